From an optimization exercise on the open Yosys and OpenROAD flow, aimed at small area, a short achievable clock period and few clock cycles per item; shortcuts taken in it are not production practice.
RTL that was checked went through simulation tests only; none was proved equivalent to the original.
Runs are listed by start time; runs that overlapped did not see each other's results, and the first one shown may already differ from the original design.
The series may have gaps, and a smaller design here may also do less where the tests do not look.
For runs 2 to 10, 18 and 24 to 27, only the layout was checked, not whether the RTL still works.

[config.mk]
export PLATFORM = sky130hd
export DESIGN_NAME = booth_multiplier
export DESIGN_NICKNAME = booth_multiplier
export VERILOG_FILES = /design/flow/design.v
export SDC_FILE = /design/flow/constraint.sdc
export NUM_CORES = 4
export LEC_CHECK = 0
export CAP_MARGIN = 20
export CELL_PAD_IN_SITES_DETAIL_PLACEMENT = 2
export CELL_PAD_IN_SITES_GLOBAL_PLACEMENT = 2
export CORE_MARGIN = 2
export CORE_UTILIZATION = 30
export PLACE_DENSITY = 0.5
export SLEW_MARGIN = 20
[constraint.sdc]
create_clock -name core_clock -period 32.0 [get_ports {clk}]
set_input_delay 6.4000 -clock core_clock [delete_from_list [all_inputs] [get_ports {clk}]]
set_output_delay 6.4000 -clock core_clock [all_outputs]
set_load 0.01 [all_outputs]
[design.v]
module CLA(
	input[3:0]	in1	,
	input[3:0]	in2	,
	input		cin	,
	output		cout,
	output[3:0]	s	
);
wire[3:0]	p,g;
wire[4:0]	c_temp;
assign	p=in1^in2;
assign	g=in1&in2;
assign	c_temp[0] = cin;
assign	cout = c_temp[4];
assign	s = p^c_temp[3:0];
assign	c_temp[1] = g[0]|(p[0]&c_temp[0]);
assign	c_temp[2] = g[1]|(p[1]&(g[0]|(p[0]&c_temp[0])));
assign	c_temp[3] = g[2]|(p[2]&(g[1]|(p[1]&(g[0]|(p[0]&c_temp[0])))));
assign	c_temp[4] = g[3]|(p[3]&(g[2]|(p[2]&(g[1]|(p[1]&(g[0]|(p[0]&c_temp[0])))))));
endmodule
module CLA_64bits(
	input[63:0]		in1,
	input[63:0]		in2,
	input			cin,
	output[63:0]	res
);
	wire[16:0]	select;
	wire[16:0]	c_temp1,c_temp2;
	wire[63:0]	s_temp1,s_temp2;
	genvar	i;
	generate
		for(i=0;i<16;i=i+1)
		begin:CLA_inst
			if(i==0)begin
				CLA CLA_0(
					.in1	(in1[3:0]),
					.in2	(in2[3:0]),
					.cin	(cin),
					.cout	(select[1]),
					.s	    (s_temp1[3:0])
				);
				assign	res[3:0] = s_temp1[3:0];
			end
			else begin
				CLA CLA_c0(
					.in1	(in1[4*i+3:4*i]),
					.in2	(in2[4*i+3:4*i]),
					.cin	(1'b0),
					.cout	(c_temp1[i+1]),
					.s	    (s_temp1[4*i+3:4*i])
				);
				CLA CLA_c1(
					.in1	(in1[4*i+3:4*i]),
					.in2	(in2[4*i+3:4*i]),
					.cin	(1'b1),
					.cout	(c_temp2[i+1]),
					.s	    (s_temp2[4*i+3:4*i])
				);
				assign	select[i+1]  = select[i]?c_temp2[i+1]:c_temp1[i+1];
				assign	res[4*i+3:4*i] = select[i]?s_temp2[4*i+3:4*i]:s_temp1[4*i+3:4*i];
			end
		end
	endgenerate
endmodule
module compressor4_2(
	input	i1		,
	input	i2		,
	input	i3		,
	input	i4		,
	input	cin		,
	output	cout	,
	output  C		,
	output	S
);
  wire s_temp = i1^i2^i3^i4;
  assign S  = cin^s_temp;
  assign cout = (i1|i2) & (i3|i4);
  assign C  = (cin&s_temp) | ~(s_temp | ~((i1&i2) | (i3&i4)));
endmodule
module	pp_compressor4_2(
	input[63:0]		i1	,
	input[63:0]		i2	,
	input[63:0]		i3	,
	input[63:0]		i4	,
	output[63:0]	C	,
	output[63:0]	S	
);
	wire[63:0]	C_comb;
	wire[63:0]	S_comb;
	wire[64:0]	c_temp_append;
	assign	c_temp_append[0] = 1'b0;
	genvar i;
	generate
	for(i=0;i<64;i=i+1)
		begin:compressor4_2_inst
			compressor4_2 u_compressor4_2(
				.i1		(i1[i]),
				.i2		(i2[i]),
				.i3		(i3[i]),
				.i4		(i4[i]),
				.cin	(c_temp_append[i]),
				.cout	(c_temp_append[i+1]),
				.C		(C_comb[i]),
				.S      (S_comb[i])
			);
		end
	endgenerate
	assign	C = {C_comb,1'b0};
	assign	S = S_comb;
endmodule
module booth_ctrl(
	input [32:0]		A,
	output[16:0]        set0,
	output[16:0]        inv,
	output[16:0]    	X2
);
	wire[34:0]	ext_data = {1'b0,A,1'b0}; 
	wire[2:0]	code[16:0];
	genvar	i;
	generate
		for(i=0;i<=16;i=i+1)
		begin:encoder
			assign code[i] = ext_data[2*i+2:2*i];
		end
	endgenerate
	genvar j;
	generate
		for(j=0;j<=16;j=j+1)
		begin:ctrl_signal
			assign	set0[j] = (code[j]==3'b000)|(code[j]==3'b111);
			assign	inv[j]	= (((~code[j][0])|(~code[j][1]))&(code[j][2])); 
			assign	X2[j]   = (code[j]==3'b011)|(code[j]==3'b100);
		end
	endgenerate
endmodule
module pp_generator(
	input 			   clk	,
	input			   rst_n,
	input [32:0]	   data_i,
	input [16:0]       set0	,	
	input [16:0]       inv	,	
	input [16:0]       X2	,
	input			valid_i,
	output			ready_o,
	input			ready_i,
	output			valid_o,
	output reg[63:0]       pp0	,
	output reg[63:0]       pp1	,
	output reg[63:0]       pp2	,
	output reg[63:0]       pp3	,
	output reg[63:0]       pp4	,
	output reg[63:0]       pp5	,
	output reg[63:0]       pp6	,
	output reg[63:0]       pp7	,
	output reg[63:0]       pp8	,
	output reg[63:0]       pp9	,
	output reg[63:0]       pp10	,
	output reg[63:0]       pp11	,
	output reg[63:0]       pp12	,
	output reg[63:0]       pp13	,
	output reg[63:0]       pp14	,
	output reg[63:0]       pp15	,
	output reg[63:0]	   pp16
);
	assign		ready_o = ready_i;
	reg			valid_r;
	always @(posedge clk or negedge rst_n) begin
		if(!rst_n)begin
			valid_r<=1'b0;
		end
		else if(ready_o)begin
			valid_r<=valid_i;
		end
	end
	wire[63:0]  pp_temp[16:0];
	wire[33:0]  data;
	assign	data = {data_i[32],data_i};
	genvar	i;
	generate
		for(i=0;i<=16;i=i+1)
		begin:pp_gen
			assign pp_temp[i] = {64{((~set0[i])&(~inv[i])&(~X2[i]))}}&({{30{data[33]}},data})
							|   {64{((inv[i])&(~X2[i]))}}&((~({{30{data[33]}},data}))+64'b1)
							|   {64{((~inv[i])&(X2[i]))}}&({{30{data[33]}},data<<1})
							|	{64{((inv[i])&(X2[i]))}}&((~({{30{data[33]}},data<<1}))+64'b1)
							|   {64{(set0[i])}}&(64'b0)
							;
		end
	endgenerate
	always@(posedge clk or negedge rst_n)begin
		if(!rst_n)begin
			{pp0,pp1,pp2,pp3,pp4,pp5,pp6,pp7,pp8,pp9,pp10,pp11,pp12,pp13,pp14,pp15,pp16} <= 'b0;
		end
		else if(ready_o&valid_i)begin
			pp0	 <= pp_temp[0];
			pp1	 <= {pp_temp[1]<<2};
			pp2	 <= {pp_temp[2]<<4};
			pp3	 <= {pp_temp[3]<<6};
			pp4	 <= {pp_temp[4]<<8};
			pp5	 <= {pp_temp[5]<<10};
			pp6	 <= {pp_temp[6]<<12};
			pp7	 <= {pp_temp[7]<<14};
			pp8	 <= {pp_temp[8]<<16};
			pp9	 <= {pp_temp[9]<<18};
			pp10 <= {pp_temp[10]<<20};	
			pp11 <= {pp_temp[11]<<22};	
			pp12 <= {pp_temp[12]<<24};	
			pp13 <= {pp_temp[13]<<26};	
			pp14 <= {pp_temp[14]<<28};	
			pp15 <= {pp_temp[15]<<30};
			pp16 <= {pp_temp[16]<<32};			
		end
	end
	assign		valid_o	= valid_r;
endmodule
module booth_multiplier(
	input			clk,
	input			rst_n,
	input [32:0]	data1,
	input [32:0]	data2,
	input			valid_i,
	output			ready_o,
	input			ready_i,
	output			valid_o,
	output [63:0] 	res
);
	wire[16:0]        set0; 
	wire[16:0]        inv; 
	wire[16:0]    	  X2; 
	wire[63:0]	pp0	;		
	wire[63:0]	pp1	;		
	wire[63:0]	pp2	;		
	wire[63:0]	pp3	;		
	wire[63:0]	pp4	;		
	wire[63:0]	pp5	;		
	wire[63:0]	pp6	;		
	wire[63:0]	pp7	;		
	wire[63:0]	pp8	;		
	wire[63:0]	pp9	;		
	wire[63:0]	pp10;		
	wire[63:0]	pp11;		
	wire[63:0]	pp12;		
	wire[63:0]	pp13;		
	wire[63:0]	pp14;		
	wire[63:0]	pp15;	
	wire[63:0]	pp16;	
booth_ctrl u_booth_ctrl(
	.A		(data2),
	.set0	(set0),
	.inv	(inv),
	.X2     (X2)
);
wire		ready_r1,valid_r1;
pp_generator u_pp_generator(
	.clk	(clk),
	.rst_n	(rst_n),
	.data_i	(data1),
	.valid_i(valid_i),
	.ready_o(ready_o),
	.ready_i(ready_i),
	.valid_o(valid_o),
	.set0	(set0),	
	.inv	(inv),	
	.X2		(X2),
	.pp0	(pp0),
	.pp1	(pp1),
	.pp2	(pp2),
	.pp3	(pp3),
	.pp4	(pp4),
	.pp5	(pp5),
	.pp6	(pp6),
	.pp7	(pp7),
	.pp8	(pp8),
	.pp9	(pp9),
	.pp10	(pp10),
	.pp11	(pp11),
	.pp12	(pp12),
	.pp13	(pp13),
	.pp14	(pp14),
	.pp15	(pp15),
	.pp16	(pp16)
);
	wire[63:0]	c0_stage1,c1_stage1,c2_stage1,c3_stage1;
	wire[63:0]	s0_stage1,s1_stage1,s2_stage1,s3_stage1;
pp_compressor4_2 pp_compressor4_2_s10(
	.i1	(pp0),
	.i2	(pp1),
	.i3	(pp2),
	.i4	(pp3),
	.C	(c0_stage1),
	.S	(s0_stage1)
);
pp_compressor4_2 pp_compressor4_2_s11(
	.i1	(pp4),
	.i2	(pp5),
	.i3	(pp6),
	.i4	(pp7),
	.C	(c1_stage1),
	.S	(s1_stage1)
);
pp_compressor4_2 pp_compressor4_2_s12(
	.i1	(pp8),
	.i2	(pp9),
	.i3	(pp10),
	.i4	(pp11),
	.C	(c2_stage1),
	.S	(s2_stage1)
);
pp_compressor4_2 pp_compressor4_2_s13(
	.i1	(pp12),
	.i2	(pp13),
	.i3	(pp14),
	.i4	(pp15),
	.C	(c3_stage1),
	.S	(s3_stage1)
);
	wire[63:0]	c0_stage2,c1_stage2;
	wire[63:0]	s0_stage2,s1_stage2;
pp_compressor4_2 pp_compressor4_2_s20(
	.i1	(c0_stage1),
	.i2	(s0_stage1),
	.i3	(c1_stage1),
	.i4	(s1_stage1),
	.C	(c0_stage2),
	.S	(s0_stage2)
);
pp_compressor4_2 pp_compressor4_2_s21(
	.i1	(c2_stage1),
	.i2	(s2_stage1),
	.i3	(c3_stage1),
	.i4	(s3_stage1),
	.C	(c1_stage2),
	.S	(s1_stage2)
);
	wire[63:0]	c0_stage3;
	wire[63:0]	s0_stage3;
	wire[63:0]	CLA_res;
pp_compressor4_2 pp_compressor4_2_s3(
	.i1	(c0_stage2),
	.i2	(s0_stage2),
	.i3	(c1_stage2),
	.i4	(s1_stage2),
	.C	(c0_stage3),
	.S	(s0_stage3)
);
CLA_64bits CLA_64bits_s4(
	.in1(c0_stage3),
	.in2(s0_stage3),
	.cin(1'b0),
	.res(CLA_res)
);
	assign res = CLA_res+pp16;
endmodule
[run.sh]
#!/bin/bash
# synth_recipe.tcl (not shown) runs the flow's synth.tcl, then flattens the netlist and writes it again
# the make line also repeats each setting of config.mk as NAME=value (left out here)
make -C /OpenROAD-flow-scripts/flow DESIGN_CONFIG=/design/flow/config.mk WORK_HOME=/design/flow/orfs CLKGATE_MAP_FILE= SYNTH_SCRIPT=/design/flow/synth_recipe.tcl finish
==> flow_metrics.env, run 1 <==
export IMPL_synth_seq_cells=817
export IMPL_fin_crit_sh=0.917
export IMPL_seq_area_frac_synth=0.248
export IMPL_grt_pass1_vias=84000
export IMPL_yosysTopAreaCell="dfrtp_1"
export IMPL_synth_edf_count=0
export IMPL_drive_gt1_frac=0.0922
export IMPL_cts_tree="built"
export IMPL_dr_pass1_iters=5
export IMPL_clock_latency_ns=0.80
export IMPL_clk_pin_slew_ns=0.06
export IMPL_clock_fmax_ghz=0.0341
export IMPL_max_cap_violations=0
export IMPL_core_area_um2=273000
export IMPL_cts_repair_resized=0
export IMPL_cts_buffer_depth=4
export IMPL_hold_viol_final=0
export IMPL_grtUsageTotal=0.314
export IMPL_hpwl_mm=314
export IMPL_critical_path_class="reg -> out"
export IMPL_die_w_um=528
export IMPL_pre_cts_slack_ns=3.41
export IMPL_drt_total_wl_mm=447
export IMPL_wire_per_inst_um=33.3
export IMPL_drc=0
export IMPL_slew_violations=0
export IMPL_crit_top_cell="a21oi_1"
export IMPL_worst_slack_ns=2.67
export IMPL_crit_path_end_kind="output pin"
export IMPL_critPathMaxFanout=3
export IMPL_cp_arrival_ns=22.93
export IMPL_status="complete, no violations"
export IMPL_slew_headroom=0.136
export IMPL_num_vias=80500
export IMPL_start_util=0.301
export IMPL_crit_path_start_kind="flip-flop"
export IMPL_root_buffer="clkbuf_16"
export IMPL_numCtsBuffers=138
export IMPL_grt_ovfl_total=0
export IMPL_die_area_um2=279000
export IMPL_final_common_cell="nor2_1"
export IMPL_netlist_area_um2=82400
export IMPL_ys_warn_count=2
export IMPL_portBuffers=135
export IMPL_die_y_um=528
export IMPL_critPathSlowestCell="fa_1"
export IMPL_placementRows=192
export IMPL_hold_buffers=0
export IMPL_final_cell_mix="958 x nor2_1, 829 x a21oi_1, 828 x inv_1, 817 x dfrtp_1, 775 x ha_1"
export IMPL_tightest_slew_ns=1.29
export IMPL_grt_max_degree=164
export IMPL_ys_flop_type="dfrtp_1"
export IMPL_cp_required_ns=25.60
export IMPL_syn_mean_instance_area_um2=8.24
export IMPL_rsz0062_at_grt="false"
export IMPL_final_net_count=10600
export IMPL_synth_cells=9995
export IMPL_postCtsSetupBuffers=0
export IMPL_fin_tns_setup_ns=0
export IMPL_ant_nets=0
export IMPL_hp_class="reg -> reg"
export IMPL_ios=136
export IMPL_synthTopCellsByArea="dfrtp_1 25%, ha_1 12%, xnor2_1 7.7%"
export IMPL_antenna_found_initial=46
export IMPL_gp_congestion=0.872
export IMPL_setup_viol=0
export IMPL_cts_max_level=4
export IMPL_layout_min_cycle_time_ns=29.33
export IMPL_area_growth_pct=11.6
export IMPL_max_stage_delay_ns=0.57
export IMPL_via_per_inst=6.00
export IMPL_synth_top_area_share=0.248
export IMPL_holdWs_ns=0.474
export IMPL_drt_iter0_drc=6952
export IMPL_cts_sinks=817
export IMPL_ys_types=94
export IMPL_synthArstFlopShare=1.00
export IMPL_grt_first_pass_wirelength_mm=635
export IMPL_finClkSkew_ns=0
[area by class of cell]
type	instances	area (um2)
Fill cell	30700	181000
Multi-Input combinational cell	7538	56300
Tap cell	3589	4490
Clock inverter	23	229
Inverter	830	3120
Timing Repair Buffer	399	3230
Antenna cell	23	57.6
Sequential cell	817	20400
Clock buffer	203	4120
[flip-flops by register name, summed over array words and instances, names as in the netlist, 34 cells and up]
name                 cells
u_pp_generator.pp14     36
u_pp_generator.pp12     40
u_pp_generator.pp1      62
u_pp_generator.pp8      48
u_pp_generator.pp10     44
u_pp_generator.pp7      50
u_pp_generator.pp11     42
u_pp_generator.pp0      64
u_pp_generator.pp4      56
u_pp_generator.pp5      54
u_pp_generator.pp9      46
u_pp_generator.pp3      58
u_pp_generator.pp13     38
u_pp_generator.pp6      52
u_pp_generator.pp15     34
u_pp_generator.pp2      60
[synthesized netlist by cell type (all sizes together), types with 10 or more instances]
master and n:
a211o 29, a211oi 145, a21boi 73, a21o 101
a21oi 833, a221o 128, a221oi 503, a222oi 10
a22oi 122, a311oi 53, a31oi 50, and2 57
and3 23, buf 103, clkbuf 707, dfrtp 817
fa 17, ha 777, inv 829, mux2 106
mux2i 191, nand2 392, nand2b 40, nand3 48
nand4 20, nor2 993, nor2b 179, nor3 129
nor3b 105, nor4 97, nor4b 106, o211ai 47
o21a 167, o21ai 340, o21ba 24, o21bai 62
o221a 34, o221ai 92, o22ai 30, o311ai 12
o31ai 16, or2 101, or3 31, xnor2 733
xor2 442
[per-layer routing]
metal,GRT usage,part of all wire,vias up
met4,0.102,0.034,14
met5,0.00554,0.00060,-
li1,-,-,34800
met3,0.0580,0.074,639
met2,0.481,0.43,2817
met1,0.439,0.46,42200
[worst max-delay path: cells and delay by family, from the launching register on]
family	cells	cell delay, ns
AOI/OAI and AO/OA	33	7.32
xor gates and xnor gates	11	2.60
adders and majority gates	20	8.16
buffers and inverters	11	1.27
DFF	1	0.36
muxes	8	2.05
and+or+nand+nor	3	0.31
[worst paths after layout]
kind	startpoint	slack [ns]	end	depth (start not counted)
setup / recovery	u_pp_generator.pp0[5]$_DFFE_PN0P_	2.67	res[63]	86
hold / removal	u_pp_generator.pp0[0]$_DFFE_PN0P_	0.47	u_pp_generator.pp0[0]$_DFFE_PN0P_	2
setup reg to reg	u_pp_generator.pp15[33]$_DFFE_PN0P_	30.94	u_pp_generator.pp15[33]$_DFFE_PN0P_	2
hold reg to reg	u_pp_generator.pp0[0]$_DFFE_PN0P_	0.47	u_pp_generator.pp0[0]$_DFFE_PN0P_	2
max in group asynchronous	rst_n	22.90	u_pp_generator.pp11[41]$_DFFE_PN0P_	5
min in group asynchronous	rst_n	5.49	u_pp_generator.pp0[4]$_DFFE_PN0P_	1
[metrics by stage]
stage          area [um2]  cells  utilization
2_1_floorplan       82400   9995            -
3_3_place_gp        87500  13200        0.320
3_5_place_dp        87500  13200        0.320
4_1_cts             91800  13400        0.336
5_1_grt             91900  13400        0.336
6_report            91900  13400        0.336
[logic make-up (layout without fill, tap and decap cells)]
kind of cell / after synthesis / after routing / synth area share
AO/OA/AOI/OAI: 2920 / 2920 / 0.248
flip-flops: 817 / 817 / 0.248
adder cells (fa/ha/maj): 794 / 794 / 0.122
buffers and inverters: 1640 / 1455 / 0.0764
other: 0 / 23 / 0
AND/OR/NAND/NOR: 2343 / 2343 / 0.140
XOR/XNOR: 1184 / 1184 / 0.128
multiplexers: 297 / 297 / 0.0377
Testbench counts, summed over its fixed seeds: cycles 2,056, items 2,048.
Power of run 1 is not shown: default switching activity piles up to over one toggle a cycle in this logic, so the estimate is an artifact.
==> run 2: too many edits to list; what changed since run 1 <==
design.v: 352 -> 2909 lines; modules unchanged: 0
  booth_multiplier: edited, 138 -> 50 lines
  mul33: new, 2851 lines, shown in part
  fa: new, 4 lines
  ha: new, 4 lines
  removed: CLA, CLA_64bits, compressor4_2, pp_compressor4_2, booth_ctrl, pp_generator
==> module booth_multiplier as of run 2 <==
module booth_multiplier(
	input			clk,
	input			rst_n,
	input [32:0]	data1,
	input [32:0]	data2,
	input			valid_i,
	output			ready_o,
	input			ready_i,
	output			valid_o,
	output [63:0] 	res
);
	reg			va, vs, vr;
	reg [32:0]	a1, a2, s1, s2;
	reg [63:0]	r;
	wire [63:0]	prod;
	wire		r_free = ~vr | ready_i;
	wire		a_load = r_free | ~va;
	assign ready_o = ~vs;
	assign valid_o = vr;
	assign res = r;
	always @(posedge clk or negedge rst_n) begin
		if (!rst_n) begin
			va <= 1'b0;
			vs <= 1'b0;
			vr <= 1'b0;
		end else begin
			if (r_free)
				vr <= va;
			if (a_load)
				va <= vs | valid_i;
			if (vs)
				vs <= ~r_free;
			else
				vs <= valid_i & ~a_load;
		end
	end
	always @(posedge clk) begin
		if (a_load) begin
			a1 <= vs ? s1 : data1;
			a2 <= vs ? s2 : data2;
		end
		if (~vs) begin
			s1 <= data1;
			s2 <= data2;
		end
		if (r_free)
			r <= prod;
	end
	mul33 u_mul (.a(a1), .b(a2), .p(prod));
endmodule
==> module mul33 as of run 2, first 139 of 2851 lines <==
module mul33 (input [32:0] a, input [32:0] b, output [63:0] p);
wire one0;
wire two0;
wire neg0;
wire pp0_0;
wire pp0_1;
wire pp0_2;
wire pp0_3;
wire pp0_4;
wire pp0_5;
wire pp0_6;
wire pp0_7;
wire pp0_8;
wire pp0_9;
wire pp0_10;
wire pp0_11;
wire pp0_12;
wire pp0_13;
wire pp0_14;
wire pp0_15;
wire pp0_16;
wire pp0_17;
wire pp0_18;
wire pp0_19;
wire pp0_20;
wire pp0_21;
wire pp0_22;
wire pp0_23;
wire pp0_24;
wire pp0_25;
wire pp0_26;
wire pp0_27;
wire pp0_28;
wire pp0_29;
wire pp0_30;
wire pp0_31;
wire pp0_32;
wire pp0_33;
wire one1;
wire two1;
wire neg1;
wire pp1_0;
wire pp1_1;
wire pp1_2;
wire pp1_3;
wire pp1_4;
wire pp1_5;
wire pp1_6;
wire pp1_7;
wire pp1_8;
wire pp1_9;
wire pp1_10;
wire pp1_11;
wire pp1_12;
wire pp1_13;
wire pp1_14;
wire pp1_15;
wire pp1_16;
wire pp1_17;
wire pp1_18;
wire pp1_19;
wire pp1_20;
wire pp1_21;
wire pp1_22;
wire pp1_23;
wire pp1_24;
wire pp1_25;
wire pp1_26;
wire pp1_27;
wire pp1_28;
wire pp1_29;
wire pp1_30;
wire pp1_31;
wire pp1_32;
wire pp1_33;
wire one2;
wire two2;
wire neg2;
wire pp2_0;
wire pp2_1;
wire pp2_2;
wire pp2_3;
wire pp2_4;
wire pp2_5;
wire pp2_6;
wire pp2_7;
wire pp2_8;
wire pp2_9;
wire pp2_10;
wire pp2_11;
wire pp2_12;
wire pp2_13;
wire pp2_14;
wire pp2_15;
wire pp2_16;
wire pp2_17;
wire pp2_18;
wire pp2_19;
wire pp2_20;
wire pp2_21;
wire pp2_22;
wire pp2_23;
wire pp2_24;
wire pp2_25;
wire pp2_26;
wire pp2_27;
wire pp2_28;
wire pp2_29;
wire pp2_30;
wire pp2_31;
wire pp2_32;
wire pp2_33;
wire one3;
wire two3;
wire neg3;
wire pp3_0;
wire pp3_1;
wire pp3_2;
wire pp3_3;
wire pp3_4;
wire pp3_5;
wire pp3_6;
wire pp3_7;
wire pp3_8;
wire pp3_9;
wire pp3_10;
wire pp3_11;
wire pp3_12;
wire pp3_13;
wire pp3_14;
wire pp3_15;
wire pp3_16;
wire pp3_17;
wire pp3_18;
wire pp3_19;
wire pp3_20;
wire pp3_21;
wire pp3_22;
wire pp3_23;
==> module fa as of run 2 <==
module fa (input a, input b, input ci, output s, output co);
assign s = a ^ b ^ ci;
assign co = (a & b) | (a & ci) | (b & ci);
endmodule
==> module ha as of run 2 <==
module ha (input a, input b, output s, output co);
assign s = a ^ b;
assign co = a & b;
endmodule
==> run 2 against run 1 <==
  * Sequential share of layout area down 10 points
  * Synthesized area down 50%
  * Clock skew up 0.030 ns
  * Still clean on timing, DRC and antenna
  * Worst hold slack better by 0.0043 ns
  * Global-route usage down 1.2 points
  * Die area down 49%
  * Core utilization down 1.2 points
  * Critical path type is now reg -> reg
==> flow_metrics.env, run 2 <==
export IMPL_synth_seq_cells=199
export IMPL_hold_viol_final=0
export IMPL_netlist_area_um2=41500
export IMPL_syn_mean_instance_area_um2=7.70
export IMPL_hp_class="reg -> reg"
export IMPL_slew_violations=0
export IMPL_yosysTopAreaCell="fa_1"
export IMPL_synthTopCellsByArea="fa_1 23%, edfxtp_1 9.4%, nand2_1 6.9%"
export IMPL_top_register="r"
export IMPL_slew_headroom=0.279
export IMPL_hold_buffers=0
export IMPL_cp_arrival_ns=9.80
export IMPL_clk_pin_slew_ns=0.10
export IMPL_drive_gt1_frac=0.0603
export IMPL_die_y_um=376
export IMPL_finClkSkew_ns=0.0299
export IMPL_synth_edf_count=130
export IMPL_die_w_um=376
export IMPL_multi_input_area_um2=31700
export IMPL_tightest_slew_ns=1.08
export IMPL_synth_common_cells="767 x nand2_1, 568 x clkbuf_1, 515 x inv_1"
export IMPL_rsz0062_at_grt="false"
export IMPL_die_area_um2=141000
export IMPL_grtUsageTotal=0.302
export IMPL_drt_total_wl_mm=216
export IMPL_ys_warn_count=1
export IMPL_cts_repair_resized=0
export IMPL_cts_max_level=4
export IMPL_ios=136
export IMPL_hpwl_mm=153
export IMPL_fin_tns_setup_ns=0
export IMPL_cp_required_ns=32.28
export IMPL_crit_path_end_kind="flip-flop"
export IMPL_final_common_cell="nand2_1"
export IMPL_critPathMaxFanout=52
export IMPL_area_growth_pct=7.24
export IMPL_fin_crit_sh=0.297
export IMPL_ys_flop_type="edfxtp_1"
export IMPL_max_cap_violations=0
export IMPL_yosysMostFrequentCell="nand2_1"
export IMPL_setup_viol=0
export IMPL_cts_tree="built"
export IMPL_crit_path_start_kind="flip-flop"
export IMPL_largest_register_ffs=64
export IMPL_grt_pass1_vias=41900
export IMPL_start_util=0.302
export IMPL_gp_congestion=0.846
export IMPL_ant_nets=0
export IMPL_numCtsBuffers=17
export IMPL_grt_ovfl_total=0
export IMPL_seq_area_frac_synth=0.128
export IMPL_fill_cells=15800
export IMPL_final_cell_mix="766 x nand2_1, 513 x inv_1, 482 x fa_1, 420 x a21oi_1, 311 x o21ai_0"
export IMPL_cts_buffer_depth=2
export IMPL_grt_first_pass_wirelength_mm=313
export IMPL_portBuffers=135
export IMPL_grt_max_degree=176
export IMPL_postCtsSetupBuffers=0
export IMPL_synthArstFlopShare=0.0151
export IMPL_wire_per_inst_um=31.7
export IMPL_via_per_inst=6.02
export IMPL_antenna_found_initial=11
export IMPL_clock_fmax_ghz=0.105
export IMPL_num_vias=41000
export IMPL_core_area_um2=137000
export IMPL_placementRows=136
export IMPL_drt_iter0_drc=3431
export IMPL_dr_pass1_iters=7
export IMPL_status="complete, no violations"
export IMPL_synth_cells=5387
export IMPL_cts_sinks=199
export IMPL_ys_types=82
export IMPL_drc=0
export IMPL_layout_min_cycle_time_ns=9.52
export IMPL_final_net_count=5644
export IMPL_clock_latency_ns=0.55
export IMPL_critical_path_class="reg -> reg"
export IMPL_synth_top_area_share=0.233
export IMPL_root_buffer="clkbuf_16"
export IMPL_regArea_um2=5300
## run 2: cell count changes in the layout (fill, tap and decap cells not counted), sizes merged, moves of 181 or more
cell / change
dfrtp: -814
nor2: -792
ha: -693
xnor2: -683
fa: +465
a221oi: -413
a21oi: -411
xor2: -399
nand2: +375
inv: -304
maj3: +224
clkbuf: -186
mux2i: -181
## run 2: kinds of logic after synthesis
logic type | share of synthesized area
buffers and inverters | 0.110
adders and majority gates | 0.312
xor gates and xnor gates | 0.0196
DFF | 0.128
and+or+nand+nor | 0.136
muxes | 0.0206
AOI/OAI and AO/OA | 0.274
## run 2: final cells by class
| type | count | area share |
|---|---|---|
| multi-input combinational | 3973 | 0.713 |
| sequential | 199 | 0.119 |
| timing repair buffer | 299 | 0.0598 |
| tap | 1794 | 0.0504 |
| inverter | 518 | 0.0437 |
| clock buffer | 17 | 0.00956 |
| clock inverter | 15 | 0.00458 |
| antenna | 2 | 0.000112 |
## run 2: metrics by stage
| step | cell area, um2 | worst slack (ns) | std cells | utilization | hold WS (ns) |
|---|---|---|---|---|---|
| 2_1_floorplan | 41500 | 23.18 | 5387 | - | 0.446 |
| 3_3_place_gp | 43900 | 22.63 | 6783 | 0.319 | 0.453 |
| 3_5_place_dp | 43900 | 22.54 | 6783 | 0.319 | 0.458 |
| 4_1_cts | 44500 | 22.49 | 6815 | 0.324 | 0.481 |
| 5_1_grt | 44500 | 22.00 | 6815 | 0.324 | 0.494 |
| 6_report | 44500 | 22.48 | 6817 | 0.324 | 0.478 |
## run 2: metal layers
layer / routed length, um / vias up / GRT usage
met5: 21 / - / 0
met3: 11200 / 163 / 0.0352
met1: 109000 / 21900 / 0.460
li1: - / 17900 / -
met2: 91200 / 1085 / 0.450
met4: 4920 / 4 / 0.0693
## run 2: path summary, 6_finish.rpt
check	from	endpoint	slack [ns]	cells after the start
setup / recovery	a2[3]$_DFFE_PP_	r[61]$_DFFE_PN_	22.48	26
hold / removal	s1[2]$_DFF_P_	s1[2]$_DFF_P_	0.48	1
setup reg to reg	a2[3]$_DFFE_PP_	r[61]$_DFFE_PN_	22.48	26
hold reg to reg	s1[2]$_DFF_P_	s1[2]$_DFF_P_	0.48	1
max in group asynchronous	rst_n	vs$_DFF_PN0_	25.81	1
min in group asynchronous	rst_n	vs$_DFF_PN0_	6.04	1
## run 2: worst max-delay path, stage by stage (launching register included)
cell      delay, ns
edfxtp_1       0.35
buf_4          0.49
inv_1          0.29
nor2_2         0.72
buf_4          0.42
a22oi_1        0.12
o221ai_1       0.36
fa_1           0.51
fa_1           0.40
inv_1          0.13
fa_1           0.46
fa_1           0.51
fa_1           0.49
inv_1          0.05
fa_1           0.50
inv_1          0.05
ha_1           0.50
nor2b_1        0.22
and3_1         0.20
and4_1         0.23
nand2_1        0.07
o211ai_1       0.60
a21oi_1        0.40
o21ai_1        0.51
a21oi_1        0.21
o31ai_1        0.33
xnor2_1        0.10
Power of run 2 is left out for the same reason.
## Run 3: large edit since run 2, in outline
design.v: 2909 -> 3379 lines; modules unchanged: 2
  booth_multiplier: edited, 50 -> 69 lines
  mul33: edited, 2851 -> 3302 lines, shown in part
==> module booth_multiplier as of run 3 <==
module booth_multiplier(
	input			clk,
	input			rst_n,
	input [32:0]	data1,
	input [32:0]	data2,
	input			valid_i,
	output			ready_o,
	input			ready_i,
	output			valid_o,
	output [63:0] 	res
);
	reg			va, vs, vr;
	reg [32:0]	a1, s1, s2;
	reg [16:0]	a_one, a_two;
	reg [15:0]	a_neg;
	reg [63:0]	r;
	wire [63:0]	prod;
	wire		r_free = ~vr | ready_i;
	wire		a_load = r_free | ~va;
	assign ready_o = ~vs;
	assign valid_o = vr;
	assign res = r;
	wire [32:0]	b_in = vs ? s2 : data2;
	wire [34:0]	b_ext = {1'b0, b_in, 1'b0};
	wire [16:0]	e_one, e_two;
	wire [15:0]	e_neg;
	genvar j;
	generate
		for (j = 0; j < 17; j = j + 1) begin : enc
			assign e_one[j] = b_ext[2*j+1] ^ b_ext[2*j];
			assign e_two[j] = (b_ext[2*j+2] & ~b_ext[2*j+1] & ~b_ext[2*j]) |
			                  (~b_ext[2*j+2] & b_ext[2*j+1] & b_ext[2*j]);
			if (j < 16) begin : n
				assign e_neg[j] = b_ext[2*j+2];
			end
		end
	endgenerate
	always @(posedge clk or negedge rst_n) begin
		if (!rst_n) begin
			va <= 1'b0;
			vs <= 1'b0;
			vr <= 1'b0;
		end else begin
			if (r_free)
				vr <= va;
			if (a_load)
				va <= vs | valid_i;
			if (vs)
				vs <= ~r_free;
			else
				vs <= valid_i & ~a_load;
		end
	end
	always @(posedge clk) begin
		if (a_load) begin
			a1 <= vs ? s1 : data1;
			a_one <= e_one;
			a_two <= e_two;
			a_neg <= e_neg;
		end
		if (~vs) begin
			s1 <= data1;
			s2 <= data2;
		end
		if (r_free)
			r <= prod;
	end
	mul33 u_mul (.a(a1), .one(a_one), .two(a_two), .neg(a_neg), .p(prod));
endmodule
==> module mul33 as of run 3, first 134 of 3302 lines <==
module mul33 (input [32:0] a, input [16:0] one, input [16:0] two, input [15:0] neg, output [63:0] p);
wire pp0_0;
wire pp0_1;
wire pp0_2;
wire pp0_3;
wire pp0_4;
wire pp0_5;
wire pp0_6;
wire pp0_7;
wire pp0_8;
wire pp0_9;
wire pp0_10;
wire pp0_11;
wire pp0_12;
wire pp0_13;
wire pp0_14;
wire pp0_15;
wire pp0_16;
wire pp0_17;
wire pp0_18;
wire pp0_19;
wire pp0_20;
wire pp0_21;
wire pp0_22;
wire pp0_23;
wire pp0_24;
wire pp0_25;
wire pp0_26;
wire pp0_27;
wire pp0_28;
wire pp0_29;
wire pp0_30;
wire pp0_31;
wire pp0_32;
wire pp0_33;
wire pp1_0;
wire pp1_1;
wire pp1_2;
wire pp1_3;
wire pp1_4;
wire pp1_5;
wire pp1_6;
wire pp1_7;
wire pp1_8;
wire pp1_9;
wire pp1_10;
wire pp1_11;
wire pp1_12;
wire pp1_13;
wire pp1_14;
wire pp1_15;
wire pp1_16;
wire pp1_17;
wire pp1_18;
wire pp1_19;
wire pp1_20;
wire pp1_21;
wire pp1_22;
wire pp1_23;
wire pp1_24;
wire pp1_25;
wire pp1_26;
wire pp1_27;
wire pp1_28;
wire pp1_29;
wire pp1_30;
wire pp1_31;
wire pp1_32;
wire pp1_33;
wire pp2_0;
wire pp2_1;
wire pp2_2;
wire pp2_3;
wire pp2_4;
wire pp2_5;
wire pp2_6;
wire pp2_7;
wire pp2_8;
wire pp2_9;
wire pp2_10;
wire pp2_11;
wire pp2_12;
wire pp2_13;
wire pp2_14;
wire pp2_15;
wire pp2_16;
wire pp2_17;
wire pp2_18;
wire pp2_19;
wire pp2_20;
wire pp2_21;
wire pp2_22;
wire pp2_23;
wire pp2_24;
wire pp2_25;
wire pp2_26;
wire pp2_27;
wire pp2_28;
wire pp2_29;
wire pp2_30;
wire pp2_31;
wire pp2_32;
wire pp2_33;
wire pp3_0;
wire pp3_1;
wire pp3_2;
wire pp3_3;
wire pp3_4;
wire pp3_5;
wire pp3_6;
wire pp3_7;
wire pp3_8;
wire pp3_9;
wire pp3_10;
wire pp3_11;
wire pp3_12;
wire pp3_13;
wire pp3_14;
wire pp3_15;
wire pp3_16;
wire pp3_17;
wire pp3_18;
wire pp3_19;
wire pp3_20;
wire pp3_21;
wire pp3_22;
wire pp3_23;
wire pp3_24;
wire pp3_25;
wire pp3_26;
wire pp3_27;
wire pp3_28;
wire pp3_29;
wire pp3_30;
--- a/config.mk
+++ b/config.mk
@@ -5,6 +5,7 @@
 export SDC_FILE = /design/flow/constraint.sdc
 export NUM_CORES = 4
 export LEC_CHECK = 0
+export ABC_AREA = 1
 export CAP_MARGIN = 20
 export CELL_PAD_IN_SITES_DETAIL_PLACEMENT = 2
 export CELL_PAD_IN_SITES_GLOBAL_PLACEMENT = 2
@@ -12,3 +13,5 @@
 export CORE_UTILIZATION = 30
 export PLACE_DENSITY = 0.5
 export SLEW_MARGIN = 20
+export SYNTH_HIERARCHICAL = 1
+export SYNTH_MINIMUM_KEEP_SIZE = 0
==> run 3 against run 2 <==
  * Critical path type is now reg -> out
  * Count of clock-buffer cells in the layout is 20 higher
  * Global-route usage is 4.3 points lower
  * Sequential cell count is 17 higher
==> flow_metrics.env, run 3 <==
export IMPL_synth_top_area_share=0.336
export IMPL_regArea_um2=5810
export IMPL_ios=136
export IMPL_rr_startpoint="a_neg[7]$_DFFE_PP_"
export IMPL_slew_headroom=0.214
export IMPL_ys_warn_count=7
export IMPL_ant_nets=0
export IMPL_cts_sinks=216
export IMPL_critPathSlowestCell="dfrtp_4"
export IMPL_synth_common_cells="558 x xor2_1, 543 x o22ai_1, 501 x fa_1"
export IMPL_root_buffer="clkbuf_16"
export IMPL_grt_first_pass_wirelength_mm=195
export IMPL_tightest_slew_ns=1.18
export IMPL_final_cell_mix="558 x xor2_1, 543 x o22ai_1, 501 x fa_1, 409 x nand2_1, 166 x inv_1"
export IMPL_drc=0
export IMPL_antenna_found_initial=0
export IMPL_synth_edf_count=147
export IMPL_core_area_um2=98600
export IMPL_num_vias=24000
export IMPL_grt_use_met3=0.0438
export IMPL_cts_max_level=1
export IMPL_drive_gt1_frac=0.0692
export IMPL_hold_viol_final=0
export IMPL_critical_path_class="reg -> out"
export IMPL_holdWs_ns=0.457
export IMPL_slew_violations=0
export IMPL_final_net_count=3635
export IMPL_grt_pass1_vias=28000
export IMPL_synth_seq_cells=216
export IMPL_grt_max_degree=74
export IMPL_grt_met1_usage=0.355
export IMPL_hp_class="reg -> reg"
export IMPL_cp_arrival_ns=2.16
export IMPL_start_util=0.303
export IMPL_max_cap_violations=0
export IMPL_die_w_um=320
export IMPL_multi_input_area_um2=22000
export IMPL_clock_latency_ns=0.64
export IMPL_placementRows=115
export IMPL_finClkSkew_ns=0.0376
export IMPL_layout_min_cycle_time_ns=8.56
export IMPL_yosysTopAreaCell="fa_1"
export IMPL_area_growth_pct=11.4
export IMPL_synthTopCellsByArea="fa_1 34%, xor2_1 16%, edfxtp_1 15%"
export IMPL_dr_pass1_iters=5
export IMPL_netlist_area_um2=29900
export IMPL_rsz0062_at_grt="false"
export IMPL_yosysMostFrequentCell="xor2_1"
export IMPL_crit_path_end_kind="output pin"
export IMPL_die_y_um=320
export IMPL_drt_iter0_drc=1680
export IMPL_portBuffers=135
export IMPL_clock_fmax_ghz=0.117
export IMPL_setup_viol=0
export IMPL_via_per_inst=5.60
export IMPL_critPathMaxFanout=33
export IMPL_ys_types=34
export IMPL_crit_path_start_kind="flip-flop"
export IMPL_gp_congestion=0.810
export IMPL_grtUsageTotal=0.259
export IMPL_top_register="r"
export IMPL_grt_ovfl_total=0
export IMPL_cts_repair_resized=0
export IMPL_hold_buffers=0
export IMPL_numCtsBuffers=29
export IMPL_cts_tree="built"
export IMPL_synthArstFlopShare=0.0139
export IMPL_ys_flop_type="edfxtp_1"
export IMPL_fin_crit_sh=0.267
export IMPL_max_stage_delay_ns=0.63
export IMPL_gr_max_usage_layer="met2"
export IMPL_final_common_cell="xor2_1"
export IMPL_use_met2=0.418
export IMPL_fill_cells=10600
export IMPL_clk_pin_slew_ns=0.06
export IMPL_seq_area_frac_synth=0.194
export IMPL_min_delay_path_depth=2
export IMPL_hold_start="s1[20]$_DFF_P_"
export IMPL_cts_buffer_depth=3
export IMPL_drt_total_wl_mm=133
export IMPL_path_cells="inv_6, clkdlybuf4s50_1"
export IMPL_postCtsSetupBuffers=0
export IMPL_reg2reg_depth=26
export IMPL_hold_end="s1[20]$_DFF_P_"
export IMPL_cp_required_ns=25.60
export IMPL_syn_mean_instance_area_um2=9.98
export IMPL_r2r_end="r[63]$_DFFE_PN_"
export IMPL_wire_per_inst_um=31.1
export IMPL_fin_tns_setup_ns=0
export IMPL_status="complete, no violations"
export IMPL_hpwl_mm=88.2
export IMPL_largest_register_ffs=64
export IMPL_r2r_slack_ns=24.15
export IMPL_die_area_um2=102000
export IMPL_synth_cells=2993
-- run 3: changes by cell type after synthesis, moves of 274 or more --
cell	change
clkbuf_1	-353
nand2_1	-357
o22ai_1	+333
o21ai_0	-293
xor2_1	+515
a21oi_1	-408
inv_1	-329
a22oi_1	-274
-- run 3: area by class of cell --
class	instances	area share
clock inverters	17	0.00451
clock buffers	37	0.0239
well taps	1287	0.0484
multi-input cells	2273	0.662
flip-flops and latches	216	0.175
repair buffers	229	0.0618
inverters	218	0.0247
diodes	1	0.0000752
-- run 3: worst max-delay path: cells and delay by family (launching register included) --
kind	cells	cell delay, ns
flops	1	0.63
buf+inv	2	0.86
-- run 3: logic make-up after synthesis --
logic type	count (synthesis)	share of synthesized area
fa+ha+maj	598	0.376
compound gates	592	0.124
xor+xnor	575	0.169
simple gates	508	0.0685
buf+inv	504	0.0685
flops	216	0.194
-- run 3: per-stage QoR --
step,std cells,worst slack (ns),cell area [um2],util
global route,4277,23.30,33300,0.338
global placement,4223,23.52,32300,0.328
floorplan,2993,22.64,29900,-
detailed placement,4223,23.49,32300,0.328
CTS,4277,23.36,33300,0.338
finish,4278,23.44,33300,0.338
-- run 3: how the worst max path moves through the flow --
| stage | to | depth (start not counted) | slack (ns) | start |
|---|---|---|---|---|
| 2_1_floorplan | a1[0]$_DFFE_PP_ | 2 | 22.64 | ready_i |
| 3_3_place_gp | r[46]$_DFFE_PN_ | 4 | 23.52 | ready_i |
| 3_5_place_dp | r[45]$_DFFE_PN_ | 4 | 23.49 | ready_i |
| 4_1_cts | ready_o | 2 | 23.36 | vs$_DFF_PN0_ |
| 5_1_grt | ready_o | 2 | 23.30 | vs$_DFF_PN0_ |
| 6_report | ready_o | 2 | 23.44 | vs$_DFF_PN0_ |
-- run 3: metal layers --
metal / vias up / share of wire
li1: 9952 / -
met1: 13000 / 0.45
met5: - / 0
met2: 847 / 0.46
met3: 196 / 0.062
met4: 0 / 0.026
-- run 3: modules after synthesis (local to each module, per instance) --
module	cells	flops+latches	area, um2	times used
ha	1	0	12.5	25
booth_multiplier	692	216	7770	1
mul33	1791	0	12100	1
fa	1	0	20.0	485
Power of run 3 is left out for the same reason.
==> run 4: changes to the inputs <==
--- a/config.mk
+++ b/config.mk
@@ -7,11 +7,11 @@
 export LEC_CHECK = 0
 export ABC_AREA = 1
 export CAP_MARGIN = 20
-export CELL_PAD_IN_SITES_DETAIL_PLACEMENT = 2
-export CELL_PAD_IN_SITES_GLOBAL_PLACEMENT = 2
+export CELL_PAD_IN_SITES_DETAIL_PLACEMENT = 0
+export CELL_PAD_IN_SITES_GLOBAL_PLACEMENT = 0
 export CORE_MARGIN = 2
-export CORE_UTILIZATION = 30
-export PLACE_DENSITY = 0.5
+export CORE_UTILIZATION = 55
+export PLACE_DENSITY = 0.7
 export SLEW_MARGIN = 20
 export SYNTH_HIERARCHICAL = 1
 export SYNTH_MINIMUM_KEEP_SIZE = 0
==> run 4 against run 3 <==
  * Still clean on timing, DRC and antenna
  * Cell count down 14%
  * First-iteration DRC count up 110%
  * Worst hold slack got worse by 0.0083 ns
  * Register-to-register slack got worse by 0.16 ns
  * Core utilization rose by 27 points
  * Fmax is 0.72% lower
  * Synthesized cell count unchanged
  * Critical endpoint unchanged
  * Largest cell class unchanged
==> flow_metrics.env, run 4 <==
export IMPL_fin_tns_setup_ns=0
export IMPL_finClkSkew_ns=0.0214
export IMPL_num_vias=25000
export IMPL_final_core_util=0.603
export IMPL_synth_top_area_share=0.336
export IMPL_startpoint="vs$_DFF_PN0_"
export IMPL_status="complete, no violations"
export IMPL_critical_path_class="reg -> out"
export IMPL_dr_pass1_iters=9
export IMPL_core_area_um2=53800
export IMPL_cts_tree="built"
export IMPL_hold_end="s1[27]$_DFF_P_"
export IMPL_final_net_count=3623
export IMPL_seq_area_frac_synth=0.194
export IMPL_drc=0
export IMPL_ios=136
export IMPL_critPathBufInv=2
export IMPL_layout_min_cycle_time_ns=8.62
export IMPL_wire_per_inst_um=27.0
export IMPL_hold_start="s1[27]$_DFF_P_"
export IMPL_grtUsageTotal=0.350
export IMPL_hp_class="reg -> reg"
export IMPL_area_growth_pct=8.61
export IMPL_cp_top_family="buffers and inverters"
export IMPL_grt_pass1_vias=26100
export IMPL_yosysTopAreaCell="fa_1"
export IMPL_max_cap_violations=0
export IMPL_worst_slack_ns=23.38
export IMPL_root_buffer="clkbuf_16"
export IMPL_placementRows=85
export IMPL_synth_seq_cells=216
export IMPL_setup_viol=0
export IMPL_synth_cells=2993
export IMPL_hpwl_mm=61.6
export IMPL_slew_violations=0
export IMPL_regArea_um2=5810
export IMPL_synth_edf_count=147
export IMPL_grt_max_degree=100
export IMPL_ys_types=34
export IMPL_drt_total_wl_mm=99.3
export IMPL_clock_fmax_ghz=0.116
export IMPL_diodes=0
export IMPL_r2r_end="r[58]$_DFFE_PN_"
export IMPL_cp_arrival_ns=2.22
export IMPL_rr_startpoint="a1[0]$_DFFE_PP_"
export IMPL_cts_max_level=1
export IMPL_gp_congestion=0.941
export IMPL_fin_crit_sh=0.269
export IMPL_r2r_slack_ns=23.99
export IMPL_die_w_um=237
export IMPL_netlist_area_um2=29900
export IMPL_clk_pin_slew_ns=0.06
export IMPL_stdcell_area_um2=32500
export IMPL_synthTopCellsByArea="fa_1 34%, xor2_1 16%, edfxtp_1 15%"
export IMPL_drive_gt1_frac=0.0551
export IMPL_grt_ovfl_total=0
export IMPL_pre_cts_slack_ns=23.74
export IMPL_numCtsBuffers=25
export IMPL_reg2reg_depth=22
export IMPL_synth_common_cells="558 x xor2_1, 543 x o22ai_1, 501 x fa_1"
export IMPL_tightest_slew_ns=1.04
export IMPL_die_area_um2=56200
export IMPL_multi_input_area_um2=22000
export IMPL_final_cell_mix="558 x xor2_1, 543 x o22ai_1, 501 x fa_1, 409 x nand2_1, 181 x inv_1"
export IMPL_cts_repair_resized=0
export IMPL_antenna_found_initial=0
export IMPL_yosysMostFrequentCell="xor2_1"
export IMPL_critPathSlowestCell="clkdlybuf4s50_1"
export IMPL_start_util=0.555
export IMPL_postCtsSetupBuffers=0
export IMPL_fill_cells=4442
export IMPL_synthArstFlopShare=0.0139
export IMPL_place_area_um2=31500
export IMPL_syn_mean_instance_area_um2=9.98
export IMPL_grt_first_pass_wirelength_mm=151
export IMPL_hold_buffers=0
export IMPL_cts_buffer_depth=3
export IMPL_ys_flop_type="edfxtp_1"
export IMPL_via_per_inst=6.82
export IMPL_top_register="r"
export IMPL_path_cells="inv_6, clkdlybuf4s50_1"
export IMPL_cts_sinks=216
export IMPL_hold_viol_final=0
export IMPL_crit_path_end_kind="output pin"
export IMPL_final_common_cell="xor2_1"
export IMPL_ant_nets=0
export IMPL_rsz0062_at_grt="false"
export IMPL_clock_latency_ns=0.60
export IMPL_die_y_um=237
export IMPL_portBuffers=135
export IMPL_ys_warn_count=7
export IMPL_slew_headroom=0.306
export IMPL_cp_required_ns=25.60
export IMPL_max_stage_delay_ns=0.67
export IMPL_largest_register_ffs=64
export IMPL_crit_path_start_kind="flip-flop"
export IMPL_drt_iter0_drc=3540
export IMPL_min_delay_path_depth=2
export IMPL_critPathMaxFanout=98
run 4: cell type report:
| type | count | share of cell area |
|---|---|---|
| Timing Repair Buffer | 221 | 0.0615 |
| Tap cell | 696 | 0.0268 |
| Clock inverter | 16 | 0.00659 |
| Inverter | 218 | 0.0254 |
| Clock buffer | 30 | 0.0214 |
| Multi-Input combinational cell | 2273 | 0.679 |
| Sequential cell | 216 | 0.179 |
run 4: through the flow:
stage	hold slack, ns	cells
after global routing	0.480	3670
after detailed placement	0.437	3624
after floorplan	0.414	2993
after global placement	0.432	3624
final	0.449	3670
after CTS	0.451	3670
run 4: cells by family after synthesis:
logic type	synth area share
flip-flops	0.194
adder cells (fa/ha/maj)	0.376
XOR/XNOR	0.169
AND/OR/NAND/NOR	0.0685
AO/OA/AOI/OAI	0.124
buffers and inverters	0.0685
run 4: metal layers:
layer,part of all wire,GRT usage,vias up
li1,-,-,9945
met1,0.35,0.439,12000
met2,0.42,0.514,2416
met3,0.16,0.138,645
met4,0.072,0.211,0
met5,0,0,-
run 4: how the worst max path moves through the flow:
stage / endpoint / slack, ns / depth (start not counted)
final: ready_o / 23.38 / 2
after global routing: ready_o / 23.31 / 2
after floorplan: a1[0]$_DFFE_PP_ / 22.64 / 2
after global placement: a1[24]$_DFFE_PP_ / 23.77 / 4
after detailed placement: a1[24]$_DFFE_PP_ / 23.74 / 4
after CTS: ready_o / 23.38 / 2
run 4: worst register-to-register path, cell delays in order, from the launching register on:
cell and delay, ns:
edfxtp_1 0.74, clkinv_1 0.85, o22ai_1 0.49, fa_1 0.50
fa_1 0.44, fa_1 0.51, fa_1 0.44, fa_1 0.46
fa_1 0.39, fa_1 0.39, fa_1 0.38, ha_1 0.33
inv_1 0.06, nor3_1 0.24, nand2_1 0.12, nor3_1 0.20
nand2_2 0.08, nand2_2 0.18, nand2_1 0.07, nand2_1 0.14
inv_1 0.09, o21ai_1 0.17, fa_1 0.46
run 4: modules after synthesis, one instance, submodules excluded:
module | flip-flops and latches | times used | cells | cell area, um2
booth_multiplier | 216 | 1 | 692 | 7770
mul33 | 0 | 1 | 1791 | 12100
fa | 0 | 485 | 1 | 20.0
ha | 0 | 25 | 1 | 12.5
Power of run 4 is left out for the same reason.
==> run 5: changes to the inputs <==
--- a/design.v
+++ b/design.v
@@ -10,6 +10,7 @@
 	output [63:0] 	res
 );
 	reg			va, vs, vr;
+	reg			rdy, vo;	 
 	reg [32:0]	a1, s1, s2;
 	reg [16:0]	a_one, a_two;
 	reg [15:0]	a_neg;
@@ -17,8 +18,8 @@
 	wire [63:0]	prod;
 	wire		r_free = ~vr | ready_i;
 	wire		a_load = r_free | ~va;
-	assign ready_o = ~vs;
-	assign valid_o = vr;
+	assign ready_o = rdy;
+	assign valid_o = vo;
 	assign res = r;
 	wire [32:0]	b_in = vs ? s2 : data2;
 	wire [34:0]	b_ext = {1'b0, b_in, 1'b0};
@@ -40,15 +41,22 @@
 			va <= 1'b0;
 			vs <= 1'b0;
 			vr <= 1'b0;
+			rdy <= 1'b1;
+			vo <= 1'b0;
 		end else begin
-			if (r_free)
+			if (r_free) begin
 				vr <= va;
+				vo <= va;
+			end
 			if (a_load)
 				va <= vs | valid_i;
-			if (vs)
+			if (vs) begin
 				vs <= ~r_free;
-			else
+				rdy <= r_free;
+			end else begin
 				vs <= valid_i & ~a_load;
+				rdy <= ~(valid_i & ~a_load);
+			end
 		end
 	end
 	always @(posedge clk) begin
==> flow/run.sh (new file) <==
#!/bin/bash
# The standard layout (standard.sh) with extra ORFS make variables:
#  - port buffers use a plain buffer cell (buf_2) instead of the default choice
#  - flow/extra.txt, if present, holds one more VAR=VALUE per line
set -euo pipefail
ARGS=("BUFFER_PORTS_ARGS=-buffer_cell sky130_fd_sc_hd__buf_2")
if [[ -f flow/extra.txt ]]; then
  while read -r line; do [[ -n "$line" ]] && ARGS+=("$line"); done < flow/extra.txt
fi
bash standard.sh "${ARGS[@]}" finish > make.log 2>&1
==> standard.sh (new file) <==
#!/bin/bash
# synth_recipe.tcl (not shown) runs the flow's synth.tcl, then flattens the netlist and writes it again
# the make line also repeats each setting of config.mk as NAME=value (left out here)
make -C /OpenROAD-flow-scripts/flow DESIGN_CONFIG=/design/flow/config.mk WORK_HOME=/design/flow/orfs CLKGATE_MAP_FILE= SYNTH_SCRIPT=/design/flow/synth_recipe.tcl "${@:-finish}"
--- a/config.mk
+++ b/config.mk
@@ -7,11 +7,11 @@
 export LEC_CHECK = 0
 export ABC_AREA = 1
 export CAP_MARGIN = 20
-export CELL_PAD_IN_SITES_DETAIL_PLACEMENT = 0
-export CELL_PAD_IN_SITES_GLOBAL_PLACEMENT = 0
+export CELL_PAD_IN_SITES_DETAIL_PLACEMENT = 2
+export CELL_PAD_IN_SITES_GLOBAL_PLACEMENT = 2
 export CORE_MARGIN = 2
-export CORE_UTILIZATION = 55
-export PLACE_DENSITY = 0.7
+export CORE_UTILIZATION = 30
+export PLACE_DENSITY = 0.5
 export SLEW_MARGIN = 20
 export SYNTH_HIERARCHICAL = 1
 export SYNTH_MINIMUM_KEEP_SIZE = 0
removed: run.sh
==> run 5 against run 4 <==
  * Core utilization shrank 27 points
  * Setup slack better by 0.83 ns
  * Sequential cell count is 1 higher
  * Count of clock-buffer cells in the layout rose by 14
  * Cell count is 17% higher
  * Via count shrank 4.5%
  * Register-to-register slack better by 0.22 ns
  * Clock skew rose by 0.019 ns
  * Global-route usage is 9.3 points lower
  * Routed wire length increased by 33%
  * Critical endpoint is now r[63]$_DFFE_PN_
==> flow_metrics.env, run 5 <==
export IMPL_multi_input_area_um2=22100
export IMPL_yosysTopAreaCell="fa_1"
export IMPL_cts_tree="built"
export IMPL_synth_cells=2995
export IMPL_wire_per_inst_um=30.9
export IMPL_cts_sinks=217
export IMPL_die_w_um=320
export IMPL_drt_iter0_drc=1633
export IMPL_critPathBufInv=3
export IMPL_crit_path_end_kind="flip-flop"
export IMPL_drc=0
export IMPL_num_vias=23900
export IMPL_crit_top_cell="fa_1"
export IMPL_clk_pin_slew_ns=0.06
export IMPL_hp_class="reg -> reg"
export IMPL_setup_viol=0
export IMPL_rsz0062_at_grt="false"
export IMPL_ys_warn_count=7
export IMPL_dp_cells=4221
export IMPL_grt_pass1_vias=27400
export IMPL_slew_violations=0
export IMPL_postCtsSetupBuffers=0
export IMPL_instances_no_fill=4282
export IMPL_dr_pass1_iters=7
export IMPL_die_area_um2=102000
export IMPL_ys_types=37
export IMPL_critical_path_class="reg -> reg"
export IMPL_grt_first_pass_wirelength_mm=195
export IMPL_max_cap_violations=0
export IMPL_start_util=0.303
export IMPL_fin_crit_sh=0.243
export IMPL_yosysMostFrequentCell="xor2_1"
export IMPL_cp_required_ns=32.38
export IMPL_cp_arrival_ns=8.16
export IMPL_seq_area_frac_synth=0.195
export IMPL_cts_repair_resized=0
export IMPL_cp_top_family="adder cells"
export IMPL_ys_flop_type="edfxtp_1"
export IMPL_final_net_count=3635
export IMPL_die_y_um=320
export IMPL_gp_congestion=0.814
export IMPL_layout_min_cycle_time_ns=7.79
export IMPL_regArea_um2=5840
export IMPL_tightest_slew_ns=1.10
export IMPL_critPathSlowestCell="fa_1"
export IMPL_antenna_found_initial=2
export IMPL_drt_total_wl_mm=132
export IMPL_final_core_util=0.332
export IMPL_final_cell_mix="558 x xor2_1, 543 x o22ai_1, 501 x fa_1, 397 x nand2_1, 165 x inv_1"
export IMPL_grt_ovfl_total=0
export IMPL_numCtsBuffers=31
export IMPL_crit_path_start_kind="flip-flop"
export IMPL_syn_mean_instance_area_um2=10.0
export IMPL_portBuffers=135
export IMPL_cts_max_level=1
export IMPL_area_growth_pct=9.56
export IMPL_placementRows=115
export IMPL_clock_latency_ns=0.65
export IMPL_netlist_area_um2=30000
export IMPL_final_common_cell="xor2_1"
export IMPL_critPathMaxFanout=21
export IMPL_root_buffer="clkbuf_16"
export IMPL_grtUsageTotal=0.258
export IMPL_synth_top_area_share=0.335
export IMPL_clock_fmax_ghz=0.128
export IMPL_ant_nets=0
export IMPL_fill_cells=10800
export IMPL_core_area_um2=98700
export IMPL_via_per_inst=5.58
export IMPL_cts_buffer_depth=3
export IMPL_hold_viol_final=0
export IMPL_status="complete, no violations"
export IMPL_top_register="r"
export IMPL_largest_register_ffs=64
export IMPL_grt_max_degree=98
export IMPL_finClkSkew_ns=0.0400
export IMPL_synthTopCellsByArea="fa_1 33%, xor2_1 16%, edfxtp_1 15%"
export IMPL_synth_seq_cells=217
export IMPL_fin_tns_setup_ns=0
export IMPL_max_stage_delay_ns=0.52
export IMPL_slew_headroom=0.265
export IMPL_ios=136
export IMPL_synthArstFlopShare=0.0184
export IMPL_hpwl_mm=87.6
export IMPL_synth_common_cells="558 x xor2_1, 543 x o22ai_1, 501 x fa_1"
export IMPL_drive_gt1_frac=0.114
export IMPL_synth_edf_count=147
export IMPL_hold_buffers=0
[run 5: cell count changes in the layout (fill, tap and decap cells not counted), sizes merged]
cell           change
buf              +139
clkdlybuf4s50    -135
clkbuf            +14
diode              +3
bufinv             +2
clkinv             -1
clkinvlp           -1
dfstp              +1
inv                -1
nand3              -1
nor3               -1
o21ai              +1
or2                +1
[run 5: final timing paths]
check / slack [ns] / endpoint / from / depth (start not counted)
max: 24.21 / r[63]$_DFFE_PN_ / a_one[10]$_DFFE_PP_ / 29
min: 0.45 / s1[19]$_DFF_P_ / s1[19]$_DFF_P_ / 2
max reg2reg: 24.21 / r[63]$_DFFE_PN_ / a_one[10]$_DFFE_PP_ / 29
min reg2reg: 0.45 / s1[19]$_DFF_P_ / s1[19]$_DFF_P_ / 2
max in group asynchronous: 26.21 / rdy$_DFF_PN1_ / rst_n / 1
min in group asynchronous: 5.58 / vs$_DFF_PN0_ / rst_n / 1
[run 5: cells by family after synthesis]
logic type | after synthesis | share of synthesized area
AO/OA/AOI/OAI | 593 | 0.123
adder cells (fa/ha/maj) | 598 | 0.375
buffers and inverters | 505 | 0.0691
XOR/XNOR | 575 | 0.168
AND/OR/NAND/NOR | 507 | 0.0692
flip-flops | 217 | 0.195
[run 5: worst reg2reg max path: cells and delay by family (launching register included)]
family | cells | cell delay [ns]
adders and majority gates | 10 | 4.11
xor gates and xnor gates | 2 | 0.37
buffers and inverters | 3 | 0.89
DFF | 1 | 0.42
AOI/OAI and AO/OA | 2 | 0.38
and+or+nand+nor | 12 | 1.33
[run 5: metal layers]
metal  GRT usage  wire [um]
met1       0.362      61200
met2       0.417      60900
met3      0.0305       6490
met4      0.0737       3740
met5           0          0
[run 5: layout make-up]
type                            instances  area share
Multi-Input combinational cell       2273       0.672
Sequential cell                       217       0.178
Tap cell                             1287      0.0491
Timing Repair Buffer                  225      0.0412
Clock buffer                           44      0.0270
Inverter                              219      0.0253
Clock inverter                         14     0.00698
Antenna cell                            3    0.000229
[run 5: Yosys stat by module, one instance, submodules excluded]
module,flops+latches,times used,area [um2]
booth_multiplier,217,1,7850
fa,0,485,20.0
ha,0,25,12.5
mul33,0,1,12100
[run 5: metrics by stage]
stage | worst slack (ns) | hold WS, ns | area (um2)
6_report | 24.21 | 0.455 | 32800
5_1_grt | 23.94 | 0.484 | 32800
4_1_cts | 24.16 | 0.461 | 32800
3_5_place_dp | 23.50 | 0.444 | 31700
3_3_place_gp | 23.54 | 0.441 | 31700
2_1_floorplan | 21.74 | 0.414 | 30000
Power of run 5 is left out for the same reason.
==> run 6: changes to the inputs <==
==> flow/extra.txt (new file) <==
SETUP_SLACK_MARGIN=24
==> run 6 against run 5 <==
  * Cell area is 0.22% lower
  * Clock skew is 0.0079 ns lower
  * Sequential cell count stayed put
  * Die area stayed put
  * Largest cell class unchanged
  * Highest routed layer is now met5
  * Worst hold slack worse by 0.0025 ns
  * Cell count is 0.14% lower
  * Critical path type unchanged
==> flow_metrics.env, run 6 <==
export IMPL_status="complete, no violations"
export IMPL_grt_use_met3=0.0282
export IMPL_ys_types=37
export IMPL_area_growth_pct=9.32
export IMPL_yosysMostFrequentCell="xor2_1"
export IMPL_layout_min_cycle_time_ns=7.72
export IMPL_instances_no_fill=4276
export IMPL_synth_edf_count=147
export IMPL_die_area_um2=102000
export IMPL_final_common_cell="xor2_1"
export IMPL_portBuffers=135
export IMPL_die_w_um=320
export IMPL_wire_per_inst_um=31.5
export IMPL_seq_area_frac_synth=0.195
export IMPL_crit_path_end_kind="flip-flop"
export IMPL_top_register="r"
export IMPL_antenna_found_initial=3
export IMPL_synthTopCellsByArea="fa_1 33%, xor2_1 16%, edfxtp_1 15%"
export IMPL_rsz0062_at_grt="false"
export IMPL_gp_congestion=0.819
export IMPL_fin_tns_setup_ns=0
export IMPL_synth_cells=2995
export IMPL_synth_top_area_share=0.335
export IMPL_syn_mean_instance_area_um2=10.0
export IMPL_use_met2=0.433
export IMPL_crit_path_start_kind="flip-flop"
export IMPL_netlist_area_um2=30000
export IMPL_via_per_inst=5.64
export IMPL_clk_pin_slew_ns=0.06
export IMPL_core_area_um2=98700
export IMPL_fin_crit_sh=0.241
export IMPL_drt_total_wl_mm=135
export IMPL_grt_first_pass_wirelength_mm=197
export IMPL_diodes=0
export IMPL_hpwl_mm=87.0
export IMPL_numCtsBuffers=29
export IMPL_synth_seq_cells=217
export IMPL_grt_max_degree=100
export IMPL_finClkSkew_ns=0.0321
export IMPL_grt_met1_usage=0.361
export IMPL_ys_warn_count=7
export IMPL_cts_sinks=217
export IMPL_critical_path_class="reg -> reg"
export IMPL_ant_nets=0
export IMPL_final_cell_mix="558 x xor2_1, 543 x o22ai_1, 501 x fa_1, 397 x nand2_1, 166 x inv_1"
export IMPL_ios=136
export IMPL_drc=0
export IMPL_cp_required_ns=32.36
export IMPL_cts_max_level=1
export IMPL_final_net_count=3634
export IMPL_tightest_slew_ns=0.993
export IMPL_dp_cells=4219
export IMPL_slew_violations=0
export IMPL_grt_ovfl_total=0
export IMPL_setup_viol=0
export IMPL_grtUsageTotal=0.261
export IMPL_clock_fmax_ghz=0.130
export IMPL_placementRows=115
export IMPL_dr_pass1_iters=5
export IMPL_gr_max_usage_layer="met2"
export IMPL_drive_gt1_frac=0.114
export IMPL_synthArstFlopShare=0.0184
export IMPL_slew_headroom=0.338
export IMPL_synth_common_cells="558 x xor2_1, 543 x o22ai_1, 501 x fa_1"
export IMPL_root_buffer="clkbuf_16"
export IMPL_num_vias=24100
export IMPL_max_cap_violations=0
export IMPL_r2r_slack_ns=24.28
export IMPL_hp_class="reg -> reg"
export IMPL_grt_pass1_vias=27600
export IMPL_yosysTopAreaCell="fa_1"
export IMPL_die_y_um=320
export IMPL_clock_latency_ns=0.64
export IMPL_largest_register_ffs=64
export IMPL_cts_tree="built"
export IMPL_cts_buffer_depth=3
export IMPL_cp_arrival_ns=8.08
export IMPL_drt_iter0_drc=1582
export IMPL_critPathMaxFanout=32
export IMPL_hold_viol_final=0
export IMPL_ys_flop_type="edfxtp_1"
export IMPL_start_util=0.303
-- run 6: changes by cell type in the layout (fill, tap and decap cells not counted), moves of 2 or more --
cell,change
clkbuf_1,-2
inv_2,-2
clkinv_1,-3
bufinv_16,-4
diode_2,-3
inv_4,+3
-- run 6: cells by family (layout without fill, tap and decap cells) --
group | after synthesis | count (layout) | synth area share
adders and majority gates | 598 | 598 | 0.375
AOI/OAI and AO/OA | 593 | 593 | 0.123
DFF | 217 | 217 | 0.195
buffers and inverters | 505 | 499 | 0.0691
xor gates and xnor gates | 575 | 575 | 0.168
and+or+nand+nor | 507 | 507 | 0.0692
-- run 6: path summary, 6_finish.rpt --
check / start / end / cells after the start
setup / recovery: a_two[3]$_DFFE_PP_ / r[58]$_DFFE_PN_ / 23
hold / removal: s1[28]$_DFF_P_ / s1[28]$_DFF_P_ / 2
setup reg to reg: a_two[3]$_DFFE_PP_ / r[58]$_DFFE_PN_ / 23
hold reg to reg: s1[28]$_DFF_P_ / s1[28]$_DFF_P_ / 2
max in group asynchronous: rst_n / rdy$_DFF_PN1_ / 1
min in group asynchronous: rst_n / va$_DFFE_PN0P_ / 1
-- run 6: per-module statistics from Yosys (local to each module, per instance) --
| module | copies in the design | flops+latches | area, um2 | cells |
|---|---|---|---|---|
| fa | 485 | 0 | 20.0 | 1 |
| booth_multiplier | 1 | 217 | 7850 | 694 |
| mul33 | 1 | 0 | 12100 | 1791 |
| ha | 25 | 0 | 12.5 | 1 |
-- run 6: layout make-up --
| cell class | count | area [um2] |
|---|---|---|
| clock buffers | 44 | 917 |
| clock inverters | 10 | 101 |
| fillers | 10700 | 66000 |
| inverters | 219 | 842 |
| multi-input cells | 2273 | 22100 |
| flip-flops and latches | 217 | 5840 |
| well taps | 1287 | 1610 |
| repair buffers | 226 | 1360 |
-- run 6: timing repair --
item	CTS	global route
setup buffers	0	3
hold buffers	0	0
setup endpoints to repair	0	5
resized for setup	0	6
-- run 6: critical path, cell delays in order (launching register included) --
cell and delay (ns):
edfxtp_1 0.41, inv_2 0.72, o22ai_1 0.24, xor2_1 0.22, fa_1 0.45, fa_1 0.45
fa_1 0.55, fa_1 0.44, fa_1 0.49, fa_1 0.41, fa_1 0.42, fa_1 0.40
ha_1 0.34, inv_1 0.07, nor3_1 0.24, nand2_1 0.12, nor3_1 0.21, nand2_2 0.08
nand2_2 0.21, nand2_1 0.11, nand2_1 0.15, inv_1 0.09, o21ai_1 0.15, fa_1 0.44
-- run 6: per-stage QoR --
stage / setup WS (ns) / hold slack, ns / util / area, um2
global route: 24.02 / 0.484 / 0.332 / 32700
CTS: 24.23 / 0.457 / 0.331 / 32700
detailed placement: 23.89 / 0.441 / 0.321 / 31700
global placement: 23.89 / 0.434 / 0.321 / 31700
finish: 24.28 / 0.452 / 0.332 / 32700
floorplan: 24.06 / 0.414 / - / 30000
-- run 6: per-layer routing --
metal | share of wire | routed length (um) | vias to the layer above
met1 | 0.45 | 60600 | 13100
met2 | 0.47 | 63400 | 859
met3 | 0.052 | 7000 | 202
met5 | 0.000097 | 13 | -
met4 | 0.026 | 3550 | 2
li1 | - | - | 9951
Power of run 6 is left out for the same reason.
==> run 7: changes to the inputs <==
--- a/design.v
+++ b/design.v
@@ -18,6 +18,7 @@
 	wire [63:0]	prod;
 	wire		r_free = ~vr | ready_i;
 	wire		a_load = r_free | ~va;
+	wire		acc = valid_i & rdy;
 	assign ready_o = rdy;
 	assign valid_o = vo;
 	assign res = r;
@@ -49,13 +50,13 @@
 				vo <= va;
 			end
 			if (a_load)
-				va <= vs | valid_i;
+				va <= vs | acc;
 			if (vs) begin
 				vs <= ~r_free;
 				rdy <= r_free;
 			end else begin
-				vs <= valid_i & ~a_load;
-				rdy <= ~(valid_i & ~a_load);
+				vs <= acc & ~a_load;
+				rdy <= ~(acc & ~a_load);
 			end
 		end
 	end
@@ -2283,15 +2284,15 @@
 fa u_s1 (.a(neg[1]), .b(pp0_2), .ci(pp1_0), .s(s1), .co(c2));
 ha u_s3 (.a(pp0_3), .b(pp1_1), .s(s3), .co(c4));
 fa u_s5 (.a(neg[2]), .b(pp0_4), .ci(pp1_2), .s(s5), .co(c6));
-fa u_s7 (.a(pp2_0), .b(c4), .ci(s5), .s(s7), .co(c8));
+ha u_s7 (.a(pp2_0), .b(c4), .s(s7), .co(c8));
 fa u_s9 (.a(pp0_5), .b(pp1_3), .ci(pp2_1), .s(s9), .co(c10));
 ha u_s11 (.a(c6), .b(s9), .s(s11), .co(c12));
 fa u_s13 (.a(neg[3]), .b(pp0_6), .ci(pp1_4), .s(s13), .co(c14));
 fa u_s15 (.a(pp2_2), .b(pp3_0), .ci(c10), .s(s15), .co(c16));
-fa u_s17 (.a(s13), .b(c12), .ci(s15), .s(s17), .co(c18));
+ha u_s17 (.a(s13), .b(c12), .s(s17), .co(c18));
 fa u_s19 (.a(pp0_7), .b(pp1_5), .ci(pp2_3), .s(s19), .co(c20));
 fa u_s21 (.a(pp3_1), .b(c14), .ci(s19), .s(s21), .co(c22));
-fa u_s23 (.a(c16), .b(s21), .ci(c18), .s(s23), .co(c24));
+ha u_s23 (.a(c16), .b(s21), .s(s23), .co(c24));
 fa u_s25 (.a(neg[4]), .b(pp0_8), .ci(pp1_6), .s(s25), .co(c26));
 fa u_s27 (.a(pp2_4), .b(pp3_2), .ci(pp4_0), .s(s27), .co(c28));
 fa u_s29 (.a(c20), .b(s25), .ci(s27), .s(s29), .co(c30));
@@ -2299,12 +2300,12 @@
 fa u_s33 (.a(pp0_9), .b(pp1_7), .ci(pp2_5), .s(s33), .co(c34));
 fa u_s35 (.a(pp3_3), .b(pp4_1), .ci(c26), .s(s35), .co(c36));
 fa u_s37 (.a(c28), .b(s33), .ci(c30), .s(s37), .co(c38));
-fa u_s39 (.a(s35), .b(c32), .ci(s37), .s(s39), .co(c40));
+ha u_s39 (.a(s35), .b(c32), .s(s39), .co(c40));
 fa u_s41 (.a(neg[5]), .b(pp0_10), .ci(pp1_8), .s(s41), .co(c42));
 fa u_s43 (.a(pp2_6), .b(pp3_4), .ci(pp4_2), .s(s43), .co(c44));
 fa u_s45 (.a(pp5_0), .b(c34), .ci(s41), .s(s45), .co(c46));
 fa u_s47 (.a(s43), .b(c36), .ci(s45), .s(s47), .co(c48));
-fa u_s49 (.a(c38), .b(s47), .ci(c40), .s(s49), .co(c50));
+ha u_s49 (.a(c38), .b(s47), .s(s49), .co(c50));
 fa u_s51 (.a(pp0_11), .b(pp1_9), .ci(pp2_7), .s(s51), .co(c52));
 fa u_s53 (.a(pp3_5), .b(pp4_3), .ci(pp5_1), .s(s53), .co(c54));
 fa u_s55 (.a(c42), .b(c44), .ci(s51), .s(s55), .co(c56));
@@ -2315,13 +2316,13 @@
 fa u_s65 (.a(pp5_2), .b(pp6_0), .ci(c52), .s(s65), .co(c66));
 fa u_s67 (.a(c54), .b(s61), .ci(s63), .s(s67), .co(c68));
 fa u_s69 (.a(c56), .b(s65), .ci(s67), .s(s69), .co(c70));
-fa u_s71 (.a(c58), .b(s69), .ci(c60), .s(s71), .co(c72));
+ha u_s71 (.a(c58), .b(s69), .s(s71), .co(c72));
 fa u_s73 (.a(pp0_13), .b(pp1_11), .ci(pp2_9), .s(s73), .co(c74));
 fa u_s75 (.a(pp3_7), .b(pp4_5), .ci(pp5_3), .s(s75), .co(c76));
 fa u_s77 (.a(pp6_1), .b(c62), .ci(c64), .s(s77), .co(c78));
 fa u_s79 (.a(s73), .b(s75), .ci(c66), .s(s79), .co(c80));
 fa u_s81 (.a(c68), .b(s77), .ci(s79), .s(s81), .co(c82));
-fa u_s83 (.a(c70), .b(s81), .ci(c72), .s(s83), .co(c84));
+ha u_s83 (.a(c70), .b(c72), .s(s83), .co(c84));
 fa u_s85 (.a(neg[7]), .b(pp0_14), .ci(pp1_12), .s(s85), .co(c86));
 fa u_s87 (.a(pp2_10), .b(pp3_8), .ci(pp4_6), .s(s87), .co(c88));
 fa u_s89 (.a(pp5_4), .b(pp6_2), .ci(pp7_0), .s(s89), .co(c90));
@@ -2335,7 +2336,7 @@
 fa u_s105 (.a(c88), .b(c90), .ci(s101), .s(s105), .co(c106));
 fa u_s107 (.a(s99), .b(c92), .ci(s103), .s(s107), .co(c108));
 fa u_s109 (.a(s105), .b(c94), .ci(s107), .s(s109), .co(c110));
-fa u_s111 (.a(c96), .b(s109), .ci(c98), .s(s111), .co(c112));
+ha u_s111 (.a(c96), .b(s109), .s(s111), .co(c112));
 fa u_s113 (.a(neg[8]), .b(pp0_16), .ci(pp1_14), .s(s113), .co(c114));
 fa u_s115 (.a(pp2_12), .b(pp3_10), .ci(pp4_8), .s(s115), .co(c116));
 fa u_s117 (.a(pp5_6), .b(pp6_4), .ci(pp7_2), .s(s117), .co(c118));
@@ -2351,7 +2352,7 @@
 fa u_s137 (.a(s129), .b(s131), .ci(s133), .s(s137), .co(c138));
 fa u_s139 (.a(c120), .b(c122), .ci(s135), .s(s139), .co(c140));
 fa u_s141 (.a(s137), .b(c124), .ci(s139), .s(s141), .co(c142));
-fa u_s143 (.a(c126), .b(s141), .ci(c128), .s(s143), .co(c144));
+ha u_s143 (.a(c126), .b(s141), .s(s143), .co(c144));
 fa u_s145 (.a(neg[9]), .b(pp0_18), .ci(pp1_16), .s(s145), .co(c146));
 fa u_s147 (.a(pp2_14), .b(pp3_12), .ci(pp4_10), .s(s147), .co(c148));
 fa u_s149 (.a(pp5_8), .b(pp6_6), .ci(pp7_4), .s(s149), .co(c150));
@@ -2369,7 +2370,7 @@
 fa u_s173 (.a(s167), .b(c152), .ci(c154), .s(s173), .co(c174));
 fa u_s175 (.a(s169), .b(s171), .ci(c156), .s(s175), .co(c176));
 fa u_s177 (.a(c158), .b(s173), .ci(s175), .s(s177), .co(c178));
-fa u_s179 (.a(c160), .b(c162), .ci(s177), .s(s179), .co(c180));
+ha u_s179 (.a(c160), .b(c162), .s(s179), .co(c180));
 fa u_s181 (.a(neg[10]), .b(pp0_20), .ci(pp10_0), .s(s181), .co(c182));
 fa u_s183 (.a(pp1_18), .b(pp2_16), .ci(pp3_14), .s(s183), .co(c184));
 fa u_s185 (.a(pp4_12), .b(pp5_10), .ci(pp6_8), .s(s185), .co(c186));
@@ -2379,7 +2380,7 @@
 fa u_s193 (.a(s187), .b(c170), .ci(c172), .s(s193), .co(c194));
 fa u_s195 (.a(s189), .b(s191), .ci(c174), .s(s195), .co(c196));
 fa u_s197 (.a(s193), .b(c176), .ci(s195), .s(s197), .co(c198));
-fa u_s199 (.a(c178), .b(s197), .ci(c180), .s(s199), .co(c200));
+ha u_s199 (.a(c178), .b(s197), .s(s199), .co(c200));
 fa u_s201 (.a(pp0_21), .b(pp10_1), .ci(pp1_19), .s(s201), .co(c202));
 fa u_s203 (.a(pp2_17), .b(pp3_15), .ci(pp4_13), .s(s203), .co(c204));
 fa u_s205 (.a(pp5_11), .b(pp6_9), .ci(pp7_7), .s(s205), .co(c206));
@@ -2400,7 +2401,7 @@
 fa u_s235 (.a(c210), .b(c212), .ci(s229), .s(s235), .co(c236));
 fa u_s237 (.a(s231), .b(c214), .ci(s233), .s(s237), .co(c238));
 fa u_s239 (.a(s235), .b(c216), .ci(s237), .s(s239), .co(c240));
-fa u_s241 (.a(c218), .b(s239), .ci(c220), .s(s241), .co(c242));
+ha u_s241 (.a(c218), .b(s239), .s(s241), .co(c242));
 fa u_s243 (.a(pp0_23), .b(pp10_3), .ci(pp11_1), .s(s243), .co(c244));
 fa u_s245 (.a(pp1_21), .b(pp2_19), .ci(pp3_17), .s(s245), .co(c246));
 fa u_s247 (.a(pp4_15), .b(pp5_13), .ci(pp6_11), .s(s247), .co(c248));
@@ -2423,7 +2424,7 @@
 fa u_s281 (.a(s273), .b(s275), .ci(s277), .s(s281), .co(c282));
 fa u_s283 (.a(c256), .b(c258), .ci(s279), .s(s283), .co(c284));
 fa u_s285 (.a(s281), .b(c260), .ci(s283), .s(s285), .co(c286));
-fa u_s287 (.a(c262), .b(s285), .ci(c264), .s(s287), .co(c288));
+ha u_s287 (.a(c262), .b(s285), .s(s287), .co(c288));
 fa u_s289 (.a(pp0_25), .b(pp10_5), .ci(pp11_3), .s(s289), .co(c290));
 fa u_s291 (.a(pp12_1), .b(pp1_23), .ci(pp2_21), .s(s291), .co(c292));
 fa u_s293 (.a(pp3_19), .b(pp4_17), .ci(pp5_15), .s(s293), .co(c294));
@@ -2448,7 +2449,7 @@
 fa u_s331 (.a(s323), .b(s325), .ci(s327), .s(s331), .co(c332));
 fa u_s333 (.a(c304), .b(c306), .ci(s329), .s(s333), .co(c334));
 fa u_s335 (.a(s331), .b(c308), .ci(s333), .s(s335), .co(c336));
-fa u_s337 (.a(c310), .b(s335), .ci(c312), .s(s337), .co(c338));
+ha u_s337 (.a(c310), .b(s335), .s(s337), .co(c338));
 fa u_s339 (.a(pp0_27), .b(pp10_7), .ci(pp11_5), .s(s339), .co(c340));
 fa u_s341 (.a(pp12_3), .b(pp13_1), .ci(pp1_25), .s(s341), .co(c342));
 fa u_s343 (.a(pp2_23), .b(pp3_21), .ci(pp4_19), .s(s343), .co(c344));
@@ -2460,7 +2461,7 @@
 fa u_s355 (.a(c326), .b(c328), .ci(s347), .s(s355), .co(c356));
 fa u_s357 (.a(s349), .b(s351), .ci(c330), .s(s357), .co(c358));
 fa u_s359 (.a(s353), .b(c332), .ci(s355), .s(s359), .co(c360));
-fa u_s361 (.a(c334), .b(s357), .ci(s359), .s(s361), .co(c362));
+fa u_s361 (.a(s357), .b(c334), .ci(s359), .s(s361), .co(c362));
 ha u_s363 (.a(c336), .b(s361), .s(s363), .co(c364));
 fa u_s365 (.a(neg[14]), .b(pp0_28), .ci(pp10_8), .s(s365), .co(c366));
 fa u_s367 (.a(pp11_6), .b(pp12_4), .ci(pp13_2), .s(s367), .co(c368));
@@ -2474,8 +2475,8 @@
 fa u_s383 (.a(c352), .b(s375), .ci(s377), .s(s383), .co(c384));
 fa u_s385 (.a(s379), .b(c354), .ci(c356), .s(s385), .co(c386));
 fa u_s387 (.a(s381), .b(s383), .ci(c358), .s(s387), .co(c388));
-fa u_s389 (.a(c360), .b(s385), .ci(s387), .s(s389), .co(c390));
-fa u_s391 (.a(c362), .b(c364), .ci(s389), .s(s391), .co(c392));
+fa u_s389 (.a(s385), .b(c360), .ci(s387), .s(s389), .co(c390));
+ha u_s391 (.a(c362), .b(c364), .s(s391), .co(c392));
 fa u_s393 (.a(pp0_29), .b(pp10_9), .ci(pp11_7), .s(s393), .co(c394));
 fa u_s395 (.a(pp12_5), .b(pp13_3), .ci(pp14_1), .s(s395), .co(c396));
 fa u_s397 (.a(pp1_27), .b(pp2_25), .ci(pp3_23), .s(s397), .co(c398));
@@ -2504,7 +2505,7 @@
 fa u_s443 (.a(s437), .b(c410), .ci(c412), .s(s443), .co(c444));
 fa u_s445 (.a(s439), .b(s441), .ci(c414), .s(s445), .co(c446));
 fa u_s447 (.a(s443), .b(c416), .ci(s445), .s(s447), .co(c448));
-fa u_s449 (.a(c418), .b(s447), .ci(c420), .s(s449), .co(c450));
+ha u_s449 (.a(c418), .b(s447), .s(s449), .co(c450));
 fa u_s451 (.a(pp0_31), .b(pp10_11), .ci(pp11_9), .s(s451), .co(c452));
 fa u_s453 (.a(pp12_7), .b(pp13_5), .ci(pp14_3), .s(s453), .co(c454));
 fa u_s455 (.a(pp15_1), .b(pp1_29), .ci(pp2_27), .s(s455), .co(c456));
@@ -2533,7 +2534,7 @@
 fa u_s501 (.a(s491), .b(s493), .ci(s495), .s(s501), .co(c502));
 fa u_s503 (.a(s497), .b(c468), .ci(c470), .s(s503), .co(c504));
 fa u_s505 (.a(c472), .b(s499), .ci(s501), .s(s505), .co(c506));
-fa u_s507 (.a(c474), .b(s503), .ci(s505), .s(s507), .co(c508));
+fa u_s507 (.a(s503), .b(c474), .ci(s505), .s(s507), .co(c508));
 fa u_s509 (.a(c476), .b(s507), .ci(c478), .s(s509), .co(c510));
 assign s511 = ~(pp0_33 ^ pp10_13);
 assign c512 = pp0_33 | pp10_13;
@@ -2568,7 +2569,7 @@
 fa u_s567 (.a(c532), .b(s561), .ci(c534), .s(s567), .co(c568));
 fa u_s569 (.a(s563), .b(s565), .ci(c536), .s(s569), .co(c570));
 fa u_s571 (.a(s567), .b(c538), .ci(s569), .s(s571), .co(c572));
-fa u_s573 (.a(c540), .b(s571), .ci(c542), .s(s573), .co(c574));
+ha u_s573 (.a(c540), .b(s571), .s(s573), .co(c574));
 fa u_s575 (.a(pp10_15), .b(pp11_13), .ci(pp12_11), .s(s575), .co(c576));
 fa u_s577 (.a(pp13_9), .b(pp14_7), .ci(pp15_5), .s(s577), .co(c578));
 fa u_s579 (.a(pp16_3), .b(pp1_33), .ci(pp2_31), .s(s579), .co(c580));
@@ -2582,7 +2583,7 @@
 fa u_s595 (.a(s585), .b(s587), .ci(s589), .s(s595), .co(c596));
 fa u_s597 (.a(s591), .b(c562), .ci(c564), .s(s597), .co(c598));
 fa u_s599 (.a(s593), .b(s595), .ci(c566), .s(s599), .co(c600));
-fa u_s601 (.a(c568), .b(s597), .ci(s599), .s(s601), .co(c602));
+fa u_s601 (.a(s597), .b(c568), .ci(s599), .s(s601), .co(c602));
 fa u_s603 (.a(c570), .b(s601), .ci(c572), .s(s603), .co(c604));
 assign s605 = ~(pp10_16 ^ pp11_14);
 assign c606 = pp10_16 | pp11_14;
@@ -2612,7 +2613,7 @@
 fa u_s653 (.a(c620), .b(s645), .ci(s647), .s(s653), .co(c654));
 fa u_s655 (.a(s649), .b(c622), .ci(c624), .s(s655), .co(c656));
 fa u_s657 (.a(s651), .b(s653), .ci(c626), .s(s657), .co(c658));
-fa u_s659 (.a(c628), .b(s655), .ci(s657), .s(s659), .co(c660));
+fa u_s659 (.a(s655), .b(c628), .ci(s657), .s(s659), .co(c660));
 fa u_s661 (.a(c630), .b(s659), .ci(c632), .s(s661), .co(c662));
 assign s663 = ~(pp10_18 ^ pp11_16);
 assign c664 = pp10_18 | pp11_16;
@@ -2628,7 +2629,7 @@
 fa u_s683 (.a(s677), .b(c652), .ci(c654), .s(s683), .co(c684));
 fa u_s685 (.a(s679), .b(s681), .ci(c656), .s(s685), .co(c686));
 fa u_s687 (.a(s683), .b(c658), .ci(s685), .s(s687), .co(c688));
-fa u_s689 (.a(c660), .b(s687), .ci(c662), .s(s689), .co(c690));
+ha u_s689 (.a(c660), .b(s687), .s(s689), .co(c690));
 fa u_s691 (.a(pp10_19), .b(pp11_17), .ci(pp12_15), .s(s691), .co(c692));
 fa u_s693 (.a(pp13_13), .b(pp14_11), .ci(pp15_9), .s(s693), .co(c694));
 fa u_s695 (.a(pp16_7), .b(pp3_33), .ci(pp4_31), .s(s695), .co(c696));
@@ -2690,8 +2691,8 @@
 fa u_s803 (.a(s795), .b(s797), .ci(c776), .s(s803), .co(c804));
 fa u_s805 (.a(c778), .b(c780), .ci(s799), .s(s805), .co(c806));
 fa u_s807 (.a(s801), .b(c782), .ci(s803), .s(s807), .co(c808));
-fa u_s809 (.a(c784), .b(s805), .ci(c786), .s(s809), .co(c810));
-fa u_s811 (.a(s807), .b(c788), .ci(s809), .s(s811), .co(c812));
+fa u_s809 (.a(c784), .b(s805), .ci(s807), .s(s809), .co(c810));
+fa u_s811 (.a(c786), .b(s809), .ci(c788), .s(s811), .co(c812));
 assign s813 = ~(pp10_24 ^ pp11_22);
 assign c814 = pp10_24 | pp11_22;
 fa u_s815 (.a(pp12_20), .b(pp13_18), .ci(pp14_16), .s(s815), .co(c816));
@@ -2724,7 +2725,7 @@
 fa u_s867 (.a(s861), .b(c844), .ci(c846), .s(s867), .co(c868));
 fa u_s869 (.a(s863), .b(s865), .ci(c848), .s(s869), .co(c870));
 fa u_s871 (.a(s867), .b(c850), .ci(s869), .s(s871), .co(c872));
-fa u_s873 (.a(c852), .b(s871), .ci(c854), .s(s873), .co(c874));
+ha u_s873 (.a(c852), .b(s871), .s(s873), .co(c874));
 fa u_s875 (.a(pp10_27), .b(pp11_25), .ci(pp12_23), .s(s875), .co(c876));
 fa u_s877 (.a(pp13_21), .b(pp14_19), .ci(pp15_17), .s(s877), .co(c878));
 fa u_s879 (.a(pp16_15), .b(pp7_33), .ci(pp8_31), .s(s879), .co(c880));
@@ -2767,7 +2768,7 @@
 fa u_s949 (.a(c930), .b(c932), .ci(s943), .s(s949), .co(c950));
 fa u_s951 (.a(s945), .b(s947), .ci(c934), .s(s951), .co(c952));
 fa u_s953 (.a(c936), .b(s949), .ci(c938), .s(s953), .co(c954));
-fa u_s955 (.a(s951), .b(c940), .ci(s953), .s(s955), .co(c956));
+fa u_s955 (.a(s951), .b(s953), .ci(c940), .s(s955), .co(c956));
 assign s957 = ~(pp10_32 ^ pp11_30);
 assign c958 = pp10_32 | pp11_30;
 fa u_s959 (.a(pp12_28), .b(pp13_26), .ci(pp14_24), .s(s959), .co(c960));
@@ -2775,7 +2776,7 @@
 fa u_s963 (.a(c944), .b(c946), .ci(s959), .s(s963), .co(c964));
 fa u_s965 (.a(c948), .b(s961), .ci(c950), .s(s965), .co(c966));
 fa u_s967 (.a(s963), .b(c952), .ci(s965), .s(s967), .co(c968));
-fa u_s969 (.a(c954), .b(s967), .ci(c956), .s(s969), .co(c970));
+ha u_s969 (.a(c954), .b(s967), .s(s969), .co(c970));
 fa u_s971 (.a(pp10_33), .b(pp11_31), .ci(pp12_29), .s(s971), .co(c972));
 fa u_s973 (.a(pp13_27), .b(pp14_25), .ci(pp15_23), .s(s973), .co(c974));
 fa u_s975 (.a(pp16_21), .b(c958), .ci(c960), .s(s975), .co(c976));
@@ -2822,8 +2823,8 @@
 assign c1048 = pp15_32 | pp16_30;
 ha u_s1049 (.a(s1047), .b(c1044), .s(s1049), .co(c1050));
 fa u_s1051 (.a(pp15_33), .b(pp16_31), .ci(c1048), .s(s1051), .co(c1052));
-wire [63:0] x = {c1050, s1049, c1042, s1041, c1030, s1029, c1014, s1013, c994, s993, s981, s969, c942, s941, c910, s909, s891, s873, c834, s833, c790, s789, c742, s741, s715, s689, c634, s633, s603, s573, s541, c480, s479, s449, s419, s391, s363, s337, s311, s287, s263, s241, s219, s199, s179, s161, s143, s127, s111, s97, s83, s71, s59, s49, s39, s31, s23, s17, s11, s7, s3, s1, pp0_1, neg[0]};
-wire [63:0] y = {s1051, c1046, s1045, c1036, s1035, c1022, s1021, c1004, s1003, c982, c970, 1'b0, s955, c926, s925, c892, c874, 1'b0, s853, c812, s811, c766, s765, c716, c690, 1'b0, s661, c604, c574, 1'b0, c510, s509, c450, 1'b0, c392, 1'b0, c338, 1'b0, c288, 1'b0, c242, 1'b0, c200, 1'b0, 1'b0, c144, 1'b0, c112, 1'b0, c84, 1'b0, 1'b0, c50, 1'b0, 1'b0, c24, 1'b0, 1'b0, c8, 1'b0, c2, 1'b0, 1'b0, pp0_0};
+wire [63:0] x = {s1051, s1049, c1042, s1041, c1030, s1029, c1014, s1013, c994, s993, c970, s969, c942, s941, c910, s909, c874, s873, c834, s833, c790, s789, c742, s741, c690, s689, c634, s633, c574, c542, s541, c480, c450, c420, c392, s389, c338, c312, c288, c264, c242, c220, c200, c180, s177, c144, c128, c112, c98, c84, s81, c60, c50, c40, s37, c24, c18, s15, c8, s5, s3, s1, pp0_1, neg[0]};
+wire [63:0] y = {c1050, c1046, s1045, c1036, s1035, c1022, s1021, c1004, s1003, c982, s981, c956, s955, c926, s925, c892, s891, c854, s853, c812, s811, c766, s765, c716, s715, c662, s661, c604, s603, s573, c510, s509, s479, s449, s419, s391, s363, s337, s311, s287, s263, s241, s219, s199, s179, s161, s143, s127, s111, s97, s83, s71, s59, s49, s39, s31, s23, s17, s11, s7, c2, 1'b0, 1'b0, pp0_0};
 wire ag0, ap0;
 assign ag0 = neg[0] & pp0_0; assign ap0 = neg[0] ^ pp0_0;
 wire ag1, ap1;
@@ -2833,77 +2834,77 @@
 wire ag3, ap3;
 assign ag3 = s3 & c2; assign ap3 = s3 ^ c2;
 wire ag4, ap4;
-assign ag4 = 1'b0; assign ap4 = s7;
+assign ag4 = s5 & s7; assign ap4 = s5 ^ s7;
 wire ag5, ap5;
-assign ag5 = s11 & c8; assign ap5 = s11 ^ c8;
+assign ag5 = c8 & s11; assign ap5 = c8 ^ s11;
 wire ag6, ap6;
-assign ag6 = 1'b0; assign ap6 = s17;
+assign ag6 = s15 & s17; assign ap6 = s15 ^ s17;
 wire ag7, ap7;
-assign ag7 = 1'b0; assign ap7 = s23;
+assign ag7 = c18 & s23; assign ap7 = c18 ^ s23;
 wire ag8, ap8;
-assign ag8 = s31 & c24; assign ap8 = s31 ^ c24;
+assign ag8 = c24 & s31; assign ap8 = c24 ^ s31;
 wire ag9, ap9;
-assign ag9 = 1'b0; assign ap9 = s39;
+assign ag9 = s37 & s39; assign ap9 = s37 ^ s39;
 wire ag10, ap10;
-assign ag10 = 1'b0; assign ap10 = s49;
+assign ag10 = c40 & s49; assign ap10 = c40 ^ s49;
 wire ag11, ap11;
-assign ag11 = s59 & c50; assign ap11 = s59 ^ c50;
+assign ag11 = c50 & s59; assign ap11 = c50 ^ s59;
 wire ag12, ap12;
-assign ag12 = 1'b0; assign ap12 = s71;
+assign ag12 = c60 & s71; assign ap12 = c60 ^ s71;
 wire ag13, ap13;
-assign ag13 = 1'b0; assign ap13 = s83;
+assign ag13 = s81 & s83; assign ap13 = s81 ^ s83;
 wire ag14, ap14;
-assign ag14 = s97 & c84; assign ap14 = s97 ^ c84;
+assign ag14 = c84 & s97; assign ap14 = c84 ^ s97;
 wire ag15, ap15;
-assign ag15 = 1'b0; assign ap15 = s111;
+assign ag15 = c98 & s111; assign ap15 = c98 ^ s111;
 wire ag16, ap16;
-assign ag16 = s127 & c112; assign ap16 = s127 ^ c112;
+assign ag16 = c112 & s127; assign ap16 = c112 ^ s127;
 wire ag17, ap17;
-assign ag17 = 1'b0; assign ap17 = s143;
+assign ag17 = c128 & s143; assign ap17 = c128 ^ s143;
 wire ag18, ap18;
-assign ag18 = s161 & c144; assign ap18 = s161 ^ c144;
+assign ag18 = c144 & s161; assign ap18 = c144 ^ s161;
 wire ag19, ap19;
-assign ag19 = 1'b0; assign ap19 = s179;
+assign ag19 = s177 & s179; assign ap19 = s177 ^ s179;
 wire ag20, ap20;
-assign ag20 = 1'b0; assign ap20 = s199;
+assign ag20 = c180 & s199; assign ap20 = c180 ^ s199;
 wire ag21, ap21;
-assign ag21 = s219 & c200; assign ap21 = s219 ^ c200;
+assign ag21 = c200 & s219; assign ap21 = c200 ^ s219;
 wire ag22, ap22;
-assign ag22 = 1'b0; assign ap22 = s241;
+assign ag22 = c220 & s241; assign ap22 = c220 ^ s241;
 wire ag23, ap23;
-assign ag23 = s263 & c242; assign ap23 = s263 ^ c242;
+assign ag23 = c242 & s263; assign ap23 = c242 ^ s263;
 wire ag24, ap24;
-assign ag24 = 1'b0; assign ap24 = s287;
+assign ag24 = c264 & s287; assign ap24 = c264 ^ s287;
 wire ag25, ap25;
-assign ag25 = s311 & c288; assign ap25 = s311 ^ c288;
+assign ag25 = c288 & s311; assign ap25 = c288 ^ s311;
 wire ag26, ap26;
-assign ag26 = 1'b0; assign ap26 = s337;
+assign ag26 = c312 & s337; assign ap26 = c312 ^ s337;
 wire ag27, ap27;
-assign ag27 = s363 & c338; assign ap27 = s363 ^ c338;
+assign ag27 = c338 & s363; assign ap27 = c338 ^ s363;
 wire ag28, ap28;
-assign ag28 = 1'b0; assign ap28 = s391;
+assign ag28 = s389 & s391; assign ap28 = s389 ^ s391;
 wire ag29, ap29;
-assign ag29 = s419 & c392; assign ap29 = s419 ^ c392;
+assign ag29 = c392 & s419; assign ap29 = c392 ^ s419;
 wire ag30, ap30;
-assign ag30 = 1'b0; assign ap30 = s449;
+assign ag30 = c420 & s449; assign ap30 = c420 ^ s449;
 wire ag31, ap31;
-assign ag31 = s479 & c450; assign ap31 = s479 ^ c450;
+assign ag31 = c450 & s479; assign ap31 = c450 ^ s479;
 wire ag32, ap32;
 assign ag32 = c480 & s509; assign ap32 = c480 ^ s509;
 wire ag33, ap33;
 assign ag33 = s541 & c510; assign ap33 = s541 ^ c510;
 wire ag34, ap34;
-assign ag34 = 1'b0; assign ap34 = s573;
+assign ag34 = c542 & s573; assign ap34 = c542 ^ s573;
 wire ag35, ap35;
-assign ag35 = s603 & c574; assign ap35 = s603 ^ c574;
+assign ag35 = c574 & s603; assign ap35 = c574 ^ s603;
 wire ag36, ap36;
 assign ag36 = s633 & c604; assign ap36 = s633 ^ c604;
 wire ag37, ap37;
 assign ag37 = c634 & s661; assign ap37 = c634 ^ s661;
 wire ag38, ap38;
-assign ag38 = 1'b0; assign ap38 = s689;
+assign ag38 = s689 & c662; assign ap38 = s689 ^ c662;
 wire ag39, ap39;
-assign ag39 = s715 & c690; assign ap39 = s715 ^ c690;
+assign ag39 = c690 & s715; assign ap39 = c690 ^ s715;
 wire ag40, ap40;
 assign ag40 = s741 & c716; assign ap40 = s741 ^ c716;
 wire ag41, ap41;
@@ -2917,9 +2918,9 @@
 wire ag45, ap45;
 assign ag45 = c834 & s853; assign ap45 = c834 ^ s853;
 wire ag46, ap46;
-assign ag46 = 1'b0; assign ap46 = s873;
+assign ag46 = s873 & c854; assign ap46 = s873 ^ c854;
 wire ag47, ap47;
-assign ag47 = s891 & c874; assign ap47 = s891 ^ c874;
+assign ag47 = c874 & s891; assign ap47 = c874 ^ s891;
 wire ag48, ap48;
 assign ag48 = s909 & c892; assign ap48 = s909 ^ c892;
 wire ag49, ap49;
@@ -2929,9 +2930,9 @@
 wire ag51, ap51;
 assign ag51 = c942 & s955; assign ap51 = c942 ^ s955;
 wire ag52, ap52;
-assign ag52 = 1'b0; assign ap52 = s969;
+assign ag52 = s969 & c956; assign ap52 = s969 ^ c956;
 wire ag53, ap53;
-assign ag53 = s981 & c970; assign ap53 = s981 ^ c970;
+assign ag53 = c970 & s981; assign ap53 = c970 ^ s981;
 wire ag54, ap54;
 assign ag54 = s993 & c982; assign ap54 = s993 ^ c982;
 wire ag55, ap55;
@@ -2951,7 +2952,7 @@
 wire ag62, ap62;
 assign ag62 = s1049 & c1046; assign ap62 = s1049 ^ c1046;
 wire ag63, ap63;
-assign ag63 = c1050 & s1051; assign ap63 = c1050 ^ s1051;
+assign ag63 = s1051 & c1050; assign ap63 = s1051 ^ c1050;
 wire bg1, bp1;
 assign bg1 = ag1 | (ap1 & ag0);
 assign bp1 = ap1 & ap0;
removed: flow/extra.txt
==> run 7 against run 6 <==
  * Worst hold slack better by 0.0032 ns
  * Synthesized cell count up 1.5%
  * Routed wire length down 1.8%
  * Cell area up 1.3%
  * Core utilization down 0.061 points
  * Fmax up 0.56%
  * Sequential cell count unchanged
==> flow_metrics.env, run 7 <==
export IMPL_cp_top_family="flip-flops"
export IMPL_gp_congestion=0.815
export IMPL_cts_sinks=217
export IMPL_max_stage_delay_ns=0.53
export IMPL_clock_latency_ns=0.63
export IMPL_crit_path_end_kind="output pin"
export IMPL_final_cell_mix="558 x xor2_1, 543 x o22ai_1, 495 x fa_1, 418 x nand2_1, 163 x inv_1"
export IMPL_rsz0062_at_grt="false"
export IMPL_drt_iter0_drc=1422
export IMPL_die_y_um=322
export IMPL_setup_viol=0
export IMPL_numCtsBuffers=30
export IMPL_drive_gt1_frac=0.122
export IMPL_num_vias=24300
export IMPL_ys_flop_type="edfxtp_1"
export IMPL_via_per_inst=5.62
export IMPL_clk_pin_slew_ns=0.06
export IMPL_synth_top_area_share=0.327
export IMPL_grt_use_met3=0.0329
export IMPL_yosysMostFrequentCell="xor2_1"
export IMPL_portBuffers=135
export IMPL_gr_max_usage_layer="met2"
export IMPL_cts_max_level=1
export IMPL_tightest_slew_ns=1.14
export IMPL_max_cap_violations=0
export IMPL_drt_total_wl_mm=132
export IMPL_status="complete, no violations"
export IMPL_top_register="r"
export IMPL_start_util=0.303
export IMPL_ys_warn_count=7
export IMPL_synthArstFlopShare=0.0184
export IMPL_grt_ovfl_total=0
export IMPL_synth_common_cells="558 x xor2_1, 543 x o22ai_1, 495 x fa_1"
export IMPL_hold_buffers=0
export IMPL_cts_repair_resized=0
export IMPL_core_area_um2=100000
export IMPL_critPathBufInv=1
export IMPL_placementRows=116
export IMPL_die_area_um2=104000
export IMPL_antenna_found_initial=0
export IMPL_netlist_area_um2=30300
export IMPL_synth_cells=3039
export IMPL_cts_tree="built"
export IMPL_multi_input_area_um2=22400
export IMPL_wire_per_inst_um=30.5
export IMPL_final_common_cell="xor2_1"
export IMPL_finClkSkew_ns=0.0353
export IMPL_drc=0
export IMPL_critPathMaxFanout=2
export IMPL_grt_pass1_vias=27900
export IMPL_grtUsageTotal=0.254
export IMPL_die_w_um=322
export IMPL_fin_tns_setup_ns=0
export IMPL_fin_crit_sh=0.240
export IMPL_hold_viol_final=0
export IMPL_synthTopCellsByArea="fa_1 33%, xor2_1 16%, edfxtp_1 15%"
export IMPL_grt_met1_usage=0.350
export IMPL_synth_edf_count=147
export IMPL_seq_area_frac_synth=0.192
export IMPL_area_growth_pct=9.36
export IMPL_slew_headroom=0.239
export IMPL_postCtsSetupBuffers=0
export IMPL_dr_pass1_iters=7
export IMPL_hp_class="reg -> reg"
export IMPL_r2r_slack_ns=24.52
export IMPL_cts_buffer_depth=3
export IMPL_syn_mean_instance_area_um2=9.98
export IMPL_critical_path_class="reg -> out"
export IMPL_ys_types=39
export IMPL_diodes=0
export IMPL_cp_arrival_ns=1.28
export IMPL_ios=136
export IMPL_slew_violations=0
export IMPL_final_net_count=3694
export IMPL_yosysTopAreaCell="fa_1"
export IMPL_layout_min_cycle_time_ns=7.68
export IMPL_grt_first_pass_wirelength_mm=194
export IMPL_use_met2=0.417
export IMPL_grt_max_degree=98
export IMPL_regArea_um2=5840
export IMPL_crit_path_start_kind="flip-flop"
export IMPL_critPathSlowestCell="dfstp_2"
export IMPL_ant_nets=0
export IMPL_largest_register_ffs=64
export IMPL_cp_required_ns=25.60
export IMPL_path_cells="buf_2"
export IMPL_synth_seq_cells=217
export IMPL_fill_cells=10900
export IMPL_clock_fmax_ghz=0.130
export IMPL_hpwl_mm=86.5
export IMPL_root_buffer="clkbuf_16"
## run 7: cell types whose count changed after synthesis, moves of 4 or more
| cell | before | now |
|---|---|---|
| nor3_1 | 5 | 0 |
| nand2_1 | 399 | 419 |
| nand3_1 | 44 | 39 |
| a31o_2 | 1 | 9 |
| o21bai_1 | 7 | 3 |
| fa_1 | 501 | 495 |
| a21oi_2 | 0 | 5 |
| ha_1 | 97 | 123 |
| a21o_1 | 4 | 8 |
| nand2_4 | 0 | 6 |
| buf_2 | 46 | 41 |
| nand2_2 | 34 | 22 |
| clkbuf_1 | 215 | 223 |
## run 7: path summary, 6_finish.rpt
| path | startpoint | depth (start not counted) | end |
|---|---|---|---|
| worst max-delay path | rdy$_DFF_PN1_ | 1 | ready_o |
| worst max register to register | a_one[15]$_DFFE_PP_ | 25 | r[63]$_DFFE_PN_ |
| min in group asynchronous | rst_n | 1 | vo$_DFFE_PN0N_ |
| worst min-delay path | s1[4]$_DFF_P_ | 2 | s1[4]$_DFF_P_ |
| max in group asynchronous | rst_n | 1 | rdy$_DFF_PN1_ |
| worst min register to register | s1[4]$_DFF_P_ | 2 | s1[4]$_DFF_P_ |
## run 7: through the flow
stage / util / worst slack (ns) / area [um2] / hold slack, ns / instances
2_1_floorplan: - / 23.22 / 30300 / 0.414 / 3039
3_3_place_gp: 0.320 / 23.99 / 32100 / 0.436 / 4272
3_5_place_dp: 0.320 / 23.93 / 32100 / 0.447 / 4272
4_1_cts: 0.331 / 24.24 / 33200 / 0.462 / 4328
5_1_grt: 0.331 / 24.22 / 33200 / 0.476 / 4328
6_report: 0.331 / 24.32 / 33200 / 0.456 / 4328
## run 7: Yosys stat by module (local to each module, per instance)
| module | area, um2 | copies in the design |
|---|---|---|
| mul33 | 12600 | 1 |
| ha | 12.5 | 45 |
| fa | 20.0 | 465 |
| booth_multiplier | 7810 | 1 |
## run 7: cells by family (layout without fill, tap and decap cells)
kind of cell	count (synthesis)	count (layout)	share of synthesized area
buffers and inverters	509	500	0.0677
adders and majority gates	618	618	0.378
and+or+nand+nor	513	513	0.0700
DFF	217	217	0.192
AOI/OAI and AO/OA	607	607	0.126
xor gates and xnor gates	575	575	0.166
## run 7: layout make-up
cell class,instances,share of cell area
multi-input cells,2313,0.677
flip-flops and latches,217,0.176
well taps,1298,0.0490
repair buffers,221,0.0401
clock buffers,39,0.0265
inverters,223,0.0254
clock inverters,17,0.00623
## run 7: worst min-delay path, delay by kind of cell (launching register included)
| family | cells | cell delay [ns] |
|---|---|---|
| AND/OR/NAND/NOR | 2 | 0.12 |
| flip-flops | 1 | 0.30 |
## run 7: layer usage
metal	share of wire	up-vias
li1	-	10100
met1	0.45	13100
met2	0.47	870
met3	0.055	234
met4	0.029	0
met5	0	-
Power of run 7 is left out for the same reason.
==> run 8: changes to the inputs <==
--- a/design.v
+++ b/design.v
@@ -3050,333 +3050,549 @@
 assign bg32 = ag63 | (ap63 & ag62);
 assign bp32 = ap63 & ap62;
 wire bg33, bp33;
-assign bg33 = bg2 | (bp2 & bg1);
-assign bp33 = bp2 & bp1;
+assign bg33 = ag2 | (ap2 & bg1);
+assign bp33 = ap2 & bp1;
 wire bg34, bp34;
-assign bg34 = bg4 | (bp4 & bg3);
-assign bp34 = bp4 & bp3;
+assign bg34 = bg2 | (bp2 & bg1);
+assign bp34 = bp2 & bp1;
 wire bg35, bp35;
-assign bg35 = bg6 | (bp6 & bg5);
-assign bp35 = bp6 & bp5;
+assign bg35 = ag6 | (ap6 & bg3);
+assign bp35 = ap6 & bp3;
 wire bg36, bp36;
-assign bg36 = bg8 | (bp8 & bg7);
-assign bp36 = bp8 & bp7;
+assign bg36 = bg4 | (bp4 & bg3);
+assign bp36 = bp4 & bp3;
 wire bg37, bp37;
-assign bg37 = bg10 | (bp10 & bg9);
-assign bp37 = bp10 & bp9;
+assign bg37 = ag10 | (ap10 & bg5);
+assign bp37 = ap10 & bp5;
 wire bg38, bp38;
-assign bg38 = bg12 | (bp12 & bg11);
-assign bp38 = bp12 & bp11;
+assign bg38 = bg6 | (bp6 & bg5);
+assign bp38 = bp6 & bp5;
 wire bg39, bp39;
-assign bg39 = bg14 | (bp14 & bg13);
-assign bp39 = bp14 & bp13;
+assign bg39 = ag14 | (ap14 & bg7);
+assign bp39 = ap14 & bp7;
 wire bg40, bp40;
-assign bg40 = bg16 | (bp16 & bg15);
-assign bp40 = bp16 & bp15;
+assign bg40 = bg8 | (bp8 & bg7);
+assign bp40 = bp8 & bp7;
 wire bg41, bp41;
-assign bg41 = bg18 | (bp18 & bg17);
-assign bp41 = bp18 & bp17;
+assign bg41 = ag18 | (ap18 & bg9);
+assign bp41 = ap18 & bp9;
 wire bg42, bp42;
-assign bg42 = bg20 | (bp20 & bg19);
-assign bp42 = bp20 & bp19;
+assign bg42 = bg10 | (bp10 & bg9);
+assign bp42 = bp10 & bp9;
 wire bg43, bp43;
-assign bg43 = bg22 | (bp22 & bg21);
-assign bp43 = bp22 & bp21;
+assign bg43 = ag22 | (ap22 & bg11);
+assign bp43 = ap22 & bp11;
 wire bg44, bp44;
-assign bg44 = bg24 | (bp24 & bg23);
-assign bp44 = bp24 & bp23;
+assign bg44 = bg12 | (bp12 & bg11);
+assign bp44 = bp12 & bp11;
 wire bg45, bp45;
-assign bg45 = bg26 | (bp26 & bg25);
-assign bp45 = bp26 & bp25;
+assign bg45 = ag26 | (ap26 & bg13);
+assign bp45 = ap26 & bp13;
 wire bg46, bp46;
-assign bg46 = bg28 | (bp28 & bg27);
-assign bp46 = bp28 & bp27;
+assign bg46 = bg14 | (bp14 & bg13);
+assign bp46 = bp14 & bp13;
 wire bg47, bp47;
-assign bg47 = bg30 | (bp30 & bg29);
-assign bp47 = bp30 & bp29;
+assign bg47 = ag30 | (ap30 & bg15);
+assign bp47 = ap30 & bp15;
 wire bg48, bp48;
-assign bg48 = bg32 | (bp32 & bg31);
-assign bp48 = bp32 & bp31;
+assign bg48 = bg16 | (bp16 & bg15);
+assign bp48 = bp16 & bp15;
 wire bg49, bp49;
-assign bg49 = bg34 | (bp34 & bg33);
-assign bp49 = bp34 & bp33;
+assign bg49 = ag34 | (ap34 & bg17);
+assign bp49 = ap34 & bp17;
 wire bg50, bp50;
-assign bg50 = bg36 | (bp36 & bg35);
-assign bp50 = bp36 & bp35;
+assign bg50 = bg18 | (bp18 & bg17);
+assign bp50 = bp18 & bp17;
 wire bg51, bp51;
-assign bg51 = bg38 | (bp38 & bg37);
-assign bp51 = bp38 & bp37;
+assign bg51 = ag38 | (ap38 & bg19);
+assign bp51 = ap38 & bp19;
 wire bg52, bp52;
-assign bg52 = bg40 | (bp40 & bg39);
-assign bp52 = bp40 & bp39;
+assign bg52 = bg20 | (bp20 & bg19);
+assign bp52 = bp20 & bp19;
 wire bg53, bp53;
-assign bg53 = bg42 | (bp42 & bg41);
-assign bp53 = bp42 & bp41;
+assign bg53 = ag42 | (ap42 & bg21);
+assign bp53 = ap42 & bp21;
 wire bg54, bp54;
-assign bg54 = bg44 | (bp44 & bg43);
-assign bp54 = bp44 & bp43;
+assign bg54 = bg22 | (bp22 & bg21);
+assign bp54 = bp22 & bp21;
 wire bg55, bp55;
-assign bg55 = bg46 | (bp46 & bg45);
-assign bp55 = bp46 & bp45;
+assign bg55 = ag46 | (ap46 & bg23);
+assign bp55 = ap46 & bp23;
 wire bg56, bp56;
-assign bg56 = bg48 | (bp48 & bg47);
-assign bp56 = bp48 & bp47;
+assign bg56 = bg24 | (bp24 & bg23);
+assign bp56 = bp24 & bp23;
 wire bg57, bp57;
-assign bg57 = bg50 | (bp50 & bg49);
-assign bp57 = bp50 & bp49;
+assign bg57 = ag50 | (ap50 & bg25);
+assign bp57 = ap50 & bp25;
 wire bg58, bp58;
-assign bg58 = bg52 | (bp52 & bg51);
-assign bp58 = bp52 & bp51;
+assign bg58 = bg26 | (bp26 & bg25);
+assign bp58 = bp26 & bp25;
 wire bg59, bp59;
-assign bg59 = bg54 | (bp54 & bg53);
-assign bp59 = bp54 & bp53;
+assign bg59 = ag54 | (ap54 & bg27);
+assign bp59 = ap54 & bp27;
 wire bg60, bp60;
-assign bg60 = bg56 | (bp56 & bg55);
-assign bp60 = bp56 & bp55;
+assign bg60 = bg28 | (bp28 & bg27);
+assign bp60 = bp28 & bp27;
 wire bg61, bp61;
-assign bg61 = bg58 | (bp58 & bg57);
-assign bp61 = bp58 & bp57;
+assign bg61 = ag58 | (ap58 & bg29);
+assign bp61 = ap58 & bp29;
 wire bg62, bp62;
-assign bg62 = bg60 | (bp60 & bg59);
-assign bp62 = bp60 & bp59;
+assign bg62 = bg30 | (bp30 & bg29);
+assign bp62 = bp30 & bp29;
 wire bg63, bp63;
-assign bg63 = bg62 | (bp62 & bg61);
-assign bp63 = bp62 & bp61;
+assign bg63 = ag62 | (ap62 & bg31);
+assign bp63 = ap62 & bp31;
 wire bg64, bp64;
-assign bg64 = bg59 | (bp59 & bg61);
-assign bp64 = bp59 & bp61;
+assign bg64 = bg32 | (bp32 & bg31);
+assign bp64 = bp32 & bp31;
 wire bg65, bp65;
-assign bg65 = bg51 | (bp51 & bg57);
-assign bp65 = bp51 & bp57;
+assign bg65 = ag4 | (ap4 & bg34);
+assign bp65 = ap4 & bp34;
 wire bg66, bp66;
-assign bg66 = bg53 | (bp53 & bg61);
-assign bp66 = bp53 & bp61;
+assign bg66 = bg3 | (bp3 & bg34);
+assign bp66 = bp3 & bp34;
 wire bg67, bp67;
-assign bg67 = bg55 | (bp55 & bg64);
-assign bp67 = bp55 & bp64;
+assign bg67 = bg35 | (bp35 & bg34);
+assign bp67 = bp35 & bp34;
 wire bg68, bp68;
-assign bg68 = bg35 | (bp35 & bg49);
-assign bp68 = bp35 & bp49;
+assign bg68 = bg36 | (bp36 & bg34);
+assign bp68 = bp36 & bp34;
 wire bg69, bp69;
-assign bg69 = bg37 | (bp37 & bg57);
-assign bp69 = bp37 & bp57;
+assign bg69 = ag12 | (ap12 & bg38);
+assign bp69 = ap12 & bp38;
 wire bg70, bp70;
-assign bg70 = bg39 | (bp39 & bg65);
-assign bp70 = bp39 & bp65;
+assign bg70 = bg7 | (bp7 & bg38);
+assign bp70 = bp7 & bp38;
 wire bg71, bp71;
-assign bg71 = bg41 | (bp41 & bg61);
-assign bp71 = bp41 & bp61;
+assign bg71 = bg39 | (bp39 & bg38);
+assign bp71 = bp39 & bp38;
 wire bg72, bp72;
-assign bg72 = bg43 | (bp43 & bg66);
-assign bp72 = bp43 & bp66;
+assign bg72 = bg40 | (bp40 & bg38);
+assign bp72 = bp40 & bp38;
 wire bg73, bp73;
-assign bg73 = bg45 | (bp45 & bg64);
-assign bp73 = bp45 & bp64;
+assign bg73 = ag20 | (ap20 & bg42);
+assign bp73 = ap20 & bp42;
 wire bg74, bp74;
-assign bg74 = bg47 | (bp47 & bg67);
-assign bp74 = bp47 & bp67;
+assign bg74 = bg11 | (bp11 & bg42);
+assign bp74 = bp11 & bp42;
 wire bg75, bp75;
-assign bg75 = bg3 | (bp3 & bg33);
-assign bp75 = bp3 & bp33;
+assign bg75 = bg43 | (bp43 & bg42);
+assign bp75 = bp43 & bp42;
 wire bg76, bp76;
-assign bg76 = bg5 | (bp5 & bg49);
-assign bp76 = bp5 & bp49;
+assign bg76 = bg44 | (bp44 & bg42);
+assign bp76 = bp44 & bp42;
 wire bg77, bp77;
-assign bg77 = bg7 | (bp7 & bg68);
-assign bp77 = bp7 & bp68;
+assign bg77 = ag28 | (ap28 & bg46);
+assign bp77 = ap28 & bp46;
 wire bg78, bp78;
-assign bg78 = bg9 | (bp9 & bg57);
-assign bp78 = bp9 & bp57;
+assign bg78 = bg15 | (bp15 & bg46);
+assign bp78 = bp15 & bp46;
 wire bg79, bp79;
-assign bg79 = bg11 | (bp11 & bg69);
-assign bp79 = bp11 & bp69;
+assign bg79 = bg47 | (bp47 & bg46);
+assign bp79 = bp47 & bp46;
 wire bg80, bp80;
-assign bg80 = bg13 | (bp13 & bg65);
-assign bp80 = bp13 & bp65;
+assign bg80 = bg48 | (bp48 & bg46);
+assign bp80 = bp48 & bp46;
 wire bg81, bp81;
-assign bg81 = bg15 | (bp15 & bg70);
-assign bp81 = bp15 & bp70;
+assign bg81 = ag36 | (ap36 & bg50);
+assign bp81 = ap36 & bp50;
 wire bg82, bp82;
-assign bg82 = bg17 | (bp17 & bg61);
-assign bp82 = bp17 & bp61;
+assign bg82 = bg19 | (bp19 & bg50);
+assign bp82 = bp19 & bp50;
 wire bg83, bp83;
-assign bg83 = bg19 | (bp19 & bg71);
-assign bp83 = bp19 & bp71;
+assign bg83 = bg51 | (bp51 & bg50);
+assign bp83 = bp51 & bp50;
 wire bg84, bp84;
-assign bg84 = bg21 | (bp21 & bg66);
-assign bp84 = bp21 & bp66;
+assign bg84 = bg52 | (bp52 & bg50);
+assign bp84 = bp52 & bp50;
 wire bg85, bp85;
-assign bg85 = bg23 | (bp23 & bg72);
-assign bp85 = bp23 & bp72;
+assign bg85 = ag44 | (ap44 & bg54);
+assign bp85 = ap44 & bp54;
 wire bg86, bp86;
-assign bg86 = bg25 | (bp25 & bg64);
-assign bp86 = bp25 & bp64;
+assign bg86 = bg23 | (bp23 & bg54);
+assign bp86 = bp23 & bp54;
 wire bg87, bp87;
-assign bg87 = bg27 | (bp27 & bg73);
-assign bp87 = bp27 & bp73;
+assign bg87 = bg55 | (bp55 & bg54);
+assign bp87 = bp55 & bp54;
 wire bg88, bp88;
-assign bg88 = bg29 | (bp29 & bg67);
-assign bp88 = bp29 & bp67;
+assign bg88 = bg56 | (bp56 & bg54);
+assign bp88 = bp56 & bp54;
 wire bg89, bp89;
-assign bg89 = bg31 | (bp31 & bg74);
-assign bp89 = bp31 & bp74;
+assign bg89 = ag52 | (ap52 & bg58);
+assign bp89 = ap52 & bp58;
 wire bg90, bp90;
-assign bg90 = ag2 | (ap2 & bg1);
-assign bp90 = ap2 & bp1;
+assign bg90 = bg27 | (bp27 & bg58);
+assign bp90 = bp27 & bp58;
 wire bg91, bp91;
-assign bg91 = ag4 | (ap4 & bg33);
-assign bp91 = ap4 & bp33;
+assign bg91 = bg59 | (bp59 & bg58);
+assign bp91 = bp59 & bp58;
 wire bg92, bp92;
-assign bg92 = ag6 | (ap6 & bg75);
-assign bp92 = ap6 & bp75;
+assign bg92 = bg60 | (bp60 & bg58);
+assign bp92 = bp60 & bp58;
 wire bg93, bp93;
-assign bg93 = ag8 | (ap8 & bg49);
-assign bp93 = ap8 & bp49;
+assign bg93 = ag60 | (ap60 & bg62);
+assign bp93 = ap60 & bp62;
 wire bg94, bp94;
-assign bg94 = ag10 | (ap10 & bg76);
-assign bp94 = ap10 & bp76;
+assign bg94 = bg31 | (bp31 & bg62);
+assign bp94 = bp31 & bp62;
 wire bg95, bp95;
-assign bg95 = ag12 | (ap12 & bg68);
-assign bp95 = ap12 & bp68;
+assign bg95 = bg63 | (bp63 & bg62);
+assign bp95 = bp63 & bp62;
 wire bg96, bp96;
-assign bg96 = ag14 | (ap14 & bg77);
-assign bp96 = ap14 & bp77;
+assign bg96 = bg64 | (bp64 & bg62);
+assign bp96 = bp64 & bp62;
 wire bg97, bp97;
-assign bg97 = ag16 | (ap16 & bg57);
-assign bp97 = ap16 & bp57;
+assign bg97 = ag8 | (ap8 & bg68);
+assign bp97 = ap8 & bp68;
 wire bg98, bp98;
-assign bg98 = ag18 | (ap18 & bg78);
-assign bp98 = ap18 & bp78;
+assign bg98 = bg5 | (bp5 & bg68);
+assign bp98 = bp5 & bp68;
 wire bg99, bp99;
-assign bg99 = ag20 | (ap20 & bg69);
-assign bp99 = ap20 & bp69;
+assign bg99 = bg37 | (bp37 & bg68);
+assign bp99 = bp37 & bp68;
 wire bg100, bp100;
-assign bg100 = ag22 | (ap22 & bg79);
-assign bp100 = ap22 & bp79;
+assign bg100 = bg38 | (bp38 & bg68);
+assign bp100 = bp38 & bp68;
 wire bg101, bp101;
-assign bg101 = ag24 | (ap24 & bg65);
-assign bp101 = ap24 & bp65;
+assign bg101 = bg69 | (bp69 & bg68);
+assign bp101 = bp69 & bp68;
 wire bg102, bp102;
-assign bg102 = ag26 | (ap26 & bg80);
-assign bp102 = ap26 & bp80;
+assign bg102 = bg70 | (bp70 & bg68);
+assign bp102 = bp70 & bp68;
 wire bg103, bp103;
-assign bg103 = ag28 | (ap28 & bg70);
-assign bp103 = ap28 & bp70;
+assign bg103 = bg71 | (bp71 & bg68);
+assign bp103 = bp71 & bp68;
 wire bg104, bp104;
-assign bg104 = ag30 | (ap30 & bg81);
-assign bp104 = ap30 & bp81;
+assign bg104 = bg72 | (bp72 & bg68);
+assign bp104 = bp72 & bp68;
 wire bg105, bp105;
-assign bg105 = ag32 | (ap32 & bg61);
-assign bp105 = ap32 & bp61;
+assign bg105 = ag24 | (ap24 & bg76);
+assign bp105 = ap24 & bp76;
 wire bg106, bp106;
-assign bg106 = ag34 | (ap34 & bg82);
-assign bp106 = ap34 & bp82;
+assign bg106 = bg13 | (bp13 & bg76);
+assign bp106 = bp13 & bp76;
 wire bg107, bp107;
-assign bg107 = ag36 | (ap36 & bg71);
-assign bp107 = ap36 & bp71;
+assign bg107 = bg45 | (bp45 & bg76);
+assign bp107 = bp45 & bp76;
 wire bg108, bp108;
-assign bg108 = ag38 | (ap38 & bg83);
-assign bp108 = ap38 & bp83;
+assign bg108 = bg46 | (bp46 & bg76);
+assign bp108 = bp46 & bp76;
 wire bg109, bp109;
-assign bg109 = ag40 | (ap40 & bg66);
-assign bp109 = ap40 & bp66;
+assign bg109 = bg77 | (bp77 & bg76);
+assign bp109 = bp77 & bp76;
 wire bg110, bp110;
-assign bg110 = ag42 | (ap42 & bg84);
-assign bp110 = ap42 & bp84;
+assign bg110 = bg78 | (bp78 & bg76);
+assign bp110 = bp78 & bp76;
 wire bg111, bp111;
-assign bg111 = ag44 | (ap44 & bg72);
-assign bp111 = ap44 & bp72;
+assign bg111 = bg79 | (bp79 & bg76);
+assign bp111 = bp79 & bp76;
 wire bg112, bp112;
-assign bg112 = ag46 | (ap46 & bg85);
-assign bp112 = ap46 & bp85;
+assign bg112 = bg80 | (bp80 & bg76);
+assign bp112 = bp80 & bp76;
 wire bg113, bp113;
-assign bg113 = ag48 | (ap48 & bg64);
-assign bp113 = ap48 & bp64;
+assign bg113 = ag40 | (ap40 & bg84);
+assign bp113 = ap40 & bp84;
 wire bg114, bp114;
-assign bg114 = ag50 | (ap50 & bg86);
-assign bp114 = ap50 & bp86;
+assign bg114 = bg21 | (bp21 & bg84);
+assign bp114 = bp21 & bp84;
 wire bg115, bp115;
-assign bg115 = ag52 | (ap52 & bg73);
-assign bp115 = ap52 & bp73;
+assign bg115 = bg53 | (bp53 & bg84);
+assign bp115 = bp53 & bp84;
 wire bg116, bp116;
-assign bg116 = ag54 | (ap54 & bg87);
-assign bp116 = ap54 & bp87;
+assign bg116 = bg54 | (bp54 & bg84);
+assign bp116 = bp54 & bp84;
 wire bg117, bp117;
-assign bg117 = ag56 | (ap56 & bg67);
-assign bp117 = ap56 & bp67;
+assign bg117 = bg85 | (bp85 & bg84);
+assign bp117 = bp85 & bp84;
 wire bg118, bp118;
-assign bg118 = ag58 | (ap58 & bg88);
-assign bp118 = ap58 & bp88;
+assign bg118 = bg86 | (bp86 & bg84);
+assign bp118 = bp86 & bp84;
 wire bg119, bp119;
-assign bg119 = ag60 | (ap60 & bg74);
-assign bp119 = ap60 & bp74;
+assign bg119 = bg87 | (bp87 & bg84);
+assign bp119 = bp87 & bp84;
 wire bg120, bp120;
-assign bg120 = ag62 | (ap62 & bg89);
-assign bp120 = ap62 & bp89;
+assign bg120 = bg88 | (bp88 & bg84);
+assign bp120 = bp88 & bp84;
+wire bg121, bp121;
+assign bg121 = ag56 | (ap56 & bg92);
+assign bp121 = ap56 & bp92;
+wire bg122, bp122;
+assign bg122 = bg29 | (bp29 & bg92);
+assign bp122 = bp29 & bp92;
+wire bg123, bp123;
+assign bg123 = bg61 | (bp61 & bg92);
+assign bp123 = bp61 & bp92;
+wire bg124, bp124;
+assign bg124 = bg62 | (bp62 & bg92);
+assign bp124 = bp62 & bp92;
+wire bg125, bp125;
+assign bg125 = bg93 | (bp93 & bg92);
+assign bp125 = bp93 & bp92;
+wire bg126, bp126;
+assign bg126 = bg94 | (bp94 & bg92);
+assign bp126 = bp94 & bp92;
+wire bg127, bp127;
+assign bg127 = bg95 | (bp95 & bg92);
+assign bp127 = bp95 & bp92;
+wire bg128, bp128;
+assign bg128 = bg96 | (bp96 & bg92);
+assign bp128 = bp96 & bp92;
+wire bg129, bp129;
+assign bg129 = ag16 | (ap16 & bg104);
+assign bp129 = ap16 & bp104;
+wire bg130, bp130;
+assign bg130 = bg9 | (bp9 & bg104);
+assign bp130 = bp9 & bp104;
+wire bg131, bp131;
+assign bg131 = bg41 | (bp41 & bg104);
+assign bp131 = bp41 & bp104;
+wire bg132, bp132;
+assign bg132 = bg42 | (bp42 & bg104);
+assign bp132 = bp42 & bp104;
+wire bg133, bp133;
+assign bg133 = bg73 | (bp73 & bg104);
+assign bp133 = bp73 & bp104;
+wire bg134, bp134;
+assign bg134 = bg74 | (bp74 & bg104);
+assign bp134 = bp74 & bp104;
+wire bg135, bp135;
+assign bg135 = bg75 | (bp75 & bg104);
+assign bp135 = bp75 & bp104;
+wire bg136, bp136;
+assign bg136 = bg76 | (bp76 & bg104);
+assign bp136 = bp76 & bp104;
+wire bg137, bp137;
+assign bg137 = bg105 | (bp105 & bg104);
+assign bp137 = bp105 & bp104;
+wire bg138, bp138;
+assign bg138 = bg106 | (bp106 & bg104);
+assign bp138 = bp106 & bp104;
+wire bg139, bp139;
+assign bg139 = bg107 | (bp107 & bg104);
+assign bp139 = bp107 & bp104;
+wire bg140, bp140;
+assign bg140 = bg108 | (bp108 & bg104);
+assign bp140 = bp108 & bp104;
+wire bg141, bp141;
+assign bg141 = bg109 | (bp109 & bg104);
+assign bp141 = bp109 & bp104;
+wire bg142, bp142;
+assign bg142 = bg110 | (bp110 & bg104);
+assign bp142 = bp110 & bp104;
+wire bg143, bp143;
+assign bg143 = bg111 | (bp111 & bg104);
+assign bp143 = bp111 & bp104;
+wire bg144, bp144;
+assign bg144 = bg112 | (bp112 & bg104);
+assign bp144 = bp112 & bp104;
+wire bg145, bp145;
+assign bg145 = ag48 | (ap48 & bg120);
+assign bp145 = ap48 & bp120;
+wire bg146, bp146;
+assign bg146 = bg25 | (bp25 & bg120);
+assign bp146 = bp25 & bp120;
+wire bg147, bp147;
+assign bg147 = bg57 | (bp57 & bg120);
+assign bp147 = bp57 & bp120;
+wire bg148, bp148;
+assign bg148 = bg58 | (bp58 & bg120);
+assign bp148 = bp58 & bp120;
+wire bg149, bp149;
+assign bg149 = bg89 | (bp89 & bg120);
+assign bp149 = bp89 & bp120;
+wire bg150, bp150;
+assign bg150 = bg90 | (bp90 & bg120);
+assign bp150 = bp90 & bp120;
+wire bg151, bp151;
+assign bg151 = bg91 | (bp91 & bg120);
+assign bp151 = bp91 & bp120;
+wire bg152, bp152;
+assign bg152 = bg92 | (bp92 & bg120);
+assign bp152 = bp92 & bp120;
+wire bg153, bp153;
+assign bg153 = bg121 | (bp121 & bg120);
+assign bp153 = bp121 & bp120;
+wire bg154, bp154;
+assign bg154 = bg122 | (bp122 & bg120);
+assign bp154 = bp122 & bp120;
+wire bg155, bp155;
+assign bg155 = bg123 | (bp123 & bg120);
+assign bp155 = bp123 & bp120;
+wire bg156, bp156;
+assign bg156 = bg124 | (bp124 & bg120);
+assign bp156 = bp124 & bp120;
+wire bg157, bp157;
+assign bg157 = bg125 | (bp125 & bg120);
+assign bp157 = bp125 & bp120;
+wire bg158, bp158;
+assign bg158 = bg126 | (bp126 & bg120);
+assign bp158 = bp126 & bp120;
+wire bg159, bp159;
+assign bg159 = bg127 | (bp127 & bg120);
+assign bp159 = bp127 & bp120;
+wire bg160, bp160;
+assign bg160 = bg128 | (bp128 & bg120);
+assign bp160 = bp128 & bp120;
+wire bg161, bp161;
+assign bg161 = ag32 | (ap32 & bg144);
+assign bp161 = ap32 & bp144;
+wire bg162, bp162;
+assign bg162 = bg17 | (bp17 & bg144);
+assign bp162 = bp17 & bp144;
+wire bg163, bp163;
+assign bg163 = bg49 | (bp49 & bg144);
+assign bp163 = bp49 & bp144;
+wire bg164, bp164;
+assign bg164 = bg50 | (bp50 & bg144);
+assign bp164 = bp50 & bp144;
+wire bg165, bp165;
+assign bg165 = bg81 | (bp81 & bg144);
+assign bp165 = bp81 & bp144;
+wire bg166, bp166;
+assign bg166 = bg82 | (bp82 & bg144);
+assign bp166 = bp82 & bp144;
+wire bg167, bp167;
+assign bg167 = bg83 | (bp83 & bg144);
+assign bp167 = bp83 & bp144;
+wire bg168, bp168;
+assign bg168 = bg84 | (bp84 & bg144);
+assign bp168 = bp84 & bp144;
+wire bg169, bp169;
+assign bg169 = bg113 | (bp113 & bg144);
+assign bp169 = bp113 & bp144;
+wire bg170, bp170;
+assign bg170 = bg114 | (bp114 & bg144);
+assign bp170 = bp114 & bp144;
+wire bg171, bp171;
+assign bg171 = bg115 | (bp115 & bg144);
+assign bp171 = bp115 & bp144;
+wire bg172, bp172;
+assign bg172 = bg116 | (bp116 & bg144);
+assign bp172 = bp116 & bp144;
+wire bg173, bp173;
+assign bg173 = bg117 | (bp117 & bg144);
+assign bp173 = bp117 & bp144;
+wire bg174, bp174;
+assign bg174 = bg118 | (bp118 & bg144);
+assign bp174 = bp118 & bp144;
+wire bg175, bp175;
+assign bg175 = bg119 | (bp119 & bg144);
+assign bp175 = bp119 & bp144;
+wire bg176, bp176;
+assign bg176 = bg120 | (bp120 & bg144);
+assign bp176 = bp120 & bp144;
+wire bg177, bp177;
+assign bg177 = bg145 | (bp145 & bg144);
+assign bp177 = bp145 & bp144;
+wire bg178, bp178;
+assign bg178 = bg146 | (bp146 & bg144);
+assign bp178 = bp146 & bp144;
+wire bg179, bp179;
+assign bg179 = bg147 | (bp147 & bg144);
+assign bp179 = bp147 & bp144;
+wire bg180, bp180;
+assign bg180 = bg148 | (bp148 & bg144);
+assign bp180 = bp148 & bp144;
+wire bg181, bp181;
+assign bg181 = bg149 | (bp149 & bg144);
+assign bp181 = bp149 & bp144;
+wire bg182, bp182;
+assign bg182 = bg150 | (bp150 & bg144);
+assign bp182 = bp150 & bp144;
+wire bg183, bp183;
+assign bg183 = bg151 | (bp151 & bg144);
+assign bp183 = bp151 & bp144;
+wire bg184, bp184;
+assign bg184 = bg152 | (bp152 & bg144);
+assign bp184 = bp152 & bp144;
+wire bg185, bp185;
+assign bg185 = bg153 | (bp153 & bg144);
+assign bp185 = bp153 & bp144;
+wire bg186, bp186;
+assign bg186 = bg154 | (bp154 & bg144);
+assign bp186 = bp154 & bp144;
+wire bg187, bp187;
+assign bg187 = bg155 | (bp155 & bg144);
+assign bp187 = bp155 & bp144;
+wire bg188, bp188;
+assign bg188 = bg156 | (bp156 & bg144);
+assign bp188 = bp156 & bp144;
+wire bg189, bp189;
+assign bg189 = bg157 | (bp157 & bg144);
+assign bp189 = bp157 & bp144;
+wire bg190, bp190;
+assign bg190 = bg158 | (bp158 & bg144);
+assign bp190 = bp158 & bp144;
+wire bg191, bp191;
+assign bg191 = bg159 | (bp159 & bg144);
+assign bp191 = bp159 & bp144;
+wire bg192, bp192;
+assign bg192 = bg160 | (bp160 & bg144);
+assign bp192 = bp160 & bp144;
 assign p[0] = ap0 ^ 1'b0;
 assign p[1] = ap1 ^ ag0;
 assign p[2] = ap2 ^ bg1;
-assign p[3] = ap3 ^ bg90;
-assign p[4] = ap4 ^ bg33;
-assign p[5] = ap5 ^ bg91;
-assign p[6] = ap6 ^ bg75;
-assign p[7] = ap7 ^ bg92;
-assign p[8] = ap8 ^ bg49;
-assign p[9] = ap9 ^ bg93;
-assign p[10] = ap10 ^ bg76;
-assign p[11] = ap11 ^ bg94;
-assign p[12] = ap12 ^ bg68;
-assign p[13] = ap13 ^ bg95;
-assign p[14] = ap14 ^ bg77;
-assign p[15] = ap15 ^ bg96;
-assign p[16] = ap16 ^ bg57;
-assign p[17] = ap17 ^ bg97;
-assign p[18] = ap18 ^ bg78;
-assign p[19] = ap19 ^ bg98;
-assign p[20] = ap20 ^ bg69;
-assign p[21] = ap21 ^ bg99;
-assign p[22] = ap22 ^ bg79;
-assign p[23] = ap23 ^ bg100;
-assign p[24] = ap24 ^ bg65;
-assign p[25] = ap25 ^ bg101;
-assign p[26] = ap26 ^ bg80;
-assign p[27] = ap27 ^ bg102;
-assign p[28] = ap28 ^ bg70;
-assign p[29] = ap29 ^ bg103;
-assign p[30] = ap30 ^ bg81;
-assign p[31] = ap31 ^ bg104;
-assign p[32] = ap32 ^ bg61;
-assign p[33] = ap33 ^ bg105;
-assign p[34] = ap34 ^ bg82;
-assign p[35] = ap35 ^ bg106;
-assign p[36] = ap36 ^ bg71;
-assign p[37] = ap37 ^ bg107;
-assign p[38] = ap38 ^ bg83;
-assign p[39] = ap39 ^ bg108;
-assign p[40] = ap40 ^ bg66;
-assign p[41] = ap41 ^ bg109;
-assign p[42] = ap42 ^ bg84;
-assign p[43] = ap43 ^ bg110;
-assign p[44] = ap44 ^ bg72;
-assign p[45] = ap45 ^ bg111;
-assign p[46] = ap46 ^ bg85;
-assign p[47] = ap47 ^ bg112;
-assign p[48] = ap48 ^ bg64;
-assign p[49] = ap49 ^ bg113;
-assign p[50] = ap50 ^ bg86;
-assign p[51] = ap51 ^ bg114;
-assign p[52] = ap52 ^ bg73;
-assign p[53] = ap53 ^ bg115;
-assign p[54] = ap54 ^ bg87;
-assign p[55] = ap55 ^ bg116;
-assign p[56] = ap56 ^ bg67;
-assign p[57] = ap57 ^ bg117;
-assign p[58] = ap58 ^ bg88;
-assign p[59] = ap59 ^ bg118;
-assign p[60] = ap60 ^ bg74;
-assign p[61] = ap61 ^ bg119;
-assign p[62] = ap62 ^ bg89;
-assign p[63] = ap63 ^ bg120;
+assign p[3] = ap3 ^ bg33;
+assign p[4] = ap4 ^ bg34;
+assign p[5] = ap5 ^ bg65;
+assign p[6] = ap6 ^ bg66;
+assign p[7] = ap7 ^ bg67;
+assign p[8] = ap8 ^ bg68;
+assign p[9] = ap9 ^ bg97;
+assign p[10] = ap10 ^ bg98;
+assign p[11] = ap11 ^ bg99;
+assign p[12] = ap12 ^ bg100;
+assign p[13] = ap13 ^ bg101;
+assign p[14] = ap14 ^ bg102;
+assign p[15] = ap15 ^ bg103;
+assign p[16] = ap16 ^ bg104;
+assign p[17] = ap17 ^ bg129;
+assign p[18] = ap18 ^ bg130;
+assign p[19] = ap19 ^ bg131;
+assign p[20] = ap20 ^ bg132;
+assign p[21] = ap21 ^ bg133;
+assign p[22] = ap22 ^ bg134;
+assign p[23] = ap23 ^ bg135;
+assign p[24] = ap24 ^ bg136;
+assign p[25] = ap25 ^ bg137;
+assign p[26] = ap26 ^ bg138;
+assign p[27] = ap27 ^ bg139;
+assign p[28] = ap28 ^ bg140;
+assign p[29] = ap29 ^ bg141;
+assign p[30] = ap30 ^ bg142;
+assign p[31] = ap31 ^ bg143;
+assign p[32] = ap32 ^ bg144;
+assign p[33] = ap33 ^ bg161;
+assign p[34] = ap34 ^ bg162;
+assign p[35] = ap35 ^ bg163;
+assign p[36] = ap36 ^ bg164;
+assign p[37] = ap37 ^ bg165;
+assign p[38] = ap38 ^ bg166;
+assign p[39] = ap39 ^ bg167;
+assign p[40] = ap40 ^ bg168;
+assign p[41] = ap41 ^ bg169;
+assign p[42] = ap42 ^ bg170;
+assign p[43] = ap43 ^ bg171;
+assign p[44] = ap44 ^ bg172;
+assign p[45] = ap45 ^ bg173;
+assign p[46] = ap46 ^ bg174;
+assign p[47] = ap47 ^ bg175;
+assign p[48] = ap48 ^ bg176;
+assign p[49] = ap49 ^ bg177;
+assign p[50] = ap50 ^ bg178;
+assign p[51] = ap51 ^ bg179;
+assign p[52] = ap52 ^ bg180;
+assign p[53] = ap53 ^ bg181;
+assign p[54] = ap54 ^ bg182;
+assign p[55] = ap55 ^ bg183;
+assign p[56] = ap56 ^ bg184;
+assign p[57] = ap57 ^ bg185;
+assign p[58] = ap58 ^ bg186;
+assign p[59] = ap59 ^ bg187;
+assign p[60] = ap60 ^ bg188;
+assign p[61] = ap61 ^ bg189;
+assign p[62] = ap62 ^ bg190;
+assign p[63] = ap63 ^ bg191;
 endmodule
 module fa (input a, input b, input ci, output s, output co);
 assign s = a ^ b ^ ci;
==> run 8 against run 7 <==
  * Routed wire length up 6.0%
  * Register-to-register slack got worse by 0.24 ns
  * Cell area up 2.8%
  * Die area increased by 3.1%
  * Sequential share of layout area is 0.48 points lower
  * Cell count rose by 10%
  * Critical path depth increased by 4
  * Non-clock buffer count grew 4
  * Core utilization fell by 0.18 points
  * Via count rose by 9.0%
  * Worst hold slack hardly changed
  * Count of clock-buffer cells in the layout decreased by 7
  * Critical endpoint is now r[61]$_DFFE_PN_
==> flow_metrics.env, run 8 <==
export IMPL_status="complete, no violations"
export IMPL_fill_cells=11500
export IMPL_syn_mean_instance_area_um2=9.20
export IMPL_seq_area_frac_synth=0.187
export IMPL_drt_iter0_drc=1700
export IMPL_antenna_found_initial=0
export IMPL_top_register="r"
export IMPL_synth_cells=3399
export IMPL_drc=0
export IMPL_cts_sinks=217
export IMPL_cts_max_level=1
export IMPL_pre_cts_slack_ns=23.57
export IMPL_grt_pass1_vias=30300
export IMPL_root_buffer="clkbuf_16"
export IMPL_cp_required_ns=32.32
export IMPL_ys_types=39
export IMPL_ios=136
export IMPL_ant_nets=0
export IMPL_grtUsageTotal=0.260
export IMPL_grt_max_degree=98
export IMPL_synth_common_cells="623 x nand2_1, 550 x xor2_1, 543 x o22ai_1"
export IMPL_drive_gt1_frac=0.106
export IMPL_final_cell_mix="621 x nand2_1, 550 x xor2_1, 543 x o22ai_1, 469 x fa_1, 225 x inv_1"
export IMPL_start_util=0.302
export IMPL_clock_latency_ns=0.64
export IMPL_hp_class="reg -> reg"
export IMPL_worst_slack_ns=24.27
export IMPL_fin_tns_setup_ns=0
export IMPL_cts_tree="built"
export IMPL_hpwl_mm=91.8
export IMPL_final_common_cell="nand2_1"
export IMPL_synth_seq_cells=217
export IMPL_synthArstFlopShare=0.0184
export IMPL_tightest_slew_ns=1.10
export IMPL_fin_crit_sh=0.242
export IMPL_final_net_count=4025
export IMPL_die_y_um=327
export IMPL_postCtsSetupBuffers=0
export IMPL_area_growth_pct=8.95
export IMPL_dp_cells=4711
export IMPL_core_area_um2=103000
export IMPL_diodes=0
export IMPL_yosysTopAreaCell="fa_1"
export IMPL_numCtsBuffers=29
export IMPL_gp_congestion=0.799
export IMPL_hold_viol_final=0
export IMPL_cts_buffer_depth=3
export IMPL_yosysMostFrequentCell="nand2_1"
export IMPL_finClkSkew_ns=0.0332
export IMPL_multi_input_area_um2=23100
export IMPL_netlist_area_um2=31300
export IMPL_clock_fmax_ghz=0.129
export IMPL_grt_first_pass_wirelength_mm=207
export IMPL_portBuffers=135
export IMPL_regArea_um2=5840
export IMPL_wire_per_inst_um=29.4
export IMPL_placementRows=118
export IMPL_setup_viol=0
export IMPL_hold_buffers=0
export IMPL_rsz0062_at_grt="false"
export IMPL_synth_edf_count=147
export IMPL_crit_path_end_kind="flip-flop"
export IMPL_slew_violations=0
export IMPL_cp_arrival_ns=8.05
export IMPL_slew_headroom=0.266
export IMPL_drt_total_wl_mm=140
export IMPL_crit_path_start_kind="input port"
export IMPL_layout_min_cycle_time_ns=7.73
export IMPL_synthTopCellsByArea="fa_1 30%, xor2_1 15%, edfxtp_1 14%"
export IMPL_num_vias=26500
export IMPL_instances_no_fill=4764
export IMPL_synth_top_area_share=0.300
export IMPL_die_w_um=327
export IMPL_max_cap_violations=0
export IMPL_ys_warn_count=7
export IMPL_largest_register_ffs=64
export IMPL_clk_pin_slew_ns=0.06
export IMPL_critical_path_class="in -> reg"
export IMPL_die_area_um2=107000
export IMPL_cts_repair_resized=0
export IMPL_grt_ovfl_total=0
export IMPL_dr_pass1_iters=5
export IMPL_via_per_inst=5.56
export IMPL_ys_flop_type="edfxtp_1"
export IMPL_critPathMaxFanout=30
-- run 8: cell count changes after synthesis, moves of 9 or more --
cell     previous run  this run
a21oi_1            14        51
inv_1             187       248
fa_1              495       469
nand2_1           419       623
a31o_2              9         0
nand3_1            39        80
nor2_1             18        59
-- run 8: modules after synthesis (local to each module, per instance) --
module            copies in the design  flip-flops and latches  cell area (um2)  cells inside
mul33                                1                       0            13600          2195
booth_multiplier                     1                     217             7810           694
fa                                 465                       0             20.0             1
ha                                  45                       0             12.5             1
-- run 8: stage by stage --
step           cell area, um2   util  hold slack [ns]
2_1_floorplan           31300      -            0.414
3_3_place_gp            33100  0.320            0.433
3_5_place_dp            33100  0.320            0.442
4_1_cts                 34100  0.329            0.461
5_1_grt                 34100  0.329            0.475
6_report                34100  0.329            0.455
-- run 8: worst max-delay path, stage by stage --
cell      delay (ns)
buf_2           0.10
nor2_1          0.34
clkinv_2        0.44
buf_4           0.37
buf_4           0.30
-- run 8: area by class of cell --
class,count,area share
Inverter,290,0.0321
Timing Repair Buffer,225,0.0396
Multi-Input combinational cell,2599,0.677
Sequential cell,217,0.171
Clock inverter,21,0.00727
Tap cell,1380,0.0507
Clock buffer,32,0.0216
-- run 8: worst paths after layout --
| kind | cells past startpoint | slack, ns | end | startpoint |
|---|---|---|---|---|
| min in group asynchronous | 1 | 5.58 | vo$_DFFE_PN0N_ | rst_n |
| worst max-delay path | 5 | 24.27 | r[61]$_DFFE_PN_ | ready_i |
| worst min register to register | 2 | 0.46 | s1[19]$_DFF_P_ | s1[19]$_DFF_P_ |
| worst max register to register | 20 | 24.28 | r[33]$_DFFE_PN_ | a1[0]$_DFFE_PP_ |
| worst min-delay path | 2 | 0.46 | s1[19]$_DFF_P_ | s1[19]$_DFF_P_ |
| max in group asynchronous | 1 | 26.21 | rdy$_DFF_PN1_ | rst_n |
-- run 8: logic make-up after synthesis --
| logic type | Yosys count | share of synthesized area |
|---|---|---|
| flip-flops | 217 | 0.187 |
| buffers and inverters | 583 | 0.0757 |
| XOR/XNOR | 565 | 0.158 |
| adder cells (fa/ha/maj) | 593 | 0.350 |
| AND/OR/NAND/NOR | 805 | 0.104 |
| AO/OA/AOI/OAI | 636 | 0.126 |
-- run 8: layer usage --
metal / part of all wire / wire length [um] / vias up / track usage
met1: 0.45 / 62700 / 14200 / 0.355
met4: 0.030 / 4190 / 0 / 0.0758
met2: 0.47 / 65700 / 898 / 0.432
met3: 0.053 / 7460 / 232 / 0.0329
met5: 0 / 0 / - / 0
li1: - / - / 11200 / -
Power of run 8 is left out for the same reason.
==> run 9: changes to the inputs <==
--- a/design.v
+++ b/design.v
@@ -10,7 +10,7 @@
 	output [63:0] 	res
 );
 	reg			va, vs, vr;
-	reg			rdy, vo;	 
+	reg			nrdy, vo;	 
 	reg [32:0]	a1, s1, s2;
 	reg [16:0]	a_one, a_two;
 	reg [15:0]	a_neg;
@@ -18,8 +18,8 @@
 	wire [63:0]	prod;
 	wire		r_free = ~vr | ready_i;
 	wire		a_load = r_free | ~va;
-	wire		acc = valid_i & rdy;
-	assign ready_o = rdy;
+	wire		acc = valid_i & ~vs;
+	assign ready_o = ~nrdy;
 	assign valid_o = vo;
 	assign res = r;
 	wire [32:0]	b_in = vs ? s2 : data2;
@@ -42,7 +42,7 @@
 			va <= 1'b0;
 			vs <= 1'b0;
 			vr <= 1'b0;
-			rdy <= 1'b1;
+			nrdy <= 1'b0;
 			vo <= 1'b0;
 		end else begin
 			if (r_free) begin
@@ -53,10 +53,10 @@
 				va <= vs | acc;
 			if (vs) begin
 				vs <= ~r_free;
-				rdy <= r_free;
+				nrdy <= ~r_free;
 			end else begin
 				vs <= acc & ~a_load;
-				rdy <= ~(acc & ~a_load);
+				nrdy <= acc & ~a_load;
 			end
 		end
 	end
@@ -3050,549 +3050,333 @@
 assign bg32 = ag63 | (ap63 & ag62);
 assign bp32 = ap63 & ap62;
 wire bg33, bp33;
-assign bg33 = ag2 | (ap2 & bg1);
-assign bp33 = ap2 & bp1;
+assign bg33 = bg2 | (bp2 & bg1);
+assign bp33 = bp2 & bp1;
 wire bg34, bp34;
-assign bg34 = bg2 | (bp2 & bg1);
-assign bp34 = bp2 & bp1;
+assign bg34 = bg4 | (bp4 & bg3);
+assign bp34 = bp4 & bp3;
 wire bg35, bp35;
-assign bg35 = ag6 | (ap6 & bg3);
-assign bp35 = ap6 & bp3;
+assign bg35 = bg6 | (bp6 & bg5);
+assign bp35 = bp6 & bp5;
 wire bg36, bp36;
-assign bg36 = bg4 | (bp4 & bg3);
-assign bp36 = bp4 & bp3;
+assign bg36 = bg8 | (bp8 & bg7);
+assign bp36 = bp8 & bp7;
 wire bg37, bp37;
-assign bg37 = ag10 | (ap10 & bg5);
-assign bp37 = ap10 & bp5;
+assign bg37 = bg10 | (bp10 & bg9);
+assign bp37 = bp10 & bp9;
 wire bg38, bp38;
-assign bg38 = bg6 | (bp6 & bg5);
-assign bp38 = bp6 & bp5;
+assign bg38 = bg12 | (bp12 & bg11);
+assign bp38 = bp12 & bp11;
 wire bg39, bp39;
-assign bg39 = ag14 | (ap14 & bg7);
-assign bp39 = ap14 & bp7;
+assign bg39 = bg14 | (bp14 & bg13);
+assign bp39 = bp14 & bp13;
 wire bg40, bp40;
-assign bg40 = bg8 | (bp8 & bg7);
-assign bp40 = bp8 & bp7;
+assign bg40 = bg16 | (bp16 & bg15);
+assign bp40 = bp16 & bp15;
 wire bg41, bp41;
-assign bg41 = ag18 | (ap18 & bg9);
-assign bp41 = ap18 & bp9;
+assign bg41 = bg18 | (bp18 & bg17);
+assign bp41 = bp18 & bp17;
 wire bg42, bp42;
-assign bg42 = bg10 | (bp10 & bg9);
-assign bp42 = bp10 & bp9;
+assign bg42 = bg20 | (bp20 & bg19);
+assign bp42 = bp20 & bp19;
 wire bg43, bp43;
-assign bg43 = ag22 | (ap22 & bg11);
-assign bp43 = ap22 & bp11;
+assign bg43 = bg22 | (bp22 & bg21);
+assign bp43 = bp22 & bp21;
 wire bg44, bp44;
-assign bg44 = bg12 | (bp12 & bg11);
-assign bp44 = bp12 & bp11;
+assign bg44 = bg24 | (bp24 & bg23);
+assign bp44 = bp24 & bp23;
 wire bg45, bp45;
-assign bg45 = ag26 | (ap26 & bg13);
-assign bp45 = ap26 & bp13;
+assign bg45 = bg26 | (bp26 & bg25);
+assign bp45 = bp26 & bp25;
 wire bg46, bp46;
-assign bg46 = bg14 | (bp14 & bg13);
-assign bp46 = bp14 & bp13;
+assign bg46 = bg28 | (bp28 & bg27);
+assign bp46 = bp28 & bp27;
 wire bg47, bp47;
-assign bg47 = ag30 | (ap30 & bg15);
-assign bp47 = ap30 & bp15;
+assign bg47 = bg30 | (bp30 & bg29);
+assign bp47 = bp30 & bp29;
 wire bg48, bp48;
-assign bg48 = bg16 | (bp16 & bg15);
-assign bp48 = bp16 & bp15;
+assign bg48 = bg32 | (bp32 & bg31);
+assign bp48 = bp32 & bp31;
 wire bg49, bp49;
-assign bg49 = ag34 | (ap34 & bg17);
-assign bp49 = ap34 & bp17;
+assign bg49 = bg34 | (bp34 & bg33);
+assign bp49 = bp34 & bp33;
 wire bg50, bp50;
-assign bg50 = bg18 | (bp18 & bg17);
-assign bp50 = bp18 & bp17;
+assign bg50 = bg36 | (bp36 & bg35);
+assign bp50 = bp36 & bp35;
 wire bg51, bp51;
-assign bg51 = ag38 | (ap38 & bg19);
-assign bp51 = ap38 & bp19;
+assign bg51 = bg38 | (bp38 & bg37);
+assign bp51 = bp38 & bp37;
 wire bg52, bp52;
-assign bg52 = bg20 | (bp20 & bg19);
-assign bp52 = bp20 & bp19;
+assign bg52 = bg40 | (bp40 & bg39);
+assign bp52 = bp40 & bp39;
 wire bg53, bp53;
-assign bg53 = ag42 | (ap42 & bg21);
-assign bp53 = ap42 & bp21;
+assign bg53 = bg42 | (bp42 & bg41);
+assign bp53 = bp42 & bp41;
 wire bg54, bp54;
-assign bg54 = bg22 | (bp22 & bg21);
-assign bp54 = bp22 & bp21;
+assign bg54 = bg44 | (bp44 & bg43);
+assign bp54 = bp44 & bp43;
 wire bg55, bp55;
-assign bg55 = ag46 | (ap46 & bg23);
-assign bp55 = ap46 & bp23;
+assign bg55 = bg46 | (bp46 & bg45);
+assign bp55 = bp46 & bp45;
 wire bg56, bp56;
-assign bg56 = bg24 | (bp24 & bg23);
-assign bp56 = bp24 & bp23;
+assign bg56 = bg48 | (bp48 & bg47);
+assign bp56 = bp48 & bp47;
 wire bg57, bp57;
-assign bg57 = ag50 | (ap50 & bg25);
-assign bp57 = ap50 & bp25;
+assign bg57 = bg50 | (bp50 & bg49);
+assign bp57 = bp50 & bp49;
 wire bg58, bp58;
-assign bg58 = bg26 | (bp26 & bg25);
-assign bp58 = bp26 & bp25;
+assign bg58 = bg52 | (bp52 & bg51);
+assign bp58 = bp52 & bp51;
 wire bg59, bp59;
-assign bg59 = ag54 | (ap54 & bg27);
-assign bp59 = ap54 & bp27;
+assign bg59 = bg54 | (bp54 & bg53);
+assign bp59 = bp54 & bp53;
 wire bg60, bp60;
-assign bg60 = bg28 | (bp28 & bg27);
-assign bp60 = bp28 & bp27;
+assign bg60 = bg56 | (bp56 & bg55);
+assign bp60 = bp56 & bp55;
 wire bg61, bp61;
-assign bg61 = ag58 | (ap58 & bg29);
-assign bp61 = ap58 & bp29;
+assign bg61 = bg58 | (bp58 & bg57);
+assign bp61 = bp58 & bp57;
 wire bg62, bp62;
-assign bg62 = bg30 | (bp30 & bg29);
-assign bp62 = bp30 & bp29;
+assign bg62 = bg60 | (bp60 & bg59);
+assign bp62 = bp60 & bp59;
 wire bg63, bp63;
-assign bg63 = ag62 | (ap62 & bg31);
-assign bp63 = ap62 & bp31;
+assign bg63 = bg62 | (bp62 & bg61);
+assign bp63 = bp62 & bp61;
 wire bg64, bp64;
-assign bg64 = bg32 | (bp32 & bg31);
-assign bp64 = bp32 & bp31;
+assign bg64 = bg59 | (bp59 & bg61);
+assign bp64 = bp59 & bp61;
 wire bg65, bp65;
-assign bg65 = ag4 | (ap4 & bg34);
-assign bp65 = ap4 & bp34;
+assign bg65 = bg51 | (bp51 & bg57);
+assign bp65 = bp51 & bp57;
 wire bg66, bp66;
-assign bg66 = bg3 | (bp3 & bg34);
-assign bp66 = bp3 & bp34;
+assign bg66 = bg53 | (bp53 & bg61);
+assign bp66 = bp53 & bp61;
 wire bg67, bp67;
-assign bg67 = bg35 | (bp35 & bg34);
-assign bp67 = bp35 & bp34;
+assign bg67 = bg55 | (bp55 & bg64);
+assign bp67 = bp55 & bp64;
 wire bg68, bp68;
-assign bg68 = bg36 | (bp36 & bg34);
-assign bp68 = bp36 & bp34;
+assign bg68 = bg35 | (bp35 & bg49);
+assign bp68 = bp35 & bp49;
 wire bg69, bp69;
-assign bg69 = ag12 | (ap12 & bg38);
-assign bp69 = ap12 & bp38;
+assign bg69 = bg37 | (bp37 & bg57);
+assign bp69 = bp37 & bp57;
 wire bg70, bp70;
-assign bg70 = bg7 | (bp7 & bg38);
-assign bp70 = bp7 & bp38;
+assign bg70 = bg39 | (bp39 & bg65);
+assign bp70 = bp39 & bp65;
 wire bg71, bp71;
-assign bg71 = bg39 | (bp39 & bg38);
-assign bp71 = bp39 & bp38;
+assign bg71 = bg41 | (bp41 & bg61);
+assign bp71 = bp41 & bp61;
 wire bg72, bp72;
-assign bg72 = bg40 | (bp40 & bg38);
-assign bp72 = bp40 & bp38;
+assign bg72 = bg43 | (bp43 & bg66);
+assign bp72 = bp43 & bp66;
 wire bg73, bp73;
-assign bg73 = ag20 | (ap20 & bg42);
-assign bp73 = ap20 & bp42;
+assign bg73 = bg45 | (bp45 & bg64);
+assign bp73 = bp45 & bp64;
 wire bg74, bp74;
-assign bg74 = bg11 | (bp11 & bg42);
-assign bp74 = bp11 & bp42;
+assign bg74 = bg47 | (bp47 & bg67);
+assign bp74 = bp47 & bp67;
 wire bg75, bp75;
-assign bg75 = bg43 | (bp43 & bg42);
-assign bp75 = bp43 & bp42;
+assign bg75 = bg3 | (bp3 & bg33);
+assign bp75 = bp3 & bp33;
 wire bg76, bp76;
-assign bg76 = bg44 | (bp44 & bg42);
-assign bp76 = bp44 & bp42;
+assign bg76 = bg5 | (bp5 & bg49);
+assign bp76 = bp5 & bp49;
 wire bg77, bp77;
-assign bg77 = ag28 | (ap28 & bg46);
-assign bp77 = ap28 & bp46;
+assign bg77 = bg7 | (bp7 & bg68);
+assign bp77 = bp7 & bp68;
 wire bg78, bp78;
-assign bg78 = bg15 | (bp15 & bg46);
-assign bp78 = bp15 & bp46;
+assign bg78 = bg9 | (bp9 & bg57);
+assign bp78 = bp9 & bp57;
 wire bg79, bp79;
-assign bg79 = bg47 | (bp47 & bg46);
-assign bp79 = bp47 & bp46;
+assign bg79 = bg11 | (bp11 & bg69);
+assign bp79 = bp11 & bp69;
 wire bg80, bp80;
-assign bg80 = bg48 | (bp48 & bg46);
-assign bp80 = bp48 & bp46;
+assign bg80 = bg13 | (bp13 & bg65);
+assign bp80 = bp13 & bp65;
 wire bg81, bp81;
-assign bg81 = ag36 | (ap36 & bg50);
-assign bp81 = ap36 & bp50;
+assign bg81 = bg15 | (bp15 & bg70);
+assign bp81 = bp15 & bp70;
 wire bg82, bp82;
-assign bg82 = bg19 | (bp19 & bg50);
-assign bp82 = bp19 & bp50;
+assign bg82 = bg17 | (bp17 & bg61);
+assign bp82 = bp17 & bp61;
 wire bg83, bp83;
-assign bg83 = bg51 | (bp51 & bg50);
-assign bp83 = bp51 & bp50;
+assign bg83 = bg19 | (bp19 & bg71);
+assign bp83 = bp19 & bp71;
 wire bg84, bp84;
-assign bg84 = bg52 | (bp52 & bg50);
-assign bp84 = bp52 & bp50;
+assign bg84 = bg21 | (bp21 & bg66);
+assign bp84 = bp21 & bp66;
 wire bg85, bp85;
-assign bg85 = ag44 | (ap44 & bg54);
-assign bp85 = ap44 & bp54;
+assign bg85 = bg23 | (bp23 & bg72);
+assign bp85 = bp23 & bp72;
 wire bg86, bp86;
-assign bg86 = bg23 | (bp23 & bg54);
-assign bp86 = bp23 & bp54;
+assign bg86 = bg25 | (bp25 & bg64);
+assign bp86 = bp25 & bp64;
 wire bg87, bp87;
-assign bg87 = bg55 | (bp55 & bg54);
-assign bp87 = bp55 & bp54;
+assign bg87 = bg27 | (bp27 & bg73);
+assign bp87 = bp27 & bp73;
 wire bg88, bp88;
-assign bg88 = bg56 | (bp56 & bg54);
-assign bp88 = bp56 & bp54;
+assign bg88 = bg29 | (bp29 & bg67);
+assign bp88 = bp29 & bp67;
 wire bg89, bp89;
-assign bg89 = ag52 | (ap52 & bg58);
-assign bp89 = ap52 & bp58;
+assign bg89 = bg31 | (bp31 & bg74);
+assign bp89 = bp31 & bp74;
 wire bg90, bp90;
-assign bg90 = bg27 | (bp27 & bg58);
-assign bp90 = bp27 & bp58;
+assign bg90 = ag2 | (ap2 & bg1);
+assign bp90 = ap2 & bp1;
 wire bg91, bp91;
-assign bg91 = bg59 | (bp59 & bg58);
-assign bp91 = bp59 & bp58;
+assign bg91 = ag4 | (ap4 & bg33);
+assign bp91 = ap4 & bp33;
 wire bg92, bp92;
-assign bg92 = bg60 | (bp60 & bg58);
-assign bp92 = bp60 & bp58;
+assign bg92 = ag6 | (ap6 & bg75);
+assign bp92 = ap6 & bp75;
 wire bg93, bp93;
-assign bg93 = ag60 | (ap60 & bg62);
-assign bp93 = ap60 & bp62;
+assign bg93 = ag8 | (ap8 & bg49);
+assign bp93 = ap8 & bp49;
 wire bg94, bp94;
-assign bg94 = bg31 | (bp31 & bg62);
-assign bp94 = bp31 & bp62;
+assign bg94 = ag10 | (ap10 & bg76);
+assign bp94 = ap10 & bp76;
 wire bg95, bp95;
-assign bg95 = bg63 | (bp63 & bg62);
-assign bp95 = bp63 & bp62;
+assign bg95 = ag12 | (ap12 & bg68);
+assign bp95 = ap12 & bp68;
 wire bg96, bp96;
-assign bg96 = bg64 | (bp64 & bg62);
-assign bp96 = bp64 & bp62;
+assign bg96 = ag14 | (ap14 & bg77);
+assign bp96 = ap14 & bp77;
 wire bg97, bp97;
-assign bg97 = ag8 | (ap8 & bg68);
-assign bp97 = ap8 & bp68;
+assign bg97 = ag16 | (ap16 & bg57);
+assign bp97 = ap16 & bp57;
 wire bg98, bp98;
-assign bg98 = bg5 | (bp5 & bg68);
-assign bp98 = bp5 & bp68;
+assign bg98 = ag18 | (ap18 & bg78);
+assign bp98 = ap18 & bp78;
 wire bg99, bp99;
-assign bg99 = bg37 | (bp37 & bg68);
-assign bp99 = bp37 & bp68;
+assign bg99 = ag20 | (ap20 & bg69);
+assign bp99 = ap20 & bp69;
 wire bg100, bp100;
-assign bg100 = bg38 | (bp38 & bg68);
-assign bp100 = bp38 & bp68;
+assign bg100 = ag22 | (ap22 & bg79);
+assign bp100 = ap22 & bp79;
 wire bg101, bp101;
-assign bg101 = bg69 | (bp69 & bg68);
-assign bp101 = bp69 & bp68;
+assign bg101 = ag24 | (ap24 & bg65);
+assign bp101 = ap24 & bp65;
 wire bg102, bp102;
-assign bg102 = bg70 | (bp70 & bg68);
-assign bp102 = bp70 & bp68;
+assign bg102 = ag26 | (ap26 & bg80);
+assign bp102 = ap26 & bp80;
 wire bg103, bp103;
-assign bg103 = bg71 | (bp71 & bg68);
-assign bp103 = bp71 & bp68;
+assign bg103 = ag28 | (ap28 & bg70);
+assign bp103 = ap28 & bp70;
 wire bg104, bp104;
-assign bg104 = bg72 | (bp72 & bg68);
-assign bp104 = bp72 & bp68;
+assign bg104 = ag30 | (ap30 & bg81);
+assign bp104 = ap30 & bp81;
 wire bg105, bp105;
-assign bg105 = ag24 | (ap24 & bg76);
-assign bp105 = ap24 & bp76;
+assign bg105 = ag32 | (ap32 & bg61);
+assign bp105 = ap32 & bp61;
 wire bg106, bp106;
-assign bg106 = bg13 | (bp13 & bg76);
-assign bp106 = bp13 & bp76;
+assign bg106 = ag34 | (ap34 & bg82);
+assign bp106 = ap34 & bp82;
 wire bg107, bp107;
-assign bg107 = bg45 | (bp45 & bg76);
-assign bp107 = bp45 & bp76;
+assign bg107 = ag36 | (ap36 & bg71);
+assign bp107 = ap36 & bp71;
 wire bg108, bp108;
-assign bg108 = bg46 | (bp46 & bg76);
-assign bp108 = bp46 & bp76;
+assign bg108 = ag38 | (ap38 & bg83);
+assign bp108 = ap38 & bp83;
 wire bg109, bp109;
-assign bg109 = bg77 | (bp77 & bg76);
-assign bp109 = bp77 & bp76;
+assign bg109 = ag40 | (ap40 & bg66);
+assign bp109 = ap40 & bp66;
 wire bg110, bp110;
-assign bg110 = bg78 | (bp78 & bg76);
-assign bp110 = bp78 & bp76;
+assign bg110 = ag42 | (ap42 & bg84);
+assign bp110 = ap42 & bp84;
 wire bg111, bp111;
-assign bg111 = bg79 | (bp79 & bg76);
-assign bp111 = bp79 & bp76;
+assign bg111 = ag44 | (ap44 & bg72);
+assign bp111 = ap44 & bp72;
 wire bg112, bp112;
-assign bg112 = bg80 | (bp80 & bg76);
-assign bp112 = bp80 & bp76;
+assign bg112 = ag46 | (ap46 & bg85);
+assign bp112 = ap46 & bp85;
 wire bg113, bp113;
-assign bg113 = ag40 | (ap40 & bg84);
-assign bp113 = ap40 & bp84;
+assign bg113 = ag48 | (ap48 & bg64);
+assign bp113 = ap48 & bp64;
 wire bg114, bp114;
-assign bg114 = bg21 | (bp21 & bg84);
-assign bp114 = bp21 & bp84;
+assign bg114 = ag50 | (ap50 & bg86);
+assign bp114 = ap50 & bp86;
 wire bg115, bp115;
-assign bg115 = bg53 | (bp53 & bg84);
-assign bp115 = bp53 & bp84;
+assign bg115 = ag52 | (ap52 & bg73);
+assign bp115 = ap52 & bp73;
 wire bg116, bp116;
-assign bg116 = bg54 | (bp54 & bg84);
-assign bp116 = bp54 & bp84;
+assign bg116 = ag54 | (ap54 & bg87);
+assign bp116 = ap54 & bp87;
 wire bg117, bp117;
-assign bg117 = bg85 | (bp85 & bg84);
-assign bp117 = bp85 & bp84;
+assign bg117 = ag56 | (ap56 & bg67);
+assign bp117 = ap56 & bp67;
 wire bg118, bp118;
-assign bg118 = bg86 | (bp86 & bg84);
-assign bp118 = bp86 & bp84;
+assign bg118 = ag58 | (ap58 & bg88);
+assign bp118 = ap58 & bp88;
 wire bg119, bp119;
-assign bg119 = bg87 | (bp87 & bg84);
-assign bp119 = bp87 & bp84;
+assign bg119 = ag60 | (ap60 & bg74);
+assign bp119 = ap60 & bp74;
 wire bg120, bp120;
-assign bg120 = bg88 | (bp88 & bg84);
-assign bp120 = bp88 & bp84;
-wire bg121, bp121;
-assign bg121 = ag56 | (ap56 & bg92);
-assign bp121 = ap56 & bp92;
-wire bg122, bp122;
-assign bg122 = bg29 | (bp29 & bg92);
-assign bp122 = bp29 & bp92;
-wire bg123, bp123;
-assign bg123 = bg61 | (bp61 & bg92);
-assign bp123 = bp61 & bp92;
-wire bg124, bp124;
-assign bg124 = bg62 | (bp62 & bg92);
-assign bp124 = bp62 & bp92;
-wire bg125, bp125;
-assign bg125 = bg93 | (bp93 & bg92);
-assign bp125 = bp93 & bp92;
-wire bg126, bp126;
-assign bg126 = bg94 | (bp94 & bg92);
-assign bp126 = bp94 & bp92;
-wire bg127, bp127;
-assign bg127 = bg95 | (bp95 & bg92);
-assign bp127 = bp95 & bp92;
-wire bg128, bp128;
-assign bg128 = bg96 | (bp96 & bg92);
-assign bp128 = bp96 & bp92;
-wire bg129, bp129;
-assign bg129 = ag16 | (ap16 & bg104);
-assign bp129 = ap16 & bp104;
-wire bg130, bp130;
-assign bg130 = bg9 | (bp9 & bg104);
-assign bp130 = bp9 & bp104;
-wire bg131, bp131;
-assign bg131 = bg41 | (bp41 & bg104);
-assign bp131 = bp41 & bp104;
-wire bg132, bp132;
-assign bg132 = bg42 | (bp42 & bg104);
-assign bp132 = bp42 & bp104;
-wire bg133, bp133;
-assign bg133 = bg73 | (bp73 & bg104);
-assign bp133 = bp73 & bp104;
-wire bg134, bp134;
-assign bg134 = bg74 | (bp74 & bg104);
-assign bp134 = bp74 & bp104;
-wire bg135, bp135;
-assign bg135 = bg75 | (bp75 & bg104);
-assign bp135 = bp75 & bp104;
-wire bg136, bp136;
-assign bg136 = bg76 | (bp76 & bg104);
-assign bp136 = bp76 & bp104;
-wire bg137, bp137;
-assign bg137 = bg105 | (bp105 & bg104);
-assign bp137 = bp105 & bp104;
-wire bg138, bp138;
-assign bg138 = bg106 | (bp106 & bg104);
-assign bp138 = bp106 & bp104;
-wire bg139, bp139;
-assign bg139 = bg107 | (bp107 & bg104);
-assign bp139 = bp107 & bp104;
-wire bg140, bp140;
-assign bg140 = bg108 | (bp108 & bg104);
-assign bp140 = bp108 & bp104;
-wire bg141, bp141;
-assign bg141 = bg109 | (bp109 & bg104);
-assign bp141 = bp109 & bp104;
-wire bg142, bp142;
-assign bg142 = bg110 | (bp110 & bg104);
-assign bp142 = bp110 & bp104;
-wire bg143, bp143;
-assign bg143 = bg111 | (bp111 & bg104);
-assign bp143 = bp111 & bp104;
-wire bg144, bp144;
-assign bg144 = bg112 | (bp112 & bg104);
-assign bp144 = bp112 & bp104;
-wire bg145, bp145;
-assign bg145 = ag48 | (ap48 & bg120);
-assign bp145 = ap48 & bp120;
-wire bg146, bp146;
-assign bg146 = bg25 | (bp25 & bg120);
-assign bp146 = bp25 & bp120;
-wire bg147, bp147;
-assign bg147 = bg57 | (bp57 & bg120);
-assign bp147 = bp57 & bp120;
-wire bg148, bp148;
-assign bg148 = bg58 | (bp58 & bg120);
-assign bp148 = bp58 & bp120;
-wire bg149, bp149;
-assign bg149 = bg89 | (bp89 & bg120);
-assign bp149 = bp89 & bp120;
-wire bg150, bp150;
-assign bg150 = bg90 | (bp90 & bg120);
-assign bp150 = bp90 & bp120;
-wire bg151, bp151;
-assign bg151 = bg91 | (bp91 & bg120);
-assign bp151 = bp91 & bp120;
-wire bg152, bp152;
-assign bg152 = bg92 | (bp92 & bg120);
-assign bp152 = bp92 & bp120;
-wire bg153, bp153;
-assign bg153 = bg121 | (bp121 & bg120);
-assign bp153 = bp121 & bp120;
-wire bg154, bp154;
-assign bg154 = bg122 | (bp122 & bg120);
-assign bp154 = bp122 & bp120;
-wire bg155, bp155;
-assign bg155 = bg123 | (bp123 & bg120);
-assign bp155 = bp123 & bp120;
-wire bg156, bp156;
-assign bg156 = bg124 | (bp124 & bg120);
-assign bp156 = bp124 & bp120;
-wire bg157, bp157;
-assign bg157 = bg125 | (bp125 & bg120);
-assign bp157 = bp125 & bp120;
-wire bg158, bp158;
-assign bg158 = bg126 | (bp126 & bg120);
-assign bp158 = bp126 & bp120;
-wire bg159, bp159;
-assign bg159 = bg127 | (bp127 & bg120);
-assign bp159 = bp127 & bp120;
-wire bg160, bp160;
-assign bg160 = bg128 | (bp128 & bg120);
-assign bp160 = bp128 & bp120;
-wire bg161, bp161;
-assign bg161 = ag32 | (ap32 & bg144);
-assign bp161 = ap32 & bp144;
-wire bg162, bp162;
-assign bg162 = bg17 | (bp17 & bg144);
-assign bp162 = bp17 & bp144;
-wire bg163, bp163;
-assign bg163 = bg49 | (bp49 & bg144);
-assign bp163 = bp49 & bp144;
-wire bg164, bp164;
-assign bg164 = bg50 | (bp50 & bg144);
-assign bp164 = bp50 & bp144;
-wire bg165, bp165;
-assign bg165 = bg81 | (bp81 & bg144);
-assign bp165 = bp81 & bp144;
-wire bg166, bp166;
-assign bg166 = bg82 | (bp82 & bg144);
-assign bp166 = bp82 & bp144;
-wire bg167, bp167;
-assign bg167 = bg83 | (bp83 & bg144);
-assign bp167 = bp83 & bp144;
-wire bg168, bp168;
-assign bg168 = bg84 | (bp84 & bg144);
-assign bp168 = bp84 & bp144;
-wire bg169, bp169;
-assign bg169 = bg113 | (bp113 & bg144);
-assign bp169 = bp113 & bp144;
-wire bg170, bp170;
-assign bg170 = bg114 | (bp114 & bg144);
-assign bp170 = bp114 & bp144;
-wire bg171, bp171;
-assign bg171 = bg115 | (bp115 & bg144);
-assign bp171 = bp115 & bp144;
-wire bg172, bp172;
-assign bg172 = bg116 | (bp116 & bg144);
-assign bp172 = bp116 & bp144;
-wire bg173, bp173;
-assign bg173 = bg117 | (bp117 & bg144);
-assign bp173 = bp117 & bp144;
-wire bg174, bp174;
-assign bg174 = bg118 | (bp118 & bg144);
-assign bp174 = bp118 & bp144;
-wire bg175, bp175;
-assign bg175 = bg119 | (bp119 & bg144);
-assign bp175 = bp119 & bp144;
-wire bg176, bp176;
-assign bg176 = bg120 | (bp120 & bg144);
-assign bp176 = bp120 & bp144;
-wire bg177, bp177;
-assign bg177 = bg145 | (bp145 & bg144);
-assign bp177 = bp145 & bp144;
-wire bg178, bp178;
-assign bg178 = bg146 | (bp146 & bg144);
-assign bp178 = bp146 & bp144;
-wire bg179, bp179;
-assign bg179 = bg147 | (bp147 & bg144);
-assign bp179 = bp147 & bp144;
-wire bg180, bp180;
-assign bg180 = bg148 | (bp148 & bg144);
-assign bp180 = bp148 & bp144;
-wire bg181, bp181;
-assign bg181 = bg149 | (bp149 & bg144);
-assign bp181 = bp149 & bp144;
-wire bg182, bp182;
-assign bg182 = bg150 | (bp150 & bg144);
-assign bp182 = bp150 & bp144;
-wire bg183, bp183;
-assign bg183 = bg151 | (bp151 & bg144);
-assign bp183 = bp151 & bp144;
-wire bg184, bp184;
-assign bg184 = bg152 | (bp152 & bg144);
-assign bp184 = bp152 & bp144;
-wire bg185, bp185;
-assign bg185 = bg153 | (bp153 & bg144);
-assign bp185 = bp153 & bp144;
-wire bg186, bp186;
-assign bg186 = bg154 | (bp154 & bg144);
-assign bp186 = bp154 & bp144;
-wire bg187, bp187;
-assign bg187 = bg155 | (bp155 & bg144);
-assign bp187 = bp155 & bp144;
-wire bg188, bp188;
-assign bg188 = bg156 | (bp156 & bg144);
-assign bp188 = bp156 & bp144;
-wire bg189, bp189;
-assign bg189 = bg157 | (bp157 & bg144);
-assign bp189 = bp157 & bp144;
-wire bg190, bp190;
-assign bg190 = bg158 | (bp158 & bg144);
-assign bp190 = bp158 & bp144;
-wire bg191, bp191;
-assign bg191 = bg159 | (bp159 & bg144);
-assign bp191 = bp159 & bp144;
-wire bg192, bp192;
-assign bg192 = bg160 | (bp160 & bg144);
-assign bp192 = bp160 & bp144;
+assign bg120 = ag62 | (ap62 & bg89);
+assign bp120 = ap62 & bp89;
 assign p[0] = ap0 ^ 1'b0;
 assign p[1] = ap1 ^ ag0;
 assign p[2] = ap2 ^ bg1;
-assign p[3] = ap3 ^ bg33;
-assign p[4] = ap4 ^ bg34;
-assign p[5] = ap5 ^ bg65;
-assign p[6] = ap6 ^ bg66;
-assign p[7] = ap7 ^ bg67;
-assign p[8] = ap8 ^ bg68;
-assign p[9] = ap9 ^ bg97;
-assign p[10] = ap10 ^ bg98;
-assign p[11] = ap11 ^ bg99;
-assign p[12] = ap12 ^ bg100;
-assign p[13] = ap13 ^ bg101;
-assign p[14] = ap14 ^ bg102;
-assign p[15] = ap15 ^ bg103;
-assign p[16] = ap16 ^ bg104;
-assign p[17] = ap17 ^ bg129;
-assign p[18] = ap18 ^ bg130;
-assign p[19] = ap19 ^ bg131;
-assign p[20] = ap20 ^ bg132;
-assign p[21] = ap21 ^ bg133;
-assign p[22] = ap22 ^ bg134;
-assign p[23] = ap23 ^ bg135;
-assign p[24] = ap24 ^ bg136;
-assign p[25] = ap25 ^ bg137;
-assign p[26] = ap26 ^ bg138;
-assign p[27] = ap27 ^ bg139;
-assign p[28] = ap28 ^ bg140;
-assign p[29] = ap29 ^ bg141;
-assign p[30] = ap30 ^ bg142;
-assign p[31] = ap31 ^ bg143;
-assign p[32] = ap32 ^ bg144;
-assign p[33] = ap33 ^ bg161;
-assign p[34] = ap34 ^ bg162;
-assign p[35] = ap35 ^ bg163;
-assign p[36] = ap36 ^ bg164;
-assign p[37] = ap37 ^ bg165;
-assign p[38] = ap38 ^ bg166;
-assign p[39] = ap39 ^ bg167;
-assign p[40] = ap40 ^ bg168;
-assign p[41] = ap41 ^ bg169;
-assign p[42] = ap42 ^ bg170;
-assign p[43] = ap43 ^ bg171;
-assign p[44] = ap44 ^ bg172;
-assign p[45] = ap45 ^ bg173;
-assign p[46] = ap46 ^ bg174;
-assign p[47] = ap47 ^ bg175;
-assign p[48] = ap48 ^ bg176;
-assign p[49] = ap49 ^ bg177;
-assign p[50] = ap50 ^ bg178;
-assign p[51] = ap51 ^ bg179;
-assign p[52] = ap52 ^ bg180;
-assign p[53] = ap53 ^ bg181;
-assign p[54] = ap54 ^ bg182;
-assign p[55] = ap55 ^ bg183;
-assign p[56] = ap56 ^ bg184;
-assign p[57] = ap57 ^ bg185;
-assign p[58] = ap58 ^ bg186;
-assign p[59] = ap59 ^ bg187;
-assign p[60] = ap60 ^ bg188;
-assign p[61] = ap61 ^ bg189;
-assign p[62] = ap62 ^ bg190;
-assign p[63] = ap63 ^ bg191;
+assign p[3] = ap3 ^ bg90;
+assign p[4] = ap4 ^ bg33;
+assign p[5] = ap5 ^ bg91;
+assign p[6] = ap6 ^ bg75;
+assign p[7] = ap7 ^ bg92;
+assign p[8] = ap8 ^ bg49;
+assign p[9] = ap9 ^ bg93;
+assign p[10] = ap10 ^ bg76;
+assign p[11] = ap11 ^ bg94;
+assign p[12] = ap12 ^ bg68;
+assign p[13] = ap13 ^ bg95;
+assign p[14] = ap14 ^ bg77;
+assign p[15] = ap15 ^ bg96;
+assign p[16] = ap16 ^ bg57;
+assign p[17] = ap17 ^ bg97;
+assign p[18] = ap18 ^ bg78;
+assign p[19] = ap19 ^ bg98;
+assign p[20] = ap20 ^ bg69;
+assign p[21] = ap21 ^ bg99;
+assign p[22] = ap22 ^ bg79;
+assign p[23] = ap23 ^ bg100;
+assign p[24] = ap24 ^ bg65;
+assign p[25] = ap25 ^ bg101;
+assign p[26] = ap26 ^ bg80;
+assign p[27] = ap27 ^ bg102;
+assign p[28] = ap28 ^ bg70;
+assign p[29] = ap29 ^ bg103;
+assign p[30] = ap30 ^ bg81;
+assign p[31] = ap31 ^ bg104;
+assign p[32] = ap32 ^ bg61;
+assign p[33] = ap33 ^ bg105;
+assign p[34] = ap34 ^ bg82;
+assign p[35] = ap35 ^ bg106;
+assign p[36] = ap36 ^ bg71;
+assign p[37] = ap37 ^ bg107;
+assign p[38] = ap38 ^ bg83;
+assign p[39] = ap39 ^ bg108;
+assign p[40] = ap40 ^ bg66;
+assign p[41] = ap41 ^ bg109;
+assign p[42] = ap42 ^ bg84;
+assign p[43] = ap43 ^ bg110;
+assign p[44] = ap44 ^ bg72;
+assign p[45] = ap45 ^ bg111;
+assign p[46] = ap46 ^ bg85;
+assign p[47] = ap47 ^ bg112;
+assign p[48] = ap48 ^ bg64;
+assign p[49] = ap49 ^ bg113;
+assign p[50] = ap50 ^ bg86;
+assign p[51] = ap51 ^ bg114;
+assign p[52] = ap52 ^ bg73;
+assign p[53] = ap53 ^ bg115;
+assign p[54] = ap54 ^ bg87;
+assign p[55] = ap55 ^ bg116;
+assign p[56] = ap56 ^ bg67;
+assign p[57] = ap57 ^ bg117;
+assign p[58] = ap58 ^ bg88;
+assign p[59] = ap59 ^ bg118;
+assign p[60] = ap60 ^ bg74;
+assign p[61] = ap61 ^ bg119;
+assign p[62] = ap62 ^ bg89;
+assign p[63] = ap63 ^ bg120;
 endmodule
 module fa (input a, input b, input ci, output s, output co);
 assign s = a ^ b ^ ci;
==> flow/extra.txt (new file) <==
REMOVE_ABC_BUFFERS=1
==> run 9 against run 8 <==
  * Still clean on timing, DRC and antenna
  * Sequential share of layout area is 0.46 points higher
  * Clock skew up 0.0044 ns
  * Setup slack got worse by 0.52 ns
  * Global-route usage fell by 0.70 points
  * Non-clock buffer count is 3 higher
  * Core utilization up 0.062 points
  * Via count fell by 9.0%
  * First-iteration DRC count is 18% lower
  * Synthesized cell count decreased by 11%
  * Largest cell class unchanged
==> flow_metrics.env, run 9 <==
export IMPL_hp_class="reg -> reg"
export IMPL_final_net_count=3698
export IMPL_status="complete, no violations"
export IMPL_path_cells="inv_6, buf_2"
export IMPL_portBuffers=135
export IMPL_max_stage_delay_ns=0.71
export IMPL_slew_violations=0
export IMPL_tightest_slew_ns=1.11
export IMPL_grt_pass1_vias=28500
export IMPL_netlist_area_um2=30300
export IMPL_critPathBufInv=2
export IMPL_cts_repair_resized=0
export IMPL_area_growth_pct=9.09
export IMPL_final_cell_mix="558 x xor2_1, 543 x o22ai_1, 495 x fa_1, 420 x nand2_1, 156 x inv_1"
export IMPL_root_buffer="clkbuf_16"
export IMPL_cts_sinks=216
export IMPL_synth_top_area_share=0.327
export IMPL_clk_pin_slew_ns=0.06
export IMPL_synthArstFlopShare=0.0139
export IMPL_final_common_cell="xor2_1"
export IMPL_num_vias=24100
export IMPL_fin_tns_setup_ns=0
export IMPL_yosysMostFrequentCell="xor2_1"
export IMPL_pre_cts_slack_ns=23.91
export IMPL_clock_latency_ns=0.64
export IMPL_drc=0
export IMPL_cts_max_level=1
export IMPL_seq_area_frac_synth=0.192
export IMPL_layout_min_cycle_time_ns=8.25
export IMPL_min_delay_path_depth=2
export IMPL_setup_viol=0
export IMPL_cts_buffer_depth=3
export IMPL_synthTopCellsByArea="fa_1 33%, xor2_1 16%, edfxtp_1 15%"
export IMPL_ys_types=38
export IMPL_largest_register_ffs=64
export IMPL_grt_max_degree=58
export IMPL_wire_per_inst_um=30.1
export IMPL_synth_common_cells="558 x xor2_1, 543 x o22ai_1, 495 x fa_1"
export IMPL_grtUsageTotal=0.253
export IMPL_grt_first_pass_wirelength_mm=193
export IMPL_top_register="r"
export IMPL_hold_buffers=0
export IMPL_cp_arrival_ns=1.85
export IMPL_drive_gt1_frac=0.127
export IMPL_crit_path_start_kind="flip-flop"
export IMPL_core_area_um2=100000
export IMPL_start_util=0.302
export IMPL_finClkSkew_ns=0.0376
export IMPL_via_per_inst=5.57
export IMPL_clock_fmax_ghz=0.121
export IMPL_reg2reg_depth=21
export IMPL_ant_nets=0
export IMPL_numCtsBuffers=29
export IMPL_hpwl_mm=85.3
export IMPL_hold_end="s1[16]$_DFF_P_"
export IMPL_syn_mean_instance_area_um2=9.97
export IMPL_slew_headroom=0.262
export IMPL_cp_top_family="flip-flops"
export IMPL_die_area_um2=104000
export IMPL_crit_path_end_kind="output pin"
export IMPL_critPathMaxFanout=47
export IMPL_grt_ovfl_total=0
export IMPL_critical_path_class="reg -> out"
export IMPL_ys_warn_count=7
export IMPL_rsz0062_at_grt="false"
export IMPL_die_y_um=322
export IMPL_cp_required_ns=25.60
export IMPL_ys_flop_type="edfxtp_1"
export IMPL_antenna_found_initial=2
export IMPL_synth_edf_count=147
export IMPL_postCtsSetupBuffers=0
export IMPL_gp_congestion=0.848
export IMPL_worst_slack_ns=23.75
export IMPL_hold_viol_final=0
export IMPL_diodes=0
export IMPL_r2r_end="r[58]$_DFFE_PN_"
export IMPL_drt_iter0_drc=1399
export IMPL_rr_startpoint="a_neg[5]$_DFFE_PP_"
export IMPL_max_cap_violations=0
export IMPL_r2r_slack_ns=24.41
export IMPL_synth_cells=3037
export IMPL_critPathSlowestCell="dfrtp_4"
export IMPL_drt_total_wl_mm=131
export IMPL_yosysTopAreaCell="fa_1"
export IMPL_fin_crit_sh=0.258
export IMPL_synth_seq_cells=216
export IMPL_die_w_um=322
export IMPL_placementRows=116
export IMPL_ios=136
export IMPL_hold_start="s1[16]$_DFF_P_"
export IMPL_cts_tree="built"
export IMPL_dr_pass1_iters=7
==> run 9: cell types whose count changed after synthesis, sizes merged, moves of 26 or more <==
cell,delta
nor2,-43
nand3,-40
fa,+26
nand2,-198
a21oi,-43
inv,-69
==> run 9: final cells by class <==
class	count	area, um2
timing repair buffer	228	1370
tap	1298	1620
fill	10900	67100
clock inverter	17	129
inverter	222	838
multi-input combinational	2313	22500
clock buffer	37	817
sequential	216	5810
==> run 9: per-module statistics from Yosys (local to each module, per instance) <==
module / copies in the design / flip-flops and latches
mul33: 1 / 0
ha: 45 / 0
fa: 465 / 0
booth_multiplier: 1 / 216
==> run 9: cells by family after synthesis <==
family                   synth area share
adder cells (fa/ha/maj)             0.378
AND/OR/NAND/NOR                    0.0702
flip-flops                          0.192
AO/OA/AOI/OAI                       0.126
XOR/XNOR                            0.166
buffers and inverters              0.0677
==> run 9: worst max path at each step <==
stage                  from         endpoint  slack (ns)  cells past startpoint
2_1_floorplan       ready_i  a1[0]$_DFFE_PP_       22.64                      2
3_3_place_gp        ready_i  r[30]$_DFFE_PN_       23.95                      4
3_5_place_dp        ready_i  r[30]$_DFFE_PN_       23.91                      4
4_1_cts        vs$_DFF_PN0_          ready_o       23.64                      2
5_1_grt        vs$_DFF_PN0_          ready_o       23.56                      2
6_report       vs$_DFF_PN0_          ready_o       23.75                      2
==> run 9: worst reg2reg max path, cell delays in order, from the launching register on <==
cell      delay, ns
edfxtp_1       1.07
buf_4          0.61
xor2_1         0.19
fa_1           0.47
fa_1           0.42
fa_1           0.47
fa_1           0.40
fa_1           0.47
fa_1           0.43
fa_1           0.49
ha_1           0.37
nand4_1        0.39
inv_1          0.16
nand2_1        0.08
nand2_1        0.20
a21oi_2        0.11
nand2_4        0.15
nand2_2        0.07
nand2_2        0.11
inv_2          0.07
o21ai_1        0.16
fa_1           0.45
==> run 9: through the flow <==
step                utilization  instances  hold slack, ns  instance area (um2)
floorplan                     -       2751           0.414                29100
global placement          0.321       4277           0.432                32100
detailed placement        0.321       4277           0.443                32100
CTS                       0.330       4331           0.459                33000
global route              0.330       4331           0.478                33000
finish                    0.330       4331           0.452                33000
==> run 9: routing by layer <==
metal / global-route usage / routed length [um] / vias to the layer above
li1: - / - / 10100
met3: 0.0292 / 6010 / 198
met1: 0.323 / 55400 / 13100
met4: 0.0712 / 3620 / 0
met5: 0 / 0 / -
met2: 0.449 / 65500 / 722
Power of run 9 is left out for the same reason.
==> run 10: changes to the inputs <==
--- a/flow/run.sh
+++ b/flow/run.sh
@@ -3,7 +3,7 @@
 #  - port buffers use a plain buffer cell (buf_2) instead of the default choice
 #  - flow/extra.txt, if present, holds one more VAR=VALUE per line
 set -euo pipefail
-ARGS=("BUFFER_PORTS_ARGS=-buffer_cell sky130_fd_sc_hd__buf_2")
+ARGS=("BUFFER_PORTS_ARGS=-buffer_cell sky130_fd_sc_hd__buf_1")
 if [[ -f flow/extra.txt ]]; then
   while read -r line; do [[ -n "$line" ]] && ARGS+=("$line"); done < flow/extra.txt
 fi
--- a/config.mk
+++ b/config.mk
@@ -11,6 +11,7 @@
 export CELL_PAD_IN_SITES_GLOBAL_PLACEMENT = 2
 export CORE_MARGIN = 2
 export CORE_UTILIZATION = 30
+export CTS_BUF_LIST = sky130_fd_sc_hd__clkbuf_8
 export PLACE_DENSITY = 0.5
 export SLEW_MARGIN = 20
 export SYNTH_HIERARCHICAL = 1
removed: flow/extra.txt
==> run 10 against run 9 <==
  * Via count grew 0.35%
  * Global-route usage grew 0.55 points
  * Core utilization shrank 0.17 points
  * Routed wire length grew 2.0%
  * Setup slack lost 0.066 ns
  * Synthesized area is the same
  * Cell count grew 0.74%
  * Critical endpoint unchanged
  * Register-to-register slack gained 0.04 ns
  * Largest cell class unchanged
  * Sequential share of layout area grew 0.090 points
  * Count of clock-buffer cells in the layout grew 17
  * Non-clock buffer count shrank 3
  * Critical path depth is the same
==> flow_metrics.env, run 10 <==
export IMPL_status="complete, no violations"
export IMPL_grtUsageTotal=0.258
export IMPL_cts_tree="built"
export IMPL_ys_flop_type="edfxtp_1"
export IMPL_synthTopCellsByArea="fa_1 33%, xor2_1 16%, edfxtp_1 15%"
export IMPL_synthArstFlopShare=0.0139
export IMPL_hold_buffers=0
export IMPL_critical_path_class="reg -> out"
export IMPL_hold_end="s1[12]$_DFF_P_"
export IMPL_fin_crit_sh=0.260
export IMPL_gp_congestion=0.815
export IMPL_die_w_um=322
export IMPL_drt_total_wl_mm=133
export IMPL_clk_pin_slew_ns=0.06
export IMPL_cts_max_level=2
export IMPL_rr_startpoint="a_one[6]$_DFFE_PP_"
export IMPL_die_y_um=322
export IMPL_portBuffers=135
export IMPL_hpwl_mm=89.5
export IMPL_cts_buffer_depth=3
export IMPL_largest_register_ffs=64
export IMPL_fill_cells=11000
export IMPL_critPathMaxFanout=44
export IMPL_final_common_cell="xor2_1"
export IMPL_tightest_slew_ns=1.16
export IMPL_die_area_um2=104000
export IMPL_hp_class="reg -> reg"
export IMPL_synth_common_cells="558 x xor2_1, 543 x o22ai_1, 495 x fa_1"
export IMPL_grt_pass1_vias=28100
export IMPL_finClkSkew_ns=0.0699
export IMPL_clock_latency_ns=0.73
export IMPL_top_register="r"
export IMPL_root_buffer="clkbuf_8"
export IMPL_placementRows=116
export IMPL_slew_violations=0
export IMPL_final_core_util=0.328
export IMPL_ant_nets=0
export IMPL_multi_input_area_um2=22500
export IMPL_regArea_um2=5810
export IMPL_r2r_slack_ns=24.45
export IMPL_seq_area_frac_synth=0.192
export IMPL_drive_gt1_frac=0.0819
export IMPL_area_growth_pct=8.54
export IMPL_grt_ovfl_total=0
export IMPL_slew_headroom=0.225
export IMPL_place_area_um2=31900
export IMPL_numCtsBuffers=47
export IMPL_final_cell_mix="558 x xor2_1, 543 x o22ai_1, 495 x fa_1, 420 x nand2_1, 175 x inv_1"
export IMPL_drt_iter0_drc=1676
export IMPL_via_per_inst=5.55
export IMPL_ys_types=38
export IMPL_syn_mean_instance_area_um2=9.97
export IMPL_num_vias=24200
export IMPL_postCtsSetupBuffers=0
export IMPL_antenna_found_initial=1
export IMPL_synth_seq_cells=216
export IMPL_start_util=0.302
export IMPL_reg2reg_depth=21
export IMPL_min_delay_path_depth=2
export IMPL_ios=136
export IMPL_drc=0
export IMPL_hold_start="s1[12]$_DFF_P_"
export IMPL_fin_tns_setup_ns=0
export IMPL_cts_sinks=216
export IMPL_cp_required_ns=25.60
export IMPL_yosysTopAreaCell="fa_1"
export IMPL_grt_max_degree=85
export IMPL_synth_top_area_share=0.327
export IMPL_synth_edf_count=147
export IMPL_synth_cells=3037
export IMPL_stdcell_area_um2=32900
export IMPL_yosysMostFrequentCell="xor2_1"
export IMPL_crit_path_start_kind="flip-flop"
export IMPL_cts_repair_resized=0
export IMPL_r2r_end="r[58]$_DFFE_PN_"
export IMPL_cp_arrival_ns=1.92
export IMPL_final_net_count=3713
export IMPL_hold_viol_final=0
export IMPL_clock_fmax_ghz=0.120
export IMPL_wire_per_inst_um=30.5
export IMPL_netlist_area_um2=30300
export IMPL_dr_pass1_iters=6
export IMPL_ys_warn_count=7
export IMPL_grt_first_pass_wirelength_mm=196
export IMPL_crit_path_end_kind="output pin"
export IMPL_max_cap_violations=0
export IMPL_layout_min_cycle_time_ns=8.32
export IMPL_setup_viol=0
export IMPL_rsz0062_at_grt="false"
export IMPL_core_area_um2=100000
## run 10: cell counts after synthesis
No cell type changed its count.
## run 10: cells by family (layout without fill, tap and decap cells)
family	Yosys count	in the layout	synth area share
flip-flops	216	216	0.192
AO/OA/AOI/OAI	605	605	0.126
other	0	1	0
AND/OR/NAND/NOR	515	515	0.0702
adder cells (fa/ha/maj)	618	618	0.378
buffers and inverters	508	535	0.0677
XOR/XNOR	575	575	0.166
## run 10: final cells by class
cell class | count | area share
multi-input cells | 2313 | 0.683
flip-flops and latches | 216 | 0.177
well taps | 1298 | 0.0494
repair buffers | 225 | 0.0362
inverters | 222 | 0.0255
clock buffers | 54 | 0.0226
clock inverters | 34 | 0.00658
diodes | 1 | 0.0000761
## run 10: worst max-delay path, stage by stage, from the launching register on
cell and delay (ns):
dfrtp_4 0.69, inv_6 0.29, buf_1 0.18
## run 10: routing by layer
layer / vias to the layer above / part of all wire / GRT usage
met5: - / 0 / 0
met4: 0 / 0.031 / 0.0801
met3: 208 / 0.051 / 0.0369
met2: 801 / 0.47 / 0.424
met1: 13000 / 0.45 / 0.352
li1: 10200 / - / -
## run 10: per-module statistics from Yosys, one instance, submodules excluded
| module | cell area, um2 | cells inside |
|---|---|---|
| booth_multiplier | 7770 | 692 |
| fa | 20.0 | 1 |
| ha | 12.5 | 1 |
| mul33 | 12600 | 1835 |
## run 10: worst max path at each step
stage	startpoint	to	slack, ns	depth (start not counted)
floorplan	ready_i	a1[0]$_DFFE_PP_	22.64	2
global placement	ready_i	a1[23]$_DFFE_PP_	23.99	4
detailed placement	ready_i	r[33]$_DFFE_PN_	23.97	4
CTS	vs$_DFF_PN0_	ready_o	23.58	2
global route	vs$_DFF_PN0_	ready_o	23.53	2
finish	vs$_DFF_PN0_	ready_o	23.68	2
## run 10: per-stage QoR
stage / hold slack [ns] / instances / setup WS [ns]
2_1_floorplan: 0.414 / 3037 / 22.64
3_5_place_dp: 0.440 / 4274 / 23.97
4_1_cts: 0.460 / 4362 / 23.58
3_3_place_gp: 0.437 / 4274 / 23.99
5_1_grt: 0.479 / 4363 / 23.53
6_report: 0.450 / 4363 / 23.68
Power of run 10 is left out for the same reason.
==> run 11: changes to the inputs <==
--- a/design.v
+++ b/design.v
@@ -10,7 +10,7 @@
 	output [63:0] 	res
 );
 	reg			va, vs, vr;
-	reg			nrdy, vo;	 
+	reg			nrdy, vo;
 	reg [32:0]	a1, s1, s2;
 	reg [16:0]	a_one, a_two;
 	reg [15:0]	a_neg;
@@ -51,13 +51,14 @@
 			end
 			if (a_load)
 				va <= vs | acc;
-			if (vs) begin
+			if (vs)
 				vs <= ~r_free;
-				nrdy <= ~r_free;
-			end else begin
+			else
 				vs <= acc & ~a_load;
+			if (nrdy)
+				nrdy <= ~r_free;
+			else
 				nrdy <= acc & ~a_load;
-			end
 		end
 	end
 	always @(posedge clk) begin
--- a/flow/run.sh
+++ b/flow/run.sh
@@ -3,7 +3,7 @@
 #  - port buffers use a plain buffer cell (buf_2) instead of the default choice
 #  - flow/extra.txt, if present, holds one more VAR=VALUE per line
 set -euo pipefail
-ARGS=("BUFFER_PORTS_ARGS=-buffer_cell sky130_fd_sc_hd__buf_1")
+ARGS=("BUFFER_PORTS_ARGS=-buffer_cell sky130_fd_sc_hd__buf_2")
 if [[ -f flow/extra.txt ]]; then
   while read -r line; do [[ -n "$line" ]] && ARGS+=("$line"); done < flow/extra.txt
 fi
--- a/config.mk
+++ b/config.mk
@@ -11,7 +11,6 @@
 export CELL_PAD_IN_SITES_GLOBAL_PLACEMENT = 2
 export CORE_MARGIN = 2
 export CORE_UTILIZATION = 30
-export CTS_BUF_LIST = sky130_fd_sc_hd__clkbuf_8
 export PLACE_DENSITY = 0.5
 export SLEW_MARGIN = 20
 export SYNTH_HIERARCHICAL = 1
==> run 11 against run 10 <==
  * Still clean
  * Global-route usage is 0.16 points lower
  * Sequential share of layout area is 0.080 points lower
  * Core utilization is 0.28 points higher
  * Count of clock-buffer cells in the layout is 18 lower
  * Critical path depth is 1 lower
  * Register-to-register slack better by 0.13 ns
  * Critical path type unchanged
==> flow_metrics.env, run 11 <==
export IMPL_status="complete, no violations"
export IMPL_critPathMaxFanout=1
export IMPL_hold_buffers=0
export IMPL_placementRows=116
export IMPL_synth_top_area_share=0.327
export IMPL_critical_path_class="reg -> out"
export IMPL_grt_pass1_vias=27700
export IMPL_crit_path_end_kind="output pin"
export IMPL_ys_flop_type="edfxtp_1"
export IMPL_setup_viol=0
export IMPL_ys_warn_count=7
export IMPL_max_cap_violations=0
export IMPL_synth_cells=3042
export IMPL_cp_top_family="flip-flops"
export IMPL_path_cells="buf_2"
export IMPL_dr_pass1_iters=7
export IMPL_cp_required_ns=25.60
export IMPL_hp_class="reg -> reg"
export IMPL_final_common_cell="xor2_1"
export IMPL_postCtsSetupBuffers=0
export IMPL_final_cell_mix="558 x xor2_1, 543 x o22ai_1, 495 x fa_1, 422 x nand2_1, 166 x inv_1"
export IMPL_tightest_slew_ns=1.23
export IMPL_final_net_count=3695
export IMPL_diodes=0
export IMPL_clock_latency_ns=0.65
export IMPL_numCtsBuffers=30
export IMPL_synth_edf_count=147
export IMPL_start_util=0.303
export IMPL_die_w_um=322
export IMPL_drt_total_wl_mm=133
export IMPL_drt_iter0_drc=1563
export IMPL_gp_congestion=0.823
export IMPL_grtUsageTotal=0.257
export IMPL_ant_nets=0
export IMPL_die_y_um=322
export IMPL_clock_fmax_ghz=0.131
export IMPL_critPathSlowestCell="edfxtp_1"
export IMPL_synth_seq_cells=217
export IMPL_clk_pin_slew_ns=0.06
export IMPL_cts_repair_resized=0
export IMPL_hpwl_mm=88.7
export IMPL_cp_arrival_ns=1.24
export IMPL_syn_mean_instance_area_um2=9.97
export IMPL_top_register="r"
export IMPL_rsz0062_at_grt="false"
export IMPL_r2r_slack_ns=24.58
export IMPL_critPathBufInv=1
export IMPL_finClkSkew_ns=0.0269
export IMPL_drive_gt1_frac=0.120
export IMPL_via_per_inst=5.59
export IMPL_yosysTopAreaCell="fa_1"
export IMPL_hold_viol_final=0
export IMPL_layout_min_cycle_time_ns=7.64
export IMPL_ios=136
export IMPL_cts_sinks=217
export IMPL_num_vias=24200
export IMPL_seq_area_frac_synth=0.192
export IMPL_root_buffer="clkbuf_16"
export IMPL_synthArstFlopShare=0.0184
export IMPL_drc=0
export IMPL_area_growth_pct=9.29
export IMPL_die_area_um2=104000
export IMPL_yosysMostFrequentCell="xor2_1"
export IMPL_largest_register_ffs=64
export IMPL_cts_max_level=1
export IMPL_grt_max_degree=100
export IMPL_antenna_found_initial=0
export IMPL_synth_common_cells="558 x xor2_1, 543 x o22ai_1, 495 x fa_1"
export IMPL_portBuffers=135
export IMPL_grt_first_pass_wirelength_mm=196
export IMPL_core_area_um2=100000
export IMPL_ys_types=38
export IMPL_crit_path_start_kind="flip-flop"
export IMPL_netlist_area_um2=30300
export IMPL_slew_headroom=0.178
export IMPL_slew_violations=0
export IMPL_wire_per_inst_um=30.6
export IMPL_synthTopCellsByArea="fa_1 33%, xor2_1 16%, edfxtp_1 15%"
export IMPL_cts_buffer_depth=3
export IMPL_cts_tree="built"
export IMPL_grt_ovfl_total=0
export IMPL_max_stage_delay_ns=0.43
export IMPL_fin_tns_setup_ns=0
export IMPL_fin_crit_sh=0.239
## run 11: cell count changes after synthesis, sizes merged
cell   previous run  this run
inv             190       192
o21ai            18        20
dfrtp             3         4
nand2           448       449
nor2             20        19
nor3              1         0
or2               0         1
## run 11: cell type report
| cell class | instances | area (um2) |
|---|---|---|
| Inverter | 224 | 847 |
| Timing Repair Buffer | 219 | 1310 |
| Tap cell | 1298 | 1620 |
| Clock buffer | 36 | 793 |
| Sequential cell | 217 | 5840 |
| Multi-Input combinational cell | 2315 | 22500 |
| Clock inverter | 19 | 289 |
| Fill cell | 10900 | 67000 |
## run 11: path summary, 6_finish.rpt
path,startpoint,to,cells after the start
min in group asynchronous,rst_n,vo$_DFFE_PN0N_,1
max reg2reg,a_neg[7]$_DFFE_PP_,r[63]$_DFFE_PN_,22
max,r[57]$_DFFE_PN_,res[57],1
min reg2reg,s1[27]$_DFF_P_,s1[27]$_DFF_P_,2
max in group asynchronous,rst_n,vs$_DFF_PN0_,1
min,s1[27]$_DFF_P_,s1[27]$_DFF_P_,2
## run 11: tightest hold or removal path: stages (launching register included)
cell and delay, ns:
dfxtp_1 0.31, nand2_1 0.05, nand2_1 0.07
## run 11: layer usage
layer  vias up  part of all wire  global-route usage  routed length [um]
met2       813              0.46               0.417               61400
met3       198             0.054              0.0345                7170
met1     13000              0.45               0.353               59500
met4         0             0.033              0.0823                4420
met5         -                 0                   0                   0
li1      10100                 -                   -                   -
## run 11: per-module statistics from Yosys (local to each module, per instance)
module | cell area [um2] | copies in the design | flip-flops and latches
mul33 | 12600 | 1 | 0
booth_multiplier | 7820 | 1 | 217
fa | 20.0 | 465 | 0
ha | 12.5 | 45 | 0
## run 11: per-stage QoR
step / hold slack, ns / util / cells / instance area, um2 / setup slack [ns]
CTS: 0.459 / 0.331 / 4328 / 33200 / 24.28
floorplan: 0.414 / - / 3042 / 30300 / 23.14
global route: 0.488 / 0.331 / 4328 / 33200 / 24.22
global placement: 0.436 / 0.320 / 4273 / 32100 / 23.75
finish: 0.452 / 0.331 / 4328 / 33200 / 24.36
detailed placement: 0.442 / 0.320 / 4273 / 32100 / 23.78
## run 11: cell families (layout without fill, tap and decap cells)
group / Yosys count / after routing / share of synthesized area
buffers and inverters: 510 / 498 / 0.0680
DFF: 217 / 217 / 0.192
and+or+nand+nor: 515 / 515 / 0.0701
AOI/OAI and AO/OA: 607 / 607 / 0.126
xor gates and xnor gates: 575 / 575 / 0.166
adders and majority gates: 618 / 618 / 0.377
Testbench counts for the RTL of run 11, summed over its fixed seeds: cycles 2,064, items 2,048.
Power of run 11 is left out for the same reason.
==> run 12: changes to the inputs <==
--- a/config.mk
+++ b/config.mk
@@ -11,6 +11,7 @@
 export CELL_PAD_IN_SITES_GLOBAL_PLACEMENT = 2
 export CORE_MARGIN = 2
 export CORE_UTILIZATION = 30
+export CTS_BUF_LIST = sky130_fd_sc_hd__clkbuf_8
 export PLACE_DENSITY = 0.5
 export SLEW_MARGIN = 20
 export SYNTH_HIERARCHICAL = 1
==> run 12 against run 11 <==
  * Still clean
  * Cell count grew 0.85%
  * Routed wire length rose by 0.46%
  * Core utilization barely moved
  * Worst hold slack gained 0.0016 ns
  * Register-to-register slack hardly changed
  * Largest cell class unchanged
==> flow_metrics.env, run 12 <==
export IMPL_ys_types=38
export IMPL_yosysMostFrequentCell="xor2_1"
export IMPL_clock_latency_ns=0.73
export IMPL_cp_arrival_ns=1.31
export IMPL_die_w_um=322
export IMPL_critical_path_class="reg -> out"
export IMPL_die_y_um=322
export IMPL_slew_violations=0
export IMPL_synth_edf_count=147
export IMPL_drt_iter0_drc=1473
export IMPL_synth_common_cells="558 x xor2_1, 543 x o22ai_1, 495 x fa_1"
export IMPL_via_per_inst=5.57
export IMPL_max_cap_violations=0
export IMPL_portBuffers=135
export IMPL_min_delay_path_depth=2
export IMPL_area_growth_pct=9.32
export IMPL_grt_ovfl_total=0
export IMPL_top_register="r"
export IMPL_numCtsBuffers=48
export IMPL_status="complete, no violations"
export IMPL_cts_max_level=2
export IMPL_max_stage_delay_ns=0.42
export IMPL_ant_nets=0
export IMPL_reg2reg_depth=24
export IMPL_ios=136
export IMPL_grt_pass1_vias=27900
export IMPL_synthTopCellsByArea="fa_1 33%, xor2_1 16%, edfxtp_1 15%"
export IMPL_r2r_end="r[63]$_DFFE_PN_"
export IMPL_root_buffer="clkbuf_8"
export IMPL_hold_start="s1[27]$_DFF_P_"
export IMPL_hpwl_mm=88.7
export IMPL_drive_gt1_frac=0.127
export IMPL_die_area_um2=104000
export IMPL_start_util=0.303
export IMPL_drc=0
export IMPL_postCtsSetupBuffers=0
export IMPL_fin_crit_sh=0.241
export IMPL_gp_congestion=0.823
export IMPL_clock_fmax_ghz=0.130
export IMPL_slew_headroom=0.208
export IMPL_cp_top_family="flip-flops"
export IMPL_dr_pass1_iters=7
export IMPL_seq_area_frac_synth=0.192
export IMPL_cts_tree="built"
export IMPL_largest_register_ffs=64
export IMPL_critPathBufInv=1
export IMPL_placementRows=116
export IMPL_synthArstFlopShare=0.0184
export IMPL_cts_repair_resized=0
export IMPL_hold_end="s1[27]$_DFF_P_"
export IMPL_finClkSkew_ns=0.0614
export IMPL_final_common_cell="xor2_1"
export IMPL_layout_min_cycle_time_ns=7.71
export IMPL_drt_total_wl_mm=133
export IMPL_clk_pin_slew_ns=0.06
export IMPL_final_net_count=3713
export IMPL_critPathSlowestCell="edfxtp_1"
export IMPL_core_area_um2=100000
export IMPL_cts_sinks=217
export IMPL_tightest_slew_ns=1.19
export IMPL_ys_flop_type="edfxtp_1"
export IMPL_hold_viol_final=0
export IMPL_grt_max_degree=100
export IMPL_synth_top_area_share=0.327
export IMPL_yosysTopAreaCell="fa_1"
export IMPL_hp_class="reg -> reg"
export IMPL_num_vias=24300
export IMPL_ys_warn_count=7
export IMPL_grtUsageTotal=0.259
export IMPL_synth_seq_cells=217
export IMPL_rr_startpoint="a1[11]$_DFFE_PP_"
export IMPL_wire_per_inst_um=30.5
export IMPL_cp_required_ns=25.60
export IMPL_fin_tns_setup_ns=0
export IMPL_syn_mean_instance_area_um2=9.97
export IMPL_final_cell_mix="558 x xor2_1, 543 x o22ai_1, 495 x fa_1, 422 x nand2_1, 178 x inv_1"
export IMPL_hold_buffers=0
export IMPL_setup_viol=0
export IMPL_antenna_found_initial=1
export IMPL_grt_first_pass_wirelength_mm=197
export IMPL_netlist_area_um2=30300
export IMPL_critPathMaxFanout=1
export IMPL_path_cells="buf_2"
export IMPL_r2r_slack_ns=24.58
export IMPL_rsz0062_at_grt="false"
export IMPL_crit_path_end_kind="output pin"
export IMPL_crit_path_start_kind="flip-flop"
export IMPL_synth_cells=3042
export IMPL_cts_buffer_depth=3
## run 12: cell count changes in the layout (fill, tap and decap cells not counted), moves of 3 or more
cell and change:
clkbuf_1 -4, clkbuf_16 -30, clkbuf_8 +55, inv_1 +12, inv_6 -3
## run 12: cell type report
cell class | count | area, um2
diodes | 2 | 5.00
fillers | 11000 | 67000
clock buffers | 57 | 785
clock inverters | 33 | 302
flip-flops and latches | 217 | 5840
multi-input cells | 2315 | 22500
repair buffers | 219 | 1310
well taps | 1298 | 1620
inverters | 224 | 847
## run 12: kinds of logic (layout without fill, tap and decap cells)
logic type | count (synthesis) | after routing | synth area share
AO/OA/AOI/OAI | 607 | 607 | 0.126
XOR/XNOR | 575 | 575 | 0.166
adder cells (fa/ha/maj) | 618 | 618 | 0.377
buffers and inverters | 510 | 533 | 0.0680
flip-flops | 217 | 217 | 0.192
other | 0 | 2 | 0
AND/OR/NAND/NOR | 515 | 515 | 0.0701
## run 12: stage by stage
step	utilization	cell area (um2)	worst slack, ns	instances	hold slack (ns)
6_report	0.331	33200	24.29	4365	0.454
5_1_grt	0.331	33200	24.21	4364	0.489
4_1_cts	0.331	33200	24.21	4363	0.458
3_5_place_dp	0.320	32100	23.78	4273	0.442
3_3_place_gp	0.320	32100	23.75	4273	0.436
2_1_floorplan	-	30300	23.14	3042	0.414
## run 12: worst max-delay path by stage
stage | from | to | slack, ns | cells after the start
after global routing | r[56]$_DFFE_PN_ | res[56] | 24.21 | 1
after detailed placement | ready_i | nrdy$_DFF_PN0_ | 23.78 | 4
final | r[11]$_DFFE_PN_ | res[11] | 24.29 | 1
after floorplan | ready_i | a1[0]$_DFFE_PP_ | 23.14 | 2
after CTS | r[56]$_DFFE_PN_ | res[56] | 24.21 | 1
after global placement | ready_i | nrdy$_DFF_PN0_ | 23.75 | 4
## run 12: per-module statistics from Yosys, one instance, submodules excluded
module	flops+latches	cells inside	times used	area [um2]
booth_multiplier	217	697	1	7820
fa	0	1	465	20.0
mul33	0	1835	1	12600
ha	0	1	45	12.5
## run 12: routing by layer
layer  global-route usage  vias to the layer above  wire, um
li1                     -                    10200         -
met1                0.352                    13100     60000
met3               0.0380                      242      6930
met4               0.0892                        0      4570
met5                    0                        -         0
met2                0.420                      844     61600
Power of run 12 is left out for the same reason.
==> run 13: changes to the inputs <==
==> flow/extra.txt (new file) <==
SETUP_SLACK_MARGIN=25
--- a/config.mk
+++ b/config.mk
@@ -11,7 +11,6 @@
 export CELL_PAD_IN_SITES_GLOBAL_PLACEMENT = 2
 export CORE_MARGIN = 2
 export CORE_UTILIZATION = 30
-export CTS_BUF_LIST = sky130_fd_sc_hd__clkbuf_8
 export PLACE_DENSITY = 0.5
 export SLEW_MARGIN = 20
 export SYNTH_HIERARCHICAL = 1
==> run 13 against run 12 <==
  * Count of clock-buffer cells in the layout is 26 lower
  * Global-route usage is 0.28 points lower
  * Synthesized area stayed put
  * Cell count is 0.30% higher
  * Synthesized cell count stayed put
  * Die area stayed put
  * Non-clock buffer count is 49 higher
  * Clock skew is 0.040 ns lower
  * Highest routed layer unchanged
==> flow_metrics.env, run 13 <==
export IMPL_reg2reg_depth=24
export IMPL_place_area_um2=32200
export IMPL_cp_required_ns=25.60
export IMPL_ios=136
export IMPL_hp_class="reg -> reg"
export IMPL_ys_types=38
export IMPL_r2r_end="r[63]$_DFFE_PN_"
export IMPL_clock_latency_ns=0.64
export IMPL_critical_path_class="reg -> out"
export IMPL_tightest_slew_ns=0.856
export IMPL_grt_pass1_vias=28200
export IMPL_slew_violations=0
export IMPL_fin_crit_sh=0.238
export IMPL_gp_congestion=0.847
export IMPL_synth_seq_cells=217
export IMPL_clk_pin_slew_ns=0.06
export IMPL_num_vias=24400
export IMPL_cts_sinks=217
export IMPL_root_buffer="clkbuf_16"
export IMPL_hold_start="s1[30]$_DFF_P_"
export IMPL_fin_tns_setup_ns=0
export IMPL_synth_adder_area_share=0.377
export IMPL_hold_end="s1[30]$_DFF_P_"
export IMPL_final_net_count=3744
export IMPL_layout_min_cycle_time_ns=7.62
export IMPL_rsz0062_at_grt="true"
export IMPL_yosys_area_share_simple=0.0701
export IMPL_synth_top_area_share=0.327
export IMPL_critPathBufInv=2
export IMPL_numCtsBuffers=29
export IMPL_synth_common_cells="558 x xor2_1, 543 x o22ai_1, 495 x fa_1"
export IMPL_min_delay_path_depth=2
export IMPL_r2r_slack_ns=25.23
export IMPL_core_area_um2=100000
export IMPL_critPathSlowestCell="dfrtp_1"
export IMPL_final_common_cell="xor2_1"
export IMPL_synth_edf_count=147
export IMPL_setup_viol=0
export IMPL_stdcell_area_um2=34700
export IMPL_hold_viol_final=0
export IMPL_cts_tree="built"
export IMPL_die_area_um2=104000
export IMPL_max_stage_delay_ns=0.39
export IMPL_portBuffers=135
export IMPL_via_per_inst=5.57
export IMPL_top_register="r"
export IMPL_cp_top_family="flip-flops"
export IMPL_synth_xor_xnor_area_share=0.166
export IMPL_largest_register_ffs=64
export IMPL_drive_gt1_frac=0.156
export IMPL_ys_flop_type="edfxtp_1"
export IMPL_synth_cells=3042
export IMPL_grt_ovfl_total=0
export IMPL_muxShareOfSynthArea=0
export IMPL_crit_path_end_kind="output pin"
export IMPL_rr_startpoint="a_one[4]$_DFFE_PP_"
export IMPL_syn_mean_instance_area_um2=9.97
export IMPL_drt_total_wl_mm=135
export IMPL_path_cells="inv_1, buf_2"
export IMPL_dr_pass1_iters=5
export IMPL_synth_top_family_by_area="adder cells"
export IMPL_yosysTopAreaCell="fa_1"
export IMPL_max_cap_violations=0
export IMPL_finClkSkew_ns=0.0211
export IMPL_critPathMaxFanout=2
export IMPL_grtUsageTotal=0.256
export IMPL_clock_fmax_ghz=0.131
export IMPL_synthTopCellsByArea="fa_1 33%, xor2_1 16%, edfxtp_1 15%"
export IMPL_wire_per_inst_um=30.8
export IMPL_cts_buffer_depth=3
export IMPL_yosysMostFrequentCell="xor2_1"
export IMPL_crit_path_start_kind="flip-flop"
export IMPL_cp_arrival_ns=1.22
export IMPL_start_util=0.303
export IMPL_final_cell_mix="555 x xor2_1, 535 x o22ai_1, 460 x fa_1, 418 x nand2_1, 158 x inv_1"
export IMPL_antenna_found_initial=1
export IMPL_synthArstFlopShare=0.0184
export IMPL_placementRows=116
export IMPL_die_y_um=322
export IMPL_grt_first_pass_wirelength_mm=196
export IMPL_drc=0
export IMPL_die_w_um=322
export IMPL_hold_buffers=0
export IMPL_status="complete, no violations"
export IMPL_slew_headroom=0.423
export IMPL_seq_area_frac_synth=0.192
export IMPL_cts_max_level=1
export IMPL_area_growth_pct=14.5
export IMPL_grt_max_degree=100
export IMPL_ant_nets=0
export IMPL_hpwl_mm=88.8
export IMPL_drt_iter0_drc=1830
export IMPL_netlist_area_um2=30300
export IMPL_synth_compound_area_frac=0.126
export IMPL_ys_warn_count=7
[run 13: cell counts after synthesis]
Identical to the previous run, type by type.
[run 13: through the flow]
stage          cells  utilization  setup slack (ns)  hold slack [ns]
2_1_floorplan   3042            -             24.11            0.414
3_3_place_gp    4281        0.321             23.99            0.438
3_5_place_dp    4281        0.321             23.96            0.441
4_1_cts         4337        0.336             24.30            0.458
5_1_grt         4377        0.347             24.32            0.477
6_report        4378        0.347             24.38            0.453
[run 13: worst max-delay path by stage]
stage          slack, ns  depth (start not counted)                to            start
3_5_place_dp       23.96                          4  a1[26]$_DFFE_PP_          ready_i
5_1_grt            24.32                          1           res[57]  r[57]$_DFFE_PN_
3_3_place_gp       23.99                          4  a1[26]$_DFFE_PP_          ready_i
4_1_cts            24.30                          1           res[57]  r[57]$_DFFE_PN_
2_1_floorplan      24.11                          2    r[0]$_DFFE_PN_          ready_i
6_report           24.38                          2           ready_o   nrdy$_DFF_PN0_
[run 13: cell type report]
type | count | area (um2)
Timing Repair Buffer | 268 | 2620
Sequential cell | 217 | 5840
Antenna cell | 1 | 2.50
Clock inverter | 23 | 292
Fill cell | 10800 | 65400
Tap cell | 1298 | 1620
Clock buffer | 31 | 733
Inverter | 224 | 930
Multi-Input combinational cell | 2316 | 22700
[run 13: repair_timing]
| item | in CTS | in global routing |
|---|---|---|
| gates cloned | 0 | 13 |
| endpoints found under the setup margin | 200 | 151 |
| pin swaps | 0 | 20 |
| setup buffers | 2 | 27 |
| gates resized for setup | 115 | 188 |
| endpoints found under the hold margin | 0 | 0 |
[run 13: worst register-to-register path: cells and delay by family (launching register included)]
| kind | cells | cell delay (ns) |
|---|---|---|
| fa+ha+maj | 8 | 3.67 |
| simple gates | 10 | 1.01 |
| compound gates | 2 | 0.54 |
| xor+xnor | 2 | 0.52 |
| flops | 1 | 0.49 |
| buf+inv | 2 | 0.28 |
[run 13: modules after synthesis (local to each module, per instance)]
module,cells inside,flip-flops and latches,cell area (um2),times used
ha,1,0,12.5,45
mul33,1835,0,12600,1
fa,1,0,20.0,465
booth_multiplier,697,217,7820,1
[run 13: logic make-up after synthesis]
| group | count (synthesis) |
|---|---|
| xor gates and xnor gates | 575 |
| DFF | 217 |
| adders and majority gates | 618 |
| AOI/OAI and AO/OA | 607 |
| buffers and inverters | 510 |
| and+or+nand+nor | 515 |
[run 13: metal layers]
metal	part of all wire	global-route usage
met4	0.024	0.0646
met1	0.45	0.355
met5	0	0
met3	0.055	0.0339
met2	0.47	0.421
Power of run 13 is left out for the same reason.
==> run 14: changes to the inputs <==
--- a/config.mk
+++ b/config.mk
@@ -10,8 +10,8 @@
 export CELL_PAD_IN_SITES_DETAIL_PLACEMENT = 2
 export CELL_PAD_IN_SITES_GLOBAL_PLACEMENT = 2
 export CORE_MARGIN = 2
-export CORE_UTILIZATION = 30
-export PLACE_DENSITY = 0.5
+export CORE_UTILIZATION = 45
+export PLACE_DENSITY = 0.6
 export SLEW_MARGIN = 20
 export SYNTH_HIERARCHICAL = 1
 export SYNTH_MINIMUM_KEEP_SIZE = 0
==> run 14 against run 13 <==
  * Still clean on timing, DRC and antenna
  * Via count grew 6.3%
  * Fmax grew 0.30%
  * Non-clock buffer count grew 5
  * Routed wire length shrank 3.2%
  * Register-to-register slack lost 0.14 ns
  * Critical path depth shrank 1
  * Cell area shrank 1.2%
  * Largest cell class unchanged
  * Highest routed layer is now met5
==> flow_metrics.env, run 14 <==
export IMPL_status="complete, no violations"
export IMPL_fin_tns_setup_ns=0
export IMPL_antenna_found_initial=2
export IMPL_netlist_area_um2=30300
export IMPL_final_common_cell="xor2_1"
export IMPL_r2r_end="r[63]$_DFFE_PN_"
export IMPL_diodes=0
export IMPL_synthArstFlopShare=0.0184
export IMPL_fin_crit_sh=0.237
export IMPL_grt_max_degree=100
export IMPL_via_per_inst=6.56
export IMPL_final_cell_mix="552 x xor2_1, 532 x o22ai_1, 469 x fa_1, 418 x nand2_1, 158 x inv_1"
export IMPL_crit_path_end_kind="output pin"
export IMPL_cts_tree="built"
export IMPL_r2r_slack_ns=25.09
export IMPL_hold_start="s1[19]$_DFF_P_"
export IMPL_critPathSlowestCell="edfxtp_1"
export IMPL_root_buffer="clkbuf_16"
export IMPL_core_area_um2=66900
export IMPL_synth_top_area_share=0.327
export IMPL_num_vias=25900
export IMPL_clk_pin_slew_ns=0.07
export IMPL_min_delay_path_depth=2
export IMPL_hpwl_mm=80.5
export IMPL_hold_viol_final=0
export IMPL_rr_startpoint="a_one[5]$_DFFE_PP_"
export IMPL_hold_end="s1[19]$_DFF_P_"
export IMPL_dr_pass1_iters=5
export IMPL_synthTopCellsByArea="fa_1 33%, xor2_1 16%, edfxtp_1 15%"
export IMPL_multi_input_area_um2=22700
export IMPL_grt_pass1_vias=29000
export IMPL_yosysTopAreaCell="fa_1"
export IMPL_clock_fmax_ghz=0.132
export IMPL_drt_iter0_drc=2830
export IMPL_layout_min_cycle_time_ns=7.60
export IMPL_drc=0
export IMPL_holdWs_ns=0.455
export IMPL_largest_register_ffs=64
export IMPL_setup_viol=0
export IMPL_rsz0062_at_grt="true"
export IMPL_max_stage_delay_ns=0.42
export IMPL_finClkSkew_ns=0.0183
export IMPL_die_w_um=264
export IMPL_cp_required_ns=25.60
export IMPL_tightest_slew_ns=1.04
export IMPL_grtUsageTotal=0.357
export IMPL_ios=136
export IMPL_seq_area_frac_synth=0.192
export IMPL_synth_seq_cells=217
export IMPL_ys_warn_count=7
export IMPL_slew_violations=0
export IMPL_ys_types=38
export IMPL_gp_congestion=0.876
export IMPL_critical_path_class="reg -> out"
export IMPL_synth_common_cells="558 x xor2_1, 543 x o22ai_1, 495 x fa_1"
export IMPL_cts_max_level=1
export IMPL_max_cap_violations=0
export IMPL_portBuffers=135
export IMPL_fill_cells=6780
export IMPL_drive_gt1_frac=0.153
export IMPL_cp_top_family="flip-flops"
export IMPL_slew_headroom=0.308
export IMPL_ys_flop_type="edfxtp_1"
export IMPL_wire_per_inst_um=33.0
export IMPL_numCtsBuffers=27
export IMPL_ant_nets=0
export IMPL_critPathMaxFanout=1
export IMPL_cts_sinks=217
export IMPL_path_cells="buf_2"
export IMPL_cp_arrival_ns=1.20
export IMPL_crit_path_start_kind="flip-flop"
export IMPL_yosysMostFrequentCell="xor2_1"
export IMPL_synth_edf_count=147
export IMPL_critPathBufInv=1
export IMPL_area_growth_pct=13.1
export IMPL_die_area_um2=69500
export IMPL_regArea_um2=5840
export IMPL_start_util=0.453
export IMPL_die_y_um=264
export IMPL_placementRows=95
export IMPL_top_register="r"
export IMPL_syn_mean_instance_area_um2=9.97
export IMPL_drt_total_wl_mm=130
export IMPL_synth_cells=3042
export IMPL_reg2reg_depth=30
export IMPL_cts_buffer_depth=3
export IMPL_grt_ovfl_total=0
export IMPL_grt_first_pass_wirelength_mm=187
export IMPL_final_net_count=3748
export IMPL_clock_latency_ns=0.62
export IMPL_hp_class="reg -> reg"
run 14: worst max path at each step:
| stage | start | end | slack (ns) | depth (start not counted) |
|---|---|---|---|---|
| after global placement | ready_i | r[25]$_DFFE_PN_ | 24.15 | 4 |
| after floorplan | ready_i | r[0]$_DFFE_PN_ | 24.11 | 2 |
| final | r[59]$_DFFE_PN_ | res[59] | 24.40 | 1 |
| after CTS | r[59]$_DFFE_PN_ | res[59] | 24.37 | 1 |
| after global routing | r[59]$_DFFE_PN_ | res[59] | 24.36 | 1 |
| after detailed placement | ready_i | nrdy$_DFF_PN0_ | 24.02 | 4 |
run 14: layout make-up:
class,instances,share of cell area
multi-input combinational,2316,0.662
sequential,217,0.170
timing repair buffer,273,0.0813
tap,873,0.0318
inverter,224,0.0266
clock buffer,30,0.0209
clock inverter,20,0.00660
timing repair inverter,1,0.000255
run 14: through the flow:
step	cells	instance area (um2)	worst slack, ns	util
after floorplan	3042	30400	24.11	-
after global placement	3852	31600	24.15	0.472
after detailed placement	3852	31600	24.02	0.472
after CTS	3917	33100	24.37	0.494
after global routing	3954	34300	24.36	0.513
final	3954	34300	24.40	0.513
run 14: modules after synthesis (local to each module, per instance):
| module | cells | flops+latches | times used | area [um2] |
|---|---|---|---|---|
| mul33 | 1835 | 0 | 1 | 12600 |
| ha | 1 | 0 | 45 | 12.5 |
| booth_multiplier | 697 | 217 | 1 | 7820 |
| fa | 1 | 0 | 465 | 20.0 |
run 14: cells by family after synthesis:
family | Yosys count | share of synthesized area
fa+ha+maj | 618 | 0.377
compound gates | 607 | 0.126
xor+xnor | 575 | 0.166
simple gates | 515 | 0.0701
buf+inv | 510 | 0.0680
flops | 217 | 0.192
run 14: timing repair:
item                                    in CTS  in global routing
resized for setup                           94                219
endpoints found under the hold margin        0                  0
hold buffers                                 0                  0
setup buffers                               13                 19
pin swaps                                    2                 14
gates cloned                                 2                 18
endpoints found under the setup margin     241                136
run 14: routing by layer:
metal	vias up	global-route usage	routed length, um
met5	-	0	10
met2	1693	0.582	60400
met4	2	0.141	6230
met1	13600	0.473	50900
met3	396	0.0626	13000
li1	10200	-	-
run 14: tightest hold or removal path, delay by kind of cell (launching register included):
kind | cells | cell delay (ns)
and+or+nand+nor | 2 | 0.11
DFF | 1 | 0.31
Power of run 14 is left out for the same reason.
==> run 15: changes to the inputs <==
--- a/config.mk
+++ b/config.mk
@@ -10,8 +10,10 @@
 export CELL_PAD_IN_SITES_DETAIL_PLACEMENT = 2
 export CELL_PAD_IN_SITES_GLOBAL_PLACEMENT = 2
 export CORE_MARGIN = 2
-export CORE_UTILIZATION = 45
-export PLACE_DENSITY = 0.6
+export CORE_UTILIZATION = 30
+export CTS_CLUSTER_DIAMETER = 100
+export CTS_CLUSTER_SIZE = 24
+export PLACE_DENSITY = 0.5
 export SLEW_MARGIN = 20
 export SYNTH_HIERARCHICAL = 1
 export SYNTH_MINIMUM_KEEP_SIZE = 0
removed: flow/extra.txt
==> run 15 against run 14 <==
  * Critical path depth is the same
  * Worst hold slack better by 0.0044 ns
  * Sequential cell count unchanged
  * Setup slack worse by 0.021 ns
  * Non-clock buffer count decreased by 54
  * Core utilization decreased by 18 points
  * Clock skew up 0.0061 ns
  * Fmax shrank 0.28%
  * Via count decreased by 7.2%
  * Count of clock-buffer cells in the layout fell by 8
==> flow_metrics.env, run 15 <==
export IMPL_clk_pin_slew_ns=0.10
export IMPL_gp_congestion=0.823
export IMPL_final_common_cell="xor2_1"
export IMPL_core_area_um2=100000
export IMPL_synth_edf_count=147
export IMPL_yosysTopAreaCell="fa_1"
export IMPL_seq_area_frac_synth=0.192
export IMPL_cts_max_level=1
export IMPL_critPathSlowestCell="edfxtp_1"
export IMPL_top_register="r"
export IMPL_clock_latency_ns=0.61
export IMPL_cp_endpoint="res[57]"
export IMPL_yosysMostFrequentCell="xor2_1"
export IMPL_hp_class="reg -> reg"
export IMPL_root_buffer="clkbuf_16"
export IMPL_area_growth_pct=8.27
export IMPL_grt_first_pass_wirelength_mm=196
export IMPL_fin_crit_sh=0.238
export IMPL_setup_viol=0
export IMPL_cts_repair_resized=0
export IMPL_r2r_slack_ns=24.57
export IMPL_r2r_end="r[63]$_DFFE_PN_"
export IMPL_postCtsSetupBuffers=0
export IMPL_placementRows=116
export IMPL_drive_gt1_frac=0.116
export IMPL_cp_top_family="flip-flops"
export IMPL_portBuffers=135
export IMPL_cp_required_ns=25.60
export IMPL_grt_ovfl_total=0
export IMPL_dr_pass1_iters=5
export IMPL_slew_violations=0
export IMPL_synth_top_area_share=0.327
export IMPL_slew_headroom=0.206
export IMPL_rsz0062_at_grt="false"
export IMPL_ant_nets=0
export IMPL_critPathMaxFanout=1
export IMPL_ys_types=38
export IMPL_crit_cells=1
export IMPL_drc=0
export IMPL_clock_fmax_ghz=0.131
export IMPL_start_util=0.303
export IMPL_synthArstFlopShare=0.0184
export IMPL_final_net_count=3686
export IMPL_critPathBufInv=1
export IMPL_die_y_um=322
export IMPL_drt_total_wl_mm=132
export IMPL_drt_iter0_drc=1532
export IMPL_rr_startpoint="a1[11]$_DFFE_PP_"
export IMPL_critical_path_class="reg -> out"
export IMPL_max_stage_delay_ns=0.44
export IMPL_numCtsBuffers=21
export IMPL_layout_min_cycle_time_ns=7.62
export IMPL_synth_common_cells="558 x xor2_1, 543 x o22ai_1, 495 x fa_1"
export IMPL_crit_path_end_kind="output pin"
export IMPL_antenna_found_initial=0
export IMPL_startpoint="r[57]$_DFFE_PN_"
export IMPL_synth_seq_cells=217
export IMPL_num_vias=24100
export IMPL_cp_arrival_ns=1.22
export IMPL_ios=136
export IMPL_cts_buffer_depth=3
export IMPL_final_cell_mix="558 x xor2_1, 543 x o22ai_1, 495 x fa_1, 422 x nand2_1, 166 x inv_1"
export IMPL_ys_warn_count=7
export IMPL_cts_tree="built"
export IMPL_die_area_um2=104000
export IMPL_netlist_area_um2=30300
export IMPL_status="complete, no violations"
export IMPL_path_cells="buf_2"
export IMPL_synthTopCellsByArea="fa_1 33%, xor2_1 16%, edfxtp_1 15%"
export IMPL_wire_per_inst_um=30.7
export IMPL_crit_path_start_kind="flip-flop"
export IMPL_tightest_slew_ns=1.19
export IMPL_hold_buffers=0
export IMPL_max_cap_violations=0
export IMPL_die_w_um=322
export IMPL_synth_cells=3042
export IMPL_fin_tns_setup_ns=0
export IMPL_grt_pass1_vias=27600
export IMPL_hold_viol_final=0
export IMPL_syn_mean_instance_area_um2=9.97
export IMPL_diodes=0
export IMPL_ys_flop_type="edfxtp_1"
export IMPL_largest_register_ffs=64
export IMPL_grtUsageTotal=0.257
export IMPL_reg2reg_depth=24
export IMPL_via_per_inst=5.58
export IMPL_hpwl_mm=88.7
export IMPL_grt_max_degree=100
export IMPL_cts_sinks=217
export IMPL_finClkSkew_ns=0.0244
-- run 15: worst min path at each step --
stage | endpoint | slack [ns] | startpoint | cells past startpoint
floorplan | s1[28]$_DFF_P_ | 0.41 | s1[28]$_DFF_P_ | 2
global placement | s1[3]$_DFF_P_ | 0.44 | s1[3]$_DFF_P_ | 2
detailed placement | s1[27]$_DFF_P_ | 0.44 | s1[27]$_DFF_P_ | 2
CTS | s1[27]$_DFF_P_ | 0.47 | s1[27]$_DFF_P_ | 2
global route | s1[18]$_DFF_P_ | 0.49 | s1[18]$_DFF_P_ | 2
finish | s1[27]$_DFF_P_ | 0.46 | s1[27]$_DFF_P_ | 2
-- run 15: stage by stage --
| stage | util | instance area [um2] | std cells | worst slack, ns | hold WS [ns] |
|---|---|---|---|---|---|
| CTS | 0.328 | 32800 | 4310 | 24.31 | 0.466 |
| detailed placement | 0.320 | 32100 | 4273 | 23.78 | 0.442 |
| global route | 0.328 | 32800 | 4310 | 24.20 | 0.495 |
| floorplan | - | 30300 | 3042 | 23.14 | 0.414 |
| finish | 0.328 | 32800 | 4310 | 24.38 | 0.459 |
| global placement | 0.320 | 32100 | 4273 | 23.75 | 0.436 |
-- run 15: metal layers --
metal  share of wire  wire (um)  vias to the layer above  global-route usage
met4           0.033       4330                        0              0.0798
li1                -          -                    10100                   -
met5               0          0                        -                   0
met3           0.049       6450                      201              0.0338
met2            0.47      61600                      740               0.420
met1            0.45      60000                    13000               0.351
-- run 15: final cells by class --
cell class / count / area [um2]
Fill cell: 10900 / 67300
Clock inverter: 15 / 243
Tap cell: 1298 / 1620
Timing Repair Buffer: 219 / 1310
Multi-Input combinational cell: 2315 / 22500
Sequential cell: 217 / 5840
Clock buffer: 22 / 529
Inverter: 224 / 847
-- run 15: modules after synthesis, one instance, submodules excluded --
| module | area [um2] | cells | flops+latches | copies in the design |
|---|---|---|---|---|
| mul33 | 12600 | 1835 | 0 | 1 |
| booth_multiplier | 7820 | 697 | 217 | 1 |
| fa | 20.0 | 1 | 0 | 465 |
| ha | 12.5 | 1 | 0 | 45 |
-- run 15: logic make-up after synthesis --
group	Yosys count	share of synthesized area
adders and majority gates	618	0.377
AOI/OAI and AO/OA	607	0.126
xor gates and xnor gates	575	0.166
and+or+nand+nor	515	0.0701
buffers and inverters	510	0.0680
DFF	217	0.192
-- run 15: tightest hold or removal path: cells and delay by family (launching register included) --
family	cells	cell delay, ns
simple gates	2	0.12
flops	1	0.32
Power of run 15 is left out for the same reason.
==> run 16: changes to the inputs <==
--- a/config.mk
+++ b/config.mk
@@ -12,7 +12,7 @@
 export CORE_MARGIN = 2
 export CORE_UTILIZATION = 30
 export CTS_CLUSTER_DIAMETER = 100
-export CTS_CLUSTER_SIZE = 24
+export CTS_CLUSTER_SIZE = 20
 export PLACE_DENSITY = 0.5
 export SLEW_MARGIN = 20
 export SYNTH_HIERARCHICAL = 1
==> run 16 against run 15 <==
  * Still clean on timing, DRC and antenna
  * Cell area is essentially flat
  * Die area stayed put
  * Cell count about the same
  * Non-clock buffer count stayed put
  * Count of clock-buffer cells in the layout rose by 3
  * Synthesized area did not move
  * Via count increased by 0.44%
  * First-iteration DRC count is 2.6% lower
  * Clock skew rose by 0.020 ns
  * Synthesized cell count stayed put
  * Fmax is essentially flat
  * Largest cell class unchanged
  * Highest routed layer unchanged
==> flow_metrics.env, run 16 <==
export IMPL_grtUsageTotal=0.257
export IMPL_synth_edf_count=147
export IMPL_cts_sinks=217
export IMPL_yosysTopAreaCell="fa_1"
export IMPL_slew_violations=0
export IMPL_cts_max_level=1
export IMPL_grt_max_degree=100
export IMPL_critPathSlowestCell="edfxtp_1"
export IMPL_critPathMaxFanout=1
export IMPL_crit_path_end_kind="output pin"
export IMPL_die_area_um2=104000
export IMPL_ys_types=38
export IMPL_layout_min_cycle_time_ns=7.62
export IMPL_max_stage_delay_ns=0.43
export IMPL_synth_cells=3042
export IMPL_path_cells="buf_2"
export IMPL_finClkSkew_ns=0.0446
export IMPL_instances_no_fill=4312
export IMPL_antenna_found_initial=0
export IMPL_num_vias=24200
export IMPL_gp_congestion=0.823
export IMPL_cts_repair_resized=0
export IMPL_grt_first_pass_wirelength_mm=196
export IMPL_cts_buffer_depth=3
export IMPL_rsz0062_at_grt="false"
export IMPL_cts_tree="built"
export IMPL_status="complete, no violations"
export IMPL_synth_common_cells="558 x xor2_1, 543 x o22ai_1, 495 x fa_1"
export IMPL_synthTopCellsByArea="fa_1 33%, xor2_1 16%, edfxtp_1 15%"
export IMPL_clk_pin_slew_ns=0.09
export IMPL_drt_iter0_drc=1492
export IMPL_start_util=0.303
export IMPL_area_growth_pct=8.28
export IMPL_syn_mean_instance_area_um2=9.97
export IMPL_placementRows=116
export IMPL_grt_ovfl_total=0
export IMPL_grt_pass1_vias=27600
export IMPL_cp_required_ns=25.60
export IMPL_core_area_um2=100000
export IMPL_final_net_count=3687
export IMPL_dr_pass1_iters=7
export IMPL_portBuffers=135
export IMPL_hpwl_mm=88.7
export IMPL_final_common_cell="xor2_1"
export IMPL_slew_headroom=0.210
export IMPL_clock_fmax_ghz=0.131
export IMPL_synth_top_area_share=0.327
export IMPL_drc=0
export IMPL_synth_seq_cells=217
export IMPL_fin_tns_setup_ns=0
export IMPL_hp_class="reg -> reg"
export IMPL_dp_cells=4273
export IMPL_numCtsBuffers=22
export IMPL_die_w_um=322
export IMPL_via_per_inst=5.60
export IMPL_critPathBufInv=1
export IMPL_cp_arrival_ns=1.22
export IMPL_top_register="r"
export IMPL_critical_path_class="reg -> out"
export IMPL_wire_per_inst_um=30.7
export IMPL_largest_register_ffs=64
export IMPL_clock_latency_ns=0.62
export IMPL_setup_viol=0
export IMPL_drive_gt1_frac=0.115
export IMPL_netlist_area_um2=30300
export IMPL_seq_area_frac_synth=0.192
export IMPL_synthArstFlopShare=0.0184
export IMPL_hold_viol_final=0
export IMPL_yosysMostFrequentCell="xor2_1"
export IMPL_postCtsSetupBuffers=0
export IMPL_diodes=0
export IMPL_ios=136
export IMPL_root_buffer="clkbuf_16"
export IMPL_tightest_slew_ns=1.18
export IMPL_max_cap_violations=0
export IMPL_final_cell_mix="558 x xor2_1, 543 x o22ai_1, 495 x fa_1, 422 x nand2_1, 166 x inv_1"
export IMPL_ant_nets=0
export IMPL_cp_top_family="flip-flops"
export IMPL_die_y_um=322
export IMPL_ys_warn_count=7
export IMPL_hold_buffers=0
export IMPL_fin_crit_sh=0.238
export IMPL_ys_flop_type="edfxtp_1"
export IMPL_drt_total_wl_mm=132
export IMPL_crit_path_start_kind="flip-flop"
run 16: cell counts after synthesis:
No cell type changed its count.
run 16: metal layers:
metal,GRT usage,part of all wire,vias to the layer above,wire [um]
met5,0,0,-,0
met4,0.0844,0.036,0,4780
met3,0.0348,0.052,224,6900
met2,0.419,0.46,750,61200
met1,0.350,0.45,13100,59600
li1,-,-,10100,-
run 16: final cells by class:
cell class              count  area, um2
inverters                 224        847
multi-input cells        2315      22500
clock inverters            14        214
clock buffers              25        562
well taps                1298       1620
flip-flops and latches    217       5840
repair buffers            219       1310
fillers                 10900      67300
run 16: worst paths after layout:
kind	slack (ns)	endpoint	from	cells after the start
setup / recovery	24.38	res[11]	r[11]$_DFFE_PN_	1
hold / removal	0.46	s1[28]$_DFF_P_	s1[28]$_DFF_P_	2
setup reg to reg	24.59	r[63]$_DFFE_PN_	a1[0]$_DFFE_PP_	27
hold reg to reg	0.46	s1[28]$_DFF_P_	s1[28]$_DFF_P_	2
max in group asynchronous	26.30	vs$_DFF_PN0_	rst_n	1
min in group asynchronous	5.56	vo$_DFFE_PN0N_	rst_n	1
run 16: modules after synthesis (local to each module, per instance):
module            cells inside  copies in the design  flip-flops and latches  cell area, um2
booth_multiplier           697                     1                     217            7820
mul33                     1835                     1                       0           12600
ha                           1                    45                       0            12.5
fa                           1                   465                       0            20.0
run 16: cells by family (layout without fill, tap and decap cells):
kind of cell	count (synthesis)	in the layout	synth area share
flops	217	217	0.192
buf+inv	510	482	0.0680
fa+ha+maj	618	618	0.377
compound gates	607	607	0.126
simple gates	515	515	0.0701
xor+xnor	575	575	0.166
run 16: stage by stage:
stage | worst slack [ns] | hold slack [ns] | utilization | instance area [um2]
6_report | 24.38 | 0.461 | 0.328 | 32800
3_5_place_dp | 23.78 | 0.442 | 0.320 | 32100
4_1_cts | 24.32 | 0.463 | 0.328 | 32800
5_1_grt | 24.18 | 0.494 | 0.328 | 32800
2_1_floorplan | 23.14 | 0.414 | - | 30300
3_3_place_gp | 23.75 | 0.436 | 0.320 | 32100
Power of run 16 is left out for the same reason.
==> run 17: changes to the inputs <==
--- a/config.mk
+++ b/config.mk
@@ -11,8 +11,8 @@
 export CELL_PAD_IN_SITES_GLOBAL_PLACEMENT = 2
 export CORE_MARGIN = 2
 export CORE_UTILIZATION = 30
-export CTS_CLUSTER_DIAMETER = 100
-export CTS_CLUSTER_SIZE = 20
+export CTS_CLUSTER_DIAMETER = 120
+export CTS_CLUSTER_SIZE = 30
 export PLACE_DENSITY = 0.5
 export SLEW_MARGIN = 20
 export SYNTH_HIERARCHICAL = 1
==> run 17 against run 16 <==
  * Still clean
  * Synthesized cell count unchanged
  * Routed wire length down 0.17%
  * Via count down 0.24%
  * Cell count down 0.16%
  * Worst hold slack better by 0.0029 ns
  * First-iteration DRC count up 6.5%
  * Cell area down 0.17%
  * Fmax up 0.28%
  * Register-to-register slack about the same
  * Core utilization down 0.056 points
  * Highest routed layer unchanged
==> flow_metrics.env, run 17 <==
export IMPL_hold_buffers=0
export IMPL_drive_gt1_frac=0.114
export IMPL_dr_pass1_iters=5
export IMPL_wire_per_inst_um=30.7
export IMPL_critPathSlowestCell="dfrtp_1"
export IMPL_rsz0062_at_grt="false"
export IMPL_ys_flop_type="edfxtp_1"
export IMPL_critPathBufInv=2
export IMPL_ios=136
export IMPL_hp_class="reg -> reg"
export IMPL_synth_edf_count=147
export IMPL_fill_cells=11000
export IMPL_path_cells="inv_1, buf_2"
export IMPL_final_cell_mix="558 x xor2_1, 543 x o22ai_1, 495 x fa_1, 422 x nand2_1, 166 x inv_1"
export IMPL_grt_max_degree=100
export IMPL_max_stage_delay_ns=0.41
export IMPL_yosysTopAreaCell="fa_1"
export IMPL_tightest_slew_ns=1.19
export IMPL_slew_violations=0
export IMPL_synth_seq_cells=217
export IMPL_yosysMostFrequentCell="xor2_1"
export IMPL_gp_congestion=0.823
export IMPL_grtUsageTotal=0.257
export IMPL_final_common_cell="xor2_1"
export IMPL_clock_latency_ns=0.60
export IMPL_cts_max_level=1
export IMPL_ys_warn_count=7
export IMPL_antenna_found_initial=0
export IMPL_cts_repair_resized=0
export IMPL_layout_min_cycle_time_ns=7.60
export IMPL_cp_top_family="flip-flops"
export IMPL_fin_crit_sh=0.237
export IMPL_drt_iter0_drc=1589
export IMPL_setup_viol=0
export IMPL_crit_path_start_kind="flip-flop"
export IMPL_grt_first_pass_wirelength_mm=196
export IMPL_netlist_area_um2=30300
export IMPL_largest_register_ffs=64
export IMPL_die_area_um2=104000
export IMPL_synth_top_area_share=0.327
export IMPL_synth_common_cells="558 x xor2_1, 543 x o22ai_1, 495 x fa_1"
export IMPL_final_net_count=3683
export IMPL_portBuffers=135
export IMPL_core_area_um2=100000
export IMPL_syn_mean_instance_area_um2=9.97
export IMPL_synth_cells=3042
export IMPL_cp_required_ns=25.60
export IMPL_numCtsBuffers=18
export IMPL_status="complete, no violations"
export IMPL_diodes=0
export IMPL_critical_path_class="reg -> out"
export IMPL_synthArstFlopShare=0.0184
export IMPL_hold_viol_final=0
export IMPL_crit_path_end_kind="output pin"
export IMPL_max_cap_violations=0
export IMPL_ys_types=38
export IMPL_grt_pass1_vias=27600
export IMPL_clk_pin_slew_ns=0.11
export IMPL_seq_area_frac_synth=0.192
export IMPL_cts_tree="built"
export IMPL_die_y_um=322
export IMPL_cp_arrival_ns=1.20
export IMPL_fin_tns_setup_ns=0
export IMPL_drt_total_wl_mm=132
export IMPL_area_growth_pct=8.09
export IMPL_start_util=0.303
export IMPL_die_w_um=322
export IMPL_via_per_inst=5.60
export IMPL_grt_ovfl_total=0
export IMPL_cts_buffer_depth=3
export IMPL_slew_headroom=0.206
export IMPL_clock_fmax_ghz=0.132
export IMPL_num_vias=24100
export IMPL_postCtsSetupBuffers=0
export IMPL_top_register="r"
export IMPL_regArea_um2=5840
export IMPL_ant_nets=0
export IMPL_placementRows=116
export IMPL_critPathMaxFanout=2
export IMPL_hpwl_mm=88.7
export IMPL_finClkSkew_ns=0.0407
export IMPL_root_buffer="clkbuf_16"
export IMPL_drc=0
export IMPL_cts_sinks=217
export IMPL_synthTopCellsByArea="fa_1 33%, xor2_1 16%, edfxtp_1 15%"
export IMPL_multi_input_area_um2=22500
-- run 17: cell counts after synthesis --
No cell type changed its count.
-- run 17: modules after synthesis, one instance, submodules excluded --
module | cells | copies in the design | cell area [um2] | flops+latches
mul33 | 1835 | 1 | 12600 | 0
booth_multiplier | 697 | 1 | 7820 | 217
fa | 1 | 465 | 20.0 | 0
ha | 1 | 45 | 12.5 | 0
-- run 17: worst register-to-register path, cell delays in order (launching register included) --
cell and delay (ns):
edfxtp_1 0.50, inv_2 0.77, o22ai_1 0.22, xor2_1 0.21, fa_1 0.54, fa_1 0.55, fa_1 0.52, fa_1 0.41
fa_1 0.46, fa_1 0.40, fa_1 0.44, ha_1 0.35, a21o_1 0.22, a31oi_1 0.15, nand2_1 0.12, a21oi_2 0.20
nand2_4 0.14, nand2_2 0.10, nand2_2 0.09, nand2_2 0.08, nand2_2 0.06, nand2_2 0.07, nand2_2 0.05, fa_1 0.38
xnor2_1 0.14
-- run 17: cell families after synthesis --
group / Yosys count / share of synthesized area
AO/OA/AOI/OAI: 607 / 0.126
buffers and inverters: 510 / 0.0680
XOR/XNOR: 575 / 0.166
flip-flops: 217 / 0.192
adder cells (fa/ha/maj): 618 / 0.377
AND/OR/NAND/NOR: 515 / 0.0701
-- run 17: stage by stage --
stage	instance area, um2	setup WS (ns)	util	std cells	hold slack, ns
global route	32800	24.21	0.327	4305	0.495
CTS	32800	24.32	0.327	4305	0.469
global placement	32100	23.75	0.320	4273	0.436
finish	32800	24.40	0.327	4305	0.464
floorplan	30300	23.14	-	3042	0.414
detailed placement	32100	23.78	0.320	4273	0.442
-- run 17: area by class of cell --
| cell class | count | share of cell area |
|---|---|---|
| clock inverter | 13 | 0.00809 |
| sequential | 217 | 0.178 |
| timing repair buffer | 219 | 0.0399 |
| inverter | 224 | 0.0258 |
| multi-input combinational | 2315 | 0.685 |
| clock buffer | 19 | 0.0139 |
| tap | 1298 | 0.0495 |
-- run 17: final timing paths --
kind	cells past startpoint	start	endpoint	slack, ns
setup reg to reg	24	a1[11]$_DFFE_PP_	r[63]$_DFFE_PN_	24.58
setup / recovery	2	nrdy$_DFF_PN0_	ready_o	24.40
hold / removal	2	s1[6]$_DFF_P_	s1[6]$_DFF_P_	0.46
hold reg to reg	2	s1[6]$_DFF_P_	s1[6]$_DFF_P_	0.46
max in group asynchronous	1	rst_n	vs$_DFF_PN0_	26.29
min in group asynchronous	1	rst_n	vo$_DFFE_PN0N_	5.58
-- run 17: routing by layer --
layer,global-route usage,up-vias,part of all wire
li1,-,10100,-
met1,0.353,13100,0.45
met2,0.422,759,0.47
met3,0.0312,182,0.050
met4,0.0762,0,0.030
met5,0,-,0
Power of run 17 is left out for the same reason.
--- run 18: outline of the changes from run 17 ---
design.v: 3389 -> 3389 lines; modules unchanged: 2
  booth_multiplier: edited, 79 -> 79 lines
  mul33: edited, 3302 -> 3302 lines, shown in part
==> module booth_multiplier, changes in run 18 <==
@@ -11,8 +11,8 @@
 );
 	reg			va, vs, vr;
 	reg			nrdy, vo;
-	reg [32:0]	a1, s1, s2;
-	reg [16:0]	a_one, a_two;
+	reg [32:0]	na1, s1, s2;
+	reg [16:0]	na_one, na_two;
 	reg [15:0]	a_neg;
 	reg [63:0]	r;
 	wire [63:0]	prod;
@@ -63,9 +63,9 @@
 	end
 	always @(posedge clk) begin
 		if (a_load) begin
-			a1 <= vs ? s1 : data1;
-			a_one <= e_one;
-			a_two <= e_two;
+			na1 <= ~(vs ? s1 : data1);
+			na_one <= ~e_one;
+			na_two <= ~e_two;
 			a_neg <= e_neg;
 		end
 		if (~vs) begin
@@ -75,5 +75,5 @@
 		if (r_free)
 			r <= prod;
 	end
-	mul33 u_mul (.a(a1), .one(a_one), .two(a_two), .neg(a_neg), .p(prod));
+	mul33 u_mul (.na(na1), .none(na_one), .ntwo(na_two), .neg(a_neg), .p(prod));
 endmodule
==> module mul33 as of run 18, first 134 of 3302 lines <==
module mul33 (input [32:0] na, input [16:0] none, input [16:0] ntwo, input [15:0] neg, output [63:0] p);
wire pp0_0;
wire pp0_1;
wire pp0_2;
wire pp0_3;
wire pp0_4;
wire pp0_5;
wire pp0_6;
wire pp0_7;
wire pp0_8;
wire pp0_9;
wire pp0_10;
wire pp0_11;
wire pp0_12;
wire pp0_13;
wire pp0_14;
wire pp0_15;
wire pp0_16;
wire pp0_17;
wire pp0_18;
wire pp0_19;
wire pp0_20;
wire pp0_21;
wire pp0_22;
wire pp0_23;
wire pp0_24;
wire pp0_25;
wire pp0_26;
wire pp0_27;
wire pp0_28;
wire pp0_29;
wire pp0_30;
wire pp0_31;
wire pp0_32;
wire pp0_33;
wire pp1_0;
wire pp1_1;
wire pp1_2;
wire pp1_3;
wire pp1_4;
wire pp1_5;
wire pp1_6;
wire pp1_7;
wire pp1_8;
wire pp1_9;
wire pp1_10;
wire pp1_11;
wire pp1_12;
wire pp1_13;
wire pp1_14;
wire pp1_15;
wire pp1_16;
wire pp1_17;
wire pp1_18;
wire pp1_19;
wire pp1_20;
wire pp1_21;
wire pp1_22;
wire pp1_23;
wire pp1_24;
wire pp1_25;
wire pp1_26;
wire pp1_27;
wire pp1_28;
wire pp1_29;
wire pp1_30;
wire pp1_31;
wire pp1_32;
wire pp1_33;
wire pp2_0;
wire pp2_1;
wire pp2_2;
wire pp2_3;
wire pp2_4;
wire pp2_5;
wire pp2_6;
wire pp2_7;
wire pp2_8;
wire pp2_9;
wire pp2_10;
wire pp2_11;
wire pp2_12;
wire pp2_13;
wire pp2_14;
wire pp2_15;
wire pp2_16;
wire pp2_17;
wire pp2_18;
wire pp2_19;
wire pp2_20;
wire pp2_21;
wire pp2_22;
wire pp2_23;
wire pp2_24;
wire pp2_25;
wire pp2_26;
wire pp2_27;
wire pp2_28;
wire pp2_29;
wire pp2_30;
wire pp2_31;
wire pp2_32;
wire pp2_33;
wire pp3_0;
wire pp3_1;
wire pp3_2;
wire pp3_3;
wire pp3_4;
wire pp3_5;
wire pp3_6;
wire pp3_7;
wire pp3_8;
wire pp3_9;
wire pp3_10;
wire pp3_11;
wire pp3_12;
wire pp3_13;
wire pp3_14;
wire pp3_15;
wire pp3_16;
wire pp3_17;
wire pp3_18;
wire pp3_19;
wire pp3_20;
wire pp3_21;
wire pp3_22;
wire pp3_23;
wire pp3_24;
wire pp3_25;
wire pp3_26;
wire pp3_27;
wire pp3_28;
wire pp3_29;
wire pp3_30;
--- a/config.mk
+++ b/config.mk
@@ -11,8 +11,8 @@
 export CELL_PAD_IN_SITES_GLOBAL_PLACEMENT = 2
 export CORE_MARGIN = 2
 export CORE_UTILIZATION = 30
-export CTS_CLUSTER_DIAMETER = 120
-export CTS_CLUSTER_SIZE = 30
+export CTS_CLUSTER_DIAMETER = 100
+export CTS_CLUSTER_SIZE = 24
 export PLACE_DENSITY = 0.5
 export SLEW_MARGIN = 20
 export SYNTH_HIERARCHICAL = 1
==> run 18 against run 17 <==
  * Still clean
  * Global-route usage decreased by 0.94 points
  * Worst hold slack improved by 0.027 ns
  * Sequential cell count unchanged
  * Core utilization decreased by 0.076 points
  * Cell count about the same
  * Sequential share of layout area about the same
  * Via count decreased by 0.56%
  * Critical path type unchanged
  * Highest routed layer unchanged
==> flow_metrics.env, run 18 <==
export IMPL_ys_types=45
export IMPL_cts_max_level=1
export IMPL_core_area_um2=100000
export IMPL_multi_input_area_um2=22500
export IMPL_critical_path_class="reg -> out"
export IMPL_critPathBufInv=1
export IMPL_drc=0
export IMPL_cp_arrival_ns=1.17
export IMPL_largest_register_ffs=64
export IMPL_drt_iter0_drc=1493
export IMPL_final_net_count=3623
export IMPL_grt_first_pass_wirelength_mm=191
export IMPL_cts_sinks=217
export IMPL_postCtsSetupBuffers=0
export IMPL_synth_seq_cells=217
export IMPL_cts_repair_resized=0
export IMPL_portBuffers=135
export IMPL_placementRows=116
export IMPL_yosysMostFrequentCell="xor2_1"
export IMPL_clock_latency_ns=0.59
export IMPL_r2r_slack_ns=24.78
export IMPL_dr_pass1_iters=5
export IMPL_fin_crit_sh=0.237
export IMPL_final_common_cell="xor2_1"
export IMPL_synth_edf_count=147
export IMPL_status="complete, no violations"
export IMPL_slew_headroom=0.335
export IMPL_setup_viol=0
export IMPL_die_y_um=323
export IMPL_synth_common_cells="558 x xor2_1, 544 x o22ai_1, 495 x fa_1"
export IMPL_grt_ovfl_total=0
export IMPL_gp_congestion=0.797
export IMPL_synthTopCellsByArea="fa_1 32%, xor2_1 16%, edfxtp_1 14%"
export IMPL_drt_total_wl_mm=129
export IMPL_cp_required_ns=25.60
export IMPL_ant_nets=0
export IMPL_synth_cells=3035
export IMPL_drive_gt1_frac=0.114
export IMPL_via_per_inst=5.57
export IMPL_crit_path_start_kind="flip-flop"
export IMPL_clock_fmax_ghz=0.132
export IMPL_antenna_found_initial=0
export IMPL_top_register="r"
export IMPL_wire_per_inst_um=29.9
export IMPL_gr_max_usage_layer="met2"
export IMPL_start_util=0.304
export IMPL_cts_tree="built"
export IMPL_cp_top_family="flip-flops"
export IMPL_area_growth_pct=7.57
export IMPL_slew_violations=0
export IMPL_hold_end="s2[12]$_DFF_P_"
export IMPL_rsz0062_at_grt="false"
export IMPL_hp_class="reg -> reg"
export IMPL_root_buffer="clkbuf_16"
export IMPL_ios=136
export IMPL_die_area_um2=104000
export IMPL_hold_buffers=0
export IMPL_critPathMaxFanout=3
export IMPL_grtUsageTotal=0.247
export IMPL_cts_buffer_depth=3
export IMPL_use_met2=0.421
export IMPL_grt_pass1_vias=28200
export IMPL_critPathSlowestCell="dfrtp_1"
export IMPL_max_cap_violations=0
export IMPL_hpwl_mm=82.3
export IMPL_min_delay_path_depth=2
export IMPL_final_core_util=0.327
export IMPL_fin_tns_setup_ns=0
export IMPL_grt_use_met3=0.0282
export IMPL_synthArstFlopShare=0.0184
export IMPL_num_vias=24000
export IMPL_tightest_slew_ns=0.997
export IMPL_ys_warn_count=7
export IMPL_diodes=0
export IMPL_synth_top_area_share=0.325
export IMPL_grt_met1_usage=0.329
export IMPL_path_cells="buf_2"
export IMPL_hold_start="s2[12]$_DFF_P_"
export IMPL_r2r_end="r[63]$_DFFE_PN_"
export IMPL_finClkSkew_ns=0.0284
export IMPL_numCtsBuffers=18
export IMPL_fill_cells=11000
export IMPL_netlist_area_um2=30500
export IMPL_ys_flop_type="edfxtp_1"
export IMPL_reg2reg_depth=28
export IMPL_clk_pin_slew_ns=0.09
export IMPL_grt_max_degree=101
export IMPL_rr_startpoint="a_neg[7]$_DFFE_PP_"
export IMPL_crit_path_end_kind="output pin"
export IMPL_yosysTopAreaCell="fa_1"
export IMPL_seq_area_frac_synth=0.191
export IMPL_layout_min_cycle_time_ns=7.57
export IMPL_regArea_um2=5840
export IMPL_die_w_um=323
export IMPL_syn_mean_instance_area_um2=10.1
export IMPL_final_cell_mix="558 x xor2_1, 544 x o22ai_1, 495 x fa_1, 340 x nand2_1, 181 x inv_1"
export IMPL_hold_viol_final=0
export IMPL_max_stage_delay_ns=0.43
-- run 18: cell count changes in the layout (fill, tap and decap cells not counted), moves of 15 or more --
cell / delta
o21ai_0: -17
nand3_1: -30
or2_1: +33
nand2_1: -82
a21oi_1: +17
inv_2: -37
o21ai_2: +33
inv_1: +15
-- run 18: through the flow --
| step | area (um2) | worst slack (ns) | cells | hold WS (ns) |
|---|---|---|---|---|
| final | 32800 | 24.43 | 4303 | 0.491 |
| after detailed placement | 32200 | 23.99 | 4271 | 0.479 |
| after global routing | 32800 | 24.36 | 4303 | 0.512 |
| after global placement | 32200 | 24.04 | 4271 | 0.458 |
| after floorplan | 30500 | 23.27 | 3035 | 0.426 |
| after CTS | 32800 | 24.37 | 4303 | 0.497 |
-- run 18: layout make-up --
type / instances / area share
repair buffers: 230 / 0.0424
inverters: 188 / 0.0216
multi-input cells: 2279 / 0.687
clock inverters: 12 / 0.00580
clock buffers: 20 / 0.0140
flip-flops and latches: 217 / 0.178
well taps: 1357 / 0.0517
-- run 18: routing by layer --
metal	up-vias	part of all wire
met5	-	0
met4	0	0.033
met3	236	0.045
met2	784	0.48
met1	13000	0.44
li1	9943	-
-- run 18: modules after synthesis (local to each module, per instance) --
module            area (um2)  cells  flops+latches
fa                      20.0      1              0
mul33                  12700   1830              0
ha                      12.5      1              0
booth_multiplier        7980    695            217
-- run 18: kinds of logic after synthesis --
logic type / count (synthesis) / synth area share
flip-flops: 217 / 0.191
adder cells (fa/ha/maj): 619 / 0.376
buffers and inverters: 539 / 0.0707
AO/OA/AOI/OAI: 643 / 0.136
AND/OR/NAND/NOR: 441 / 0.0613
XOR/XNOR: 576 / 0.165
-- run 18: worst max-delay path by stage --
stage	from	end	cells after the start
floorplan	ready_i	a_neg[0]$_DFFE_PP_	2
global placement	ready_i	na1[18]$_DFFE_PP_	4
detailed placement	ready_i	r[32]$_DFFE_PN_	4
CTS	nrdy$_DFF_PN0_	ready_o	2
global route	vo$_DFFE_PN0N_	valid_o	1
finish	vo$_DFFE_PN0N_	valid_o	1
Power of run 18 is left out for the same reason.
==> run 19: changes to the inputs <==
--- a/design.v
+++ b/design.v
@@ -45,20 +45,16 @@
 			nrdy <= 1'b0;
 			vo <= 1'b0;
 		end else begin
-			if (r_free) begin
+			if (r_free)
 				vr <= va;
-				vo <= va;
-			end
+			vo <= va | (vr & ~ready_i);
 			if (a_load)
 				va <= vs | acc;
 			if (vs)
 				vs <= ~r_free;
 			else
 				vs <= acc & ~a_load;
-			if (nrdy)
-				nrdy <= ~r_free;
-			else
-				nrdy <= acc & ~a_load;
+			nrdy <= vr & ~ready_i & (vs | (valid_i & va));
 		end
 	end
 	always @(posedge clk) begin
==> run 19 against run 18 <==
  * Still clean on timing, DRC and antenna
  * Synthesized area down 0.34%
  * Via count is 0.27% lower
  * First-iteration DRC count increased by 2.1%
  * Clock skew shrank 0.0013 ns
  * Setup slack better by 0.0030 ns
  * Core utilization about the same
  * Sequential cell count is 1 higher
  * Worst hold slack worse by 0.011 ns
  * Synthesized cell count hardly changed
  * Critical endpoint is now res[19]
  * Highest routed layer unchanged
==> flow_metrics.env, run 19 <==
export IMPL_core_area_um2=100000
export IMPL_grt_ovfl_total=0
export IMPL_yosysTopAreaCell="fa_1"
export IMPL_tightest_slew_ns=1.00
export IMPL_syn_mean_instance_area_um2=10.0
export IMPL_wire_per_inst_um=29.8
export IMPL_hold_buffers=0
export IMPL_cp_top_family="flip-flops"
export IMPL_drt_total_wl_mm=128
export IMPL_cp_required_ns=25.60
export IMPL_cp_arrival_ns=1.17
export IMPL_critPathMaxFanout=1
export IMPL_portBuffers=135
export IMPL_cts_tree="built"
export IMPL_grt_first_pass_wirelength_mm=190
export IMPL_synthTopCellsByArea="fa_1 33%, xor2_1 16%, edfxtp_1 15%"
export IMPL_fin_crit_sh=0.236
export IMPL_die_y_um=322
export IMPL_top_register="r"
export IMPL_seq_area_frac_synth=0.193
export IMPL_holdWs_ns=0.480
export IMPL_max_stage_delay_ns=0.42
export IMPL_clock_latency_ns=0.60
export IMPL_ant_nets=0
export IMPL_start_util=0.303
export IMPL_largest_register_ffs=64
export IMPL_stdcell_area_um2=32700
export IMPL_crit_path_end_kind="output pin"
export IMPL_status="complete, no violations"
export IMPL_ys_flop_type="edfxtp_1"
export IMPL_placementRows=116
export IMPL_fin_tns_setup_ns=0
export IMPL_gp_congestion=0.798
export IMPL_drt_iter0_drc=1525
export IMPL_hold_viol_final=0
export IMPL_hp_class="reg -> reg"
export IMPL_diodes=0
export IMPL_grtUsageTotal=0.248
export IMPL_crit_path_start_kind="flip-flop"
export IMPL_cts_buffer_depth=3
export IMPL_path_cells="buf_2"
export IMPL_area_growth_pct=7.71
export IMPL_synth_edf_count=147
export IMPL_drive_gt1_frac=0.110
export IMPL_cts_repair_resized=0
export IMPL_drc=0
export IMPL_slew_headroom=0.331
export IMPL_place_area_um2=32100
export IMPL_num_vias=23900
export IMPL_grt_max_degree=98
export IMPL_grt_pass1_vias=27800
export IMPL_final_net_count=3627
export IMPL_synth_common_cells="558 x xor2_1, 542 x o22ai_1, 495 x fa_1"
export IMPL_layout_min_cycle_time_ns=7.57
export IMPL_dp_cells=4275
export IMPL_critPathBufInv=1
export IMPL_yosysMostFrequentCell="xor2_1"
export IMPL_final_cell_mix="558 x xor2_1, 542 x o22ai_1, 495 x fa_1, 340 x nand2_1, 172 x inv_1"
export IMPL_cts_sinks=218
export IMPL_ios=136
export IMPL_final_common_cell="xor2_1"
export IMPL_die_w_um=322
export IMPL_numCtsBuffers=18
export IMPL_hpwl_mm=82.3
export IMPL_rsz0062_at_grt="false"
export IMPL_instances_no_fill=4307
export IMPL_root_buffer="clkbuf_16"
export IMPL_synth_top_area_share=0.326
export IMPL_synthArstFlopShare=0.0229
export IMPL_via_per_inst=5.55
export IMPL_netlist_area_um2=30400
export IMPL_ys_warn_count=7
export IMPL_die_area_um2=104000
export IMPL_slew_violations=0
export IMPL_critPathSlowestCell="edfxtp_1"
export IMPL_antenna_found_initial=5
export IMPL_critical_path_class="reg -> out"
export IMPL_finClkSkew_ns=0.0272
export IMPL_synth_cells=3036
export IMPL_max_cap_violations=0
export IMPL_cts_max_level=1
export IMPL_clk_pin_slew_ns=0.10
export IMPL_ys_types=44
export IMPL_dr_pass1_iters=5
export IMPL_synth_seq_cells=218
export IMPL_postCtsSetupBuffers=0
export IMPL_clock_fmax_ghz=0.132
export IMPL_setup_viol=0
run 19: path summary, 6_finish.rpt:
path / endpoint / from / cells after the start / slack (ns)
worst max-delay path: res[19] / r[19]$_DFFE_PN_ / 1 / 24.43
worst max register to register: r[63]$_DFFE_PN_ / a_neg[8]$_DFFE_PP_ / 23 / 24.72
worst min register to register: s2[32]$_DFF_P_ / s2[32]$_DFF_P_ / 2 / 0.48
min in group asynchronous: vs$_DFF_PN0_ / rst_n / 1 / 5.61
max in group asynchronous: vs$_DFF_PN0_ / rst_n / 1 / 26.24
worst min-delay path: s2[32]$_DFF_P_ / s2[32]$_DFF_P_ / 2 / 0.48
run 19: kinds of logic (layout without fill, tap and decap cells):
logic type	count (synthesis)	count (layout)	share of synthesized area
adders and majority gates	619	619	0.377
DFF	218	218	0.193
xor gates and xnor gates	576	576	0.166
AOI/OAI and AO/OA	642	642	0.132
and+or+nand+nor	443	443	0.0618
buffers and inverters	538	452	0.0701
run 19: area by class of cell:
cell class | instances | area (um2)
Timing Repair Buffer | 233 | 1420
Tap cell | 1357 | 1700
Sequential cell | 218 | 5860
Fill cell | 10900 | 67600
Inverter | 187 | 706
Clock inverter | 13 | 185
Multi-Input combinational cell | 2280 | 22400
Clock buffer | 19 | 454
run 19: per-module statistics from Yosys (local to each module, per instance):
| module | flops+latches | cells |
|---|---|---|
| mul33 | 0 | 1830 |
| booth_multiplier | 218 | 696 |
| fa | 0 | 1 |
| ha | 0 | 1 |
run 19: through the flow:
step,worst slack (ns),utilization
2_1_floorplan,23.23,-
3_3_place_gp,24.03,0.320
3_5_place_dp,24.01,0.320
4_1_cts,24.37,0.326
5_1_grt,24.37,0.326
6_report,24.43,0.326
run 19: per-layer routing:
metal  vias to the layer above  wire (um)  GRT usage
met3                       252       5940     0.0258
met4                         0       5000     0.0945
met1                     12900      55300      0.323
met2                       795      62100      0.422
met5                         -          0          0
li1                       9948          -          -
Testbench counts for the RTL of run 19, summed over its fixed seeds: cycles 2,064, items 2,048.
Power of run 19 is left out for the same reason.
==> run 20: changes to the inputs <==
--- a/config.mk
+++ b/config.mk
@@ -6,7 +6,7 @@
 export NUM_CORES = 4
 export LEC_CHECK = 0
 export ABC_AREA = 1
-export CAP_MARGIN = 20
+export CAP_MARGIN = 0
 export CELL_PAD_IN_SITES_DETAIL_PLACEMENT = 2
 export CELL_PAD_IN_SITES_GLOBAL_PLACEMENT = 2
 export CORE_MARGIN = 2
@@ -14,6 +14,6 @@
 export CTS_CLUSTER_DIAMETER = 100
 export CTS_CLUSTER_SIZE = 24
 export PLACE_DENSITY = 0.5
-export SLEW_MARGIN = 20
+export SLEW_MARGIN = 0
 export SYNTH_HIERARCHICAL = 1
 export SYNTH_MINIMUM_KEEP_SIZE = 0
==> run 20 against run 19 <==
  * Count of clock-buffer cells in the layout unchanged
  * Via count about the same
  * Die area unchanged
  * Fmax about the same
  * Largest cell class unchanged
  * Sequential share of layout area about the same
  * Sequential cell count unchanged
==> flow_metrics.env, run 20 <==
export IMPL_fin_tns_setup_ns=0
export IMPL_antenna_found_initial=5
export IMPL_cts_buffer_depth=3
export IMPL_synth_cells=3036
export IMPL_clock_latency_ns=0.60
export IMPL_cp_top_family="flip-flops"
export IMPL_crit_path_end_kind="output pin"
export IMPL_core_area_um2=100000
export IMPL_reg2reg_depth=23
export IMPL_final_common_cell="xor2_1"
export IMPL_die_y_um=322
export IMPL_clk_pin_slew_ns=0.10
export IMPL_grt_first_pass_wirelength_mm=190
export IMPL_final_cell_mix="558 x xor2_1, 542 x o22ai_1, 495 x fa_1, 340 x nand2_1, 172 x inv_1"
export IMPL_critical_path_class="reg -> out"
export IMPL_status="complete, no violations"
export IMPL_gp_congestion=0.798
export IMPL_grtUsageTotal=0.248
export IMPL_critPathMaxFanout=1
export IMPL_wire_per_inst_um=29.8
export IMPL_slew_violations=0
export IMPL_synth_seq_cells=218
export IMPL_final_net_count=3627
export IMPL_synthArstFlopShare=0.0229
export IMPL_min_delay_path_depth=2
export IMPL_cts_repair_resized=0
export IMPL_root_buffer="clkbuf_16"
export IMPL_cts_max_level=1
export IMPL_ios=136
export IMPL_slew_headroom=0.232
export IMPL_clock_fmax_ghz=0.132
export IMPL_cp_required_ns=25.60
export IMPL_seq_area_frac_synth=0.193
export IMPL_ys_flop_type="edfxtp_1"
export IMPL_grt_ovfl_total=0
export IMPL_fin_crit_sh=0.236
export IMPL_postCtsSetupBuffers=0
export IMPL_ant_nets=0
export IMPL_drc=0
export IMPL_critPathSlowestCell="edfxtp_1"
export IMPL_ys_types=44
export IMPL_grt_max_degree=98
export IMPL_crit_path_start_kind="flip-flop"
export IMPL_finClkSkew_ns=0.0272
export IMPL_max_cap_violations=0
export IMPL_top_register="r"
export IMPL_largest_register_ffs=64
export IMPL_diodes=0
export IMPL_stdcell_area_um2=32700
export IMPL_drt_iter0_drc=1526
export IMPL_num_vias=23900
export IMPL_drt_total_wl_mm=128
export IMPL_grt_pass1_vias=27800
export IMPL_synth_top_area_share=0.326
export IMPL_cp_arrival_ns=1.17
export IMPL_hold_end="s2[32]$_DFF_P_"
export IMPL_syn_mean_instance_area_um2=10.0
export IMPL_placementRows=116
export IMPL_die_area_um2=104000
export IMPL_start_util=0.303
export IMPL_yosysTopAreaCell="fa_1"
export IMPL_cts_tree="built"
export IMPL_r2r_end="r[63]$_DFFE_PN_"
export IMPL_numCtsBuffers=18
export IMPL_ys_warn_count=7
export IMPL_tightest_slew_ns=1.15
export IMPL_layout_min_cycle_time_ns=7.57
export IMPL_dr_pass1_iters=5
export IMPL_max_stage_delay_ns=0.42
export IMPL_hp_class="reg -> reg"
export IMPL_hold_start="s2[32]$_DFF_P_"
export IMPL_setup_viol=0
export IMPL_hold_buffers=0
export IMPL_rsz0062_at_grt="false"
export IMPL_fill_cells=10900
export IMPL_hold_viol_final=0
export IMPL_drive_gt1_frac=0.110
export IMPL_yosysMostFrequentCell="xor2_1"
export IMPL_synth_edf_count=147
export IMPL_rr_startpoint="a_neg[8]$_DFFE_PP_"
export IMPL_netlist_area_um2=30400
export IMPL_synth_common_cells="558 x xor2_1, 542 x o22ai_1, 495 x fa_1"
export IMPL_path_cells="buf_2"
export IMPL_synthTopCellsByArea="fa_1 33%, xor2_1 16%, edfxtp_1 15%"
export IMPL_hpwl_mm=82.3
export IMPL_critPathBufInv=1
export IMPL_portBuffers=135
export IMPL_die_w_um=322
export IMPL_cts_sinks=218
export IMPL_r2r_slack_ns=24.72
export IMPL_area_growth_pct=7.68
export IMPL_via_per_inst=5.55
export IMPL_place_area_um2=32100
[run 20: cell counts after synthesis]
Identical to the previous run, type by type.
[run 20: cells by family after synthesis]
family,after synthesis,share of synthesized area
compound gates,642,0.132
xor+xnor,576,0.166
fa+ha+maj,619,0.377
buf+inv,538,0.0701
flops,218,0.193
simple gates,443,0.0618
[run 20: routing by layer]
metal | track usage | vias to the layer above | share of wire
li1 | - | 9950 | -
met1 | 0.323 | 12900 | 0.43
met2 | 0.422 | 781 | 0.48
met3 | 0.0258 | 253 | 0.045
met4 | 0.0945 | 0 | 0.039
met5 | 0 | - | 0
[run 20: area by class of cell]
cell class / instances / area, um2 / share of cell area
timing repair buffer: 233 / 1410 / 0.0431
tap: 1357 / 1700 / 0.0519
inverter: 187 / 706 / 0.0216
sequential: 218 / 5860 / 0.179
clock inverter: 13 / 185 / 0.00566
multi-input combinational: 2280 / 22400 / 0.685
clock buffer: 19 / 454 / 0.0139
[run 20: how the worst max path moves through the flow]
stage / to / slack [ns] / cells after the start / from
floorplan: a_neg[0]$_DFFE_PP_ / 23.23 / 2 / ready_i
global placement: na1[26]$_DFFE_PP_ / 24.03 / 4 / ready_i
detailed placement: na1[26]$_DFFE_PP_ / 24.01 / 4 / ready_i
CTS: res[19] / 24.37 / 1 / r[19]$_DFFE_PN_
global route: res[19] / 24.37 / 1 / r[19]$_DFFE_PN_
finish: res[19] / 24.43 / 1 / r[19]$_DFFE_PN_
[run 20: through the flow]
step                setup WS (ns)  hold slack, ns  cells   util
floorplan                   23.23           0.426   3036      -
global placement            24.03           0.456   4275  0.320
detailed placement          24.01           0.461   4275  0.320
CTS                         24.37           0.489   4307  0.326
global route                24.37           0.517   4307  0.326
finish                      24.43           0.480   4307  0.326
[run 20: Yosys stat by module, one instance, submodules excluded]
module / cells inside / area (um2) / flops+latches
ha: 1 / 12.5 / 0
booth_multiplier: 696 / 7880 / 218
fa: 1 / 20.0 / 0
mul33: 1830 / 12700 / 0
Power of run 20 is left out for the same reason.
==> run 21: changes to the inputs <==
--- a/config.mk
+++ b/config.mk
@@ -6,14 +6,14 @@
 export NUM_CORES = 4
 export LEC_CHECK = 0
 export ABC_AREA = 1
-export CAP_MARGIN = 0
+export CAP_MARGIN = 20
 export CELL_PAD_IN_SITES_DETAIL_PLACEMENT = 2
 export CELL_PAD_IN_SITES_GLOBAL_PLACEMENT = 2
 export CORE_MARGIN = 2
-export CORE_UTILIZATION = 30
+export CORE_UTILIZATION = 60
 export CTS_CLUSTER_DIAMETER = 100
 export CTS_CLUSTER_SIZE = 24
-export PLACE_DENSITY = 0.5
-export SLEW_MARGIN = 0
+export PLACE_DENSITY = 0.75
+export SLEW_MARGIN = 20
 export SYNTH_HIERARCHICAL = 1
 export SYNTH_MINIMUM_KEEP_SIZE = 0
==> run 21 against run 20 <==
  * The run now fails in detailed placement (3_5_place_dp)
  * Synthesized area unchanged
  * Synthesized cell count unchanged
==> flow_metrics.env, run 21 <==
export IMPL_netlist_area_um2=30400
export IMPL_yosysTopAreaCell="fa_1"
export IMPL_seq_area_frac_synth=0.193
export IMPL_lastStage="detailed placement (3_5_place_dp)"
export IMPL_hpwl_mm=93.3
export IMPL_synth_seq_cells=218
export IMPL_ios=136
export IMPL_ys_types=44
export IMPL_die_y_um=229
export IMPL_ys_warn_count=7
export IMPL_synthTopCellsByArea="fa_1 33%, xor2_1 16%, edfxtp_1 15%"
export IMPL_synthArstFlopShare=0.0229
export IMPL_gp_congestion=0.897
export IMPL_synth_edf_count=147
export IMPL_die_w_um=229
export IMPL_portBuffers=135
export IMPL_syn_mean_instance_area_um2=10.0
export IMPL_synth_top_area_share=0.326
export IMPL_error="[ERROR DPL-0033] detailed placement checks failed during check placement."
export IMPL_synth_common_cells="558 x xor2_1, 542 x o22ai_1, 495 x fa_1"
export IMPL_ys_flop_type="edfxtp_1"
export IMPL_status="stopped before the end"
export IMPL_start_util=0.607
export IMPL_synth_cells=3036
export IMPL_yosysMostFrequentCell="xor2_1"
export IMPL_placementRows=82
==> run 21: how the worst max path moves through the flow <==
stage                    endpoint  startpoint  slack (ns)  depth (start not counted)
3_3_place_gp    na1[24]$_DFFE_PP_     ready_i       23.96                          3
2_1_floorplan  a_neg[0]$_DFFE_PP_     ready_i       23.23                          2
==> run 21: cell families after synthesis <==
group | after synthesis | synth area share
compound gates | 642 | 0.132
buf+inv | 538 | 0.0701
xor+xnor | 576 | 0.166
flops | 218 | 0.193
simple gates | 443 | 0.0618
fa+ha+maj | 619 | 0.377
==> run 21: modules after synthesis, one instance, submodules excluded <==
module	cells	flops+latches
mul33	1830	0
booth_multiplier	696	218
fa	1	0
ha	1	0
==> run 21: through the flow <==
stage | cell area [um2] | hold slack, ns | instances
3_3_place_gp | 31200 | 0.440 | 3579
2_1_floorplan | 30400 | 0.426 | 3036
==> run 22: changes to the inputs <==
==> flow/extra.txt (new file) <==
CTS_ARGS=-sink_clustering_enable -repair_clock_nets -sink_clustering_size 24 -sink_clustering_max_diameter 100 -buf_list sky130_fd_sc_hd__clkbuf_16 -branching_point_buffers_distance 1000 -distance_between_buffers 1000
--- a/config.mk
+++ b/config.mk
@@ -10,10 +10,10 @@
 export CELL_PAD_IN_SITES_DETAIL_PLACEMENT = 2
 export CELL_PAD_IN_SITES_GLOBAL_PLACEMENT = 2
 export CORE_MARGIN = 2
-export CORE_UTILIZATION = 60
+export CORE_UTILIZATION = 50
 export CTS_CLUSTER_DIAMETER = 100
 export CTS_CLUSTER_SIZE = 24
-export PLACE_DENSITY = 0.75
+export PLACE_DENSITY = 0.65
 export SLEW_MARGIN = 20
 export SYNTH_HIERARCHICAL = 1
 export SYNTH_MINIMUM_KEEP_SIZE = 0
==> run 22 against run 21 <==
  * Now clean on timing, DRC and antenna
  * Synthesized area stayed put
  * Synthesized cell count is the same
==> flow_metrics.env, run 22 <==
export IMPL_drt_iter0_drc=2469
export IMPL_critPathMaxFanout=1
export IMPL_rsz0062_at_grt="false"
export IMPL_critPathSlowestCell="edfxtp_1"
export IMPL_ys_flop_type="edfxtp_1"
export IMPL_root_buffer="clkbuf_16"
export IMPL_cp_required_ns=25.60
export IMPL_place_area_um2=31300
export IMPL_max_cap_violations=0
export IMPL_die_y_um=251
export IMPL_start_util=0.505
export IMPL_diodes=0
export IMPL_ys_types=44
export IMPL_stdcell_area_um2=31900
export IMPL_yosysTopAreaCell="fa_1"
export IMPL_hold_start="s2[30]$_DFF_P_"
export IMPL_netlist_area_um2=30400
export IMPL_cts_max_level=1
export IMPL_core_area_um2=60200
export IMPL_gp_congestion=0.862
export IMPL_antenna_found_initial=1
export IMPL_ys_warn_count=7
export IMPL_grt_met1_usage=0.469
export IMPL_dr_pass1_iters=7
export IMPL_hold_buffers=0
export IMPL_rr_startpoint="na1[25]$_DFFE_PP_"
export IMPL_cp_top_family="flip-flops"
export IMPL_synth_edf_count=147
export IMPL_slew_violations=0
export IMPL_clock_latency_ns=0.61
export IMPL_setup_viol=0
export IMPL_hp_class="reg -> reg"
export IMPL_portBuffers=135
export IMPL_status="complete, no violations"
export IMPL_gr_max_usage_layer="met2"
export IMPL_finClkSkew_ns=0.0434
export IMPL_area_growth_pct=4.79
export IMPL_min_delay_path_depth=2
export IMPL_ios=136
export IMPL_yosysMostFrequentCell="xor2_1"
export IMPL_clk_pin_slew_ns=0.10
export IMPL_synth_common_cells="558 x xor2_1, 542 x o22ai_1, 495 x fa_1"
export IMPL_wire_per_inst_um=33.2
export IMPL_final_cell_mix="558 x xor2_1, 542 x o22ai_1, 495 x fa_1, 340 x nand2_1, 175 x inv_1"
export IMPL_reg2reg_depth=26
export IMPL_path_cells="buf_2"
export IMPL_slew_headroom=0.347
export IMPL_synthTopCellsByArea="fa_1 33%, xor2_1 16%, edfxtp_1 15%"
export IMPL_max_stage_delay_ns=0.44
export IMPL_tightest_slew_ns=0.979
export IMPL_crit_path_end_kind="output pin"
export IMPL_synth_seq_cells=218
export IMPL_top_register="r"
export IMPL_synth_top_area_share=0.326
export IMPL_numCtsBuffers=16
export IMPL_grt_ovfl_total=0
export IMPL_use_met2=0.668
export IMPL_critical_path_class="reg -> out"
export IMPL_r2r_slack_ns=24.75
export IMPL_postCtsSetupBuffers=0
export IMPL_seq_area_frac_synth=0.193
export IMPL_placementRows=90
export IMPL_drc=0
export IMPL_grt_max_degree=98
export IMPL_num_vias=25500
export IMPL_grt_pass1_vias=29900
export IMPL_grt_first_pass_wirelength_mm=186
export IMPL_cts_buffer_depth=3
export IMPL_drive_gt1_frac=0.105
export IMPL_cts_tree="built"
export IMPL_layout_min_cycle_time_ns=7.61
export IMPL_r2r_end="r[63]$_DFFE_PN_"
export IMPL_cp_arrival_ns=1.21
export IMPL_grt_use_met3=0.0874
export IMPL_cts_repair_resized=0
export IMPL_grtUsageTotal=0.395
export IMPL_clock_fmax_ghz=0.131
export IMPL_synth_cells=3036
export IMPL_largest_register_ffs=64
export IMPL_die_area_um2=62800
export IMPL_fin_tns_setup_ns=0
export IMPL_final_net_count=3614
export IMPL_hold_end="s2[30]$_DFF_P_"
export IMPL_ant_nets=0
export IMPL_drt_total_wl_mm=123
export IMPL_fin_crit_sh=0.238
export IMPL_crit_path_start_kind="flip-flop"
export IMPL_critPathBufInv=1
export IMPL_hpwl_mm=77.5
export IMPL_hold_viol_final=0
export IMPL_syn_mean_instance_area_um2=10.0
export IMPL_synthArstFlopShare=0.0229
export IMPL_cts_sinks=218
export IMPL_via_per_inst=6.86
export IMPL_die_w_um=251
export IMPL_final_common_cell="xor2_1"
==> run 22: through the flow <==
step | utilization | setup slack [ns] | instances | hold WS (ns)
after floorplan | - | 23.23 | 3036 | 0.426
after global placement | 0.519 | 24.07 | 3688 | 0.445
after CTS | 0.528 | 24.41 | 3716 | 0.491
final | 0.529 | 24.39 | 3717 | 0.489
after global routing | 0.529 | 24.39 | 3717 | 0.505
after detailed placement | 0.519 | 24.04 | 3688 | 0.468
==> run 22: modules after synthesis, one instance, submodules excluded <==
module,times used,flops+latches
booth_multiplier,1,218
ha,45,0
mul33,1,0
fa,465,0
==> run 22: logic make-up after synthesis <==
group,synth area share
xor+xnor,0.166
buf+inv,0.0701
fa+ha+maj,0.377
simple gates,0.0618
flops,0.193
compound gates,0.132
==> run 22: worst max path at each step <==
stage	start	end	cells after the start
after floorplan	ready_i	a_neg[0]$_DFFE_PP_	2
after global placement	ready_i	na1[30]$_DFFE_PP_	4
after detailed placement	ready_i	na1[25]$_DFFE_PP_	4
after CTS	r[31]$_DFFE_PN_	res[31]	1
after global routing	r[48]$_DFFE_PN_	res[48]	1
final	r[31]$_DFFE_PN_	res[31]	1
==> run 22: final cells by class <==
cell class	count	area (um2)
clock buffers	17	425
clock inverters	11	120
fillers	6155	28400
inverters	187	706
multi-input cells	2280	22400
flip-flops and latches	218	5860
well taps	782	978
repair buffers	222	1350
==> run 22: metal layers <==
layer	up-vias	routed length, um
li1	9916	-
met3	523	11000
met2	1675	60500
met4	2	7040
met1	13400	44800
met5	-	13
Power of run 22 is left out for the same reason.
==> run 23: changes to the inputs <==
--- a/config.mk
+++ b/config.mk
@@ -10,10 +10,10 @@
 export CELL_PAD_IN_SITES_DETAIL_PLACEMENT = 2
 export CELL_PAD_IN_SITES_GLOBAL_PLACEMENT = 2
 export CORE_MARGIN = 2
-export CORE_UTILIZATION = 50
+export CORE_UTILIZATION = 30
 export CTS_CLUSTER_DIAMETER = 100
 export CTS_CLUSTER_SIZE = 24
-export PLACE_DENSITY = 0.65
+export PLACE_DENSITY = 0.5
 export SLEW_MARGIN = 20
 export SYNTH_HIERARCHICAL = 1
 export SYNTH_MINIMUM_KEEP_SIZE = 0
==> run 23 against run 22 <==
  * Routed wire length grew 4.0%
  * Die area grew 65%
  * Cell count grew 16%
  * Via count shrank 6.3%
  * Sequential cell count is the same
  * Worst hold slack lost 0.0089 ns
  * Critical endpoint is now res[19]
==> flow_metrics.env, run 23 <==
export IMPL_finClkSkew_ns=0.0272
export IMPL_portBuffers=135
export IMPL_synthTopCellsByArea="fa_1 33%, xor2_1 16%, edfxtp_1 15%"
export IMPL_reg2reg_depth=23
export IMPL_cp_endpoint="res[19]"
export IMPL_grt_first_pass_wirelength_mm=190
export IMPL_critical_path_class="reg -> out"
export IMPL_dr_pass1_iters=5
export IMPL_cts_tree="built"
export IMPL_seq_area_frac_synth=0.193
export IMPL_die_area_um2=104000
export IMPL_cts_sinks=218
export IMPL_hold_buffers=0
export IMPL_diodes=0
export IMPL_ys_types=44
export IMPL_netlist_area_um2=30400
export IMPL_multi_input_area_um2=22400
export IMPL_synth_top_area_share=0.326
export IMPL_critPathBufInv=1
export IMPL_root_buffer="clkbuf_16"
export IMPL_max_cap_violations=0
export IMPL_cp_arrival_ns=1.17
export IMPL_grt_ovfl_total=0
export IMPL_die_y_um=322
export IMPL_tightest_slew_ns=1.00
export IMPL_synth_common_cells="558 x xor2_1, 542 x o22ai_1, 495 x fa_1"
export IMPL_regArea_um2=5860
export IMPL_final_common_cell="xor2_1"
export IMPL_largest_register_ffs=64
export IMPL_fill_cells=10900
export IMPL_crit_cells=1
export IMPL_grt_pass1_vias=27800
export IMPL_synthArstFlopShare=0.0229
export IMPL_drc=0
export IMPL_via_per_inst=5.55
export IMPL_final_net_count=3627
export IMPL_drt_iter0_drc=1525
export IMPL_clock_latency_ns=0.60
export IMPL_drive_gt1_frac=0.110
export IMPL_wire_per_inst_um=29.8
export IMPL_cts_max_level=1
export IMPL_gp_congestion=0.798
export IMPL_cts_repair_resized=0
export IMPL_core_area_um2=100000
export IMPL_setup_viol=0
export IMPL_ios=136
export IMPL_yosysMostFrequentCell="xor2_1"
export IMPL_final_core_util=0.326
export IMPL_cts_buffer_depth=3
export IMPL_start_util=0.303
export IMPL_clk_pin_slew_ns=0.10
export IMPL_ant_nets=0
export IMPL_grt_max_degree=98
export IMPL_grtUsageTotal=0.248
export IMPL_synth_edf_count=147
export IMPL_antenna_found_initial=5
export IMPL_ys_warn_count=7
export IMPL_cp_required_ns=25.60
export IMPL_rsz0062_at_grt="false"
export IMPL_ys_flop_type="edfxtp_1"
export IMPL_area_growth_pct=7.71
export IMPL_critPathMaxFanout=1
export IMPL_min_delay_path_depth=2
export IMPL_r2r_end="r[63]$_DFFE_PN_"
export IMPL_critPathSlowestCell="edfxtp_1"
export IMPL_crit_path_start_kind="flip-flop"
export IMPL_hold_viol_final=0
export IMPL_die_w_um=322
export IMPL_fin_crit_sh=0.236
export IMPL_slew_headroom=0.331
export IMPL_status="complete, no violations"
export IMPL_rr_startpoint="a_neg[8]$_DFFE_PP_"
export IMPL_path_cells="buf_2"
export IMPL_r2r_slack_ns=24.72
export IMPL_yosysTopAreaCell="fa_1"
export IMPL_cp_top_family="flip-flops"
export IMPL_placementRows=116
export IMPL_synth_seq_cells=218
export IMPL_startpoint="r[19]$_DFFE_PN_"
export IMPL_clock_fmax_ghz=0.132
export IMPL_crit_path_end_kind="output pin"
export IMPL_num_vias=23900
export IMPL_fin_tns_setup_ns=0
export IMPL_syn_mean_instance_area_um2=10.0
export IMPL_final_cell_mix="558 x xor2_1, 542 x o22ai_1, 495 x fa_1, 340 x nand2_1, 173 x inv_1"
export IMPL_max_stage_delay_ns=0.42
export IMPL_postCtsSetupBuffers=0
export IMPL_slew_violations=0
export IMPL_drt_total_wl_mm=128
export IMPL_layout_min_cycle_time_ns=7.57
export IMPL_synth_cells=3036
export IMPL_top_register="r"
export IMPL_numCtsBuffers=18
export IMPL_hpwl_mm=82.3
export IMPL_hp_class="reg -> reg"
[run 23: layer usage]
| metal | global-route usage | wire length, um | vias to the layer above |
|---|---|---|---|
| met5 | 0 | 0 | - |
| met4 | 0.0945 | 5000 | 0 |
| met3 | 0.0258 | 5810 | 252 |
| met2 | 0.422 | 62100 | 789 |
| met1 | 0.323 | 55400 | 12900 |
| li1 | - | - | 9949 |
[run 23: cells by family (layout without fill, tap and decap cells)]
| group | after synthesis | after routing | synth area share |
|---|---|---|---|
| XOR/XNOR | 576 | 576 | 0.166 |
| buffers and inverters | 538 | 452 | 0.0701 |
| adder cells (fa/ha/maj) | 619 | 619 | 0.377 |
| AND/OR/NAND/NOR | 443 | 443 | 0.0618 |
| flip-flops | 218 | 218 | 0.193 |
| AO/OA/AOI/OAI | 642 | 642 | 0.132 |
[run 23: tightest hold or removal path, cell delays in order, from the launching register on]
cell,delay [ns]
dfxtp_1,0.32
nand2_1,0.05
nand2_1,0.08
[run 23: worst min-delay path by stage]
stage,start,to
final,s2[32]$_DFF_P_,s2[32]$_DFF_P_
after global routing,s2[2]$_DFF_P_,s2[2]$_DFF_P_
after CTS,s2[26]$_DFF_P_,s2[26]$_DFF_P_
after detailed placement,s2[32]$_DFF_P_,s2[32]$_DFF_P_
after global placement,s2[26]$_DFF_P_,s2[26]$_DFF_P_
after floorplan,s2[32]$_DFF_P_,s2[32]$_DFF_P_
[run 23: area by class of cell]
type	instances	area share
well taps	1357	0.0519
flip-flops and latches	218	0.179
multi-input cells	2280	0.685
repair buffers	233	0.0433
inverters	187	0.0216
clock inverters	14	0.00577
clock buffers	18	0.0138
[run 23: per-stage QoR]
stage	instances	hold WS, ns	cell area (um2)	setup WS [ns]
after floorplan	3036	0.426	30400	23.23
after global placement	4275	0.456	32100	24.03
after detailed placement	4275	0.461	32100	24.01
after CTS	4307	0.489	32700	24.37
after global routing	4307	0.517	32700	24.36
final	4307	0.480	32700	24.43
[run 23: per-module statistics from Yosys (local to each module, per instance)]
| module | area [um2] | cells inside |
|---|---|---|
| fa | 20.0 | 1 |
| mul33 | 12700 | 1830 |
| ha | 12.5 | 1 |
| booth_multiplier | 7880 | 696 |
Power of run 23 is left out for the same reason.
==> run 24: changes to the inputs <==
--- a/design.v
+++ b/design.v
@@ -11,9 +11,7 @@
 );
 	reg			va, vs, vr;
 	reg			nrdy, vo;
-	reg [32:0]	na1, s1, s2;
-	reg [16:0]	na_one, na_two;
-	reg [15:0]	a_neg;
+	reg [32:0]	na1, a2, s1, s2;
 	reg [63:0]	r;
 	wire [63:0]	prod;
 	wire		r_free = ~vr | ready_i;
@@ -22,21 +20,6 @@
 	assign ready_o = ~nrdy;
 	assign valid_o = vo;
 	assign res = r;
-	wire [32:0]	b_in = vs ? s2 : data2;
-	wire [34:0]	b_ext = {1'b0, b_in, 1'b0};
-	wire [16:0]	e_one, e_two;
-	wire [15:0]	e_neg;
-	genvar j;
-	generate
-		for (j = 0; j < 17; j = j + 1) begin : enc
-			assign e_one[j] = b_ext[2*j+1] ^ b_ext[2*j];
-			assign e_two[j] = (b_ext[2*j+2] & ~b_ext[2*j+1] & ~b_ext[2*j]) |
-			                  (~b_ext[2*j+2] & b_ext[2*j+1] & b_ext[2*j]);
-			if (j < 16) begin : n
-				assign e_neg[j] = b_ext[2*j+2];
-			end
-		end
-	endgenerate
 	always @(posedge clk or negedge rst_n) begin
 		if (!rst_n) begin
 			va <= 1'b0;
@@ -60,9 +43,7 @@
 	always @(posedge clk) begin
 		if (a_load) begin
 			na1 <= ~(vs ? s1 : data1);
-			na_one <= ~e_one;
-			na_two <= ~e_two;
-			a_neg <= e_neg;
+			a2 <= vs ? s2 : data2;
 		end
 		if (~vs) begin
 			s1 <= data1;
@@ -71,9 +52,22 @@
 		if (r_free)
 			r <= prod;
 	end
-	mul33 u_mul (.na(na1), .none(na_one), .ntwo(na_two), .neg(a_neg), .p(prod));
+	mul33 u_mul (.na(na1), .b(a2), .p(prod));
 endmodule
-module mul33 (input [32:0] na, input [16:0] none, input [16:0] ntwo, input [15:0] neg, output [63:0] p);
+module mul33 (input [32:0] na, input [32:0] b, output [63:0] p);
+wire [34:0] b_ext = {1'b0, b, 1'b0};
+wire [16:0] none, ntwo;
+wire [15:0] neg;
+genvar j;
+generate
+for (j = 0; j < 17; j = j + 1) begin : enc
+assign none[j] = ~(b_ext[2*j+1] ^ b_ext[2*j]);
+assign ntwo[j] = ~((b_ext[2*j+2] & ~b_ext[2*j+1] & ~b_ext[2*j]) | (~b_ext[2*j+2] & b_ext[2*j+1] & b_ext[2*j]));
+if (j < 16) begin : n
+assign neg[j] = b_ext[2*j+2];
+end
+end
+endgenerate
 wire pp0_0;
 wire pp0_1;
 wire pp0_2;
removed: flow/extra.txt
==> run 24 against run 23 <==
  * Via count decreased by 4.5%
  * Count of clock-buffer cells in the layout grew 2
  * Register-to-register slack got worse by 1.4 ns
==> flow_metrics.env, run 24 <==
export IMPL_status="complete, no violations"
export IMPL_diodes=0
export IMPL_root_buffer="clkbuf_16"
export IMPL_finClkSkew_ns=0.0262
export IMPL_ant_nets=0
export IMPL_critPathBufInv=2
export IMPL_yosysMostFrequentCell="xor2_1"
export IMPL_ys_flop_type="edfxtp_1"
export IMPL_syn_mean_instance_area_um2=10.1
export IMPL_drt_met1_wl_mm=52.5
export IMPL_drt_total_wl_mm=122
export IMPL_cp_top_family="adder cells"
export IMPL_slew_violations=0
export IMPL_antenna_found_initial=1
export IMPL_layout_min_cycle_time_ns=8.72
export IMPL_yosysTopAreaCell="fa_1"
export IMPL_crit_path_start_kind="flip-flop"
export IMPL_grtUsageTotal=0.245
export IMPL_top_layer="met4"
export IMPL_die_area_um2=100000
export IMPL_hold_buffers=0
export IMPL_ys_types=36
export IMPL_wire_per_inst_um=29.5
export IMPL_synthTopCellsByArea="fa_1 34%, xor2_1 16%, edfxtp_1 13%"
export IMPL_cp_required_ns=32.34
export IMPL_crit_path_end_kind="flip-flop"
export IMPL_postCtsSetupBuffers=0
export IMPL_tightest_slew_ns=1.08
export IMPL_slew_headroom=0.279
export IMPL_top_register="r"
export IMPL_final_net_count=3525
export IMPL_die_y_um=317
export IMPL_die_w_um=317
export IMPL_synth_edf_count=130
export IMPL_grt_ovfl_total=0
export IMPL_drc=0
export IMPL_hp_class="reg -> reg"
export IMPL_fin_tns_setup_ns=0
export IMPL_cts_sinks=201
export IMPL_core_area_um2=96900
export IMPL_grt_max_degree=68
export IMPL_final_common_cell="xor2_1"
export IMPL_grt_first_pass_wirelength_mm=181
export IMPL_cp_arrival_ns=9.05
export IMPL_cts_buffer_depth=3
export IMPL_dr_pass1_iters=5
export IMPL_grt_pass1_vias=26500
export IMPL_clock_fmax_ghz=0.115
export IMPL_numCtsBuffers=19
export IMPL_hold_viol_final=0
export IMPL_synth_top_area_share=0.338
export IMPL_met3WireLength_mm=4.48
export IMPL_ys_warn_count=7
export IMPL_synthArstFlopShare=0.0249
export IMPL_rsz0062_at_grt="false"
export IMPL_setup_viol=0
export IMPL_synth_common_cells="549 x xor2_1, 542 x o22ai_1, 495 x fa_1"
export IMPL_clk_pin_slew_ns=0.10
export IMPL_crit_top_cell="fa_1"
export IMPL_largest_register_ffs=64
export IMPL_placementRows=114
export IMPL_num_vias=22800
export IMPL_hpwl_mm=84.4
export IMPL_final_cell_mix="549 x xor2_1, 542 x o22ai_1, 495 x fa_1, 263 x nand2_1, 141 x inv_1"
export IMPL_netlist_area_um2=29300
export IMPL_drive_gt1_frac=0.110
export IMPL_max_cap_violations=0
export IMPL_via_per_inst=5.54
export IMPL_seq_area_frac_synth=0.182
export IMPL_clock_latency_ns=0.59
export IMPL_start_util=0.303
export IMPL_critical_path_class="reg -> reg"
export IMPL_ios=136
export IMPL_area_growth_pct=8.29
export IMPL_max_stage_delay_ns=0.63
export IMPL_cts_max_level=1
export IMPL_synth_seq_cells=201
export IMPL_critPathMaxFanout=40
export IMPL_gp_congestion=0.847
export IMPL_drt_iter0_drc=1189
export IMPL_fin_crit_sh=0.272
export IMPL_critPathSlowestCell="fa_1"
export IMPL_portBuffers=135
export IMPL_synth_cells=2906
export IMPL_wl_met2_mm=60.7
export IMPL_cts_tree="built"
export IMPL_cts_repair_resized=0
[run 24: worst min-delay path: cells and delay by family, from the launching register on]
kind                   cells  cell delay, ns
buffers and inverters      1            0.06
flip-flops                 1            0.31
AO/OA/AOI/OAI              1            0.05
[run 24: logic make-up after synthesis]
| kind of cell | after synthesis | share of synthesized area |
|---|---|---|
| buffers and inverters | 465 | 0.0646 |
| XOR/XNOR | 559 | 0.167 |
| flip-flops | 201 | 0.182 |
| AND/OR/NAND/NOR | 357 | 0.0479 |
| adder cells (fa/ha/maj) | 619 | 0.391 |
| AO/OA/AOI/OAI | 705 | 0.148 |
[run 24: final cells by class]
| cell class | instances | area (um2) |
|---|---|---|
| well taps | 1276 | 1600 |
| clock inverters | 14 | 189 |
| flip-flops and latches | 201 | 5350 |
| inverters | 143 | 538 |
| multi-input cells | 2240 | 22200 |
| clock buffers | 20 | 479 |
| fillers | 10500 | 65100 |
| repair buffers | 231 | 1400 |
[run 24: Yosys stat by module (local to each module, per instance)]
module	cell area, um2	copies in the design	flops+latches
booth_multiplier	6620	1	201
fa	20.0	465	0
ha	12.5	45	0
mul33	12800	1	0
[run 24: through the flow]
| stage | instance area, um2 | hold slack (ns) | util | setup WS (ns) | std cells |
|---|---|---|---|---|---|
| 2_1_floorplan | 29300 | 0.418 | - | 23.17 | 2906 |
| 3_3_place_gp | 31100 | 0.434 | 0.321 | 23.37 | 4091 |
| 3_5_place_dp | 31100 | 0.444 | 0.321 | 23.20 | 4091 |
| 4_1_cts | 31800 | 0.459 | 0.328 | 23.15 | 4125 |
| 5_1_grt | 31800 | 0.478 | 0.328 | 22.86 | 4125 |
| 6_report | 31800 | 0.454 | 0.328 | 23.28 | 4125 |
[run 24: layer usage]
| layer | global-route usage | vias to the layer above |
|---|---|---|
| li1 | - | 9737 |
| met1 | 0.320 | 12400 |
| met2 | 0.428 | 524 |
| met3 | 0.0265 | 154 |
| met4 | 0.0721 | 0 |
| met5 | 0 | - |
[run 24: worst paths after layout]
kind	to	startpoint	slack [ns]	depth (start not counted)
setup reg to reg	r[47]$_DFFE_PN_	a2[7]$_DFFE_PP_	23.28	26
hold reg to reg	s1[9]$_DFF_P_	s1[9]$_DFF_P_	0.45	2
min in group asynchronous	vo$_DFF_PN0_	rst_n	5.62	1
setup / recovery	r[47]$_DFFE_PN_	a2[7]$_DFFE_PP_	23.28	26
max in group asynchronous	vs$_DFF_PN0_	rst_n	26.23	1
hold / removal	s1[9]$_DFF_P_	s1[9]$_DFF_P_	0.45	2
Power of run 24 is left out for the same reason.
==> run 25: changes to the inputs <==
--- a/config.mk
+++ b/config.mk
@@ -10,10 +10,10 @@
 export CELL_PAD_IN_SITES_DETAIL_PLACEMENT = 2
 export CELL_PAD_IN_SITES_GLOBAL_PLACEMENT = 2
 export CORE_MARGIN = 2
-export CORE_UTILIZATION = 30
+export CORE_UTILIZATION = 50
 export CTS_CLUSTER_DIAMETER = 100
 export CTS_CLUSTER_SIZE = 24
-export PLACE_DENSITY = 0.5
+export PLACE_DENSITY = 0.65
 export SLEW_MARGIN = 20
 export SYNTH_HIERARCHICAL = 1
 export SYNTH_MINIMUM_KEEP_SIZE = 0
==> run 25 against run 24 <==
  * Still clean
  * Synthesized cell count unchanged
  * Register-to-register slack lost 0.19 ns
  * Non-clock buffer count is 9 lower
  * Cell count decreased by 13%
  * Sequential share of layout area is 0.45 points higher
  * Setup slack lost 0.19 ns
  * Critical path depth stayed put
  * Routed wire length fell by 0.12%
  * Largest cell class unchanged
  * Highest routed layer unchanged
==> flow_metrics.env, run 25 <==
export IMPL_top_register="r"
export IMPL_drt_met1_wl_mm=43.6
export IMPL_synth_seq_cells=201
export IMPL_die_area_um2=60600
export IMPL_fin_tns_setup_ns=0
export IMPL_portBuffers=135
export IMPL_critPathMaxFanout=37
export IMPL_die_w_um=246
export IMPL_finClkSkew_ns=0.0509
export IMPL_final_core_util=0.535
export IMPL_syn_mean_instance_area_um2=10.1
export IMPL_synthTopCellsByArea="fa_1 34%, xor2_1 16%, edfxtp_1 13%"
export IMPL_cts_repair_resized=0
export IMPL_cts_sinks=201
export IMPL_ys_types=36
export IMPL_layout_min_cycle_time_ns=8.90
export IMPL_grt_pass1_vias=29000
export IMPL_rsz0062_at_grt="false"
export IMPL_antenna_found_initial=2
export IMPL_clock_fmax_ghz=0.112
export IMPL_core_area_um2=57800
export IMPL_top_layer="met4"
export IMPL_max_cap_violations=0
export IMPL_grt_max_degree=89
export IMPL_cp_required_ns=32.31
export IMPL_drt_iter0_drc=1973
export IMPL_cp_top_family="adder cells"
export IMPL_synth_cells=2906
export IMPL_synth_edf_count=130
export IMPL_diodes=0
export IMPL_cts_buffer_depth=3
export IMPL_area_growth_pct=5.46
export IMPL_hpwl_mm=82.7
export IMPL_ys_flop_type="edfxtp_1"
export IMPL_netlist_area_um2=29300
export IMPL_postCtsSetupBuffers=0
export IMPL_yosysMostFrequentCell="xor2_1"
export IMPL_cp_arrival_ns=9.21
export IMPL_crit_path_start_kind="flip-flop"
export IMPL_slew_violations=0
export IMPL_final_cell_mix="549 x xor2_1, 542 x o22ai_1, 495 x fa_1, 262 x nand2_1, 141 x inv_1"
export IMPL_tightest_slew_ns=1.12
export IMPL_final_net_count=3512
export IMPL_grt_ovfl_total=0
export IMPL_grt_first_pass_wirelength_mm=183
export IMPL_placementRows=88
export IMPL_yosysTopAreaCell="fa_1"
export IMPL_hold_buffers=0
export IMPL_num_vias=24600
export IMPL_root_buffer="clkbuf_16"
export IMPL_cts_max_level=1
export IMPL_met3WireLength_mm=10.1
export IMPL_critPathSlowestCell="o21ai_2"
export IMPL_wl_met2_mm=59.9
export IMPL_ant_nets=0
export IMPL_status="complete, no violations"
export IMPL_via_per_inst=6.85
export IMPL_place_area_um2=30400
export IMPL_stdcell_area_um2=30900
export IMPL_clock_latency_ns=0.57
export IMPL_crit_path_end_kind="flip-flop"
export IMPL_critical_path_class="reg -> reg"
export IMPL_worst_slack_ns=23.10
export IMPL_wire_per_inst_um=33.8
export IMPL_critPathBufInv=3
export IMPL_drive_gt1_frac=0.104
export IMPL_fill_cells=5880
export IMPL_ys_warn_count=7
export IMPL_max_stage_delay_ns=0.91
export IMPL_hold_viol_final=0
export IMPL_hp_class="reg -> reg"
export IMPL_cts_tree="built"
export IMPL_setup_viol=0
export IMPL_numCtsBuffers=15
export IMPL_start_util=0.508
export IMPL_grtUsageTotal=0.406
export IMPL_drt_total_wl_mm=121
export IMPL_crit_top_cell="fa_1"
export IMPL_final_common_cell="xor2_1"
export IMPL_synthArstFlopShare=0.0249
export IMPL_fin_crit_sh=0.278
export IMPL_clk_pin_slew_ns=0.11
export IMPL_seq_area_frac_synth=0.182
export IMPL_slew_headroom=0.250
export IMPL_gp_congestion=0.938
export IMPL_ios=136
export IMPL_drc=0
export IMPL_dr_pass1_iters=7
export IMPL_pre_cts_slack_ns=23.35
export IMPL_synth_top_area_share=0.338
export IMPL_die_y_um=246
export IMPL_largest_register_ffs=64
export IMPL_synth_common_cells="549 x xor2_1, 542 x o22ai_1, 495 x fa_1"
## run 25: cell families after synthesis
group | share of synthesized area
xor gates and xnor gates | 0.167
buffers and inverters | 0.0646
DFF | 0.182
and+or+nand+nor | 0.0479
adders and majority gates | 0.391
AOI/OAI and AO/OA | 0.148
## run 25: cell type report
cell class	instances	area (um2)	area share
clock inverter	7	114	0.00368
clock buffer	19	400	0.0129
inverter	143	538	0.0174
tap	765	957	0.0309
timing repair buffer	222	1370	0.0442
sequential	201	5350	0.173
multi-input combinational	2240	22200	0.718
## run 25: worst min-delay path: stages, from the launching register on
cell	delay [ns]
dfxtp_1	0.30
inv_1	0.06
o21ai_1	0.05
## run 25: worst paths after layout
kind                            slack [ns]  cells past startpoint         endpoint             start
worst max register to register       23.10                     26  r[58]$_DFFE_PN_  a2[27]$_DFFE_PP_
min in group asynchronous             5.63                      1     vo$_DFF_PN0_             rst_n
max in group asynchronous            26.23                      1     vs$_DFF_PN0_             rst_n
worst min-delay path                  0.46                      2   s1[21]$_DFF_P_    s1[21]$_DFF_P_
worst max-delay path                 23.10                     26  r[58]$_DFFE_PN_  a2[27]$_DFFE_PP_
worst min register to register        0.46                      2   s1[21]$_DFF_P_    s1[21]$_DFF_P_
## run 25: per-layer routing
layer | up-vias | GRT usage
met2 | 1489 | 0.687
met3 | 521 | 0.0902
li1 | 9701 | -
met4 | 0 | 0.246
met5 | - | 0
met1 | 12900 | 0.470
## run 25: per-stage QoR
stage	hold slack, ns	cells
2_1_floorplan	0.418	2906
3_3_place_gp	0.431	3569
3_5_place_dp	0.448	3570
4_1_cts	0.462	3596
5_1_grt	0.473	3597
6_report	0.456	3597
## run 25: per-module statistics from Yosys, one instance, submodules excluded
module,flops+latches,cell area (um2),cells inside,times used
booth_multiplier,201,6620,500,1
mul33,0,12800,1896,1
fa,0,20.0,1,465
ha,0,12.5,1,45
Power of run 25 is left out for the same reason.
==> run 26: changes to the inputs <==
==> flow/extra.txt (new file) <==
SETUP_SLACK_MARGIN=24.5
--- a/config.mk
+++ b/config.mk
@@ -10,10 +10,10 @@
 export CELL_PAD_IN_SITES_DETAIL_PLACEMENT = 2
 export CELL_PAD_IN_SITES_GLOBAL_PLACEMENT = 2
 export CORE_MARGIN = 2
-export CORE_UTILIZATION = 50
+export CORE_UTILIZATION = 30
 export CTS_CLUSTER_DIAMETER = 100
 export CTS_CLUSTER_SIZE = 24
-export PLACE_DENSITY = 0.65
+export PLACE_DENSITY = 0.5
 export SLEW_MARGIN = 20
 export SYNTH_HIERARCHICAL = 1
 export SYNTH_MINIMUM_KEEP_SIZE = 0
==> run 26 against run 25 <==
  * Global-route usage is 15 points lower
  * Die area up 65%
  * Fmax increased by 17%
  * Still clean on timing, DRC and antenna
  * Highest routed layer unchanged
  * Critical endpoint is now res[47]
==> flow_metrics.env, run 26 <==
export IMPL_synth_edf_count=130
export IMPL_setup_viol=0
export IMPL_final_cell_mix="544 x xor2_1, 538 x o22ai_1, 483 x fa_1, 247 x nand2_1, 136 x inv_1"
export IMPL_cp_required_ns=25.60
export IMPL_grt_max_degree=80
export IMPL_slew_violations=0
export IMPL_holdWs_ns=0.458
export IMPL_max_stage_delay_ns=0.43
export IMPL_ant_nets=0
export IMPL_cts_max_level=1
export IMPL_rsz0062_at_grt="true"
export IMPL_wire_per_inst_um=30.4
export IMPL_drt_iter0_drc=1673
export IMPL_drive_gt1_frac=0.166
export IMPL_synth_top_area_share=0.338
export IMPL_portBuffers=135
export IMPL_finClkSkew_ns=0.0261
export IMPL_cts_tree="built"
export IMPL_hold_viol_final=0
export IMPL_fill_cells=10300
export IMPL_ios=136
export IMPL_antenna_found_initial=0
export IMPL_final_net_count=3626
export IMPL_gp_congestion=0.868
export IMPL_clock_latency_ns=0.60
export IMPL_instances_no_fill=4227
export IMPL_synth_cells=2906
export IMPL_root_buffer="clkbuf_16"
export IMPL_num_vias=23800
export IMPL_clk_pin_slew_ns=0.09
export IMPL_ys_types=36
export IMPL_core_area_um2=96900
export IMPL_layout_min_cycle_time_ns=7.60
export IMPL_grt_pass1_vias=27300
export IMPL_netlist_area_um2=29300
export IMPL_crit_path_start_kind="flip-flop"
export IMPL_hp_class="reg -> reg"
export IMPL_grt_first_pass_wirelength_mm=188
export IMPL_ys_warn_count=7
export IMPL_crit_path_end_kind="output pin"
export IMPL_critical_path_class="reg -> out"
export IMPL_cts_sinks=201
export IMPL_top_register="r"
export IMPL_slew_headroom=0.277
export IMPL_drc=0
export IMPL_placementRows=114
export IMPL_tightest_slew_ns=1.09
export IMPL_hpwl_mm=84.8
export IMPL_critPathBufInv=1
export IMPL_dp_cells=4089
export IMPL_die_area_um2=100000
export IMPL_seq_area_frac_synth=0.182
export IMPL_ys_flop_type="edfxtp_1"
export IMPL_area_growth_pct=15.9
export IMPL_grt_ovfl_total=0
export IMPL_synthArstFlopShare=0.0249
export IMPL_diodes=0
export IMPL_yosysTopAreaCell="fa_1"
export IMPL_r2r_slack_ns=24.73
export IMPL_path_cells="buf_2"
export IMPL_largest_register_ffs=64
export IMPL_final_common_cell="xor2_1"
export IMPL_die_y_um=317
export IMPL_grtUsageTotal=0.255
export IMPL_status="complete, no violations"
export IMPL_synth_common_cells="549 x xor2_1, 542 x o22ai_1, 495 x fa_1"
export IMPL_yosysMostFrequentCell="xor2_1"
export IMPL_dr_pass1_iters=7
export IMPL_max_cap_violations=0
export IMPL_critPathSlowestCell="edfxtp_1"
export IMPL_syn_mean_instance_area_um2=10.1
export IMPL_cts_buffer_depth=3
export IMPL_clock_fmax_ghz=0.132
export IMPL_cp_arrival_ns=1.20
export IMPL_synth_seq_cells=201
export IMPL_fin_tns_setup_ns=0
export IMPL_cp_top_family="flip-flops"
export IMPL_start_util=0.303
export IMPL_fin_crit_sh=0.237
export IMPL_die_w_um=317
export IMPL_via_per_inst=5.62
export IMPL_numCtsBuffers=20
export IMPL_drt_total_wl_mm=129
export IMPL_synthTopCellsByArea="fa_1 34%, xor2_1 16%, edfxtp_1 13%"
export IMPL_critPathMaxFanout=1
run 26: changes by cell type in the layout (fill, tap and decap cells not counted), moves of 10 or more:
cell / delta
clkbuf_16: +13
nand2_4: +10
fa_2: +12
fa_1: -12
buf_4: +42
buf_6: +10
buf_12: +32
nor2_1: -18
nor2_4: +12
nand2_1: -15
run 26: stage by stage:
step	area [um2]	util	setup WS [ns]
after floorplan	29400	-	24.48
after global placement	31100	0.321	23.50
after detailed placement	31100	0.321	23.31
after CTS	33000	0.340	24.33
after global routing	34000	0.351	24.35
final	34000	0.351	24.40
run 26: worst paths after layout:
kind / to / depth (start not counted) / from
max: res[47] / 1 / r[47]$_DFFE_PN_
min: s1[13]$_DFF_P_ / 2 / s1[13]$_DFF_P_
max reg2reg: r[55]$_DFFE_PN_ / 30 / a2[15]$_DFFE_PP_
min reg2reg: s1[13]$_DFF_P_ / 2 / s1[13]$_DFF_P_
max in group asynchronous: vs$_DFF_PN0_ / 1 / rst_n
min in group asynchronous: va$_DFFE_PN0P_ / 1 / rst_n
run 26: per-module statistics from Yosys, one instance, submodules excluded:
module / cells inside / flip-flops and latches
booth_multiplier: 500 / 201
fa: 1 / 0
ha: 1 / 0
mul33: 1896 / 0
run 26: cell families (layout without fill, tap and decap cells):
| kind of cell | Yosys count | count (layout) | share of synthesized area |
|---|---|---|---|
| compound gates | 705 | 707 | 0.148 |
| fa+ha+maj | 619 | 619 | 0.391 |
| xor+xnor | 559 | 559 | 0.167 |
| buf+inv | 465 | 507 | 0.0646 |
| simple gates | 357 | 358 | 0.0479 |
| flops | 201 | 201 | 0.182 |
run 26: per-layer routing:
| metal | wire length, um | part of all wire | track usage |
|---|---|---|---|
| met1 | 54200 | 0.42 | 0.327 |
| met2 | 63900 | 0.50 | 0.445 |
| met3 | 5480 | 0.043 | 0.0273 |
| met4 | 5060 | 0.039 | 0.0887 |
| met5 | 0 | 0 | 0 |
run 26: area by class of cell:
| cell class | count | area, um2 | area share |
|---|---|---|---|
| inverters | 143 | 552 | 0.0162 |
| clock inverters | 14 | 231 | 0.00681 |
| flip-flops and latches | 201 | 5350 | 0.157 |
| repair buffers | 328 | 3010 | 0.0886 |
| clock buffers | 22 | 518 | 0.0152 |
| well taps | 1276 | 1600 | 0.0469 |
| multi-input cells | 2243 | 22700 | 0.669 |
run 26: timing repair:
action / 4_1_cts / 5_1_grt
cloned: 11 / 9
pin swaps: 12 / 29
resized for setup: 129 / 112
hold buffers: 0 / 0
endpoints found under the setup margin: 142 / 87
setup buffers: 38 / 44
Power of run 26 is left out for the same reason.
==> run 27: changes to the inputs <==
--- a/config.mk
+++ b/config.mk
@@ -10,10 +10,10 @@
 export CELL_PAD_IN_SITES_DETAIL_PLACEMENT = 2
 export CELL_PAD_IN_SITES_GLOBAL_PLACEMENT = 2
 export CORE_MARGIN = 2
-export CORE_UTILIZATION = 30
+export CORE_UTILIZATION = 50
 export CTS_CLUSTER_DIAMETER = 100
 export CTS_CLUSTER_SIZE = 24
-export PLACE_DENSITY = 0.5
+export PLACE_DENSITY = 0.65
 export SLEW_MARGIN = 20
 export SYNTH_HIERARCHICAL = 1
 export SYNTH_MINIMUM_KEEP_SIZE = 0
==> run 27 against run 26 <==
  * The flow now stops in global routing (5_1_grt)
  * Synthesized cell count unchanged
  * Synthesized area unchanged
==> flow_metrics.env, run 27 <==
export IMPL_status="stopped before the end"
export IMPL_lastStage="global routing (5_1_grt)"
export IMPL_error="[ERROR DPL-0033] detailed placement checks failed during check placement."
export IMPL_cts_buffer_depth=3
export IMPL_ios=136
export IMPL_synthTopCellsByArea="fa_1 34%, xor2_1 16%, edfxtp_1 13%"
export IMPL_die_y_um=246
export IMPL_hpwl_mm=80.8
export IMPL_synthArstFlopShare=0.0249
export IMPL_numCtsBuffers=15
export IMPL_cts_max_level=1
export IMPL_root_buffer="clkbuf_16"
export IMPL_yosysMostFrequentCell="xor2_1"
export IMPL_antenna_found_initial=11
export IMPL_netlist_area_um2=29300
export IMPL_grt_max_degree=62
export IMPL_syn_mean_instance_area_um2=10.1
export IMPL_gp_congestion=0.944
export IMPL_ys_flop_type="edfxtp_1"
export IMPL_synth_top_area_share=0.338
export IMPL_synth_common_cells="549 x xor2_1, 542 x o22ai_1, 495 x fa_1"
export IMPL_seq_area_frac_synth=0.182
export IMPL_portBuffers=135
export IMPL_cts_sinks=201
export IMPL_start_util=0.508
export IMPL_worst_endpoint="res[38]"
export IMPL_yosysTopAreaCell="fa_1"
export IMPL_die_w_um=246
export IMPL_placementRows=88
export IMPL_ys_warn_count=7
export IMPL_synth_edf_count=130
export IMPL_ys_types=36
export IMPL_hold_buffers=0
export IMPL_synth_cells=2906
export IMPL_worst_path_end_type="top-level output"
export IMPL_synth_seq_cells=201
[run 27: logic make-up after synthesis]
kind of cell / Yosys count / share of synthesized area
buf+inv: 465 / 0.0646
fa+ha+maj: 619 / 0.391
compound gates: 705 / 0.148
xor+xnor: 559 / 0.167
flops: 201 / 0.182
simple gates: 357 / 0.0479
[run 27: repair_timing]
item,4_1_cts
cloned,6
pin swaps,7
setup endpoints to repair,176
gates resized for setup,122
buffers inserted,24
[run 27: how the worst max path moves through the flow]
stage               cells past startpoint         endpoint
floorplan                               2  a2[0]$_DFFE_PP_
CTS                                     1          res[38]
global placement                       25  r[47]$_DFFE_PN_
detailed placement                     27  r[63]$_DFFE_PN_
[run 27: per-stage QoR]
stage          instance area, um2  hold slack, ns  worst slack (ns)  std cells
3_5_place_dp                30400           0.435             23.19       3571
4_1_cts                     31800           0.459             24.40       3627
3_3_place_gp                30400           0.428             23.55       3570
2_1_floorplan               29400           0.418             24.48       2906
[run 27: Yosys stat by module, one instance, submodules excluded]
module | flip-flops and latches | cell area [um2] | times used | cells
mul33 | 0 | 12800 | 1 | 1896
ha | 0 | 12.5 | 45 | 1
booth_multiplier | 201 | 6620 | 1 | 500
fa | 0 | 20.0 | 465 | 1
==> run 28: changes to the inputs <==
--- a/design.v
+++ b/design.v
@@ -11,7 +11,9 @@
 );
 	reg			va, vs, vr;
 	reg			nrdy, vo;
-	reg [32:0]	na1, a2, s1, s2;
+	reg [32:0]	na1, s1, s2;
+	reg [16:0]	na_one, na_two;
+	reg [15:0]	a_neg;
 	reg [63:0]	r;
 	wire [63:0]	prod;
 	wire		r_free = ~vr | ready_i;
@@ -20,6 +22,21 @@
 	assign ready_o = ~nrdy;
 	assign valid_o = vo;
 	assign res = r;
+	wire [32:0]	b_in = vs ? s2 : data2;
+	wire [34:0]	b_ext = {1'b0, b_in, 1'b0};
+	wire [16:0]	e_one, e_two;
+	wire [15:0]	e_neg;
+	genvar j;
+	generate
+		for (j = 0; j < 17; j = j + 1) begin : enc
+			assign e_one[j] = b_ext[2*j+1] ^ b_ext[2*j];
+			assign e_two[j] = (b_ext[2*j+2] & ~b_ext[2*j+1] & ~b_ext[2*j]) |
+			                  (~b_ext[2*j+2] & b_ext[2*j+1] & b_ext[2*j]);
+			if (j < 16) begin : n
+				assign e_neg[j] = b_ext[2*j+2];
+			end
+		end
+	endgenerate
 	always @(posedge clk or negedge rst_n) begin
 		if (!rst_n) begin
 			va <= 1'b0;
@@ -43,7 +60,9 @@
 	always @(posedge clk) begin
 		if (a_load) begin
 			na1 <= ~(vs ? s1 : data1);
-			a2 <= vs ? s2 : data2;
+			na_one <= ~e_one;
+			na_two <= ~e_two;
+			a_neg <= e_neg;
 		end
 		if (~vs) begin
 			s1 <= data1;
@@ -52,22 +71,9 @@
 		if (r_free)
 			r <= prod;
 	end
-	mul33 u_mul (.na(na1), .b(a2), .p(prod));
+	mul33 u_mul (.na(na1), .none(na_one), .ntwo(na_two), .neg(a_neg), .p(prod));
 endmodule
-module mul33 (input [32:0] na, input [32:0] b, output [63:0] p);
-wire [34:0] b_ext = {1'b0, b, 1'b0};
-wire [16:0] none, ntwo;
-wire [15:0] neg;
-genvar j;
-generate
-for (j = 0; j < 17; j = j + 1) begin : enc
-assign none[j] = ~(b_ext[2*j+1] ^ b_ext[2*j]);
-assign ntwo[j] = ~((b_ext[2*j+2] & ~b_ext[2*j+1] & ~b_ext[2*j]) | (~b_ext[2*j+2] & b_ext[2*j+1] & b_ext[2*j]));
-if (j < 16) begin : n
-assign neg[j] = b_ext[2*j+2];
-end
-end
-endgenerate
+module mul33 (input [32:0] na, input [16:0] none, input [16:0] ntwo, input [15:0] neg, output [63:0] p);
 wire pp0_0;
 wire pp0_1;
 wire pp0_2;
removed: flow/extra.txt
==> run 28 against run 27 <==
  * Now clean on timing, DRC and antenna
  * Synthesized area up 3.6%
  * Synthesized cell count up 4.5%
==> flow_metrics.env, run 28 <==
export IMPL_ant_nets=0
export IMPL_area_growth_pct=4.83
export IMPL_placementRows=90
export IMPL_slew_headroom=0.338
export IMPL_clock_fmax_ghz=0.131
export IMPL_startpoint="r[31]$_DFFE_PN_"
export IMPL_path_cells="buf_2"
export IMPL_drt_total_wl_mm=123
export IMPL_synth_top_area_share=0.326
export IMPL_r2r_end="r[63]$_DFFE_PN_"
export IMPL_clock_latency_ns=0.61
export IMPL_start_util=0.505
export IMPL_rr_startpoint="na1[25]$_DFFE_PP_"
export IMPL_cp_arrival_ns=1.21
export IMPL_die_w_um=251
export IMPL_cp_top_family="flip-flops"
export IMPL_finClkSkew_ns=0.0446
export IMPL_drive_gt1_frac=0.105
export IMPL_wire_per_inst_um=33.2
export IMPL_num_vias=25500
export IMPL_rsz0062_at_grt="false"
export IMPL_r2r_slack_ns=24.73
export IMPL_largest_register_ffs=64
export IMPL_cp_required_ns=25.60
export IMPL_synth_common_cells="558 x xor2_1, 542 x o22ai_1, 495 x fa_1"
export IMPL_hold_viol_final=0
export IMPL_fin_tns_setup_ns=0
export IMPL_grt_pass1_vias=29900
export IMPL_cts_sinks=218
export IMPL_via_per_inst=6.86
export IMPL_yosysTopAreaCell="fa_1"
export IMPL_dr_pass1_iters=5
export IMPL_crit_path_start_kind="flip-flop"
export IMPL_drc=0
export IMPL_fin_crit_sh=0.238
export IMPL_final_common_cell="xor2_1"
export IMPL_place_area_um2=31300
export IMPL_grtUsageTotal=0.395
export IMPL_layout_min_cycle_time_ns=7.61
export IMPL_cts_tree="built"
export IMPL_holdWs_ns=0.489
export IMPL_drt_iter0_drc=2549
export IMPL_seq_area_frac_synth=0.193
export IMPL_cts_max_level=1
export IMPL_min_delay_path_depth=2
export IMPL_crit_path_end_kind="output pin"
export IMPL_final_net_count=3614
export IMPL_reg2reg_depth=26
export IMPL_yosysMostFrequentCell="xor2_1"
export IMPL_tightest_slew_ns=0.993
export IMPL_final_core_util=0.529
export IMPL_synthArstFlopShare=0.0229
export IMPL_max_stage_delay_ns=0.44
export IMPL_hold_start="s2[32]$_DFF_P_"
export IMPL_grt_max_degree=98
export IMPL_slew_violations=0
export IMPL_hold_buffers=0
export IMPL_root_buffer="clkbuf_16"
export IMPL_ios=136
export IMPL_setup_viol=0
export IMPL_synth_seq_cells=218
export IMPL_die_area_um2=62800
export IMPL_netlist_area_um2=30400
export IMPL_syn_mean_instance_area_um2=10.0
export IMPL_synthTopCellsByArea="fa_1 33%, xor2_1 16%, edfxtp_1 15%"
export IMPL_synth_edf_count=147
export IMPL_ys_warn_count=7
export IMPL_hpwl_mm=77.5
export IMPL_critPathSlowestCell="edfxtp_1"
export IMPL_antenna_found_initial=2
export IMPL_critical_path_class="reg -> out"
export IMPL_ys_types=44
export IMPL_status="complete, no violations"
export IMPL_critPathMaxFanout=1
export IMPL_numCtsBuffers=16
export IMPL_ys_flop_type="edfxtp_1"
export IMPL_synth_cells=3036
export IMPL_cts_repair_resized=0
export IMPL_hold_end="s2[32]$_DFF_P_"
export IMPL_core_area_um2=60200
export IMPL_postCtsSetupBuffers=0
export IMPL_clk_pin_slew_ns=0.09
export IMPL_max_cap_violations=0
export IMPL_grt_first_pass_wirelength_mm=186
export IMPL_hp_class="reg -> reg"
export IMPL_top_register="r"
export IMPL_cts_buffer_depth=3
export IMPL_grt_ovfl_total=0
export IMPL_portBuffers=135
export IMPL_gp_congestion=0.862
export IMPL_final_cell_mix="558 x xor2_1, 542 x o22ai_1, 495 x fa_1, 340 x nand2_1, 172 x inv_1"
export IMPL_stdcell_area_um2=31900
export IMPL_die_y_um=251
export IMPL_critPathBufInv=1
==> run 28: cells by family (layout without fill, tap and decap cells) <==
| kind of cell | Yosys count | count (layout) | synth area share |
|---|---|---|---|
| AND/OR/NAND/NOR | 443 | 443 | 0.0618 |
| AO/OA/AOI/OAI | 642 | 642 | 0.132 |
| buffers and inverters | 538 | 437 | 0.0701 |
| flip-flops | 218 | 218 | 0.193 |
| adder cells (fa/ha/maj) | 619 | 619 | 0.377 |
| XOR/XNOR | 576 | 576 | 0.166 |
| other | 0 | 1 | 0 |
==> run 28: routing by layer <==
layer | up-vias | share of wire | GRT usage
met2 | 1638 | 0.49 | 0.667
met5 | - | 0.00011 | 0.00463
met3 | 515 | 0.090 | 0.0878
met1 | 13400 | 0.36 | 0.469
li1 | 9922 | - | -
met4 | 2 | 0.058 | 0.213
==> run 28: worst max path at each step <==
stage	to	slack, ns	cells past startpoint
finish	res[31]	24.39	1
global placement	na1[30]$_DFFE_PP_	24.07	4
global route	res[48]	24.39	1
detailed placement	na1[25]$_DFFE_PP_	24.04	4
CTS	res[31]	24.41	1
floorplan	a_neg[0]$_DFFE_PP_	23.23	2
==> run 28: final cells by class <==
type,count,area [um2]
fillers,6152,28400
multi-input cells,2280,22400
flip-flops and latches,218,5860
repair buffers,222,1350
well taps,782,978
inverters,187,706
clock buffers,21,450
clock inverters,7,105
diodes,1,2.50
==> run 28: per-stage QoR <==
stage / std cells / worst slack, ns
floorplan: 3036 / 23.23
global placement: 3688 / 24.07
CTS: 3716 / 24.41
global route: 3718 / 24.39
detailed placement: 3688 / 24.04
finish: 3718 / 24.39
==> run 28: Yosys stat by module, one instance, submodules excluded <==
module            cells  copies in the design
mul33              1830                     1
fa                    1                   465
ha                    1                    45
booth_multiplier    696                     1
Testbench counts for the RTL of run 28, summed over its fixed seeds: cycles 2,064, items 2,048.
Power of run 28 is left out for the same reason.

==> afterwards: timing with drivers on the ports <==
The flow's constraints put no driver on any port. The routed layouts listed below were extracted and timed again, unchanged, in two steps.
Step 1 assumes that a clkbuf_16 drives the clock port and a buf_2 every other input.
Step 2 adds t to the input delays and takes it off the output delays; t is the mean of the earliest and latest rising clock arrival at the registers after step 1. Input paths then give back, and output paths get back, about the clock's delay inside the block.
a / b / c = ideal ports / drivers / drivers and shift; a / b = the first two.
run	t, ns	slack for setup (ns)	worst setup path after step 2	latest minus earliest clock arrival (ns)	pins driven straight from the clock port
run 1	0.919	2.666 / 2.566 / 3.485	register to output	0.065 / 0.065	1
run 2	0.621	22.481 / 22.481 / 22.481	register to register	0.030 / 0.030	1
run 3	0.685	23.443 / 23.376 / 23.523	input to register	0.039 / 0.039	1
run 4	0.652	23.381 / 23.313 / 23.736	input to register	0.023 / 0.022	1
run 5	0.710	24.211 / 24.211 / 23.559	input to register	0.041 / 0.041	1
run 6	0.700	24.281 / 24.255 / 23.915	input to register	0.032 / 0.032	1
run 7	0.678	24.323 / 24.256 / 23.963	input to register	0.036 / 0.035	1
run 8	0.697	24.270 / 24.259 / 23.629	input to register	0.036 / 0.036	1
run 9	0.697	23.749 / 23.675 / 23.966	input to register	0.038 / 0.038	1
run 10	0.759	23.684 / 23.618 / 24.213	input to register	0.070 / 0.070	1
run 11	0.710	24.365 / 24.291 / 23.908	input to register	0.026 / 0.027	1
run 12	0.760	24.292 / 24.231 / 23.876	input to register	0.062 / 0.062	1
run 13	0.694	24.381 / 24.313 / 24.364	input to register	0.022 / 0.021	1
run 14	0.681	24.404 / 24.330 / 24.381	input to register	0.019 / 0.018	1
run 15	0.669	24.382 / 24.309 / 23.914	input to register	0.024 / 0.025	1
run 16	0.673	24.381 / 24.310 / 23.915	input to register	0.045 / 0.044	1
run 17	0.661	24.402 / 24.323 / 23.913	input to register	0.042 / 0.042	1
run 18	0.641	24.430 / 24.361 / 24.058	input to register	0.029 / 0.029	1
run 19	0.657	24.433 / 24.361 / 24.298	input to register	0.027 / 0.027	1
run 20	0.657	24.433 / 24.361 / 24.057	input to register	0.027 / 0.027	1
run 22	0.653	24.393 / 24.328 / 24.136	input to register	0.046 / 0.046	1
run 23	0.657	24.433 / 24.361 / 24.298	input to register	0.027 / 0.027	1
run 24	0.647	23.284 / 23.284 / 23.284	register to register	0.027 / 0.027	1
run 25	0.610	23.096 / 23.096 / 23.096	register to register	0.058 / 0.058	1
run 26	0.658	24.401 / 24.329 / 24.067	input to register	0.026 / 0.026	1
run 28	0.654	24.392 / 24.327 / 24.133	input to register	0.045 / 0.046	1
After both steps setup and hold are still met in every run listed. For run 5, which loses most, drivers alone change the setup slack by 0.000 ns; drivers and shift together by -0.652 ns.
